This design comes from an exercise in tuning for small area, a short achievable clock period and few clock cycles on the open sky130 flow, not from production work. Where RTL was checked, it was by simulation tests only, not by an equivalence proof against the original. Order is by start time. A run may have started before the one above it ended, and the first run may already hold edits. Not every run is shown, and edits may drop behaviour that the tests do not exercise. Only the layout flow was run in runs 3 to 7 and 29 to 36; the RTL was not checked for function there. The clock port is modelled as an ideal driver; clocking choices that lean on that would not hold on a real chip. No activity file was given, so power comes from the tool's default toggle rates.

### design/flow/design.v
module axi4_mgr # (
  parameter unsigned AXI4_ADDR_WIDTH    = 32,
  parameter unsigned AXI4_DATA_WIDTH    = 64,
  parameter unsigned AXI_XSIZE         = (AXI4_DATA_WIDTH / 8),
  parameter unsigned DATA_COUNT_WIDTH  =  8
) (
  input  logic                         clk_i,
  input  logic                         rstn_i,
  input  logic [                2-1:0] req_i,
  input  logic [  AXI4_ADDR_WIDTH-1:0] axi_wr_addr_i,
  input  logic [  AXI4_ADDR_WIDTH-1:0] axi_rd_addr_i,
  input  logic                         wr_fifo_gnt_i,
  input  logic                         rd_fifo_req_i,
  input  logic [  AXI4_DATA_WIDTH-1:0] wr_fifo_data_i,
  input  logic [ DATA_COUNT_WIDTH-1:0] wr_data_count_i,
  input  logic [ DATA_COUNT_WIDTH-1:0] rd_data_count_i,
  output logic [                2-1:0] busy_o,    
  output logic [                2-1:0] wr_err_o,  
  output logic [                2-1:0] rd_err_o,  
  output logic                         wr_fifo_req_o,
  output logic                         rd_fifo_gnt_o,
  output logic [  AXI4_DATA_WIDTH-1:0] rd_fifo_data_o,
  output logic [  AXI4_ADDR_WIDTH-1:0] m_axi_aw_addr,
  output logic [                8-1:0] m_axi_aw_len,
  output logic [                3-1:0] m_axi_aw_size,
  output logic [                2-1:0] m_axi_aw_burst,
  output logic                         m_axi_aw_valid,
  input  logic                         m_axi_aw_ready,
  output logic [  AXI4_DATA_WIDTH-1:0] m_axi_w_data,
  output logic [AXI4_DATA_WIDTH/8-1:0] m_axi_w_strb,
  output logic                         m_axi_w_last,
  output logic                         m_axi_w_valid,
  input  logic                         m_axi_w_ready,
  input  logic [                2-1:0] m_axi_b_resp,
  input  logic                         m_axi_b_valid,
  output logic                         m_axi_b_ready,
  output logic [  AXI4_ADDR_WIDTH-1:0] m_axi_ar_addr,
  output logic [                8-1:0] m_axi_ar_len,
  output logic [                3-1:0] m_axi_ar_size,
  output logic [                2-1:0] m_axi_ar_burst,
  output logic                         m_axi_ar_valid,
  input  logic                         m_axi_ar_ready,
  input  logic [  AXI4_DATA_WIDTH-1:0] m_axi_r_data,
  input  logic [                2-1:0] m_axi_r_resp,
  input  logic                         m_axi_r_last,
  input  logic                         m_axi_r_valid,
  output logic                         m_axi_r_ready
);
  localparam int AW = AXI4_ADDR_WIDTH;
  logic          busy_wr_r, aw_valid_r, w_valid_r;
  logic [AW-1:3] aw_addr_r;
  logic [   7:0] aw_len_r;      
  logic [   1:0] wr_err_r;
  logic          busy_rd_r, ar_valid_r;
  logic [AW-1:3] ar_addr_r;
  logic [   7:0] ar_len_r;
  logic [   1:0] rd_err_r;
  logic wr_start, rd_start, w_hs, r_hs;
  assign wr_start = req_i[0] & ~busy_wr_r & (wr_data_count_i != '0);
  assign rd_start = req_i[1] & ~busy_rd_r & (rd_data_count_i != '0);
  assign w_hs     = w_valid_r & m_axi_w_ready;
  assign r_hs     = m_axi_r_valid & rd_fifo_req_i;
  assign busy_o         = {busy_rd_r, busy_wr_r};
  assign wr_err_o       = wr_err_r;
  assign rd_err_o       = rd_err_r;
  assign m_axi_aw_addr  = {aw_addr_r, 3'b000};
  assign m_axi_aw_len   = aw_len_r;
  assign m_axi_aw_size  = $clog2(AXI_XSIZE);
  assign m_axi_aw_burst = 2'b01;
  assign m_axi_aw_valid = aw_valid_r;
  assign m_axi_w_data   = wr_fifo_data_i;
  assign m_axi_w_strb   = '1;
  assign m_axi_w_last   = (aw_len_r == '0);
  assign m_axi_w_valid  = w_valid_r;
  assign wr_fifo_req_o  = w_hs;
  assign m_axi_b_ready  = 1'b1;
  assign m_axi_ar_addr  = {ar_addr_r, 3'b000};
  assign m_axi_ar_len   = ar_len_r;
  assign m_axi_ar_size  = $clog2(AXI_XSIZE);
  assign m_axi_ar_burst = 2'b01;
  assign m_axi_ar_valid = ar_valid_r;
  assign m_axi_r_ready  = rd_fifo_req_i;
  assign rd_fifo_gnt_o  = r_hs;
  assign rd_fifo_data_o = m_axi_r_data;
  always_ff @(posedge clk_i or negedge rstn_i) begin
    if (~rstn_i) begin
      busy_wr_r  <= 1'b0;
      aw_valid_r <= 1'b0;
      w_valid_r  <= 1'b0;
    end else begin
      if (wr_start) begin
        busy_wr_r  <= 1'b1;
        aw_valid_r <= 1'b1;
      end else if (aw_valid_r) begin
        if (m_axi_aw_ready) begin
          aw_valid_r <= 1'b0;
          w_valid_r  <= 1'b1;
        end
      end else if (w_valid_r) begin
        if (m_axi_w_ready && aw_len_r == '0) w_valid_r <= 1'b0;
      end else if (m_axi_b_valid) begin
        busy_wr_r <= 1'b0;
      end
    end
  end
  always_ff @(posedge clk_i) begin
    if (wr_start) begin
      aw_addr_r <= axi_wr_addr_i[AW-1:3];
      aw_len_r  <= wr_data_count_i - 8'd1;
    end else if (w_hs) begin
      aw_len_r  <= aw_len_r - 8'd1;
    end
  end
  always_ff @(posedge clk_i or negedge rstn_i) begin
    if (~rstn_i) begin
      busy_rd_r  <= 1'b0;
      ar_valid_r <= 1'b0;
    end else begin
      if (rd_start) begin
        busy_rd_r  <= 1'b1;
        ar_valid_r <= 1'b1;
      end else if (ar_valid_r) begin
        if (m_axi_ar_ready) ar_valid_r <= 1'b0;
      end else if (r_hs && m_axi_r_last) begin
        busy_rd_r <= 1'b0;
      end
    end
  end
  always_ff @(posedge clk_i) begin
    if (rd_start) begin
      ar_addr_r <= axi_rd_addr_i[AW-1:3];
      ar_len_r  <= rd_data_count_i - 8'd1;
    end
  end
  always_ff @(posedge clk_i or negedge rstn_i) begin
    if (~rstn_i) begin
      wr_err_r <= '0;
      rd_err_r <= '0;
    end else begin
      if (~busy_wr_r & req_i[0])   wr_err_r <= '0;
      else if (m_axi_b_resp != '0) wr_err_r <= m_axi_b_resp;
      if (~busy_rd_r & req_i[1])   rd_err_r <= '0;
      else if (m_axi_r_resp != '0) rd_err_r <= m_axi_r_resp;
    end
  end
endmodule
### design/flow/run.sh
#!/bin/bash
# synth_recipe.tcl (not shown) runs the flow's synth.tcl, then flattens the netlist and writes it again
# the make line also repeats each setting of config.mk as NAME=value (left out here)
make -C /OpenROAD-flow-scripts/flow DESIGN_CONFIG=/design/flow/config.mk WORK_HOME=/design/flow/orfs CLKGATE_MAP_FILE= SYNTH_SCRIPT=/design/flow/synth_recipe.tcl finish
### design/flow/config.mk
export PLATFORM = sky130hd
export DESIGN_NAME = axi4_mgr
export DESIGN_NICKNAME = axi4_mgr
export VERILOG_FILES = /design/flow/design.v
export SDC_FILE = /design/flow/constraint.sdc
export NUM_CORES = 4
export LEC_CHECK = 0
export CAP_MARGIN = 20
export CORE_AREA = 10 10 190 190
export DIE_AREA = 0 0 200 200
export SLEW_MARGIN = 20
### design/flow/constraint.sdc
create_clock -name core_clock -period 4.5 [get_ports {clk_i}]
set_input_delay 0.9000 -clock core_clock [delete_from_list [all_inputs] [get_ports {clk_i}]]
set_output_delay 0.9000 -clock core_clock [all_outputs]
set_load 0.01 [all_outputs]
==> summary.md, run 1 <==
| Metric | Value |
|---|---|
| Status | `timing/DRC/antenna clean` |
| Pin count of the biggest net entering global routing | `32` |
| Drt drc | `0` |
| Kind of critical path | `input pin to primary output` |
| Yosys top cell by area | `edfxtp_1` |
| CORE AREA | `31800 um^2` |
| Worst Hold Class | `flip-flop to flip-flop` |
| Placed cell area | `5490 um^2` |
| Setup violators final | `0` |
| Yosys cell types | `37` |
| DRT Wirelength | `15.3 mm` |
| Syn-to-layout area delta | `34.2%` |
| CTS sink cnt | `83` |
| Min cycle time layout | `3.04 ns` |
| Clock buffer count from CTS | `9` |
| Avg Inst Size Synth | `12.5 um^2` |
| Commonest cells post-synth | `buf_4 (156), edfxtp_1 (74), nor2_1 (14)` |
| Clock Tree Buf Depth | `2` |
| Post-DRT Antenna Nets | `0` |
| Post-Syn Instances | `344` |
| First-pass GRT wire length | `19.8 mm` |
| Die ar. | `40000 um^2` |
| Nets | `624` |
| Relative slew slack | `63.0%` |
| Initial drt markers | `70` |
| Seq/Total Area, Yosys | `57.1%` |
| CP Max Fanout | `2` |
| Startpoint Class | `input pin` |
| Post-synth ARST share | `10.8%` |
| Leak | `1.99 nW` |
| Count leader, synth | `buf_4` |
| Synth Warn # | `1` |
| Worst reg2reg path depth | `7` |
| Initial antenna violation count | `0` |
| Num rows | `65` |
| TritonCTS clock tree | `built` |
| Root Driver | `clkbuf_16` |
| Layout Cells excl Fill | `837` |
| Post-CTS resize count | `0` |
| Share of cells above drive strength 1 | `5.97%` |
| CTS clk-pin slew, worst paths | `0.06 ns` |
| DP Cell Count | `821` |
| Wire length per cell | `18.2 um` |
| Die Y | `200 um` |
| CTS H-Tree Depth | `3` |
| Die W | `200 um` |
| Post-CTS Hold Buffers | `0` |
| Gr ovfl total | `0` |
| Worst EP arrival | `2.14 ns` |
| Hold Fails Final Rpt | `0` |
| Port-buffer cells | `175` |
| Initial core utilization | `13.5%` |
| CP required | `3.60 ns` |
| Post-CTS setup buffer count | `0` |
| Netlist Area Pre-Place | `4290 um^2` |
| RSZ-0062 raised after global routing | `false` |
| Worst Hold Depth | `2` |
| I/O Pins | `464` |
| GPL Wtd Cong | `0.768` |
| Peak VDD IR | `0.256 mV` |
| Flops & latches, synth | `83` |
| Ant. Diodes | `0` |
| Drt pass-1 iters | `4` |
| Post-Route Setup TNS | `0 ns` |
| Post-synth EDFFs | `74` |
| CP Capture Type | `primary output` |
| DR vias/cell | `3.02` |
| Vias in the first global route | `2689` |
| Clk_skew | `0.00816 ns` |
| Share of the synthesized area in the top cell type | `51.8%` |
| Hpwl dp | `13.3 mm` |
| Max-Cap Viols | `0` |
| Worst skew pair latency | `0.35 ns` |
| PwrDens | `456 nW/um^2` |
| Vias | `2526` |
| Largest cells by area after synthesis | `edfxtp_1 (52%), buf_4 (27%), dfrtp_1 (5.3%), mux2i_1 (1.4%), nor2_1 (1.2%)` |
| Final instance area | `5760 um^2` |
| Most common flop cell mapped by yosys | `edfxtp_1` |
| Worst-Margin Slew | `0.553 ns` |
| Period utilization | `67.6%` |
| Max Transition Viols Final | `0` |
| All-Layer GR Usage | `7.00%` |
| FMAX | `0.329 GHz` |
## worst paths after layout
| path | startpoint | slack [ns] | endpoint |
|---|---|---|---|
| worst max-delay path | m_axi_w_ready | 1.46 | wr_fifo_req_o |
| worst min register to register | busy_rd_r$_DFFE_PN0P_ | 0.53 | busy_rd_r$_DFFE_PN0P_ |
| worst min-delay path | busy_rd_r$_DFFE_PN0P_ | 0.53 | busy_rd_r$_DFFE_PN0P_ |
| max in group asynchronous | rstn_i | 3.22 | aw_valid_r$_DFF_PN0_ |
| min in group asynchronous | rstn_i | 0.91 | rd_err_r[1]$_DFFE_PN0P_ |
| worst max register to register | busy_wr_r$_DFFE_PN0P_ | 2.35 | aw_len_r[4]$_DFFE_PP_ |
## worst max-delay path, cell delays in order
cell             delay (ns)
clkdlybuf4s50_1        0.49
and2_1                 0.17
clkdlybuf4s50_1        0.57
## per-stage QoR
step	setup WS, ns	total power [mW]	hold WS, ns	util (%)
final	1.46	2.63	0.528	18.1
after global routing	1.41	2.78	0.573	18.1
after CTS	1.43	2.68	0.531	18.1
after detailed placement	1.22	2.00	0.517	17.3
after global placement	1.27	1.98	0.506	17.3
after floorplan	1.85	1.63	0.466	-
## metal layers
layer  track usage [%]  share of wire (%)  vias up
li1                  -                  -     1077
met1              5.27                 28     1120
met2              11.8                 46      268
met3              5.94                 22       61
met4              4.40                4.6        0
met5                 0                  0        -
## cell usage in the layout, fill, tap and decap left out, types with 2 or more instances in the layout
cell | netlist | final
dfrtp_1 | 9 | 9
inv_1 | 13 | 13
nand3b_1 | 3 | 3
nand2b_1 | 4 | 4
clkinvlp_4 | 0 | 3
conb_1 | 2 | 25
a21oi_1 | 7 | 7
and2_1 | 2 | 2
clkdlybuf4s50_1 | 0 | 175
nor3_1 | 3 | 3
ha_1 | 3 | 3
nor2_1 | 14 | 14
nand3_1 | 3 | 3
clkinv_2 | 0 | 2
clkbuf_1 | 0 | 2
mux2i_1 | 6 | 6
buf_4 | 156 | 2
xor2_1 | 5 | 5
o21ai_0 | 3 | 3
clkbuf_16 | 0 | 9
nand2_1 | 11 | 11
xnor2_1 | 6 | 6
edfxtp_1 | 74 | 74
## cell type report
type	instances	area, um^2
Clock buffer	11	233
Tap cell	435	544
Inverter	13	48.8
Fill cell	3444	26000
Multi-Input combinational cell	113	686
Timing Repair Buffer	177	1770
Clock inverter	5	32.5
Sequential cell	83	2450
## sequential cells by signal (all words and copies together) (netlist names), 2 cells and up
signal     flops
ar_addr_r     29
aw_addr_r     29
ar_len_r       8
aw_len_r       8
rd_err_r       2
wr_err_r       2
## power by group
part	leakage, nW	internal, mW	switching (mW)
sequential	0.795	1.06	0.0936
clock	0.122	0.372	0.296
combinational	1.07	0.420	0.388
total	1.99	1.85	0.777
## kinds of logic (layout without fill, tap and decap cells)
kind of cell	Yosys count	count (layout)	share of synthesized area (%)
DFF	83	83	57.1
buffers and inverters	171	206	29.0
AOI/OAI and AO/OA	18	18	2.74
and+or+nand+nor	50	50	6.53
adders and majority gates	3	3	0.875
muxes	6	6	1.40
xor gates and xnor gates	11	11	2.25
other	2	25	0.175
Testbench counts, summed over its fixed seeds: cycles 38,180.
==> run 2: changes to the inputs <==
==> design/flow/flow/run.sh (new file) <==
#!/bin/bash
# Standard ORFS layout, with the port buffers made from the small buf_1 cell
# instead of the delay buffer buffer_ports picks by default.
set -euo pipefail
export BUFFER_PORTS_ARGS="-buffer_cell sky130_fd_sc_hd__buf_1"
bash standard.sh finish > orfs_make.log 2>&1
==> design/flow/standard.sh (new file) <==
#!/bin/bash
# synth_recipe.tcl (not shown) runs the flow's synth.tcl, then flattens the netlist and writes it again
# the make line also repeats each setting of config.mk as NAME=value (left out here)
make -C /OpenROAD-flow-scripts/flow DESIGN_CONFIG=/design/flow/config.mk WORK_HOME=/design/flow/orfs CLKGATE_MAP_FILE= SYNTH_SCRIPT=/design/flow/synth_recipe.tcl "${@:-finish}"
removed: design/flow/run.sh
==> run 2 against run 1 <==
  * Maximum frequency is 20% higher
  * Non-clock buffer count stayed put
  * Combinational power is about 30% lower
  * Largest power group unchanged
  * Clock skew is 0.0017 ns lower
  * Sequential power hardly changed
  * Global-route usage is 0.52 points lower
  * Critical path type is now input pin to flip-flop
  * Largest cell class unchanged
  * Final area is 19% lower
  * Critical path depth is 6 higher
  * Clock power is 2% higher
  * Still clean
==> summary.md, run 2 <==
| Metric | Value |
|---|---|
| Most frequent cells in the layout | `buf_1 (175), edfxtp_1 (74), conb_1 (25)` |
| Relative slew slack | `50.5%` |
| Drt drc | `0` |
| All-Layer GR Usage | `6.48%` |
| Post-Syn Instances | `344` |
| Status | `timing/DRC/antenna clean` |
| Root Driver | `clkbuf_16` |
| Min cycle time layout | `2.54 ns` |
| Complex-gate fraction of the synthesized area | `2.74%` |
| Share of cells above drive strength 1 | `6.22%` |
| Initial antenna violation count | `0` |
| Hpwl dp | `12.6 mm` |
| Worst EP arrival | `2.62 ns` |
| Leak | `1.52 nW` |
| CTS sink cnt | `83` |
| I/O Pins | `464` |
| Flops & latches, synth | `83` |
| Pin count of the biggest net entering global routing | `31` |
| Largest regs | `ar_addr_r x29, aw_addr_r x29` |
| Post-Route Setup TNS | `0 ns` |
| Synth Warn # | `1` |
| Most common cell after layout, fill and taps aside | `buf_1` |
| Gr ovfl total | `0` |
| FMAX | `0.394 GHz` |
| PwrDens | `512 nW/um^2` |
| Nets | `624` |
| First-pass GRT wire length | `18.3 mm` |
| Initial core utilization | `13.5%` |
| Initial drt markers | `72` |
| RSZ-0062 raised after global routing | `false` |
| Count leader, synth | `buf_4` |
| M3 GR Usage | `5.14%` |
| Commonest cells post-synth | `buf_4 (156), edfxtp_1 (74), nor2_1 (14)` |
| Synth Area in Simple Gates | `6.53%` |
| Netlist Area Pre-Place | `4290 um^2` |
| Avg Inst Size Synth | `12.5 um^2` |
| CTS clk-pin slew, worst paths | `0.07 ns` |
| Share of the synthesized area in the top cell type | `51.8%` |
| Max Transition Viols Final | `0` |
| Yosys cell types | `37` |
| Seq/Total Area, Yosys | `57.1%` |
| CP Capture Type | `flip-flop` |
| Largest family of logic cells by synthesized area | `buffers and inverters` |
| Worst skew pair latency | `0.33 ns` |
| Post-DRT Antenna Nets | `0` |
| Die W | `200 um` |
| M1 GR Usage | `4.45%` |
| Met2 GRT Util | `11.5%` |
| Post-synth EDFFs | `74` |
| Placed cell area | `4400 um^2` |
| Syn-to-layout area delta | `8.98%` |
| TritonCTS clock tree | `built` |
| Port-buffer cells | `175` |
| Mux cell area share after synthesis | `1.40%` |
| Vias in the first global route | `2670` |
| DR vias/cell | `3.00` |
| Clock buffer count from CTS | `9` |
| Peak VDD IR | `0.138 mV` |
| Worst Hold Class | `flip-flop to flip-flop` |
| Post-CTS Hold Buffers | `0` |
| Vias | `2512` |
| Filler cell count | `3557` |
| CP Max Fanout | `11` |
| Post-CTS setup buffer count | `0` |
| CTS H-Tree Depth | `3` |
| GPL Wtd Cong | `0.801` |
| Period utilization | `56.4%` |
| Num rows | `65` |
| CORE AREA | `31800 um^2` |
| Drt pass-1 iters | `4` |
| Die Y | `200 um` |
| Max-Cap Viols | `0` |
| DRT Wirelength | `14.4 mm` |
| Ant. Diodes | `0` |
| Most common flop cell mapped by yosys | `edfxtp_1` |
| Setup violators final | `0` |
| Yosys top cell by area | `edfxtp_1` |
| Kind of critical path | `input pin to flip-flop` |
| Clk_skew | `0.00649 ns` |
| Die ar. | `40000 um^2` |
| Post-Synth Adder-Cell Area | `0.875%` |
| XOR/XNOR Fraction of Synth Area | `2.25%` |
| Startpoint Class | `input pin` |
| Wire length per cell | `17.2 um` |
| Most used routing layer in global routing | `met2` |
| CP required | `4.58 ns` |
| Final instance area | `4670 um^2` |
| Post-synth ARST share | `10.8%` |
| Clock Tree Buf Depth | `2` |
| Hold Fails Final Rpt | `0` |
| Largest cells by area after synthesis | `edfxtp_1 (52%), buf_4 (27%), dfrtp_1 (5.3%), mux2i_1 (1.4%), nor2_1 (1.2%)` |
| Worst-Margin Slew | `0.743 ns` |
| Post-CTS resize count | `0` |
## run 2: through the flow
stage | util, % | worst slack, ns | total power [mW] | hold WS (ns) | cells
after floorplan | - | 1.85 | 1.63 | 0.466 | 367
after global placement | 13.8 | 1.61 | 1.74 | 0.505 | 821
after detailed placement | 13.8 | 1.56 | 1.75 | 0.500 | 821
after CTS | 14.7 | 1.93 | 2.44 | 0.515 | 837
after global routing | 14.7 | 1.78 | 2.54 | 0.566 | 837
final | 14.7 | 1.96 | 2.39 | 0.518 | 837
## run 2: worst paths after layout
kind                                        from               endpoint  slack, ns  cells after the start
min                        busy_rd_r$_DFFE_PN0P_  busy_rd_r$_DFFE_PN0P_       0.52                      2
min reg2reg                busy_rd_r$_DFFE_PN0P_  busy_rd_r$_DFFE_PN0P_       0.52                      2
max reg2reg                busy_wr_r$_DFFE_PN0P_  aw_len_r[4]$_DFFE_PP_       2.33                      7
max                           wr_data_count_i[3]  aw_len_r[4]$_DFFE_PP_       1.96                      9
min in group asynchronous                 rstn_i   ar_valid_r$_DFF_PN0_       0.60                      1
max in group asynchronous                 rstn_i   aw_valid_r$_DFF_PN0_       3.43                      1
## run 2: power breakdown
group	total (mW)	switching [mW]	internal, mW
clock	0.680	0.303	0.377
combinational	0.564	0.384	0.180
sequential	1.15	0.0890	1.06
## run 2: critical path: stages
cell and delay, ns:
buf_1 0.12, nor4_4 0.38, nand2_1 0.11, nand2_2 0.27
mux2i_1 0.27, ha_1 0.18, inv_1 0.07, nor3_1 0.23
xnor2_1 0.10
## run 2: cell families after synthesis
family / Yosys count
simple gates: 50
flops: 83
buf+inv: 171
compound gates: 18
mux: 6
other cells: 2
fa+ha+maj: 3
xor+xnor: 11
## run 2: cell type report
| cell class | instances | area, um^2 | area share (%) |
|---|---|---|---|
| flip-flops and latches | 83 | 2450 | 52.4 |
| multi-input cells | 113 | 686 | 14.7 |
| repair buffers | 177 | 672 | 14.4 |
| clock inverters | 7 | 51.3 | 1.10 |
| inverters | 13 | 48.8 | 1.04 |
| well taps | 435 | 544 | 11.6 |
| clock buffers | 9 | 225 | 4.82 |
## run 2: per-layer routing
| layer | routed length (um) | vias to the layer above |
|---|---|---|
| met5 | 0 | - |
| met4 | 699 | 0 |
| met3 | 3200 | 62 |
| met2 | 6780 | 266 |
| met1 | 3690 | 1111 |
| li1 | - | 1073 |
==> run 3: changes to the inputs <==
--- a/design/flow/design.v
+++ b/design/flow/design.v
@@ -104,7 +104,7 @@
     end
   end
   always_ff @(posedge clk_i) begin
-    if (wr_start) begin
+    if (~busy_wr_r) begin
       aw_addr_r <= axi_wr_addr_i[AW-1:3];
       aw_len_r  <= wr_data_count_i - 8'd1;
     end else if (w_hs) begin
@@ -127,7 +127,7 @@
     end
   end
   always_ff @(posedge clk_i) begin
-    if (rd_start) begin
+    if (~busy_rd_r) begin
       ar_addr_r <= axi_rd_addr_i[AW-1:3];
       ar_len_r  <= rd_data_count_i - 8'd1;
     end
==> run 3 against run 2 <==
  * Still clean
  * Register-to-register slack better by 0.16 ns
  * Non-clock buffer count down 1
  * Sequential cell count is the same
  * Core utilization down 0.075 points
  * Power up 7.2%
==> summary.md, run 3 <==
| Metric | Value |
|---|---|
| Ant. Diodes | `0` |
| Largest regs | `ar_addr_r x29, aw_addr_r x29` |
| First-pass GRT wire length | `18.3 mm` |
| Post-synth ARST share | `10.8%` |
| Filler cell count | `3550` |
| Setup violators final | `0` |
| CORE AREA | `31800 um^2` |
| Vias in the first global route | `2451` |
| Worst skew pair latency | `0.34 ns` |
| Die Y | `200 um` |
| Min cycle time layout | `2.58 ns` |
| Vias | `2440` |
| Total design power | `2.56 mW` |
| Fin util | `14.6%` |
| Relative slew slack | `51.0%` |
| Gr ovfl total | `0` |
| Most common cell after layout, fill and taps aside | `buf_1` |
| Sequential cell area | `2450 um^2` |
| Post-CTS Hold Buffers | `0` |
| Yosys cell types | `31` |
| Die ar. | `40000 um^2` |
| Num rows | `65` |
| Commonest cells post-synth | `buf_4 (156), edfxtp_1 (74), inv_1 (10)` |
| Period utilization | `57.3%` |
| Startpoint Class | `flip-flop` |
| FMAX | `0.388 GHz` |
| GPL Wtd Cong | `0.786` |
| Yosys top cell by area | `edfxtp_1` |
| TritonCTS clock tree | `built` |
| Most frequent cells in the layout | `buf_1 (175), edfxtp_1 (74), conb_1 (25)` |
| All-Layer GR Usage | `6.59%` |
| Most common flop cell mapped by yosys | `edfxtp_1` |
| Drt pass-1 iters | `6` |
| RSZ-0062 raised after global routing | `false` |
| Hold Fails Final Rpt | `0` |
| Root Driver | `clkbuf_16` |
| Initial core utilization | `13.3%` |
| DP Cell Count | `808` |
| CP Max Fanout | `3` |
| Layout Cells excl Fill | `824` |
| DRT Wirelength | `14.7 mm` |
| Die W | `200 um` |
| Initial drt markers | `62` |
| Hpwl dp | `13.1 mm` |
| CTS sink cnt | `83` |
| Pin count of the biggest net entering global routing | `31` |
| Largest delay share family, worst path | `simple AND/OR/NAND/NOR gates` |
| CTS H-Tree Depth | `3` |
| PwrDens | `551 nW/um^2` |
| Worst Hold Class | `flip-flop to flip-flop` |
| Largest cells by area after synthesis | `edfxtp_1 (53%), buf_4 (28%), dfrtp_1 (5.3%), xor2_1 (1.9%), mux2i_1 (1.7%)` |
| Leak | `1.51 nW` |
| Post-CTS setup buffer count | `0` |
| Synth Warn # | `1` |
| Status | `timing/DRC/antenna clean` |
| Kind of critical path | `flip-flop to primary output` |
| Multi-input logic area | `651 um^2` |
| Buf/Inv on CP | `1` |
| Peak VDD IR | `0.162 mV` |
| Max-Cap Viols | `0` |
| Seq/Total Area, Yosys | `57.9%` |
| Share of the synthesized area in the top cell type | `52.5%` |
| CP required | `3.60 ns` |
| Critical path cell sequence | `nor4_1 -> and3b_1 -> buf_1` |
| Post-Route Setup TNS | `0 ns` |
| Drt drc | `0` |
| Avg Inst Size Synth | `12.7 um^2` |
| Clk_skew | `0.00776 ns` |
| Post-CTS resize count | `0` |
| Post-DRT Antenna Nets | `0` |
| CTS clk-pin slew, worst paths | `0.06 ns` |
| Initial antenna violation count | `0` |
| Slowest stage delay, CP | `0.41 ns` |
| Clock buffer count from CTS | `9` |
| Max Transition Viols Final | `0` |
| Flops & latches, synth | `83` |
| Post-synth EDFFs | `74` |
| Port-buffer cells | `175` |
| DR vias/cell | `2.96` |
| Clock Tree Buf Depth | `2` |
| Post-Syn Instances | `332` |
| CP Capture Type | `primary output` |
| Nets | `611` |
| Worst EP arrival | `1.68 ns` |
| Syn-to-layout area delta | `9.97%` |
| CP max-delay cell | `edfxtp_1` |
| Wire length per cell | `17.9 um` |
| Netlist Area Pre-Place | `4230 um^2` |
| Worst-Margin Slew | `0.735 ns` |
| Share of cells above drive strength 1 | `5.66%` |
| Count leader, synth | `buf_4` |
| I/O Pins | `464` |
run 3: changes by cell type after synthesis, moves of 2 or more:
cell / delta
o21ai_0: +2
nor2_1: -7
nand2_1: -4
inv_1: -3
nor4_1: +3
xor2_1: +4
buf_6: -2
run 3: cells by family after synthesis:
| logic type | synth area share [%] |
|---|---|
| AO/OA/AOI/OAI | 2.22 |
| XOR/XNOR | 3.11 |
| adder cells (fa/ha/maj) | 0.888 |
| buffers and inverters | 28.8 |
| flip-flops | 57.9 |
| multiplexers | 1.66 |
| other | 0.178 |
| AND/OR/NAND/NOR | 5.30 |
run 3: worst paths after layout:
path	startpoint	end	slack [ns]	cells past startpoint
worst min-delay path	rd_err_r[0]$_DFFE_PN0P_	rd_err_r[0]$_DFFE_PN0P_	0.53	2
min in group asynchronous	rstn_i	rd_err_r[1]$_DFFE_PN0P_	0.54	1
worst max-delay path	aw_len_r[6]$_DFFE_PP_	m_axi_w_last	1.92	3
max in group asynchronous	rstn_i	busy_rd_r$_DFFE_PN0P_	3.57	1
worst max register to register	busy_wr_r$_DFFE_PN0P_	aw_len_r[4]$_DFFE_PP_	2.49	5
worst min register to register	rd_err_r[0]$_DFFE_PN0P_	rd_err_r[0]$_DFFE_PN0P_	0.53	2
run 3: stage by stage:
stage,cell area [um^2],setup slack [ns],hold WS (ns)
4_1_cts,4650,1.86,0.529
5_1_grt,4650,1.78,0.573
2_1_floorplan,4320,2.40,0.527
6_report,4650,1.92,0.529
3_3_place_gp,4340,2.23,0.504
3_5_place_dp,4340,2.23,0.513
run 3: report_power, final:
| part | total [mW] | switching [mW] | internal, mW |
|---|---|---|---|
| combinational | 0.590 | 0.409 | 0.182 |
| clock | 0.743 | 0.306 | 0.437 |
| sequential | 1.23 | 0.110 | 1.12 |
run 3: final cells by class:
cell class              count  share of cell area [%]
clock buffers               9                    4.84
flip-flops and latches     83                    52.6
inverters                  10                   0.807
well taps                 435                    11.7
clock inverters             7                    1.75
repair buffers            176                    14.3
multi-input cells         104                    14.0
run 3: routing by layer:
| layer | vias up | part of all wire (%) | global-route usage (%) |
|---|---|---|---|
| met5 | - | 0 | 0 |
| met2 | 282 | 50 | 12.4 |
| met4 | 0 | 5.6 | 4.80 |
| met1 | 1051 | 24 | 4.13 |
| met3 | 71 | 21 | 4.77 |
| li1 | 1036 | - | - |
run 3: worst register-to-register path, cell delays in order, from the launching register on:
cell      delay, ns
dfrtp_1        0.81
mux2i_1        0.33
ha_1           0.27
nand3b_1       0.11
xor2_1         0.14
mux2i_1        0.08
==> run 4: changes to the inputs <==
--- a/design/flow/design.v
+++ b/design/flow/design.v
@@ -51,6 +51,7 @@
   logic [AW-1:3] aw_addr_r;
   logic [   7:0] aw_len_r;      
   logic [   1:0] wr_err_r;
+  logic          w_last_r;      
   logic          busy_rd_r, ar_valid_r;
   logic [AW-1:3] ar_addr_r;
   logic [   7:0] ar_len_r;
@@ -70,7 +71,7 @@
   assign m_axi_aw_valid = aw_valid_r;
   assign m_axi_w_data   = wr_fifo_data_i;
   assign m_axi_w_strb   = '1;
-  assign m_axi_w_last   = (aw_len_r == '0);
+  assign m_axi_w_last   = w_last_r;
   assign m_axi_w_valid  = w_valid_r;
   assign wr_fifo_req_o  = w_hs;
   assign m_axi_b_ready  = 1'b1;
@@ -107,8 +108,10 @@
     if (~busy_wr_r) begin
       aw_addr_r <= axi_wr_addr_i[AW-1:3];
       aw_len_r  <= wr_data_count_i - 8'd1;
+      w_last_r  <= (wr_data_count_i == 8'd1);
     end else if (w_hs) begin
       aw_len_r  <= aw_len_r - 8'd1;
+      w_last_r  <= (aw_len_r == 8'd1);
     end
   end
   always_ff @(posedge clk_i or negedge rstn_i) begin
==> run 4 against run 3 <==
  * Global-route usage grew 0.38 points
  * Synthesized cell count rose by 6.0%
  * Hold slack better by 0.0021 ns
  * Sequential share of layout area decreased by 0.56 points
  * Sequential cell count grew 1
  * Routed wire length is 5.4% higher
  * Maximum frequency grew 14%
  * Critical path type unchanged
  * Critical endpoint is now busy_o[0]
==> summary.md, run 4 <==
| Metric | Value |
|---|---|
| CP Capture Type | `primary output` |
| I/O Pins | `464` |
| Most frequent cells in the layout | `buf_1 (175), edfxtp_1 (75), conb_1 (25)` |
| CP required | `3.60 ns` |
| Vias in the first global route | `2603` |
| RSZ-0062 raised after global routing | `false` |
| Netlist Area Pre-Place | `4370 um^2` |
| Post-Syn Instances | `352` |
| Peak VDD IR | `0.183 mV` |
| Clock Tree Buf Depth | `2` |
| Share of the synthesized area in the top cell type | `51.6%` |
| Kind of critical path | `flip-flop to primary output` |
| CORE AREA | `31800 um^2` |
| PwrDens | `518 nW/um^2` |
| Combinational share of power | `23.3%` |
| Commonest cells post-synth | `buf_4 (156), edfxtp_1 (75), inv_1 (14)` |
| Initial antenna violation count | `0` |
| Vias | `2537` |
| CTS H-Tree Depth | `3` |
| Post-CTS resize count | `0` |
| Post-Route Setup TNS | `0 ns` |
| Pint | `1.67 mW` |
| Gr ovfl total | `0` |
| Share of cells above drive strength 1 | `4.14%` |
| Worst Hold Depth | `2` |
| Initial drt markers | `125` |
| Num rows | `65` |
| Ant. Diodes | `0` |
| Met2 routed WL | `7.08 mm` |
| Syn-to-layout area delta | `8.94%` |
| Post-CTS Hold Buffers | `0` |
| Flops & latches, synth | `84` |
| Sequential cell area | `2480 um^2` |
| Setup violators final | `0` |
| Min cycle time layout | `2.27 ns` |
| Worst-Margin Slew | `0.736 ns` |
| Max Used Layer | `met4` |
| Critical path cell sequence | `buf_1` |
| Count leader, synth | `buf_4` |
| Root Driver | `clkbuf_16` |
| Wire length per cell | `18.4 um` |
| Drt pass-1 iters | `4` |
| Worst reg2reg path depth | `4` |
| Avg Inst Size Synth | `12.4 um^2` |
| Largest regs | `ar_addr_r x29, aw_addr_r x29` |
| Switching power | `0.797 mW` |
| Die Y | `200 um` |
| Worst skew pair latency | `0.34 ns` |
| Stages on the worst setup path | `1` |
| Post-synth ARST share | `10.7%` |
| Startpoint Class | `flip-flop` |
| Leak | `1.57 nW` |
| DR vias/cell | `3.00` |
| Seq/Total Area, Yosys | `56.7%` |
| Filler cell count | `3541` |
| Post-CTS setup buffer count | `0` |
| Die ar. | `40000 um^2` |
| All-Layer GR Usage | `6.97%` |
| Clock buffer count from CTS | `9` |
| Buf/Inv on CP | `1` |
| Most common cell after layout, fill and taps aside | `buf_1` |
| Routed met3 length | `3.62 mm` |
| WL met1 | `4.07 mm` |
| Nets | `638` |
| TritonCTS clock tree | `built` |
| Yosys cell types | `33` |
| Synth Warn # | `1` |
| DRT Wirelength | `15.5 mm` |
| Hold Fails Final Rpt | `0` |
| Largest delay share family, worst path | `flip-flops` |
| Clock share of power | `26.8%` |
| Final Worst Setup Slack | `2.23 ns` |
| Relative slew slack | `51.0%` |
| Worst Hold Class | `flip-flop to flip-flop` |
| Hpwl dp | `13.7 mm` |
| Pin count of the biggest net entering global routing | `28` |
| First-pass GRT wire length | `19.1 mm` |
| Slowest stage delay, CP | `0.79 ns` |
| Sw Ratio | `32.3%` |
| CP max-delay cell | `dfrtp_1` |
| Clk_skew | `0.00798 ns` |
| Yosys top cell by area | `edfxtp_1` |
| Drt drc | `0` |
| Initial core utilization | `13.7%` |
| CTS clk-pin slew, worst paths | `0.06 ns` |
| Worst EP arrival | `1.37 ns` |
| Post-DRT Antenna Nets | `0` |
| FMAX | `0.441 GHz` |
| DP Worst Slack | `2.22 ns` |
| Status | `timing/DRC/antenna clean` |
| Max-Cap Viols | `0` |
| Multi-input logic area | `749 um^2` |
| Period utilization | `50.4%` |
| CTS sink cnt | `84` |
| CP Max Fanout | `17` |
| Port-buffer cells | `175` |
| Die W | `200 um` |
| Flop pwr share | `49.9%` |
| Largest cells by area after synthesis | `edfxtp_1 (52%), buf_4 (27%), dfrtp_1 (5.2%), ha_1 (2.3%), xor2_1 (2.0%)` |
| Most common flop cell mapped by yosys | `edfxtp_1` |
| Post-synth EDFFs | `75` |
| GPL Wtd Cong | `0.769` |
| Max Transition Viols Final | `0` |
==> run 4: cell count changes in the layout (fill, tap and decap cells not counted), moves of 2 or more <==
cell / before / now
nand2_1: 7 / 13
nand3b_1: 2 / 0
a21o_1: 0 / 2
o21ai_1: 0 / 2
inv_1: 9 / 14
inv_6: 3 / 0
clkbuf_1: 0 / 2
nor2_1: 7 / 13
mux2i_1: 7 / 5
ha_1: 3 / 8
clkinv_2: 0 / 2
o21ai_0: 5 / 1
==> run 4: routing by layer <==
metal	up-vias	GRT usage (%)
li1	1103	-
met1	1079	4.87
met2	278	11.7
met3	77	6.20
met4	0	4.96
met5	-	0.764
==> run 4: tightest hold or removal path: cells and delay by family, from the launching register on <==
family | cells | cell delay (ns)
flops | 1 | 0.35
compound gates | 1 | 0.07
simple gates | 1 | 0.07
==> run 4: area by class of cell <==
| cell class | count | share of cell area (%) |
|---|---|---|
| flip-flops and latches | 84 | 52.1 |
| multi-input cells | 120 | 15.8 |
| repair buffers | 177 | 14.1 |
| well taps | 435 | 11.4 |
| clock buffers | 11 | 4.89 |
| inverters | 14 | 1.10 |
| clock inverters | 5 | 0.631 |
==> run 4: worst paths after layout <==
check                                             start                 endpoint  slack (ns)
worst max register to register    aw_len_r[4]$_DFFE_PP_    w_valid_r$_DFFE_PN0P_        2.53
worst max-delay path              busy_wr_r$_DFFE_PN0P_                busy_o[0]        2.23
worst min-delay path            rd_err_r[0]$_DFFE_PN0P_  rd_err_r[0]$_DFFE_PN0P_        0.53
min in group asynchronous                        rstn_i     ar_valid_r$_DFF_PN0_        0.60
max in group asynchronous                        rstn_i  rd_err_r[0]$_DFFE_PN0P_        3.44
worst min register to register  rd_err_r[0]$_DFFE_PN0P_  rd_err_r[0]$_DFFE_PN0P_        0.53
==> run 4: power by group through the flow <==
stage	Sequential, mW	Combinational [mW]	Clock [mW]
6_report	1.23	0.574	0.661
5_1_grt	1.26	0.645	0.710
4_1_cts	1.23	0.593	0.684
3_5_place_dp	1.25	0.591	0
3_3_place_gp	1.25	0.588	0
2_1_floorplan	1.32	0.374	0
==> run 4: cell families (layout without fill, tap and decap cells) <==
kind of cell               after synthesis  in the layout  share of synthesized area, %
adders and majority gates                8              8                          2.29
xor gates and xnor gates                17             17                          3.41
muxes                                    5              5                          1.15
other                                    2             25                         0.172
buffers and inverters                  171            207                          28.1
DFF                                     84             84                          56.7
and+or+nand+nor                         50             50                          5.93
AOI/OAI and AO/OA                       15             15                          2.23
==> run 4: metrics by stage <==
step / instance area, um^2 / instances / util (%) / power, mW / hold slack [ns]
global route: 4760 / 846 / 15.0 / 2.61 / 0.575
detailed placement: 4500 / 830 / 14.1 / 1.84 / 0.521
global placement: 4500 / 830 / 14.1 / 1.83 / 0.499
floorplan: 4450 / 375 / - / 1.69 / 0.527
CTS: 4760 / 846 / 15.0 / 2.51 / 0.536
finish: 4760 / 846 / 15.0 / 2.47 / 0.531
==> run 5: changes to the inputs <==
--- a/design/flow/config.mk
+++ b/design/flow/config.mk
@@ -8,4 +8,5 @@
 export CAP_MARGIN = 20
 export CORE_AREA = 10 10 190 190
 export DIE_AREA = 0 0 200 200
+export SETUP_SLACK_MARGIN = 2.6
 export SLEW_MARGIN = 20
==> run 5 against run 4 <==
  * Synthesized cell count stayed put
  * Core utilization is 0.52 points higher
  * Register-to-register slack improved by 0.13 ns
  * Still clean
  * Final area up 3.5%
  * Clock power is 9.7% higher
==> summary.md, run 5 <==
| Metric | Value |
|---|---|
| Status | `timing/DRC/antenna clean` |
| Clock share of power | `27.9%` |
| Post-synth EDFFs | `75` |
| CP Max Fanout | `2` |
| CTS sink cnt | `84` |
| Commonest cells post-synth | `buf_4 (156), edfxtp_1 (75), inv_1 (14)` |
| All-Layer GR Usage | `6.46%` |
| Max Transition Viols Final | `0` |
| Clk_skew | `0.00830 ns` |
| Yosys cell types | `33` |
| Vias in the first global route | `2650` |
| Seq/Total Area, Yosys | `56.7%` |
| Clock buffer count from CTS | `9` |
| CTS H-Tree Depth | `3` |
| Drt drc | `0` |
| Gr ovfl total | `0` |
| Worst EP arrival | `1.24 ns` |
| Avg Inst Size Synth | `12.4 um^2` |
| Most used routing layer in global routing | `met2` |
| I/O Pins | `464` |
| RSZ-0062 raised after global routing | `true` |
| Flops & latches, synth | `84` |
| Largest cells by area after synthesis | `edfxtp_1 (52%), buf_4 (27%), dfrtp_1 (5.2%), ha_1 (2.3%), xor2_1 (2.0%)` |
| Yosys top cell by area | `edfxtp_1` |
| Pint | `1.78 mW` |
| Num rows | `65` |
| Pin count of the biggest net entering global routing | `32` |
| M3 GR Usage | `4.94%` |
| First-pass GRT wire length | `18.1 mm` |
| Die W | `200 um` |
| Post-Route Setup TNS | `0 ns` |
| Count leader, synth | `buf_4` |
| Worst skew pair latency | `0.33 ns` |
| Post-DRT Antenna Nets | `0` |
| Flop pwr share | `46.8%` |
| Nets | `649` |
| DR vias/cell | `3.02` |
| Ant. Diodes | `0` |
| Post-Syn Instances | `352` |
| Initial drt markers | `63` |
| Most frequent cells in the layout | `buf_1 (165), edfxtp_1 (75), conb_1 (25)` |
| DP Worst Slack | `2.28 ns` |
| Share of the synthesized area in the top cell type | `51.6%` |
| Met2 GRT Util | `11.2%` |
| Period utilization | `47.5%` |
| Share of cells above drive strength 1 | `10.9%` |
| Sw Ratio | `31.5%` |
| Worst Hold Class | `flip-flop to flip-flop` |
| Switching power | `0.819 mW` |
| CORE AREA | `31800 um^2` |
| Vias | `2592` |
| Min cycle time layout | `2.14 ns` |
| Wire length per cell | `16.8 um` |
| Final Worst Setup Slack | `2.36 ns` |
| Hold Fails Final Rpt | `0` |
| Slowest stage delay, CP | `0.13 ns` |
| Root Driver | `clkbuf_16` |
| DRT Wirelength | `14.4 mm` |
| Fin util | `15.5%` |
| Most frequent CP cell | `buf_6` |
| TritonCTS clock tree | `built` |
| GPL Wtd Cong | `0.794` |
| CTS clk-pin slew, worst paths | `0.06 ns` |
| Combinational share of power | `25.3%` |
| Initial antenna violation count | `0` |
| Hpwl dp | `12.5 mm` |
| Port-buffer cells | `175` |
| Peak VDD IR | `0.165 mV` |
| Post-CTS Hold Buffers | `0` |
| PwrDens | `528 nW/um^2` |
| Relative slew slack | `56.0%` |
| Setup violators final | `0` |
| Kind of critical path | `input pin to primary output` |
| Startpoint Class | `input pin` |
| Drt pass-1 iters | `4` |
| Clock Tree Buf Depth | `2` |
| Initial core utilization | `13.7%` |
| Largest regs | `ar_addr_r x29, aw_addr_r x29` |
| Post-synth ARST share | `10.7%` |
| Most common flop cell mapped by yosys | `edfxtp_1` |
| CP required | `3.60 ns` |
| Die Y | `200 um` |
| Worst-Margin Slew | `0.659 ns` |
| Syn-to-layout area delta | `12.7%` |
| FMAX | `0.468 GHz` |
| Netlist Area Pre-Place | `4370 um^2` |
| Synth Warn # | `1` |
| CP Capture Type | `primary output` |
| Max-Cap Viols | `0` |
| Leak | `1.67 nW` |
| M1 GR Usage | `4.44%` |
| Most common cell after layout, fill and taps aside | `buf_1` |
| Die ar. | `40000 um^2` |
| Critical path cell sequence | `buf_6 -> and2_4 -> buf_6` |
| CP max-delay cell | `and2_4` |
## run 5: per-stage QoR
stage	hold slack [ns]	instance area (um^2)	power [mW]	instances
2_1_floorplan	0.527	4940	1.73	375
3_3_place_gp	0.504	4490	1.84	829
3_5_place_dp	0.517	4490	1.85	829
4_1_cts	0.530	4860	2.61	852
5_1_grt	0.568	4920	2.75	857
6_report	0.523	4920	2.60	857
## run 5: per-layer routing
metal / routed length, um / share of wire (%)
met4: 838 / 5.8
met2: 6730 / 47
met3: 3110 / 22
met5: 49 / 0.34
met1: 3690 / 26
## run 5: kinds of logic (layout without fill, tap and decap cells)
kind of cell	Yosys count	after routing	synth area share, %
fa+ha+maj	8	8	2.29
other cells	2	25	0.172
buf+inv	171	218	28.1
xor+xnor	17	17	3.41
simple gates	50	50	5.93
flops	84	84	56.7
mux	5	5	1.15
compound gates	15	15	2.23
## run 5: repair_timing
action | 4_1_cts | 5_1_grt
pin swaps | 1 | 1
setup buffers | 7 | 5
endpoints found under the setup margin | 7 | 9
gates resized for setup | 9 | 11
## run 5: power by group through the flow
stage / registers [mW] / logic (mW) / clock network, mW
3_3_place_gp: 1.26 / 0.584 / 0
6_report: 1.22 / 0.658 / 0.725
3_5_place_dp: 1.26 / 0.589 / 0
5_1_grt: 1.24 / 0.734 / 0.778
4_1_cts: 1.23 / 0.633 / 0.747
2_1_floorplan: 1.32 / 0.412 / 0
## run 5: path summary, 6_finish.rpt
kind	startpoint	endpoint	slack, ns	depth (start not counted)
worst min register to register	rd_err_r[0]$_DFFE_PN0P_	rd_err_r[0]$_DFFE_PN0P_	0.52	2
worst max register to register	aw_len_r[5]$_DFFE_PP_	w_valid_r$_DFFE_PN0P_	2.66	4
max in group asynchronous	rstn_i	busy_wr_r$_DFFE_PN0P_	3.49	1
worst min-delay path	rd_err_r[0]$_DFFE_PN0P_	rd_err_r[0]$_DFFE_PN0P_	0.52	2
worst max-delay path	m_axi_w_ready	wr_fifo_req_o	2.36	3
min in group asynchronous	rstn_i	ar_valid_r$_DFF_PN0_	0.55	1
## run 5: critical path: cells and delay by family
kind / cells / cell delay (ns)
and+or+nand+nor: 1 / 0.13
buffers and inverters: 2 / 0.21
## run 5: final cells by class
type                            count  area, um^2
Fill cell                        3543       26900
Sequential cell                    84        2480
Timing Repair Buffer              188         786
Multi-Input combinational cell    120         768
Tap cell                          435         544
Clock buffer                       10         229
Clock inverter                      6        63.8
Inverter                           14        52.6
==> run 6: changes to the inputs <==
--- a/design/flow/config.mk
+++ b/design/flow/config.mk
@@ -7,6 +7,6 @@
 export LEC_CHECK = 0
 export CAP_MARGIN = 20
 export CORE_AREA = 10 10 190 190
+export CTS_BUF_LIST = sky130_fd_sc_hd__clkbuf_8
 export DIE_AREA = 0 0 200 200
-export SETUP_SLACK_MARGIN = 2.6
 export SLEW_MARGIN = 20
==> run 6 against run 5 <==
  * Sequential power about the same
  * Global-route usage increased by 0.52 points
  * Clock-buffer cell count decreased by 1
  * First-iteration DRC count increased by 29%
  * Synthesized cell count unchanged
  * Register-to-register slack got worse by 0.10 ns
  * Routed wire length increased by 7.7%
  * Critical path type is now flip-flop to primary output
  * Largest cell class unchanged
  * Largest power group unchanged
==> summary.md, run 6 <==
| Metric | Value |
|---|---|
| Post-CTS setup buffer count | `0` |
| Share of the synthesized area in the top cell type | `51.6%` |
| Vias | `2527` |
| CP required | `3.60 ns` |
| Post-synth EDFFs | `75` |
| Flops & latches, synth | `84` |
| First-pass GRT wire length | `19.2 mm` |
| Worst EP arrival | `1.38 ns` |
| Post-synth ARST share | `10.7%` |
| Peak VDD IR | `0.135 mV` |
| Largest cells by area after synthesis | `edfxtp_1 (52%), buf_4 (27%), dfrtp_1 (5.2%), ha_1 (2.3%), xor2_1 (2.0%)` |
| Vias in the first global route | `2597` |
| Post-DRT Antenna Nets | `0` |
| Clk_skew | `0.0160 ns` |
| CP Max Fanout | `17` |
| DR vias/cell | `2.99` |
| Total design power | `2.26 mW` |
| Yosys cell types | `33` |
| Initial antenna violation count | `0` |
| Worst reg2reg path depth | `4` |
| Die ar. | `40000 um^2` |
| Min cycle time layout | `2.28 ns` |
| Max-Cap Viols | `0` |
| Seq/Total Area, Yosys | `56.7%` |
| Max Transition Viols Final | `0` |
| Most frequent cells in the layout | `buf_1 (175), edfxtp_1 (75), conb_1 (25)` |
| TritonCTS clock tree | `built` |
| Largest regs | `ar_addr_r x29, aw_addr_r x29` |
| Gr ovfl total | `0` |
| Worst-Margin Slew | `0.770 ns` |
| Post-CTS Hold Buffers | `0` |
| Hold Fails Final Rpt | `0` |
| Count leader, synth | `buf_4` |
| Hpwl dp | `13.7 mm` |
| DP Cell Count | `830` |
| FMAX | `0.438 GHz` |
| RSZ-0062 raised after global routing | `false` |
| PwrDens | `485 nW/um^2` |
| Setup violators final | `0` |
| Kind of critical path | `flip-flop to primary output` |
| Pin count of the biggest net entering global routing | `28` |
| Layout Cells excl Fill | `846` |
| GPL Wtd Cong | `0.769` |
| Yosys top cell by area | `edfxtp_1` |
| Drt pass-1 iters | `5` |
| DRT Wirelength | `15.5 mm` |
| Startpoint Class | `flip-flop` |
| CTS H-Tree Depth | `3` |
| Largest delay share family, worst path | `flip-flops` |
| Post-Route Setup TNS | `0 ns` |
| Port-buffer cells | `175` |
| Worst Hold Class | `flip-flop to flip-flop` |
| Drt drc | `0` |
| Most common cell after layout, fill and taps aside | `buf_1` |
| Clock buffer count from CTS | `9` |
| Die W | `200 um` |
| CTS clk-pin slew, worst paths | `0.08 ns` |
| Most common flop cell mapped by yosys | `edfxtp_1` |
| Critical path cell sequence | `buf_1` |
| CORE AREA | `31800 um^2` |
| Slowest stage delay, CP | `0.80 ns` |
| Worst Hold Depth | `2` |
| CP Capture Type | `primary output` |
| Leak | `1.53 nW` |
| Status | `timing/DRC/antenna clean` |
| Initial drt markers | `81` |
| Clock Tree Buf Depth | `2` |
| Initial core utilization | `13.7%` |
| Worst skew pair latency | `0.36 ns` |
| Die Y | `200 um` |
| CTS sink cnt | `84` |
| Share of cells above drive strength 1 | `4.14%` |
| I/O Pins | `464` |
| Num rows | `65` |
| Period utilization | `50.8%` |
| CP max-delay cell | `dfrtp_1` |
| Buf/Inv on CP | `1` |
| Stages on the worst setup path | `1` |
| Avg Inst Size Synth | `12.4 um^2` |
| Commonest cells post-synth | `buf_4 (156), edfxtp_1 (75), inv_1 (14)` |
| Wire length per cell | `18.3 um` |
| Synth Warn # | `1` |
| Root Driver | `clkbuf_8` |
| Ant. Diodes | `0` |
| Post-CTS resize count | `0` |
| Relative slew slack | `48.6%` |
| Nets | `638` |
| All-Layer GR Usage | `6.97%` |
| Syn-to-layout area delta | `6.62%` |
| Post-Syn Instances | `352` |
| Netlist Area Pre-Place | `4370 um^2` |
## run 6: cell type report
class / instances / area (um^2)
clock buffer: 9 / 124
clock inverter: 7 / 37.5
fill: 3553 / 27100
inverter: 14 / 52.6
multi-input combinational: 120 / 749
sequential: 84 / 2480
tap: 435 / 544
timing repair buffer: 177 / 672
## run 6: path summary, 6_finish.rpt
path	to	slack, ns	from
worst max-delay path	busy_o[0]	2.22	busy_wr_r$_DFFE_PN0P_
worst min-delay path	rd_err_r[0]$_DFFE_PN0P_	0.53	rd_err_r[0]$_DFFE_PN0P_
worst max register to register	w_valid_r$_DFFE_PN0P_	2.56	aw_len_r[4]$_DFFE_PP_
worst min register to register	rd_err_r[0]$_DFFE_PN0P_	0.53	rd_err_r[0]$_DFFE_PN0P_
max in group asynchronous	w_valid_r$_DFFE_PN0P_	3.42	rstn_i
min in group asynchronous	ar_valid_r$_DFF_PN0_	0.59	rstn_i
## run 6: worst min-delay path: cells and delay by family (launching register included)
kind | cells | cell delay, ns
AND/OR/NAND/NOR | 1 | 0.07
AO/OA/AOI/OAI | 1 | 0.07
flip-flops | 1 | 0.35
## run 6: power by group
group | switching (mW) | total [mW] | internal [mW]
clock network | 0.261 | 0.455 | 0.194
logic | 0.394 | 0.573 | 0.179
registers | 0.110 | 1.23 | 1.12
total | 0.766 | 2.26 | 1.49
## run 6: cells by family (layout without fill, tap and decap cells)
kind of cell	after synthesis	in the layout	share of synthesized area, %
compound gates	15	15	2.23
buf+inv	171	207	28.1
xor+xnor	17	17	3.41
mux	5	5	1.15
other cells	2	25	0.172
flops	84	84	56.7
simple gates	50	50	5.93
fa+ha+maj	8	8	2.29
## run 6: through the flow
stage / util [%] / cell area [um^2] / setup slack, ns / hold WS [ns]
final: 14.6 / 4660 / 2.22 / 0.535
after global routing: 14.6 / 4660 / 2.10 / 0.579
after CTS: 14.6 / 4660 / 2.17 / 0.541
after detailed placement: 14.1 / 4500 / 2.22 / 0.521
after global placement: 14.1 / 4500 / 2.22 / 0.499
after floorplan: - / 4450 / 2.53 / 0.527
## run 6: per-layer routing
metal	track usage [%]	share of wire, %	vias to the layer above
li1	-	-	1100
met1	4.46	24	1067
met2	11.6	45	280
met3	6.56	25	78
met4	5.50	5.3	2
met5	1.15	0.41	-
==> run 7: changes to the inputs <==
--- a/design/flow/config.mk
+++ b/design/flow/config.mk
@@ -7,6 +7,6 @@
 export LEC_CHECK = 0
 export CAP_MARGIN = 20
 export CORE_AREA = 10 10 190 190
-export CTS_BUF_LIST = sky130_fd_sc_hd__clkbuf_8
+export CTS_BUF_LIST = sky130_fd_sc_hd__clkbuf_4 sky130_fd_sc_hd__clkbuf_8
 export DIE_AREA = 0 0 200 200
 export SLEW_MARGIN = 20
==> run 7 against run 6 <==
  * Clock-buffer cell count grew 2
  * Critical path type unchanged
  * Clock skew is essentially flat
  * Die area is the same
  * Final area grew 0.16%
  * Via count grew 0.24%
  * Still clean on timing, DRC and antenna
  * Power grew 0.73%
==> summary.md, run 7 <==
| Metric | Value |
|---|---|
| Share of the synthesized area in the top cell type | `51.6%` |
| All-Layer GR Usage | `6.95%` |
| Commonest cells post-synth | `buf_4 (156), edfxtp_1 (75), inv_1 (14)` |
| Sequential cell area | `2480 um^2` |
| Seq/Total Area, Yosys | `56.7%` |
| DRT Wirelength | `15.5 mm` |
| Hpwl dp | `13.7 mm` |
| Drt pass-1 iters | `4` |
| Die ar. | `40000 um^2` |
| Post-synth EDFFs | `75` |
| Worst flop-to-flop path startpoint | `aw_len_r[4]$_DFFE_PP_` |
| Synth Warn # | `1` |
| Worst skew pair latency | `0.36 ns` |
| Largest delay share family, worst path | `flip-flops` |
| Clk_skew | `0.0160 ns` |
| Ant. Diodes | `0` |
| GPL Wtd Cong | `0.769` |
| Vias in the first global route | `2591` |
| Leak | `1.53 nW` |
| Worst-Margin Slew | `0.750 ns` |
| PwrDens | `487 nW/um^2` |
| Share of cells above drive strength 1 | `4.62%` |
| Post-CTS Hold Buffers | `0` |
| CTS clk-pin slew, worst paths | `0.08 ns` |
| Port-buffer cells | `175` |
| Clock Tree Buf Depth | `2` |
| Min cycle time layout | `2.29 ns` |
| Slowest stage delay, CP | `0.80 ns` |
| Relative slew slack | `50.0%` |
| CTS H-Tree Depth | `3` |
| Worst reg2reg path depth | `4` |
| Post-Route Setup TNS | `0 ns` |
| Buf/Inv on CP | `1` |
| Crit path launch | `busy_wr_r$_DFFE_PN0P_` |
| Post-CTS setup buffer count | `0` |
| Root Driver | `clkbuf_8` |
| Multi-input logic area | `749 um^2` |
| Kind of critical path | `flip-flop to primary output` |
| I/O Pins | `464` |
| Wire length per cell | `18.3 um` |
| Clock share of power | `20.7%` |
| Initial antenna violation count | `0` |
| DP Worst Slack | `2.22 ns` |
| Most common cell after layout, fill and taps aside | `buf_1` |
| First-pass GRT wire length | `19.1 mm` |
| Syn-to-layout area delta | `6.79%` |
| Post-DRT Antenna Nets | `0` |
| Flop pwr share | `54.0%` |
| CP Max Fanout | `17` |
| Post-Syn Instances | `352` |
| Gr ovfl total | `0` |
| Num rows | `65` |
| FMAX | `0.438 GHz` |
| Hold Fails Final Rpt | `0` |
| Die Y | `200 um` |
| FF-to-FF End | `w_valid_r$_DFFE_PN0P_` |
| Final Worst Setup Slack | `2.21 ns` |
| Initial drt markers | `87` |
| Post-synth ARST share | `10.7%` |
| RSZ-0062 raised after global routing | `false` |
| CP Capture Type | `primary output` |
| Pint | `1.51 mW` |
| Largest regs | `ar_addr_r x29, aw_addr_r x29` |
| Clock buffer count from CTS | `9` |
| CP max-delay cell | `dfrtp_1` |
| Largest cells by area after synthesis | `edfxtp_1 (52%), buf_4 (27%), dfrtp_1 (5.2%), ha_1 (2.3%), xor2_1 (2.0%)` |
| Worst EP arrival | `1.39 ns` |
| Yosys top cell by area | `edfxtp_1` |
| Filler cell count | `3550` |
| CP required | `3.60 ns` |
| Sw Ratio | `33.7%` |
| Max Transition Viols Final | `0` |
| Max-Cap Viols | `0` |
| Stages on the worst setup path | `1` |
| Worst R2R Setup Slack | `2.55 ns` |
| Count leader, synth | `buf_4` |
| Status | `timing/DRC/antenna clean` |
| DR vias/cell | `2.99` |
| Initial core utilization | `13.7%` |
| Peak VDD IR | `0.135 mV` |
| TritonCTS clock tree | `built` |
| Period utilization | `50.8%` |
| Startpoint Class | `flip-flop` |
| Fin util | `14.7%` |
| Critical path cell sequence | `buf_1` |
| Avg Inst Size Synth | `12.4 um^2` |
| Final hold slack | `0.535 ns` |
| Netlist Area Pre-Place | `4370 um^2` |
| CORE AREA | `31800 um^2` |
| Most common flop cell mapped by yosys | `edfxtp_1` |
| Most frequent cells in the layout | `buf_1 (175), edfxtp_1 (75), conb_1 (25)` |
| Post-CTS resize count | `0` |
| Setup violators final | `0` |
| Drt drc | `0` |
| Die W | `200 um` |
| Worst Hold Class | `flip-flop to flip-flop` |
| CTS sink cnt | `84` |
| Nets | `638` |
| Pin count of the biggest net entering global routing | `28` |
| Vias | `2533` |
| Critical path destination | `busy_o[0]` |
| Flops & latches, synth | `84` |
| Switching power | `0.766 mW` |
| Yosys cell types | `33` |
| Combinational share of power | `25.2%` |
run 7: cell counts after synthesis:
Identical to the previous run, type by type.
run 7: cell type report:
type | instances | share of cell area (%)
clock buffer | 11 | 2.98
clock inverter | 5 | 0.644
inverter | 14 | 1.13
multi-input combinational | 120 | 16.1
sequential | 84 | 53.1
tap | 435 | 11.7
timing repair buffer | 177 | 14.4
run 7: routing by layer:
metal  routed length (um)  GRT usage, %  share of wire [%]
met5                   64          1.15               0.41
met4                  826          5.50                5.3
met3                 3860          6.56                 25
met2                 7010          11.6                 45
met1                 3720          4.46                 24
run 7: worst min-delay path by stage:
stage / endpoint / start / slack (ns) / cells after the start
floorplan: rd_err_r[0]$_DFFE_PN0P_ / busy_rd_r$_DFFE_PN0P_ / 0.53 / 2
global placement: wr_err_r[1]$_DFFE_PN0P_ / wr_err_r[1]$_DFFE_PN0P_ / 0.50 / 2
detailed placement: rd_err_r[0]$_DFFE_PN0P_ / rd_err_r[0]$_DFFE_PN0P_ / 0.52 / 2
CTS: rd_err_r[0]$_DFFE_PN0P_ / rd_err_r[0]$_DFFE_PN0P_ / 0.54 / 2
global route: rd_err_r[1]$_DFFE_PN0P_ / rd_err_r[1]$_DFFE_PN0P_ / 0.58 / 2
finish: rd_err_r[0]$_DFFE_PN0P_ / rd_err_r[0]$_DFFE_PN0P_ / 0.53 / 2
run 7: power by group through the flow:
stage                     clock network [mW]  logic, mW  registers, mW
after floorplan                            0      0.374           1.32
after global placement                     0      0.588           1.25
after detailed placement                   0      0.591           1.25
after CTS                              0.498      0.592           1.23
after global routing                   0.521      0.646           1.25
final                                  0.471      0.573           1.23
run 7: stage by stage:
stage,total power [mW],cells,cell area (um^2)
after global placement,1.83,830,4500
final,2.27,846,4660
after floorplan,1.69,375,4450
after CTS,2.32,846,4660
after detailed placement,1.84,830,4500
after global routing,2.42,846,4660
run 7: cells by family after synthesis:
| group | synth area share, % |
|---|---|
| buf+inv | 28.1 |
| flops | 56.7 |
| simple gates | 5.93 |
| xor+xnor | 3.41 |
| compound gates | 2.23 |
| fa+ha+maj | 2.29 |
| mux | 1.15 |
| other cells | 0.172 |
==> run 8: changes to the inputs <==
--- a/design/flow/design.v
+++ b/design/flow/design.v
@@ -104,15 +104,15 @@
       end
     end
   end
+  logic [7:0] wcnt_m, wcnt_n;
+  logic       wcnt_d;
+  assign wcnt_m = busy_wr_r ? aw_len_r : wr_data_count_i;
+  assign wcnt_d = ~busy_wr_r | w_hs;
+  assign wcnt_n = wcnt_m - {7'd0, wcnt_d};
   always_ff @(posedge clk_i) begin
-    if (~busy_wr_r) begin
-      aw_addr_r <= axi_wr_addr_i[AW-1:3];
-      aw_len_r  <= wr_data_count_i - 8'd1;
-      w_last_r  <= (wr_data_count_i == 8'd1);
-    end else if (w_hs) begin
-      aw_len_r  <= aw_len_r - 8'd1;
-      w_last_r  <= (aw_len_r == 8'd1);
-    end
+    if (~busy_wr_r) aw_addr_r <= axi_wr_addr_i[AW-1:3];
+    aw_len_r <= wcnt_n;
+    if (wcnt_d) w_last_r <= (wcnt_m == 8'd1);
   end
   always_ff @(posedge clk_i or negedge rstn_i) begin
     if (~rstn_i) begin
==> design/flow/config.mk (replaced) <==
export PLATFORM = sky130hd
export DESIGN_NAME = axi4_mgr
export DESIGN_NICKNAME = axi4_mgr
export VERILOG_FILES = /design/flow/design.v
export SDC_FILE = /design/flow/constraint.sdc
export NUM_CORES = 4
export LEC_CHECK = 0
export CAP_MARGIN = 20
export CORE_AREA = 5 5 115 115
export CTS_BUF_LIST = sky130_fd_sc_hd__clkbuf_8
export DIE_AREA = 0 0 120 120
export SLEW_MARGIN = 20
==> run 8 against run 7 <==
  * The flow now stops in I/O pin placement
  * Synthesized cell count decreased by 4.8%
  * Area after synthesis fell by 3.0%
==> summary.md, run 8 <==
| Metric | Value |
|---|---|
| Stop err | `[ERROR PPL-0024] Number of IO pins (464) exceeds maximum number of available positions (426). Increase the die perimeter from 480.00um to 631.04um.` |
| Post-Syn Instances | `335` |
| Netlist Area Pre-Place | `4240 um^2` |
| Yosys top cell by area | `edfxtp_1` |
| Status | `aborted with a tool error` |
| Synth Warn # | `1` |
| Flops & latches, synth | `84` |
| Share of the synthesized area in the top cell type | `47.5%` |
| Most common flop cell mapped by yosys | `edfxtp_1` |
| Num rows | `40` |
| Count leader, synth | `buf_4` |
| Post-synth ARST share | `10.7%` |
| Avg Inst Size Synth | `12.6 um^2` |
| Largest cells by area after synthesis | `edfxtp_1 (48%), buf_4 (28%), dfrtp_1 (5.3%), dfxtp_1 (3.8%), xor2_1 (2.1%)` |
| Initial core utilization | `35.4%` |
| Die Y | `120 um` |
| Die W | `120 um` |
| Seq/Total Area, Yosys | `56.6%` |
| Commonest cells post-synth | `buf_4 (157), edfxtp_1 (67), inv_1 (14)` |
| Post-synth EDFFs | `67` |
| Yosys cell types | `33` |
| Stopped at | `I/O pin placement` |
[run 8: cell types whose count changed after synthesis, moves of 3 or more]
cell      delta
nand3_1      -3
xnor2_1      -4
nor2_1       -7
edfxtp_1     -8
dfxtp_1      +8
nand2_1     -12
o21ai_0      +4
ha_1         -3
mux2i_1      +3
[run 8: logic make-up after synthesis]
group	count (synthesis)	synth area share [%]
AOI/OAI and AO/OA	15	2.30
xor gates and xnor gates	13	2.69
adders and majority gates	5	1.48
buffers and inverters	172	29.2
DFF	84	56.6
muxes	8	1.89
other	2	0.177
and+or+nand+nor	36	5.67
Testbench counts for the RTL of run 8, summed over its fixed seeds: cycles 38,180.
==> run 9: changes to the inputs <==
==> design/flow/config.mk (replaced) <==
export PLATFORM = sky130hd
export DESIGN_NAME = axi4_mgr
export DESIGN_NICKNAME = axi4_mgr
export VERILOG_FILES = /design/flow/design.v
export SDC_FILE = /design/flow/constraint.sdc
export NUM_CORES = 4
export LEC_CHECK = 0
export ABC_AREA = 1
export CAP_MARGIN = 20
export CORE_AREA = 10 10 190 190
export CTS_BUF_LIST = sky130_fd_sc_hd__clkbuf_8
export DIE_AREA = 0 0 200 200
export SLEW_MARGIN = 20
==> run 9 against run 8 <==
  * Now clean on timing, DRC and antenna
  * Area after synthesis increased by 0.24%
  * Synthesized cell count increased by 13%
==> summary.md, run 9 <==
| Metric | Value |
|---|---|
| Post-synth ARST share | `10.7%` |
| DR vias/cell | `2.99` |
| Setup violators final | `0` |
| Fin util | `14.5%` |
| Max-Cap Viols | `0` |
| Relative slew slack | `53.9%` |
| First-pass GRT wire length | `21.0 mm` |
| Initial core utilization | `13.4%` |
| Port-buffer cells | `175` |
| Most common flop cell mapped by yosys | `edfxtp_1` |
| Hold Fails Final Rpt | `0` |
| RSZ-0062 raised after global routing | `false` |
| Leak | `1.61 nW` |
| Sw Ratio | `35.9%` |
| FMAX | `0.435 GHz` |
| Pint | `1.64 mW` |
| DP Cell Count | `857` |
| Most common cell after layout, fill and taps aside | `buf_1` |
| Switching power | `0.920 mW` |
| Die Y | `200 um` |
| Post-synth EDFFs | `67` |
| Period utilization | `51.1%` |
| Filler cell count | `3554` |
| Yosys top cell by area | `edfxtp_1` |
| Drt drc | `0` |
| Total design power | `2.56 mW` |
| Worst EP arrival | `1.40 ns` |
| Seq/Total Area, Yosys | `56.5%` |
| Kind of critical path | `input pin to primary output` |
| Share of the synthesized area in the top cell type | `47.4%` |
| Post-CTS resize count | `0` |
| Max Transition Viols Final | `0` |
| Startpoint Class | `input pin` |
| Commonest cells post-synth | `buf_4 (156), edfxtp_1 (67), nand2_1 (39)` |
| Share of cells above drive strength 1 | `4.79%` |
| CP required | `3.60 ns` |
| Combinational share of power | `28.0%` |
| Flops & latches, synth | `84` |
| Pin count of the biggest net entering global routing | `38` |
| Post-DRT Antenna Nets | `0` |
| Nets | `662` |
| PwrDens | `557 nW/um^2` |
| CTS clk-pin slew, worst paths | `0.09 ns` |
| Post-CTS setup buffer count | `0` |
| I/O Pins | `464` |
| Flop pwr share | `47.7%` |
| Worst Hold Class | `flip-flop to flip-flop` |
| Largest cells by area after synthesis | `edfxtp_1 (47%), buf_4 (28%), dfrtp_1 (5.3%), dfxtp_1 (3.8%), nand2_1 (3.4%)` |
| Post-Route Setup TNS | `0 ns` |
| Synth Warn # | `1` |
| Vias | `2611` |
| DRT Wirelength | `17.3 mm` |
| Avg Inst Size Synth | `11.2 um^2` |
| Clock share of power | `24.3%` |
| Count leader, synth | `buf_4` |
| Peak VDD IR | `0.138 mV` |
| Root Driver | `clkbuf_8` |
| CP Capture Type | `primary output` |
| Die W | `200 um` |
| Min cycle time layout | `2.30 ns` |
| Clock buffer count from CTS | `9` |
| Hpwl dp | `15.4 mm` |
| Largest regs | `ar_addr_r x29, aw_addr_r x29` |
| GPL Wtd Cong | `0.826` |
| Post-CTS Hold Buffers | `0` |
| Die ar. | `40000 um^2` |
| Syn-to-layout area delta | `8.37%` |
| Vias in the first global route | `2609` |
| CTS sink cnt | `84` |
| Worst-Margin Slew | `0.691 ns` |
| Ant. Diodes | `0` |
| Wire length per cell | `19.8 um` |
| CORE AREA | `31800 um^2` |
| Layout Cells excl Fill | `873` |
| Drt pass-1 iters | `4` |
| Status | `timing/DRC/antenna clean` |
| Gr ovfl total | `0` |
| Yosys cell types | `23` |
| Initial drt markers | `72` |
| Num rows | `65` |
| Initial antenna violation count | `0` |
| All-Layer GR Usage | `7.73%` |
| Netlist Area Pre-Place | `4250 um^2` |
| Worst skew pair latency | `0.37 ns` |
| Clk_skew | `0.0114 ns` |
| TritonCTS clock tree | `built` |
| CTS H-Tree Depth | `3` |
| Post-Syn Instances | `379` |
| CP Max Fanout | `2` |
| Most frequent cells in the layout | `buf_1 (175), edfxtp_1 (67), nand2_1 (39)` |
| Clock Tree Buf Depth | `2` |
## run 9: cell types whose count changed after synthesis, sizes merged, moves of 6 or more
cell | before | now
nand3 | 0 | 10
nand2 | 1 | 40
inv | 14 | 30
nor2 | 6 | 19
o21ai | 6 | 12
mux2i | 8 | 0
## run 9: power by group through the flow
stage	clock (mW)	combinational, mW	sequential (mW)
6_report	0.623	0.717	1.22
5_1_grt	0.676	0.814	1.24
3_5_place_dp	0	0.738	1.24
2_1_floorplan	0	0.459	1.32
4_1_cts	0.661	0.741	1.23
3_3_place_gp	0	0.735	1.24
## run 9: logic make-up after synthesis
family                   Yosys count  share of synthesized area, %
AO/OA/AOI/OAI                     16                          1.89
XOR/XNOR                          10                          2.06
adder cells (fa/ha/maj)            5                          1.47
buffers and inverters            187                          30.5
flip-flops                        84                          56.5
other                              2                         0.177
AND/OR/NAND/NOR                   75                          7.43
## run 9: worst max-delay path: stages
cell and delay, ns:
buf_1 0.14, nand2_1 0.12, inv_1 0.07, buf_1 0.17
## run 9: cell type report
cell class                      count  area [um^2]  share of cell area, %
Tap cell                          435          544                   11.8
Clock inverter                      7          111                   2.42
Multi-Input combinational cell    131          639                   13.9
Timing Repair Buffer              177          672                   14.6
Clock buffer                        9          124                   2.69
Sequential cell                    84         2400                   52.1
Inverter                           30          113                   2.45
## run 9: metrics by stage
step | area (um^2) | hold slack [ns] | setup WS, ns
after detailed placement | 4370 | 0.532 | 2.18
after floorplan | 4330 | 0.517 | 2.53
final | 4600 | 0.537 | 2.20
after global placement | 4370 | 0.517 | 2.22
after CTS | 4600 | 0.546 | 2.18
after global routing | 4600 | 0.561 | 2.13
## run 9: final timing paths
path	start	end	slack, ns	cells after the start
setup / recovery	m_axi_w_ready	wr_fifo_req_o	2.20	4
hold / removal	wr_err_r[1]$_DFFE_PN0P_	wr_err_r[1]$_DFFE_PN0P_	0.54	2
setup reg to reg	busy_wr_r$_DFFE_PN0P_	aw_len_r[5]$_DFF_P_	2.60	7
hold reg to reg	wr_err_r[1]$_DFFE_PN0P_	wr_err_r[1]$_DFFE_PN0P_	0.54	2
max in group asynchronous	rstn_i	wr_err_r[0]$_DFFE_PN0P_	3.51	1
min in group asynchronous	rstn_i	busy_rd_r$_DFFE_PN0P_	0.55	1
## run 9: routing by layer
layer  routed length, um  track usage, %  vias up  part of all wire [%]
li1                    -               -     1144                     -
met1                4120            4.96     1092                    24
met2                8380            14.1      322                    49
met3                4100            7.17       51                    24
met4                 608            3.59        2                   3.5
met5                  51           0.892        -                  0.30
==> run 10: changes to the inputs <==
--- a/design/flow/config.mk
+++ b/design/flow/config.mk
@@ -5,7 +5,6 @@
 export SDC_FILE = /design/flow/constraint.sdc
 export NUM_CORES = 4
 export LEC_CHECK = 0
-export ABC_AREA = 1
 export CAP_MARGIN = 20
 export CORE_AREA = 10 10 190 190
 export CTS_BUF_LIST = sky130_fd_sc_hd__clkbuf_8
==> run 10 against run 9 <==
  * Routed wire length down 5.8%
  * Sequential cell count unchanged
  * Die area unchanged
  * Register-to-register slack worse by 0.25 ns
  * Clock power down 18%
  * Critical endpoint is now busy_o[0]
  * Synthesized cell count down 12%
  * Clock skew down 0.00081 ns
  * Core utilization down 0.22 points
==> summary.md, run 10 <==
| Metric | Value |
|---|---|
| Synth Warn # | `1` |
| Syn-to-layout area delta | `7.00%` |
| Drt drc | `0` |
| Vias | `2454` |
| Kind of critical path | `flip-flop to primary output` |
| Commonest cells post-synth | `buf_4 (157), edfxtp_1 (67), inv_1 (14)` |
| Peak VDD IR | `0.159 mV` |
| Relative slew slack | `48.8%` |
| XOR/XNOR Fraction of Synth Area | `2.69%` |
| Avg Inst Size Synth | `12.6 um^2` |
| Seq/Total Area, Yosys | `56.6%` |
| I/O Pins | `464` |
| Flops & latches, synth | `84` |
| Wire length per cell | `19.7 um` |
| PwrDens | `558 nW/um^2` |
| Worst reg2reg path depth | `6` |
| Most common cell after layout, fill and taps aside | `buf_1` |
| Initial antenna violation count | `0` |
| CP required | `3.60 ns` |
| Final hold slack | `0.522 ns` |
| Leak | `1.50 nW` |
| Post-Route Setup TNS | `0 ns` |
| Root Driver | `clkbuf_8` |
| Initial drt markers | `91` |
| Count leader, synth | `buf_4` |
| Netlist Area Pre-Place | `4240 um^2` |
| Crit path launch | `busy_wr_r$_DFFE_PN0P_` |
| Clk_skew | `0.0106 ns` |
| Final instance area | `4530 um^2` |
| First-pass GRT wire length | `19.9 mm` |
| CP Max Fanout | `18` |
| Worst flop-to-flop path startpoint | `busy_wr_r$_DFFE_PN0P_` |
| Clock Tree Buf Depth | `2` |
| Critical path destination | `busy_o[0]` |
| TritonCTS clock tree | `built` |
| Slowest stage delay, CP | `0.84 ns` |
| Initial core utilization | `13.3%` |
| Worst Hold Class | `flip-flop to flip-flop` |
| CP Capture Type | `primary output` |
| CP max-delay cell | `dfrtp_1` |
| Yosys cell types | `33` |
| Worst skew pair latency | `0.35 ns` |
| Complex-gate fraction of the synthesized area | `2.30%` |
| RSZ-0062 raised after global routing | `false` |
| Num rows | `65` |
| Largest regs | `ar_addr_r x29, aw_addr_r x29` |
| Period utilization | `51.5%` |
| Filler cell count | `3576` |
| DP Cell Count | `811` |
| CTS sink cnt | `84` |
| Buf/Inv on CP | `1` |
| Post-Syn Instances | `335` |
| Clock buffer count from CTS | `9` |
| CTS H-Tree Depth | `3` |
| Ant. Diodes | `0` |
| Mux cell area share after synthesis | `1.89%` |
| Critical path cell sequence | `buf_1` |
| DRT Wirelength | `16.3 mm` |
| CTS clk-pin slew, worst paths | `0.08 ns` |
| Die ar. | `40000 um^2` |
| Yosys top cell by area | `edfxtp_1` |
| Setup violators final | `0` |
| All-Layer GR Usage | `7.38%` |
| FF-to-FF End | `aw_len_r[4]$_DFF_P_` |
| GPL Wtd Cong | `0.776` |
| Die W | `200 um` |
| Max Transition Viols Final | `0` |
| Stages on the worst setup path | `1` |
| Share of the synthesized area in the top cell type | `47.5%` |
| Worst EP arrival | `1.42 ns` |
| Post-synth ARST share | `10.7%` |
| Hpwl dp | `14.4 mm` |
| CORE AREA | `31800 um^2` |
| Min cycle time layout | `2.32 ns` |
| Post-CTS resize count | `0` |
| Hold Fails Final Rpt | `0` |
| Post-DRT Antenna Nets | `0` |
| Max-Cap Viols | `0` |
| Post-synth EDFFs | `67` |
| Nets | `616` |
| Share of cells above drive strength 1 | `5.61%` |
| Vias in the first global route | `2527` |
| Total design power | `2.53 mW` |
| Placed cell area | `4350 um^2` |
| Post-CTS Hold Buffers | `0` |
| Worst-Margin Slew | `0.768 ns` |
| DR vias/cell | `2.97` |
| Synth Area in Simple Gates | `5.67%` |
| Startpoint Class | `flip-flop` |
| Worst R2R Setup Slack | `2.35 ns` |
| Largest delay share family, worst path | `flip-flops` |
| Worst Hold Depth | `2` |
| Most common flop cell mapped by yosys | `edfxtp_1` |
| Most frequent cells in the layout | `buf_1 (175), edfxtp_1 (67), conb_1 (25)` |
| FMAX | `0.431 GHz` |
| Post-Synth Adder-Cell Area | `1.48%` |
| Drt pass-1 iters | `4` |
| Layout Cells excl Fill | `827` |
| Die Y | `200 um` |
| Port-buffer cells | `175` |
| Post-CTS setup buffer count | `0` |
| Largest family of logic cells by synthesized area | `buffers and inverters` |
| Largest cells by area after synthesis | `edfxtp_1 (48%), buf_4 (28%), dfrtp_1 (5.3%), dfxtp_1 (3.8%), xor2_1 (2.1%)` |
| Status | `timing/DRC/antenna clean` |
| Pin count of the biggest net entering global routing | `39` |
| Gr ovfl total | `0` |
-- run 10: changes by cell type in the layout (fill, tap and decap cells not counted), moves of 3 or more --
cell	previous run	this run
nand2_1	39	1
inv_1	30	16
nand3_1	10	0
nand2b_1	0	4
mux2i_1	0	8
xor2_1	6	10
nor2_1	18	6
nor3_1	0	4
clkinv_4	3	0
o21ai_0	10	5
-- run 10: where the power goes --
group          switching (mW)  internal, mW
combinational           0.494         0.224
clock                   0.263         0.250
sequential              0.141          1.15
-- run 10: final cells by class --
cell class / count / area, um^2 / area share (%)
inverters: 14 / 52.6 / 1.16
flip-flops and latches: 84 / 2400 / 52.9
repair buffers: 176 / 664 / 14.7
clock inverters: 7 / 61.3 / 1.35
clock buffers: 9 / 124 / 2.73
multi-input cells: 102 / 688 / 15.2
well taps: 435 / 544 / 12.0
-- run 10: cell families after synthesis --
| kind of cell | after synthesis |
|---|---|
| xor gates and xnor gates | 13 |
| buffers and inverters | 172 |
| adders and majority gates | 5 |
| muxes | 8 |
| other | 2 |
| and+or+nand+nor | 36 |
| DFF | 84 |
| AOI/OAI and AO/OA | 15 |
-- run 10: worst register-to-register path: cells and delay by family, from the launching register on --
kind,cells,cell delay (ns)
XOR/XNOR,1,0.15
adder cells (fa/ha/maj),2,0.44
flip-flops,1,0.84
multiplexers,2,0.48
AND/OR/NAND/NOR,1,0.11
-- run 10: layer usage --
metal	up-vias	track usage, %	share of wire (%)
met2	287	13.3	49
met3	64	5.84	22
met4	0	4.60	4.4
li1	1045	-	-
met5	-	0.764	0
met1	1058	5.08	24
-- run 10: how the worst min path moves through the flow --
stage / start / endpoint / slack, ns
after floorplan: busy_rd_r$_DFFE_PN0P_ / rd_err_r[0]$_DFFE_PN0P_ / 0.54
after global placement: wr_err_r[0]$_DFFE_PN0P_ / wr_err_r[0]$_DFFE_PN0P_ / 0.50
after detailed placement: wr_err_r[0]$_DFFE_PN0P_ / wr_err_r[0]$_DFFE_PN0P_ / 0.51
after global routing: wr_err_r[0]$_DFFE_PN0P_ / wr_err_r[0]$_DFFE_PN0P_ / 0.57
after CTS: wr_err_r[0]$_DFFE_PN0P_ / wr_err_r[0]$_DFFE_PN0P_ / 0.52
final: wr_err_r[0]$_DFFE_PN0P_ / wr_err_r[0]$_DFFE_PN0P_ / 0.52
-- run 10: metrics by stage --
step / setup WS (ns) / utilization, %
floorplan: 2.41 / -
global placement: 2.16 / 13.7
detailed placement: 2.13 / 13.7
CTS: 2.14 / 14.3
global route: 2.06 / 14.3
finish: 2.18 / 14.3
==> run 11: changes to the inputs <==
--- a/design/flow/config.mk
+++ b/design/flow/config.mk
@@ -9,4 +9,5 @@
 export CORE_AREA = 10 10 190 190
 export CTS_BUF_LIST = sky130_fd_sc_hd__clkbuf_8
 export DIE_AREA = 0 0 200 200
+export SETUP_SLACK_MARGIN = 2.3
 export SLEW_MARGIN = 20
==> run 11 against run 10 <==
  * Die area unchanged
  * Register-to-register slack improved by 0.25 ns
  * Clock skew about the same
  * First-iteration DRC count increased by 8.8%
  * Maximum frequency increased by 7.1%
  * Highest routed layer is now met5
  * Largest power group unchanged
  * Still clean on timing, DRC and antenna
  * Sequential share of layout area decreased by 0.41 points
  * Sequential power about the same
==> summary.md, run 11 <==
| Metric | Value |
|---|---|
| Status | `timing/DRC/antenna clean` |
| DRT Wirelength | `16.3 mm` |
| Setup violators final | `0` |
| Clock Tree Buf Depth | `2` |
| Wire length per cell | `19.7 um` |
| Hold Fails Final Rpt | `0` |
| Port-buffer cells | `175` |
| Vias | `2465` |
| Most frequent cells in the layout | `buf_1 (173), edfxtp_1 (67), conb_1 (25)` |
| Period utilization | `48.1%` |
| Share of the synthesized area in the top cell type | `47.5%` |
| Placed cell area | `4350 um^2` |
| Syn-to-layout area delta | `7.89%` |
| Filler cell count | `3568` |
| Vias in the first global route | `2527` |
| Largest cells by area after synthesis | `edfxtp_1 (48%), buf_4 (28%), dfrtp_1 (5.3%), dfxtp_1 (3.8%), xor2_1 (2.1%)` |
| Total design power | `2.56 mW` |
| Initial drt markers | `99` |
| Initial core utilization | `13.3%` |
| Fin util | `14.4%` |
| Final Worst Setup Slack | `2.33 ns` |
| All-Layer GR Usage | `7.38%` |
| Worst Hold Class | `flip-flop to flip-flop` |
| Netlist Area Pre-Place | `4240 um^2` |
| GPL Wtd Cong | `0.776` |
| Die W | `200 um` |
| Post-CTS setup buffer count | `0` |
| Final instance area | `4570 um^2` |
| Crit path launch | `m_axi_w_ready` |
| Min cycle time layout | `2.17 ns` |
| Count leader, synth | `buf_4` |
| Most common cell after layout, fill and taps aside | `buf_1` |
| Layout Cells excl Fill | `828` |
| Commonest cells post-synth | `buf_4 (157), edfxtp_1 (67), inv_1 (14)` |
| Worst-Margin Slew | `0.758 ns` |
| CP Max Fanout | `2` |
| I/O Pins | `464` |
| Largest regs | `ar_addr_r x29, aw_addr_r x29` |
| Worst Hold Depth | `2` |
| FF-to-FF End | `aw_len_r[4]$_DFF_P_` |
| Relative slew slack | `49.5%` |
| CP max-delay cell | `and2_4` |
| Post-CTS Hold Buffers | `0` |
| Post-Syn Instances | `335` |
| Worst R2R Setup Slack | `2.60 ns` |
| Critical path destination | `wr_fifo_req_o` |
| DR vias/cell | `2.98` |
| PwrDens | `559 nW/um^2` |
| Max Transition Viols Final | `0` |
| Worst reg2reg path depth | `6` |
| Yosys top cell by area | `edfxtp_1` |
| Worst flop-to-flop path startpoint | `busy_wr_r$_DFFE_PN0P_` |
| Pin count of the biggest net entering global routing | `39` |
| DP Cell Count | `811` |
| Num rows | `65` |
| Max-Cap Viols | `0` |
| Die ar. | `40000 um^2` |
| Critical path cell sequence | `buf_1 -> and2_4 -> buf_6` |
| CP required | `3.60 ns` |
| Slowest stage delay, CP | `0.17 ns` |
| Initial antenna violation count | `0` |
| Avg Inst Size Synth | `12.6 um^2` |
| Seq/Total Area, Yosys | `56.6%` |
| Hpwl dp | `14.4 mm` |
| Multi-input logic area | `691 um^2` |
| Startpoint Class | `input pin` |
| Share of cells above drive strength 1 | `6.62%` |
| Flops & latches, synth | `84` |
| Post-synth EDFFs | `67` |
| TritonCTS clock tree | `built` |
| Root Driver | `clkbuf_8` |
| Yosys cell types | `33` |
| CTS clk-pin slew, worst paths | `0.07 ns` |
| Worst EP arrival | `1.27 ns` |
| Gr ovfl total | `0` |
| Post-Route Setup TNS | `0 ns` |
| First-pass GRT wire length | `19.9 mm` |
| Kind of critical path | `input pin to primary output` |
| Leak | `1.52 nW` |
| FMAX | `0.462 GHz` |
| Synth Warn # | `1` |
| RSZ-0062 raised after global routing | `false` |
| Most common flop cell mapped by yosys | `edfxtp_1` |
| Drt drc | `0` |
| Final hold slack | `0.523 ns` |
| CTS H-Tree Depth | `3` |
| DP Worst Slack | `2.13 ns` |
| Sequential cell area | `2400 um^2` |
| Clock buffer count from CTS | `9` |
| CTS sink cnt | `84` |
| Peak VDD IR | `0.184 mV` |
| Worst skew pair latency | `0.35 ns` |
| Drt pass-1 iters | `4` |
| CP Capture Type | `primary output` |
| Die Y | `200 um` |
| Clk_skew | `0.0102 ns` |
| Nets | `617` |
| Ant. Diodes | `0` |
| Post-synth ARST share | `10.7%` |
| Post-DRT Antenna Nets | `0` |
| CORE AREA | `31800 um^2` |
[run 11: cell counts after synthesis]
No cell type changed its count.
[run 11: final cells by class]
| cell class | instances | area share, % |
|---|---|---|
| tap | 435 | 11.9 |
| sequential | 84 | 52.5 |
| inverter | 14 | 1.15 |
| clock buffer | 9 | 2.71 |
| timing repair buffer | 177 | 15.3 |
| multi-input combinational | 102 | 15.1 |
| clock inverter | 7 | 1.34 |
[run 11: power breakdown]
group / total (mW) / internal (mW) / switching (mW)
clock: 0.512 / 0.250 / 0.263
sequential: 1.30 / 1.15 / 0.142
combinational: 0.747 / 0.248 / 0.499
[run 11: worst min path at each step]
stage	from	end
floorplan	busy_rd_r$_DFFE_PN0P_	rd_err_r[0]$_DFFE_PN0P_
global placement	wr_err_r[0]$_DFFE_PN0P_	wr_err_r[0]$_DFFE_PN0P_
detailed placement	wr_err_r[0]$_DFFE_PN0P_	wr_err_r[0]$_DFFE_PN0P_
CTS	wr_err_r[0]$_DFFE_PN0P_	wr_err_r[0]$_DFFE_PN0P_
global route	wr_err_r[0]$_DFFE_PN0P_	wr_err_r[0]$_DFFE_PN0P_
finish	wr_err_r[0]$_DFFE_PN0P_	wr_err_r[0]$_DFFE_PN0P_
[run 11: per-layer routing]
metal	GRT usage [%]	share of wire [%]
met1	5.09	25
met2	13.3	50
met3	5.84	21
met4	4.60	4.4
met5	0.764	0.26
[run 11: cells by family after synthesis]
family          Yosys count  share of synthesized area (%)
other cells               2                          0.177
buf+inv                 172                           29.2
flops                    84                           56.6
fa+ha+maj                 5                           1.48
xor+xnor                 13                           2.69
simple gates             36                           5.67
compound gates           15                           2.30
mux                       8                           1.89
[run 11: what timing repair did]
action	CTS	global route
resized for setup	3	2
setup endpoints to repair	2	2
hold endpoints to repair	0	0
[run 11: worst max-delay path: cells and delay by family]
| kind | cells | cell delay, ns |
|---|---|---|
| buf+inv | 2 | 0.19 |
| simple gates | 1 | 0.17 |
==> run 12: changes to the inputs <==
--- a/design/flow/config.mk
+++ b/design/flow/config.mk
@@ -9,5 +9,5 @@
 export CORE_AREA = 10 10 190 190
 export CTS_BUF_LIST = sky130_fd_sc_hd__clkbuf_8
 export DIE_AREA = 0 0 200 200
-export SETUP_SLACK_MARGIN = 2.3
+export SETUP_SLACK_MARGIN = 2.45
 export SLEW_MARGIN = 20
==> run 12 against run 11 <==
  * Worst setup slack better by 0.022 ns
  * Clock skew is 0.0054 ns higher
  * Final area grew 2.2%
  * Combinational power rose by 9.2%
  * Power is 2.0% higher
  * Critical path depth stayed put
  * Sequential share of layout area down 1.1 points
  * Highest routed layer unchanged
  * Hold slack better by 0.0068 ns
  * Register-to-register slack improved by 0.10 ns
  * Synthesized cell count did not move
  * Sequential cell count is the same
  * Largest power group unchanged
  * Die area unchanged
==> summary.md, run 12 <==
| Metric | Value |
|---|---|
| Status | `timing/DRC/antenna clean` |
| Period utilization | `47.6%` |
| Post-CTS Hold Buffers | `0` |
| RSZ-0062 raised after global routing | `true` |
| Count leader, synth | `buf_4` |
| CP Max Fanout | `2` |
| Clock buffer count from CTS | `9` |
| Startpoint Class | `input pin` |
| Drt pass-1 iters | `4` |
| Num rows | `65` |
| Most common cell after layout, fill and taps aside | `buf_1` |
| GPL Wtd Cong | `0.825` |
| Clock Tree Buf Depth | `2` |
| I/O Pins | `464` |
| Die W | `200 um` |
| Max Transition Viols Final | `0` |
| CTS clk-pin slew, worst paths | `0.08 ns` |
| Largest regs | `ar_addr_r x29, aw_addr_r x29` |
| Worst reg2reg path depth | `7` |
| Nets | `626` |
| Largest delay share family, worst path | `buffers and inverters` |
| Critical path cell sequence | `buf_6 -> and2_4 -> buf_6` |
| All-Layer GR Usage | `7.32%` |
| Port-buffer cells | `175` |
| Share of cells above drive strength 1 | `9.95%` |
| Layout Cells excl Fill | `837` |
| Wire length per cell | `19.5 um` |
| FMAX | `0.467 GHz` |
| Leak | `1.58 nW` |
| Filler cell count | `3567` |
| Initial core utilization | `13.3%` |
| Die ar. | `40000 um^2` |
| Most common flop cell mapped by yosys | `edfxtp_1` |
| Commonest cells post-synth | `buf_4 (157), edfxtp_1 (67), inv_1 (14)` |
| Slowest stage delay, CP | `0.13 ns` |
| Vias | `2500` |
| DP Cell Count | `811` |
| CP Capture Type | `primary output` |
| Kind of critical path | `input pin to primary output` |
| Worst-Margin Slew | `0.658 ns` |
| Post-DRT Antenna Nets | `0` |
| Seq/Total Area, Yosys | `56.6%` |
| Gr ovfl total | `0` |
| Peak VDD IR | `0.167 mV` |
| Die Y | `200 um` |
| Hold Fails Final Rpt | `0` |
| Vias in the first global route | `2497` |
| CORE AREA | `31800 um^2` |
| First-pass GRT wire length | `19.8 mm` |
| Worst Hold Class | `flip-flop to flip-flop` |
| Worst skew pair latency | `0.35 ns` |
| Initial drt markers | `62` |
| Post-Route Setup TNS | `0 ns` |
| Relative slew slack | `56.1%` |
| Post-synth EDFFs | `67` |
| Max-Cap Viols | `0` |
| Stages on the worst setup path | `3` |
| CP required | `3.60 ns` |
| Avg Inst Size Synth | `12.6 um^2` |
| PwrDens | `558 nW/um^2` |
| Most frequent CP cell | `buf_6` |
| Initial antenna violation count | `0` |
| Post-synth ARST share | `10.7%` |
| Hpwl dp | `14.2 mm` |
| Setup violators final | `0` |
| Netlist Area Pre-Place | `4240 um^2` |
| Worst EP arrival | `1.24 ns` |
| CP max-delay cell | `and2_4` |
| Post-Syn Instances | `335` |
| Drt drc | `0` |
| DRT Wirelength | `16.3 mm` |
| Yosys cell types | `33` |
| Synth Warn # | `1` |
| Share of the synthesized area in the top cell type | `47.5%` |
| Ant. Diodes | `0` |
| Flops & latches, synth | `84` |
| Root Driver | `clkbuf_8` |
| DR vias/cell | `2.99` |
| Largest cells by area after synthesis | `edfxtp_1 (48%), buf_4 (28%), dfrtp_1 (5.3%), dfxtp_1 (3.8%), xor2_1 (2.1%)` |
| Pin count of the biggest net entering global routing | `38` |
| CTS sink cnt | `84` |
| CTS H-Tree Depth | `3` |
| Most frequent cells in the layout | `buf_1 (171), edfxtp_1 (67), conb_1 (25)` |
| Syn-to-layout area delta | `10.3%` |
| Clk_skew | `0.0156 ns` |
| Buf/Inv on CP | `2` |
| TritonCTS clock tree | `built` |
| Worst Hold Depth | `2` |
| Yosys top cell by area | `edfxtp_1` |
| Min cycle time layout | `2.14 ns` |
-- run 12: cell counts after synthesis --
No cell type changed its count.
-- run 12: final timing paths --
| path | to | slack, ns | start |
|---|---|---|---|
| setup / recovery | wr_fifo_req_o | 2.36 | m_axi_w_ready |
| hold / removal | wr_err_r[0]$_DFFE_PN0P_ | 0.53 | wr_err_r[0]$_DFFE_PN0P_ |
| setup reg to reg | aw_len_r[4]$_DFF_P_ | 2.70 | busy_wr_r$_DFFE_PN0P_ |
| hold reg to reg | wr_err_r[0]$_DFFE_PN0P_ | 0.53 | wr_err_r[0]$_DFFE_PN0P_ |
| max in group asynchronous | busy_wr_r$_DFFE_PN0P_ | 3.47 | rstn_i |
| min in group asynchronous | busy_wr_r$_DFFE_PN0P_ | 0.55 | rstn_i |
-- run 12: cell type report --
cell class	instances	area, um^2	share of cell area (%)
flip-flops and latches	84	2400	51.4
repair buffers	186	782	16.7
multi-input cells	102	701	15.0
well taps	435	544	11.7
clock buffers	9	124	2.65
clock inverters	7	62.6	1.34
inverters	14	56.3	1.21
-- run 12: worst register-to-register path: stages, from the launching register on --
cell	delay, ns
dfrtp_4	0.49
buf_12	0.15
mux2i_1	0.26
ha_1	0.21
ha_1	0.25
nand3b_1	0.12
xor2_1	0.15
mux2i_1	0.12
-- run 12: power breakdown --
part	internal [mW]	switching, mW
combinational	0.285	0.531
clock	0.251	0.265
sequential	1.16	0.115
total	1.69	0.911
-- run 12: metrics by stage --
stage	setup WS, ns	hold WS (ns)	total power, mW	util, %	area, um^2
after floorplan	2.45	0.537	1.85	-	4330
after global placement	2.23	0.507	2.05	13.7	4350
after detailed placement	2.18	0.516	2.06	13.7	4350
after CTS	2.36	0.535	2.60	14.4	4590
after global routing	2.35	0.564	2.78	14.7	4670
final	2.36	0.530	2.61	14.7	4670
-- run 12: cells by family (layout without fill, tap and decap cells) --
group / count (synthesis) / after routing / share of synthesized area [%]
multiplexers: 8 / 8 / 1.89
buffers and inverters: 172 / 216 / 29.2
adder cells (fa/ha/maj): 5 / 5 / 1.48
other: 2 / 25 / 0.177
AO/OA/AOI/OAI: 15 / 15 / 2.30
XOR/XNOR: 13 / 13 / 2.69
AND/OR/NAND/NOR: 36 / 36 / 5.67
flip-flops: 84 / 84 / 56.6
-- run 12: what timing repair did --
item,4_1_cts,5_1_grt
endpoints found under the setup margin,5,34
setup buffers,3,7
gates resized for setup,10,3
gates cloned,0,0
-- run 12: per-layer routing --
| metal | GRT usage [%] | share of wire (%) | vias to the layer above |
|---|---|---|---|
| met1 | 5.11 | 26 | 1081 |
| met2 | 12.7 | 48 | 299 |
| li1 | - | - | 1065 |
| met3 | 6.48 | 22 | 53 |
| met5 | 1.02 | 0.34 | - |
| met4 | 4.21 | 3.8 | 2 |
==> run 13: changes to the inputs <==
--- a/design/flow/config.mk
+++ b/design/flow/config.mk
@@ -9,5 +9,5 @@
 export CORE_AREA = 10 10 190 190
 export CTS_BUF_LIST = sky130_fd_sc_hd__clkbuf_8
 export DIE_AREA = 0 0 200 200
-export SETUP_SLACK_MARGIN = 2.45
+export SETUP_SLACK_MARGIN = 2.6
 export SLEW_MARGIN = 20
==> run 13 against run 12 <==
  * Clock power increased by 8.5%
  * Clock-buffer cell count increased by 2
  * Critical path depth unchanged
  * Clock skew decreased by 0.0039 ns
  * Core utilization increased by 0.17 points
  * Largest cell class unchanged
  * Sequential power about the same
  * Critical path type unchanged
  * Maximum frequency decreased by 0.65%
==> summary.md, run 13 <==
| Metric | Value |
|---|---|
| Initial drt markers | `50` |
| Commonest cells post-synth | `buf_4 (157), edfxtp_1 (67), inv_1 (14)` |
| Gr ovfl total | `0` |
| CP required | `3.60 ns` |
| Syn-to-layout area delta | `11.5%` |
| Avg Inst Size Synth | `12.6 um^2` |
| Flops & latches, synth | `84` |
| Buf/Inv on CP | `2` |
| Largest delay share family, worst path | `buffers and inverters` |
| Share of the synthesized area in the top cell type | `47.5%` |
| Startpoint Class | `input pin` |
| CTS sink cnt | `84` |
| Period utilization | `47.9%` |
| Peak VDD IR | `0.175 mV` |
| All-Layer GR Usage | `5.98%` |
| Post-Synth Adder-Cell Area | `1.48%` |
| Most frequent CP cell | `buf_6` |
| Num rows | `65` |
| Vias | `2483` |
| Synth Area in Simple Gates | `5.67%` |
| Status | `timing/DRC/antenna clean` |
| Post-Syn Instances | `335` |
| Min cycle time layout | `2.16 ns` |
| Post-synth EDFFs | `67` |
| CP Max Fanout | `2` |
| FMAX | `0.464 GHz` |
| Largest cells by area after synthesis | `edfxtp_1 (48%), buf_4 (28%), dfrtp_1 (5.3%), dfxtp_1 (3.8%), xor2_1 (2.1%)` |
| TritonCTS clock tree | `built` |
| Wire length per cell | `16.5 um` |
| Count leader, synth | `buf_4` |
| First-pass GRT wire length | `17.2 mm` |
| PwrDens | `562 nW/um^2` |
| Drt pass-1 iters | `4` |
| Share of cells above drive strength 1 | `12.5%` |
| WL met1 | `3.97 mm` |
| Max-Cap Viols | `0` |
| Clock buffer count from CTS | `9` |
| Mux cell area share after synthesis | `1.89%` |
| Yosys cell types | `33` |
| Die Y | `200 um` |
| CTS clk-pin slew, worst paths | `0.08 ns` |
| Worst Hold Class | `flip-flop to flip-flop` |
| Largest family of logic cells by synthesized area | `buffers and inverters` |
| Clk_skew | `0.0117 ns` |
| Critical path cell sequence | `buf_6 -> and2_4 -> buf_6` |
| Most common cell after layout, fill and taps aside | `buf_1` |
| Worst skew pair latency | `0.35 ns` |
| Slowest stage delay, CP | `0.15 ns` |
| Most frequent cells in the layout | `buf_1 (164), edfxtp_1 (67), conb_1 (25)` |
| DR vias/cell | `2.98` |
| Port-buffer cells | `175` |
| Final hold slack | `0.519 ns` |
| Die W | `200 um` |
| Ant. Diodes | `0` |
| DRT Wirelength | `13.8 mm` |
| Total design power | `2.65 mW` |
| CORE AREA | `31800 um^2` |
| XOR/XNOR Fraction of Synth Area | `2.69%` |
| Post-CTS Hold Buffers | `0` |
| Nets | `623` |
| Relative slew slack | `57.5%` |
| CTS H-Tree Depth | `3` |
| Hold Fails Final Rpt | `0` |
| Max Transition Viols Final | `0` |
| Vias in the first global route | `2527` |
| Seq/Total Area, Yosys | `56.6%` |
| Netlist Area Pre-Place | `4240 um^2` |
| Synth Warn # | `1` |
| GPL Wtd Cong | `0.796` |
| Most common flop cell mapped by yosys | `edfxtp_1` |
| Pin count of the biggest net entering global routing | `31` |
| Initial core utilization | `13.3%` |
| Initial antenna violation count | `0` |
| Post-synth ARST share | `10.7%` |
| Setup violators final | `0` |
| Root Driver | `clkbuf_8` |
| Post-Route Setup TNS | `0 ns` |
| Worst-Margin Slew | `0.638 ns` |
| Clock Tree Buf Depth | `2` |
| Leak | `1.59 nW` |
| Post-DRT Antenna Nets | `0` |
| CP Capture Type | `primary output` |
| Worst EP arrival | `1.26 ns` |
| Largest regs | `ar_addr_r x29, aw_addr_r x29` |
| Max Used Layer | `met4` |
| Met2 routed WL | `6.50 mm` |
| RSZ-0062 raised after global routing | `true` |
| I/O Pins | `464` |
| Hpwl dp | `11.8 mm` |
| Complex-gate fraction of the synthesized area | `2.30%` |
| Die ar. | `40000 um^2` |
| Kind of critical path | `input pin to primary output` |
| CP max-delay cell | `and2_4` |
| Routed met3 length | `2.69 mm` |
| Yosys top cell by area | `edfxtp_1` |
| Drt drc | `0` |
## run 13: timing repair
item,in CTS,in global routing
setup endpoints to repair,43,13
cloned,0,0
pin swaps,0,1
resized for setup,9,14
buffers inserted,2,4
## run 13: worst min-delay path: cells and delay by family (launching register included)
family             cells  cell delay (ns)
DFF                    1             0.34
and+or+nand+nor        1             0.07
AOI/OAI and AO/OA      1             0.06
## run 13: path summary, 6_finish.rpt
| check | start | endpoint | slack, ns | cells after the start |
|---|---|---|---|---|
| worst max-delay path | rd_fifo_req_i | rd_fifo_gnt_o | 2.34 | 3 |
| worst min-delay path | rd_err_r[0]$_DFFE_PN0P_ | rd_err_r[0]$_DFFE_PN0P_ | 0.52 | 2 |
| worst max register to register | busy_wr_r$_DFFE_PN0P_ | aw_len_r[6]$_DFF_P_ | 2.72 | 6 |
| worst min register to register | rd_err_r[0]$_DFFE_PN0P_ | rd_err_r[0]$_DFFE_PN0P_ | 0.52 | 2 |
| max in group asynchronous | rstn_i | busy_wr_r$_DFFE_PN0P_ | 3.48 | 1 |
| min in group asynchronous | rstn_i | ar_valid_r$_DFF_PN0_ | 0.54 | 1 |
## run 13: cells by family after synthesis
family	count (synthesis)
AO/OA/AOI/OAI	15
multiplexers	8
buffers and inverters	172
XOR/XNOR	13
other	2
AND/OR/NAND/NOR	36
adder cells (fa/ha/maj)	5
flip-flops	84
## run 13: cell type report
cell class | count | area (um^2)
fill | 3548 | 27100
sequential | 84 | 2400
timing repair buffer | 183 | 769
multi-input combinational | 102 | 744
tap | 435 | 544
clock buffer | 11 | 151
clock inverter | 5 | 58.8
inverter | 14 | 52.6
## run 13: power breakdown
group          switching, mW  total [mW]  internal [mW]  leakage [nW]
combinational          0.512       0.793          0.282         0.668
sequential             0.143        1.30           1.16         0.816
clock                  0.272       0.560          0.288         0.104
total                  0.927        2.65           1.73          1.59
## run 13: per-layer routing
| layer | vias to the layer above | track usage [%] |
|---|---|---|
| met5 | - | 0 |
| met4 | 0 | 3.76 |
| met3 | 65 | 4.02 |
| met2 | 277 | 10.7 |
| met1 | 1080 | 4.62 |
| li1 | 1061 | - |
## run 13: metrics by stage
step	cells	util [%]	setup WS [ns]	area [um^2]
3_3_place_gp	811	13.8	2.27	4380
6_report	834	14.9	2.34	4720
3_5_place_dp	811	13.8	2.23	4380
5_1_grt	834	14.9	2.34	4720
4_1_cts	829	14.5	2.34	4620
2_1_floorplan	358	-	2.55	4840
==> run 14: changes to the inputs <==
--- a/design/flow/config.mk
+++ b/design/flow/config.mk
@@ -6,8 +6,7 @@
 export NUM_CORES = 4
 export LEC_CHECK = 0
 export CAP_MARGIN = 20
-export CORE_AREA = 10 10 190 190
+export CORE_AREA = 5 5 155 155
 export CTS_BUF_LIST = sky130_fd_sc_hd__clkbuf_8
-export DIE_AREA = 0 0 200 200
-export SETUP_SLACK_MARGIN = 2.6
+export DIE_AREA = 0 0 160 160
 export SLEW_MARGIN = 20
==> run 14 against run 13 <==
  * Critical path type is now flip-flop to primary output
  * Non-clock buffer count is 7 lower
  * Still clean on timing, DRC and antenna
  * Clock skew is 0.0019 ns higher
  * Synthesized cell count stayed put
==> summary.md, run 14 <==
| Metric | Value |
|---|---|
| FMAX | `0.433 GHz` |
| RSZ-0062 raised after global routing | `false` |
| FF-to-FF End | `aw_len_r[4]$_DFF_P_` |
| CP Capture Type | `primary output` |
| Clock buffer count from CTS | `9` |
| Largest cells by area after synthesis | `edfxtp_1 (48%), buf_4 (28%), dfrtp_1 (5.3%), dfxtp_1 (3.8%), xor2_1 (2.1%)` |
| Max Transition Viols Final | `0` |
| CTS clk-pin slew, worst paths | `0.09 ns` |
| Worst Hold Depth | `2` |
| Min cycle time layout | `2.31 ns` |
| Post-Syn Instances | `335` |
| Placed cell area | `4150 um^2` |
| Worst Hold Class | `flip-flop to flip-flop` |
| All-Layer GR Usage | `9.63%` |
| Filler cell count | `2411` |
| Post-synth ARST share | `10.7%` |
| DR vias/cell | `3.62` |
| Nets | `616` |
| Vias | `2433` |
| Worst EP arrival | `1.41 ns` |
| Share of the synthesized area in the top cell type | `47.5%` |
| Total design power | `2.48 mW` |
| Leak | `1.49 nW` |
| Largest regs | `ar_addr_r x29, aw_addr_r x29` |
| Hold Fails Final Rpt | `0` |
| Worst flop-to-flop path startpoint | `busy_wr_r$_DFFE_PN0P_` |
| Yosys top cell by area | `edfxtp_1` |
| Gr ovfl total | `0` |
| TritonCTS clock tree | `built` |
| Initial core utilization | `19.3%` |
| Die Y | `160 um` |
| Peak VDD IR | `0.138 mV` |
| I/O Pins | `464` |
| Clock Tree Buf Depth | `2` |
| CORE AREA | `22000 um^2` |
| Ant. Diodes | `0` |
| Critical path cell sequence | `buf_1` |
| PwrDens | `573 nW/um^2` |
| Most frequent cells in the layout | `buf_1 (175), edfxtp_1 (67), conb_1 (25)` |
| Worst skew pair latency | `0.35 ns` |
| Avg Inst Size Synth | `12.6 um^2` |
| Largest delay share family, worst path | `flip-flops` |
| Setup violators final | `0` |
| Worst R2R Setup Slack | `2.39 ns` |
| DP Cell Count | `656` |
| Count leader, synth | `buf_4` |
| Post-Route Setup TNS | `0 ns` |
| Drt pass-1 iters | `4` |
| Post-DRT Antenna Nets | `0` |
| Seq/Total Area, Yosys | `56.6%` |
| Share of cells above drive strength 1 | `6.12%` |
| Kind of critical path | `flip-flop to primary output` |
| Netlist Area Pre-Place | `4240 um^2` |
| Period utilization | `51.3%` |
| Buf/Inv on CP | `1` |
| Synth Warn # | `1` |
| Yosys cell types | `33` |
| Post-CTS setup buffer count | `0` |
| Commonest cells post-synth | `buf_4 (157), edfxtp_1 (67), inv_1 (14)` |
| Max-Cap Viols | `0` |
| Hpwl dp | `11.5 mm` |
| Status | `timing/DRC/antenna clean` |
| CP max-delay cell | `dfrtp_1` |
| Wire length per cell | `19.8 um` |
| Vias in the first global route | `2485` |
| Slowest stage delay, CP | `0.82 ns` |
| Worst-Margin Slew | `0.735 ns` |
| Clk_skew | `0.0136 ns` |
| Most common flop cell mapped by yosys | `edfxtp_1` |
| Initial drt markers | `130` |
| Post-synth EDFFs | `67` |
| CP required | `3.60 ns` |
| CP Max Fanout | `18` |
| Relative slew slack | `51.0%` |
| Layout Cells excl Fill | `672` |
| Num rows | `54` |
| CTS H-Tree Depth | `3` |
| Worst reg2reg path depth | `6` |
| Final Worst Setup Slack | `2.19 ns` |
| Port-buffer cells | `175` |
| DP Worst Slack | `2.11 ns` |
| Initial antenna violation count | `0` |
| First-pass GRT wire length | `18.2 mm` |
| GPL Wtd Cong | `0.772` |
| Root Driver | `clkbuf_8` |
| Drt drc | `0` |
| Die W | `160 um` |
| Flops & latches, synth | `84` |
| CTS sink cnt | `84` |
| Post-CTS resize count | `0` |
| WHS Endpoint | `wr_err_r[0]$_DFFE_PN0P_` |
| Most common cell after layout, fill and taps aside | `buf_1` |
| Die ar. | `25600 um^2` |
| Final instance area | `4340 um^2` |
| Post-CTS Hold Buffers | `0` |
| Syn-to-layout area delta | `2.36%` |
| DRT Wirelength | `13.3 mm` |
| HP Start | `wr_err_r[0]$_DFFE_PN0P_` |
| Startpoint Class | `flip-flop` |
| Pin count of the biggest net entering global routing | `31` |
run 14: power breakdown:
group	switching, mW	leakage (nW)	internal (mW)
clock network	0.288	0.0937	0.209
registers	0.135	0.816	1.15
logic	0.473	0.583	0.224
run 14: metal layers:
layer	up-vias	share of wire (%)	GRT usage, %
met3	51	21	8.81
met4	2	5.0	5.24
met2	274	47	16.0
met1	1059	26	7.26
li1	1047	-	-
met5	-	0.47	2.08
run 14: worst max path at each step:
| stage | startpoint | endpoint | depth (start not counted) | slack (ns) |
|---|---|---|---|---|
| after floorplan | m_axi_w_ready | aw_len_r[4]$_DFF_P_ | 7 | 2.41 |
| after global placement | m_axi_w_ready | aw_len_r[4]$_DFF_P_ | 8 | 2.14 |
| after detailed placement | m_axi_w_ready | aw_len_r[4]$_DFF_P_ | 8 | 2.11 |
| after CTS | busy_wr_r$_DFFE_PN0P_ | busy_o[0] | 1 | 2.13 |
| after global routing | busy_wr_r$_DFFE_PN0P_ | busy_o[0] | 1 | 2.06 |
| final | busy_wr_r$_DFFE_PN0P_ | busy_o[0] | 1 | 2.19 |
run 14: logic make-up after synthesis:
| family | share of synthesized area, % |
|---|---|
| AND/OR/NAND/NOR | 5.67 |
| buffers and inverters | 29.2 |
| adder cells (fa/ha/maj) | 1.48 |
| multiplexers | 1.89 |
| other | 0.177 |
| AO/OA/AOI/OAI | 2.30 |
| XOR/XNOR | 2.69 |
| flip-flops | 56.6 |
run 14: stage by stage:
stage,utilization [%],hold slack [ns]
2_1_floorplan,-,0.537
3_3_place_gp,18.9,0.507
3_5_place_dp,18.9,0.511
4_1_cts,19.7,0.533
5_1_grt,19.7,0.547
6_report,19.7,0.525
run 14: final cells by class:
class                      count  area (um^2)  share of cell area (%)
inverter                      14         52.6                    1.21
multi-input combinational    102          688                    15.9
clock buffer                   9          124                    2.86
timing repair buffer         176          664                    15.3
tap                          280          350                    8.08
clock inverter                 7         58.8                    1.36
sequential                    84         2400                    55.3
run 14: worst reg2reg max path: stages, from the launching register on:
cell and delay (ns):
dfrtp_1 0.82, mux2i_1 0.39, ha_1 0.20, ha_1 0.23, nand3b_1 0.11, xor2_1 0.14
mux2i_1 0.08
==> run 15: changes to the inputs <==
--- a/design/flow/config.mk
+++ b/design/flow/config.mk
@@ -6,7 +6,10 @@
 export NUM_CORES = 4
 export LEC_CHECK = 0
 export CAP_MARGIN = 20
-export CORE_AREA = 5 5 155 155
+export CORE_AREA = 10 10 190 190
 export CTS_BUF_LIST = sky130_fd_sc_hd__clkbuf_8
-export DIE_AREA = 0 0 160 160
+export CTS_CLUSTER_DIAMETER = 100
+export CTS_CLUSTER_SIZE = 30
+export DIE_AREA = 0 0 200 200
+export SETUP_SLACK_MARGIN = 2.3
 export SLEW_MARGIN = 20
==> run 15 against run 14 <==
  * Still clean on timing, DRC and antenna
  * Maximum frequency grew 6.7%
  * Core utilization shrank 5.4 points
  * Cell count grew 23%
  * Die area grew 56%
  * First-iteration DRC count shrank 24%
  * Register-to-register slack gained 0.21 ns
  * Worst setup slack gained 0.15 ns
  * Clock-buffer cell count is the same
  * Clock skew shrank 0.0034 ns
  * Power grew 2.9%
  * Sequential power is essentially flat
  * Critical endpoint is now wr_fifo_req_o
==> summary.md, run 15 <==
| Metric | Value |
|---|---|
| Die Y | `200 um` |
| Die W | `200 um` |
| Peak VDD IR | `0.184 mV` |
| Worst Hold Class | `flip-flop to flip-flop` |
| Final Worst Setup Slack | `2.33 ns` |
| Most common flop cell mapped by yosys | `edfxtp_1` |
| Post-CTS Hold Buffers | `0` |
| PwrDens | `559 nW/um^2` |
| Clock Tree Buf Depth | `2` |
| Gr ovfl total | `0` |
| Multi-input logic area | `691 um^2` |
| Wire length per cell | `19.7 um` |
| RSZ-0062 raised after global routing | `false` |
| Largest cells by area after synthesis | `edfxtp_1 (48%), buf_4 (28%), dfrtp_1 (5.3%), dfxtp_1 (3.8%), xor2_1 (2.1%)` |
| Leak | `1.52 nW` |
| Startpoint Class | `input pin` |
| CTS H-Tree Depth | `3` |
| Buf/Inv on CP | `2` |
| Final hold slack | `0.523 ns` |
| CP Max Fanout | `2` |
| CP Capture Type | `primary output` |
| Post-synth EDFFs | `67` |
| Worst-Margin Slew | `0.758 ns` |
| Share of the synthesized area in the top cell type | `47.5%` |
| Hpwl dp | `14.4 mm` |
| Num rows | `65` |
| CORE AREA | `31800 um^2` |
| Hold Fails Final Rpt | `0` |
| Share of cells above drive strength 1 | `6.62%` |
| Sequential cell area | `2400 um^2` |
| Seq/Total Area, Yosys | `56.6%` |
| CP required | `3.60 ns` |
| Max Transition Viols Final | `0` |
| Filler cell count | `3568` |
| CTS clk-pin slew, worst paths | `0.07 ns` |
| Port-buffer cells | `175` |
| Max-Cap Viols | `0` |
| Yosys cell types | `33` |
| Period utilization | `48.1%` |
| Kind of critical path | `input pin to primary output` |
| Syn-to-layout area delta | `7.89%` |
| First-pass GRT wire length | `19.9 mm` |
| Clock buffer count from CTS | `9` |
| Post-Syn Instances | `335` |
| Largest delay share family, worst path | `buffers and inverters` |
| Slowest stage delay, CP | `0.17 ns` |
| FMAX | `0.462 GHz` |
| DRT Wirelength | `16.3 mm` |
| Drt drc | `0` |
| Setup violators final | `0` |
| Synth Warn # | `1` |
| Root Driver | `clkbuf_8` |
| Most common cell after layout, fill and taps aside | `buf_1` |
| Post-Route Setup TNS | `0 ns` |
| Critical path cell sequence | `buf_1 -> and2_4 -> buf_6` |
| CTS sink cnt | `84` |
| Relative slew slack | `49.5%` |
| All-Layer GR Usage | `7.38%` |
| TritonCTS clock tree | `built` |
| Post-CTS setup buffer count | `0` |
| Status | `timing/DRC/antenna clean` |
| DR vias/cell | `2.98` |
| Flops & latches, synth | `84` |
| Worst skew pair latency | `0.35 ns` |
| Commonest cells post-synth | `buf_4 (157), edfxtp_1 (67), inv_1 (14)` |
| Ant. Diodes | `0` |
| Worst EP arrival | `1.27 ns` |
| Initial antenna violation count | `0` |
| Clk_skew | `0.0102 ns` |
| Count leader, synth | `buf_4` |
| DP Worst Slack | `2.13 ns` |
| Nets | `617` |
| Most frequent cells in the layout | `buf_1 (173), edfxtp_1 (67), conb_1 (25)` |
| Vias | `2465` |
| Post-DRT Antenna Nets | `0` |
| GPL Wtd Cong | `0.776` |
| Die ar. | `40000 um^2` |
| Yosys top cell by area | `edfxtp_1` |
| Drt pass-1 iters | `4` |
| Largest regs | `ar_addr_r x29, aw_addr_r x29` |
| Avg Inst Size Synth | `12.6 um^2` |
| I/O Pins | `464` |
| Fin util | `14.4%` |
| CP max-delay cell | `and2_4` |
| Total design power | `2.56 mW` |
| Min cycle time layout | `2.17 ns` |
| Initial core utilization | `13.3%` |
| Vias in the first global route | `2527` |
| Pin count of the biggest net entering global routing | `39` |
| Post-synth ARST share | `10.7%` |
| Initial drt markers | `99` |
| Netlist Area Pre-Place | `4240 um^2` |
==> run 15: routing by layer <==
metal	global-route usage [%]	share of wire [%]	vias up
li1	-	-	1047
met1	5.09	25	1060
met2	13.3	50	289
met3	5.84	21	67
met4	4.60	4.4	2
met5	0.764	0.26	-
==> run 15: stage by stage <==
| stage | cells | area [um^2] |
|---|---|---|
| floorplan | 358 | 4320 |
| global placement | 811 | 4350 |
| detailed placement | 811 | 4350 |
| CTS | 827 | 4540 |
| global route | 828 | 4570 |
| finish | 828 | 4570 |
==> run 15: timing repair <==
item / in CTS / in global routing
endpoints found under the setup margin: 2 / 2
gates resized for setup: 3 / 2
cloned: 0 / 0
==> run 15: logic make-up after synthesis <==
kind of cell	share of synthesized area (%)
buffers and inverters	29.2
DFF	56.6
and+or+nand+nor	5.67
AOI/OAI and AO/OA	2.30
xor gates and xnor gates	2.69
muxes	1.89
adders and majority gates	1.48
other	0.177
==> run 15: worst paths after layout <==
path	from	end	slack, ns	cells after the start
worst max-delay path	m_axi_w_ready	wr_fifo_req_o	2.33	3
worst min-delay path	wr_err_r[0]$_DFFE_PN0P_	wr_err_r[0]$_DFFE_PN0P_	0.52	2
worst max register to register	busy_wr_r$_DFFE_PN0P_	aw_len_r[4]$_DFF_P_	2.60	6
worst min register to register	wr_err_r[0]$_DFFE_PN0P_	wr_err_r[0]$_DFFE_PN0P_	0.52	2
max in group asynchronous	rstn_i	busy_wr_r$_DFFE_PN0P_	3.38	1
min in group asynchronous	rstn_i	ar_valid_r$_DFF_PN0_	0.59	1
==> run 15: power breakdown <==
| part | switching, mW | internal [mW] | total, mW |
|---|---|---|---|
| Sequential | 0.142 | 1.15 | 1.30 |
| Combinational | 0.499 | 0.248 | 0.747 |
| Clock | 0.263 | 0.250 | 0.512 |
| Total | 0.904 | 1.65 | 2.56 |
==> run 15: worst reg2reg max path, cell delays in order (launching register included) <==
cell and delay, ns:
dfrtp_2 0.64, mux2i_1 0.37, ha_1 0.20, ha_1 0.23
nand3b_1 0.11, xor2_1 0.15, mux2i_1 0.08
==> run 15: area by class of cell <==
cell class	instances	area share (%)
sequential	84	52.5
clock buffer	9	2.71
clock inverter	7	1.34
multi-input combinational	102	15.1
tap	435	11.9
timing repair buffer	177	15.3
inverter	14	1.15
==> run 16: changes to the inputs <==
--- a/design/flow/config.mk
+++ b/design/flow/config.mk
@@ -7,9 +7,9 @@
 export LEC_CHECK = 0
 export CAP_MARGIN = 20
 export CORE_AREA = 10 10 190 190
-export CTS_BUF_LIST = sky130_fd_sc_hd__clkbuf_8
-export CTS_CLUSTER_DIAMETER = 100
-export CTS_CLUSTER_SIZE = 30
+export CTS_BUF_LIST = sky130_fd_sc_hd__clkbuf_16
+export CTS_CLUSTER_DIAMETER = 200
+export CTS_CLUSTER_SIZE = 45
 export DIE_AREA = 0 0 200 200
 export SETUP_SLACK_MARGIN = 2.3
 export SLEW_MARGIN = 20
==> run 16 against run 15 <==
  * Still clean on timing, DRC and antenna
  * Die area is the same
  * Critical path depth is the same
  * Sequential share of layout area is 1.1 points lower
  * Register-to-register slack about the same
  * Sequential power about the same
  * Routed wire length about the same
  * Hold slack got worse by 0.0078 ns
  * Area after synthesis did not move
  * Core utilization rose by 0.32 points
  * Largest cell class unchanged
==> summary.md, run 16 <==
| Metric | Value |
|---|---|
| Max Transition Viols Final | `0` |
| I/O Pins | `464` |
| Ant. Diodes | `0` |
| Hpwl dp | `14.4 mm` |
| Most common cell after layout, fill and taps aside | `buf_1` |
| Share of the synthesized area in the top cell type | `47.5%` |
| Drt drc | `0` |
| Clock Tree Buf Depth | `2` |
| Largest cells by area after synthesis | `edfxtp_1 (48%), buf_4 (28%), dfrtp_1 (5.3%), dfxtp_1 (3.8%), xor2_1 (2.1%)` |
| FMAX | `0.462 GHz` |
| Port-buffer cells | `175` |
| Vias in the first global route | `2533` |
| Status | `timing/DRC/antenna clean` |
| Met2 GRT Util | `13.3%` |
| Count leader, synth | `buf_4` |
| Max-Cap Viols | `0` |
| M1 GR Usage | `5.10%` |
| Peak VDD IR | `0.183 mV` |
| Initial antenna violation count | `0` |
| Seq/Total Area, Yosys | `56.6%` |
| GPL Wtd Cong | `0.776` |
| Die ar. | `40000 um^2` |
| Flops & latches, synth | `84` |
| Most frequent cells in the layout | `buf_1 (173), edfxtp_1 (67), conb_1 (25)` |
| All-Layer GR Usage | `7.39%` |
| Pin count of the biggest net entering global routing | `39` |
| Setup violators final | `0` |
| Relative slew slack | `49.7%` |
| TritonCTS clock tree | `built` |
| First-pass GRT wire length | `20.0 mm` |
| CTS clk-pin slew, worst paths | `0.05 ns` |
| Yosys cell types | `33` |
| Post-Syn Instances | `335` |
| Most common flop cell mapped by yosys | `edfxtp_1` |
| Root Driver | `clkbuf_16` |
| Initial drt markers | `94` |
| CP Capture Type | `primary output` |
| Largest regs | `ar_addr_r x29, aw_addr_r x29` |
| Min cycle time layout | `2.17 ns` |
| Synth Warn # | `1` |
| Vias | `2462` |
| Drt pass-1 iters | `4` |
| Leak | `1.56 nW` |
| Startpoint Class | `input pin` |
| Share of cells above drive strength 1 | `6.62%` |
| Most used routing layer in global routing | `met2` |
| Worst EP arrival | `1.27 ns` |
| Nets | `617` |
| Post-synth EDFFs | `67` |
| DR vias/cell | `2.97` |
| Netlist Area Pre-Place | `4240 um^2` |
| Period utilization | `48.1%` |
| Clk_skew | `0.00857 ns` |
| Post-CTS Hold Buffers | `0` |
| CTS sink cnt | `84` |
| Post-Route Setup TNS | `0 ns` |
| Hold Fails Final Rpt | `0` |
| Post-DRT Antenna Nets | `0` |
| CTS H-Tree Depth | `3` |
| CP required | `3.60 ns` |
| CP Max Fanout | `2` |
| M3 GR Usage | `5.84%` |
| CORE AREA | `31800 um^2` |
| Total design power | `2.75 mW` |
| PwrDens | `589 nW/um^2` |
| Wire length per cell | `19.7 um` |
| Worst reg2reg path depth | `6` |
| Worst-Margin Slew | `0.754 ns` |
| RSZ-0062 raised after global routing | `false` |
| Die W | `200 um` |
| Post-synth ARST share | `10.7%` |
| Worst skew pair latency | `0.33 ns` |
| Num rows | `65` |
| Post-CTS setup buffer count | `0` |
| Yosys top cell by area | `edfxtp_1` |
| Worst Hold Class | `flip-flop to flip-flop` |
| Syn-to-layout area delta | `10.3%` |
| Gr ovfl total | `0` |
| Commonest cells post-synth | `buf_4 (157), edfxtp_1 (67), inv_1 (14)` |
| Avg Inst Size Synth | `12.6 um^2` |
| Worst Hold Depth | `2` |
| Kind of critical path | `input pin to primary output` |
| Die Y | `200 um` |
| Clock buffer count from CTS | `9` |
| Initial core utilization | `13.3%` |
| DRT Wirelength | `16.3 mm` |
-- run 16: cell counts after synthesis --
Identical to the previous run, type by type.
-- run 16: what timing repair did --
item / CTS / global route
gates resized for setup: 3 / 2
cloned: 0 / 0
endpoints found under the setup margin: 2 / 2
-- run 16: kinds of logic after synthesis --
group / after synthesis / synth area share (%)
fa+ha+maj: 5 / 1.48
buf+inv: 172 / 29.2
simple gates: 36 / 5.67
other cells: 2 / 0.177
mux: 8 / 1.89
flops: 84 / 56.6
compound gates: 15 / 2.30
xor+xnor: 13 / 2.69
-- run 16: stage by stage --
step                      util, %  instances  worst slack [ns]  hold slack [ns]  instance area [um^2]
after floorplan                 -        358              2.41            0.537                  4320
after global placement       13.7        811              2.16            0.500                  4350
after detailed placement     13.7        811              2.13            0.506                  4350
after CTS                    14.6        827              2.31            0.520                  4640
after global routing         14.7        828              2.32            0.566                  4670
final                        14.7        828              2.33            0.515                  4670
-- run 16: final timing paths --
kind                                    startpoint                      end  slack [ns]
min reg2reg                wr_err_r[0]$_DFFE_PN0P_  wr_err_r[0]$_DFFE_PN0P_        0.52
max                                  m_axi_w_ready            wr_fifo_req_o        2.33
max reg2reg                  busy_wr_r$_DFFE_PN0P_      aw_len_r[4]$_DFF_P_        2.60
min                        wr_err_r[0]$_DFFE_PN0P_  wr_err_r[0]$_DFFE_PN0P_        0.52
max in group asynchronous                   rstn_i    busy_wr_r$_DFFE_PN0P_        3.37
min in group asynchronous                   rstn_i     ar_valid_r$_DFF_PN0_        0.61
-- run 16: critical path, cell delays in order --
cell,delay (ns)
buf_1,0.09
and2_4,0.17
buf_6,0.10
-- run 16: power breakdown --
group          total [mW]  internal, mW  switching [mW]
combinational       0.747         0.248           0.499
clock               0.707         0.423           0.285
sequential           1.30          1.16           0.140
-- run 16: cell type report --
type / instances / area (um^2)
Timing Repair Buffer: 177 / 698
Inverter: 14 / 52.6
Sequential cell: 84 / 2400
Multi-Input combinational cell: 102 / 691
Tap cell: 435 / 544
Clock buffer: 9 / 225
Clock inverter: 7 / 61.3
Fill cell: 3562 / 27100
-- run 16: metal layers --
layer | share of wire [%] | vias up | routed length, um
met5 | 0 | - | 0
met4 | 4.2 | 0 | 686
met3 | 22 | 63 | 3520
met2 | 50 | 284 | 8110
met1 | 25 | 1066 | 4030
li1 | - | 1049 | -
==> run 17: changes to the inputs <==
--- a/design/flow/config.mk
+++ b/design/flow/config.mk
@@ -7,9 +7,8 @@
 export LEC_CHECK = 0
 export CAP_MARGIN = 20
 export CORE_AREA = 10 10 190 190
-export CTS_BUF_LIST = sky130_fd_sc_hd__clkbuf_16
-export CTS_CLUSTER_DIAMETER = 200
-export CTS_CLUSTER_SIZE = 45
+export CTS_BUF_LIST = sky130_fd_sc_hd__clkbuf_8
 export DIE_AREA = 0 0 200 200
+export PLACE_DENSITY = 0.9
 export SETUP_SLACK_MARGIN = 2.3
 export SLEW_MARGIN = 20
==> run 17 against run 16 <==
  * Routed wire length shrank 5.4%
  * Combinational power shrank 3.2%
  * Hold slack gained 0.028 ns
  * Register-to-register slack lost 0.06 ns
  * Global-route usage shrank 0.53 points
  * Die area is the same
  * Clock power shrank about 30%
==> summary.md, run 17 <==
| Metric | Value |
|---|---|
| Post-CTS Hold Buffers | `0` |
| Num rows | `65` |
| Yosys top cell by area | `edfxtp_1` |
| Initial core utilization | `13.3%` |
| Share of the synthesized area in the top cell type | `47.5%` |
| Clock share of power | `19.6%` |
| Worst EP arrival | `1.32 ns` |
| Post-synth ARST share | `10.7%` |
| CORE AREA | `31800 um^2` |
| PwrDens | `554 nW/um^2` |
| Ant. Diodes | `0` |
| Gr ovfl total | `0` |
| Pin count of the biggest net entering global routing | `39` |
| Max-Cap Viols | `0` |
| RSZ-0062 raised after global routing | `true` |
| Wire length per cell | `18.7 um` |
| Nets | `616` |
| First-pass GRT wire length | `19.0 mm` |
| Final hold slack | `0.543 ns` |
| Share of cells above drive strength 1 | `6.65%` |
| Clk_skew | `0.0112 ns` |
| Worst flop-to-flop path startpoint | `busy_wr_r$_DFFE_PN0P_` |
| Largest cells by area after synthesis | `edfxtp_1 (48%), buf_4 (28%), dfrtp_1 (5.3%), dfxtp_1 (3.8%), xor2_1 (2.1%)` |
| Clock Tree Buf Depth | `2` |
| Die W | `200 um` |
| FMAX | `0.450 GHz` |
| CP Max Fanout | `2` |
| Relative slew slack | `56.7%` |
| Leak | `1.50 nW` |
| Synth Warn # | `1` |
| Drt drc | `0` |
| Root Driver | `clkbuf_8` |
| DRT Wirelength | `15.5 mm` |
| Syn-to-layout area delta | `7.21%` |
| Die ar. | `40000 um^2` |
| CTS clk-pin slew, worst paths | `0.07 ns` |
| Initial antenna violation count | `0` |
| Avg Inst Size Synth | `12.6 um^2` |
| All-Layer GR Usage | `6.86%` |
| Peak VDD IR | `0.313 mV` |
| Max Transition Viols Final | `0` |
| Vias | `2481` |
| Most common flop cell mapped by yosys | `edfxtp_1` |
| Worst reg2reg path depth | `6` |
| Total design power | `2.52 mW` |
| Startpoint Class | `input pin` |
| Flops & latches, synth | `84` |
| Initial drt markers | `80` |
| Port-buffer cells | `175` |
| Status | `timing/DRC/antenna clean` |
| Drt pass-1 iters | `4` |
| GPL Wtd Cong | `0.826` |
| CP required | `3.60 ns` |
| Commonest cells post-synth | `buf_4 (157), edfxtp_1 (67), inv_1 (14)` |
| Sw Ratio | `35.0%` |
| Hold Fails Final Rpt | `0` |
| TritonCTS clock tree | `built` |
| Placed cell area | `4350 um^2` |
| Post-CTS setup buffer count | `0` |
| Netlist Area Pre-Place | `4240 um^2` |
| CTS sink cnt | `84` |
| Combinational share of power | `28.8%` |
| Most common cell after layout, fill and taps aside | `buf_1` |
| Kind of critical path | `input pin to primary output` |
| Worst Hold Class | `input pin to asynchronous set/reset pin` |
| I/O Pins | `464` |
| Final instance area | `4540 um^2` |
| Setup violators final | `0` |
| Pint | `1.63 mW` |
| CP Capture Type | `primary output` |
| Min cycle time layout | `2.22 ns` |
| Hpwl dp | `13.9 mm` |
| CTS H-Tree Depth | `3` |
| DR vias/cell | `3.00` |
| Post-synth EDFFs | `67` |
| Largest regs | `ar_addr_r x29, aw_addr_r x29` |
| Switching power | `0.882 mW` |
| Seq/Total Area, Yosys | `56.6%` |
| Count leader, synth | `buf_4` |
| Worst skew pair latency | `0.35 ns` |
| FF-to-FF End | `aw_len_r[4]$_DFF_P_` |
| Worst-Margin Slew | `0.644 ns` |
| Post-Route Setup TNS | `0 ns` |
| Post-DRT Antenna Nets | `0` |
| Most frequent cells in the layout | `buf_1 (173), edfxtp_1 (67), conb_1 (25)` |
| Flop pwr share | `51.6%` |
| Vias in the first global route | `2531` |
| Worst R2R Setup Slack | `2.54 ns` |
| Clock buffer count from CTS | `9` |
| Period utilization | `49.4%` |
| Yosys cell types | `33` |
| Post-Syn Instances | `335` |
| Die Y | `200 um` |
## run 17: cell counts after synthesis
Identical to the previous run, type by type.
## run 17: metrics by stage
step	utilization [%]	cells	worst slack, ns
2_1_floorplan	-	358	2.41
3_3_place_gp	13.7	811	2.12
3_5_place_dp	13.7	811	2.10
4_1_cts	14.2	826	2.20
5_1_grt	14.3	826	2.25
6_report	14.3	826	2.28
## run 17: cell type report
| type | instances | area (um^2) |
|---|---|---|
| fill | 3494 | 27300 |
| sequential | 84 | 2400 |
| multi-input combinational | 102 | 693 |
| timing repair buffer | 176 | 667 |
| tap | 435 | 544 |
| clock buffer | 9 | 124 |
| clock inverter | 6 | 57.6 |
| inverter | 14 | 56.3 |
## run 17: logic make-up after synthesis
| group | count (synthesis) | share of synthesized area (%) |
|---|---|---|
| buffers and inverters | 172 | 29.2 |
| DFF | 84 | 56.6 |
| and+or+nand+nor | 36 | 5.67 |
| AOI/OAI and AO/OA | 15 | 2.30 |
| xor gates and xnor gates | 13 | 2.69 |
| muxes | 8 | 1.89 |
| adders and majority gates | 5 | 1.48 |
| other | 2 | 0.177 |
## run 17: timing repair
action,CTS,global route
endpoints found under the hold margin,0,0
setup endpoints to repair,2,32
gates resized for setup,2,5
## run 17: worst max-delay path, cell delays in order
cell and delay, ns:
buf_1 0.11, and2_4 0.17, buf_2 0.15
## run 17: power groups by stage
stage	Sequential (mW)	Combinational, mW	Clock (mW)
CTS	1.30	0.739	0.524
global placement	1.31	0.718	0
finish	1.30	0.723	0.494
global route	1.33	0.799	0.541
detailed placement	1.32	0.736	0
floorplan	1.39	0.457	0
## run 17: how the worst max path moves through the flow
stage	depth (start not counted)	start	slack [ns]	end
floorplan	7	m_axi_w_ready	2.41	aw_len_r[4]$_DFF_P_
global placement	8	m_axi_w_ready	2.12	aw_len_r[4]$_DFF_P_
detailed placement	8	m_axi_w_ready	2.10	aw_len_r[4]$_DFF_P_
CTS	3	m_axi_w_ready	2.20	wr_fifo_req_o
global route	3	m_axi_w_ready	2.25	wr_fifo_req_o
finish	3	m_axi_w_ready	2.28	wr_fifo_req_o
## run 17: per-layer routing
metal	global-route usage, %	vias up	routed length, um	part of all wire (%)
li1	-	1047	-	-
met1	4.09	1055	3590	23
met2	12.1	322	7250	47
met3	6.95	57	3990	26
met4	4.18	0	632	4.1
met5	0	-	0	0
==> run 18: changes to the inputs <==
==> design/flow/flow/run.sh (replaced) <==
#!/bin/bash
set -euo pipefail
export BUFFER_PORTS_ARGS="-buffer_cell sky130_fd_sc_hd__buf_1"
export SKIP_REPAIR_TIE_FANOUT=1
bash standard.sh finish > orfs_make.log 2>&1
--- a/design/flow/config.mk
+++ b/design/flow/config.mk
@@ -9,6 +9,5 @@
 export CORE_AREA = 10 10 190 190
 export CTS_BUF_LIST = sky130_fd_sc_hd__clkbuf_8
 export DIE_AREA = 0 0 200 200
-export PLACE_DENSITY = 0.9
 export SETUP_SLACK_MARGIN = 2.3
 export SLEW_MARGIN = 20
==> run 18 against run 17 <==
  * Hold slack worse by 0.018 ns
  * Power up 1.3%
  * Final area down 1.7%
  * Global-route usage up 0.16 points
  * Clock power up 6.3%
  * Area after synthesis unchanged
  * Clock-buffer cell count unchanged
  * Via count down 3.2%
  * Die area unchanged
  * First-iteration DRC count up 39%
  * Worst setup slack better by 0.048 ns
  * Critical path type unchanged
  * Critical endpoint unchanged
==> summary.md, run 18 <==
| Metric | Value |
|---|---|
| DP Worst Slack | `2.10 ns` |
| CTS sink cnt | `84` |
| Synth Area in Simple Gates | `5.67%` |
| First-pass GRT wire length | `19.2 mm` |
| Status | `timing/DRC/antenna clean` |
| XOR/XNOR Fraction of Synth Area | `2.69%` |
| Root Driver | `clkbuf_8` |
| Mux cell area share after synthesis | `1.89%` |
| RSZ-0062 raised after global routing | `false` |
| Ant. Diodes | `0` |
| Initial antenna violation count | `0` |
| Fin util | `14.0%` |
| Commonest cells post-synth | `buf_4 (157), edfxtp_1 (67), inv_1 (14)` |
| Max Transition Viols Final | `0` |
| DRT Wirelength | `15.6 mm` |
| Share of the synthesized area in the top cell type | `47.5%` |
| CTS clk-pin slew, worst paths | `0.08 ns` |
| Post-CTS Hold Buffers | `0` |
| Clock Tree Buf Depth | `2` |
| Worst-Margin Slew | `0.682 ns` |
| Worst Hold Depth | `2` |
| Initial drt markers | `111` |
| Drt pass-1 iters | `4` |
| CP max-delay cell | `and2_4` |
| Period utilization | `48.3%` |
| Seq/Total Area, Yosys | `56.6%` |
| Relative slew slack | `54.5%` |
| Startpoint Class | `input pin` |
| Min cycle time layout | `2.17 ns` |
| Gr ovfl total | `0` |
| Most frequent cells in the layout | `buf_1 (173), edfxtp_1 (67), inv_1 (16)` |
| Initial core utilization | `13.3%` |
| Critical path cell sequence | `buf_1 -> and2_4 -> buf_6` |
| Hpwl dp | `13.7 mm` |
| Most common flop cell mapped by yosys | `edfxtp_1` |
| Vias | `2402` |
| Worst reg2reg path depth | `6` |
| Worst EP arrival | `1.27 ns` |
| Final Worst Setup Slack | `2.33 ns` |
| Count leader, synth | `buf_4` |
| CP Max Fanout | `2` |
| Flops & latches, synth | `84` |
| Complex-gate fraction of the synthesized area | `2.30%` |
| Pin count of the biggest net entering global routing | `31` |
| Peak VDD IR | `0.142 mV` |
| Post-Route Setup TNS | `0 ns` |
| Leak | `1.43 nW` |
| Largest family of logic cells by synthesized area | `buffers and inverters` |
| CP required | `3.60 ns` |
| Num rows | `65` |
| CORE AREA | `31800 um^2` |
| Post-Synth Adder-Cell Area | `1.48%` |
| Drt drc | `0` |
| Die Y | `200 um` |
| Share of cells above drive strength 1 | `7.05%` |
| Largest regs | `ar_addr_r x29, aw_addr_r x29` |
| Worst skew pair latency | `0.36 ns` |
| Netlist Area Pre-Place | `4240 um^2` |
| Kind of critical path | `input pin to primary output` |
| Clk_skew | `0.0147 ns` |
| Max-Cap Viols | `0` |
| CP Capture Type | `primary output` |
| CTS H-Tree Depth | `3` |
| Wire length per cell | `19.4 um` |
| Port-buffer cells | `175` |
| Slowest stage delay, CP | `0.17 ns` |
| Worst Hold Class | `flip-flop to flip-flop` |
| Syn-to-layout area delta | `5.41%` |
| GPL Wtd Cong | `0.795` |
| FMAX | `0.460 GHz` |
| TritonCTS clock tree | `built` |
| Yosys cell types | `33` |
| Nets | `593` |
| Yosys top cell by area | `edfxtp_1` |
| Most common cell after layout, fill and taps aside | `buf_1` |
| Post-Syn Instances | `335` |
| Post-synth EDFFs | `67` |
| All-Layer GR Usage | `7.02%` |
| Largest cells by area after synthesis | `edfxtp_1 (48%), buf_4 (28%), dfrtp_1 (5.3%), dfxtp_1 (3.8%), xor2_1 (2.1%)` |
| I/O Pins | `464` |
| Filler cell count | `3558` |
| Avg Inst Size Synth | `12.6 um^2` |
| Post-DRT Antenna Nets | `0` |
| Die ar. | `40000 um^2` |
| Hold Fails Final Rpt | `0` |
| PwrDens | `571 nW/um^2` |
| Clock buffer count from CTS | `9` |
| Setup violators final | `0` |
| Die W | `200 um` |
| DR vias/cell | `2.99` |
| Vias in the first global route | `2420` |
| Post-synth ARST share | `10.7%` |
| Synth Warn # | `1` |
[run 18: cell types whose count changed in the layout (fill, tap and decap cells not counted), sizes merged]
cell | before | now
clkinvlp | 2 | 3
conb | 25 | 2
[run 18: cells by family (layout without fill, tap and decap cells)]
family	count (synthesis)	in the layout
flops	84	84
compound gates	15	15
mux	8	8
fa+ha+maj	5	5
simple gates	36	36
xor+xnor	13	13
buf+inv	172	206
other cells	2	2
[run 18: where the power goes]
part	internal [mW]	total (mW)	leakage [nW]	switching, mW
clock network	0.250	0.525	0.0990	0.275
registers	1.16	1.30	0.816	0.139
logic	0.230	0.729	0.515	0.498
[run 18: cell type report]
cell class,count,area [um^2],share of cell area (%)
multi-input combinational,79,604,13.5
timing repair buffer,176,673,15.1
inverter,14,56.3,1.26
clock inverter,7,61.3,1.37
sequential,84,2400,53.8
tap,435,544,12.2
clock buffer,9,124,2.77
[run 18: per-stage QoR]
| stage | power [mW] | instance area (um^2) | hold slack (ns) | std cells |
|---|---|---|---|---|
| floorplan | 1.85 | 4240 | 0.537 | 335 |
| global placement | 2.05 | 4260 | 0.508 | 788 |
| detailed placement | 2.07 | 4260 | 0.511 | 788 |
| CTS | 2.61 | 4450 | 0.528 | 804 |
| global route | 2.73 | 4460 | 0.572 | 804 |
| finish | 2.55 | 4460 | 0.525 | 804 |
[run 18: final timing paths]
path / slack (ns) / endpoint / from
max in group asynchronous: 3.45 / busy_wr_r$_DFFE_PN0P_ / rstn_i
hold reg to reg: 0.52 / rd_err_r[0]$_DFFE_PN0P_ / rd_err_r[0]$_DFFE_PN0P_
min in group asynchronous: 0.54 / busy_rd_r$_DFFE_PN0P_ / rstn_i
setup reg to reg: 2.62 / aw_len_r[4]$_DFF_P_ / busy_wr_r$_DFFE_PN0P_
hold / removal: 0.52 / rd_err_r[0]$_DFFE_PN0P_ / rd_err_r[0]$_DFFE_PN0P_
setup / recovery: 2.33 / wr_fifo_req_o / m_axi_w_ready
[run 18: what timing repair did]
action	CTS	global route
setup endpoints to repair	3	33
buffers inserted	0	0
gates resized for setup	3	5
[run 18: worst max-delay path: cells and delay by family]
| family | cells | cell delay, ns |
|---|---|---|
| and+or+nand+nor | 1 | 0.17 |
| buffers and inverters | 2 | 0.21 |
[run 18: per-layer routing]
| layer | global-route usage [%] | up-vias | share of wire (%) |
|---|---|---|---|
| li1 | - | 1020 | - |
| met1 | 4.67 | 1040 | 25 |
| met2 | 12.9 | 292 | 50 |
| met3 | 5.58 | 48 | 21 |
| met4 | 4.04 | 2 | 3.7 |
| met5 | 1.27 | - | 0.42 |
==> run 19: changes to the inputs <==
==> design/flow/flow/run.sh (replaced) <==
#!/bin/bash
set -euo pipefail
export BUFFER_PORTS_ARGS="-buffer_cell sky130_fd_sc_hd__buf_1"
export CTS_ARGS="-sink_clustering_enable -repair_clock_nets -buf_list sky130_fd_sc_hd__clkbuf_8 -dont_use_dummy_load"
bash standard.sh finish > orfs_make.log 2>&1
==> run 19 against run 18 <==
  * Still clean
  * Maximum frequency up 0.38%
  * Clock power down 22%
  * Critical path depth unchanged
  * Sequential power hardly changed
  * Register-to-register slack worse by 0.03 ns
  * Cell count increased by 2.1%
  * Worst setup slack gained 0.0083 ns
  * Clock-buffer cell count stayed put
  * Routed wire length rose by 4.5%
  * Critical path type unchanged
  * Highest routed layer unchanged
==> summary.md, run 19 <==
| Metric | Value |
|---|---|
| Post-Syn Instances | `335` |
| Pin count of the biggest net entering global routing | `39` |
| Post-synth ARST share | `10.7%` |
| Commonest cells post-synth | `buf_4 (157), edfxtp_1 (67), inv_1 (14)` |
| Seq/Total Area, Yosys | `56.6%` |
| Post-Route Setup TNS | `0 ns` |
| Die W | `200 um` |
| Count leader, synth | `buf_4` |
| Initial core utilization | `13.3%` |
| Post-CTS setup buffer count | `0` |
| Initial antenna violation count | `0` |
| Peak VDD IR | `0.183 mV` |
| CTS H-Tree Depth | `3` |
| Flop pwr share | `52.8%` |
| GPL Wtd Cong | `0.776` |
| Root Driver | `clkbuf_8` |
| Period utilization | `48.1%` |
| Yosys top cell by area | `edfxtp_1` |
| Combinational share of power | `30.4%` |
| Pint | `1.58 mW` |
| PwrDens | `545 nW/um^2` |
| Crit path launch | `m_axi_w_ready` |
| Most common flop cell mapped by yosys | `edfxtp_1` |
| Largest cells by area after synthesis | `edfxtp_1 (48%), buf_4 (28%), dfrtp_1 (5.3%), dfxtp_1 (3.8%), xor2_1 (2.1%)` |
| Vias in the first global route | `2513` |
| Total design power | `2.46 mW` |
| Wire length per cell | `19.9 um` |
| Largest regs | `ar_addr_r x29, aw_addr_r x29` |
| Most frequent cells in the layout | `buf_1 (173), edfxtp_1 (67), conb_1 (25)` |
| XOR/XNOR Fraction of Synth Area | `2.69%` |
| Die Y | `200 um` |
| CORE AREA | `31800 um^2` |
| Avg Inst Size Synth | `12.6 um^2` |
| Share of cells above drive strength 1 | `5.70%` |
| Sequential cell area | `2400 um^2` |
| Setup violators final | `0` |
| Max Transition Viols Final | `0` |
| Initial drt markers | `88` |
| FF-to-FF End | `aw_len_r[4]$_DFF_P_` |
| Die ar. | `40000 um^2` |
| Nets | `617` |
| Drt pass-1 iters | `4` |
| Post-synth EDFFs | `67` |
| Yosys cell types | `33` |
| Netlist Area Pre-Place | `4240 um^2` |
| Hpwl dp | `14.4 mm` |
| Syn-to-layout area delta | `6.44%` |
| Critical path destination | `wr_fifo_req_o` |
| Largest family of logic cells by synthesized area | `buffers and inverters` |
| First-pass GRT wire length | `19.8 mm` |
| TritonCTS clock tree | `built` |
| CP required | `3.60 ns` |
| Clock buffer count from CTS | `9` |
| RSZ-0062 raised after global routing | `false` |
| FMAX | `0.462 GHz` |
| Synth Warn # | `1` |
| Filler cell count | `3575` |
| Clk_skew | `0.0169 ns` |
| DR vias/cell | `2.97` |
| Max-Cap Viols | `0` |
| Ant. Diodes | `0` |
| Multi-input logic area | `691 um^2` |
| Worst-Margin Slew | `0.749 ns` |
| Post-Synth Adder-Cell Area | `1.48%` |
| CP Max Fanout | `2` |
| CTS sink cnt | `84` |
| DRT Wirelength | `16.3 mm` |
| Fin util | `14.2%` |
| Vias | `2441` |
| Clock share of power | `16.8%` |
| Worst Hold Class | `flip-flop to flip-flop` |
| Post-DRT Antenna Nets | `0` |
| Synth Area in Simple Gates | `5.67%` |
| Status | `timing/DRC/antenna clean` |
| Startpoint Class | `input pin` |
| All-Layer GR Usage | `7.36%` |
| Worst skew pair latency | `0.35 ns` |
| I/O Pins | `464` |
| Slowest stage delay, CP | `0.17 ns` |
| Num rows | `65` |
| Mux cell area share after synthesis | `1.89%` |
| Flops & latches, synth | `84` |
| Most common cell after layout, fill and taps aside | `buf_1` |
| Leak | `1.48 nW` |
| Clock Tree Buf Depth | `2` |
| Complex-gate fraction of the synthesized area | `2.30%` |
| Worst R2R Setup Slack | `2.59 ns` |
| Sw Ratio | `35.6%` |
| Placed cell area | `4350 um^2` |
| CP max-delay cell | `and2_4` |
| Gr ovfl total | `0` |
| Min cycle time layout | `2.17 ns` |
| CP Capture Type | `primary output` |
| Share of the synthesized area in the top cell type | `47.5%` |
| Critical path cell sequence | `buf_1 -> and2_4 -> buf_6` |
| Hold Fails Final Rpt | `0` |
| Final instance area | `4510 um^2` |
| Worst EP arrival | `1.27 ns` |
| Relative slew slack | `50.1%` |
| CTS clk-pin slew, worst paths | `0.06 ns` |
| Worst reg2reg path depth | `6` |
| Drt drc | `0` |
| Port-buffer cells | `175` |
| Worst flop-to-flop path startpoint | `busy_wr_r$_DFFE_PN0P_` |
| Final hold slack | `0.517 ns` |
| Kind of critical path | `input pin to primary output` |
| Switching power | `0.874 mW` |
==> run 19: per-layer routing <==
layer	track usage (%)	routed length (um)
met5	0.764	42
met4	4.51	713
met3	5.86	3550
met2	13.3	8050
met1	5.05	3950
==> run 19: timing repair <==
| item | CTS | global route |
|---|---|---|
| hold buffers | 0 | 0 |
| setup endpoints to repair | 2 | 2 |
| hold endpoints to repair | 0 | 0 |
| gates resized for setup | 3 | 2 |
==> run 19: area by class of cell <==
cell class | instances | area share (%)
flip-flops and latches | 84 | 53.2
repair buffers | 177 | 15.5
multi-input cells | 102 | 15.3
well taps | 435 | 12.1
clock buffers | 9 | 2.75
inverters | 14 | 1.17
==> run 19: stage by stage <==
step / cells / setup WS [ns]
floorplan: 358 / 2.41
global placement: 811 / 2.16
detailed placement: 811 / 2.13
CTS: 820 / 2.31
global route: 821 / 2.32
finish: 821 / 2.33
==> run 19: worst max-delay path, delay by kind of cell <==
kind	cells	cell delay (ns)
buf+inv	2	0.19
simple gates	1	0.17
==> run 19: worst min-delay path by stage <==
stage | start | endpoint | slack (ns) | depth (start not counted)
2_1_floorplan | busy_rd_r$_DFFE_PN0P_ | rd_err_r[0]$_DFFE_PN0P_ | 0.54 | 2
3_3_place_gp | wr_err_r[0]$_DFFE_PN0P_ | wr_err_r[0]$_DFFE_PN0P_ | 0.50 | 2
3_5_place_dp | wr_err_r[0]$_DFFE_PN0P_ | wr_err_r[0]$_DFFE_PN0P_ | 0.51 | 2
4_1_cts | wr_err_r[0]$_DFFE_PN0P_ | wr_err_r[0]$_DFFE_PN0P_ | 0.52 | 2
5_1_grt | wr_err_r[0]$_DFFE_PN0P_ | wr_err_r[0]$_DFFE_PN0P_ | 0.57 | 2
6_report | wr_err_r[0]$_DFFE_PN0P_ | wr_err_r[0]$_DFFE_PN0P_ | 0.52 | 2
==> run 19: power by group through the flow <==
stage / combinational [mW] / sequential [mW] / clock (mW)
global route: 0.828 / 1.32 / 0.463
finish: 0.746 / 1.30 / 0.412
detailed placement: 0.737 / 1.32 / 0
global placement: 0.732 / 1.31 / 0
CTS: 0.739 / 1.30 / 0.442
floorplan: 0.457 / 1.39 / 0
==> run 19: cells by family (layout without fill, tap and decap cells) <==
family / after synthesis / count (layout)
xor+xnor: 13 / 13
compound gates: 15 / 15
fa+ha+maj: 5 / 5
other cells: 2 / 25
simple gates: 36 / 36
buf+inv: 172 / 200
mux: 8 / 8
flops: 84 / 84
==> run 20: changes to the inputs <==
==> design/flow/flow/run.sh (replaced) <==
#!/bin/bash
set -euo pipefail
export BUFFER_PORTS_ARGS="-buffer_cell sky130_fd_sc_hd__buf_1"
export CTS_ARGS="-sink_clustering_enable -repair_clock_nets -buf_list sky130_fd_sc_hd__clkbuf_8 -dont_use_dummy_load -sink_clustering_size 30 -sink_clustering_max_diameter 150"
bash standard.sh finish > orfs_make.log 2>&1
==> run 20 against run 19 <==
  * Routed wire length unchanged
  * Power is the same
  * Combinational power about the same
  * Global-route usage unchanged
  * Die area unchanged
  * Sequential share of layout area did not move
  * Final area stayed put
  * Via count unchanged
  * Synthesized cell count did not move
  * Clock-buffer cell count unchanged
  * Highest routed layer unchanged
==> summary.md, run 20 <==
| Metric | Value |
|---|---|
| Max-Cap Viols | `0` |
| Initial core utilization | `13.3%` |
| Largest family of logic cells by synthesized area | `buffers and inverters` |
| RSZ-0062 raised after global routing | `false` |
| Avg Inst Size Synth | `12.6 um^2` |
| First-pass GRT wire length | `19.8 mm` |
| CTS H-Tree Depth | `3` |
| Final instance area | `4510 um^2` |
| Largest cells by area after synthesis | `edfxtp_1 (48%), buf_4 (28%), dfrtp_1 (5.3%), dfxtp_1 (3.8%), xor2_1 (2.1%)` |
| Hold Fails Final Rpt | `0` |
| Most frequent cells in the layout | `buf_1 (173), edfxtp_1 (67), conb_1 (25)` |
| Most common cell after layout, fill and taps aside | `buf_1` |
| CTS sink cnt | `84` |
| CP max-delay cell | `and2_4` |
| Final Worst Setup Slack | `2.33 ns` |
| Yosys top cell by area | `edfxtp_1` |
| Clock Tree Buf Depth | `2` |
| Slowest stage delay, CP | `0.17 ns` |
| Die ar. | `40000 um^2` |
| Fin util | `14.2%` |
| Worst Hold Class | `flip-flop to flip-flop` |
| Combinational share of power | `30.4%` |
| Startpoint Class | `input pin` |
| Initial drt markers | `88` |
| Sequential cell area | `2400 um^2` |
| Most used routing layer in global routing | `met2` |
| Buf/Inv on CP | `2` |
| Total design power | `2.46 mW` |
| Mux cell area share after synthesis | `1.89%` |
| Count leader, synth | `buf_4` |
| Die Y | `200 um` |
| M3 GR Usage | `5.86%` |
| Synth Area in Simple Gates | `5.67%` |
| Multi-input logic area | `691 um^2` |
| Worst EP arrival | `1.27 ns` |
| CP required | `3.60 ns` |
| Clock share of power | `16.8%` |
| Die W | `200 um` |
| Netlist Area Pre-Place | `4240 um^2` |
| All-Layer GR Usage | `7.36%` |
| Period utilization | `48.1%` |
| Port-buffer cells | `175` |
| Vias | `2441` |
| Post-DRT Antenna Nets | `0` |
| CP Max Fanout | `2` |
| Share of cells above drive strength 1 | `5.70%` |
| DP Worst Slack | `2.13 ns` |
| Pin count of the biggest net entering global routing | `39` |
| M1 GR Usage | `5.05%` |
| FMAX | `0.462 GHz` |
| Drt pass-1 iters | `4` |
| Commonest cells post-synth | `buf_4 (157), edfxtp_1 (67), inv_1 (14)` |
| DR vias/cell | `2.97` |
| Max Transition Viols Final | `0` |
| DRT Wirelength | `16.3 mm` |
| Critical path cell sequence | `buf_1 -> and2_4 -> buf_6` |
| Vias in the first global route | `2513` |
| Met2 GRT Util | `13.3%` |
| PwrDens | `545 nW/um^2` |
| Sw Ratio | `35.6%` |
| Min cycle time layout | `2.17 ns` |
| Post-Syn Instances | `335` |
| Flops & latches, synth | `84` |
| Seq/Total Area, Yosys | `56.6%` |
| Nets | `617` |
| Leak | `1.48 nW` |
| CP Capture Type | `primary output` |
| Largest regs | `ar_addr_r x29, aw_addr_r x29` |
| Drt drc | `0` |
| Synth Warn # | `1` |
| Worst reg2reg path depth | `6` |
| Pint | `1.58 mW` |
| GPL Wtd Cong | `0.776` |
| Largest delay share family, worst path | `buffers and inverters` |
| Relative slew slack | `50.1%` |
| Switching power | `0.874 mW` |
| Ant. Diodes | `0` |
| Post-Route Setup TNS | `0 ns` |
| Peak VDD IR | `0.183 mV` |
| I/O Pins | `464` |
| Flop pwr share | `52.8%` |
| Clk_skew | `0.0169 ns` |
| Clock buffer count from CTS | `9` |
| Share of the synthesized area in the top cell type | `47.5%` |
| Root Driver | `clkbuf_8` |
| Complex-gate fraction of the synthesized area | `2.30%` |
| Kind of critical path | `input pin to primary output` |
| Initial antenna violation count | `0` |
| Hpwl dp | `14.4 mm` |
| Worst-Margin Slew | `0.749 ns` |
| CORE AREA | `31800 um^2` |
| Stages on the worst setup path | `3` |
| XOR/XNOR Fraction of Synth Area | `2.69%` |
| TritonCTS clock tree | `built` |
| Gr ovfl total | `0` |
| Yosys cell types | `33` |
| Post-Synth Adder-Cell Area | `1.48%` |
| Num rows | `65` |
| Wire length per cell | `19.9 um` |
| Placed cell area | `4350 um^2` |
| CTS clk-pin slew, worst paths | `0.06 ns` |
| Post-synth ARST share | `10.7%` |
| Most common flop cell mapped by yosys | `edfxtp_1` |
| Filler cell count | `3575` |
| Status | `timing/DRC/antenna clean` |
| Post-synth EDFFs | `67` |
| Syn-to-layout area delta | `6.44%` |
| Worst Hold Depth | `2` |
| Setup violators final | `0` |
| Worst skew pair latency | `0.35 ns` |
run 20: per-stage QoR:
step                      cells  hold slack [ns]
after CTS                   820            0.520
after global routing        821            0.567
after floorplan             358            0.537
after detailed placement    811            0.506
final                       821            0.517
after global placement      811            0.500
run 20: cell families (layout without fill, tap and decap cells):
| family | after synthesis | count (layout) |
|---|---|---|
| AOI/OAI and AO/OA | 15 | 15 |
| xor gates and xnor gates | 13 | 13 |
| adders and majority gates | 5 | 5 |
| buffers and inverters | 172 | 200 |
| DFF | 84 | 84 |
| muxes | 8 | 8 |
| other | 2 | 25 |
| and+or+nand+nor | 36 | 36 |
run 20: final cells by class:
class | count | area share, %
clock buffer | 9 | 2.75
inverter | 14 | 1.17
multi-input combinational | 102 | 15.3
sequential | 84 | 53.2
tap | 435 | 12.1
timing repair buffer | 177 | 15.5
run 20: final timing paths:
path                                         startpoint                       to  slack, ns
worst min-delay path            wr_err_r[0]$_DFFE_PN0P_  wr_err_r[0]$_DFFE_PN0P_       0.52
worst max-delay path                      m_axi_w_ready            wr_fifo_req_o       2.33
worst min register to register  wr_err_r[0]$_DFFE_PN0P_  wr_err_r[0]$_DFFE_PN0P_       0.52
worst max register to register    busy_wr_r$_DFFE_PN0P_      aw_len_r[4]$_DFF_P_       2.59
min in group asynchronous                        rstn_i  rd_err_r[1]$_DFFE_PN0P_       0.59
max in group asynchronous                        rstn_i    busy_wr_r$_DFFE_PN0P_       3.39
run 20: what timing repair did:
item                       4_1_cts  5_1_grt
setup endpoints to repair        2        2
buffers inserted                 0        0
hold buffers                     0        0
gates resized for setup          3        2
run 20: per-layer routing:
| layer | part of all wire [%] | wire length [um] |
|---|---|---|
| met4 | 4.4 | 713 |
| met1 | 24 | 3950 |
| met3 | 22 | 3550 |
| met5 | 0.26 | 42 |
| met2 | 49 | 8050 |
run 20: worst min-delay path: stages, from the launching register on:
cell and delay, ns:
dfrtp_1 0.34, a21oi_1 0.07, nor2_1 0.07
run 20: power groups by stage:
stage / combinational (mW) / sequential (mW) / clock (mW)
after global placement: 0.732 / 1.31 / 0
after CTS: 0.739 / 1.30 / 0.442
after floorplan: 0.457 / 1.39 / 0
after detailed placement: 0.737 / 1.32 / 0
after global routing: 0.828 / 1.32 / 0.463
final: 0.746 / 1.30 / 0.412
==> run 21: changes to the inputs <==
==> design/flow/flow/run.sh (replaced) <==
#!/bin/bash
# Standard ORFS layout (standard.sh) with three layout choices:
# - port buffers made from buf_1 instead of the delay buffer buffer_ports picks;
# - one shared tie cell per constant instead of one per constant output;
# - no dummy clock loads in CTS.
set -euo pipefail
export BUFFER_PORTS_ARGS="-buffer_cell sky130_fd_sc_hd__buf_1"
export SKIP_REPAIR_TIE_FANOUT=1
export CTS_ARGS="-sink_clustering_enable -repair_clock_nets -buf_list sky130_fd_sc_hd__clkbuf_8 -dont_use_dummy_load"
bash standard.sh finish > orfs_make.log 2>&1
==> run 21 against run 20 <==
  * Maximum frequency shrank 0.40%
  * Register-to-register slack worse by 0.06 ns
  * Die area did not move
  * Critical endpoint unchanged
  * Sequential power about the same
  * Synthesized cell count unchanged
==> summary.md, run 21 <==
| Metric | Value |
|---|---|
| Yosys top cell by area | `edfxtp_1` |
| Leak | `1.39 nW` |
| Worst Hold Depth | `2` |
| Multi-input logic area | `604 um^2` |
| Post-CTS Hold Buffers | `0` |
| Post-CTS setup buffer count | `0` |
| Worst EP arrival | `1.27 ns` |
| First-pass GRT wire length | `19.1 mm` |
| Largest regs | `ar_addr_r x29, aw_addr_r x29` |
| Wire length per cell | `19.5 um` |
| Share of the synthesized area in the top cell type | `47.5%` |
| Largest cells by area after synthesis | `edfxtp_1 (48%), buf_4 (28%), dfrtp_1 (5.3%), dfxtp_1 (3.8%), xor2_1 (2.1%)` |
| Filler cell count | `3559` |
| Worst reg2reg path depth | `6` |
| DR vias/cell | `2.98` |
| Post-Route Setup TNS | `0 ns` |
| Count leader, synth | `buf_4` |
| CTS sink cnt | `84` |
| Root Driver | `clkbuf_8` |
| Setup violators final | `0` |
| Synth Warn # | `1` |
| Nets | `593` |
| PwrDens | `556 nW/um^2` |
| All-Layer GR Usage | `7.00%` |
| Post-synth ARST share | `10.7%` |
| Min cycle time layout | `2.17 ns` |
| Sequential cell area | `2400 um^2` |
| I/O Pins | `464` |
| Ant. Diodes | `0` |
| Seq/Total Area, Yosys | `56.6%` |
| Period utilization | `48.3%` |
| Worst R2R Setup Slack | `2.53 ns` |
| Pin count of the biggest net entering global routing | `31` |
| Commonest cells post-synth | `buf_4 (157), edfxtp_1 (67), inv_1 (14)` |
| Vias in the first global route | `2398` |
| Syn-to-layout area delta | `3.90%` |
| CTS H-Tree Depth | `3` |
| Clk_skew | `0.0187 ns` |
| TritonCTS clock tree | `built` |
| Most frequent cells in the layout | `buf_1 (173), edfxtp_1 (67), inv_1 (13)` |
| Crit path launch | `m_axi_w_ready` |
| Vias | `2379` |
| Peak VDD IR | `0.137 mV` |
| Final hold slack | `0.523 ns` |
| GPL Wtd Cong | `0.795` |
| DRT Wirelength | `15.6 mm` |
| Netlist Area Pre-Place | `4240 um^2` |
| Share of cells above drive strength 1 | `6.08%` |
| Worst-Margin Slew | `0.679 ns` |
| Die Y | `200 um` |
| CP required | `3.60 ns` |
| Initial antenna violation count | `0` |
| CORE AREA | `31800 um^2` |
| Die ar. | `40000 um^2` |
| CP Max Fanout | `2` |
| Kind of critical path | `input pin to primary output` |
| Post-DRT Antenna Nets | `0` |
| RSZ-0062 raised after global routing | `true` |
| FMAX | `0.460 GHz` |
| Most common cell after layout, fill and taps aside | `buf_1` |
| Hpwl dp | `13.7 mm` |
| Num rows | `65` |
| Hold Fails Final Rpt | `0` |
| Post-synth EDFFs | `67` |
| Startpoint Class | `input pin` |
| Yosys cell types | `33` |
| Avg Inst Size Synth | `12.6 um^2` |
| HP Start | `rd_err_r[0]$_DFFE_PN0P_` |
| Clock Tree Buf Depth | `2` |
| Worst Hold Class | `flip-flop to flip-flop` |
| Drt pass-1 iters | `4` |
| Clock buffer count from CTS | `9` |
| Die W | `200 um` |
| Port-buffer cells | `175` |
| Flops & latches, synth | `84` |
| Relative slew slack | `54.7%` |
| CP Capture Type | `primary output` |
| Most common flop cell mapped by yosys | `edfxtp_1` |
| CTS clk-pin slew, worst paths | `0.07 ns` |
| Worst flop-to-flop path startpoint | `busy_wr_r$_DFFE_PN0P_` |
| Max Transition Viols Final | `0` |
| Post-Syn Instances | `335` |
| Gr ovfl total | `0` |
| Drt drc | `0` |
| Max-Cap Viols | `0` |
| Initial core utilization | `13.3%` |
| Worst skew pair latency | `0.35 ns` |
| Initial drt markers | `100` |
| Status | `timing/DRC/antenna clean` |
## run 21: cell types whose count changed in the layout (fill, tap and decap cells not counted)
| cell | change |
|---|---|
| conb_1 | -23 |
| clkbuf_16 | -1 |
| buf_2 | +1 |
| clkinvlp_4 | +1 |
| clkinv_1 | -1 |
| clkbuf_2 | -1 |
## run 21: layer usage
layer | wire [um] | track usage (%) | vias to the layer above
li1 | - | - | 1013
met1 | 3740 | 4.56 | 1019
met2 | 7830 | 12.9 | 298
met3 | 3350 | 5.71 | 47
met4 | 573 | 3.95 | 2
met5 | 66 | 1.27 | -
## run 21: worst paths after layout
| check | to |
|---|---|
| min in group asynchronous | busy_rd_r$_DFFE_PN0P_ |
| max | wr_fifo_req_o |
| min | rd_err_r[0]$_DFFE_PN0P_ |
| max in group asynchronous | busy_wr_r$_DFFE_PN0P_ |
| max reg2reg | aw_len_r[4]$_DFF_P_ |
| min reg2reg | rd_err_r[0]$_DFFE_PN0P_ |
## run 21: cell type report
| type | instances | share of cell area [%] |
|---|---|---|
| clock buffer | 9 | 2.81 |
| timing repair buffer | 176 | 15.3 |
| sequential | 84 | 54.5 |
| tap | 435 | 12.4 |
| multi-input combinational | 79 | 13.7 |
| inverter | 14 | 1.28 |
## run 21: worst max-delay path: stages
cell	delay, ns
buf_1	0.11
and2_4	0.17
buf_6	0.10
## run 21: what timing repair did
item,CTS,global route
endpoints found under the setup margin,3,32
pin swaps,0,0
resized for setup,3,4
## run 21: metrics by stage
step	setup WS [ns]	cells	utilization, %	power (mW)	area, um^2
2_1_floorplan	2.41	335	-	1.85	4240
3_3_place_gp	2.15	788	13.4	2.05	4260
3_5_place_dp	2.10	788	13.4	2.07	4260
4_1_cts	2.30	797	13.8	2.51	4390
5_1_grt	2.29	797	13.8	2.62	4400
6_report	2.33	797	13.8	2.45	4400
## run 21: logic make-up after synthesis
| kind of cell | after synthesis | share of synthesized area [%] |
|---|---|---|
| and+or+nand+nor | 36 | 5.67 |
| AOI/OAI and AO/OA | 15 | 2.30 |
| adders and majority gates | 5 | 1.48 |
| DFF | 84 | 56.6 |
| xor gates and xnor gates | 13 | 2.69 |
| muxes | 8 | 1.89 |
| buffers and inverters | 172 | 29.2 |
| other | 2 | 0.177 |
## run 21: where the power goes
| group | internal, mW | switching (mW) |
|---|---|---|
| combinational | 0.231 | 0.498 |
| sequential | 1.16 | 0.139 |
| clock | 0.179 | 0.245 |
| total | 1.57 | 0.881 |
==> run 22: changes to the inputs <==
==> design/flow/flow/run.sh (replaced) <==
#!/bin/bash
set -euo pipefail
export BUFFER_PORTS_ARGS="-buffer_cell sky130_fd_sc_hd__buf_1"
export SKIP_REPAIR_TIE_FANOUT=1
export CTS_ARGS="-sink_clustering_enable -repair_clock_nets -dont_use_dummy_load -buf_list {sky130_fd_sc_hd__clkbuf_2 sky130_fd_sc_hd__clkbuf_4 sky130_fd_sc_hd__clkbuf_8}"
bash standard.sh finish > orfs_make.log 2>&1
==> run 22 against run 21 <==
  * Still clean
  * Global-route usage did not move
  * Non-clock buffer count unchanged
  * Synthesized cell count stayed put
  * Area after synthesis unchanged
  * Via count unchanged
  * Worst setup slack did not move
  * Maximum frequency is the same
  * First-iteration DRC count unchanged
  * Critical path depth unchanged
  * Routed wire length stayed put
  * Clock skew unchanged
  * Critical endpoint unchanged
  * Largest power group unchanged
==> summary.md, run 22 <==
| Metric | Value |
|---|---|
| Status | `timing/DRC/antenna clean` |
| Max Used Layer | `met5` |
| Multi-input logic area | `604 um^2` |
| Leak | `1.39 nW` |
| Fin util | `13.8%` |
| Share of the synthesized area in the top cell type | `47.5%` |
| WL met1 | `3.74 mm` |
| Post-Syn Instances | `335` |
| Synth Warn # | `1` |
| Kind of critical path | `input pin to primary output` |
| DRT Wirelength | `15.6 mm` |
| Share of cells above drive strength 1 | `6.08%` |
| Yosys top cell by area | `edfxtp_1` |
| FMAX | `0.460 GHz` |
| Pin count of the biggest net entering global routing | `31` |
| Num rows | `65` |
| Most frequent cells in the layout | `buf_1 (173), edfxtp_1 (67), inv_1 (13)` |
| Vias | `2379` |
| Syn-to-layout area delta | `3.90%` |
| Period utilization | `48.3%` |
| Drt drc | `0` |
| CP max-delay cell | `and2_4` |
| Peak VDD IR | `0.137 mV` |
| Clock buffer count from CTS | `9` |
| Clk_skew | `0.0187 ns` |
| CP required | `3.60 ns` |
| Hpwl dp | `13.7 mm` |
| Commonest cells post-synth | `buf_4 (157), edfxtp_1 (67), inv_1 (14)` |
| Placed cell area | `4260 um^2` |
| Met2 routed WL | `7.83 mm` |
| CTS sink cnt | `84` |
| All-Layer GR Usage | `7.00%` |
| Hold Fails Final Rpt | `0` |
| Gr ovfl total | `0` |
| Final hold slack | `0.523 ns` |
| Largest cells by area after synthesis | `edfxtp_1 (48%), buf_4 (28%), dfrtp_1 (5.3%), dfxtp_1 (3.8%), xor2_1 (2.1%)` |
| Min cycle time layout | `2.17 ns` |
| Post-Route Setup TNS | `0 ns` |
| Initial drt markers | `100` |
| Initial core utilization | `13.3%` |
| Worst Hold Class | `flip-flop to flip-flop` |
| Post-DRT Antenna Nets | `0` |
| Initial antenna violation count | `0` |
| Worst skew pair latency | `0.35 ns` |
| Filler cell count | `3559` |
| Final instance area | `4400 um^2` |
| Final Worst Setup Slack | `2.33 ns` |
| CP Max Fanout | `2` |
| Worst-Margin Slew | `0.679 ns` |
| Ant. Diodes | `0` |
| Count leader, synth | `buf_4` |
| Port-buffer cells | `175` |
| DR vias/cell | `2.98` |
| Max-Cap Viols | `0` |
| DP Worst Slack | `2.10 ns` |
| Die Y | `200 um` |
| I/O Pins | `464` |
| Startpoint Class | `input pin` |
| Slowest stage delay, CP | `0.17 ns` |
| GPL Wtd Cong | `0.795` |
| Post-CTS setup buffer count | `0` |
| CTS clk-pin slew, worst paths | `0.07 ns` |
| Wire length per cell | `19.5 um` |
| Nets | `593` |
| Most common cell after layout, fill and taps aside | `buf_1` |
| Buf/Inv on CP | `2` |
| Worst EP arrival | `1.27 ns` |
| Max Transition Viols Final | `0` |
| Largest regs | `ar_addr_r x29, aw_addr_r x29` |
| Relative slew slack | `54.7%` |
| Sequential cell area | `2400 um^2` |
| Largest delay share family, worst path | `buffers and inverters` |
| Die W | `200 um` |
| Post-synth ARST share | `10.7%` |
| CORE AREA | `31800 um^2` |
| Yosys cell types | `33` |
| PwrDens | `556 nW/um^2` |
| Die ar. | `40000 um^2` |
| Most common flop cell mapped by yosys | `edfxtp_1` |
| Setup violators final | `0` |
| RSZ-0062 raised after global routing | `true` |
| CTS H-Tree Depth | `3` |
| CP Capture Type | `primary output` |
| Drt pass-1 iters | `4` |
| Critical path cell sequence | `buf_1 -> and2_4 -> buf_6` |
| Seq/Total Area, Yosys | `56.6%` |
| Routed met3 length | `3.35 mm` |
| Post-synth EDFFs | `67` |
| TritonCTS clock tree | `built` |
| Root Driver | `clkbuf_8` |
| Clock Tree Buf Depth | `2` |
| Avg Inst Size Synth | `12.6 um^2` |
| Vias in the first global route | `2398` |
| Flops & latches, synth | `84` |
| Netlist Area Pre-Place | `4240 um^2` |
| First-pass GRT wire length | `19.1 mm` |
-- run 22: cell counts after synthesis --
No cell type changed its count.
-- run 22: cells by family after synthesis --
logic type,share of synthesized area (%)
DFF,56.6
buffers and inverters,29.2
muxes,1.89
xor gates and xnor gates,2.69
other,0.177
adders and majority gates,1.48
and+or+nand+nor,5.67
AOI/OAI and AO/OA,2.30
-- run 22: tightest hold or removal path: stages (launching register included) --
cell     delay [ns]
dfrtp_1        0.35
a21oi_1        0.07
nor2_1         0.07
-- run 22: where the power goes --
group | leakage [nW] | total [mW] | switching [mW] | internal (mW)
Combinational | 0.515 | 0.729 | 0.498 | 0.231
Clock | 0.0647 | 0.424 | 0.245 | 0.179
Sequential | 0.815 | 1.29 | 0.139 | 1.16
-- run 22: worst paths after layout --
check	startpoint	endpoint	slack (ns)	cells after the start
max	m_axi_w_ready	wr_fifo_req_o	2.33	3
min	rd_err_r[0]$_DFFE_PN0P_	rd_err_r[0]$_DFFE_PN0P_	0.52	2
max reg2reg	busy_wr_r$_DFFE_PN0P_	aw_len_r[4]$_DFF_P_	2.53	6
min reg2reg	rd_err_r[0]$_DFFE_PN0P_	rd_err_r[0]$_DFFE_PN0P_	0.52	2
max in group asynchronous	rstn_i	busy_wr_r$_DFFE_PN0P_	3.47	1
min in group asynchronous	rstn_i	busy_rd_r$_DFFE_PN0P_	0.56	1
-- run 22: final cells by class --
| cell class | count | area share, % |
|---|---|---|
| Tap cell | 435 | 12.4 |
| Sequential cell | 84 | 54.5 |
| Timing Repair Buffer | 176 | 15.3 |
| Clock buffer | 9 | 2.81 |
| Inverter | 14 | 1.28 |
| Multi-Input combinational cell | 79 | 13.7 |
-- run 22: metal layers --
layer / GRT usage, % / up-vias
li1: - / 1013
met1: 4.56 / 1019
met2: 12.9 / 298
met3: 5.71 / 47
met4: 3.95 / 2
met5: 1.27 / -
-- run 22: timing repair --
| action | 4_1_cts | 5_1_grt |
|---|---|---|
| gates cloned | 0 | 0 |
| hold buffers | 0 | 0 |
| setup endpoints to repair | 3 | 32 |
| gates resized for setup | 3 | 4 |
-- run 22: stage by stage --
step / cells / power (mW)
after global routing: 797 / 2.62
after detailed placement: 788 / 2.07
final: 797 / 2.45
after global placement: 788 / 2.05
after floorplan: 335 / 1.85
after CTS: 797 / 2.51
==> run 23: changes to the inputs <==
==> design/flow/flow/run.sh (replaced) <==
#!/bin/bash
set -euo pipefail
export BUFFER_PORTS_ARGS="-buffer_cell sky130_fd_sc_hd__buf_1"
export SKIP_REPAIR_TIE_FANOUT=1
export CTS_ARGS="-repair_clock_nets -dont_use_dummy_load -buf_list sky130_fd_sc_hd__clkbuf_8"
bash standard.sh finish > orfs_make.log 2>&1
==> run 23 against run 22 <==
  * Still clean
  * Area after synthesis unchanged
  * Global-route usage unchanged
  * Critical path depth did not move
  * Worst setup slack stayed put
  * Clock-buffer cell count unchanged
  * Cell count unchanged
  * Register-to-register slack about the same
  * Hold slack stayed put
  * Clock skew unchanged
  * First-iteration DRC count unchanged
  * Critical endpoint unchanged
==> summary.md, run 23 <==
| Metric | Value |
|---|---|
| Status | `timing/DRC/antenna clean` |
| Drt pass-1 iters | `4` |
| Ant. Diodes | `0` |
| FMAX | `0.460 GHz` |
| Fin util | `13.8%` |
| Worst EP arrival | `1.27 ns` |
| Initial core utilization | `13.3%` |
| Avg Inst Size Synth | `12.6 um^2` |
| Filler cell count | `3559` |
| CP Max Fanout | `2` |
| Flop pwr share | `52.9%` |
| CP max-delay cell | `and2_4` |
| Relative slew slack | `54.7%` |
| Largest delay share family, worst path | `buffers and inverters` |
| Most common flop cell mapped by yosys | `edfxtp_1` |
| Pint | `1.57 mW` |
| Post-CTS Hold Buffers | `0` |
| Critical path cell sequence | `buf_1 -> and2_4 -> buf_6` |
| Largest regs | `ar_addr_r x29, aw_addr_r x29` |
| Most common cell after layout, fill and taps aside | `buf_1` |
| Clock Tree Buf Depth | `2` |
| Pin count of the biggest net entering global routing | `31` |
| Vias | `2379` |
| Nets | `593` |
| First-pass GRT wire length | `19.1 mm` |
| Largest cells by area after synthesis | `edfxtp_1 (48%), buf_4 (28%), dfrtp_1 (5.3%), dfxtp_1 (3.8%), xor2_1 (2.1%)` |
| Worst skew pair latency | `0.35 ns` |
| GPL Wtd Cong | `0.795` |
| Yosys top cell by area | `edfxtp_1` |
| Sw Ratio | `36.0%` |
| Hpwl dp | `13.7 mm` |
| Initial drt markers | `100` |
| Num rows | `65` |
| Post-synth ARST share | `10.7%` |
| Post-Route Setup TNS | `0 ns` |
| RSZ-0062 raised after global routing | `true` |
| CTS H-Tree Depth | `3` |
| Share of cells above drive strength 1 | `6.08%` |
| CTS sink cnt | `84` |
| Worst-Margin Slew | `0.679 ns` |
| PwrDens | `556 nW/um^2` |
| Max-Cap Viols | `0` |
| Post-CTS setup buffer count | `0` |
| Wire length per cell | `19.5 um` |
| Post-Syn Instances | `335` |
| Die Y | `200 um` |
| Netlist Area Pre-Place | `4240 um^2` |
| Worst Hold Class | `flip-flop to flip-flop` |
| Clock buffer count from CTS | `9` |
| CP Capture Type | `primary output` |
| Final Worst Setup Slack | `2.33 ns` |
| Clk_skew | `0.0187 ns` |
| DR vias/cell | `2.98` |
| Count leader, synth | `buf_4` |
| Root Driver | `clkbuf_8` |
| Yosys cell types | `33` |
| Drt drc | `0` |
| CTS clk-pin slew, worst paths | `0.07 ns` |
| Hold Fails Final Rpt | `0` |
| Leak | `1.39 nW` |
| Post-DRT Antenna Nets | `0` |
| Commonest cells post-synth | `buf_4 (157), edfxtp_1 (67), inv_1 (14)` |
| Peak VDD IR | `0.137 mV` |
| Setup violators final | `0` |
| Gr ovfl total | `0` |
| Period utilization | `48.3%` |
| DRT Wirelength | `15.6 mm` |
| Vias in the first global route | `2398` |
| Flops & latches, synth | `84` |
| Syn-to-layout area delta | `3.90%` |
| Slowest stage delay, CP | `0.17 ns` |
| Startpoint Class | `input pin` |
| CP required | `3.60 ns` |
| Buf/Inv on CP | `2` |
| Share of the synthesized area in the top cell type | `47.5%` |
| Clock share of power | `17.3%` |
| Max Transition Viols Final | `0` |
| Die ar. | `40000 um^2` |
| CORE AREA | `31800 um^2` |
| All-Layer GR Usage | `7.00%` |
| DP Cell Count | `788` |
| Synth Warn # | `1` |
| Seq/Total Area, Yosys | `56.6%` |
| Die W | `200 um` |
| Post-CTS resize count | `3` |
| Layout Cells excl Fill | `797` |
| Initial antenna violation count | `0` |
| Final hold slack | `0.523 ns` |
| Combinational share of power | `29.8%` |
| I/O Pins | `464` |
| Min cycle time layout | `2.17 ns` |
| Total design power | `2.45 mW` |
| TritonCTS clock tree | `built` |
| DP Worst Slack | `2.10 ns` |
| Final instance area | `4400 um^2` |
| Kind of critical path | `input pin to primary output` |
| Most frequent cells in the layout | `buf_1 (173), edfxtp_1 (67), inv_1 (13)` |
| Placed cell area | `4260 um^2` |
| Post-synth EDFFs | `67` |
| Port-buffer cells | `175` |
| Switching power | `0.881 mW` |
run 23: cell counts after synthesis:
Identical to the previous run, type by type.
run 23: routing by layer:
metal | part of all wire [%] | up-vias | GRT usage, %
li1 | - | 1013 | -
met1 | 24 | 1019 | 4.56
met2 | 50 | 298 | 12.9
met3 | 22 | 47 | 5.71
met4 | 3.7 | 2 | 3.95
met5 | 0.42 | - | 1.27
run 23: worst paths after layout:
path | from | end | slack (ns) | cells past startpoint
hold reg to reg | rd_err_r[0]$_DFFE_PN0P_ | rd_err_r[0]$_DFFE_PN0P_ | 0.52 | 2
setup reg to reg | busy_wr_r$_DFFE_PN0P_ | aw_len_r[4]$_DFF_P_ | 2.53 | 6
setup / recovery | m_axi_w_ready | wr_fifo_req_o | 2.33 | 3
hold / removal | rd_err_r[0]$_DFFE_PN0P_ | rd_err_r[0]$_DFFE_PN0P_ | 0.52 | 2
min in group asynchronous | rstn_i | busy_rd_r$_DFFE_PN0P_ | 0.56 | 1
max in group asynchronous | rstn_i | busy_wr_r$_DFFE_PN0P_ | 3.47 | 1
run 23: cell type report:
class	instances	area [um^2]	area share, %
clock buffers	9	124	2.81
inverters	14	56.3	1.28
multi-input cells	79	604	13.7
flip-flops and latches	84	2400	54.5
well taps	435	544	12.4
repair buffers	176	673	15.3
run 23: cell families after synthesis:
group                      synth area share [%]
buffers and inverters                      29.2
adders and majority gates                  1.48
muxes                                      1.89
and+or+nand+nor                            5.67
DFF                                        56.6
xor gates and xnor gates                   2.69
AOI/OAI and AO/OA                          2.30
other                                     0.177
run 23: worst min-delay path, cell delays in order, from the launching register on:
cell and delay (ns):
dfrtp_1 0.35, a21oi_1 0.07, nor2_1 0.07
run 23: power groups by stage:
stage	clock [mW]	combinational [mW]	sequential [mW]
after global routing	0.476	0.818	1.33
after floorplan	0	0.457	1.39
after detailed placement	0	0.752	1.32
final	0.424	0.729	1.29
after CTS	0.451	0.756	1.30
after global placement	0	0.743	1.31
==> run 24: changes to the inputs <==
==> design/flow/flow/run.sh (replaced) <==
#!/bin/bash
set -euo pipefail
export BUFFER_PORTS_ARGS="-buffer_cell sky130_fd_sc_hd__buf_1"
export SKIP_REPAIR_TIE_FANOUT=1
export CTS_ARGS="-sink_clustering_enable -repair_clock_nets -dont_use_dummy_load -buf_list sky130_fd_sc_hd__clkbuf_8 -sink_clustering_levels 1 -sink_clustering_size 30 -sink_clustering_max_diameter 200"
bash standard.sh finish > orfs_make.log 2>&1
==> run 24 against run 23 <==
  * Via count is the same
  * Sequential power is essentially flat
  * Routed wire length is the same
  * First-iteration DRC count is the same
  * Clock power is essentially flat
  * Final area is the same
  * Cell count is the same
  * Maximum frequency is the same
  * Hold slack is the same
  * Clock skew is the same
  * Largest cell class unchanged
==> summary.md, run 24 <==
| Metric | Value |
|---|---|
| Buf/Inv on CP | `2` |
| Ant. Diodes | `0` |
| Worst R2R Setup Slack | `2.53 ns` |
| Critical path cell sequence | `buf_1 -> and2_4 -> buf_6` |
| First-pass GRT wire length | `19.1 mm` |
| Worst reg2reg path depth | `6` |
| Clock buffer count from CTS | `9` |
| Period utilization | `48.3%` |
| Port-buffer cells | `175` |
| CP max-delay cell | `and2_4` |
| Leak | `1.39 nW` |
| Worst EP arrival | `1.27 ns` |
| Most frequent cells in the layout | `buf_1 (173), edfxtp_1 (67), inv_1 (13)` |
| Hpwl dp | `13.7 mm` |
| Syn-to-layout area delta | `3.90%` |
| Initial drt markers | `100` |
| Layout Cells excl Fill | `797` |
| PwrDens | `556 nW/um^2` |
| Share of the synthesized area in the top cell type | `47.5%` |
| TritonCTS clock tree | `built` |
| Gr ovfl total | `0` |
| CP required | `3.60 ns` |
| Post-CTS Hold Buffers | `0` |
| Worst Hold Class | `flip-flop to flip-flop` |
| Setup violators final | `0` |
| Post-synth ARST share | `10.7%` |
| CTS sink cnt | `84` |
| Status | `timing/DRC/antenna clean` |
| Largest cells by area after synthesis | `edfxtp_1 (48%), buf_4 (28%), dfrtp_1 (5.3%), dfxtp_1 (3.8%), xor2_1 (2.1%)` |
| Die W | `200 um` |
| Filler cell count | `3559` |
| FF-to-FF End | `aw_len_r[4]$_DFF_P_` |
| CTS clk-pin slew, worst paths | `0.07 ns` |
| All-Layer GR Usage | `7.00%` |
| Total design power | `2.45 mW` |
| Clock Tree Buf Depth | `2` |
| Hold Fails Final Rpt | `0` |
| Startpoint Class | `input pin` |
| Worst flop-to-flop path startpoint | `busy_wr_r$_DFFE_PN0P_` |
| M1 GR Usage | `4.56%` |
| Relative slew slack | `54.7%` |
| CP Capture Type | `primary output` |
| Nets | `593` |
| Most common flop cell mapped by yosys | `edfxtp_1` |
| Pin count of the biggest net entering global routing | `31` |
| RSZ-0062 raised after global routing | `true` |
| DP Cell Count | `788` |
| Seq/Total Area, Yosys | `56.6%` |
| Most used routing layer in global routing | `met2` |
| Worst Hold Depth | `2` |
| M3 GR Usage | `5.71%` |
| DR vias/cell | `2.98` |
| WHS Endpoint | `rd_err_r[0]$_DFFE_PN0P_` |
| Avg Inst Size Synth | `12.6 um^2` |
| Max-Cap Viols | `0` |
| Post-Syn Instances | `335` |
| Largest regs | `ar_addr_r x29, aw_addr_r x29` |
| Vias in the first global route | `2398` |
| Vias | `2379` |
| Largest delay share family, worst path | `buffers and inverters` |
| CORE AREA | `31800 um^2` |
| HP Start | `rd_err_r[0]$_DFFE_PN0P_` |
| Multi-input logic area | `604 um^2` |
| FMAX | `0.460 GHz` |
| Synth Warn # | `1` |
| Kind of critical path | `input pin to primary output` |
| Post-Route Setup TNS | `0 ns` |
| Min cycle time layout | `2.17 ns` |
| Flops & latches, synth | `84` |
| Post-CTS setup buffer count | `0` |
| Worst-Margin Slew | `0.679 ns` |
| Die ar. | `40000 um^2` |
| Initial core utilization | `13.3%` |
| Commonest cells post-synth | `buf_4 (157), edfxtp_1 (67), inv_1 (14)` |
| Worst skew pair latency | `0.35 ns` |
| Yosys top cell by area | `edfxtp_1` |
| Max Transition Viols Final | `0` |
| Share of cells above drive strength 1 | `6.08%` |
| Most common cell after layout, fill and taps aside | `buf_1` |
| Initial antenna violation count | `0` |
| Final hold slack | `0.523 ns` |
| Peak VDD IR | `0.137 mV` |
| Num rows | `65` |
| Slowest stage delay, CP | `0.17 ns` |
| GPL Wtd Cong | `0.795` |
| DRT Wirelength | `15.6 mm` |
| Post-DRT Antenna Nets | `0` |
| Drt pass-1 iters | `4` |
| CP Max Fanout | `2` |
| Root Driver | `clkbuf_8` |
| Netlist Area Pre-Place | `4240 um^2` |
| Clk_skew | `0.0187 ns` |
| I/O Pins | `464` |
| Count leader, synth | `buf_4` |
| Drt drc | `0` |
| Met2 GRT Util | `12.9%` |
| Wire length per cell | `19.5 um` |
| CTS H-Tree Depth | `3` |
| Die Y | `200 um` |
| Yosys cell types | `33` |
| Post-synth EDFFs | `67` |
| Sequential cell area | `2400 um^2` |
## run 24: how the worst max path moves through the flow
stage	to	cells past startpoint	startpoint	slack, ns
after floorplan	aw_len_r[4]$_DFF_P_	7	m_axi_w_ready	2.41
after global placement	aw_len_r[4]$_DFF_P_	8	m_axi_w_ready	2.15
after detailed placement	aw_len_r[4]$_DFF_P_	8	m_axi_w_ready	2.10
after CTS	wr_fifo_req_o	3	m_axi_w_ready	2.30
after global routing	busy_o[0]	1	busy_wr_r$_DFFE_PN0P_	2.29
final	wr_fifo_req_o	3	m_axi_w_ready	2.33
## run 24: power by group
group,switching (mW),total (mW),internal (mW)
combinational,0.498,0.729,0.231
sequential,0.139,1.29,1.16
clock,0.245,0.424,0.179
## run 24: cell families (layout without fill, tap and decap cells)
logic type      Yosys count  in the layout  synth area share, %
xor+xnor                 13             13                 2.69
buf+inv                 172            199                 29.2
flops                    84             84                 56.6
other cells               2              2                0.177
mux                       8              8                 1.89
fa+ha+maj                 5              5                 1.48
compound gates           15             15                 2.30
simple gates             36             36                 5.67
## run 24: cell type report
class	count	area share (%)
Clock buffer	9	2.81
Inverter	14	1.28
Multi-Input combinational cell	79	13.7
Sequential cell	84	54.5
Tap cell	435	12.4
Timing Repair Buffer	176	15.3
## run 24: repair_timing
item	CTS	global route
endpoints found under the setup margin	3	32
pin swaps	0	0
resized for setup	3	4
## run 24: layer usage
metal	up-vias	part of all wire [%]	wire length (um)
met1	1019	24	3740
li1	1013	-	-
met3	47	22	3350
met4	2	3.7	573
met5	-	0.42	66
met2	298	50	7830
## run 24: through the flow
stage                     worst slack [ns]  cell area, um^2  util (%)
after global routing                  2.29             4400      13.8
final                                 2.33             4400      13.8
after detailed placement              2.10             4260      13.4
after floorplan                       2.41             4240         -
after global placement                2.15             4260      13.4
after CTS                             2.30             4390      13.8
## run 24: worst register-to-register path: stages (launching register included)
cell and delay, ns:
dfrtp_2 0.67, mux2i_1 0.37, ha_1 0.21, ha_1 0.26, nand3b_1 0.12, xor2_1 0.15, mux2i_1 0.08
==> run 25: changes to the inputs <==
==> design/flow/flow/run.sh (replaced) <==
#!/bin/bash
set -euo pipefail
export BUFFER_PORTS_ARGS="-buffer_cell sky130_fd_sc_hd__buf_1"
export SKIP_REPAIR_TIE_FANOUT=1
export CTS_ARGS="-sink_clustering_enable -repair_clock_nets -dont_use_dummy_load -buf_list sky130_fd_sc_hd__clkbuf_8"
bash standard.sh finish > orfs_make.log 2>&1
--- a/design/flow/config.mk
+++ b/design/flow/config.mk
@@ -9,5 +9,5 @@
 export CORE_AREA = 10 10 190 190
 export CTS_BUF_LIST = sky130_fd_sc_hd__clkbuf_8
 export DIE_AREA = 0 0 200 200
-export SETUP_SLACK_MARGIN = 2.3
+export SETUP_SLACK_MARGIN = 2.25
 export SLEW_MARGIN = 20
==> run 25 against run 24 <==
  * Non-clock buffer count did not move
  * Maximum frequency fell by 2.2%
  * Synthesized cell count did not move
  * Worst setup slack got worse by 0.048 ns
  * Hold slack did not move
  * Power fell by 0.15%
  * Critical path depth did not move
  * Final area fell by 0.23%
  * Core utilization barely moved
  * Sequential share of layout area rose by 0.12 points
  * Combinational power fell by 0.7%
  * Sequential cell count did not move
  * Critical endpoint unchanged
==> summary.md, run 25 <==
| Metric | Value |
|---|---|
| Status | `timing/DRC/antenna clean` |
| Initial drt markers | `105` |
| Wire length per cell | `19.5 um` |
| Most common flop cell mapped by yosys | `edfxtp_1` |
| Worst Hold Class | `flip-flop to flip-flop` |
| Worst-Margin Slew | `0.679 ns` |
| FMAX | `0.450 GHz` |
| Synth Warn # | `1` |
| Die ar. | `40000 um^2` |
| Multi-input logic area | `602 um^2` |
| Drt drc | `0` |
| Clk_skew | `0.0201 ns` |
| Kind of critical path | `input pin to primary output` |
| Die W | `200 um` |
| Worst R2R Setup Slack | `2.52 ns` |
| First-pass GRT wire length | `19.1 mm` |
| Share of cells above drive strength 1 | `5.52%` |
| RSZ-0062 raised after global routing | `false` |
| Commonest cells post-synth | `buf_4 (157), edfxtp_1 (67), inv_1 (14)` |
| Syn-to-layout area delta | `3.66%` |
| Ant. Diodes | `0` |
| Most common cell after layout, fill and taps aside | `buf_1` |
| Max-Cap Viols | `0` |
| Post-CTS setup buffer count | `0` |
| Seq/Total Area, Yosys | `56.6%` |
| Drt pass-1 iters | `4` |
| Vias | `2389` |
| Filler cell count | `3562` |
| Flops & latches, synth | `84` |
| Count leader, synth | `buf_4` |
| Fin util | `13.8%` |
| Startpoint Class | `input pin` |
| Vias in the first global route | `2398` |
| Total design power | `2.44 mW` |
| Relative slew slack | `54.7%` |
| Yosys top cell by area | `edfxtp_1` |
| CORE AREA | `31800 um^2` |
| Sequential cell area | `2400 um^2` |
| Peak VDD IR | `0.137 mV` |
| Final instance area | `4390 um^2` |
| Setup violators final | `0` |
| Leak | `1.39 nW` |
| Root Driver | `clkbuf_8` |
| Num rows | `65` |
| Pin count of the biggest net entering global routing | `31` |
| Gr ovfl total | `0` |
| Post-synth EDFFs | `67` |
| Final hold slack | `0.523 ns` |
| CTS clk-pin slew, worst paths | `0.07 ns` |
| Hpwl dp | `13.7 mm` |
| DR vias/cell | `3.00` |
| All-Layer GR Usage | `7.00%` |
| I/O Pins | `464` |
| CP Max Fanout | `2` |
| CTS sink cnt | `84` |
| Worst EP arrival | `1.32 ns` |
| Die Y | `200 um` |
| CP required | `3.60 ns` |
| PwrDens | `557 nW/um^2` |
| CP Capture Type | `primary output` |
| GPL Wtd Cong | `0.795` |
| DRT Wirelength | `15.6 mm` |
| Netlist Area Pre-Place | `4240 um^2` |
| Clock buffer count from CTS | `9` |
| Period utilization | `49.4%` |
| Most frequent cells in the layout | `buf_1 (174), edfxtp_1 (67), inv_1 (13)` |
| Port-buffer cells | `175` |
| Post-Syn Instances | `335` |
| Largest cells by area after synthesis | `edfxtp_1 (48%), buf_4 (28%), dfrtp_1 (5.3%), dfxtp_1 (3.8%), xor2_1 (2.1%)` |
| Initial core utilization | `13.3%` |
| Placed cell area | `4260 um^2` |
| Clock Tree Buf Depth | `2` |
| Initial antenna violation count | `0` |
| Yosys cell types | `33` |
| Min cycle time layout | `2.22 ns` |
| Post-synth ARST share | `10.7%` |
| Largest regs | `ar_addr_r x29, aw_addr_r x29` |
| Share of the synthesized area in the top cell type | `47.5%` |
| TritonCTS clock tree | `built` |
| CTS H-Tree Depth | `3` |
| Avg Inst Size Synth | `12.6 um^2` |
| Hold Fails Final Rpt | `0` |
| Max Transition Viols Final | `0` |
| Nets | `593` |
| Worst skew pair latency | `0.35 ns` |
| Post-DRT Antenna Nets | `0` |
| Post-Route Setup TNS | `0 ns` |
run 25: cell types whose count changed in the layout (fill, tap and decap cells not counted):
cell | before | now
buf_1 | 173 | 174
and2_1 | 1 | 2
buf_6 | 1 | 0
and2_4 | 1 | 0
run 25: logic make-up after synthesis:
family	count (synthesis)	share of synthesized area (%)
XOR/XNOR	13	2.69
buffers and inverters	172	29.2
multiplexers	8	1.89
other	2	0.177
adder cells (fa/ha/maj)	5	1.48
flip-flops	84	56.6
AO/OA/AOI/OAI	15	2.30
AND/OR/NAND/NOR	36	5.67
run 25: through the flow:
| step | worst slack [ns] | std cells |
|---|---|---|
| detailed placement | 2.10 | 788 |
| global route | 2.27 | 797 |
| finish | 2.28 | 797 |
| CTS | 2.28 | 797 |
| global placement | 2.15 | 788 |
| floorplan | 2.41 | 335 |
run 25: final cells by class:
cell class,instances,share of cell area (%)
sequential,84,54.6
timing repair buffer,176,15.2
multi-input combinational,79,13.7
tap,435,12.4
clock buffer,9,2.82
inverter,14,1.28
run 25: metal layers:
metal / routed length, um / GRT usage [%] / part of all wire [%] / up-vias
met5: 66 / 1.27 / 0.42 / -
met4: 573 / 3.95 / 3.7 / 2
met3: 3350 / 5.71 / 21 / 47
met2: 7830 / 12.9 / 50 / 298
met1: 3750 / 4.54 / 24 / 1028
li1: - / - / - / 1014
run 25: final timing paths:
check                           cells past startpoint                 endpoint                     from
worst max-delay path                                3            wr_fifo_req_o            m_axi_w_ready
worst min-delay path                                2  rd_err_r[0]$_DFFE_PN0P_  rd_err_r[0]$_DFFE_PN0P_
worst max register to register                      6      aw_len_r[4]$_DFF_P_    busy_wr_r$_DFFE_PN0P_
worst min register to register                      2  rd_err_r[0]$_DFFE_PN0P_  rd_err_r[0]$_DFFE_PN0P_
max in group asynchronous                           1    busy_wr_r$_DFFE_PN0P_                   rstn_i
min in group asynchronous                           1    busy_rd_r$_DFFE_PN0P_                   rstn_i
run 25: where the power goes:
group / leakage, nW / internal (mW) / switching [mW]
combinational: 0.508 / 0.226 / 0.498
sequential: 0.815 / 1.16 / 0.139
clock: 0.0647 / 0.179 / 0.245
run 25: critical path, cell delays in order:
cell	delay, ns
buf_1	0.10
and2_1	0.17
buf_2	0.15
run 25: timing repair:
action                     in CTS  in global routing
setup endpoints to repair       2                 30
hold buffers                    0                  0
gates resized for setup         2                  1
==> run 26: changes to the inputs <==
--- a/design/flow/config.mk
+++ b/design/flow/config.mk
@@ -9,5 +9,5 @@
 export CORE_AREA = 10 10 190 190
 export CTS_BUF_LIST = sky130_fd_sc_hd__clkbuf_8
 export DIE_AREA = 0 0 200 200
-export SETUP_SLACK_MARGIN = 2.25
+export SETUP_SLACK_MARGIN = 2.35
 export SLEW_MARGIN = 20
==> run 26 against run 25 <==
  * Still clean on timing, DRC and antenna
  * Hold slack hardly changed
  * Sequential share of layout area is 0.48 points lower
  * Register-to-register slack improved by 0.09 ns
  * Area after synthesis stayed put
  * Die area unchanged
  * Sequential cell count unchanged
  * First-iteration DRC count is 13% lower
  * Non-clock buffer count rose by 1
  * Critical path type unchanged
  * Critical endpoint is now rd_fifo_gnt_o
  * Largest power group unchanged
==> summary.md, run 26 <==
| Metric | Value |
|---|---|
| Status | `timing/DRC/antenna clean` |
| FMAX | `0.464 GHz` |
| Post-Syn Instances | `335` |
| Flop pwr share | `52.9%` |
| Post-synth EDFFs | `67` |
| Largest cells by area after synthesis | `edfxtp_1 (48%), buf_4 (28%), dfrtp_1 (5.3%), dfxtp_1 (3.8%), xor2_1 (2.1%)` |
| Wire length per cell | `19.6 um` |
| Ant. Diodes | `0` |
| Num rows | `65` |
| CTS clk-pin slew, worst paths | `0.07 ns` |
| Flops & latches, synth | `84` |
| Total design power | `2.45 mW` |
| Netlist Area Pre-Place | `4240 um^2` |
| Commonest cells post-synth | `buf_4 (157), edfxtp_1 (67), inv_1 (14)` |
| Buf/Inv on CP | `2` |
| CTS H-Tree Depth | `3` |
| Vias in the first global route | `2405` |
| Post-DRT Antenna Nets | `0` |
| CP required | `3.60 ns` |
| Critical path cell sequence | `buf_6 -> and2_4 -> buf_6` |
| Layout Cells excl Fill | `798` |
| Initial antenna violation count | `0` |
| All-Layer GR Usage | `7.01%` |
| DRT Wirelength | `15.6 mm` |
| Max Transition Viols Final | `0` |
| Yosys top cell by area | `edfxtp_1` |
| Most common cell after layout, fill and taps aside | `buf_1` |
| Slowest stage delay, CP | `0.15 ns` |
| CP max-delay cell | `and2_4` |
| Avg Inst Size Synth | `12.6 um^2` |
| DR vias/cell | `3.00` |
| Final Worst Setup Slack | `2.34 ns` |
| Nets | `594` |
| Switching power | `0.883 mW` |
| Syn-to-layout area delta | `4.70%` |
| Post-CTS Hold Buffers | `0` |
| Max-Cap Viols | `0` |
| Largest delay share family, worst path | `buffers and inverters` |
| I/O Pins | `464` |
| Relative slew slack | `54.6%` |
| Largest regs | `ar_addr_r x29, aw_addr_r x29` |
| CP Capture Type | `primary output` |
| Synth Warn # | `1` |
| Count leader, synth | `buf_4` |
| Share of the synthesized area in the top cell type | `47.5%` |
| Hpwl dp | `13.7 mm` |
| Clock Tree Buf Depth | `2` |
| Leak | `1.41 nW` |
| Startpoint Class | `input pin` |
| Yosys cell types | `33` |
| Placed cell area | `4260 um^2` |
| Sw Ratio | `36.0%` |
| CTS sink cnt | `84` |
| Most common flop cell mapped by yosys | `edfxtp_1` |
| DP Worst Slack | `2.10 ns` |
| Post-Route Setup TNS | `0 ns` |
| Clock buffer count from CTS | `9` |
| Root Driver | `clkbuf_8` |
| Post-synth ARST share | `10.7%` |
| Most frequent cells in the layout | `buf_1 (171), edfxtp_1 (67), inv_1 (13)` |
| Share of cells above drive strength 1 | `7.16%` |
| CORE AREA | `31800 um^2` |
| Setup violators final | `0` |
| Initial core utilization | `13.3%` |
| Most frequent CP cell | `buf_6` |
| Pint | `1.57 mW` |
| Pin count of the biggest net entering global routing | `31` |
| Worst-Margin Slew | `0.681 ns` |
| Seq/Total Area, Yosys | `56.6%` |
| Worst EP arrival | `1.26 ns` |
| Drt drc | `0` |
| DP Cell Count | `788` |
| RSZ-0062 raised after global routing | `true` |
| Final instance area | `4430 um^2` |
| GPL Wtd Cong | `0.795` |
| Die Y | `200 um` |
| Worst Hold Class | `flip-flop to flip-flop` |
| Period utilization | `47.9%` |
| Clk_skew | `0.0200 ns` |
| Gr ovfl total | `0` |
| Min cycle time layout | `2.16 ns` |
| TritonCTS clock tree | `built` |
| Initial drt markers | `91` |
| First-pass GRT wire length | `19.1 mm` |
| Kind of critical path | `input pin to primary output` |
| Drt pass-1 iters | `4` |
| PwrDens | `554 nW/um^2` |
| Hold Fails Final Rpt | `0` |
| Port-buffer cells | `175` |
| Die W | `200 um` |
| Peak VDD IR | `0.139 mV` |
| Die ar. | `40000 um^2` |
| Vias | `2392` |
| Worst skew pair latency | `0.35 ns` |
| Clock share of power | `17.3%` |
| Combinational share of power | `29.8%` |
| CP Max Fanout | `2` |
-- run 26: cell counts after synthesis --
No cell type changed its count.
-- run 26: final cells by class --
cell class | count | area (um^2)
Inverter | 14 | 56.3
Multi-Input combinational cell | 79 | 607
Fill cell | 3562 | 27400
Tap cell | 435 | 544
Sequential cell | 84 | 2400
Clock buffer | 9 | 124
Timing Repair Buffer | 177 | 702
-- run 26: what timing repair did --
item / in CTS / in global routing
endpoints found under the setup margin: 5 / 33
setup buffers: 0 / 1
gates resized for setup: 8 / 5
pin swaps: 0 / 1
-- run 26: path summary, 6_finish.rpt --
kind | startpoint | to | slack [ns] | depth (start not counted)
max | rd_fifo_req_i | rd_fifo_gnt_o | 2.34 | 3
min | rd_err_r[0]$_DFFE_PN0P_ | rd_err_r[0]$_DFFE_PN0P_ | 0.52 | 2
max reg2reg | busy_wr_r$_DFFE_PN0P_ | aw_len_r[4]$_DFF_P_ | 2.61 | 6
min reg2reg | rd_err_r[0]$_DFFE_PN0P_ | rd_err_r[0]$_DFFE_PN0P_ | 0.52 | 2
max in group asynchronous | rstn_i | busy_wr_r$_DFFE_PN0P_ | 3.44 | 1
min in group asynchronous | rstn_i | busy_rd_r$_DFFE_PN0P_ | 0.56 | 1
-- run 26: power by group through the flow --
stage          clock (mW)  combinational (mW)  sequential [mW]
5_1_grt             0.476               0.821             1.33
2_1_floorplan           0               0.457             1.39
3_3_place_gp            0               0.743             1.31
6_report            0.425               0.732             1.30
4_1_cts             0.451               0.760             1.30
3_5_place_dp            0               0.752             1.32
-- run 26: logic make-up after synthesis --
group           Yosys count  synth area share, %
other cells               2                0.177
buf+inv                 172                 29.2
fa+ha+maj                 5                 1.48
mux                       8                 1.89
flops                    84                 56.6
simple gates             36                 5.67
compound gates           15                 2.30
xor+xnor                 13                 2.69
-- run 26: metrics by stage --
stage | utilization, % | hold WS, ns
3_3_place_gp | 13.4 | 0.508
5_1_grt | 13.9 | 0.570
2_1_floorplan | - | 0.537
4_1_cts | 13.9 | 0.527
3_5_place_dp | 13.4 | 0.511
6_report | 13.9 | 0.523
-- run 26: layer usage --
metal  track usage [%]  wire, um  vias to the layer above
met4              3.95       569                        2
met1              4.57      3800                     1034
met3              5.71      3310                       47
li1                  -         -                     1016
met5              1.27        66                        -
met2              13.0      7860                      293
-- run 26: worst register-to-register path, cell delays in order (launching register included) --
cell,delay (ns)
dfrtp_4,0.61
mux2i_1,0.36
ha_1,0.21
ha_1,0.26
nand3b_1,0.12
xor2_1,0.15
mux2i_1,0.08
==> run 27: changes to the inputs <==
--- a/design/flow/config.mk
+++ b/design/flow/config.mk
@@ -9,5 +9,5 @@
 export CORE_AREA = 10 10 190 190
 export CTS_BUF_LIST = sky130_fd_sc_hd__clkbuf_8
 export DIE_AREA = 0 0 200 200
-export SETUP_SLACK_MARGIN = 2.35
+export SETUP_SLACK_MARGIN = 2.4
 export SLEW_MARGIN = 20
==> run 27 against run 26 <==
  * Register-to-register slack gained 0.11 ns
  * Still clean
  * Clock skew fell by 0.00061 ns
  * Routed wire length is essentially flat
  * Core utilization is 0.13 points higher
==> summary.md, run 27 <==
| Metric | Value |
|---|---|
| Seq/Total Area, Yosys | `56.6%` |
| Filler cell count | `3560` |
| Min cycle time layout | `2.16 ns` |
| Die ar. | `40000 um^2` |
| Pin count of the biggest net entering global routing | `31` |
| Initial drt markers | `110` |
| Syn-to-layout area delta | `5.67%` |
| Largest regs | `ar_addr_r x29, aw_addr_r x29` |
| Die Y | `200 um` |
| Nets | `599` |
| Initial core utilization | `13.3%` |
| Startpoint Class | `input pin` |
| CTS clk-pin slew, worst paths | `0.07 ns` |
| Max-Cap Viols | `0` |
| Share of the synthesized area in the top cell type | `47.5%` |
| Vias in the first global route | `2406` |
| Post-DRT Antenna Nets | `0` |
| Clock buffer count from CTS | `9` |
| Leak | `1.44 nW` |
| Count leader, synth | `buf_4` |
| Hpwl dp | `13.7 mm` |
| Most common cell after layout, fill and taps aside | `buf_1` |
| Pint | `1.60 mW` |
| DR vias/cell | `3.00` |
| Port-buffer cells | `175` |
| Avg Inst Size Synth | `12.6 um^2` |
| Post-synth EDFFs | `67` |
| CP max-delay cell | `and2_4` |
| DRT Wirelength | `15.6 mm` |
| PwrDens | `556 nW/um^2` |
| CTS sink cnt | `84` |
| FMAX | `0.464 GHz` |
| Yosys cell types | `33` |
| Most common flop cell mapped by yosys | `edfxtp_1` |
| Drt pass-1 iters | `4` |
| Die W | `200 um` |
| GPL Wtd Cong | `0.795` |
| Netlist Area Pre-Place | `4240 um^2` |
| Clock share of power | `17.0%` |
| RSZ-0062 raised after global routing | `true` |
| Fin util | `14.1%` |
| Largest cells by area after synthesis | `edfxtp_1 (48%), buf_4 (28%), dfrtp_1 (5.3%), dfxtp_1 (3.8%), xor2_1 (2.1%)` |
| Flops & latches, synth | `84` |
| Most frequent cells in the layout | `buf_1 (171), edfxtp_1 (67), inv_1 (14)` |
| Critical path cell sequence | `buf_6 -> and2_4 -> buf_6` |
| Worst EP arrival | `1.26 ns` |
| Post-CTS Hold Buffers | `0` |
| CORE AREA | `31800 um^2` |
| Synth Warn # | `1` |
| Wire length per cell | `19.4 um` |
| Gr ovfl total | `0` |
| Buf/Inv on CP | `2` |
| First-pass GRT wire length | `19.1 mm` |
| Clock Tree Buf Depth | `2` |
| CP required | `3.60 ns` |
| Sw Ratio | `35.7%` |
| Share of cells above drive strength 1 | `8.15%` |
| Post-Route Setup TNS | `0 ns` |
| Switching power | `0.888 mW` |
| Vias | `2407` |
| Initial antenna violation count | `0` |
| Slowest stage delay, CP | `0.15 ns` |
| Status | `timing/DRC/antenna clean` |
| Most frequent CP cell | `buf_6` |
| Root Driver | `clkbuf_8` |
| Post-synth ARST share | `10.7%` |
| Worst-Margin Slew | `0.683 ns` |
| Peak VDD IR | `0.181 mV` |
| Clk_skew | `0.0194 ns` |
| Post-Syn Instances | `335` |
| CTS H-Tree Depth | `3` |
| Period utilization | `47.9%` |
| Relative slew slack | `54.5%` |
| Setup violators final | `0` |
| Drt drc | `0` |
| Ant. Diodes | `0` |
| CP Max Fanout | `2` |
| I/O Pins | `464` |
| Largest delay share family, worst path | `buffers and inverters` |
| Commonest cells post-synth | `buf_4 (157), edfxtp_1 (67), inv_1 (14)` |
| Flop pwr share | `51.4%` |
| Num rows | `65` |
| Hold Fails Final Rpt | `0` |
| All-Layer GR Usage | `7.02%` |
| Combinational share of power | `31.6%` |
| Max Transition Viols Final | `0` |
| TritonCTS clock tree | `built` |
| Kind of critical path | `input pin to primary output` |
| Worst Hold Class | `flip-flop to flip-flop` |
| Worst skew pair latency | `0.35 ns` |
| Yosys top cell by area | `edfxtp_1` |
| CP Capture Type | `primary output` |
==> run 27: cell counts after synthesis <==
No cell type changed its count.
==> run 27: worst paths after layout <==
kind | from | slack [ns] | to | cells after the start
max | rd_fifo_req_i | 2.34 | rd_fifo_gnt_o | 3
min | rd_err_r[0]$_DFFE_PN0P_ | 0.52 | rd_err_r[0]$_DFFE_PN0P_ | 2
max reg2reg | busy_wr_r$_DFFE_PN0P_ | 2.72 | aw_len_r[4]$_DFF_P_ | 6
min in group asynchronous | rstn_i | 0.56 | busy_rd_r$_DFFE_PN0P_ | 1
min reg2reg | rd_err_r[0]$_DFFE_PN0P_ | 0.52 | rd_err_r[0]$_DFFE_PN0P_ | 2
max in group asynchronous | rstn_i | 3.44 | busy_wr_r$_DFFE_PN0P_ | 1
==> run 27: metal layers <==
layer | global-route usage (%) | vias up | share of wire, %
li1 | - | 1028 | -
met1 | 4.58 | 1033 | 24
met2 | 13.0 | 297 | 50
met3 | 5.71 | 47 | 21
met4 | 3.95 | 2 | 3.7
met5 | 1.27 | - | 0.42
==> run 27: kinds of logic (layout without fill, tap and decap cells) <==
family,count (synthesis),count (layout),synth area share [%]
buffers and inverters,172,205,29.2
flip-flops,84,84,56.6
AND/OR/NAND/NOR,36,36,5.67
AO/OA/AOI/OAI,15,15,2.30
XOR/XNOR,13,13,2.69
multiplexers,8,8,1.89
adder cells (fa/ha/maj),5,5,1.48
other,2,2,0.177
==> run 27: worst reg2reg max path: cells and delay by family, from the launching register on <==
family	cells	cell delay [ns]
flops	1	0.56
mux	2	0.41
simple gates	1	0.12
fa+ha+maj	2	0.47
xor+xnor	1	0.16
==> run 27: area by class of cell <==
type	instances	area [um^2]	share of cell area [%]
multi-input combinational	79	607	13.6
sequential	84	2400	53.6
clock buffer	9	124	2.77
tap	435	544	12.2
inverter	14	52.6	1.17
timing repair buffer	182	747	16.7
==> run 27: power groups by stage <==
stage | Clock [mW] | Combinational [mW] | Sequential, mW
2_1_floorplan | 0 | 0.457 | 1.39
5_1_grt | 0.476 | 0.876 | 1.31
4_1_cts | 0.451 | 0.761 | 1.30
3_3_place_gp | 0 | 0.743 | 1.31
3_5_place_dp | 0 | 0.752 | 1.32
6_report | 0.423 | 0.786 | 1.28
==> run 27: metrics by stage <==
step,hold WS (ns),instance area [um^2],total power [mW],setup WS (ns),cells
6_report,0.523,4480,2.49,2.34,803
4_1_cts,0.527,4420,2.52,2.36,798
5_1_grt,0.570,4480,2.66,2.34,803
3_5_place_dp,0.511,4260,2.07,2.10,788
2_1_floorplan,0.537,4240,1.85,2.41,335
3_3_place_gp,0.508,4260,2.05,2.15,788
==> run 27: repair_timing <==
item,4_1_cts,5_1_grt
pin swaps,0,1
setup endpoints to repair,13,3
cloned,0,0
resized for setup,10,2
setup buffers,1,4
==> run 28: changes to the inputs <==
==> design/flow/flow/run.sh (replaced) <==
#!/bin/bash
set -euo pipefail
export BUFFER_PORTS_ARGS="-buffer_cell sky130_fd_sc_hd__buf_1"
export SKIP_REPAIR_TIE_FANOUT=1
export CTS_ARGS="-sink_clustering_enable -repair_clock_nets -dont_use_dummy_load -buf_list sky130_fd_sc_hd__clkbuf_4 -root_buf sky130_fd_sc_hd__clkbuf_8"
bash standard.sh finish > orfs_make.log 2>&1
--- a/design/flow/config.mk
+++ b/design/flow/config.mk
@@ -9,5 +9,5 @@
 export CORE_AREA = 10 10 190 190
 export CTS_BUF_LIST = sky130_fd_sc_hd__clkbuf_8
 export DIE_AREA = 0 0 200 200
-export SETUP_SLACK_MARGIN = 2.4
+export SETUP_SLACK_MARGIN = 2.3
 export SLEW_MARGIN = 20
==> run 28 against run 27 <==
  * Still clean on timing, DRC and antenna
  * Routed wire length down 0.33%
  * Sequential cell count stayed put
  * Cell count down 0.75%
  * Clock skew decreased by 0.00067 ns
  * Hold slack hardly changed
  * Maximum frequency shrank 0.86%
  * Core utilization shrank 0.24 points
  * Worst setup slack got worse by 0.019 ns
==> summary.md, run 28 <==
| Metric | Value |
|---|---|
| Initial drt markers | `100` |
| Most common flop cell mapped by yosys | `edfxtp_1` |
| Most common cell after layout, fill and taps aside | `buf_1` |
| Avg Inst Size Synth | `12.6 um^2` |
| Post-synth EDFFs | `67` |
| Worst EP arrival | `1.27 ns` |
| Ant. Diodes | `0` |
| Hpwl dp | `13.7 mm` |
| Gr ovfl total | `0` |
| Wire length per cell | `19.5 um` |
| Die ar. | `40000 um^2` |
| Filler cell count | `3559` |
| Mux cell area share after synthesis | `1.89%` |
| All-Layer GR Usage | `7.00%` |
| FMAX | `0.460 GHz` |
| Commonest cells post-synth | `buf_4 (157), edfxtp_1 (67), inv_1 (14)` |
| Initial antenna violation count | `0` |
| Status | `timing/DRC/antenna clean` |
| Share of cells above drive strength 1 | `6.08%` |
| Placed cell area | `4260 um^2` |
| Min cycle time layout | `2.17 ns` |
| Period utilization | `48.3%` |
| Complex-gate fraction of the synthesized area | `2.30%` |
| Worst skew pair latency | `0.35 ns` |
| Post-CTS Hold Buffers | `0` |
| CORE AREA | `31800 um^2` |
| Flops & latches, synth | `84` |
| Num rows | `65` |
| CTS clk-pin slew, worst paths | `0.07 ns` |
| Clock buffer count from CTS | `9` |
| Largest family of logic cells by synthesized area | `buffers and inverters` |
| Worst Hold Class | `flip-flop to flip-flop` |
| Pin count of the biggest net entering global routing | `31` |
| Seq/Total Area, Yosys | `56.6%` |
| Share of the synthesized area in the top cell type | `47.5%` |
| Die W | `200 um` |
| CP required | `3.60 ns` |
| Setup violators final | `0` |
| Initial core utilization | `13.3%` |
| Peak VDD IR | `0.137 mV` |
| DRT Wirelength | `15.6 mm` |
| Syn-to-layout area delta | `3.90%` |
| Largest cells by area after synthesis | `edfxtp_1 (48%), buf_4 (28%), dfrtp_1 (5.3%), dfxtp_1 (3.8%), xor2_1 (2.1%)` |
| Vias | `2379` |
| Die Y | `200 um` |
| Critical path cell sequence | `buf_1 -> and2_4 -> buf_6` |
| Post-synth ARST share | `10.7%` |
| CP max-delay cell | `and2_4` |
| Synth Area in Simple Gates | `5.67%` |
| PwrDens | `556 nW/um^2` |
| Vias in the first global route | `2398` |
| Clk_skew | `0.0187 ns` |
| Max Transition Viols Final | `0` |
| CP Capture Type | `primary output` |
| Drt drc | `0` |
| RSZ-0062 raised after global routing | `true` |
| Max-Cap Viols | `0` |
| Largest regs | `ar_addr_r x29, aw_addr_r x29` |
| Yosys top cell by area | `edfxtp_1` |
| Most frequent cells in the layout | `buf_1 (173), edfxtp_1 (67), inv_1 (13)` |
| Post-DRT Antenna Nets | `0` |
| I/O Pins | `464` |
| Netlist Area Pre-Place | `4240 um^2` |
| Root Driver | `clkbuf_8` |
| Total design power | `2.45 mW` |
| Relative slew slack | `54.7%` |
| First-pass GRT wire length | `19.1 mm` |
| Hold Fails Final Rpt | `0` |
| Startpoint Class | `input pin` |
| CP Max Fanout | `2` |
| Final instance area | `4400 um^2` |
| CTS H-Tree Depth | `3` |
| Drt pass-1 iters | `4` |
| CTS sink cnt | `84` |
| GPL Wtd Cong | `0.795` |
| Post-Syn Instances | `335` |
| Kind of critical path | `input pin to primary output` |
| Leak | `1.39 nW` |
| Count leader, synth | `buf_4` |
| XOR/XNOR Fraction of Synth Area | `2.69%` |
| TritonCTS clock tree | `built` |
| DR vias/cell | `2.98` |
| Worst-Margin Slew | `0.679 ns` |
| Yosys cell types | `33` |
| Nets | `593` |
| Clock Tree Buf Depth | `2` |
| Slowest stage delay, CP | `0.17 ns` |
| Post-Route Setup TNS | `0 ns` |
| Post-Synth Adder-Cell Area | `1.48%` |
| Port-buffer cells | `175` |
| Synth Warn # | `1` |
-- run 28: final cells by class --
| type | instances | area (um^2) | area share, % |
|---|---|---|---|
| Tap cell | 435 | 544 | 12.4 |
| Inverter | 14 | 56.3 | 1.28 |
| Sequential cell | 84 | 2400 | 54.5 |
| Timing Repair Buffer | 176 | 673 | 15.3 |
| Clock buffer | 9 | 124 | 2.81 |
| Multi-Input combinational cell | 79 | 604 | 13.7 |
-- run 28: worst max-delay path: cells and delay by family --
family	cells	cell delay (ns)
and+or+nand+nor	1	0.17
buffers and inverters	2	0.21
-- run 28: kinds of logic (layout without fill, tap and decap cells) --
group | after synthesis | in the layout
AOI/OAI and AO/OA | 15 | 15
DFF | 84 | 84
and+or+nand+nor | 36 | 36
adders and majority gates | 5 | 5
muxes | 8 | 8
other | 2 | 2
xor gates and xnor gates | 13 | 13
buffers and inverters | 172 | 199
-- run 28: repair_timing --
action,CTS,global route
setup buffers,0,0
gates resized for setup,3,4
endpoints found under the setup margin,3,32
-- run 28: routing by layer --
layer | routed length (um) | GRT usage, % | up-vias
met3 | 3350 | 5.71 | 47
li1 | - | - | 1013
met2 | 7830 | 12.9 | 298
met4 | 573 | 3.95 | 2
met1 | 3740 | 4.56 | 1019
met5 | 66 | 1.27 | -
-- run 28: stage by stage --
step / util, % / setup slack, ns / hold slack (ns) / instances
after floorplan: - / 2.41 / 0.537 / 335
after global placement: 13.4 / 2.15 / 0.508 / 788
after detailed placement: 13.4 / 2.10 / 0.511 / 788
after CTS: 13.8 / 2.30 / 0.527 / 797
after global routing: 13.8 / 2.29 / 0.570 / 797
final: 13.8 / 2.33 / 0.523 / 797
-- run 28: path summary, 6_finish.rpt --
| kind | from | to | slack, ns | depth (start not counted) |
|---|---|---|---|---|
| worst max-delay path | m_axi_w_ready | wr_fifo_req_o | 2.33 | 3 |
| max in group asynchronous | rstn_i | busy_wr_r$_DFFE_PN0P_ | 3.47 | 1 |
| worst min-delay path | rd_err_r[0]$_DFFE_PN0P_ | rd_err_r[0]$_DFFE_PN0P_ | 0.52 | 2 |
| worst max register to register | busy_wr_r$_DFFE_PN0P_ | aw_len_r[4]$_DFF_P_ | 2.53 | 6 |
| worst min register to register | rd_err_r[0]$_DFFE_PN0P_ | rd_err_r[0]$_DFFE_PN0P_ | 0.52 | 2 |
| min in group asynchronous | rstn_i | busy_rd_r$_DFFE_PN0P_ | 0.56 | 1 |
-- run 28: power breakdown --
group | leakage, nW | switching, mW | total, mW | internal, mW
logic | 0.515 | 0.498 | 0.729 | 0.231
registers | 0.815 | 0.139 | 1.29 | 1.16
clock network | 0.0647 | 0.245 | 0.424 | 0.179
total | 1.39 | 0.881 | 2.45 | 1.57
==> run 29: changes to the inputs <==
--- a/design/flow/design.v
+++ b/design/flow/design.v
@@ -98,7 +98,7 @@
           w_valid_r  <= 1'b1;
         end
       end else if (w_valid_r) begin
-        if (m_axi_w_ready && aw_len_r == '0) w_valid_r <= 1'b0;
+        if (m_axi_w_ready && w_last_r) w_valid_r <= 1'b0;
       end else if (m_axi_b_valid) begin
         busy_wr_r <= 1'b0;
       end
==> design/flow/flow/run.sh (replaced) <==
#!/bin/bash
set -euo pipefail
export BUFFER_PORTS_ARGS="-buffer_cell sky130_fd_sc_hd__buf_1"
export SKIP_REPAIR_TIE_FANOUT=1
export CTS_ARGS="-sink_clustering_enable -repair_clock_nets -dont_use_dummy_load -buf_list sky130_fd_sc_hd__clkbuf_8"
bash standard.sh finish > orfs_make.log 2>&1
--- a/design/flow/config.mk
+++ b/design/flow/config.mk
@@ -6,8 +6,8 @@
 export NUM_CORES = 4
 export LEC_CHECK = 0
 export CAP_MARGIN = 20
-export CORE_AREA = 10 10 190 190
+export CORE_AREA = 5 5 155 155
 export CTS_BUF_LIST = sky130_fd_sc_hd__clkbuf_8
-export DIE_AREA = 0 0 200 200
+export DIE_AREA = 0 0 160 160
 export SETUP_SLACK_MARGIN = 2.3
 export SLEW_MARGIN = 20
==> run 29 against run 28 <==
  * First-iteration DRC count is 39% higher
  * Highest routed layer unchanged
  * Still clean on timing, DRC and antenna
  * Final area fell by 4.2%
  * Critical endpoint is now rd_fifo_gnt_o
  * Critical path depth unchanged
  * Clock skew increased by 0.018 ns
  * Global-route usage is 3.5 points higher
  * Sequential share of layout area up 2.4 points
  * Sequential cell count is the same
  * Power decreased by 2.1%
  * Maximum frequency down 0.42%
  * Die area fell by 36%
==> summary.md, run 29 <==
| Metric | Value |
|---|---|
| Met2 routed WL | `7.29 mm` |
| Netlist Area Pre-Place | `4240 um^2` |
| Max-Cap Viols | `0` |
| GPL Wtd Cong | `0.842` |
| Leak | `1.40 nW` |
| FMAX | `0.458 GHz` |
| Most frequent CP cell | `buf_2` |
| Die Y | `160 um` |
| All-Layer GR Usage | `10.5%` |
| Slowest stage delay, CP | `0.13 ns` |
| CP max-delay cell | `and2_4` |
| Num rows | `54` |
| DRT Wirelength | `14.4 mm` |
| Drt drc | `0` |
| Sw Ratio | `34.8%` |
| Multi-input logic area | `614 um^2` |
| Most common flop cell mapped by yosys | `edfxtp_1` |
| Root Driver | `clkbuf_8` |
| Kind of critical path | `input pin to primary output` |
| First-pass GRT wire length | `19.2 mm` |
| Die W | `160 um` |
| CTS H-Tree Depth | `3` |
| Largest regs | `ar_addr_r x29, aw_addr_r x29` |
| Sequential cell area | `2400 um^2` |
| Most common cell after layout, fill and taps aside | `buf_1` |
| PwrDens | `568 nW/um^2` |
| Buf/Inv on CP | `2` |
| Drt pass-1 iters | `4` |
| Setup violators final | `0` |
| Seq/Total Area, Yosys | `56.6%` |
| Pint | `1.56 mW` |
| Vias | `2345` |
| Clock buffer count from CTS | `9` |
| Critical path cell sequence | `buf_2 -> and2_4 -> buf_2` |
| Ant. Diodes | `0` |
| Layout Cells excl Fill | `645` |
| Gr ovfl total | `0` |
| Flops & latches, synth | `84` |
| CP required | `3.60 ns` |
| Clk_skew | `0.0371 ns` |
| Post-DRT Antenna Nets | `0` |
| Clock Tree Buf Depth | `2` |
| Initial core utilization | `19.3%` |
| Initial antenna violation count | `0` |
| Filler cell count | `2415` |
| Combinational share of power | `29.3%` |
| TritonCTS clock tree | `built` |
| Post-synth ARST share | `10.7%` |
| Routed met3 length | `3.26 mm` |
| Port-buffer cells | `175` |
| Final hold slack | `0.530 ns` |
| Wire length per cell | `22.3 um` |
| RSZ-0062 raised after global routing | `false` |
| Clock share of power | `16.9%` |
| Max Transition Viols Final | `0` |
| CTS clk-pin slew, worst paths | `0.07 ns` |
| Peak VDD IR | `0.150 mV` |
| Startpoint Class | `input pin` |
| Largest cells by area after synthesis | `edfxtp_1 (48%), buf_4 (28%), dfrtp_1 (5.3%), dfxtp_1 (3.8%), mux2i_1 (1.9%)` |
| Switching power | `0.834 mW` |
| Flop pwr share | `53.8%` |
| Avg Inst Size Synth | `12.6 um^2` |
| Count leader, synth | `buf_4` |
| Yosys top cell by area | `edfxtp_1` |
| CP Capture Type | `primary output` |
| CORE AREA | `22000 um^2` |
| Largest delay share family, worst path | `buffers and inverters` |
| Synth Warn # | `1` |
| CTS sink cnt | `84` |
| Pin count of the biggest net entering global routing | `28` |
| Share of the synthesized area in the top cell type | `47.5%` |
| Hold Fails Final Rpt | `0` |
| Nets | `596` |
| DP Cell Count | `634` |
| Status | `timing/DRC/antenna clean` |
| Share of cells above drive strength 1 | `6.58%` |
| Vias in the first global route | `2396` |
| Syn-to-layout area delta | `-0.443%` |
| Worst skew pair latency | `0.35 ns` |
| Worst-Margin Slew | `0.822 ns` |
| Min cycle time layout | `2.18 ns` |
| Post-synth EDFFs | `67` |
| CP Max Fanout | `2` |
| Commonest cells post-synth | `buf_4 (156), edfxtp_1 (67), inv_1 (11)` |
| Yosys cell types | `35` |
| Hpwl dp | `12.6 mm` |
| Post-Route Setup TNS | `0 ns` |
| Initial drt markers | `139` |
| Placed cell area | `4060 um^2` |
| Die ar. | `25600 um^2` |
| I/O Pins | `464` |
| Worst Hold Class | `flip-flop to flip-flop` |
| WL met1 | `3.55 mm` |
| Relative slew slack | `45.2%` |
| Final instance area | `4220 um^2` |
| Worst EP arrival | `1.28 ns` |
| Post-CTS Hold Buffers | `0` |
| Most frequent cells in the layout | `buf_1 (171), edfxtp_1 (67), inv_1 (10)` |
| Max Used Layer | `met5` |
| Period utilization | `48.5%` |
| DR vias/cell | `3.64` |
| Post-Syn Instances | `336` |
run 29: worst register-to-register path, delay by kind of cell, from the launching register on:
family | cells | cell delay [ns]
adders and majority gates | 2 | 0.51
buffers and inverters | 1 | 0.13
DFF | 1 | 0.41
muxes | 1 | 0.09
xor gates and xnor gates | 1 | 0.16
and+or+nand+nor | 3 | 0.47
run 29: layout make-up:
cell class | count | share of cell area, %
clock buffer | 9 | 2.94
timing repair inverter | 1 | 0.119
tap | 280 | 8.31
multi-input combinational | 83 | 14.6
inverter | 11 | 1.07
timing repair buffer | 177 | 16.1
sequential | 84 | 56.9
run 29: per-layer routing:
| metal | track usage, % | vias to the layer above |
|---|---|---|
| met1 | 7.48 | 1008 |
| met2 | 18.7 | 293 |
| met4 | 3.01 | 2 |
| li1 | - | 1018 |
| met5 | 1.70 | - |
| met3 | 10.5 | 24 |
run 29: worst paths after layout:
check                                        start                      end  slack [ns]  cells after the start
setup / recovery                     rd_fifo_req_i            rd_fifo_gnt_o        2.32                      3
hold / removal             wr_err_r[0]$_DFFE_PN0P_  wr_err_r[0]$_DFFE_PN0P_        0.53                      2
setup reg to reg             w_valid_r$_DFFE_PN0P_      aw_len_r[4]$_DFF_P_        2.62                      8
hold reg to reg            wr_err_r[0]$_DFFE_PN0P_  wr_err_r[0]$_DFFE_PN0P_        0.53                      2
max in group asynchronous                   rstn_i    busy_wr_r$_DFFE_PN0P_        3.24                      1
min in group asynchronous                   rstn_i  rd_err_r[1]$_DFFE_PN0P_        0.61                      1
run 29: per-stage QoR:
stage / setup slack (ns) / utilization [%] / total power, mW
3_3_place_gp: 2.11 / 18.5 / 1.99
2_1_floorplan: 2.40 / - / 1.83
6_report: 2.32 / 19.2 / 2.40
3_5_place_dp: 2.08 / 18.5 / 2.01
4_1_cts: 2.30 / 19.1 / 2.44
5_1_grt: 2.30 / 19.2 / 2.56
run 29: kinds of logic after synthesis:
kind of cell / after synthesis / synth area share (%)
AO/OA/AOI/OAI: 16 / 2.22
XOR/XNOR: 13 / 2.69
adder cells (fa/ha/maj): 5 / 1.48
buffers and inverters: 169 / 29.0
flip-flops: 84 / 56.6
multiplexers: 8 / 1.89
other: 2 / 0.177
AND/OR/NAND/NOR: 39 / 5.94
run 29: repair_timing:
action / CTS / global route
cloned: 1 / 0
endpoints found under the setup margin: 4 / 3
endpoints found under the hold margin: 0 / 0
buffers inserted: 0 / 1
gates resized for setup: 6 / 3
run 29: power by group through the flow:
stage	Combinational, mW	Sequential, mW	Clock, mW
finish	0.702	1.29	0.405
global route	0.783	1.32	0.460
CTS	0.718	1.29	0.433
detailed placement	0.709	1.30	0
global placement	0.700	1.29	0
floorplan	0.451	1.38	0
==> run 30: changes to the inputs <==
--- a/design/flow/config.mk
+++ b/design/flow/config.mk
@@ -6,8 +6,8 @@
 export NUM_CORES = 4
 export LEC_CHECK = 0
 export CAP_MARGIN = 20
-export CORE_AREA = 5 5 155 155
+export CORE_AREA = 10 10 190 190
 export CTS_BUF_LIST = sky130_fd_sc_hd__clkbuf_8
-export DIE_AREA = 0 0 160 160
+export DIE_AREA = 0 0 200 200
 export SETUP_SLACK_MARGIN = 2.3
 export SLEW_MARGIN = 20
==> run 30 against run 29 <==
  * Area after synthesis unchanged
  * Hold slack got worse by 0.012 ns
  * Synthesized cell count unchanged
  * Still clean
  * Die area increased by 56%
  * First-iteration DRC count decreased by 41%
  * Critical path depth unchanged
  * Critical path type unchanged
  * Non-clock buffer count decreased by 1
  * Clock-buffer cell count unchanged
  * Clock power increased by 1%
  * Power increased by 0.80%
  * Final area increased by 4.7%
==> summary.md, run 30 <==
| Metric | Value |
|---|---|
| Die Y | `200 um` |
| I/O Pins | `464` |
| Status | `timing/DRC/antenna clean` |
| Worst EP arrival | `1.27 ns` |
| Post-Route Setup TNS | `0 ns` |
| Nets | `595` |
| Worst R2R Setup Slack | `2.64 ns` |
| Drt pass-1 iters | `4` |
| Count leader, synth | `buf_4` |
| Vias in the first global route | `2330` |
| Peak VDD IR | `0.134 mV` |
| Clk_skew | `0.0251 ns` |
| Final hold slack | `0.518 ns` |
| CP max-delay cell | `and2_4` |
| Min cycle time layout | `2.17 ns` |
| Initial core utilization | `13.3%` |
| Gr ovfl total | `0` |
| CORE AREA | `31800 um^2` |
| Die W | `200 um` |
| Clock Tree Buf Depth | `2` |
| Syn-to-layout area delta | `4.19%` |
| Most common cell after layout, fill and taps aside | `buf_1` |
| CP required | `3.60 ns` |
| Seq/Total Area, Yosys | `56.6%` |
| Post-DRT Antenna Nets | `0` |
| Hold Fails Final Rpt | `0` |
| PwrDens | `547 nW/um^2` |
| Flops & latches, synth | `84` |
| TritonCTS clock tree | `built` |
| Kind of critical path | `input pin to primary output` |
| Avg Inst Size Synth | `12.6 um^2` |
| Final instance area | `4410 um^2` |
| Worst skew pair latency | `0.36 ns` |
| All-Layer GR Usage | `6.52%` |
| Placed cell area | `4260 um^2` |
| Filler cell count | `3576` |
| RSZ-0062 raised after global routing | `false` |
| Relative slew slack | `42.2%` |
| GPL Wtd Cong | `0.793` |
| Netlist Area Pre-Place | `4240 um^2` |
| Post-synth ARST share | `10.7%` |
| Post-Syn Instances | `336` |
| Drt drc | `0` |
| Port-buffer cells | `175` |
| FMAX | `0.461 GHz` |
| Slowest stage delay, CP | `0.17 ns` |
| Yosys cell types | `35` |
| CTS sink cnt | `84` |
| Share of the synthesized area in the top cell type | `47.5%` |
| Initial antenna violation count | `0` |
| Commonest cells post-synth | `buf_4 (156), edfxtp_1 (67), inv_1 (11)` |
| Max Transition Viols Final | `0` |
| Buf/Inv on CP | `2` |
| Largest cells by area after synthesis | `edfxtp_1 (48%), buf_4 (28%), dfrtp_1 (5.3%), dfxtp_1 (3.8%), mux2i_1 (1.9%)` |
| CP Capture Type | `primary output` |
| Wire length per cell | `18.5 um` |
| Synth Warn # | `1` |
| Leak | `1.39 nW` |
| Post-CTS Hold Buffers | `0` |
| DR vias/cell | `2.96` |
| Critical path cell sequence | `buf_1 -> and2_4 -> buf_6` |
| Clock buffer count from CTS | `9` |
| Root Driver | `clkbuf_8` |
| Die ar. | `40000 um^2` |
| Most common flop cell mapped by yosys | `edfxtp_1` |
| CTS H-Tree Depth | `3` |
| Largest delay share family, worst path | `buffers and inverters` |
| Worst-Margin Slew | `0.867 ns` |
| Vias | `2368` |
| Yosys top cell by area | `edfxtp_1` |
| CP Max Fanout | `2` |
| CTS clk-pin slew, worst paths | `0.07 ns` |
| Post-synth EDFFs | `67` |
| Hpwl dp | `12.8 mm` |
| Pin count of the biggest net entering global routing | `30` |
| Initial drt markers | `82` |
| Max-Cap Viols | `0` |
| Startpoint Class | `input pin` |
| Period utilization | `48.2%` |
| Num rows | `65` |
| Share of cells above drive strength 1 | `5.77%` |
| First-pass GRT wire length | `17.8 mm` |
| Largest regs | `ar_addr_r x29, aw_addr_r x29` |
| Setup violators final | `0` |
| Worst Hold Class | `flip-flop to flip-flop` |
| Ant. Diodes | `0` |
| DRT Wirelength | `14.8 mm` |
| Layout Cells excl Fill | `799` |
| Most frequent cells in the layout | `buf_1 (173), edfxtp_1 (67), inv_1 (10)` |
| DP Cell Count | `789` |
run 30: cell counts after synthesis:
Identical to the previous run, type by type.
run 30: layer usage:
| metal | global-route usage, % | routed length [um] | vias up |
|---|---|---|---|
| met1 | 4.14 | 3500 | 1025 |
| met4 | 4.37 | 636 | 0 |
| li1 | - | - | 1015 |
| met3 | 5.66 | 3260 | 63 |
| met2 | 11.7 | 7380 | 265 |
| met5 | 0 | 0 | - |
run 30: worst paths after layout:
check / from / end / cells after the start
setup / recovery: rd_fifo_req_i / rd_fifo_gnt_o / 3
hold / removal: wr_err_r[0]$_DFFE_PN0P_ / wr_err_r[0]$_DFFE_PN0P_ / 2
setup reg to reg: busy_wr_r$_DFFE_PN0P_ / aw_len_r[4]$_DFF_P_ / 6
hold reg to reg: wr_err_r[0]$_DFFE_PN0P_ / wr_err_r[0]$_DFFE_PN0P_ / 2
max in group asynchronous: rstn_i / busy_wr_r$_DFFE_PN0P_ / 1
min in group asynchronous: rstn_i / ar_valid_r$_DFF_PN0_ / 1
run 30: through the flow:
step,power [mW],setup WS [ns],utilization (%)
6_report,2.42,2.33,13.9
3_5_place_dp,2.03,2.09,13.4
2_1_floorplan,1.83,2.40,-
5_1_grt,2.57,2.31,13.9
4_1_cts,2.48,2.31,13.8
3_3_place_gp,2.03,2.14,13.4
run 30: kinds of logic (layout without fill, tap and decap cells):
group | after synthesis | after routing | synth area share, %
adder cells (fa/ha/maj) | 5 | 5 | 1.48
multiplexers | 8 | 8 | 1.89
flip-flops | 84 | 84 | 56.6
XOR/XNOR | 13 | 13 | 2.69
other | 2 | 2 | 0.177
AO/OA/AOI/OAI | 16 | 16 | 2.22
buffers and inverters | 169 | 197 | 29.0
AND/OR/NAND/NOR | 39 | 39 | 5.94
run 30: cell type report:
type | count | area, um^2 | share of cell area [%]
clock buffers | 9 | 124 | 2.81
repair buffers | 176 | 679 | 15.4
multi-input cells | 83 | 614 | 13.9
inverters | 11 | 45.0 | 1.02
well taps | 435 | 544 | 12.3
repair inverters | 1 | 5.00 | 0.113
flip-flops and latches | 84 | 2400 | 54.4
run 30: repair_timing:
item	CTS	global route
buffers inserted	0	0
setup endpoints to repair	4	2
resized for setup	8	2
pin swaps	0	1
endpoints found under the hold margin	0	0
gates cloned	1	0
run 30: tightest hold or removal path, stage by stage (launching register included):
cell,delay [ns]
dfrtp_1,0.34
a21oi_1,0.06
nor2_1,0.07
run 30: where the power goes:
| part | leakage (nW) | switching, mW | internal [mW] |
|---|---|---|---|
| registers | 0.811 | 0.142 | 1.15 |
| clock network | 0.0647 | 0.230 | 0.179 |
| logic | 0.517 | 0.482 | 0.229 |
| total | 1.39 | 0.854 | 1.56 |
==> run 31: changes to the inputs <==
==> design/flow/flow/run.sh (replaced) <==
#!/bin/bash
set -euo pipefail
export BUFFER_PORTS_ARGS="-buffer_cell sky130_fd_sc_hd__buf_1"
export SKIP_REPAIR_TIE_FANOUT=1
export CTS_ARGS="-sink_clustering_enable -repair_clock_nets -dont_use_dummy_load -buf_list sky130_fd_sc_hd__clkbuf_4"
export POST_CTS_TCL="$PWD/flow/post_cts.tcl"
bash standard.sh finish > orfs_make.log 2>&1
==> design/flow/flow/post_cts.tcl (new file) <==
# Upsize leaf clock buffers whose sinks would see a slow clock edge.
estimate_parasitics -placement
set n_up 0
foreach inst [get_cells -quiet -filter "ref_name == sky130_fd_sc_hd__clkbuf_4" *] {
  set name [get_full_name $inst]
  set worst 0.0
  foreach p [get_pins -quiet -of_objects [get_nets -of_objects [get_pins $name/X]] -filter "direction == input"] {
    foreach e {rise fall} {
      set s [get_property $p slew_max_$e]
      if {$s > $worst} { set worst $s }
    }
  }
  puts "clock buffer $name worst sink slew $worst"
  if {$worst > 0.095} {
    replace_cell $inst sky130_fd_sc_hd__clkbuf_8
    incr n_up
  }
}
puts "upsized $n_up clock buffers"
if {$n_up > 0} { detailed_placement }
==> run 31 against run 30 <==
  * Still clean
  * Sequential power is essentially flat
  * Non-clock buffer count increased by 1
  * Routed wire length fell by 0.91%
  * Register-to-register slack better by 0.04 ns
  * Clock power fell by 3%
  * Largest cell class unchanged
  * Highest routed layer unchanged
==> summary.md, run 31 <==
| Metric | Value |
|---|---|
| Post-Synth Adder-Cell Area | `1.48%` |
| Yosys cell types | `35` |
| Largest cells by area after synthesis | `edfxtp_1 (48%), buf_4 (28%), dfrtp_1 (5.3%), dfxtp_1 (3.8%), mux2i_1 (1.9%)` |
| Most common flop cell mapped by yosys | `edfxtp_1` |
| Post-Route Setup TNS | `0 ns` |
| CTS clk-pin slew, worst paths | `0.07 ns` |
| Crit path launch | `rd_fifo_req_i` |
| Vias in the first global route | `2319` |
| Share of the synthesized area in the top cell type | `47.5%` |
| Worst EP arrival | `1.27 ns` |
| Netlist Area Pre-Place | `4240 um^2` |
| Critical path cell sequence | `buf_1 -> and2_4 -> buf_6` |
| Min cycle time layout | `2.17 ns` |
| RSZ-0062 raised after global routing | `false` |
| Post-synth ARST share | `10.7%` |
| Die Y | `200 um` |
| Vias | `2363` |
| Gr ovfl total | `0` |
| Final Worst Setup Slack | `2.33 ns` |
| TritonCTS clock tree | `built` |
| Count leader, synth | `buf_4` |
| Worst Hold Class | `flip-flop to flip-flop` |
| Die W | `200 um` |
| Initial core utilization | `13.3%` |
| Largest family of logic cells by synthesized area | `buffers and inverters` |
| Startpoint Class | `input pin` |
| Wire length per cell | `18.3 um` |
| Buf/Inv on CP | `2` |
| Most common cell after layout, fill and taps aside | `buf_1` |
| DP Worst Slack | `2.09 ns` |
| CTS sink cnt | `84` |
| Critical path destination | `rd_fifo_gnt_o` |
| Relative slew slack | `43.0%` |
| Post-Syn Instances | `336` |
| Peak VDD IR | `0.232 mV` |
| Complex-gate fraction of the synthesized area | `2.22%` |
| Commonest cells post-synth | `buf_4 (156), edfxtp_1 (67), inv_1 (11)` |
| Initial drt markers | `74` |
| All-Layer GR Usage | `6.46%` |
| Drt drc | `0` |
| Initial antenna violation count | `0` |
| Worst skew pair latency | `0.36 ns` |
| Ant. Diodes | `0` |
| Max-Cap Viols | `0` |
| Kind of critical path | `input pin to primary output` |
| FMAX | `0.461 GHz` |
| Post-DRT Antenna Nets | `0` |
| Die ar. | `40000 um^2` |
| Worst flop-to-flop path startpoint | `busy_wr_r$_DFFE_PN0P_` |
| Mux cell area share after synthesis | `1.89%` |
| CP Max Fanout | `2` |
| Port-buffer cells | `175` |
| Flops & latches, synth | `84` |
| PwrDens | `546 nW/um^2` |
| Synth Area in Simple Gates | `5.94%` |
| Max Transition Viols Final | `0` |
| Worst-Margin Slew | `0.855 ns` |
| CORE AREA | `31800 um^2` |
| Largest delay share family, worst path | `buffers and inverters` |
| First-pass GRT wire length | `17.7 mm` |
| Pin count of the biggest net entering global routing | `31` |
| Avg Inst Size Synth | `12.6 um^2` |
| Share of cells above drive strength 1 | `5.49%` |
| Worst reg2reg path depth | `6` |
| Post-synth EDFFs | `67` |
| Filler cell count | `3572` |
| Worst R2R Setup Slack | `2.68 ns` |
| GPL Wtd Cong | `0.793` |
| Final hold slack | `0.518 ns` |
| Seq/Total Area, Yosys | `56.6%` |
| Hold Fails Final Rpt | `0` |
| CP max-delay cell | `and2_4` |
| DRT Wirelength | `14.6 mm` |
| Yosys top cell by area | `edfxtp_1` |
| XOR/XNOR Fraction of Synth Area | `2.69%` |
| Largest regs | `ar_addr_r x29, aw_addr_r x29` |
| Synth Warn # | `1` |
| CP Capture Type | `primary output` |
| Leak | `1.40 nW` |
| Hpwl dp | `12.8 mm` |
| Period utilization | `48.2%` |
| Num rows | `65` |
| FF-to-FF End | `aw_len_r[4]$_DFF_P_` |
| Stages on the worst setup path | `3` |
| DR vias/cell | `2.96` |
| I/O Pins | `464` |
| Status | `timing/DRC/antenna clean` |
| CP required | `3.60 ns` |
| Syn-to-layout area delta | `4.49%` |
| Drt pass-1 iters | `4` |
| Setup violators final | `0` |
| Clk_skew | `0.0251 ns` |
| Most frequent cells in the layout | `buf_1 (173), edfxtp_1 (67), inv_1 (10)` |
| Slowest stage delay, CP | `0.17 ns` |
| Nets | `595` |
## run 31: cell counts after synthesis
Identical to the previous run, type by type.
## run 31: metrics by stage
stage,total power [mW],instances,cell area [um^2],utilization [%]
after floorplan,1.83,336,4240,-
after global placement,2.03,789,4260,13.4
after detailed placement,2.03,789,4260,13.4
after global routing,2.58,799,4430,13.9
final,2.42,799,4430,13.9
## run 31: worst min path at each step
stage                                        from                       to  slack [ns]  cells after the start
after detailed placement  wr_err_r[0]$_DFFE_PN0P_  wr_err_r[0]$_DFFE_PN0P_        0.52                      2
after global placement    wr_err_r[0]$_DFFE_PN0P_  wr_err_r[0]$_DFFE_PN0P_        0.51                      2
after global routing      wr_err_r[1]$_DFFE_PN0P_  wr_err_r[1]$_DFFE_PN0P_        0.58                      2
final                     wr_err_r[0]$_DFFE_PN0P_  wr_err_r[0]$_DFFE_PN0P_        0.52                      2
after floorplan             busy_rd_r$_DFFE_PN0P_  rd_err_r[0]$_DFFE_PN0P_        0.53                      2
## run 31: routing by layer
metal  track usage [%]  wire length (um)  vias up
met1              4.18              3480     1019
li1                  -                 -     1017
met3              5.66              3250       63
met5                 0                 0        -
met2              11.5              7270      264
met4              4.37               644        0
## run 31: cell type report
cell class                      instances  area, um^2  share of cell area (%)
Sequential cell                        84        2400                    54.3
Timing Repair Buffer                  177         707                    16.0
Multi-Input combinational cell         83         614                    13.9
Tap cell                              435         544                    12.3
Clock buffer                            9         118                    2.66
Inverter                               11        41.3                   0.933
## run 31: power breakdown
part	internal, mW	leakage (nW)	switching [mW]
Combinational	0.250	0.531	0.483
Sequential	1.15	0.811	0.136
Clock	0.170	0.0621	0.227
Total	1.57	1.40	0.846
## run 31: kinds of logic (layout without fill, tap and decap cells)
kind of cell / count (synthesis) / count (layout)
buf+inv: 169 / 197
flops: 84 / 84
simple gates: 39 / 39
compound gates: 16 / 16
xor+xnor: 13 / 13
mux: 8 / 8
fa+ha+maj: 5 / 5
other cells: 2 / 2
## run 31: worst min-delay path, cell delays in order (launching register included)
cell     delay, ns
dfrtp_1       0.34
a21oi_1       0.06
nor2_1        0.07
==> run 32: changes to the inputs <==
--- a/design/flow/design.v
+++ b/design/flow/design.v
@@ -83,25 +83,21 @@
   assign m_axi_r_ready  = rd_fifo_req_i;
   assign rd_fifo_gnt_o  = r_hs;
   assign rd_fifo_data_o = m_axi_r_data;
+  logic wr_s0_r, wr_s1_r;
+  assign busy_wr_r  = wr_s0_r | wr_s1_r;
+  assign aw_valid_r = wr_s0_r & ~wr_s1_r;
+  assign w_valid_r  = wr_s0_r & wr_s1_r;
   always_ff @(posedge clk_i or negedge rstn_i) begin
     if (~rstn_i) begin
-      busy_wr_r  <= 1'b0;
-      aw_valid_r <= 1'b0;
-      w_valid_r  <= 1'b0;
+      wr_s0_r <= 1'b0;
+      wr_s1_r <= 1'b0;
     end else begin
-      if (wr_start) begin
-        busy_wr_r  <= 1'b1;
-        aw_valid_r <= 1'b1;
-      end else if (aw_valid_r) begin
-        if (m_axi_aw_ready) begin
-          aw_valid_r <= 1'b0;
-          w_valid_r  <= 1'b1;
-        end
-      end else if (w_valid_r) begin
-        if (m_axi_w_ready && w_last_r) w_valid_r <= 1'b0;
-      end else if (m_axi_b_valid) begin
-        busy_wr_r <= 1'b0;
-      end
+      case ({wr_s1_r, wr_s0_r})
+        2'b00: wr_s0_r <= wr_start;
+        2'b01: wr_s1_r <= m_axi_aw_ready;
+        2'b11: wr_s0_r <= ~(m_axi_w_ready & w_last_r);
+        default: wr_s1_r <= ~m_axi_b_valid;
+      endcase
     end
   end
   logic [7:0] wcnt_m, wcnt_n;
==> design/flow/flow/run.sh (replaced) <==
#!/bin/bash
set -euo pipefail
export BUFFER_PORTS_ARGS="-buffer_cell sky130_fd_sc_hd__buf_1"
export SKIP_REPAIR_TIE_FANOUT=1
export CTS_ARGS="-sink_clustering_enable -repair_clock_nets -dont_use_dummy_load -buf_list sky130_fd_sc_hd__clkbuf_8"
bash standard.sh finish > orfs_make.log 2>&1
removed: design/flow/flow/post_cts.tcl
==> run 32 against run 31 <==
  * Via count grew 3.0%
  * Non-clock buffer count rose by 9
  * Die area unchanged
  * Clock-buffer cell count stayed put
  * Sequential power barely moved
  * Routed wire length is 4.8% higher
  * Power rose by 7.8%
  * Synthesized cell count is 0.89% higher
  * Clock power up 3%
  * First-iteration DRC count is 45% higher
  * Maximum frequency fell by 0.81%
  * Clock skew fell by 0.0081 ns
==> summary.md, run 32 <==
| Metric | Value |
|---|---|
| Switching power | `0.931 mW` |
| Min cycle time layout | `2.19 ns` |
| Post-synth EDFFs | `67` |
| Layout Cells excl Fill | `812` |
| DRT Wirelength | `15.3 mm` |
| Pint | `1.67 mW` |
| Port-buffer cells | `175` |
| Hpwl dp | `13.3 mm` |
| Most common flop cell mapped by yosys | `edfxtp_1` |
| Share of cells above drive strength 1 | `10.6%` |
| Initial antenna violation count | `1` |
| Mux cell area share after synthesis | `1.92%` |
| Worst Hold Depth | `2` |
| CP Max Fanout | `2` |
| Yosys cell types | `37` |
| Placed cell area | `4270 um^2` |
| CTS clk-pin slew, worst paths | `0.07 ns` |
| XOR/XNOR Fraction of Synth Area | `2.49%` |
| Initial drt markers | `107` |
| All-Layer GR Usage | `6.81%` |
| Flops & latches, synth | `83` |
| Synth Area in Simple Gates | `5.24%` |
| Initial core utilization | `13.3%` |
| Largest family of logic cells by synthesized area | `buffers and inverters` |
| Post-Route Setup TNS | `0 ns` |
| DP Worst Slack | `2.07 ns` |
| Post-Syn Instances | `339` |
| Num rows | `65` |
| Yosys top cell by area | `edfxtp_1` |
| RSZ-0062 raised after global routing | `true` |
| Pin count of the biggest net entering global routing | `38` |
| Fin util | `14.3%` |
| Worst skew pair latency | `0.35 ns` |
| Status | `timing/DRC/antenna clean` |
| CORE AREA | `31800 um^2` |
| First-pass GRT wire length | `18.7 mm` |
| Netlist Area Pre-Place | `4230 um^2` |
| I/O Pins | `464` |
| Clock buffer count from CTS | `9` |
| CTS H-Tree Depth | `3` |
| CP required | `3.60 ns` |
| Worst reg2reg path depth | `10` |
| Vias in the first global route | `2428` |
| CP Capture Type | `primary output` |
| Most common cell after layout, fill and taps aside | `buf_1` |
| PwrDens | `574 nW/um^2` |
| Period utilization | `48.6%` |
| Root Driver | `clkbuf_8` |
| Most frequent cells in the layout | `buf_1 (170), edfxtp_1 (67), inv_1 (11)` |
| Peak VDD IR | `0.184 mV` |
| Wire length per cell | `18.9 um` |
| Final Worst Setup Slack | `2.31 ns` |
| Die ar. | `40000 um^2` |
| Largest cells by area after synthesis | `edfxtp_1 (48%), buf_4 (28%), dfrtp_1 (4.7%), dfxtp_1 (3.8%), ha_1 (2.1%)` |
| Syn-to-layout area delta | `7.40%` |
| Flop pwr share | `48.5%` |
| Clk_skew | `0.0169 ns` |
| Drt pass-1 iters | `4` |
| Total design power | `2.61 mW` |
| Count leader, synth | `buf_4` |
| Clock share of power | `15.6%` |
| Complex-gate fraction of the synthesized area | `2.63%` |
| Gr ovfl total | `0` |
| Final hold slack | `0.521 ns` |
| Die W | `200 um` |
| Max-Cap Viols | `0` |
| Seq/Total Area, Yosys | `56.1%` |
| Die Y | `200 um` |
| DR vias/cell | `3.00` |
| Sw Ratio | `35.7%` |
| Kind of critical path | `input pin to primary output` |
| Vias | `2435` |
| Largest regs | `ar_addr_r x29, aw_addr_r x29` |
| Worst Hold Class | `flip-flop to flip-flop` |
| GPL Wtd Cong | `0.831` |
| Combinational share of power | `35.9%` |
| Startpoint Class | `input pin` |
| DP Cell Count | `792` |
| Commonest cells post-synth | `buf_4 (156), edfxtp_1 (67), inv_1 (13)` |
| Share of the synthesized area in the top cell type | `47.6%` |
| Hold Fails Final Rpt | `0` |
| Max Transition Viols Final | `0` |
| Post-DRT Antenna Nets | `0` |
| TritonCTS clock tree | `built` |
| Post-CTS Hold Buffers | `0` |
| Clock Tree Buf Depth | `2` |
| Drt drc | `0` |
| Worst-Margin Slew | `0.670 ns` |
| Avg Inst Size Synth | `12.5 um^2` |
| Synth Warn # | `1` |
| Post-synth ARST share | `9.64%` |
| Leak | `1.47 nW` |
| CTS sink cnt | `83` |
| Relative slew slack | `55.3%` |
| Post-Synth Adder-Cell Area | `2.07%` |
| Setup violators final | `0` |
| Final instance area | `4540 um^2` |
| Worst EP arrival | `1.29 ns` |
| Nets | `609` |
| FMAX | `0.457 GHz` |
-- run 32: cell count changes in the layout (fill, tap and decap cells not counted), moves of 3 or more --
cell | before | now
nor3b_1 | 3 | 0
ha_4 | 0 | 3
inv_2 | 0 | 3
buf_4 | 1 | 10
buf_1 | 173 | 170
a21oi_1 | 5 | 10
-- run 32: power groups by stage --
stage               clock (mW)  sequential [mW]  combinational [mW]
finish                   0.407             1.26               0.935
global route             0.454             1.29                1.03
CTS                      0.430             1.27               0.927
detailed placement           0             1.28               0.843
global placement             0             1.28               0.834
floorplan                    0             1.37               0.542
-- run 32: layout make-up --
type	instances	area (um^2)
fillers	3545	27300
diodes	1	2.50
multi-input cells	84	664
repair buffers	186	778
inverters	14	52.6
well taps	435	544
clock buffers	9	124
flip-flops and latches	83	2370
-- run 32: critical path, cell delays in order --
cell and delay (ns):
buf_2 0.12, and2_4 0.16, buf_6 0.11
-- run 32: cells by family after synthesis --
family | Yosys count
buffers and inverters | 172
AO/OA/AOI/OAI | 17
XOR/XNOR | 12
other | 2
multiplexers | 8
flip-flops | 83
AND/OR/NAND/NOR | 38
adder cells (fa/ha/maj) | 7
-- run 32: path summary, 6_finish.rpt --
kind | start | to | slack, ns
max | m_axi_w_ready | wr_fifo_req_o | 2.31
min | rd_err_r[0]$_DFFE_PN0P_ | rd_err_r[0]$_DFFE_PN0P_ | 0.52
max reg2reg | wr_s1_r$_DFFE_PN0N_ | aw_len_r[5]$_DFF_P_ | 2.38
min reg2reg | rd_err_r[0]$_DFFE_PN0P_ | rd_err_r[0]$_DFFE_PN0P_ | 0.52
max in group asynchronous | rstn_i | wr_s0_r$_DFFE_PN0P_ | 3.47
min in group asynchronous | rstn_i | ar_valid_r$_DFF_PN0_ | 0.54
-- run 32: layer usage --
| layer | vias to the layer above | GRT usage (%) | share of wire, % |
|---|---|---|---|
| met4 | 2 | 3.90 | 3.9 |
| met3 | 57 | 5.79 | 22 |
| met1 | 1035 | 4.43 | 24 |
| li1 | 1050 | - | - |
| met2 | 291 | 12.4 | 50 |
| met5 | - | 0.892 | 0.30 |
-- run 32: what timing repair did --
| action | CTS | global route |
|---|---|---|
| resized for setup | 4 | 11 |
| pin swaps | 0 | 3 |
| buffers inserted | 7 | 3 |
| endpoints found under the setup margin | 6 | 4 |
| hold endpoints to repair | 0 | 0 |
==> run 33: changes to the inputs <==
--- a/design/flow/config.mk
+++ b/design/flow/config.mk
@@ -9,5 +9,5 @@
 export CORE_AREA = 10 10 190 190
 export CTS_BUF_LIST = sky130_fd_sc_hd__clkbuf_8
 export DIE_AREA = 0 0 200 200
-export SETUP_SLACK_MARGIN = 2.3
+export SETUP_SLACK_MARGIN = 2.35
 export SLEW_MARGIN = 20
==> run 33 against run 32 <==
  * Critical path type unchanged
  * Still clean on timing, DRC and antenna
  * Clock skew is 0.00076 ns lower
  * Sequential power about the same
  * First-iteration DRC count fell by 16%
  * Sequential share of layout area fell by 0.23 points
==> summary.md, run 33 <==
| Metric | Value |
|---|---|
| Worst-Margin Slew | `0.569 ns` |
| RSZ-0062 raised after global routing | `true` |
| Combinational share of power | `36.0%` |
| GPL Wtd Cong | `0.822` |
| DP Cell Count | `792` |
| Gr ovfl total | `0` |
| PwrDens | `572 nW/um^2` |
| Post-synth ARST share | `9.64%` |
| Flop pwr share | `48.3%` |
| Switching power | `0.936 mW` |
| Worst skew pair latency | `0.35 ns` |
| Yosys top cell by area | `edfxtp_1` |
| Hold Fails Final Rpt | `0` |
| Pin count of the biggest net entering global routing | `39` |
| Peak VDD IR | `0.182 mV` |
| Relative slew slack | `62.0%` |
| Kind of critical path | `input pin to primary output` |
| Largest regs | `ar_addr_r x29, aw_addr_r x29` |
| Largest family of logic cells by synthesized area | `buffers and inverters` |
| Period utilization | `47.7%` |
| Hpwl dp | `13.8 mm` |
| TritonCTS clock tree | `built` |
| Buf/Inv on CP | `2` |
| Drt pass-1 iters | `4` |
| Largest cells by area after synthesis | `edfxtp_1 (48%), buf_4 (28%), dfrtp_1 (4.7%), dfxtp_1 (3.8%), ha_1 (2.1%)` |
| Layout Cells excl Fill | `811` |
| CP required | `3.60 ns` |
| Drt drc | `0` |
| Min cycle time layout | `2.14 ns` |
| Port-buffer cells | `175` |
| CP Max Fanout | `2` |
| Startpoint Class | `input pin` |
| Clock Tree Buf Depth | `2` |
| Yosys cell types | `37` |
| CTS H-Tree Depth | `3` |
| Die Y | `200 um` |
| XOR/XNOR Fraction of Synth Area | `2.49%` |
| Commonest cells post-synth | `buf_4 (156), edfxtp_1 (67), inv_1 (13)` |
| Met2 routed WL | `7.91 mm` |
| Post-CTS Hold Buffers | `0` |
| Post-Syn Instances | `339` |
| DRT Wirelength | `15.9 mm` |
| CP Capture Type | `primary output` |
| Seq/Total Area, Yosys | `56.1%` |
| FMAX | `0.466 GHz` |
| CP max-delay cell | `and2_4` |
| Root Driver | `clkbuf_8` |
| Post-DRT Antenna Nets | `0` |
| Leak | `1.48 nW` |
| Initial core utilization | `13.3%` |
| Mux cell area share after synthesis | `1.92%` |
| WL met1 | `3.85 mm` |
| Max-Cap Viols | `0` |
| Post-Synth Adder-Cell Area | `2.07%` |
| DR vias/cell | `3.03` |
| Slowest stage delay, CP | `0.15 ns` |
| Clk_skew | `0.0162 ns` |
| Die W | `200 um` |
| Sequential cell area | `2370 um^2` |
| Pint | `1.67 mW` |
| Wire length per cell | `19.7 um` |
| Most common flop cell mapped by yosys | `edfxtp_1` |
| Worst Hold Class | `input pin to asynchronous set/reset pin` |
| Largest delay share family, worst path | `buffers and inverters` |
| Worst reg2reg path depth | `10` |
| Die ar. | `40000 um^2` |
| Nets | `608` |
| Share of the synthesized area in the top cell type | `47.6%` |
| Most frequent cells in the layout | `buf_1 (168), edfxtp_1 (67), inv_1 (10), a21oi_1 (10)` |
| Vias | `2457` |
| Complex-gate fraction of the synthesized area | `2.63%` |
| Worst EP arrival | `1.24 ns` |
| Routed met3 length | `3.41 mm` |
| Netlist Area Pre-Place | `4230 um^2` |
| CORE AREA | `31800 um^2` |
| Clock buffer count from CTS | `9` |
| Avg Inst Size Synth | `12.5 um^2` |
| Num rows | `65` |
| All-Layer GR Usage | `7.12%` |
| Post-Route Setup TNS | `0 ns` |
| I/O Pins | `464` |
| Flops & latches, synth | `83` |
| Max Used Layer | `met5` |
| First-pass GRT wire length | `19.5 mm` |
| Share of cells above drive strength 1 | `12.3%` |
| Most common cell after layout, fill and taps aside | `buf_1` |
| Syn-to-layout area delta | `7.93%` |
| Initial drt markers | `90` |
| CTS sink cnt | `83` |
| Setup violators final | `0` |
| Filler cell count | `3546` |
| Max Transition Viols Final | `0` |
| CTS clk-pin slew, worst paths | `0.08 ns` |
| Count leader, synth | `buf_4` |
| Final hold slack | `0.505 ns` |
| Stages on the worst setup path | `3` |
| Synth Warn # | `1` |
| Critical path cell sequence | `buf_1 -> and2_4 -> buf_6` |
| Sw Ratio | `35.9%` |
| Clock share of power | `15.7%` |
| Vias in the first global route | `2533` |
| Multi-input logic area | `674 um^2` |
| Synth Area in Simple Gates | `5.24%` |
| Status | `timing/DRC/antenna clean` |
| Initial antenna violation count | `2` |
| Post-synth EDFFs | `67` |
[run 33: kinds of logic after synthesis]
| logic type | Yosys count |
|---|---|
| buffers and inverters | 172 |
| other | 2 |
| DFF | 83 |
| AOI/OAI and AO/OA | 17 |
| muxes | 8 |
| adders and majority gates | 7 |
| xor gates and xnor gates | 12 |
| and+or+nand+nor | 38 |
[run 33: final timing paths]
path	endpoint	slack, ns	from
worst max-delay path	rd_fifo_gnt_o	2.36	m_axi_r_valid
worst min-delay path	ar_valid_r$_DFF_PN0_	0.51	rstn_i
max in group asynchronous	wr_s0_r$_DFFE_PN0P_	3.56	rstn_i
worst max register to register	aw_len_r[7]$_DFF_P_	2.41	wr_s0_r$_DFFE_PN0P_
worst min register to register	rd_err_r[0]$_DFFE_PN0P_	0.53	rd_err_r[0]$_DFFE_PN0P_
min in group core_clock	rd_err_r[0]$_DFFE_PN0P_	0.53	rd_err_r[0]$_DFFE_PN0P_
[run 33: worst register-to-register path: stages, from the launching register on]
cell and delay [ns]:
dfrtp_2 0.44, inv_2 0.08, ha_4 0.15, buf_4 0.15, mux2_4 0.31, inv_2 0.08
ha_4 0.13, nor4b_2 0.18, a31o_2 0.19, nand4_1 0.11, xor2_1 0.17
[run 33: layer usage]
metal,track usage [%],vias to the layer above
met5,1.02,-
met4,4.32,4
met3,5.56,56
met2,12.8,283
met1,4.96,1071
li1,-,1043
[run 33: power by group through the flow]
stage | registers [mW] | logic [mW] | clock network, mW
3_5_place_dp | 1.28 | 0.853 | 0
3_3_place_gp | 1.28 | 0.846 | 0
6_report | 1.26 | 0.939 | 0.410
4_1_cts | 1.26 | 0.946 | 0.436
2_1_floorplan | 1.37 | 0.559 | 0
5_1_grt | 1.29 | 1.03 | 0.458
[run 33: what timing repair did]
action | CTS | global route
gates cloned | 0 | 0
pin swaps | 2 | 1
setup buffers | 8 | 1
gates resized for setup | 16 | 3
endpoints found under the setup margin | 10 | 6
[run 33: cell type report]
class                   instances  share of cell area (%)
inverters                      14                    1.15
repair buffers                185                    17.3
well taps                     435                    11.9
diodes                          1                  0.0549
clock buffers                   9                    2.72
multi-input cells              84                    14.8
flip-flops and latches         83                    52.1
[run 33: per-stage QoR]
step	power, mW	setup slack (ns)	util, %	area [um^2]
2_1_floorplan	1.93	2.32	-	4270
5_1_grt	2.78	2.31	14.3	4560
3_3_place_gp	2.12	2.14	13.5	4290
6_report	2.61	2.36	14.3	4560
4_1_cts	2.65	2.32	14.3	4540
3_5_place_dp	2.13	2.10	13.5	4290
==> run 34: changes to the inputs <==
--- a/design/flow/design.v
+++ b/design/flow/design.v
@@ -83,21 +83,25 @@
   assign m_axi_r_ready  = rd_fifo_req_i;
   assign rd_fifo_gnt_o  = r_hs;
   assign rd_fifo_data_o = m_axi_r_data;
-  logic wr_s0_r, wr_s1_r;
-  assign busy_wr_r  = wr_s0_r | wr_s1_r;
-  assign aw_valid_r = wr_s0_r & ~wr_s1_r;
-  assign w_valid_r  = wr_s0_r & wr_s1_r;
   always_ff @(posedge clk_i or negedge rstn_i) begin
     if (~rstn_i) begin
-      wr_s0_r <= 1'b0;
-      wr_s1_r <= 1'b0;
+      busy_wr_r  <= 1'b0;
+      aw_valid_r <= 1'b0;
+      w_valid_r  <= 1'b0;
     end else begin
-      case ({wr_s1_r, wr_s0_r})
-        2'b00: wr_s0_r <= wr_start;
-        2'b01: wr_s1_r <= m_axi_aw_ready;
-        2'b11: wr_s0_r <= ~(m_axi_w_ready & w_last_r);
-        default: wr_s1_r <= ~m_axi_b_valid;
-      endcase
+      if (wr_start) begin
+        busy_wr_r  <= 1'b1;
+        aw_valid_r <= 1'b1;
+      end else if (aw_valid_r) begin
+        if (m_axi_aw_ready) begin
+          aw_valid_r <= 1'b0;
+          w_valid_r  <= 1'b1;
+        end
+      end else if (w_valid_r) begin
+        if (m_axi_w_ready && w_last_r) w_valid_r <= 1'b0;
+      end else if (m_axi_b_valid) begin
+        busy_wr_r <= 1'b0;
+      end
     end
   end
   logic [7:0] wcnt_m, wcnt_n;
==> run 34 against run 33 <==
  * Die area unchanged
  * Area after synthesis grew 0.21%
  * Largest power group unchanged
  * Still clean on timing, DRC and antenna
  * Power shrank 7.0%
  * Combinational power shrank 22%
  * Maximum frequency decreased by 0.58%
  * Critical path type unchanged
  * Register-to-register slack gained 0.21 ns
  * Worst setup slack worse by 0.012 ns
  * Sequential power is essentially flat
  * Global-route usage shrank 0.59 points
  * Cell count decreased by 1.2%
  * First-iteration DRC count is 8.9% lower
  * Largest cell class unchanged
  * Via count fell by 3.3%
==> summary.md, run 34 <==
| Metric | Value |
|---|---|
| Status | `timing/DRC/antenna clean` |
| Drt drc | `0` |
| Post-synth EDFFs | `67` |
| Wire length per cell | `18.5 um` |
| Yosys cell types | `35` |
| Avg Inst Size Synth | `12.6 um^2` |
| CP Max Fanout | `2` |
| Critical path destination | `rd_fifo_gnt_o` |
| Worst reg2reg path depth | `8` |
| Min cycle time layout | `2.16 ns` |
| Vias in the first global route | `2333` |
| Nets | `597` |
| Slowest stage delay, CP | `0.17 ns` |
| Commonest cells post-synth | `buf_4 (156), edfxtp_1 (67), inv_1 (11)` |
| Critical path cell sequence | `buf_1 -> and2_4 -> buf_6` |
| Worst skew pair latency | `0.36 ns` |
| Post-DRT Antenna Nets | `0` |
| Worst Hold Class | `flip-flop to flip-flop` |
| Most frequent cells in the layout | `buf_1 (172), edfxtp_1 (67), inv_1 (10)` |
| Share of cells above drive strength 1 | `6.56%` |
| Kind of critical path | `input pin to primary output` |
| Hold Fails Final Rpt | `0` |
| Ant. Diodes | `0` |
| Syn-to-layout area delta | `4.73%` |
| RSZ-0062 raised after global routing | `true` |
| FF-to-FF End | `aw_len_r[4]$_DFF_P_` |
| I/O Pins | `464` |
| Vias | `2376` |
| Initial core utilization | `13.3%` |
| Largest regs | `ar_addr_r x29, aw_addr_r x29` |
| DRT Wirelength | `14.8 mm` |
| CTS sink cnt | `84` |
| Placed cell area | `4260 um^2` |
| Final instance area | `4440 um^2` |
| Crit path launch | `rd_fifo_req_i` |
| CP max-delay cell | `and2_4` |
| First-pass GRT wire length | `17.9 mm` |
| Share of the synthesized area in the top cell type | `47.5%` |
| Root Driver | `clkbuf_8` |
| Drt pass-1 iters | `4` |
| Synth Warn # | `1` |
| Num rows | `65` |
| PwrDens | `547 nW/um^2` |
| Die W | `200 um` |
| Peak VDD IR | `0.134 mV` |
| Flops & latches, synth | `84` |
| Worst EP arrival | `1.26 ns` |
| Gr ovfl total | `0` |
| Initial drt markers | `82` |
| DR vias/cell | `2.97` |
| FMAX | `0.464 GHz` |
| Initial antenna violation count | `0` |
| Most common flop cell mapped by yosys | `edfxtp_1` |
| Most common cell after layout, fill and taps aside | `buf_1` |
| Post-Syn Instances | `336` |
| Max Transition Viols Final | `0` |
| Worst R2R Setup Slack | `2.62 ns` |
| CTS clk-pin slew, worst paths | `0.07 ns` |
| Clock buffer count from CTS | `9` |
| Yosys top cell by area | `edfxtp_1` |
| CORE AREA | `31800 um^2` |
| Seq/Total Area, Yosys | `56.6%` |
| Max-Cap Viols | `0` |
| All-Layer GR Usage | `6.53%` |
| Count leader, synth | `buf_4` |
| Setup violators final | `0` |
| GPL Wtd Cong | `0.793` |
| Clk_skew | `0.0251 ns` |
| Port-buffer cells | `175` |
| Hpwl dp | `12.8 mm` |
| Buf/Inv on CP | `2` |
| Post-synth ARST share | `10.7%` |
| Relative slew slack | `42.8%` |
| Worst flop-to-flop path startpoint | `w_valid_r$_DFFE_PN0P_` |
| Netlist Area Pre-Place | `4240 um^2` |
| Startpoint Class | `input pin` |
| Leak | `1.41 nW` |
| CP Capture Type | `primary output` |
| CP required | `3.60 ns` |
| Stages on the worst setup path | `3` |
| Post-CTS Hold Buffers | `0` |
| CTS H-Tree Depth | `3` |
| Largest delay share family, worst path | `buffers and inverters` |
| TritonCTS clock tree | `built` |
| Die ar. | `40000 um^2` |
| Worst-Margin Slew | `0.859 ns` |
| Largest cells by area after synthesis | `edfxtp_1 (48%), buf_4 (28%), dfrtp_1 (5.3%), dfxtp_1 (3.8%), mux2i_1 (1.9%)` |
| Pin count of the biggest net entering global routing | `30` |
| Post-Route Setup TNS | `0 ns` |
| Die Y | `200 um` |
| Clock Tree Buf Depth | `2` |
| Period utilization | `47.9%` |
## run 34: changes by cell type in the layout (fill, tap and decap cells not counted), moves of 3 or more
| cell | delta |
|---|---|
| a21oi_1 | -5 |
| buf_1 | +4 |
| buf_4 | -5 |
| ha_4 | -3 |
| inv_2 | -4 |
| nor3b_1 | +3 |
## run 34: how the worst min path moves through the flow
stage | slack, ns | to | startpoint | cells past startpoint
after floorplan | 0.53 | rd_err_r[0]$_DFFE_PN0P_ | busy_rd_r$_DFFE_PN0P_ | 2
after global placement | 0.51 | wr_err_r[0]$_DFFE_PN0P_ | wr_err_r[0]$_DFFE_PN0P_ | 2
after detailed placement | 0.52 | wr_err_r[0]$_DFFE_PN0P_ | wr_err_r[0]$_DFFE_PN0P_ | 2
after CTS | 0.53 | wr_err_r[0]$_DFFE_PN0P_ | wr_err_r[0]$_DFFE_PN0P_ | 2
after global routing | 0.58 | wr_err_r[1]$_DFFE_PN0P_ | wr_err_r[1]$_DFFE_PN0P_ | 2
final | 0.52 | wr_err_r[0]$_DFFE_PN0P_ | wr_err_r[0]$_DFFE_PN0P_ | 2
## run 34: tightest hold or removal path, stage by stage (launching register included)
cell and delay, ns:
dfrtp_1 0.34, a21oi_1 0.06, nor2_1 0.07
## run 34: metal layers
metal / wire length, um / vias to the layer above / track usage [%]
li1: - / 1022 / -
met1: 3510 / 1020 / 4.15
met2: 7400 / 271 / 11.7
met3: 3290 / 63 / 5.66
met4: 636 / 0 / 4.37
met5: 0 / - / 0
## run 34: stage by stage
stage	setup slack [ns]	total power, mW	cells	hold slack (ns)	utilization (%)
finish	2.34	2.43	801	0.518	13.9
global route	2.31	2.59	801	0.579	13.9
CTS	2.33	2.48	800	0.533	13.9
detailed placement	2.09	2.03	789	0.515	13.4
global placement	2.14	2.03	789	0.505	13.4
floorplan	2.40	1.83	336	0.527	-
## run 34: where the power goes
part | switching [mW] | internal (mW)
Clock | 0.230 | 0.179
Sequential | 0.127 | 1.15
Combinational | 0.499 | 0.238
## run 34: area by class of cell
| cell class | instances | area (um^2) |
|---|---|---|
| fillers | 3572 | 27400 |
| flip-flops and latches | 84 | 2400 |
| repair buffers | 178 | 702 |
| multi-input cells | 83 | 614 |
| well taps | 435 | 544 |
| clock buffers | 9 | 124 |
| inverters | 11 | 45.0 |
| repair inverters | 1 | 5.00 |
## run 34: kinds of logic (layout without fill, tap and decap cells)
group	after synthesis	count (layout)	share of synthesized area (%)
compound gates	16	16	2.22
xor+xnor	13	13	2.69
fa+ha+maj	5	5	1.48
buf+inv	169	199	29.0
flops	84	84	56.6
mux	8	8	1.89
other cells	2	2	0.177
simple gates	39	39	5.94
## run 34: timing repair
action                     in CTS  in global routing
buffers inserted                1                  1
resized for setup              10                  2
setup endpoints to repair       5                  3
gates cloned                    1                  0
==> run 35: changes to the inputs <==
--- a/design/flow/design.v
+++ b/design/flow/design.v
@@ -51,7 +51,6 @@
   logic [AW-1:3] aw_addr_r;
   logic [   7:0] aw_len_r;      
   logic [   1:0] wr_err_r;
-  logic          w_last_r;      
   logic          busy_rd_r, ar_valid_r;
   logic [AW-1:3] ar_addr_r;
   logic [   7:0] ar_len_r;
@@ -71,7 +70,7 @@
   assign m_axi_aw_valid = aw_valid_r;
   assign m_axi_w_data   = wr_fifo_data_i;
   assign m_axi_w_strb   = '1;
-  assign m_axi_w_last   = w_last_r;
+  assign m_axi_w_last   = (aw_len_r == '0);
   assign m_axi_w_valid  = w_valid_r;
   assign wr_fifo_req_o  = w_hs;
   assign m_axi_b_ready  = 1'b1;
@@ -98,7 +97,7 @@
           w_valid_r  <= 1'b1;
         end
       end else if (w_valid_r) begin
-        if (m_axi_w_ready && w_last_r) w_valid_r <= 1'b0;
+        if (m_axi_w_ready && m_axi_w_last) w_valid_r <= 1'b0;
       end else if (m_axi_b_valid) begin
         busy_wr_r <= 1'b0;
       end
@@ -112,7 +111,6 @@
   always_ff @(posedge clk_i) begin
     if (~busy_wr_r) aw_addr_r <= axi_wr_addr_i[AW-1:3];
     aw_len_r <= wcnt_n;
-    if (wcnt_d) w_last_r <= (wcnt_m == 8'd1);
   end
   always_ff @(posedge clk_i or negedge rstn_i) begin
     if (~rstn_i) begin
--- a/design/flow/config.mk
+++ b/design/flow/config.mk
@@ -9,5 +9,5 @@
 export CORE_AREA = 10 10 190 190
 export CTS_BUF_LIST = sky130_fd_sc_hd__clkbuf_8
 export DIE_AREA = 0 0 200 200
-export SETUP_SLACK_MARGIN = 2.35
+export SETUP_SLACK_MARGIN = 2.3
 export SLEW_MARGIN = 20
==> run 35 against run 34 <==
  * Still clean
  * Worst setup slack worse by 0.12 ns
  * Non-clock buffer count is 1 higher
  * Power is 5.3% lower
  * Clock-buffer cell count unchanged
  * Final area fell by 0.34%
  * Critical path type is now flip-flop to primary output
  * Largest power group unchanged
  * Highest routed layer unchanged
==> summary.md, run 35 <==
| Metric | Value |
|---|---|
| Status | `timing/DRC/antenna clean` |
| Die W | `200 um` |
| Period utilization | `50.7%` |
| Most frequent cells in the layout | `buf_1 (172), edfxtp_1 (66), xor2_1 (14)` |
| Startpoint Class | `flip-flop` |
| Filler cell count | `3550` |
| Post-synth ARST share | `10.8%` |
| Kind of critical path | `flip-flop to primary output` |
| Drt pass-1 iters | `4` |
| Largest regs | `ar_addr_r x29, aw_addr_r x29` |
| TritonCTS clock tree | `built` |
| Most common cell after layout, fill and taps aside | `buf_1` |
| CP required | `3.60 ns` |
| Min cycle time layout | `2.28 ns` |
| Post-Route Setup TNS | `0 ns` |
| Netlist Area Pre-Place | `4200 um^2` |
| CTS clk-pin slew, worst paths | `0.08 ns` |
| Yosys cell types | `34` |
| Drt drc | `0` |
| Share of the synthesized area in the top cell type | `47.2%` |
| Slowest stage delay, CP | `0.36 ns` |
| Root Driver | `clkbuf_8` |
| Relative slew slack | `51.2%` |
| Switching power | `0.804 mW` |
| Worst Hold Depth | `2` |
| Syn-to-layout area delta | `5.18%` |
| Clock share of power | `18.0%` |
| Final hold slack | `0.519 ns` |
| Setup violators final | `0` |
| Post-DRT Antenna Nets | `0` |
| Pint | `1.49 mW` |
| WHS Endpoint | `rd_err_r[0]$_DFFE_PN0P_` |
| Worst EP arrival | `1.38 ns` |
| Die ar. | `40000 um^2` |
| Largest cells by area after synthesis | `edfxtp_1 (47%), buf_4 (28%), dfrtp_1 (5.4%), dfxtp_1 (3.8%), xor2_1 (2.9%)` |
| Nets | `596` |
| Ant. Diodes | `0` |
| CP max-delay cell | `dfxtp_4` |
| Worst reg2reg path depth | `6` |
| Clock Tree Buf Depth | `2` |
| Hpwl dp | `14.6 mm` |
| Port-buffer cells | `175` |
| Vias in the first global route | `2383` |
| Worst skew pair latency | `0.35 ns` |
| Post-CTS Hold Buffers | `0` |
| Num rows | `65` |
| Wire length per cell | `20.6 um` |
| PwrDens | `520 nW/um^2` |
| Share of cells above drive strength 1 | `7.40%` |
| CP Capture Type | `primary output` |
| HP Start | `rd_err_r[0]$_DFFE_PN0P_` |
| Worst-Margin Slew | `0.731 ns` |
| Initial core utilization | `13.2%` |
| CTS H-Tree Depth | `3` |
| CTS sink cnt | `83` |
| DR vias/cell | `2.98` |
| Avg Inst Size Synth | `12.6 um^2` |
| Synth Warn # | `1` |
| All-Layer GR Usage | `7.32%` |
| Hold Fails Final Rpt | `0` |
| Post-synth EDFFs | `66` |
| Total design power | `2.30 mW` |
| Leak | `1.40 nW` |
| CORE AREA | `31800 um^2` |
| Flop pwr share | `53.4%` |
| Count leader, synth | `buf_4` |
| Gr ovfl total | `0` |
| Initial antenna violation count | `0` |
| Max Transition Viols Final | `0` |
| RSZ-0062 raised after global routing | `true` |
| Commonest cells post-synth | `buf_4 (156), edfxtp_1 (66), xor2_1 (14)` |
| Die Y | `200 um` |
| I/O Pins | `464` |
| Worst R2R Setup Slack | `2.74 ns` |
| First-pass GRT wire length | `19.7 mm` |
| Post-Syn Instances | `334` |
| FMAX | `0.438 GHz` |
| FF-to-FF End | `aw_len_r[6]$_DFF_P_` |
| Combinational share of power | `28.5%` |
| Critical path cell sequence | `nor4_4 -> and3_4 -> buf_6` |
| Seq/Total Area, Yosys | `56.3%` |
| Vias | `2382` |
| Sw Ratio | `35.0%` |
| Initial drt markers | `63` |
| Peak VDD IR | `0.123 mV` |
| Flops & latches, synth | `83` |
| CP Max Fanout | `3` |
| Worst Hold Class | `flip-flop to flip-flop` |
| Most common flop cell mapped by yosys | `edfxtp_1` |
| Clk_skew | `0.0156 ns` |
| DRT Wirelength | `16.5 mm` |
| GPL Wtd Cong | `0.775` |
| Pin count of the biggest net entering global routing | `34` |
| Yosys top cell by area | `edfxtp_1` |
| Max-Cap Viols | `0` |
| Worst flop-to-flop path startpoint | `busy_wr_r$_DFFE_PN0P_` |
| Clock buffer count from CTS | `9` |
[run 35: layout make-up]
class	instances	area, um^2	area share [%]
multi-input combinational	81	633	14.3
inverter	13	48.8	1.10
sequential	83	2370	53.7
timing repair buffer	179	697	15.8
tap	435	544	12.3
clock buffer	9	124	2.80
[run 35: worst max path at each step]
| stage | slack [ns] | from | end | depth (start not counted) |
|---|---|---|---|---|
| 2_1_floorplan | 2.43 | m_axi_w_ready | aw_len_r[6]$_DFF_P_ | 7 |
| 3_3_place_gp | 2.24 | m_axi_w_ready | aw_len_r[6]$_DFF_P_ | 8 |
| 3_5_place_dp | 2.23 | m_axi_w_ready | aw_len_r[6]$_DFF_P_ | 8 |
| 4_1_cts | 2.18 | aw_len_r[3]$_DFF_P_ | m_axi_w_last | 3 |
| 5_1_grt | 2.16 | aw_len_r[6]$_DFF_P_ | m_axi_w_last | 3 |
| 6_report | 2.22 | aw_len_r[6]$_DFF_P_ | m_axi_w_last | 3 |
[run 35: timing repair]
item,4_1_cts,5_1_grt
gates resized for setup,7,5
setup buffers,1,1
pin swaps,2,2
endpoints found under the setup margin,3,3
[run 35: per-stage QoR]
| stage | worst slack, ns | cell area [um^2] | utilization [%] | instances |
|---|---|---|---|---|
| floorplan | 2.43 | 4200 | - | 334 |
| global placement | 2.24 | 4240 | 13.3 | 789 |
| detailed placement | 2.23 | 4240 | 13.3 | 789 |
| CTS | 2.18 | 4400 | 13.8 | 799 |
| global route | 2.16 | 4420 | 13.9 | 800 |
| finish | 2.22 | 4420 | 13.9 | 800 |
[run 35: power groups by stage]
stage | Clock [mW] | Combinational [mW] | Sequential [mW]
5_1_grt | 0.464 | 0.731 | 1.25
3_5_place_dp | 0 | 0.658 | 1.24
2_1_floorplan | 0 | 0.414 | 1.30
4_1_cts | 0.445 | 0.664 | 1.23
3_3_place_gp | 0 | 0.650 | 1.23
6_report | 0.414 | 0.655 | 1.23
[run 35: metal layers]
metal / GRT usage [%] / vias up / share of wire, %
met5: 0.255 / - / 0
met1: 4.06 / 1022 / 21
met3: 7.12 / 51 / 25
met4: 4.71 / 0 / 5.2
met2: 13.4 / 286 / 49
li1: - / 1023 / -
[run 35: logic make-up after synthesis]
family / count (synthesis) / synth area share, %
simple gates: 37 / 5.48
compound gates: 13 / 2.05
other cells: 2 / 0.179
buf+inv: 170 / 29.1
mux: 8 / 1.99
fa+ha+maj: 5 / 1.49
xor+xnor: 16 / 3.33
flops: 83 / 56.3
[run 35: critical path, delay by kind of cell, from the launching register on]
| family | cells | cell delay (ns) |
|---|---|---|
| buffers and inverters | 1 | 0.10 |
| and+or+nand+nor | 2 | 0.56 |
| DFF | 1 | 0.36 |
==> run 36: changes to the inputs <==
--- a/design/flow/config.mk
+++ b/design/flow/config.mk
@@ -9,5 +9,5 @@
 export CORE_AREA = 10 10 190 190
 export CTS_BUF_LIST = sky130_fd_sc_hd__clkbuf_8
 export DIE_AREA = 0 0 200 200
-export SETUP_SLACK_MARGIN = 2.3
+export SETUP_SLACK_MARGIN = 2.4
 export SLEW_MARGIN = 20
==> run 36 against run 35 <==
  * Power grew 1.3%
  * Via count rose by 0.59%
  * Routed wire length grew 0.77%
  * Sequential cell count stayed put
  * First-iteration DRC count is 25% higher
  * Critical path type unchanged
  * Largest cell class unchanged
==> summary.md, run 36 <==
| Metric | Value |
|---|---|
| Status | `timing/DRC/antenna clean` |
| Netlist Area Pre-Place | `4200 um^2` |
| Synth Warn # | `1` |
| Post-synth ARST share | `10.8%` |
| Peak VDD IR | `0.122 mV` |
| Final instance area | `4480 um^2` |
| Wire length per cell | `20.6 um` |
| First-pass GRT wire length | `19.9 mm` |
| Worst skew pair latency | `0.35 ns` |
| FF-to-FF End | `aw_len_r[6]$_DFF_P_` |
| Post-Syn Instances | `334` |
| Worst Hold Depth | `2` |
| Commonest cells post-synth | `buf_4 (156), edfxtp_1 (66), xor2_1 (14)` |
| Worst R2R Setup Slack | `2.70 ns` |
| Seq/Total Area, Yosys | `56.3%` |
| Initial core utilization | `13.2%` |
| DRT Wirelength | `16.6 mm` |
| Final Worst Setup Slack | `2.26 ns` |
| Most common cell after layout, fill and taps aside | `buf_1` |
| Clock Tree Buf Depth | `2` |
| Hpwl dp | `14.6 mm` |
| Clock buffer count from CTS | `9` |
| Num rows | `65` |
| Setup violators final | `0` |
| Ant. Diodes | `0` |
| PwrDens | `519 nW/um^2` |
| Syn-to-layout area delta | `6.64%` |
| GPL Wtd Cong | `0.775` |
| Kind of critical path | `flip-flop to primary output` |
| Worst-Margin Slew | `0.771 ns` |
| Fin util | `14.1%` |
| Initial antenna violation count | `0` |
| Min cycle time layout | `2.24 ns` |
| WHS Endpoint | `rd_err_r[0]$_DFFE_PN0P_` |
| Pin count of the biggest net entering global routing | `34` |
| Startpoint Class | `flip-flop` |
| Avg Inst Size Synth | `12.6 um^2` |
| Most common flop cell mapped by yosys | `edfxtp_1` |
| Yosys cell types | `34` |
| Die Y | `200 um` |
| Relative slew slack | `48.6%` |
| Largest cells by area after synthesis | `edfxtp_1 (47%), buf_4 (28%), dfrtp_1 (5.4%), dfxtp_1 (3.8%), xor2_1 (2.9%)` |
| Post-Route Setup TNS | `0 ns` |
| Yosys top cell by area | `edfxtp_1` |
| Period utilization | `49.8%` |
| Die W | `200 um` |
| Gr ovfl total | `0` |
| FMAX | `0.446 GHz` |
| Worst Hold Class | `flip-flop to flip-flop` |
| HP Start | `rd_err_r[0]$_DFFE_PN0P_` |
| CTS H-Tree Depth | `3` |
| Nets | `601` |
| Largest regs | `ar_addr_r x29, aw_addr_r x29` |
| Max Transition Viols Final | `0` |
| Worst reg2reg path depth | `8` |
| TritonCTS clock tree | `built` |
| Placed cell area | `4240 um^2` |
| Port-buffer cells | `175` |
| Post-DRT Antenna Nets | `0` |
| Most frequent cells in the layout | `buf_1 (170), edfxtp_1 (66), xor2_1 (14)` |
| Worst EP arrival | `1.34 ns` |
| CP Max Fanout | `2` |
| Die ar. | `40000 um^2` |
| Vias | `2396` |
| DR vias/cell | `2.98` |
| Hold Fails Final Rpt | `0` |
| Count leader, synth | `buf_4` |
| DP Worst Slack | `2.23 ns` |
| Post-CTS Hold Buffers | `0` |
| Worst flop-to-flop path startpoint | `w_valid_r$_DFFE_PN0P_` |
| Clk_skew | `0.0174 ns` |
| CP Capture Type | `primary output` |
| Initial drt markers | `79` |
| I/O Pins | `464` |
| Vias in the first global route | `2416` |
| CP required | `3.60 ns` |
| CTS sink cnt | `83` |
| Leak | `1.44 nW` |
| RSZ-0062 raised after global routing | `true` |
| Share of the synthesized area in the top cell type | `47.2%` |
| CORE AREA | `31800 um^2` |
| CTS clk-pin slew, worst paths | `0.08 ns` |
| All-Layer GR Usage | `7.39%` |
| Post-synth EDFFs | `66` |
| Drt drc | `0` |
| Flops & latches, synth | `83` |
| Max-Cap Viols | `0` |
| Drt pass-1 iters | `4` |
| Root Driver | `clkbuf_8` |
| Share of cells above drive strength 1 | `9.46%` |
-- run 36: cell counts after synthesis --
Identical to the previous run, type by type.
-- run 36: critical path, cell delays in order, from the launching register on --
cell and delay [ns]:
dfxtp_4 0.36, nor4_4 0.29, and3_4 0.24, buf_6 0.10
-- run 36: stage by stage --
stage	hold WS, ns	cells	power, mW
floorplan	0.537	334	1.72
global placement	0.500	789	1.88
detailed placement	0.506	789	1.89
CTS	0.525	801	2.35
global route	0.569	805	2.48
finish	0.519	805	2.33
-- run 36: layer usage --
| layer | wire length (um) | track usage, % | up-vias | share of wire [%] |
|---|---|---|---|---|
| li1 | - | - | 1029 | - |
| met1 | 3530 | 4.16 | 1027 | 21 |
| met2 | 8190 | 13.5 | 289 | 49 |
| met3 | 4050 | 7.12 | 51 | 24 |
| met4 | 862 | 4.71 | 0 | 5.2 |
| met5 | 0 | 0.255 | - | 0 |
-- run 36: kinds of logic after synthesis --
group,Yosys count,synth area share [%]
buf+inv,170,29.1
flops,83,56.3
simple gates,37,5.48
xor+xnor,16,3.33
compound gates,13,2.05
mux,8,1.99
fa+ha+maj,5,1.49
other cells,2,0.179
-- run 36: repair_timing --
item / CTS / global route
endpoints found under the setup margin: 4 / 4
pin swaps: 2 / 1
gates resized for setup: 15 / 3
hold endpoints to repair: 0 / 0
buffers inserted: 3 / 4
-- run 36: where the power goes --
| group | switching (mW) | internal (mW) |
|---|---|---|
| clock network | 0.237 | 0.179 |
| registers | 0.110 | 1.10 |
| logic | 0.463 | 0.234 |
| total | 0.810 | 1.52 |
-- run 36: cell type report --
type	count	area [um^2]
clock buffers	9	124
fillers	3559	27300
inverters	13	48.8
multi-input cells	81	636
flip-flops and latches	83	2370
well taps	435	544
repair buffers	184	756
-- run 36: worst max-delay path by stage --
stage / slack [ns] / start / cells past startpoint / end
detailed placement: 2.23 / m_axi_w_ready / 8 / aw_len_r[6]$_DFF_P_
floorplan: 2.43 / m_axi_w_ready / 7 / aw_len_r[6]$_DFF_P_
finish: 2.26 / aw_len_r[3]$_DFF_P_ / 3 / m_axi_w_last
global placement: 2.24 / m_axi_w_ready / 8 / aw_len_r[6]$_DFF_P_
CTS: 2.21 / aw_len_r[3]$_DFF_P_ / 3 / m_axi_w_last
global route: 2.20 / aw_len_r[5]$_DFF_P_ / 3 / m_axi_w_last

-- what the ideal ports hide --
No port has a modelled driver above. Below, the same layouts with a new extraction and two added sets of constraints. Step 1: set_driving_cell puts a clkbuf_16 on clk_i and a buf_2 on each other input, an assumption about the parent block. Step 2 times the ports against the registers' clock, not the clock port: input delays grow and output delays shrink by t, the midpoint of the rising clock arrivals with the driver on. Slacks: no drivers / after step 1 / after step 2; pairs: no drivers / after step 1.
run | t, ns | slack for setup (ns) | worst setup path after step 2 | worst slew at a driven data input, ns
run 1 | 0.382 | 1.459 / 1.396 / 1.215 | input to register | 0.14
run 2 | 0.368 | 1.961 / 1.974 / 1.606 | input to register | 0.14
run 3 | 0.372 | 1.922 / 1.882 / 2.205 | input to output | 0.18
run 4 | 0.381 | 2.231 / 2.182 / 2.182 | input to output | 0.19
run 5 | 0.372 | 2.362 / 2.305 / 2.305 | input to output | 0.15
run 6 | 0.394 | 2.216 / 2.163 / 2.163 | input to output | 0.19
run 7 | 0.394 | 2.215 / 2.164 / 2.164 | input to output | 0.19
run 9 | 0.394 | 2.199 / 2.159 / 2.159 | input to output | 0.18
run 10 | 0.388 | 2.181 / 2.141 / 2.110 | input to register | 0.22
run 11 | 0.388 | 2.335 / 2.285 / 2.186 | input to register | 0.22
run 12 | 0.389 | 2.357 / 2.305 / 2.153 | input to register | 0.18
run 13 | 0.381 | 2.343 / 2.308 / 2.240 | input to register | 0.15
run 14 | 0.371 | 2.190 / 2.158 / 2.127 | input to register | 0.16
run 15 | 0.388 | 2.335 / 2.285 / 2.186 | input to register | 0.22
run 16 | 0.372 | 2.335 / 2.285 / 2.183 | input to register | 0.22
run 17 | 0.383 | 2.278 / 2.234 / 2.162 | input to register | 0.15
run 18 | 0.394 | 2.327 / 2.286 / 2.185 | input to register | 0.20
run 19 | 0.376 | 2.335 / 2.285 / 2.183 | input to register | 0.22
run 20 | 0.376 | 2.335 / 2.285 / 2.183 | input to register | 0.22
run 21 | 0.383 | 2.326 / 2.285 / 2.161 | input to register | 0.20
run 22 | 0.383 | 2.326 / 2.285 / 2.161 | input to register | 0.20
run 23 | 0.383 | 2.326 / 2.285 / 2.161 | input to register | 0.20
run 24 | 0.383 | 2.326 / 2.285 / 2.161 | input to register | 0.20
run 25 | 0.383 | 2.278 / 2.237 / 2.144 | input to register | 0.20
run 26 | 0.383 | 2.344 / 2.309 / 2.180 | input to register | 0.20
run 27 | 0.385 | 2.345 / 2.310 / 2.181 | input to register | 0.20
run 28 | 0.383 | 2.326 / 2.285 / 2.161 | input to register | 0.20
run 29 | 0.367 | 2.317 / 2.293 / 2.049 | input to register | 0.18
run 30 | 0.388 | 2.329 / 2.299 / 2.155 | input to register | 0.16
run 31 | 0.383 | 2.329 / 2.299 / 2.161 | input to register | 0.14
run 32 | 0.380 | 2.312 / 2.288 / 1.995 | input to register | 0.18
run 33 | 0.372 | 2.355 / 2.266 / 2.011 | input to register | 0.18
run 34 | 0.388 | 2.343 / 2.308 / 2.042 | input to register | 0.16
run 35 | 0.377 | 2.219 / 2.186 / 2.274 | input to register | 0.23
run 36 | 0.377 | 2.257 / 2.225 / 2.166 | input to register | 0.22
After both steps setup and hold are still met in every run listed. The setup slack of run 2, which loses most, moves by +0.013 ns with the drivers and by -0.355 ns with both steps.
